Context: an optimization exercise on an open-source flow, tuned for small area and a short achievable clock period. The choices shown serve that exercise and are no tape-out recipe.
Where RTL was checked, it was by simulation tests only, not by an equivalence proof against the original.
Order is by start time. A run may have started before the one above it ended, and the first run may already hold edits.
The series may have gaps, and a smaller design here may also do less where the tests do not look.
No functional check of the RTL was part of runs 2 to 10, 12 to 22, 34, 37, 42, 43, 46, 48, 50, 54 and 55.
The clock port is modelled as an ideal driver; clocking choices that lean on that would not hold on a real chip.
Power figures rest on the tool's default switching activity, not on a simulated workload.

==> design/flow/design.v <==
`timescale 1ns/1ps
module counter #(
    parameter length = 10
) (
    input  logic                  clk,
    input  logic                  ld,       
    input  logic                  u_d,      
    input  logic                  cen,      
    input  logic [length-1:0]     d_in,     
    output logic [length-1:0]     q,        
    output logic                  cout      
);
    logic [length-1:0] next_q;
    always_ff @(posedge clk) begin
        if (cen) begin
            if (ld) begin
                q <= d_in;
                cout <= 0;
            end else begin
                if (u_d) begin
                    next_q = q + 1;
                    cout <= (q == {length{1'b1}});
                    q <= next_q;
                end else begin
                    next_q = q - 1;
                    cout <= (q == {length{1'b0}});
                    q <= next_q;
                end
            end
        end
    end
endmodule
`timescale 1ns/1ps
module controller (
    input  logic clk,         
    input  logic rst,         
    input  logic start,       
    input  logic cout,        
    output logic NbarT,       
    output logic ld           
);
    typedef enum logic [1:0] {RESET, TEST} state_t;
    state_t state, next;
    always_ff @(posedge clk or posedge rst) begin
        if (rst)
            state <= RESET;
        else
            state <= next;
    end
    always_comb begin
        NbarT = 0;
        ld = 0;
        case (state)
            RESET: begin
                ld = 1;
                if (start)
                    next = TEST;
                else
                    next = RESET;
            end
            TEST: begin
                NbarT = 1;
                if (cout)
                    next = RESET;
                else
                    next = TEST;
            end
            default: next = RESET;
        endcase
    end
endmodule
`timescale 1ns/1ps
module decoder (
    input  logic [2:0] q,          
    output logic [7:0] data_t      
);
    always_comb begin
        case (q)
            3'b000: data_t = 8'b10101010;
            3'b001: data_t = 8'b01010101;
            3'b010: data_t = 8'b11110000;
            3'b011: data_t = 8'b00001111;
            3'b100: data_t = 8'b00000000;
            3'b101: data_t = 8'b11111111;
            default: data_t = 8'bxxxxxxxx;
        endcase
    end
endmodule
`timescale 1ns/1ps
module comparator (
    input  logic [7:0] data_t,    
    input  logic [7:0] ramout,    
    output logic       gt,        
    output logic       eq,        
    output logic       lt         
);
    always_comb begin
        gt = 0;
        eq = 0;
        lt = 0;
        if (data_t > ramout)
            gt = 1;
        else if (data_t < ramout)
            lt = 1;
        else
            eq = 1;
    end
endmodule
`timescale 1ns/1ps
module multiplexer #(
    parameter WIDTH = 8
) (
    input  logic [WIDTH-1:0] normal_in,
    input  logic [WIDTH-1:0] bist_in,
    input  logic             NbarT,      
    output logic [WIDTH-1:0] out
);
    always_comb begin
        if (NbarT)
            out = bist_in;
        else
            out = normal_in;
    end
endmodule
`timescale 1ns/1ps
module single_port_ram (
    input  logic         clk,
    input  logic         we,          
    input  logic [5:0]   ramaddr,     
    input  logic [7:0]   ramin,       
    output logic [7:0]   ramout       
);
    logic [7:0] ram [0:63];           
    logic [5:0] addr_reg;
    always_ff @(posedge clk) begin
        addr_reg <= ramaddr;
        if (we)
            ram[ramaddr] <= ramin;
    end
    assign ramout = ram[addr_reg];
endmodule
`timescale 1ns/1ps
module bist #(
    parameter size   = 6,   
    parameter length = 8    
)(
    input  logic                 clk,
    input  logic                 rst,
    input  logic                 start,
    input  logic                 csin,
    input  logic                 rwbarin,
    input  logic                 opr,            
    input  logic [size-1:0]      address,
    input  logic [length-1:0]    datain,
    output logic [length-1:0]    dataout,
    output logic                 fail
);
    logic [size-1:0]      bist_addr;
    logic [length-1:0]    bist_data;
    logic [length-1:0]    ramout;
    logic [length-1:0]    ref_data;
    logic [length-1:0]    pattern_latched;
    logic [6:0]           q;
    logic                 cout, NbarT, ld;
    logic                 we_select;
    logic                 eq, gt, lt;
    logic [2:0]           selector;
    counter #(.length(7)) u_counter (
        .clk(clk),
        .ld(ld),
        .u_d(1'b1),
        .cen(1'b1),
        .d_in(7'd0),
        .q(q),
        .cout(cout)
    );
    controller u_controller (
        .clk(clk),
        .rst(rst),
        .start(start),
        .cout(cout),
        .NbarT(NbarT),
        .ld(ld)
    );
    assign selector = (q[6:4] <= 3'b101) ? q[6:4] : 3'b000;
    decoder u_decoder (
        .q(selector),
        .data_t(ref_data)
    );
    always_ff @(posedge clk or posedge rst) begin
        if (rst)
            pattern_latched <= 0;
        else if (NbarT && q[6] == 1'b0 && q[5:0] == 6'd0)
            pattern_latched <= ref_data;
    end
    comparator u_comparator (
        .data_t(pattern_latched),
        .ramout(ramout),
        .gt(gt),
        .eq(eq),
        .lt(lt)
    );
    multiplexer #(.WIDTH(size)) u_addr_mux (
        .normal_in(address),
        .bist_in(q[size-1:0]),
        .NbarT(NbarT),
        .out(bist_addr)
    );
    multiplexer #(.WIDTH(length)) u_data_mux (
        .normal_in(datain),
        .bist_in(pattern_latched),
        .NbarT(NbarT),
        .out(bist_data)
    );
    assign we_select = (NbarT) ? ~q[6] : ~rwbarin;
    single_port_ram u_ram (
        .clk(clk),
        .we(we_select),
        .ramaddr(bist_addr),
        .ramin(bist_data),
        .ramout(ramout)
    );
    assign dataout = ramout;
    always_ff @(posedge clk or posedge rst) begin
    if (rst) begin
        fail <= 0;
    end 
    else if (NbarT && q[6] == 0 && q[5:0] == 6'd0) begin
        fail <= 0;
    end 
    else if (NbarT && opr && q[6] && !eq) begin
        fail <= 1;
    end
    end
endmodule
==> design/flow/run.sh <==
#!/bin/bash
# synth_recipe.tcl (not shown) runs the flow's synth.tcl, then flattens the netlist and writes it again
# the make line also repeats each setting of config.mk as NAME=value (left out here)
make -C /OpenROAD-flow-scripts/flow DESIGN_CONFIG=/design/flow/config.mk WORK_HOME=/design/flow/orfs CLKGATE_MAP_FILE= SYNTH_SCRIPT=/design/flow/synth_recipe.tcl finish
==> design/flow/config.mk <==
export PLATFORM = sky130hd
export DESIGN_NAME = bist
export DESIGN_NICKNAME = bist
export VERILOG_FILES = /design/flow/design.v
export SDC_FILE = /design/flow/constraint.sdc
export NUM_CORES = 4
export LEC_CHECK = 0
export CAP_MARGIN = 20
export CORE_MARGIN = 2
export CORE_UTILIZATION = 40
export SLEW_MARGIN = 20
==> design/flow/constraint.sdc <==
create_clock -name core_clock -period 6.0 [get_ports {clk}]
set_input_delay 1.2000 -clock core_clock [delete_from_list [all_inputs] [get_ports {clk}]]
set_output_delay 1.2000 -clock core_clock [all_outputs]
set_load 0.01 [all_outputs]
==> flow_summary.json, run 1 <==
{
  "hold_buffers": 0,
  "clk_latency_ps": 580,
  "post_dp_cell_area_um2": 22000,
  "syn_area_per_cell_um2": 20.2,
  "post_cts_buffers": 0,
  "cp_common_cell": "mux2i_1",
  "drt-total-wl_um": 46400,
  "clockPowerShare_pct": 28.8,
  "cts.clk_slew.worst_paths_ps": 70,
  "die_w_um": 233,
  "final_util_pct": 46.0,
  "clkSinkCount": 532,
  "drtIter0Drc": 1181,
  "p_sw_share_pct": 31.2,
  "crit_chain": "buf_4, mux4_2, mux2i_1, mux2i_1, a21oi_1, o21ai_0, clkdlybuf4s50_1",
  "antenna_found_initial": 0,
  "min_to": "u_controller.state[0]$_DFF_PP0_",
  "avgViaCountPerCell": 5.64,
  "grt.overflow.total": 0,
  "slew_viol_final": 0,
  "cts_tree": "done",
  "min_path_cells": 1,
  "async_flop_share_pct": 1.13,
  "io_buffers": 27,
  "end_kind": "output pin",
  "synth_cells": 1034,
  "drive_gt1_share_pct": 22.2,
  "max_slew.worst_pin.slew_ps": 1090,
  "powerDensity_nw_per_um2": 466,
  "reg2reg_depth": 11,
  "start_util_pct": 40.6,
  "drc": 0,
  "final_common_cell": "edfxtp_1",
  "cts_made_buffers": 51,
  "yosysWarnings": 8,
  "grt_pass1_wl_um": 68900,
  "max-slew-margin-rel_pct": 27.3,
  "r2r_end": "fail$_DFFE_PP0P_",
  "yosysSeqAreaShare_pct": 75.7,
  "clockRootBuffer": "clkbuf_16",
  "rsz0062_at_grt": "no",
  "fin_hold_ws_ps": 399,
  "synth_edf_count": 512,
  "syn-num-nets": 1064,
  "core_um2": 51500,
  "arrival_ps": 4030,
  "crit_fanout": 44,
  "worst-setup-path-type": "flop to output pin",
  "min-delay-path-class": "flop to flop",
  "max_freq_mhz": 191,
  "seq_power_share_pct": 43.2,
  "areaGrowthSynthToFinish_pct": 13.4,
  "wl_per_cell_um": 25.7,
  "pre_cts_slack_ps": 1410,
  "p_switching_w": 0.00344,
  "final_nets": 1119,
  "r2r_slack_ps": 2160,
  "dieHeight_um": 233,
  "ys_seq_elements": 532,
  "hold_violations": 0,
  "rows": 83,
  "cts_resized": 0,
  "finalCriticalPeriod_ps": 5230,
  "syn_area_um2": 20900,
  "place_hpwl_um": 28200,
  "hp-start": "u_counter.cout$_SDFF_PN0_",
  "die-area_um2": 54100,
  "gp_congestion": 0.789,
  "clockBufferDepth": 3,
  "ir_drop_uv": 241,
  "cpPeakStageDelay_ps": 790,
  "setup-tns-final_ps": 0,
  "fin_ws_ps": 767,
  "p_comb_share_pct": 28.0,
  "first_pass_iters": 5,
  "grt_pass1_vias": 10222,
  "grt_max_degree": 65,
  "vias": 10206,
  "worstPathRequired_ps": 4800,
  "synth_cell_types": 49,
  "cap_viol_max_count": 0,
  "htree_num_levels": 2,
  "clock_skew_ps": 12.1,
  "grt_usage_pct": 17.5,
  "startpoint_type": "flop",
  "synth_flop_cell": "edfxtp_1",
  "ant_nets": 0,
  "layout_common_cells": "edfxtp_1 (512), mux4_2 (129), nor2_1 (79), clkbuf_16 (51), nand2_1 (31)",
  "ios": 29,
  "postLayoutCellArea_um2": 23700,
  "setup_violations": 0,
  "fin_crit_sh_pct": 87.2,
  "internal-power_w": 0.00759,
  "worst_path_max_delay_cell": "dfxtp_4",
  "antenna_cells": 0,
  "leakagePower_nw": 7.30,
  "status": "no timing/DRC/antenna violations"
}
[cell families (layout without fill, tap and decap cells)]
group	after synthesis	in the layout	share of synthesized area [%]
fa+ha+maj	10	10	0.599
simple gates	162	162	3.49
flops	532	532	75.7
mux	153	153	15.1
buf+inv	70	164	1.69
xor+xnor	5	5	0.210
compound gates	102	102	3.24
[Yosys cell counts (12+ instances only)]
library cell  count  area, um2
edfxtp_1        512      15400
o22ai_1          15       93.8
a21oi_1          16       80.1
nor2_1           79        297
o21ai_0          21        105
mux4_2          129       2910
dfxtp_1          14        280
nand2_1          31        116
nand3_1          12       60.1
mux2i_1          15        150
buf_2            17       85.1
clkbuf_1         16       60.1
inv_1            20       75.1
[worst max-delay path by stage]
stage | from | cells past startpoint | slack (ps) | to
floorplan | datain[6] | 2 | 1540 | u_ram.ram[0][6]$_DFFE_PP_
global placement | flop | 7 | 1440 | dataout[5]
detailed placement | flop | 7 | 1410 | dataout[5]
CTS | flop | 7 | 780 | dataout[5]
global route | flop | 7 | 680 | dataout[5]
finish | flop | 7 | 770 | dataout[0]
[layout make-up]
type                            instances  area [um2]
Clock buffer                           59        1330
Clock inverter                         33         318
Fill cell                            4304       27800
Inverter                               21        78.8
Multi-Input combinational cell        432        4820
Sequential cell                       532       15800
Tap cell                              680         851
Timing Repair Buffer                   51         475
[critical path: cells and delay by family (launching register included)]
kind	cells	cell delay [ps]
AOI/OAI and AO/OA	2	800
buffers and inverters	2	1080
DFF	1	790
muxes	3	730
[registers in the layout, indices dropped and copies added (netlist names), named ones only]
register            count
u_ram.ram             512
u_counter.q             7
pattern_latched         4
fail                    1
u_controller.state      1
u_counter.cout          1
[metal layers]
| layer | vias up | routed length [um] | part of all wire, % | GRT usage [%] |
|---|---|---|---|---|
| met2 | 372 | 22000 | 47 | 27.3 |
| li1 | 4369 | - | - | - |
| met1 | 5398 | 20500 | 44 | 25.8 |
| met3 | 67 | 2930 | 6.3 | 2.76 |
| met4 | 0 | 993 | 2.1 | 4.88 |
| met5 | - | 0 | 0 | 0 |
[per-stage QoR]
stage | power (W) | cells
floorplan | 0.00675 | 1034
global placement | 0.00790 | 1716
detailed placement | 0.00795 | 1716
CTS | 0.0111 | 1808
global route | 0.0115 | 1808
finish | 0.0110 | 1808
[power by group through the flow]
| stage | Clock [W] | Sequential (W) | Combinational (W) |
|---|---|---|---|
| 6_report | 0.00318 | 0.00477 | 0.00309 |
| 5_1_grt | 0.00338 | 0.00480 | 0.00330 |
| 4_1_cts | 0.00324 | 0.00477 | 0.00311 |
| 3_5_place_dp | 0 | 0.00485 | 0.00310 |
| 3_3_place_gp | 0 | 0.00484 | 0.00307 |
| 2_1_floorplan | 0 | 0.00468 | 0.00207 |
==> run 2: changes to the inputs <==
==> design/flow/design.v (replaced) <==
`timescale 1ns/1ps
module bist #(
    parameter size   = 6,
    parameter length = 8
)(
    input  logic                 clk,
    input  logic                 rst,
    input  logic                 start,
    input  logic                 csin,
    input  logic                 rwbarin,
    input  logic                 opr,
    input  logic [size-1:0]      address,
    input  logic [length-1:0]    datain,
    output logic [length-1:0]    dataout,
    output logic                 fail
);
    logic       NbarT;
    logic [6:0] q;
    logic       cout;
    logic       pat;        
    always_ff @(posedge clk or posedge rst) begin
        if (rst)
            NbarT <= 1'b0;
        else if (NbarT)
            NbarT <= ~cout;
        else
            NbarT <= start;
    end
    always_ff @(posedge clk) begin
        if (!NbarT) begin
            q    <= 7'd0;
            cout <= 1'b0;
        end else begin
            q    <= q + 7'd1;
            cout <= (q == 7'd127);
        end
    end
    wire q_zero = (q == 7'd0);
    always_ff @(posedge clk or posedge rst) begin
        if (rst)
            pat <= 1'b0;
        else if (NbarT && q_zero)
            pat <= 1'b1;
    end
    wire [7:0] P = {pat, 1'b0, pat, 1'b0, pat, 1'b0, pat, 1'b0};
    wire [5:0] a  = NbarT ? q[5:0] : address;
    wire       we = NbarT ? ~q[6]  : ~rwbarin;
    wire [7:0] wd = NbarT ? P      : datain;
    logic [7:0] ram [0:63];
    always_ff @(posedge clk) begin
        if (we)
            ram[a] <= wd;
    end
    always_ff @(posedge clk) begin
        dataout <= we ? wd : ram[a];
    end
    always_ff @(posedge clk or posedge rst) begin
        if (rst)
            fail <= 1'b0;
        else if (NbarT && q_zero)
            fail <= 1'b0;
        else if (NbarT && opr && q[6] && (dataout != P))
            fail <= 1'b1;
    end
endmodule
==> run 2 against run 1 <==
Compared with the run above:
- die area rose by 0.20%
- via count rose by 0.73%
- still clean
- worst setup slack improved by 70 ps
- synthesized cell count rose by 1.7%
- clock power barely moved
- combinational power rose by 15%
- largest cell class unchanged
- fmax rose by 1.4%
- critical endpoint is now dataout[1]
- utilization rose by 0.085 points
==> flow_summary.json, run 2 <==
{
  "crit_chain": "buf_4, nor2_1, a22oi_1, nand3_1, o21ai_0, a221oi_1, clkdlybuf4s50_1",
  "yosysWarnings": 1,
  "cap_viol_max_count": 0,
  "synth_edf_count": 512,
  "dieHeight_um": 233,
  "synth_cells": 1052,
  "core_um2": 51500,
  "worst_path_max_delay_cell": "a221oi_1",
  "end_kind": "output pin",
  "start_util_pct": 40.6,
  "r2r_slack_ps": 2330,
  "synth_cell_types": 55,
  "place_hpwl_um": 29600,
  "r2r_end": "fail$_DFFE_PP0P_",
  "layout_common_cells": "edfxtp_1 (512), mux4_2 (107), nor2_1 (86), clkbuf_16 (57), nand2_1 (56)",
  "hold_buffers": 0,
  "crit_fanout": 16,
  "first_pass_iters": 5,
  "ant_nets": 0,
  "grt_usage_pct": 18.2,
  "cpLargestDelayFamily": "compound AO/OA/AOI/OAI gates",
  "syn_area_um2": 20900,
  "cts.clk_slew.worst_paths_ps": 60,
  "powerDensity_nw_per_um2": 487,
  "arrival_ps": 3960,
  "clkSinkCount": 529,
  "drt-total-wl_um": 48100,
  "max-slew-margin-rel_pct": 31.2,
  "rows": 83,
  "clockRootBuffer": "clkbuf_16",
  "grt_pass1_wl_um": 70800,
  "synth_common_cells": "edfxtp_1 (512), mux4_2 (107), nor2_1 (86)",
  "yosysSeqAreaShare_pct": 75.2,
  "fin_crit_sh_pct": 86.1,
  "rsz0062_at_grt": "no",
  "ys_seq_elements": 529,
  "antenna_found_initial": 1,
  "syn-num-nets": 1074,
  "reg_top3": "ram (512), q (7)",
  "die-area_um2": 54200,
  "grt.overflow.total": 0,
  "startpoint_type": "flop",
  "die_w_um": 233,
  "final_nets": 1139,
  "max_freq_mhz": 194,
  "reg2reg_depth": 9,
  "largest-register": "ram",
  "netlist.area_leader.share_pct": 73.5,
  "clock_skew_ps": 15.3,
  "cp_num_buf_inv": 2,
  "drc": 0,
  "min-delay-path-class": "flop to flop",
  "avgViaCountPerCell": 5.59,
  "worst-setup-path-type": "flop to output pin",
  "synth_flop_cell": "edfxtp_1",
  "vias": 10281,
  "setup_violations": 0,
  "leakagePower_nw": 7.53,
  "ios": 29,
  "gp_congestion": 0.818,
  "p_total_w": 0.0116,
  "async_flop_share_pct": 0.567,
  "yosysMostFrequentCell": "edfxtp_1",
  "setup-tns-final_ps": 0,
  "slew_viol_final": 0,
  "htree_num_levels": 2,
  "io_buffers": 27,
  "cpPeakStageDelay_ps": 830,
  "max_slew.worst_pin.slew_ps": 1030,
  "antenna_cells": 0,
  "post_cts_buffers": 0,
  "synth_area_leaders": "edfxtp_1 (73%), mux4_2 (12%), mux2i_1 (2.0%), nor2_1 (1.5%), mux4_1 (1.5%)",
  "areaGrowthSynthToFinish_pct": 13.4,
  "worstPathRequired_ps": 4800,
  "hold_violations": 0,
  "cts_made_buffers": 54,
  "status": "no timing/DRC/antenna violations",
  "clockBufferDepth": 3,
  "syn_area_per_cell_um2": 19.9,
  "fillers": 4356,
  "grt_max_degree": 65,
  "drive_gt1_share_pct": 20.2,
  "synth_top_area_cell": "edfxtp_1",
  "critical_path_cell_count": 7,
  "largest_reg_flops": 512,
  "grt_pass1_vias": 10502,
  "cts_tree": "done",
  "drtIter0Drc": 1016,
  "final_common_cell": "edfxtp_1",
  "cts_resized": 0,
  "clk_latency_ps": 600,
  "finalCriticalPeriod_ps": 5160,
  "cp-endpoint": "dataout[1]",
  "wl_per_cell_um": 26.1,
  "ir_drop_uv": 267
}
[run 2: area by class of cell]
type / count / area [um2] / area share, %
Clock inverter: 26 / 189 / 0.796
Timing Repair Buffer: 55 / 543 / 2.29
Multi-Input combinational cell: 461 / 4860 / 20.5
Clock buffer: 73 / 1490 / 6.26
Inverter: 16 / 60.1 / 0.253
Sequential cell: 529 / 15700 / 66.3
Tap cell: 680 / 851 / 3.59
[run 2: metal layers]
| metal | vias up | track usage (%) | wire, um |
|---|---|---|---|
| li1 | 4425 | - | - |
| met1 | 5434 | 24.9 | 20100 |
| met2 | 327 | 29.5 | 23600 |
| met3 | 93 | 3.10 | 2880 |
| met4 | 2 | 6.45 | 1450 |
| met5 | - | 0 | 11 |
[run 2: worst min-delay path by stage]
stage,start,endpoint,slack (ps),depth (start not counted)
floorplan,cout$_SDFF_PN0_,NbarT$_DFF_PP0_,390,1
global placement,cout$_SDFF_PN0_,NbarT$_DFF_PP0_,400,1
detailed placement,cout$_SDFF_PN0_,NbarT$_DFF_PP0_,420,1
CTS,cout$_SDFF_PN0_,NbarT$_DFF_PP0_,420,1
global route,cout$_SDFF_PN0_,NbarT$_DFF_PP0_,430,1
finish,cout$_SDFF_PN0_,NbarT$_DFF_PP0_,430,1
[run 2: power breakdown]
part | internal (W) | switching (W) | total (W)
clock | 0.00185 | 0.00136 | 0.00321
combinational | 0.00139 | 0.00215 | 0.00354
sequential | 0.00457 | 0.000227 | 0.00480
total | 0.00782 | 0.00373 | 0.0116
[run 2: per-stage QoR]
step           setup slack, ps  std cells  hold slack (ps)  util [%]  instance area, um2
2_1_floorplan             1550       1052              386         -               20900
3_3_place_gp              1410       1741              398      42.8               22100
3_5_place_dp              1400       1741              415      42.8               22100
4_1_cts                    764       1840              416      46.1               23700
5_1_grt                    545       1840              428      46.1               23700
6_report                   837       1840              426      46.1               23700
[run 2: kinds of logic after synthesis]
| group | Yosys count | share of synthesized area (%) |
|---|---|---|
| AND/OR/NAND/NOR | 207 | 4.40 |
| multiplexers | 171 | 15.6 |
| flip-flops | 529 | 75.2 |
| AO/OA/AOI/OAI | 76 | 2.55 |
| XOR/XNOR | 5 | 0.209 |
| buffers and inverters | 62 | 2.00 |
| adder cells (fa/ha/maj) | 2 | 0.120 |
==> run 3: changes to the inputs <==
--- a/design/flow/design.v
+++ b/design/flow/design.v
@@ -47,11 +47,24 @@
     wire       we = NbarT ? ~q[6]  : ~rwbarin;
     wire [7:0] wd = NbarT ? P      : datain;
-    logic [7:0] ram [0:63];
-    always_ff @(posedge clk) begin
-        if (we)
-            ram[a] <= wd;
+    logic [63:0] sel;
+    logic [7:0]  mem [64];
+    logic [7:0]  rd;
+    always_comb begin
+        for (int r = 0; r < 64; r++)
+            sel[r] = (a == r[5:0]);
+    end
+    for (genvar r = 0; r < 64; r++) begin : g_word
+        always_ff @(posedge clk) begin
+            if (we && sel[r])
+                mem[r] <= wd;
+        end
+    end
+    always_comb begin
+        rd = 8'd0;
+        for (int r = 0; r < 64; r++)
+            rd = rd | (mem[r] & {8{sel[r]}});
     end
     always_ff @(posedge clk) begin
-        dataout <= we ? wd : ram[a];
+        dataout <= we ? wd : rd;
     end
     always_ff @(posedge clk or posedge rst) begin
--- a/design/flow/config.mk
+++ b/design/flow/config.mk
@@ -9,3 +9,4 @@
 export CORE_MARGIN = 2
 export CORE_UTILIZATION = 40
+export SETUP_SLACK_MARGIN = 3.0
 export SLEW_MARGIN = 20
==> run 3 against run 2 <==
Compared with the run above:
- non-clock buffer count up 165
- largest power group unchanged
- global-route usage up 14 points
- synthesized cell count up 24%
- synthesized area down 0.92%
- worst setup slack better by 1900 ps
- die area down 0.90%
- highest routed layer unchanged
==> flow_summary.json, run 3 <==
{
  "status": "no timing/DRC/antenna violations",
  "worst-setup-path-type": "flop to flop",
  "hold_violations": 0,
  "largest_reg_flops": 512,
  "synth_top_family_by_area": "compound AO/OA/AOI/OAI gates",
  "r2r_slack_ps": 2730,
  "place_hpwl_um": 53900,
  "ir_drop_uv": 233,
  "core_um2": 51300,
  "synth_flop_cell": "edfxtp_1",
  "arrival_ps": 3740,
  "syn_area_per_cell_um2": 15.9,
  "synth_common_cells": "edfxtp_1 (512), a22oi_1 (125), nor2_1 (75)",
  "grt_pass1_vias": 14410,
  "synth_cell_types": 71,
  "die_w_um": 232,
  "powerDensity_nw_per_um2": 473,
  "synth_area_leaders": "edfxtp_1 (74%), a22oi_1 (4.5%), a22o_1 (1.6%), dfxtp_1 (1.5%), nor2_1 (1.4%)",
  "max_freq_mhz": 306,
  "clk_latency_ps": 640,
  "leakagePower_nw": 8.43,
  "areaGrowthSynthToFinish_pct": 26.4,
  "finalCriticalPeriod_ps": 3270,
  "wl_per_cell_um": 38.2,
  "first_pass_iters": 6,
  "cp-endpoint": "dataout[6]$_DFF_P_",
  "slew_viol_final": 0,
  "syn_area_um2": 20700,
  "synth_top_area_cell": "edfxtp_1",
  "worst_path_max_delay_cell": "or4_4",
  "syn-num-nets": 1324,
  "yosysMostFrequentCell": "edfxtp_1",
  "cts_made_buffers": 53,
  "setup-tns-final_ps": 0,
  "crit_fanout": 12,
  "async_flop_share_pct": 0.565,
  "synthMuxAreaShare_pct": 0.0483,
  "synth_cells": 1302,
  "ant_nets": 0,
  "htree_num_levels": 2,
  "dieHeight_um": 232,
  "end_kind": "flop",
  "fin_ws_ps": 2730,
  "layout_common_cells": "edfxtp_1 (512), buf_4 (160), a22oi_1 (115), clkbuf_16 (55), nand2_1 (45)",
  "cpLargestDelayFamily": "simple AND/OR/NAND/NOR gates",
  "reg2reg_depth": 9,
  "synth_edf_count": 512,
  "synthSimpleGateAreaFrac_pct": 8.95,
  "cpPeakStageDelay_ps": 560,
  "reg_top3": "mem (512), dataout (8), q (7)",
  "drt-total-wl_um": 85300,
  "ys_seq_elements": 531,
  "final_nets": 1532,
  "avgViaCountPerCell": 6.87,
  "die-area_um2": 53700,
  "crit_chain": "buf_12, and3b_2, buf_12, o22ai_4, buf_6, o22ai_1, or4_4, or4_4, o32a_1",
  "drive_gt1_share_pct": 29.8,
  "pre_cts_slack_ps": 1030,
  "clkSinkCount": 531,
  "drtIter0Drc": 2665,
  "max-slew-margin-rel_pct": 22.6,
  "synth-adder-area-share_pct": 0.121,
  "startpoint_type": "flop",
  "r2r_end": "dataout[6]$_DFF_P_",
  "gp_congestion": 0.989,
  "setup_violations": 0,
  "cts_tree": "done",
  "min-delay-path-class": "flop to flop",
  "largest-register": "mem",
  "clockBufferDepth": 3,
  "yosysWarnings": 2,
  "min_path_cells": 1,
  "cts.clk_slew.worst_paths_ps": 60,
  "grt.overflow.total": 0,
  "clock_skew_ps": 26.2,
  "antenna_found_initial": 1,
  "netlist.area_leader.share_pct": 74.1,
  "hold_buffers": 0,
  "rsz0062_at_grt": "yes",
  "vias": 15344,
  "io_buffers": 27,
  "rr_startpoint": "NbarT$_DFF_PP0_",
  "yosysSeqAreaShare_pct": 76.0,
  "start_util_pct": 40.4,
  "grt_pass1_wl_um": 116000,
  "rows": 83,
  "fin_crit_sh_pct": 54.4,
  "synth_xor_area_share_pct": 0.169,
  "final_util_pct": 51.1,
  "final_common_cell": "edfxtp_1",
  "clockRootBuffer": "clkbuf_16",
  "max_slew.worst_pin.slew_ps": 1150,
  "startpoint": "NbarT$_DFF_PP0_",
  "critical_path_cell_count": 9,
  "ios": 29,
  "cp_num_buf_inv": 3,
  "grt_usage_pct": 31.7,
  "grt_max_degree": 66,
  "worstPathRequired_ps": 6480,
  "drc": 0,
  "cap_viol_max_count": 0,
  "synth_compound_area_share_pct": 12.9
}
[run 3: cells by family after synthesis]
kind of cell    count (synthesis)
flops                         531
compound gates                345
simple gates                  341
buf+inv                        78
xor+xnor                        4
fa+ha+maj                       2
mux                             1
[run 3: final cells by class]
type / count / area (um2)
Antenna cell: 2 / 5.00
Clock buffer: 82 / 1520
Clock inverter: 16 / 214
Fill cell: 4169 / 25100
Inverter: 10 / 41.3
Multi-Input combinational cell: 694 / 5780
Sequential cell: 531 / 15800
Tap cell: 680 / 851
Timing Repair Buffer: 220 / 2020
[run 3: where the power goes]
part / internal (W) / switching [W]
combinational: 0.00131 / 0.00298
clock: 0.00195 / 0.00143
sequential: 0.00457 / 0.000151
total: 0.00783 / 0.00456
[run 3: per-layer routing]
layer  wire (um)  track usage [%]  vias up
li1            -                -     5831
met1       29000             39.4     7600
met2       35800             45.7     1499
met3       12900             12.1      412
met4        7620             21.8        2
met5          14                0        -
[run 3: metrics by stage]
step                hold WS, ps  total power [W]  std cells  instance area, um2
floorplan                   386          0.00642       1302               21100
global placement            398          0.00803       2035               22700
detailed placement          400          0.00806       2037               22700
CTS                         421           0.0120       2211               25800
global route                473           0.0125       2233               26200
finish                      430           0.0124       2235               26200
[run 3: worst min path at each step]
stage,endpoint,startpoint,slack [ps]
after floorplan,NbarT$_DFF_PP0_,cout$_SDFF_PN0_,390
after global placement,NbarT$_DFF_PP0_,cout$_SDFF_PN0_,400
after detailed placement,NbarT$_DFF_PP0_,cout$_SDFF_PN0_,400
after CTS,NbarT$_DFF_PP0_,cout$_SDFF_PN0_,420
after global routing,NbarT$_DFF_PP0_,cout$_SDFF_PN0_,470
final,NbarT$_DFF_PP0_,cout$_SDFF_PN0_,430
[run 3: what timing repair did]
item | in CTS | in global routing
buffers inserted | 74 | 22
pin swaps | 41 | 19
resized for setup | 188 | 42
setup endpoints to repair | 514 | 58
gates cloned | 2 | 0
==> run 4: changes to the inputs <==
--- a/design/flow/config.mk
+++ b/design/flow/config.mk
@@ -9,4 +9,3 @@
 export CORE_MARGIN = 2
 export CORE_UTILIZATION = 40
-export SETUP_SLACK_MARGIN = 3.0
 export SLEW_MARGIN = 20
==> run 4 against run 3 <==
Compared with the run above:
- power fell by 8.0%
- non-clock buffer count is 73 lower
- global-route usage fell by 1.3 points
- worst hold slack worse by 19 ps
- synthesized cell count unchanged
- register-to-register slack worse by 1100 ps
- highest routed layer unchanged
==> flow_summary.json, run 4 <==
{
  "final_nets": 1457,
  "cts_tree": "done",
  "p_sw_share_pct": 36.3,
  "post_cts_buffers": 0,
  "grt_pass1_wl_um": 111000,
  "clockBufferDepth": 3,
  "htree_num_levels": 2,
  "worst-setup-path-type": "primary input to flop",
  "antenna_found_initial": 3,
  "dpl.cell_count": 2059,
  "place_hpwl_um": 53700,
  "synthSimpleGateAreaFrac_pct": 8.95,
  "cpPeakStageDelay_ps": 870,
  "avgViaCountPerCell": 6.79,
  "syn-num-nets": 1324,
  "pg_clk_w": 0.00328,
  "setup-tns-final_ps": 0,
  "final_common_cell": "edfxtp_1",
  "finalCriticalPeriod_ps": 4610,
  "start_util_pct": 40.4,
  "synth_cells": 1302,
  "worst_path_max_delay_cell": "o22ai_1",
  "powerDensity_nw_per_um2": 468,
  "clockPowerShare_pct": 28.8,
  "r2r_slack_ps": 1590,
  "drive_gt1_share_pct": 16.4,
  "rsz0062_at_grt": "no",
  "synth_top_area_cell": "edfxtp_1",
  "ios": 29,
  "dieHeight_um": 232,
  "synth_flop_cell": "edfxtp_1",
  "synth_xor_area_share_pct": 0.169,
  "synth_common_cells": "edfxtp_1 (512), a22oi_1 (125), nor2_1 (75)",
  "grt_pass1_vias": 13687,
  "p_switching_w": 0.00413,
  "cts_made_buffers": 52,
  "clkSinkCount": 531,
  "clock_skew_ps": 26.0,
  "p_comb_w": 0.00341,
  "ant_nets": 0,
  "largest_reg_flops": 512,
  "seq_power_w": 0.00470,
  "synthMuxAreaShare_pct": 0.0483,
  "max_freq_mhz": 217,
  "yosysWarnings": 2,
  "fin_crit_sh_pct": 76.8,
  "drt-total-wl_um": 81200,
  "clk_latency_ps": 620,
  "first_pass_iters": 7,
  "arrival_ps": 5120,
  "r2r_end": "dataout[4]$_DFF_P_",
  "layout_common_cells": "edfxtp_1 (512), a22oi_1 (125), buf_4 (117), nor2_1 (70), nand2_1 (55)",
  "leakagePower_nw": 7.72,
  "core_um2": 51300,
  "crit_fanout": 7,
  "max-slew-margin-rel_pct": 14.2,
  "internal-power_w": 0.00726,
  "clockRootBuffer": "clkbuf_16",
  "max_slew.worst_pin.slew_ps": 1290,
  "synth-adder-area-share_pct": 0.121,
  "cp-endpoint": "dataout[4]$_DFF_P_",
  "async_flop_share_pct": 0.565,
  "netlist.area_leader.share_pct": 74.1,
  "drtIter0Drc": 2914,
  "status": "no timing/DRC/antenna violations",
  "synth_edf_count": 512,
  "ys_seq_elements": 531,
  "slew_viol_final": 0,
  "cts_resized": 0,
  "die-area_um2": 53700,
  "synth_cell_types": 71,
  "rows": 83,
  "worstPathRequired_ps": 6520,
  "grt_max_degree": 66,
  "grt.overflow.total": 0,
  "reg_top3": "mem (512), dataout (8), q (7)",
  "cts.clk_slew.worst_paths_ps": 70,
  "reg2reg_depth": 7,
  "fin_hold_ws_ps": 411,
  "crit_chain": "clkdlybuf4s50_1, nor3b_1, buf_4, o22ai_1, nor2_1, a221oi_1, nand4_1, or4_1, o32a_1",
  "end_kind": "flop",
  "cap_viol_max_count": 0,
  "wl_per_cell_um": 37.7,
  "finalNonFillerCells": 2155,
  "min-delay-path-class": "flop to flop",
  "drc": 0,
  "grt_usage_pct": 30.4,
  "startpoint": "address[5]",
  "setup_violations": 0,
  "startpoint_type": "primary input",
  "synth_compound_area_share_pct": 12.9,
  "areaGrowthSynthToFinish_pct": 17.3,
  "ir_drop_uv": 192,
  "gp_congestion": 0.985,
  "hold_buffers": 0,
  "io_buffers": 27,
  "synth_area_leaders": "edfxtp_1 (74%), a22oi_1 (4.5%), a22o_1 (1.6%), dfxtp_1 (1.5%), nor2_1 (1.4%)",
  "die_w_um": 232,
  "p_comb_share_pct": 29.9,
  "vias": 14632,
  "synth_top_family_by_area": "compound AO/OA/AOI/OAI gates",
  "syn_area_per_cell_um2": 15.9,
  "largest-register": "mem",
  "yosysSeqAreaShare_pct": 76.0,
  "fillers": 4363,
  "largestPowerGroup": "registers",
  "rr_startpoint": "NbarT$_DFF_PP0_",
  "hold_violations": 0,
  "syn_area_um2": 20700,
  "yosysMostFrequentCell": "edfxtp_1",
  "seq_power_share_pct": 41.3
}
run 4: cell types whose count changed in the layout (fill, tap and decap cells not counted), moves of 13 or more:
cell      delta
clkbuf_1    -13
buf_12      -18
nor2_4      -32
buf_6       -13
buf_4       -43
nor3_1      +15
nor2_1      +42
run 4: kinds of logic (layout without fill, tap and decap cells):
logic type,Yosys count,count (layout)
XOR/XNOR,4,4
multiplexers,1,1
AND/OR/NAND/NOR,341,341
buffers and inverters,78,250
flip-flops,531,531
other,0,1
AO/OA/AOI/OAI,345,345
adder cells (fa/ha/maj),2,2
run 4: cell type report:
cell class	instances	area (um2)	share of cell area [%]
Sequential cell	531	15800	64.8
Multi-Input combinational cell	693	4810	19.8
Timing Repair Buffer	147	1180	4.83
Antenna cell	1	2.50	0.0103
Inverter	10	37.5	0.154
Tap cell	680	851	3.50
Clock buffer	67	1410	5.79
Clock inverter	26	270	1.11
run 4: worst max-delay path, delay by kind of cell:
family	cells	cell delay (ps)
AND/OR/NAND/NOR	4	1380
buffers and inverters	2	740
AO/OA/AOI/OAI	3	1790
run 4: worst min-delay path by stage:
stage	start	end	depth (start not counted)
detailed placement	cout$_SDFF_PN0_	NbarT$_DFF_PP0_	1
floorplan	cout$_SDFF_PN0_	NbarT$_DFF_PP0_	1
CTS	cout$_SDFF_PN0_	NbarT$_DFF_PP0_	1
finish	cout$_SDFF_PN0_	NbarT$_DFF_PP0_	1
global route	cout$_SDFF_PN0_	NbarT$_DFF_PP0_	1
global placement	cout$_SDFF_PN0_	NbarT$_DFF_PP0_	1
run 4: metal layers:
| layer | share of wire (%) | wire length [um] | vias up | track usage, % |
|---|---|---|---|---|
| met5 | 0.016 | 13 | - | 0 |
| met4 | 7.8 | 6380 | 2 | 18.9 |
| met3 | 15 | 12400 | 335 | 10.3 |
| met2 | 42 | 34400 | 1413 | 44.2 |
| met1 | 35 | 28100 | 7213 | 39.1 |
| li1 | - | - | 5669 | - |
run 4: stage by stage:
stage / total power [W] / setup slack [ps] / util (%) / instance area, um2
after floorplan: 0.00633 / 1490 / - / 20700
after global placement: 0.00796 / 1010 / 44.1 / 22600
after detailed placement: 0.00799 / 1010 / 44.1 / 22600
after CTS: 0.0112 / 1620 / 47.4 / 24300
after global routing: 0.0116 / 1360 / 47.4 / 24300
final: 0.0114 / 1390 / 47.4 / 24300
==> run 5: changes to the inputs <==
--- a/design/flow/design.v
+++ b/design/flow/design.v
@@ -47,25 +47,47 @@
     wire       we = NbarT ? ~q[6]  : ~rwbarin;
     wire [7:0] wd = NbarT ? P      : datain;
-    logic [63:0] sel;
-    logic [7:0]  mem [64];
-    logic [7:0]  rd;
-    always_comb begin
-        for (int r = 0; r < 64; r++)
-            sel[r] = (a == r[5:0]);
+    logic       pw;
+    logic [5:0] pa;
+    logic [7:0] pd;
+    always_ff @(posedge clk) begin
+        pw <= we;
+        pa <= a;
+        pd <= wd;
     end
+    logic [7:0] mem [64];
     for (genvar r = 0; r < 64; r++) begin : g_word
         always_ff @(posedge clk) begin
-            if (we && sel[r])
-                mem[r] <= wd;
+            if (pw && pa == r[5:0])
+                mem[r] <= pd;
         end
     end
+    logic [15:0] lsel;
     always_comb begin
-        rd = 8'd0;
-        for (int r = 0; r < 64; r++)
-            rd = rd | (mem[r] & {8{sel[r]}});
+        for (int l = 0; l < 16; l++)
+            lsel[l] = (a[3:0] == l[3:0]);
+    end
+    wire lhit = pw && (pa[3:0] == a[3:0]);
+    logic [7:0] cand [4];
+    logic [1:0] hsel;
+    for (genvar j = 0; j < 4; j++) begin : g_cand
+        logic [7:0] rd;
+        always_comb begin
+            rd = 8'd0;
+            for (int l = 0; l < 16; l++)
+                rd = rd | (mem[j*16 + l] & {8{lsel[l]}});
+        end
+        always_ff @(posedge clk) begin
+            if (we)
+                cand[j] <= wd;
+            else if (lhit && pa[5:4] == j[1:0])
+                cand[j] <= pd;
+            else
+                cand[j] <= rd;
+        end
     end
     always_ff @(posedge clk) begin
-        dataout <= we ? wd : rd;
+        hsel <= a[5:4];
     end
+    assign dataout = cand[hsel];
     always_ff @(posedge clk or posedge rst) begin
         if (rst)
--- a/design/flow/config.mk
+++ b/design/flow/config.mk
@@ -9,3 +9,4 @@
 export CORE_MARGIN = 2
 export CORE_UTILIZATION = 40
+export SETUP_SLACK_MARGIN = 3.0
 export SLEW_MARGIN = 20
==> run 5 against run 4 <==
Compared with the run above:
- global-route usage down 4.5 points
- synthesized area is 8.6% higher
- critical path depth is 5 lower
- utilization shrank 0.38 points
- die area grew 8.5%
- routed wire length fell by 7.0%
- worst setup slack better by 1500 ps
- non-clock buffer count decreased by 24
- sequential power grew 1%
- register-to-register slack better by 1400 ps
- count of clock-buffer cells in the layout increased by 7
- clock power is 2% higher
==> flow_summary.json, run 5 <==
{
  "crit_fanout": 5,
  "antenna_cells": 0,
  "synth_area_leaders": "edfxtp_1 (68%), dfxtp_1 (4.9%), a22oi_1 (2.2%), o21ai_0 (1.8%), nor2_1 (1.8%)",
  "clkSinkCount": 570,
  "dieHeight_um": 241,
  "cap_viol_max_count": 0,
  "drt-total-wl_um": 75600,
  "syn_area_per_cell_um2": 14.7,
  "die_w_um": 241,
  "largest-register": "mem",
  "arrival_ps": 1930,
  "drive_gt1_share_pct": 16.7,
  "worstPathRequired_ps": 4800,
  "setup-tns-final_ps": 0,
  "synth_edf_count": 512,
  "powerDensity_nw_per_um2": 454,
  "synth_top_area_cell": "edfxtp_1",
  "grt_usage_pct": 25.9,
  "cts_tree": "done",
  "crit_chain": "buf_6, buf_6, mux4_2, buf_6",
  "worst-setup-path-type": "flop to output pin",
  "core_um2": 55400,
  "vias": 15337,
  "cts_made_buffers": 57,
  "max_freq_mhz": 319,
  "start_util_pct": 40.7,
  "fin_crit_sh_pct": 52.2,
  "avgViaCountPerCell": 6.40,
  "leakagePower_nw": 8.32,
  "synth_flop_cell": "edfxtp_1",
  "place_hpwl_um": 43800,
  "grt.overflow.total": 0,
  "clockBufferDepth": 3,
  "synth_cells": 1532,
  "wl_met3_um": 9620,
  "p_total_w": 0.0118,
  "max_slew.worst_pin.slew_ps": 1190,
  "rsz0062_at_grt": "yes",
  "first_pass_iters": 6,
  "gp_congestion": 0.914,
  "slew_viol_final": 0,
  "ir_drop_uv": 217,
  "largest_reg_flops": 512,
  "grt_max_degree": 69,
  "wl_per_cell_um": 31.5,
  "setup_violations": 0,
  "io_buffers": 27,
  "syn-num-nets": 1554,
  "drc": 0,
  "min-delay-path-class": "flop to flop",
  "hold_violations": 0,
  "final_common_cell": "edfxtp_1",
  "synth_common_cells": "edfxtp_1 (512), nor2_1 (109), o21ai_0 (83)",
  "finalCriticalPeriod_ps": 3130,
  "startpoint_type": "flop",
  "wl_met2_um": 33000,
  "grt_pass1_vias": 14415,
  "fin_hold_ws_ps": 416,
  "r2r_slack_ps": 2980,
  "end_kind": "output pin",
  "areaGrowthSynthToFinish_pct": 15.7,
  "clk_latency_ps": 620,
  "drtIter0Drc": 2620,
  "cts.clk_slew.worst_paths_ps": 60,
  "async_flop_share_pct": 0.526,
  "cpPeakStageDelay_ps": 570,
  "yosysSeqAreaShare_pct": 73.5,
  "die-area_um2": 58200,
  "grt_pass1_wl_um": 107000,
  "max-slew-margin-rel_pct": 20.1,
  "ant_nets": 0,
  "clockRootBuffer": "clkbuf_16",
  "ys_seq_elements": 570,
  "syn_area_um2": 22500,
  "top_layer": "met5",
  "cpLargestDelayFamily": "multiplexers",
  "layout_common_cells": "edfxtp_1 (512), nor2_1 (99), o21ai_0 (83), nand2_1 (76), buf_4 (73)",
  "yosysWarnings": 3,
  "status": "no timing/DRC/antenna violations",
  "cp_common_cell": "buf_6",
  "yosysMostFrequentCell": "edfxtp_1",
  "clock_skew_ps": 10.0,
  "reg_top3": "mem (512), cand (32), pd (8)",
  "final_nets": 1629,
  "fillers": 4773,
  "synth_cell_types": 76,
  "met1_length_um": 29100,
  "ios": 29,
  "rows": 86,
  "worst_path_max_delay_cell": "mux4_2",
  "htree_num_levels": 2,
  "cp_num_buf_inv": 3,
  "antenna_found_initial": 3,
  "netlist.area_leader.share_pct": 68.2
}
-- run 5: logic make-up after synthesis --
kind of cell / after synthesis / share of synthesized area [%]
DFF: 570 / 73.5
adders and majority gates: 2 / 0.111
xor gates and xnor gates: 9 / 0.350
buffers and inverters: 129 / 2.58
muxes: 51 / 2.92
AOI/OAI and AO/OA: 405 / 12.8
and+or+nand+nor: 366 / 7.83
-- run 5: what timing repair did --
action,4_1_cts,5_1_grt
buffers inserted,17,14
hold buffers,0,0
pin swaps,4,4
endpoints found under the setup margin,139,32
cloned,4,2
gates resized for setup,108,23
-- run 5: metrics by stage --
step | area, um2 | util [%] | instances | worst slack [ps]
finish | 26100 | 47.0 | 2398 | 2870
global route | 26100 | 47.0 | 2398 | 2850
CTS | 25900 | 46.7 | 2380 | 2840
detailed placement | 23800 | 42.9 | 2257 | 1380
global placement | 23700 | 42.9 | 2256 | 1380
floorplan | 22500 | - | 1532 | 3000
-- run 5: worst paths after layout --
kind,from,endpoint,cells past startpoint
worst max-delay path,hsel[1]$_DFF_P_,dataout[3],4
worst min-delay path,cout$_SDFF_PN0_,NbarT$_DFF_PP0_,1
worst max register to register,NbarT$_DFF_PP0_,cand[1][3]$_DFF_P_,9
worst min register to register,cout$_SDFF_PN0_,NbarT$_DFF_PP0_,1
max in group asynchronous,rst,NbarT$_DFF_PP0_,2
min in group asynchronous,rst,pat$_DFFE_PP0P_,2
-- run 5: area by class of cell --
| class | instances | area [um2] | area share, % |
|---|---|---|---|
| multi-input cells | 837 | 5620 | 21.5 |
| repair buffers | 123 | 1170 | 4.50 |
| clock inverters | 28 | 165 | 0.633 |
| clock buffers | 74 | 1530 | 5.87 |
| inverters | 18 | 76.3 | 0.293 |
| flip-flops and latches | 570 | 16600 | 63.6 |
| well taps | 748 | 936 | 3.59 |
-- run 5: per-layer routing --
| layer | up-vias | GRT usage [%] |
|---|---|---|
| met5 | - | 0 |
| met4 | 6 | 11.3 |
| met3 | 235 | 6.67 |
| met2 | 1106 | 38.8 |
| met1 | 7718 | 35.7 |
| li1 | 6272 | - |
-- run 5: power breakdown --
part / internal (W) / switching [W]
clock: 0.00183 / 0.00151
combinational: 0.00120 / 0.00253
sequential: 0.00460 / 0.000159
total: 0.00763 / 0.00420
==> run 6: changes to the inputs <==
--- a/design/flow/config.mk
+++ b/design/flow/config.mk
@@ -8,5 +8,6 @@
 export CAP_MARGIN = 20
 export CORE_MARGIN = 2
-export CORE_UTILIZATION = 40
-export SETUP_SLACK_MARGIN = 3.0
+export CORE_UTILIZATION = 60
+export CTS_BUF_LIST = sky130_fd_sc_hd__clkbuf_4 sky130_fd_sc_hd__clkbuf_8
+export SETUP_SLACK_MARGIN = 3.3
 export SLEW_MARGIN = 20
==> run 6 against run 5 <==
Compared with the run above:
- still clean
- sequential power about the same
- count of clock-buffer cells in the layout is 56 higher
- non-clock buffer count rose by 81
- synthesized area stayed put
- critical path type unchanged
- largest power group unchanged
- highest routed layer is now met4
==> flow_summary.json, run 6 <==
{
  "vias": 16176,
  "dieHeight_um": 198,
  "synth_cells": 1532,
  "status": "no timing/DRC/antenna violations",
  "die_w_um": 198,
  "ios": 29,
  "io_buffers": 27,
  "syn_area_um2": 22500,
  "worst-setup-path-type": "flop to output pin",
  "powerDensity_nw_per_um2": 464,
  "cap_viol_max_count": 0,
  "max_freq_mhz": 316,
  "drtIter0Drc": 2666,
  "yosysSeqAreaShare_pct": 73.5,
  "critical_path_cell_count": 3,
  "ys_seq_elements": 570,
  "grt_pass1_vias": 14989,
  "rsz0062_at_grt": "yes",
  "synth_area_leaders": "edfxtp_1 (68%), dfxtp_1 (4.9%), a22oi_1 (2.2%), o21ai_0 (1.8%), nor2_1 (1.8%)",
  "postLayoutCellArea_um2": 27300,
  "final_nets": 1741,
  "largest-register": "mem",
  "grt.overflow.total": 0,
  "avgViaCountPerCell": 7.17,
  "netlist.area_leader.share_pct": 68.2,
  "arrival_ps": 1960,
  "synth_cell_types": 76,
  "slew_viol_final": 0,
  "areaGrowthSynthToFinish_pct": 21.2,
  "leakagePower_nw": 9.04,
  "cts_made_buffers": 89,
  "start_util_pct": 61.3,
  "startpoint": "hsel[1]$_DFF_P_",
  "r2r_slack_ps": 3130,
  "syn_area_per_cell_um2": 14.7,
  "yosysMostFrequentCell": "edfxtp_1",
  "cp_num_buf_inv": 2,
  "drive_gt1_share_pct": 28.6,
  "clk_latency_ps": 680,
  "syn-num-nets": 1554,
  "layout_common_cells": "edfxtp_1 (512), buf_4 (113), clkbuf_8 (96), nand2_1 (74), o21ai_0 (74)",
  "synth_edf_count": 512,
  "synth_common_cells": "edfxtp_1 (512), nor2_1 (109), o21ai_0 (83)",
  "ant_nets": 0,
  "antenna_cells": 0,
  "place_hpwl_um": 42100,
  "min_path_cells": 1,
  "grt_usage_pct": 38.9,
  "clockBufferDepth": 3,
  "finalNonFillerCells": 2256,
  "drt-total-wl_um": 77900,
  "grt_max_degree": 69,
  "core_um2": 36800,
  "cp-endpoint": "dataout[3]",
  "end_kind": "output pin",
  "fin_crit_sh_pct": 52.7,
  "max-slew-margin-rel_pct": 26.6,
  "cts_tree": "done",
  "cpPeakStageDelay_ps": 600,
  "cts.clk_slew.worst_paths_ps": 60,
  "rows": 70,
  "max_slew.worst_pin.slew_ps": 1100,
  "finalCriticalPeriod_ps": 3160,
  "min-delay-path-class": "flop to flop",
  "synth_top_area_cell": "edfxtp_1",
  "final_util_pct": 74.2,
  "post_dp_cell_area_um2": 23400,
  "hold_buffers": 0,
  "clkSinkCount": 570,
  "wl_per_cell_um": 34.5,
  "final_common_cell": "edfxtp_1",
  "antenna_found_initial": 0,
  "rr_startpoint": "NbarT$_DFF_PP0_",
  "htree_num_levels": 3,
  "hold_violations": 0,
  "async_flop_share_pct": 0.526,
  "setup_violations": 0,
  "fillers": 2387,
  "die-area_um2": 39100,
  "ir_drop_uv": 263,
  "fin_hold_ws_ps": 411,
  "setup-tns-final_ps": 0,
  "startpoint_type": "flop",
  "gp_congestion": 0.918,
  "grt_pass1_wl_um": 106000,
  "worstPathRequired_ps": 4800,
  "largest_reg_flops": 512,
  "worst_path_max_delay_cell": "mux4_2",
  "clockRootBuffer": "clkbuf_8",
  "dpl.cell_count": 1971,
  "first_pass_iters": 7,
  "r2r_end": "cand[2][1]$_DFF_P_",
  "drc": 0,
  "reg2reg_depth": 12,
  "yosysWarnings": 3,
  "crit_chain": "buf_12, mux4_2, buf_6",
  "reg_top3": "mem (512), cand (32), pd (8)",
  "synth_flop_cell": "edfxtp_1",
  "crit_fanout": 6,
  "cpLargestDelayFamily": "multiplexers",
  "clock_skew_ps": 38.9
}
==> run 6: cell counts after synthesis <==
Identical to the previous run, type by type.
==> run 6: cell families (layout without fill, tap and decap cells) <==
family	count (synthesis)	after routing	synth area share (%)
flip-flops	570	570	73.5
buffers and inverters	129	382	2.58
XOR/XNOR	9	9	0.350
AND/OR/NAND/NOR	366	368	7.83
adder cells (fa/ha/maj)	2	2	0.111
multiplexers	51	52	2.92
AO/OA/AOI/OAI	405	405	12.8
==> run 6: how the worst min path moves through the flow <==
stage | start | end | slack (ps)
6_report | cout$_SDFF_PN0_ | NbarT$_DFF_PP0_ | 410
5_1_grt | cout$_SDFF_PN0_ | NbarT$_DFF_PP0_ | 450
4_1_cts | cout$_SDFF_PN0_ | NbarT$_DFF_PP0_ | 420
3_5_place_dp | cout$_SDFF_PN0_ | NbarT$_DFF_PP0_ | 410
3_3_place_gp | cout$_SDFF_PN0_ | NbarT$_DFF_PP0_ | 390
2_1_floorplan | cout$_SDFF_PN0_ | NbarT$_DFF_PP0_ | 380
==> run 6: layout make-up <==
class                   count  area (um2)  share of cell area, %
multi-input cells         836        6080                   22.3
clock inverters            30         135                  0.495
inverters                  18        93.8                  0.344
well taps                 468         586                   2.14
flip-flops and latches    570       16600                   60.7
clock buffers             130        1570                   5.75
repair buffers            204        2270                   8.30
==> run 6: report_power, final <==
| group | internal [W] | switching (W) | total (W) |
|---|---|---|---|
| Clock | 0.00167 | 0.00151 | 0.00318 |
| Sequential | 0.00460 | 0.000154 | 0.00476 |
| Combinational | 0.00183 | 0.00291 | 0.00473 |
==> run 6: routing by layer <==
| layer | track usage, % | share of wire (%) | vias up |
|---|---|---|---|
| met2 | 56.8 | 43 | 1431 |
| met3 | 11.5 | 16 | 255 |
| met4 | 18.2 | 4.9 | 0 |
| met1 | 54.4 | 36 | 7971 |
| met5 | 0 | 0 | - |
| li1 | - | - | 6519 |
==> run 6: timing repair <==
action	in CTS	in global routing
endpoints found under the setup margin	326	143
gates cloned	6	9
pin swaps	19	52
buffers inserted	51	57
resized for setup	190	114
==> run 6: stage by stage <==
step / setup slack (ps) / total power (W)
2_1_floorplan: 3120 / 0.00676
3_3_place_gp: 1450 / 0.00802
3_5_place_dp: 1480 / 0.00806
4_1_cts: 2870 / 0.0118
5_1_grt: 2850 / 0.0129
6_report: 2840 / 0.0127
==> run 7: changes to the inputs <==
--- a/design/flow/config.mk
+++ b/design/flow/config.mk
@@ -9,5 +9,6 @@
 export CORE_MARGIN = 2
 export CORE_UTILIZATION = 60
-export CTS_BUF_LIST = sky130_fd_sc_hd__clkbuf_4 sky130_fd_sc_hd__clkbuf_8
-export SETUP_SLACK_MARGIN = 3.3
+export CTS_CLUSTER_DIAMETER = 70
+export CTS_CLUSTER_SIZE = 30
+export SETUP_SLACK_MARGIN = 3.0
 export SLEW_MARGIN = 20
==> run 7 against run 6 <==
Compared with the run above:
- die area is the same
- synthesized area unchanged
- clock power decreased by 14%
- still clean on timing, DRC and antenna
- sequential power is essentially flat
- worst hold slack lost 2.7 ps
- utilization decreased by 5.1 points
- via count down 6.3%
- largest cell class unchanged
- first-iteration DRC count shrank 6.6%
- highest routed layer unchanged
- critical path depth unchanged
==> flow_summary.json, run 7 <==
{
  "status": "no timing/DRC/antenna violations",
  "grt_max_degree": 69,
  "clockBufferDepth": 3,
  "synth_common_cells": "edfxtp_1 (512), nor2_1 (109), o21ai_0 (83)",
  "max-slew-margin-rel_pct": 22.3,
  "place_hpwl_um": 42000,
  "wl_met2_um": 30900,
  "end_kind": "output pin",
  "final_common_cell": "edfxtp_1",
  "synth_cells": 1532,
  "fin_crit_sh_pct": 50.7,
  "grt_usage_pct": 37.4,
  "min-delay-path-class": "flop to flop",
  "leakagePower_nw": 8.15,
  "synth_area_leaders": "edfxtp_1 (68%), dfxtp_1 (4.9%), a22oi_1 (2.2%), o21ai_0 (1.8%), nor2_1 (1.8%)",
  "clkSinkCount": 570,
  "syn_area_per_cell_um2": 14.7,
  "synth_flop_cell": "edfxtp_1",
  "cts.clk_slew.worst_paths_ps": 110,
  "wl_met3_um": 9670,
  "drt-total-wl_um": 71800,
  "powerDensity_nw_per_um2": 446,
  "yosysSeqAreaShare_pct": 73.5,
  "die-area_um2": 39100,
  "finalNonFillerCells": 2078,
  "synthSimpleGateAreaFrac_pct": 7.83,
  "vias": 15157,
  "clockRootBuffer": "clkbuf_16",
  "ir_drop_uv": 308,
  "dpl.cell_count": 1972,
  "cts_made_buffers": 35,
  "rsz0062_at_grt": "yes",
  "slew_viol_final": 0,
  "synth_edf_count": 512,
  "drtIter0Drc": 2490,
  "synth-adder-area-share_pct": 0.111,
  "grt_pass1_vias": 14322,
  "setup-tns-final_ps": 0,
  "die_w_um": 198,
  "antenna_cells": 0,
  "ios": 29,
  "startpoint_type": "flop",
  "finalCriticalPeriod_ps": 3040,
  "antenna_found_initial": 1,
  "arrival_ps": 1840,
  "met1_length_um": 27500,
  "grt.overflow.total": 0,
  "synth_xor_area_share_pct": 0.350,
  "drive_gt1_share_pct": 16.0,
  "max_slew.worst_pin.slew_ps": 1160,
  "rows": 70,
  "worst-setup-path-type": "flop to output pin",
  "synthMuxAreaShare_pct": 2.92,
  "core_um2": 36800,
  "clock_skew_ps": 33.0,
  "dieHeight_um": 198,
  "max_freq_mhz": 329,
  "yosysMostFrequentCell": "edfxtp_1",
  "cts_tree": "done",
  "p_total_w": 0.0114,
  "first_pass_iters": 7,
  "syn-num-nets": 1554,
  "cap_viol_max_count": 0,
  "top_layer": "met4",
  "netlist.area_leader.share_pct": 68.2,
  "synth_top_area_cell": "edfxtp_1",
  "hold_buffers": 0,
  "crit_fanout": 4,
  "reg_top3": "mem (512), cand (32), pd (8)",
  "drc": 0,
  "wl_per_cell_um": 34.6,
  "layout_common_cells": "edfxtp_1 (512), nor2_1 (97), o21ai_0 (82), nand2_1 (75), buf_4 (70)",
  "ant_nets": 0,
  "clk_latency_ps": 590,
  "grt_pass1_wl_um": 102000,
  "setup_violations": 0,
  "hold_violations": 0,
  "largest-register": "mem",
  "final_nets": 1607,
  "largest_reg_flops": 512,
  "synth_compound_area_share_pct": 12.8,
  "syn_area_um2": 22500,
  "worstPathRequired_ps": 4800,
  "start_util_pct": 61.3,
  "htree_num_levels": 2,
  "gp_congestion": 0.932,
  "avgViaCountPerCell": 7.29,
  "synth_top_family_by_area": "compound AO/OA/AOI/OAI gates",
  "postLayoutCellArea_um2": 25400,
  "io_buffers": 27,
  "yosysWarnings": 3,
  "areaGrowthSynthToFinish_pct": 12.9,
  "synth_cell_types": 76,
  "post_dp_cell_area_um2": 23400,
  "async_flop_share_pct": 0.526,
  "ys_seq_elements": 570
}
## run 7: changes by cell type in the layout (fill, tap and decap cells not counted), sizes merged, moves of 2 or more
cell	previous run	this run
buf	175	105
clkbuf	141	38
bufinv	0	2
clkinv	30	10
clkdlybuf4s50	13	15
inv	15	31
clkinvlp	3	1
## run 7: final cells by class
| cell class | count | area, um2 |
|---|---|---|
| flip-flops and latches | 570 | 16600 |
| fillers | 2518 | 11300 |
| multi-input cells | 836 | 5660 |
| repair buffers | 124 | 1290 |
| clock buffers | 36 | 880 |
| well taps | 468 | 586 |
| clock inverters | 26 | 367 |
| inverters | 18 | 92.6 |
## run 7: path summary, 6_finish.rpt
| path | startpoint | end | slack (ps) | depth (start not counted) |
|---|---|---|---|---|
| worst max register to register | NbarT$_DFF_PP0_ | cand[1][1]$_DFF_P_ | 3060 | 8 |
| max in group asynchronous | rst | NbarT$_DFF_PP0_ | 5060 | 2 |
| min in group asynchronous | rst | fail$_DFFE_PP0P_ | 780 | 2 |
| worst max-delay path | hsel[1]$_DFF_P_ | dataout[5] | 2960 | 3 |
| worst min-delay path | cout$_SDFF_PN0_ | NbarT$_DFF_PP0_ | 410 | 1 |
| worst min register to register | cout$_SDFF_PN0_ | NbarT$_DFF_PP0_ | 410 | 1 |
## run 7: worst max-delay path, cell delays in order (launching register included)
cell and delay [ps]:
dfxtp_4 400, buf_6 110, mux4_2 580, buf_6 160
## run 7: what timing repair did
item | in CTS | in global routing
pin swaps | 8 | 6
buffers inserted | 29 | 9
gates resized for setup | 116 | 27
gates cloned | 5 | 1
endpoints found under the setup margin | 40 | 27
## run 7: through the flow
stage	setup WS [ps]	hold WS, ps	utilization (%)
3_5_place_dp	1400	398	63.6
4_1_cts	2950	409	68.5
3_3_place_gp	1430	389	63.6
2_1_floorplan	3000	384	-
5_1_grt	2940	433	69.2
6_report	2960	408	69.2
## run 7: report_power, final
part / switching, W / leakage (nW) / total (W) / internal (W)
Sequential: 0.000157 / 5.08 / 0.00475 / 0.00459
Combinational: 0.00254 / 2.46 / 0.00387 / 0.00133
Clock: 0.00147 / 0.607 / 0.00274 / 0.00126
Total: 0.00417 / 8.15 / 0.0114 / 0.00718
## run 7: metal layers
metal / vias up / global-route usage (%)
li1: 6223 / -
met1: 7555 / 54.1
met2: 1160 / 54.1
met3: 219 / 9.28
met4: 0 / 17.3
met5: - / 0
==> run 8: changes to the inputs <==
--- a/design/flow/config.mk
+++ b/design/flow/config.mk
@@ -9,6 +9,6 @@
 export CORE_MARGIN = 2
 export CORE_UTILIZATION = 60
-export CTS_CLUSTER_DIAMETER = 70
-export CTS_CLUSTER_SIZE = 30
+export CTS_CLUSTER_DIAMETER = 120
+export CTS_CLUSTER_SIZE = 24
 export SETUP_SLACK_MARGIN = 3.0
 export SLEW_MARGIN = 20
==> run 8 against run 7 <==
Compared with the run above:
- still clean
- routed wire length is essentially flat
- fmax is 0.97% lower
- via count decreased by 1.1%
- cell count fell by 0.96%
- critical endpoint unchanged
- largest power group unchanged
- highest routed layer is now met5
==> flow_summary.json, run 8 <==
{
  "synth_cells": 1532,
  "start_util_pct": 61.3,
  "largest-register": "mem",
  "antenna_cells": 0,
  "multi_input_comb_area_um2": 5610,
  "cts.clk_slew.worst_paths_ps": 100,
  "grt.overflow.total": 0,
  "rsz0062_at_grt": "yes",
  "areaGrowthSynthToFinish_pct": 10.2,
  "end_kind": "output pin",
  "yosysSeqAreaShare_pct": 73.5,
  "max_freq_mhz": 326,
  "post_dp_cell_area_um2": 23400,
  "ir_drop_uv": 296,
  "status": "no timing/DRC/antenna violations",
  "hold_violations": 0,
  "yosysWarnings": 3,
  "finalNonFillerCells": 2058,
  "dieHeight_um": 198,
  "grt_usage_pct": 37.1,
  "synth_flop_cell": "edfxtp_1",
  "cap_viol_max_count": 0,
  "min-delay-path-class": "flop to flop",
  "regArea_um2": 16600,
  "fin_crit_sh_pct": 51.2,
  "fin_ws_ps": 2930,
  "clk_latency_ps": 620,
  "rows": 70,
  "largest_reg_flops": 512,
  "fillers": 2577,
  "clkSinkCount": 570,
  "core_um2": 36800,
  "leakagePower_nw": 7.85,
  "synth_top_area_cell": "edfxtp_1",
  "final_util_pct": 67.5,
  "setup-tns-final_ps": 0,
  "startpoint_type": "flop",
  "vias": 14997,
  "clockBufferDepth": 3,
  "drive_gt1_share_pct": 13.3,
  "max-slew-margin-rel_pct": 19.7,
  "syn_area_um2": 22500,
  "reg_top3": "mem (512), cand (32), pd (8)",
  "die-area_um2": 39100,
  "drtIter0Drc": 2472,
  "synth_edf_count": 512,
  "avgViaCountPerCell": 7.29,
  "ant_nets": 0,
  "grt_pass1_vias": 14152,
  "syn_area_per_cell_um2": 14.7,
  "gp_congestion": 0.932,
  "fin_hold_ws_ps": 407,
  "setup_violations": 0,
  "synth_area_leaders": "edfxtp_1 (68%), dfxtp_1 (4.9%), a22oi_1 (2.2%), o21ai_0 (1.8%), nor2_1 (1.8%)",
  "crit_fanout": 5,
  "slew_viol_final": 0,
  "max_slew.worst_pin.slew_ps": 1200,
  "htree_num_levels": 1,
  "die_w_um": 198,
  "worstPathRequired_ps": 4800,
  "io_buffers": 27,
  "antenna_found_initial": 2,
  "grt_max_degree": 69,
  "final_nets": 1591,
  "ios": 29,
  "drc": 0,
  "finalCriticalPeriod_ps": 3070,
  "netlist.area_leader.share_pct": 68.2,
  "postLayoutCellArea_um2": 24800,
  "synth_cell_types": 76,
  "syn-num-nets": 1554,
  "hold_buffers": 0,
  "arrival_ps": 1870,
  "wl_per_cell_um": 34.9,
  "pre_cts_slack_ps": 1400,
  "dpl.cell_count": 1972,
  "drt-total-wl_um": 71800,
  "final_common_cell": "edfxtp_1",
  "powerDensity_nw_per_um2": 426,
  "grt_pass1_wl_um": 101000,
  "clockRootBuffer": "clkbuf_16",
  "ys_seq_elements": 570,
  "place_hpwl_um": 42000,
  "async_flop_share_pct": 0.526,
  "layout_common_cells": "edfxtp_1 (512), nor2_1 (99), o21ai_0 (82), nand2_1 (76), a22oi_1 (65)",
  "yosysMostFrequentCell": "edfxtp_1",
  "cts_tree": "done",
  "synth_common_cells": "edfxtp_1 (512), nor2_1 (109), o21ai_0 (83)",
  "worst-setup-path-type": "flop to output pin",
  "p_total_w": 0.0106,
  "clock_skew_ps": 29.3,
  "first_pass_iters": 6,
  "cts_made_buffers": 27
}
## run 8: cell count changes in the layout (fill, tap and decap cells not counted), moves of 3 or more
cell	previous run	this run
clkbuf_1	1	21
inv_8	8	0
clkbuf_16	36	29
buf_4	70	64
clkinv_8	6	0
buf_12	13	10
inv_6	5	2
## run 8: cell type report
| type | instances | area share (%) |
|---|---|---|
| flip-flops and latches | 570 | 66.8 |
| multi-input cells | 836 | 22.6 |
| repair buffers | 116 | 4.83 |
| clock buffers | 48 | 3.04 |
| well taps | 468 | 2.36 |
| inverters | 18 | 0.343 |
| clock inverters | 2 | 0.0706 |
## run 8: where the power goes
| part | switching [W] | leakage (nW) | internal (W) | total [W] |
|---|---|---|---|---|
| sequential | 0.000159 | 5.08 | 0.00459 | 0.00475 |
| combinational | 0.00251 | 2.40 | 0.00125 | 0.00376 |
| clock | 0.00121 | 0.366 | 0.000863 | 0.00207 |
## run 8: worst paths after layout
path,slack [ps],from,end,cells after the start
max in group asynchronous,5090,rst,NbarT$_DFF_PP0_,2
min in group asynchronous,760,rst,NbarT$_DFF_PP0_,2
worst max-delay path,2930,hsel[1]$_DFF_P_,dataout[5],3
worst max register to register,3050,NbarT$_DFF_PP0_,cand[3][1]$_DFF_P_,9
worst min register to register,410,cout$_SDFF_PN0_,NbarT$_DFF_PP0_,1
worst min-delay path,410,cout$_SDFF_PN0_,NbarT$_DFF_PP0_,1
## run 8: worst max-delay path: stages (launching register included)
cell and delay [ps]:
dfxtp_4 400, buf_6 120, mux4_2 590, buf_6 160
## run 8: layer usage
layer / vias to the layer above / GRT usage, % / wire length, um
met1: 7430 / 54.6 / 27400
met2: 1170 / 53.7 / 30900
met4: 2 / 15.0 / 3600
met3: 221 / 8.98 / 9900
met5: - / 0 / 8
li1: 6174 / - / -
## run 8: timing repair
| action | 4_1_cts | 5_1_grt |
|---|---|---|
| endpoints found under the setup margin | 40 | 24 |
| pin swaps | 6 | 4 |
| gates resized for setup | 109 | 23 |
| gates cloned | 5 | 2 |
| setup buffers | 22 | 7 |
## run 8: logic make-up (layout without fill, tap and decap cells)
logic type      Yosys count  count (layout)  share of synthesized area [%]
simple gates            366             369                           7.83
buf+inv                 129             184                           2.58
flops                   570             570                           73.5
compound gates          405             405                           12.8
mux                      51              51                           2.92
fa+ha+maj                 2               2                          0.111
xor+xnor                  9               9                          0.350
==> run 9: changes to the inputs <==
--- a/design/flow/design.v
+++ b/design/flow/design.v
@@ -47,17 +47,9 @@
     wire       we = NbarT ? ~q[6]  : ~rwbarin;
     wire [7:0] wd = NbarT ? P      : datain;
-    logic       pw;
-    logic [5:0] pa;
-    logic [7:0] pd;
-    always_ff @(posedge clk) begin
-        pw <= we;
-        pa <= a;
-        pd <= wd;
-    end
     logic [7:0] mem [64];
     for (genvar r = 0; r < 64; r++) begin : g_word
         always_ff @(posedge clk) begin
-            if (pw && pa == r[5:0])
-                mem[r] <= pd;
+            if (we && a == r[5:0])
+                mem[r] <= wd;
         end
     end
@@ -67,5 +59,4 @@
             lsel[l] = (a[3:0] == l[3:0]);
     end
-    wire lhit = pw && (pa[3:0] == a[3:0]);
     logic [7:0] cand [4];
     logic [1:0] hsel;
@@ -78,10 +69,5 @@
         end
         always_ff @(posedge clk) begin
-            if (we)
-                cand[j] <= wd;
-            else if (lhit && pa[5:4] == j[1:0])
-                cand[j] <= pd;
-            else
-                cand[j] <= rd;
+            cand[j] <= we ? wd : rd;
         end
     end
==> run 9 against run 8 <==
Compared with the run above:
- critical path type is now primary input to flop
- sequential power grew 4.2%
- global-route usage shrank 0.95 points
- count of clock-buffer cells in the layout is the same
- combinational power grew 19%
- worst hold slack lost 3.0 ps
- cell count shrank 4.6%
- power grew 8.5%
- via count shrank 4.4%
- non-clock buffer count shrank 10
- still clean on timing, DRC and antenna
- sequential share of layout area shrank 0.36 points
- largest power group unchanged
==> flow_summary.json, run 9 <==
{
  "status": "no timing/DRC/antenna violations",
  "hp-start": "cout$_SDFF_PN0_",
  "htree_num_levels": 1,
  "crit_chain": "clkdlybuf4s15_2, nand3b_4, nand2_1, nand2_1, nor2_4",
  "areaGrowthSynthToFinish_pct": 12.3,
  "startpoint_type": "primary input",
  "avgViaCountPerCell": 7.30,
  "wl_per_cell_um": 34.8,
  "max_slew.worst_pin.slew_ps": 1060,
  "postLayoutCellArea_um2": 24600,
  "rr_startpoint": "q[1]$_SDFF_PN0_",
  "cp_common_cell": "nand2_1",
  "yosysSeqAreaShare_pct": 74.5,
  "clk_latency_ps": 580,
  "leakagePower_nw": 7.63,
  "synth_cells": 1439,
  "async_flop_share_pct": 0.539,
  "grt_usage_pct": 36.1,
  "die_w_um": 195,
  "powerDensity_nw_per_um2": 468,
  "syn_area_per_cell_um2": 15.2,
  "clkSinkCount": 557,
  "reg_top3": "mem (512), cand (32), q (7)",
  "layout_common_cells": "edfxtp_1 (512), a22oi_1 (89), nand3_1 (83), a21oi_1 (82), buf_4 (57)",
  "core_um2": 35700,
  "synth_top_family_by_area": "compound AO/OA/AOI/OAI gates",
  "end_kind": "flop",
  "cts_tree": "done",
  "ys_seq_elements": 557,
  "p_total_w": 0.0115,
  "largest_reg_flops": 512,
  "p_comb_share_pct": 39.1,
  "cts.clk_slew.worst_paths_ps": 100,
  "slew_viol_final": 0,
  "yosysWarnings": 3,
  "cap_viol_max_count": 0,
  "p_sw_share_pct": 39.3,
  "grt_pass1_wl_um": 96600,
  "synth_common_cells": "edfxtp_1 (512), nor2_1 (109), a22oi_1 (89)",
  "clock_skew_ps": 28.8,
  "worstPathRequired_ps": 6240,
  "cts_made_buffers": 27,
  "synth_area_leaders": "edfxtp_1 (70%), dfxtp_1 (3.8%), a22oi_1 (3.1%), a21oi_1 (1.9%), nand3_1 (1.9%)",
  "synth_top_area_cell": "edfxtp_1",
  "seq_power_share_pct": 43.1,
  "p_switching_w": 0.00451,
  "synth-adder-area-share_pct": 0.114,
  "cpLargestDelayFamily": "simple AND/OR/NAND/NOR gates",
  "worst_path_max_delay_cell": "nand2_1",
  "yosysMostFrequentCell": "edfxtp_1",
  "start_util_pct": 61.1,
  "cpPeakStageDelay_ps": 500,
  "clockRootBuffer": "clkbuf_16",
  "arrival_ps": 3320,
  "fillers": 2495,
  "synth_compound_area_share_pct": 12.5,
  "drtIter0Drc": 2239,
  "drt-total-wl_um": 68300,
  "post_dp_cell_area_um2": 22700,
  "netlist.area_leader.share_pct": 70.3,
  "grt_max_degree": 66,
  "synthMuxAreaShare_pct": 2.48,
  "grt.overflow.total": 0,
  "synthSimpleGateAreaFrac_pct": 7.55,
  "cp_num_buf_inv": 1,
  "drive_gt1_share_pct": 17.5,
  "finalCriticalPeriod_ps": 3080,
  "ant_nets": 0,
  "first_pass_iters": 7,
  "clockPowerShare_pct": 17.8,
  "rows": 69,
  "ir_drop_uv": 296,
  "final_nets": 1503,
  "die-area_um2": 38000,
  "worst-setup-path-type": "primary input to flop",
  "syn_area_um2": 21900,
  "finalNonFillerCells": 1963,
  "rsz0062_at_grt": "yes",
  "grt_pass1_vias": 13315,
  "min-delay-path-class": "flop to flop",
  "fin_crit_sh_pct": 51.4,
  "synth_cell_types": 74,
  "vias": 14330,
  "largest-register": "mem",
  "dieHeight_um": 195,
  "hold_violations": 0,
  "antenna_found_initial": 0,
  "clockBufferDepth": 3,
  "crit_fanout": 11,
  "syn-num-nets": 1461,
  "synth_edf_count": 512,
  "setup-tns-final_ps": 0,
  "dpl.cell_count": 1875,
  "internal-power_w": 0.00698,
  "final_common_cell": "edfxtp_1",
  "startpoint": "address[1]",
  "max-slew-margin-rel_pct": 29.3,
  "io_buffers": 27,
  "synth_xor_area_share_pct": 0.200,
  "max_freq_mhz": 324,
  "setup_violations": 0,
  "ios": 29,
  "place_hpwl_um": 40900,
  "gp_congestion": 1.01,
  "drc": 0,
  "synth_flop_cell": "edfxtp_1"
}
run 9: changes by cell type after synthesis, sizes merged, moves of 14 or more:
cell / change
o21ai: -67
a21oi: +28
a22oi: +24
clkbuf: -20
nand3: +19
a32oi: -18
nand2: -16
a222oi: -14
run 9: power groups by stage:
| stage | Clock, W | Combinational [W] | Sequential (W) |
|---|---|---|---|
| final | 0.00204 | 0.00449 | 0.00495 |
| after global routing | 0.00218 | 0.00462 | 0.00496 |
| after CTS | 0.00204 | 0.00424 | 0.00494 |
| after detailed placement | 0 | 0.00377 | 0.00503 |
| after global placement | 0 | 0.00375 | 0.00502 |
| after floorplan | 0 | 0.00233 | 0.00489 |
run 9: stage by stage:
step           setup WS, ps  util, %  hold WS (ps)
2_1_floorplan          2680        -           386
3_3_place_gp           1400     63.5           387
3_5_place_dp           1380     63.5           389
4_1_cts                2840     68.0           403
5_1_grt                2920     68.7           435
6_report               2920     68.7           404
run 9: path summary, 6_finish.rpt:
check                                  endpoint  slack [ps]  depth (start not counted)
hold / removal                  NbarT$_DFF_PP0_         400                          1
hold reg to reg                 NbarT$_DFF_PP0_         400                          1
max in group asynchronous       NbarT$_DFF_PP0_        5070                          2
min in group asynchronous       NbarT$_DFF_PP0_         770                          2
setup reg to reg           mem[47][6]$_DFFE_PP_        2920                          4
setup / recovery           mem[47][6]$_DFFE_PP_        2920                          5
run 9: metal layers:
metal / track usage, % / share of wire, % / up-vias
met5: 0.255 / 0 / -
li1: - / - / 5830
met2: 53.3 / 44 / 1095
met4: 13.7 / 4.8 / 0
met3: 8.36 / 13 / 209
met1: 53.1 / 38 / 7196
run 9: area by class of cell:
| cell class | count | area [um2] | area share, % |
|---|---|---|---|
| clock buffers | 48 | 754 | 3.07 |
| diodes | 1 | 2.50 | 0.0102 |
| flip-flops and latches | 557 | 16300 | 66.4 |
| clock inverters | 1 | 20.0 | 0.0815 |
| inverters | 12 | 45.0 | 0.183 |
| repair buffers | 106 | 1080 | 4.40 |
| well taps | 461 | 577 | 2.35 |
| multi-input cells | 777 | 5770 | 23.5 |
run 9: timing repair:
action / in CTS / in global routing
setup buffers: 22 / 12
hold buffers: 0 / 0
resized for setup: 190 / 28
gates cloned: 4 / 0
pin swaps: 8 / 6
endpoints found under the setup margin: 552 / 502
endpoints found under the hold margin: 0 / 0
==> run 10: changes to the inputs <==
--- a/design/flow/design.v
+++ b/design/flow/design.v
@@ -47,9 +47,17 @@
     wire       we = NbarT ? ~q[6]  : ~rwbarin;
     wire [7:0] wd = NbarT ? P      : datain;
+    logic       pw;
+    logic [5:0] pa;
+    logic [7:0] pd;
+    always_ff @(posedge clk) begin
+        pw <= we;
+        pa <= a;
+        pd <= wd;
+    end
     logic [7:0] mem [64];
     for (genvar r = 0; r < 64; r++) begin : g_word
         always_ff @(posedge clk) begin
-            if (we && a == r[5:0])
-                mem[r] <= wd;
+            if (pw && pa == r[5:0])
+                mem[r] <= pd;
         end
     end
@@ -59,4 +67,5 @@
             lsel[l] = (a[3:0] == l[3:0]);
     end
+    wire lhit = pw && (pa[3:0] == a[3:0]);
     logic [7:0] cand [4];
     logic [1:0] hsel;
@@ -69,5 +78,10 @@
         end
         always_ff @(posedge clk) begin
-            cand[j] <= we ? wd : rd;
+            if (we)
+                cand[j] <= wd;
+            else if (lhit && pa[5:4] == j[1:0])
+                cand[j] <= pd;
+            else
+                cand[j] <= rd;
         end
     end
--- a/design/flow/config.mk
+++ b/design/flow/config.mk
@@ -6,5 +6,5 @@
 export NUM_CORES = 4
 export LEC_CHECK = 0
-export CAP_MARGIN = 20
+export CAP_MARGIN = 5
 export CORE_MARGIN = 2
 export CORE_UTILIZATION = 60
@@ -12,3 +12,3 @@
 export CTS_CLUSTER_SIZE = 24
 export SETUP_SLACK_MARGIN = 3.0
-export SLEW_MARGIN = 20
+export SLEW_MARGIN = 5
==> run 10 against run 9 <==
Compared with the run above:
- die area grew 3.0%
- first-iteration DRC count grew 6.2%
- global-route usage grew 0.97 points
- worst hold slack gained 1.3 ps
- sequential share of layout area grew 0.40 points
==> flow_summary.json, run 10 <==
{
  "synth_cells": 1532,
  "yosysMostFrequentCell": "edfxtp_1",
  "dieHeight_um": 198,
  "grt_usage_pct": 37.1,
  "fin_crit_sh_pct": 51.2,
  "final_common_cell": "edfxtp_1",
  "synth_edf_count": 512,
  "final_nets": 1591,
  "grt_pass1_vias": 14197,
  "setup-tns-final_ps": 0,
  "regArea_um2": 16600,
  "worst-setup-path-type": "flop to output pin",
  "layout_common_cells": "edfxtp_1 (512), nor2_1 (103), o21ai_0 (82), nand2_1 (76), buf_4 (66)",
  "synth_area_leaders": "edfxtp_1 (68%), dfxtp_1 (4.9%), a22oi_1 (2.2%), o21ai_0 (1.8%), nor2_1 (1.8%)",
  "r2r_slack_ps": 3060,
  "worstPathRequired_ps": 4800,
  "synth_top_area_cell": "edfxtp_1",
  "yosysSeqAreaShare_pct": 73.5,
  "max-slew-margin-rel_pct": 22.4,
  "cts_resized": 108,
  "ios": 29,
  "htree_num_levels": 1,
  "largest-register": "mem",
  "ant_nets": 0,
  "rsz0062_at_grt": "yes",
  "grt_max_degree": 69,
  "arrival_ps": 1870,
  "clockBufferDepth": 3,
  "ir_drop_uv": 274,
  "rr_startpoint": "NbarT$_DFF_PP0_",
  "synth_cell_types": 76,
  "min-delay-path-class": "flop to flop",
  "leakagePower_nw": 7.84,
  "synth_flop_cell": "edfxtp_1",
  "die_w_um": 198,
  "finalCriticalPeriod_ps": 3070,
  "crit_fanout": 5,
  "syn_area_per_cell_um2": 14.7,
  "grt_pass1_wl_um": 101000,
  "final_util_pct": 67.4,
  "netlist.area_leader.share_pct": 68.2,
  "core_um2": 36800,
  "reg2reg_depth": 8,
  "hold_buffers": 0,
  "clk_latency_ps": 610,
  "areaGrowthSynthToFinish_pct": 10.1,
  "status": "no timing/DRC/antenna violations",
  "finalNonFillerCells": 2059,
  "antenna_found_initial": 3,
  "r2r_end": "cand[1][1]$_DFF_P_",
  "place_hpwl_um": 42000,
  "wl_met3_um": 9850,
  "drive_gt1_share_pct": 13.3,
  "startpoint_type": "flop",
  "synth_common_cells": "edfxtp_1 (512), nor2_1 (109), o21ai_0 (83)",
  "post_cts_buffers": 27,
  "max_slew.worst_pin.slew_ps": 1160,
  "gp_congestion": 0.932,
  "cts_made_buffers": 27,
  "dpl.cell_count": 1972,
  "clockRootBuffer": "clkbuf_16",
  "largest_reg_flops": 512,
  "slew_viol_final": 0,
  "grt.overflow.total": 0,
  "cts_tree": "done",
  "rows": 70,
  "reg_top3": "mem (512), cand (32), pd (8)",
  "wl_met2_um": 31300,
  "top_layer": "met4",
  "powerDensity_nw_per_um2": 426,
  "async_flop_share_pct": 0.526,
  "syn-num-nets": 1554,
  "ys_seq_elements": 570,
  "fillers": 2574,
  "yosysWarnings": 3,
  "met1_length_um": 27200,
  "clkSinkCount": 570,
  "io_buffers": 27,
  "cap_viol_max_count": 0,
  "drtIter0Drc": 2378,
  "first_pass_iters": 6,
  "clock_skew_ps": 33.7,
  "avgViaCountPerCell": 7.27,
  "max_freq_mhz": 326,
  "hp-start": "cout$_SDFF_PN0_",
  "cts.clk_slew.worst_paths_ps": 100,
  "wl_per_cell_um": 34.8,
  "die-area_um2": 39100,
  "drt-total-wl_um": 71600,
  "syn_area_um2": 22500,
  "start_util_pct": 61.3,
  "drc": 0,
  "end_kind": "output pin",
  "vias": 14974,
  "setup_violations": 0,
  "min_path_cells": 1,
  "hold_violations": 0,
  "min_to": "NbarT$_DFF_PP0_",
  "multi_input_comb_area_um2": 5610
}
-- run 10: cell types whose count changed after synthesis, sizes merged, moves of 13 or more --
cell,previous run,this run
a32oi,2,20
a22oi,89,65
nand3,83,64
nand2,65,81
a31oi,22,9
dfxtp,42,55
clkbuf,18,38
mux2,2,15
o21ai,23,90
o221ai,4,17
a222oi,13,27
a21oi,87,59
-- run 10: layout make-up --
cell class | count | share of cell area (%)
clock inverters | 2 | 0.0706
multi-input cells | 836 | 22.6
diodes | 1 | 0.0101
flip-flops and latches | 570 | 66.8
well taps | 468 | 2.36
repair buffers | 116 | 4.77
inverters | 18 | 0.338
clock buffers | 48 | 3.04
-- run 10: kinds of logic (layout without fill, tap and decap cells) --
family,Yosys count,in the layout,synth area share [%]
compound gates,405,405,12.8
fa+ha+maj,2,2,0.111
simple gates,366,369,7.83
xor+xnor,9,9,0.350
mux,51,51,2.92
other cells,0,1,0
buf+inv,129,184,2.58
flops,570,570,73.5
-- run 10: per-layer routing --
metal / up-vias / GRT usage, %
met3: 200 / 8.57
met1: 7429 / 54.5
met4: 0 / 15.7
li1: 6159 / -
met5: - / 0.383
met2: 1186 / 53.9
-- run 10: power breakdown --
part           internal [W]  switching (W)
Sequential          0.00459       0.000158
Clock              0.000863        0.00120
Combinational       0.00124        0.00250
Total               0.00670        0.00386
-- run 10: how the worst max path moves through the flow --
stage	start	endpoint	slack [ps]	cells after the start
after floorplan	address[0]	cand[3][6]$_DFF_P_	3000	9
after global placement	address[2]	cand[1][2]$_DFF_P_	1430	9
after detailed placement	address[2]	cand[1][5]$_DFF_P_	1400	9
after CTS	hsel[1]$_DFF_P_	dataout[3]	2940	3
after global routing	hsel[1]$_DFF_P_	dataout[5]	2880	3
final	hsel[1]$_DFF_P_	dataout[3]	2930	3
-- run 10: critical path, stage by stage, from the launching register on --
cell and delay, ps:
dfxtp_4 410, buf_6 130, mux4_2 580, buf_6 160
-- run 10: per-stage QoR --
stage	total power [W]	hold WS, ps	setup slack (ps)	cell area (um2)
3_3_place_gp	0.00801	389	1430	23400
2_1_floorplan	0.00668	384	3000	22500
6_report	0.0106	406	2930	24800
3_5_place_dp	0.00804	398	1400	23400
4_1_cts	0.0104	411	2940	24700
5_1_grt	0.0108	431	2880	24800
==> run 11: changes to the inputs <==
--- a/design/flow/design.v
+++ b/design/flow/design.v
@@ -1,3 +1,17 @@
 `timescale 1ns/1ps
+module ao8 (
+    input  logic [7:0] s,
+    input  logic [7:0] d,
+    output logic       y
+);
+    assign y = |(s & d);
+endmodule
+module ao4 (
+    input  logic [3:0] s,
+    input  logic [3:0] d,
+    output logic       y
+);
+    assign y = |(s & d);
+endmodule
 module bist #(
     parameter size   = 6,
@@ -69,11 +83,16 @@
     wire lhit = pw && (pa[3:0] == a[3:0]);
     logic [7:0] cand [4];
-    logic [1:0] hsel;
+    logic [3:0] hsel;
     for (genvar j = 0; j < 4; j++) begin : g_cand
         logic [7:0] rd;
-        always_comb begin
-            rd = 8'd0;
-            for (int l = 0; l < 16; l++)
-                rd = rd | (mem[j*16 + l] & {8{lsel[l]}});
+        for (genvar b = 0; b < 8; b++) begin : g_bit
+            logic [15:0] col;
+            logic [1:0]  half;
+            for (genvar l = 0; l < 16; l++) begin : g_col
+                assign col[l] = mem[j*16 + l][b];
+            end
+            ao8 u_lo (.s(lsel[7:0]),  .d(col[7:0]),  .y(half[0]));
+            ao8 u_hi (.s(lsel[15:8]), .d(col[15:8]), .y(half[1]));
+            assign rd[b] = half[0] | half[1];
         end
         always_ff @(posedge clk) begin
@@ -87,7 +106,11 @@
     end
     always_ff @(posedge clk) begin
-        hsel <= a[5:4];
+        for (int j = 0; j < 4; j++)
+            hsel[j] <= (a[5:4] == j[1:0]);
     end
-    assign dataout = cand[hsel];
+    for (genvar b = 0; b < 8; b++) begin : g_out
+        ao4 u_out (.s(hsel), .d({cand[3][b], cand[2][b], cand[1][b], cand[0][b]}),
+                   .y(dataout[b]));
+    end
     always_ff @(posedge clk or posedge rst) begin
         if (rst)
--- a/design/flow/config.mk
+++ b/design/flow/config.mk
@@ -6,5 +6,5 @@
 export NUM_CORES = 4
 export LEC_CHECK = 0
-export CAP_MARGIN = 5
+export CAP_MARGIN = 20
 export CORE_MARGIN = 2
 export CORE_UTILIZATION = 60
@@ -12,3 +12,4 @@
 export CTS_CLUSTER_SIZE = 24
 export SETUP_SLACK_MARGIN = 3.0
-export SLEW_MARGIN = 5
+export SLEW_MARGIN = 20
+export SYNTH_HIERARCHICAL = 1
==> run 11 against run 10 <==
Compared with the run above:
- fmax rose by 4.6%
- via count down 17%
- utilization increased by 1.2 points
- worst hold slack improved by 6.9 ps
- die area fell by 6.2%
- largest cell class unchanged
- sequential share of layout area is 3.3 points higher
- combinational power is 4% higher
- worst setup slack better by 130 ps
- sequential power rose by about 10%
- routed wire length down 24%
- critical path type is now primary input to flop
- count of clock-buffer cells in the layout rose by 1
==> flow_summary.json, run 11 <==
{
  "status": "no timing/DRC/antenna violations",
  "cts.clk_slew.worst_paths_ps": 100,
  "seq_power_share_pct": 46.8,
  "clockRootBuffer": "clkbuf_16",
  "final_nets": 1402,
  "clkSinkCount": 574,
  "wl_met2_um": 26300,
  "multi_input_comb_area_um2": 4660,
  "post_dp_cell_area_um2": 22100,
  "crit_fanout": 6,
  "setup-tns-final_ps": 0,
  "ir_drop_uv": 331,
  "top_layer": "met4",
  "pre_cts_slack_ps": 1570,
  "min-delay-path-class": "flop to flop",
  "grt_pass1_wl_um": 78200,
  "clockBufferDepth": 3,
  "final_util_pct": 68.6,
  "drc": 0,
  "startpoint_type": "primary input",
  "cpLargestDelayFamily": "buffers and inverters",
  "async_flop_share_pct": 0.523,
  "dieHeight_um": 192,
  "finalNonFillerCells": 1855,
  "final_common_cell": "edfxtp_1",
  "leakagePower_nw": 7.32,
  "cpPeakStageDelay_ps": 620,
  "grt_max_degree": 69,
  "setup_violations": 0,
  "fillers": 2317,
  "fin_hold_ws_ps": 413,
  "yosysSeqAreaShare_pct": 78.8,
  "first_pass_iters": 6,
  "die_w_um": 192,
  "drt-total-wl_um": 54500,
  "internal-power_w": 0.00710,
  "max_slew.worst_pin.slew_ps": 920,
  "fin_crit_sh_pct": 49.0,
  "max-slew-margin-rel_pct": 38.4,
  "max_freq_mhz": 340,
  "antenna_cells": 0,
  "die-area_um2": 36700,
  "syn_area_um2": 21100,
  "start_util_pct": 61.0,
  "core_um2": 34600,
  "reg2reg_depth": 8,
  "drive_gt1_share_pct": 12.7,
  "antenna_found_initial": 0,
  "yosysMostFrequentCell": "edfxtp_1",
  "cp_common_cell": "buf_4",
  "p_sw_share_pct": 36.5,
  "regArea_um2": 16700,
  "avgViaCountPerCell": 6.71,
  "ant_nets": 0,
  "met1_length_um": 22000,
  "synth_common_cells": "edfxtp_1 (512), a22oi_1 (272), nor2_1 (104)",
  "synth_edf_count": 512,
  "cts_tree": "done",
  "netlist.area_leader.share_pct": 72.8,
  "reg_top3": "mem (512), cand (32), pd (8)",
  "r2r_slack_ps": 3110,
  "synth_cell_types": 40,
  "slew_viol_final": 0,
  "clk_latency_ps": 580,
  "synth_cells": 1272,
  "yosysWarnings": 9,
  "cp_num_buf_inv": 3,
  "rows": 68,
  "gp_congestion": 0.893,
  "finalCriticalPeriod_ps": 2940,
  "rsz0062_at_grt": "no",
  "worstPathRequired_ps": 6490,
  "crit_chain": "dlygate4sd2_1, mux2i_4, buf_4, buf_4, xnor2_1, or3_2, o31a_1, o31ai_1",
  "worst-setup-path-type": "primary input to flop",
  "synth_top_area_cell": "edfxtp_1",
  "hold_buffers": 0,
  "grt_pass1_vias": 12026,
  "syn_area_per_cell_um2": 16.6,
  "clockPowerShare_pct": 18.2,
  "cts_made_buffers": 27,
  "layout_common_cells": "edfxtp_1 (512), a22oi_1 (266), nor2_1 (83), nand4_1 (65), buf_4 (53)",
  "clock_skew_ps": 30.0,
  "postLayoutCellArea_um2": 23800,
  "worst_path_max_delay_cell": "or3_2",
  "p_total_w": 0.0112,
  "largest_reg_flops": 512,
  "htree_num_levels": 1,
  "critical_path_cell_count": 8,
  "synth_flop_cell": "edfxtp_1",
  "synth_area_leaders": "edfxtp_1 (73%), a22oi_1 (9.7%), dfxtp_1 (5.6%), nand4_1 (1.9%), nor2_1 (1.8%)",
  "largest-register": "mem",
  "syn-num-nets": 1294,
  "p_comb_share_pct": 35.0,
  "powerDensity_nw_per_um2": 470,
  "fin_ws_ps": 3060,
  "grt.overflow.total": 0,
  "hold_violations": 0,
  "drtIter0Drc": 1519,
  "ys_seq_elements": 574,
  "wl_per_cell_um": 29.4,
  "arrival_ps": 3430,
  "min_path_cells": 1,
  "vias": 12449,
  "grt_usage_pct": 29.7,
  "ios": 29,
  "p_switching_w": 0.00408,
  "end_kind": "flop",
  "wl_met3_um": 4750,
  "dpl.cell_count": 1741,
  "place_hpwl_um": 31200,
  "cap_viol_max_count": 0,
  "areaGrowthSynthToFinish_pct": 12.5,
  "io_buffers": 27
}
-- run 11: cell count changes after synthesis, moves of 22 or more --
cell      change
a22oi_1     +207
o21ai_0      -78
a21oi_1      -58
nand4_1      +54
nand3_1      -52
nand2_1      -46
buf_2        -41
o31ai_1      +29
a222oi_1     -27
o22ai_1      -25
nor4_1       +23
a221oi_1     -22
-- run 11: per-module statistics from Yosys (local to each module, per instance) --
| module | flip-flops and latches | copies in the design | cells inside |
|---|---|---|---|
| ao8 | 0 | 64 | 5 |
| bist | 574 | 1 | 928 |
| ao4 | 0 | 8 | 3 |
-- run 11: layout make-up --
cell class / count / share of cell area, %
flip-flops and latches: 574 / 70.1
multi-input cells: 661 / 19.6
repair buffers: 102 / 4.46
clock buffers: 49 / 3.23
well taps: 455 / 2.40
inverters: 14 / 0.221
-- run 11: kinds of logic after synthesis --
| logic type | after synthesis | share of synthesized area (%) |
|---|---|---|
| flops | 574 | 78.8 |
| compound gates | 343 | 12.3 |
| fa+ha+maj | 2 | 0.118 |
| simple gates | 286 | 6.83 |
| buf+inv | 49 | 1.00 |
| mux | 9 | 0.604 |
| xor+xnor | 9 | 0.373 |
-- run 11: routing by layer --
metal / GRT usage (%) / up-vias
li1: - / 5506
met5: 0 / -
met2: 48.1 / 562
met1: 42.9 / 6303
met4: 7.99 / 0
met3: 4.44 / 78
-- run 11: path summary, 6_finish.rpt --
kind                                 start            endpoint
hold reg to reg            cout$_SDFF_PN0_     NbarT$_DFF_PP0_
setup / recovery                address[1]  cand[2][0]$_DFF_P_
min in group asynchronous              rst     pat$_DFFE_PP0P_
max in group asynchronous              rst     NbarT$_DFF_PP0_
hold / removal             cout$_SDFF_PN0_     NbarT$_DFF_PP0_
setup reg to reg           NbarT$_DFF_PP0_  cand[2][0]$_DFF_P_
-- run 11: power groups by stage --
stage               combinational [W]  clock [W]  sequential [W]
floorplan                     0.00193          0         0.00531
finish                        0.00391    0.00203         0.00523
detailed placement            0.00325          0         0.00530
CTS                           0.00373    0.00205         0.00522
global route                  0.00410    0.00219         0.00526
global placement              0.00319          0         0.00528
-- run 11: repair_timing --
| action | CTS | global route |
|---|---|---|
| cloned | 9 | 3 |
| setup endpoints to repair | 40 | 33 |
| setup buffers | 52 | 1 |
| pin swaps | 33 | 6 |
| resized for setup | 64 | 21 |
==> run 12: changes to the inputs <==
--- a/design/flow/design.v
+++ b/design/flow/design.v
@@ -61,17 +61,9 @@
     wire       we = NbarT ? ~q[6]  : ~rwbarin;
     wire [7:0] wd = NbarT ? P      : datain;
-    logic       pw;
-    logic [5:0] pa;
-    logic [7:0] pd;
-    always_ff @(posedge clk) begin
-        pw <= we;
-        pa <= a;
-        pd <= wd;
-    end
     logic [7:0] mem [64];
     for (genvar r = 0; r < 64; r++) begin : g_word
         always_ff @(posedge clk) begin
-            if (pw && pa == r[5:0])
-                mem[r] <= pd;
+            if (we && a == r[5:0])
+                mem[r] <= wd;
         end
     end
@@ -81,5 +73,4 @@
             lsel[l] = (a[3:0] == l[3:0]);
     end
-    wire lhit = pw && (pa[3:0] == a[3:0]);
     logic [7:0] cand [4];
     logic [3:0] hsel;
@@ -97,10 +88,5 @@
         end
         always_ff @(posedge clk) begin
-            if (we)
-                cand[j] <= wd;
-            else if (lhit && pa[5:4] == j[1:0])
-                cand[j] <= pd;
-            else
-                cand[j] <= rd;
+            cand[j] <= we ? wd : rd;
         end
     end
==> run 12 against run 11 <==
Compared with the run above:
- highest routed layer unchanged
- largest power group unchanged
- worst setup slack gained 32 ps
- first-iteration DRC count is 7.8% lower
- sequential share of layout area decreased by 0.78 points
- via count shrank 2.1%
==> flow_summary.json, run 12 <==
{
  "status": "no timing/DRC/antenna violations",
  "clock_area_share_pct": 3.32,
  "pre_cts_slack_ps": 1500,
  "fillers": 2213,
  "r2r_slack_ps": 3110,
  "antenna_found_initial": 0,
  "clockRootBuffer": "clkbuf_16",
  "syn-num-nets": 1215,
  "ys_seq_elements": 559,
  "yosysSeqAreaShare_pct": 79.5,
  "nMultiInputCombCells": 593,
  "drc": 0,
  "clkSinkCount": 559,
  "dieHeight_um": 189,
  "worst_path_max_delay_cell": "nor2_2",
  "vias": 12189,
  "antenna_cells": 0,
  "die_w_um": 189,
  "p_total_w": 0.00886,
  "multi_input_area_share_pct": 19.3,
  "grt_pass1_vias": 11835,
  "first_pass_iters": 6,
  "gp_congestion": 0.860,
  "reg2reg_depth": 11,
  "cts_made_buffers": 27,
  "nonClkBufAreaFrac_pct": 5.53,
  "grt_max_degree": 65,
  "end_kind": "flop",
  "largest_reg_flops": 512,
  "sh_seq_area_pct": 69.3,
  "post_dp_cell_area_um2": 22000,
  "areaGrowthSynthToFinish_pct": 14.9,
  "largest_cell_class": "flip-flops and latches",
  "largest-register": "mem",
  "clockBufferDepth": 3,
  "regArea_um2": 16300,
  "cts.clk_slew.worst_paths_ps": 100,
  "cpPeakStageDelay_ps": 870,
  "min-delay-path-class": "flop to flop",
  "yosysWarnings": 9,
  "worst-setup-path-type": "primary input to flop",
  "nWellTaps": 448,
  "ir_drop_uv": 328,
  "layout_common_cells": "edfxtp_1 (512), a22oi_1 (262), buf_4 (104), nand4_1 (65), dfxtp_1 (40)",
  "drtIter0Drc": 1400,
  "syn_area_per_cell_um2": 17.2,
  "cap_viol_max_count": 0,
  "syn_area_um2": 20500,
  "ios": 29,
  "start_util_pct": 61.1,
  "min_path_cells": 1,
  "htree_num_levels": 1,
  "n_all_buffers": 148,
  "powerDensity_nw_per_um2": 375,
  "busiest_layer": "met2",
  "avgViaCountPerCell": 6.73,
  "multi_input_comb_area_um2": 4550,
  "dpl.cell_count": 1708,
  "clock_skew_ps": 21.2,
  "p_comb_share_pct": 25.7,
  "grt_usage_pct": 29.3,
  "p_sw_share_pct": 31.3,
  "grt_use_met2_pct": 48.0,
  "fin_crit_sh_pct": 48.4,
  "synth_common_cells": "edfxtp_1 (512), a22oi_1 (272), nand4_1 (65)",
  "synth_area_leaders": "edfxtp_1 (75%), a22oi_1 (9.9%), dfxtp_1 (4.3%), nand4_1 (2.0%), nor4_1 (0.94%)",
  "crit_fanout": 16,
  "io_buffers": 27,
  "leakagePower_nw": 7.25,
  "drt-total-wl_um": 51400,
  "startpoint_type": "primary input",
  "critical_path_cell_count": 8,
  "clockPowerShare_pct": 22.8,
  "seq_power_share_pct": 51.6,
  "synth_edf_count": 512,
  "finalCriticalPeriod_ps": 2900,
  "inverters": 12,
  "grt.overflow.total": 0,
  "synth_cells": 1193,
  "p_switching_w": 0.00277,
  "numSequentialCells": 559,
  "cp_num_buf_inv": 2,
  "ant_nets": 0,
  "yosysMostFrequentCell": "edfxtp_1",
  "place_hpwl_um": 31000,
  "setup_violations": 0,
  "cpLargestDelayFamily": "simple AND/OR/NAND/NOR gates",
  "met1_usage_pct": 42.4,
  "max_freq_mhz": 344,
  "final_common_cell": "edfxtp_1",
  "slew_viol_final": 0,
  "rsz0062_at_grt": "yes",
  "clk_latency_ps": 580,
  "grt_pass1_wl_um": 76500,
  "reg_top3": "mem (512), cand (32), q (7)",
  "fin_ws_ps": 3100,
  "hold_violations": 0,
  "die-area_um2": 35700,
  "final_nets": 1363,
  "fin_hold_ws_ps": 415,
  "rows": 67,
  "drive_gt1_share_pct": 17.8,
  "cts_tree": "done",
  "internal-power_w": 0.00609,
  "postLayoutCellArea_um2": 23600,
  "finalNonFillerCells": 1810,
  "worstPathRequired_ps": 6530,
  "synth_cell_types": 46,
  "max_slew.worst_pin.slew_ps": 1120,
  "async_flop_share_pct": 0.537,
  "wl_per_cell_um": 28.4,
  "max-slew-margin-rel_pct": 25.0,
  "core_um2": 33600,
  "clock_buffers": 48,
  "crit_chain": "dlygate4sd2_1, nor3b_2, nor2_1, buf_6, nor2_2, a22oi_1, nand4_1, o31a_1",
  "arrival_ps": 3430,
  "grt_util_met3_pct": 3.43,
  "setup-tns-final_ps": 0,
  "synth_top_area_cell": "edfxtp_1",
  "final_util_pct": 70.2,
  "netlist.area_leader.share_pct": 74.9,
  "synth_flop_cell": "edfxtp_1"
}
==> run 12: changes by cell type after synthesis, moves of 16 or more <==
| cell | delta |
|---|---|
| a311oi_1 | -16 |
| buf_2 | +17 |
| clkbuf_1 | -16 |
| nand2_1 | -20 |
| nor2_1 | -59 |
| nor3_1 | +26 |
| o21ai_0 | +31 |
| o31ai_1 | -32 |
==> run 12: per-layer routing <==
metal  share of wire, %  up-vias
met3                7.4       89
li1                   -     5345
met2                 49      538
met4                2.9        0
met5                  0        -
met1                 40     6217
==> run 12: cells by family (layout without fill, tap and decap cells) <==
| group | Yosys count | count (layout) | synth area share [%] |
|---|---|---|---|
| DFF | 559 | 559 | 79.5 |
| AOI/OAI and AO/OA | 360 | 360 | 12.8 |
| and+or+nand+nor | 221 | 227 | 6.24 |
| buffers and inverters | 47 | 210 | 1.10 |
| xor gates and xnor gates | 3 | 3 | 0.128 |
| adders and majority gates | 2 | 2 | 0.122 |
| muxes | 1 | 1 | 0.0488 |
==> run 12: power groups by stage <==
| stage | clock network, W | logic [W] | registers [W] |
|---|---|---|---|
| 4_1_cts | 0.00204 | 0.00221 | 0.00456 |
| 5_1_grt | 0.00218 | 0.00239 | 0.00459 |
| 3_3_place_gp | 0 | 0.00182 | 0.00464 |
| 6_report | 0.00202 | 0.00227 | 0.00457 |
| 2_1_floorplan | 0 | 0.00105 | 0.00461 |
| 3_5_place_dp | 0 | 0.00185 | 0.00464 |
==> run 12: path summary, 6_finish.rpt <==
check / start / endpoint
worst max-delay path: address[2] / cand[1][7]$_DFF_P_
worst min-delay path: cout$_SDFF_PN0_ / NbarT$_DFF_PP0_
worst max register to register: NbarT$_DFF_PP0_ / cand[1][4]$_DFF_P_
worst min register to register: cout$_SDFF_PN0_ / NbarT$_DFF_PP0_
max in group asynchronous: rst / NbarT$_DFF_PP0_
min in group asynchronous: rst / NbarT$_DFF_PP0_
==> run 12: modules after synthesis, one instance, submodules excluded <==
module  cells inside  copies in the design  cell area [um2]
ao8                5                    64             36.3
ao4                3                     8             18.8
bist             849                     1            18100
==> run 12: repair_timing <==
| action | 4_1_cts | 5_1_grt |
|---|---|---|
| pin swaps | 33 | 7 |
| gates cloned | 8 | 0 |
| hold buffers | 0 | 0 |
| buffers inserted | 38 | 5 |
| resized for setup | 84 | 13 |
| endpoints found under the setup margin | 283 | 85 |
==> run 13: changes to the inputs <==
--- a/design/flow/design.v
+++ b/design/flow/design.v
@@ -7,7 +7,7 @@
     assign y = |(s & d);
 endmodule
-module ao4 (
-    input  logic [3:0] s,
-    input  logic [3:0] d,
+module ao3 (
+    input  logic [2:0] s,
+    input  logic [2:0] d,
     output logic       y
 );
@@ -61,40 +61,53 @@
     wire       we = NbarT ? ~q[6]  : ~rwbarin;
     wire [7:0] wd = NbarT ? P      : datain;
+    logic       pw;
+    logic [5:0] pa;
+    logic [7:0] pd;
+    always_ff @(posedge clk) begin
+        pw <= we;
+        pa <= a;
+        if (we)
+            pd <= wd;
+    end
     logic [7:0] mem [64];
     for (genvar r = 0; r < 64; r++) begin : g_word
         always_ff @(posedge clk) begin
-            if (we && a == r[5:0])
-                mem[r] <= wd;
+            if (pw && pa == r[5:0])
+                mem[r] <= pd;
         end
     end
-    logic [15:0] lsel;
+    logic [31:0] lsel;
     always_comb begin
-        for (int l = 0; l < 16; l++)
-            lsel[l] = (a[3:0] == l[3:0]);
+        for (int l = 0; l < 32; l++)
+            lsel[l] = (a[4:0] == l[4:0]);
     end
-    logic [7:0] cand [4];
-    logic [3:0] hsel;
-    for (genvar j = 0; j < 4; j++) begin : g_cand
+    logic [7:0] cand [2];
+    for (genvar j = 0; j < 2; j++) begin : g_cand
         logic [7:0] rd;
         for (genvar b = 0; b < 8; b++) begin : g_bit
-            logic [15:0] col;
-            logic [1:0]  half;
-            for (genvar l = 0; l < 16; l++) begin : g_col
-                assign col[l] = mem[j*16 + l][b];
+            logic [31:0] col;
+            logic [3:0]  part;
+            for (genvar l = 0; l < 32; l++) begin : g_col
+                assign col[l] = mem[j*32 + l][b];
             end
-            ao8 u_lo (.s(lsel[7:0]),  .d(col[7:0]),  .y(half[0]));
-            ao8 u_hi (.s(lsel[15:8]), .d(col[15:8]), .y(half[1]));
-            assign rd[b] = half[0] | half[1];
+            for (genvar k = 0; k < 4; k++) begin : g_part
+                ao8 u_ao (.s(lsel[k*8 +: 8]), .d(col[k*8 +: 8]), .y(part[k]));
+            end
+            assign rd[b] = |part;
         end
         always_ff @(posedge clk) begin
-            cand[j] <= we ? wd : rd;
+            cand[j] <= rd;
         end
     end
+    wire use_pd = we || (pw && pa == a);
+    logic [1:0] hsel;
+    logic       psel;
     always_ff @(posedge clk) begin
-        for (int j = 0; j < 4; j++)
-            hsel[j] <= (a[5:4] == j[1:0]);
+        psel    <= use_pd;
+        hsel[0] <= ~use_pd && ~a[5];
+        hsel[1] <= ~use_pd &&  a[5];
     end
     for (genvar b = 0; b < 8; b++) begin : g_out
-        ao4 u_out (.s(hsel), .d({cand[3][b], cand[2][b], cand[1][b], cand[0][b]}),
+        ao3 u_out (.s({psel, hsel}), .d({pd[b], cand[1][b], cand[0][b]}),
                    .y(dataout[b]));
     end
==> run 13 against run 12 <==
Compared with the run above:
- synthesized area down 2.2%
- critical path depth down 4
- die area down 2.1%
- largest cell class unchanged
- non-clock buffer count down 14
- synthesized cell count down 4.7%
- highest routed layer unchanged
- cell area down 1.7%
- flip-flop and latch count down 2
- worst setup slack worse by 400 ps
- count of clock-buffer cells in the layout unchanged
==> flow_summary.json, run 13 <==
{
  "cts.clk_slew.worst_paths_ps": 100,
  "worstPathRequired_ps": 4800,
  "grt_pass1_vias": 11100,
  "final_common_cell": "edfxtp_1",
  "leakagePower_nw": 7.36,
  "areaGrowthSynthToFinish_pct": 15.4,
  "ant_nets": 0,
  "largest_reg_flops": 512,
  "die-area_um2": 35000,
  "yosysWarnings": 9,
  "synth_common_cells": "edfxtp_1 (520), a22oi_1 (256), nor2_1 (104)",
  "clk_latency_ps": 580,
  "htree_num_levels": 1,
  "max_slew.worst_pin.slew_ps": 904,
  "async_flop_share_pct": 0.539,
  "yosysMostFrequentCell": "edfxtp_1",
  "grt_max_degree": 33,
  "cts_resized": 112,
  "synth_area_leaders": "edfxtp_1 (78%), a22oi_1 (9.6%), dfxtp_1 (3.4%), nand4_1 (2.1%), nor2_1 (1.9%)",
  "first_pass_iters": 7,
  "final_util_pct": 69.6,
  "drc": 0,
  "hp-start": "cout$_SDFF_PN0_",
  "top_layer": "met4",
  "clockBufferDepth": 3,
  "setup_violations": 0,
  "place_hpwl_um": 29800,
  "start_util_pct": 60.4,
  "drive_gt1_share_pct": 14.7,
  "min_path_cells": 1,
  "ir_drop_uv": 301,
  "syn-num-nets": 1159,
  "min-delay-path-class": "flop to flop",
  "yosysSeqAreaShare_pct": 81.5,
  "die_w_um": 187,
  "clkSinkCount": 557,
  "reg_top3": "mem (512), cand (16), pd (8)",
  "wl_met2_um": 25100,
  "synthSimpleGateAreaFrac_pct": 6.20,
  "ios": 29,
  "grt_usage_pct": 30.8,
  "io_buffers": 27,
  "synth_edf_count": 520,
  "met1_length_um": 22000,
  "rr_startpoint": "pd[7]$_DFFE_PP_",
  "synth_compound_area_share_pct": 10.3,
  "synth_flop_cell": "edfxtp_1",
  "arrival_ps": 2100,
  "drtIter0Drc": 1539,
  "cts_tree": "done",
  "synth_cell_types": 36,
  "fin_crit_sh_pct": 55.0,
  "startpoint_type": "flop",
  "gp_congestion": 0.854,
  "max-slew-margin-rel_pct": 39.5,
  "cap_viol_max_count": 0,
  "rows": 67,
  "hold_violations": 0,
  "final_nets": 1309,
  "avgViaCountPerCell": 6.53,
  "min_to": "NbarT$_DFF_PP0_",
  "wl_met3_um": 4550,
  "syn_area_per_cell_um2": 17.7,
  "layout_common_cells": "edfxtp_1 (520), a22oi_1 (244), nor2_1 (95), nand4_1 (66), buf_4 (65)",
  "cts_made_buffers": 27,
  "synth_cells": 1137,
  "post_cts_buffers": 54,
  "powerDensity_nw_per_um2": 460,
  "core_um2": 33300,
  "antenna_found_initial": 3,
  "synth_xor_area_share_pct": 0.436,
  "netlist.area_leader.share_pct": 77.7,
  "hold_buffers": 0,
  "slew_viol_final": 0,
  "clock_skew_ps": 22.3,
  "status": "no timing/DRC/antenna violations",
  "synth_top_family_by_area": "compound AO/OA/AOI/OAI gates",
  "synthMuxAreaShare_pct": 0.716,
  "synth-adder-area-share_pct": 0.125,
  "finalCriticalPeriod_ps": 3300,
  "fin_hold_ws_ps": 441,
  "largest-register": "mem",
  "drt-total-wl_um": 53300,
  "clockRootBuffer": "clkbuf_16",
  "worst-setup-path-type": "flop to output pin",
  "ys_seq_elements": 557,
  "synth_top_area_cell": "edfxtp_1",
  "r2r_end": "fail$_DFFE_PP0P_",
  "grt_pass1_wl_um": 77200,
  "r2r_slack_ps": 2810,
  "wl_per_cell_um": 30.3,
  "end_kind": "output pin",
  "grt.overflow.total": 0,
  "vias": 11466,
  "syn_area_um2": 20100,
  "setup-tns-final_ps": 0,
  "crit_fanout": 3,
  "max_freq_mhz": 303,
  "reg2reg_depth": 18,
  "rsz0062_at_grt": "yes",
  "dieHeight_um": 187
}
-- run 13: cell types whose count changed in the layout (fill, tap and decap cells not counted), sizes merged, moves of 11 or more --
cell    change
o31a       -16
or4        +16
bufbuf     +14
nor4       -39
o21ai      -32
o21a       -11
nor2       +53
a22oi      -16
buf        -20
nand2      +12
nor3       -28
-- run 13: cell type report --
cell class | instances | area [um2]
Sequential cell | 557 | 16400
Fill cell | 2197 | 10100
Multi-Input combinational cell | 545 | 3770
Timing Repair Buffer | 134 | 1610
Clock buffer | 48 | 754
Tap cell | 448 | 561
Inverter | 22 | 82.6
Clock inverter | 1 | 20.0
Antenna cell | 2 | 5.00
-- run 13: how the worst max path moves through the flow --
stage,cells past startpoint,from,slack (ps),end
5_1_grt,4,pd[5]$_DFFE_PP_,2700,dataout[5]
3_3_place_gp,8,address[1],1820,cand[1][6]$_DFF_P_
2_1_floorplan,7,address[1],3190,cand[0][0]$_DFF_P_
6_report,4,pd[5]$_DFFE_PP_,2700,dataout[5]
4_1_cts,4,pd[5]$_DFFE_PP_,2780,dataout[5]
3_5_place_dp,9,address[1],1870,cand[1][1]$_DFF_P_
-- run 13: modules after synthesis (local to each module, per instance) --
module  flip-flops and latches  area (um2)  cells inside
bist                       557       17700           801
ao8                          0        36.3             5
ao3                          0        13.8             2
-- run 13: per-layer routing --
metal	GRT usage (%)	up-vias
li1	-	5013
met1	45.5	5830
met2	48.9	543
met3	4.52	80
met4	8.42	0
met5	0	-
-- run 13: through the flow --
stage | setup slack [ps] | cells | total power [W] | area (um2)
6_report | 2700 | 1757 | 0.0107 | 23200
5_1_grt | 2700 | 1755 | 0.0110 | 23200
3_3_place_gp | 1820 | 1634 | 0.00757 | 21100
2_1_floorplan | 3190 | 1137 | 0.00651 | 20100
4_1_cts | 2780 | 1753 | 0.0105 | 23100
3_5_place_dp | 1870 | 1634 | 0.00765 | 21100
-- run 13: power breakdown --
part | switching [W] | total, W | internal [W]
combinational | 0.00210 | 0.00339 | 0.00128
sequential | 0.000194 | 0.00525 | 0.00506
clock | 0.00115 | 0.00202 | 0.000865
-- run 13: critical path, stage by stage, from the launching register on --
cell	delay [ps]
edfxtp_1	450
buf_12	170
a222oi_1	550
inv_1	170
buf_2	190
==> run 14: changes to the inputs <==
--- a/design/flow/design.v
+++ b/design/flow/design.v
@@ -7,7 +7,7 @@
     assign y = |(s & d);
 endmodule
-module ao3 (
-    input  logic [2:0] s,
-    input  logic [2:0] d,
+module ao2 (
+    input  logic [1:0] s,
+    input  logic [1:0] d,
     output logic       y
 );
@@ -77,38 +77,34 @@
         end
     end
-    logic [31:0] lsel;
+    logic [63:0] lsel;
     always_comb begin
-        for (int l = 0; l < 32; l++)
-            lsel[l] = (a[4:0] == l[4:0]);
+        for (int l = 0; l < 64; l++)
+            lsel[l] = (a == l[5:0]);
     end
-    logic [7:0] cand [2];
-    for (genvar j = 0; j < 2; j++) begin : g_cand
-        logic [7:0] rd;
-        for (genvar b = 0; b < 8; b++) begin : g_bit
-            logic [31:0] col;
-            logic [3:0]  part;
-            for (genvar l = 0; l < 32; l++) begin : g_col
-                assign col[l] = mem[j*32 + l][b];
-            end
-            for (genvar k = 0; k < 4; k++) begin : g_part
-                ao8 u_ao (.s(lsel[k*8 +: 8]), .d(col[k*8 +: 8]), .y(part[k]));
-            end
-            assign rd[b] = |part;
+    logic [7:0] dout;
+    logic [7:0] rd;
+    for (genvar b = 0; b < 8; b++) begin : g_bit
+        logic [63:0] col;
+        logic [7:0]  part;
+        for (genvar l = 0; l < 64; l++) begin : g_col
+            assign col[l] = mem[l][b];
         end
-        always_ff @(posedge clk) begin
-            cand[j] <= rd;
+        for (genvar k = 0; k < 8; k++) begin : g_part
+            ao8 u_ao (.s(lsel[k*8 +: 8]), .d(col[k*8 +: 8]), .y(part[k]));
         end
+        assign rd[b] = |part;
+    end
+    always_ff @(posedge clk) begin
+        dout <= rd;
     end
     wire use_pd = we || (pw && pa == a);
-    logic [1:0] hsel;
-    logic       psel;
+    logic hsel;
+    logic psel;
     always_ff @(posedge clk) begin
-        psel    <= use_pd;
-        hsel[0] <= ~use_pd && ~a[5];
-        hsel[1] <= ~use_pd &&  a[5];
+        psel <= use_pd;
+        hsel <= ~use_pd;
     end
     for (genvar b = 0; b < 8; b++) begin : g_out
-        ao3 u_out (.s({psel, hsel}), .d({pd[b], cand[1][b], cand[0][b]}),
-                   .y(dataout[b]));
+        ao2 u_out (.s({psel, hsel}), .d({pd[b], dout[b]}), .y(dataout[b]));
     end
     always_ff @(posedge clk or posedge rst) begin
==> run 14 against run 13 <==
Compared with the run above:
- cell area grew 1.4%
- largest cell class unchanged
- synthesized area is 0.11% lower
- synthesized cell count up 3.9%
- sequential power is 2% lower
- critical endpoint is now dout[3]$_DFF_P_
==> flow_summary.json, run 14 <==
{
  "status": "no timing/DRC/antenna violations",
  "reg_top3": "mem (512), dout (8), pd (8)",
  "cts_tree": "done",
  "end_kind": "flop",
  "antenna_cells": 0,
  "ir_drop_uv": 302,
  "hold_violations": 0,
  "cts_made_buffers": 26,
  "met1_length_um": 21200,
  "max-slew-margin-rel_pct": 44.5,
  "drc": 0,
  "slew_viol_final": 0,
  "setup_violations": 0,
  "clkSinkCount": 548,
  "powerDensity_nw_per_um2": 445,
  "wl_per_cell_um": 31.7,
  "worstPathRequired_ps": 6460,
  "hold_buffers": 0,
  "areaGrowthSynthToFinish_pct": 17.1,
  "core_um2": 32700,
  "crit_chain": "dlygate4sd2_1, nand2b_4, o22ai_2, nand2_2, nor2_2, a22oi_1, nand4_1, nor4_2, nand2_1",
  "setup-tns-final_ps": 0,
  "yosysSeqAreaShare_pct": 80.7,
  "synth_edf_count": 520,
  "synth_top_area_cell": "edfxtp_1",
  "largest_reg_flops": 512,
  "synth_cell_types": 38,
  "min-delay-path-class": "flop to flop",
  "max_freq_mhz": 333,
  "cts.clk_slew.worst_paths_ps": 100,
  "worst-setup-path-type": "primary input to flop",
  "syn_area_um2": 20100,
  "syn-num-nets": 1203,
  "die-area_um2": 34900,
  "postLayoutCellArea_um2": 23500,
  "io_buffers": 27,
  "wl_met2_um": 26800,
  "cap_viol_max_count": 0,
  "post_dp_cell_area_um2": 20900,
  "async_flop_share_pct": 0.547,
  "first_pass_iters": 6,
  "drive_gt1_share_pct": 18.1,
  "grt_util_met3_pct": 5.20,
  "gp_congestion": 0.849,
  "clockBufferDepth": 3,
  "final_util_pct": 71.9,
  "dieHeight_um": 187,
  "yosysMostFrequentCell": "edfxtp_1",
  "finalCriticalPeriod_ps": 3000,
  "clk_latency_ps": 580,
  "grt_use_met2_pct": 50.7,
  "layout_common_cells": "edfxtp_1 (520), a22oi_1 (239), nor2_1 (69), nand4_1 (67), nor2_2 (41)",
  "synth_common_cells": "edfxtp_1 (520), a22oi_1 (256), nor2_1 (132)",
  "cpLargestDelayFamily": "simple AND/OR/NAND/NOR gates",
  "antenna_found_initial": 1,
  "grt_pass1_vias": 11407,
  "cpPeakStageDelay_ps": 420,
  "die_w_um": 187,
  "synth_flop_cell": "edfxtp_1",
  "top_layer": "met4",
  "wl_met3_um": 5260,
  "grt_max_degree": 34,
  "largest-register": "mem",
  "start_util_pct": 61.4,
  "cp_num_buf_inv": 1,
  "grt.overflow.total": 0,
  "met1_usage_pct": 43.6,
  "ant_nets": 0,
  "ys_seq_elements": 548,
  "rsz0062_at_grt": "no",
  "final_nets": 1307,
  "busiest_layer": "met2",
  "synth_cells": 1181,
  "max_slew.worst_pin.slew_ps": 829,
  "synth_area_leaders": "edfxtp_1 (78%), a22oi_1 (9.6%), dfxtp_1 (2.5%), nor2_1 (2.5%), nand4_1 (2.1%)",
  "clock_skew_ps": 27.4,
  "worst_path_max_delay_cell": "nor4_2",
  "leakagePower_nw": 7.35,
  "final_common_cell": "edfxtp_1",
  "fin_crit_sh_pct": 50.0,
  "htree_num_levels": 1,
  "ios": 29,
  "arrival_ps": 3460,
  "grt_usage_pct": 31.2,
  "rows": 66,
  "netlist.area_leader.share_pct": 77.8,
  "vias": 11895,
  "grt_pass1_wl_um": 77500,
  "yosysWarnings": 8,
  "avgViaCountPerCell": 6.81,
  "fillers": 2093,
  "place_hpwl_um": 31100,
  "syn_area_per_cell_um2": 17.0,
  "crit_fanout": 8,
  "drt-total-wl_um": 55400,
  "startpoint_type": "primary input",
  "drtIter0Drc": 1502,
  "clockRootBuffer": "clkbuf_16"
}
[run 14: cells by family (layout without fill, tap and decap cells)]
logic type / after synthesis / count (layout) / share of synthesized area (%)
compound gates: 281 / 281 / 10.5
xor+xnor: 10 / 10 / 0.436
fa+ha+maj: 2 / 2 / 0.125
buf+inv: 32 / 155 / 0.680
flops: 548 / 548 / 80.7
mux: 7 / 7 / 0.399
simple gates: 301 / 302 / 7.19
[run 14: area by class of cell]
class,count,area [um2],area share (%)
clock buffers,48,776,3.30
inverters,13,56.3,0.240
multi-input cells,602,4560,19.4
flip-flops and latches,548,16200,68.9
repair buffers,94,1370,5.81
well taps,442,553,2.35
[run 14: timing repair]
item                                    CTS  global route
buffers inserted                         24            17
pin swaps                                10            16
endpoints found under the setup margin   16            14
resized for setup                       193            40
gates cloned                             16             1
[run 14: final timing paths]
| kind | from | endpoint | slack, ps | depth (start not counted) |
|---|---|---|---|---|
| max | address[0] | dout[3]$_DFF_P_ | 3000 | 9 |
| min | cout$_SDFF_PN0_ | NbarT$_DFF_PP0_ | 410 | 1 |
| max reg2reg | NbarT$_DFF_PP0_ | dout[6]$_DFF_P_ | 3040 | 9 |
| min reg2reg | cout$_SDFF_PN0_ | NbarT$_DFF_PP0_ | 410 | 1 |
| max in group asynchronous | rst | NbarT$_DFF_PP0_ | 4930 | 2 |
| min in group asynchronous | rst | NbarT$_DFF_PP0_ | 850 | 2 |
[run 14: per-module statistics from Yosys, one instance, submodules excluded]
module,area [um2],times used,flops+latches,cells inside
bist,17700,1,548,853
ao8,36.3,64,0,5
ao2,8.76,8,0,1
[run 14: worst reg2reg max path: stages, from the launching register on]
cell	delay, ps
dfrtp_2	780
mux2i_4	460
inv_4	130
nand2_8	190
buf_12	150
nor2_4	50
a22oi_1	310
nand4_1	280
nor4_1	390
nand2_1	100
[run 14: power by group]
group / internal, W / leakage (nW) / total, W / switching, W
logic: 0.00120 / 2.09 / 0.00332 / 0.00212
clock network: 0.000880 / 0.369 / 0.00200 / 0.00112
registers: 0.00493 / 4.89 / 0.00513 / 0.000205
[run 14: metrics by stage]
stage	worst slack, ps	hold slack (ps)	std cells	total power [W]
floorplan	3250	386	1181	0.00626
detailed placement	1560	399	1641	0.00723
global placement	1600	398	1641	0.00718
finish	3000	407	1747	0.0104
global route	2980	421	1747	0.0107
CTS	2820	409	1729	0.0101
==> run 15: changes to the inputs <==
==> design/flow/design.v: back to that of run 12 <==
--- a/design/flow/config.mk
+++ b/design/flow/config.mk
@@ -11,5 +11,5 @@
 export CTS_CLUSTER_DIAMETER = 120
 export CTS_CLUSTER_SIZE = 24
-export SETUP_SLACK_MARGIN = 3.0
+export SETUP_SLACK_MARGIN = 3.3
 export SLEW_MARGIN = 20
 export SYNTH_HIERARCHICAL = 1
==> run 15 against run 14 <==
Compared with the run above:
- still clean
- sequential power shrank 11%
- cell area grew 6.6%
- flip-flop and latch count grew 11
- clock skew grew 5.4 ps
- sequential share of layout area shrank 3.6 points
- register-to-register slack gained 70 ps
- synthesized area grew 2.3%
- synthesized cell count grew 1.0%
- cell count grew 8.1%
- critical path depth grew 5
- critical path type is now flop to flop
- largest power group unchanged
==> flow_summary.json, run 15 <==
{
  "finalCriticalPeriod_ps": 2890,
  "netlist.area_leader.share_pct": 74.9,
  "multi_input_comb_area_um2": 5060,
  "htree_num_levels": 1,
  "clock_buffers": 48,
  "worst_path_max_delay_cell": "dfxtp_4",
  "inverters": 12,
  "grt.overflow.total": 0,
  "yosysMostFrequentCell": "edfxtp_1",
  "cp-endpoint": "fail$_DFFE_PP0P_",
  "drtIter0Drc": 1397,
  "wl_per_cell_um": 29.7,
  "powerDensity_nw_per_um2": 375,
  "cpPeakStageDelay_ps": 410,
  "clock_skew_ps": 32.8,
  "syn_area_per_cell_um2": 17.2,
  "rsz0062_at_grt": "yes",
  "start_util_pct": 61.1,
  "min-delay-path-class": "flop to flop",
  "finalNonFillerCells": 1889,
  "numSequentialCells": 559,
  "largest_cell_class": "flip-flops and latches",
  "max_freq_mhz": 346,
  "regArea_um2": 16300,
  "io_buffers": 27,
  "min_path_cells": 1,
  "cp_common_cell": "buf_4",
  "cp_num_buf_inv": 9,
  "ys_seq_elements": 559,
  "setup_violations": 0,
  "setup-tns-final_ps": 0,
  "cpLargestDelayFamily": "buffers and inverters",
  "synth_top_area_cell": "edfxtp_1",
  "dieHeight_um": 189,
  "grt_max_degree": 65,
  "areaGrowthSynthToFinish_pct": 22.0,
  "max_slew.worst_pin.slew_ps": 1080,
  "max-slew-margin-rel_pct": 27.7,
  "synth_cells": 1193,
  "cts_resized": 144,
  "synth_common_cells": "edfxtp_1 (512), a22oi_1 (272), nand4_1 (65)",
  "vias": 12776,
  "n_all_buffers": 217,
  "critical_path_cell_count": 14,
  "yosysSeqAreaShare_pct": 79.5,
  "reg_top3": "mem (512), cand (32), q (7)",
  "layout_common_cells": "edfxtp_1 (512), a22oi_1 (247), buf_4 (135), nand4_1 (65), buf_12 (43)",
  "drive_gt1_share_pct": 26.1,
  "crit_fanout": 8,
  "ant_nets": 0,
  "post_dp_cell_area_um2": 22100,
  "cts.clk_slew.worst_paths_ps": 100,
  "postLayoutCellArea_um2": 25000,
  "nonClkBufAreaFrac_pct": 8.99,
  "clk_latency_ps": 600,
  "gp_congestion": 0.887,
  "slew_viol_final": 0,
  "end_kind": "flop",
  "ir_drop_uv": 318,
  "syn_area_um2": 20500,
  "largest_reg_flops": 512,
  "drc": 0,
  "post_cts_buffers": 107,
  "clkSinkCount": 559,
  "grt_pass1_vias": 12241,
  "syn-num-nets": 1215,
  "drt-total-wl_um": 56100,
  "r2r_end": "fail$_DFFE_PP0P_",
  "synth_edf_count": 512,
  "status": "no timing/DRC/antenna violations",
  "cts_tree": "done",
  "startpoint_type": "flop",
  "r2r_slack_ps": 3110,
  "nWellTaps": 448,
  "synth_area_leaders": "edfxtp_1 (75%), a22oi_1 (9.9%), dfxtp_1 (4.3%), nand4_1 (2.0%), nor4_1 (0.94%)",
  "final_nets": 1442,
  "startpoint": "hsel[0]$_DFF_P_",
  "dpl.cell_count": 1681,
  "rr_startpoint": "hsel[0]$_DFF_P_",
  "arrival_ps": 3340,
  "fin_crit_sh_pct": 48.2,
  "antenna_found_initial": 1,
  "worst-setup-path-type": "flop to flop",
  "largest-register": "mem",
  "cts_made_buffers": 27,
  "leakagePower_nw": 7.75,
  "clockRootBuffer": "clkbuf_16",
  "hold_violations": 0,
  "core_um2": 33600,
  "clock_area_share_pct": 3.13,
  "final_common_cell": "edfxtp_1",
  "first_pass_iters": 6,
  "grt_usage_pct": 30.7,
  "sh_seq_area_pct": 65.3,
  "place_hpwl_um": 30100,
  "clockBufferDepth": 3,
  "nMultiInputCombCells": 603,
  "grt_pass1_wl_um": 79600,
  "rows": 67,
  "hold_buffers": 0,
  "synth_cell_types": 46,
  "cap_viol_max_count": 0,
  "yosysWarnings": 9,
  "async_flop_share_pct": 0.537,
  "antenna_cells": 0,
  "reg2reg_depth": 14,
  "synth_flop_cell": "edfxtp_1",
  "die_w_um": 189,
  "ios": 29,
  "crit_chain": "a22oi_2, nand2_1, buf_4, buf_4, buf_4, buf_4, buf_4, buf_4, buf_4, buf_4, buf_4, or4_1, mux2i_1, a31oi_1",
  "worstPathRequired_ps": 6450,
  "fillers": 1980,
  "avgViaCountPerCell": 6.76,
  "die-area_um2": 35700,
  "multi_input_area_share_pct": 20.2
}
run 15: cell count changes after synthesis, sizes merged, moves of 22 or more:
cell	previous run	this run
nor4	18	40
o21ai	6	37
nand2	42	15
nor2	132	45
nor3	2	29
run 15: routing by layer:
metal | vias up | part of all wire (%) | global-route usage, %
met1 | 6508 | 40 | 45.4
met3 | 129 | 8.5 | 4.13
li1 | 5511 | - | -
met2 | 626 | 47 | 48.1
met5 | - | 0.020 | 0
met4 | 2 | 4.1 | 10.2
run 15: how the worst min path moves through the flow:
stage	from	end	slack (ps)
CTS	cout$_SDFF_PN0_	NbarT$_DFF_PP0_	440
floorplan	cout$_SDFF_PN0_	NbarT$_DFF_PP0_	380
global route	cout$_SDFF_PN0_	NbarT$_DFF_PP0_	470
global placement	cout$_SDFF_PN0_	NbarT$_DFF_PP0_	410
detailed placement	cout$_SDFF_PN0_	NbarT$_DFF_PP0_	420
finish	cout$_SDFF_PN0_	NbarT$_DFF_PP0_	460
run 15: cells by family (layout without fill, tap and decap cells):
kind of cell               count (synthesis)  after routing  share of synthesized area [%]
DFF                                      559            559                           79.5
AOI/OAI and AO/OA                        360            362                           12.8
and+or+nand+nor                          221            235                           6.24
buffers and inverters                     47            279                           1.10
xor gates and xnor gates                   3              3                          0.128
adders and majority gates                  2              2                          0.122
muxes                                      1              1                         0.0488
run 15: worst reg2reg max path: stages, from the launching register on:
cell,delay [ps]
dfxtp_4,410
a22oi_2,340
nand2_1,150
buf_4,160
buf_4,120
buf_4,120
buf_4,120
buf_4,120
buf_4,120
buf_4,120
buf_4,120
buf_4,130
or4_1,390
mux2i_1,240
a31oi_1,110
run 15: power by group:
part	internal, W	total (W)	switching, W
Clock	0.000868	0.00202	0.00115
Combinational	0.00105	0.00278	0.00173
Sequential	0.00447	0.00458	0.000111
Total	0.00639	0.00939	0.00299
run 15: per-stage QoR:
stage / setup slack, ps / utilization [%] / hold slack, ps / total power, W
after floorplan: 2890 / - / 384 / 0.00579
after global placement: 1620 / 65.7 / 411 / 0.00648
after detailed placement: 1530 / 65.7 / 423 / 0.00652
after CTS: 3200 / 72.9 / 436 / 0.00916
after global routing: 3090 / 74.5 / 467 / 0.00965
final: 3110 / 74.5 / 457 / 0.00939
==> run 16: changes to the inputs <==
--- a/design/flow/design.v
+++ b/design/flow/design.v
@@ -7,10 +7,17 @@
     assign y = |(s & d);
 endmodule
-module ao4 (
-    input  logic [3:0] s,
-    input  logic [3:0] d,
-    output logic       y
+module nor2m (
+    input  logic a,
+    input  logic b,
+    output logic y
 );
-    assign y = |(s & d);
+    assign y = ~(a | b);
+endmodule
+module nand2m (
+    input  logic a,
+    input  logic b,
+    output logic y
+);
+    assign y = ~(a & b);
 endmodule
 module bist #(
@@ -68,22 +75,26 @@
         end
     end
-    logic [15:0] lsel;
+    logic [31:0] lsel;
     always_comb begin
-        for (int l = 0; l < 16; l++)
-            lsel[l] = (a[3:0] == l[3:0]);
+        for (int l = 0; l < 32; l++)
+            lsel[l] = (a[4:0] == l[4:0]);
     end
-    logic [7:0] cand [4];
-    logic [3:0] hsel;
-    for (genvar j = 0; j < 4; j++) begin : g_cand
+    logic [7:0] cand [2];
+    logic [1:0] hsel;
+    for (genvar j = 0; j < 2; j++) begin : g_cand
         logic [7:0] rd;
         for (genvar b = 0; b < 8; b++) begin : g_bit
-            logic [15:0] col;
-            logic [1:0]  half;
-            for (genvar l = 0; l < 16; l++) begin : g_col
-                assign col[l] = mem[j*16 + l][b];
+            logic [31:0] col;
+            logic [3:0]  part;
+            logic [1:0]  nor_part;
+            for (genvar l = 0; l < 32; l++) begin : g_col
+                assign col[l] = mem[j*32 + l][b];
             end
-            ao8 u_lo (.s(lsel[7:0]),  .d(col[7:0]),  .y(half[0]));
-            ao8 u_hi (.s(lsel[15:8]), .d(col[15:8]), .y(half[1]));
-            assign rd[b] = half[0] | half[1];
+            for (genvar k = 0; k < 4; k++) begin : g_part
+                ao8 u_ao (.s(lsel[k*8 +: 8]), .d(col[k*8 +: 8]), .y(part[k]));
+            end
+            nor2m u_n0 (.a(part[0]), .b(part[1]), .y(nor_part[0]));
+            nor2m u_n1 (.a(part[2]), .b(part[3]), .y(nor_part[1]));
+            assign rd[b] = ~(nor_part[0] & nor_part[1]);
         end
         always_ff @(posedge clk) begin
@@ -92,10 +103,12 @@
     end
     always_ff @(posedge clk) begin
-        for (int j = 0; j < 4; j++)
-            hsel[j] <= (a[5:4] == j[1:0]);
+        hsel[0] <= ~a[5];
+        hsel[1] <=  a[5];
     end
     for (genvar b = 0; b < 8; b++) begin : g_out
-        ao4 u_out (.s(hsel), .d({cand[3][b], cand[2][b], cand[1][b], cand[0][b]}),
-                   .y(dataout[b]));
+        logic [1:0] t;
+        nand2m u_t0 (.a(hsel[0]), .b(cand[0][b]), .y(t[0]));
+        nand2m u_t1 (.a(hsel[1]), .b(cand[1][b]), .y(t[1]));
+        nand2m u_o  (.a(t[0]),    .b(t[1]),       .y(dataout[b]));
     end
     always_ff @(posedge clk or posedge rst) begin
--- a/design/flow/config.mk
+++ b/design/flow/config.mk
@@ -11,5 +11,5 @@
 export CTS_CLUSTER_DIAMETER = 120
 export CTS_CLUSTER_SIZE = 24
-export SETUP_SLACK_MARGIN = 3.3
+export SETUP_SLACK_MARGIN = 3.0
 export SLEW_MARGIN = 20
 export SYNTH_HIERARCHICAL = 1
==> run 16 against run 15 <==
Compared with the run above:
- utilization is 5.3 points lower
- highest routed layer is now met4
- die area is 2.7% lower
- synthesized cell count is 3.3% lower
- worst setup slack worse by 140 ps
- critical path type is now primary input to flop
- sequential power is 4% lower
- clock power is 4% lower
==> flow_summary.json, run 16 <==
{
  "cpPeakStageDelay_ps": 850,
  "min_path_cells": 1,
  "drt-total-wl_um": 47400,
  "dieHeight_um": 186,
  "rsz0062_at_grt": "yes",
  "status": "no timing/DRC/antenna violations",
  "synth_common_cells": "edfxtp_1 (512), a22oi_1 (256), nor2_1 (127)",
  "first_pass_iters": 6,
  "layout_common_cells": "edfxtp_1 (512), a22oi_1 (255), nand4_1 (65), nor2_1 (55), buf_4 (54)",
  "vias": 11337,
  "synth_top_area_cell": "edfxtp_1",
  "yosysWarnings": 11,
  "wl_per_cell_um": 27.6,
  "synth_area_leaders": "edfxtp_1 (77%), a22oi_1 (9.6%), dfxtp_1 (2.6%), nor2_1 (2.4%), nand4_1 (2.0%)",
  "startpoint": "rwbarin",
  "die_w_um": 186,
  "syn-num-nets": 1176,
  "clkSinkCount": 541,
  "grt_pass1_vias": 10758,
  "die-area_um2": 34700,
  "hold_violations": 0,
  "cp-endpoint": "mem[16][5]$_DFFE_PP_",
  "htree_num_levels": 1,
  "finalNonFillerCells": 1717,
  "crit_fanout": 8,
  "ir_drop_uv": 249,
  "yosysMostFrequentCell": "edfxtp_1",
  "clock_skew_ps": 17.9,
  "max-slew-margin-rel_pct": 26.4,
  "p_total_w": 0.00817,
  "grt_usage_pct": 27.0,
  "clk_latency_ps": 570,
  "max_freq_mhz": 330,
  "cts_tree": "done",
  "grt_max_degree": 66,
  "antenna_cells": 0,
  "end_kind": "flop",
  "cp_num_buf_inv": 2,
  "grt.overflow.total": 0,
  "hp-start": "cout$_SDFF_PN0_",
  "reg2reg_depth": 9,
  "clockRootBuffer": "clkbuf_16",
  "max_slew.worst_pin.slew_ps": 1100,
  "cts_made_buffers": 26,
  "yosysSeqAreaShare_pct": 80.0,
  "synth_cell_types": 41,
  "crit_chain": "clkdlybuf4s50_1, nor3_4, nor2_1, nor3_1, buf_4",
  "syn_area_um2": 20000,
  "leakagePower_nw": 6.87,
  "final_common_cell": "edfxtp_1",
  "critical_path_cell_count": 5,
  "setup-tns-final_ps": 0,
  "areaGrowthSynthToFinish_pct": 13.1,
  "clockBufferDepth": 3,
  "min-delay-path-class": "flop to flop",
  "gp_congestion": 0.813,
  "dpl.cell_count": 1634,
  "cpLargestDelayFamily": "simple AND/OR/NAND/NOR gates",
  "grt_pass1_wl_um": 69200,
  "final_util_pct": 69.2,
  "cts.clk_slew.worst_paths_ps": 90,
  "worst-setup-path-type": "primary input to flop",
  "reg_top3": "mem (512), cand (16), q (7)",
  "min_to": "NbarT$_DFF_PP0_",
  "avgViaCountPerCell": 6.60,
  "finalCriticalPeriod_ps": 3030,
  "place_hpwl_um": 29100,
  "synth_edf_count": 512,
  "largest_reg_flops": 512,
  "synth_flop_cell": "edfxtp_1",
  "r2r_slack_ps": 3040,
  "largest-register": "mem",
  "async_flop_share_pct": 0.555,
  "powerDensity_nw_per_um2": 362,
  "drtIter0Drc": 1423,
  "fillers": 2142,
  "fin_crit_sh_pct": 50.5,
  "final_nets": 1287,
  "rr_startpoint": "NbarT$_DFF_PP0_",
  "worstPathRequired_ps": 6330,
  "core_um2": 32600,
  "hold_buffers": 0,
  "cap_viol_max_count": 0,
  "start_util_pct": 61.2,
  "ys_seq_elements": 541,
  "slew_viol_final": 0,
  "ios": 29,
  "fin_hold_ws_ps": 403,
  "netlist.area_leader.share_pct": 77.0,
  "io_buffers": 27,
  "ant_nets": 0,
  "drc": 0,
  "synth_cells": 1154,
  "rows": 66,
  "antenna_found_initial": 1,
  "syn_area_per_cell_um2": 17.3,
  "r2r_end": "cand[1][2]$_DFF_P_",
  "startpoint_type": "primary input",
  "arrival_ps": 3360,
  "setup_violations": 0,
  "worst_path_max_delay_cell": "nor2_1",
  "drive_gt1_share_pct": 17.7
}
[run 16: cell count changes in the layout (fill, tap and decap cells not counted), moves of 12 or more]
cell     before  now
buf_4       135   54
nor2_2        1   44
buf_12       43    9
nor2_1       27   55
nand2_1       9   36
a22oi_2      25    1
o21ai_0      26    3
nor4_1       20    0
o31a_1       16    0
dfxtp_1      39   24
nor4_4       15    0
buf_6        14    0
nor3_4       15    2
o21a_1       12    0
[run 16: what timing repair did]
action / 4_1_cts / 5_1_grt
pin swaps: 13 / 10
setup buffers: 28 / 14
endpoints found under the setup margin: 130 / 300
hold endpoints to repair: 0 / 0
resized for setup: 95 / 46
gates cloned: 1 / 1
[run 16: metal layers]
| layer | vias to the layer above | share of wire [%] | track usage [%] |
|---|---|---|---|
| li1 | 5006 | - | - |
| met1 | 5704 | 44 | 43.7 |
| met2 | 561 | 44 | 39.4 |
| met3 | 66 | 9.0 | 3.10 |
| met4 | 0 | 2.8 | 7.05 |
| met5 | - | 0 | 0 |
[run 16: through the flow]
step           instance area, um2  worst slack (ps)
3_3_place_gp                20900              1470
2_1_floorplan               20000              2660
3_5_place_dp                20900              1540
6_report                    22600              2970
5_1_grt                     22600              2910
4_1_cts                     22300              2750
[run 16: cell type report]
cell class	instances	area, um2	share of cell area, %
tap	442	553	2.45
timing repair buffer	91	860	3.81
multi-input combinational	600	4430	19.6
sequential	541	16000	70.8
inverter	5	18.8	0.0832
clock buffer	37	713	3.16
clock inverter	1	16.3	0.0721
[run 16: logic make-up (layout without fill, tap and decap cells)]
family | count (synthesis) | count (layout) | share of synthesized area (%)
flops | 541 | 541 | 80.0
compound gates | 297 | 298 | 11.3
simple gates | 287 | 288 | 7.31
buf+inv | 15 | 134 | 0.495
mux | 9 | 9 | 0.571
xor+xnor | 3 | 3 | 0.132
fa+ha+maj | 2 | 2 | 0.125
[run 16: Yosys stat by module (local to each module, per instance)]
module  area (um2)  times used  flops+latches
bist         17400           1            541
ao8           36.3          64              0
nor2m         3.75          32              0
nand2m        3.75          24              0
[run 16: where the power goes]
| part | leakage [nW] | internal (W) | switching [W] |
|---|---|---|---|
| registers | 4.81 | 0.00431 | 0.0000839 |
| logic | 1.71 | 0.000575 | 0.00127 |
| clock network | 0.351 | 0.000832 | 0.00109 |
| total | 6.87 | 0.00572 | 0.00245 |
==> run 17: changes to the inputs <==
==> design/flow/design.v (replaced) <==
`timescale 1ns/1ps
module ao8 (
    input  logic [7:0] s,
    input  logic [7:0] d,
    output logic       y
);
    assign y = |(s & d);
endmodule
module or9 (
    input  logic [7:0] p,
    input  logic       e,
    output logic       y
);
    logic [3:0] n;
    assign n[0] = ~(p[0] | p[1]);
    assign n[1] = ~(p[2] | p[3]);
    assign n[2] = ~(p[4] | p[5]);
    assign n[3] = ~(p[6] | p[7] | e);
    assign y = ~(n[0] & n[1] & n[2] & n[3]);
endmodule
module pre3 (
    input  logic [2:0] a,
    output logic [7:0] y_n
);
    always_comb begin
        for (int i = 0; i < 8; i++)
            y_n[i] = ~(a == i[2:0]);
    end
endmodule
module sel8 (
    input  logic       hi_n,
    input  logic [7:0] lo_n,
    input  logic       we,
    output logic [7:0] rsel,
    output logic [7:0] wen
);
    assign rsel = ~({8{hi_n}} | lo_n | {8{we}});
    assign wen  = ~({8{hi_n}} | lo_n | {8{~we}});
endmodule
module bist #(
    parameter size   = 6,
    parameter length = 8
)(
    input  logic                 clk,
    input  logic                 rst,
    input  logic                 start,
    input  logic                 csin,
    input  logic                 rwbarin,
    input  logic                 opr,
    input  logic [size-1:0]      address,
    input  logic [length-1:0]    datain,
    output logic [length-1:0]    dataout,
    output logic                 fail
);
    logic       NbarT;
    logic [6:0] q;
    logic       cout;
    logic       pat;        
    always_ff @(posedge clk or posedge rst) begin
        if (rst)
            NbarT <= 1'b0;
        else if (NbarT)
            NbarT <= ~cout;
        else
            NbarT <= start;
    end
    always_ff @(posedge clk) begin
        if (!NbarT) begin
            q    <= 7'd0;
            cout <= 1'b0;
        end else begin
            q    <= q + 7'd1;
            cout <= (q == 7'd127);
        end
    end
    wire q_zero = (q == 7'd0);
    always_ff @(posedge clk or posedge rst) begin
        if (rst)
            pat <= 1'b0;
        else if (NbarT && q_zero)
            pat <= 1'b1;
    end
    wire [7:0] P = {pat, 1'b0, pat, 1'b0, pat, 1'b0, pat, 1'b0};
    wire [5:0] a    = NbarT ? q[5:0] : address;
    wire       we   = NbarT ? ~q[6]  : ~rwbarin;
    wire [7:0] wd   = NbarT ? P      : datain;
    logic [7:0] lo_n, hi_n;
    pre3 u_lo (.a(a[2:0]), .y_n(lo_n));
    pre3 u_hi (.a(a[5:3]), .y_n(hi_n));
    logic [63:0] rsel, wen;
    for (genvar h = 0; h < 8; h++) begin : g_sel
        sel8 u_sel (.hi_n(hi_n[h]), .lo_n(lo_n), .we(we),
                    .rsel(rsel[h*8 +: 8]), .wen(wen[h*8 +: 8]));
    end
    logic [7:0] mem [64];
    for (genvar r = 0; r < 64; r++) begin : g_word
        always_ff @(posedge clk) begin
            if (wen[r])
                mem[r] <= wd;
        end
    end
    wire [7:0] bw = wd & {8{we}};
    logic [7:0] rd;
    for (genvar b = 0; b < 8; b++) begin : g_bit
        logic [63:0] col;
        logic [7:0]  p;
        for (genvar r = 0; r < 64; r++) begin : g_col
            assign col[r] = mem[r][b];
        end
        for (genvar m = 0; m < 8; m++) begin : g_p
            ao8 u_ao (.s(rsel[m*8 +: 8]), .d(col[m*8 +: 8]), .y(p[m]));
        end
        or9 u_or (.p(p), .e(bw[b]), .y(rd[b]));
    end
    logic [7:0] dout;
    always_ff @(posedge clk) begin
        dout <= rd;
    end
    assign dataout = dout;
    always_ff @(posedge clk or posedge rst) begin
        if (rst)
            fail <= 1'b0;
        else if (NbarT && q_zero)
            fail <= 1'b0;
        else if (NbarT && opr && q[6] && (dataout != P))
            fail <= 1'b1;
    end
endmodule
==> run 17 against run 16 <==
Compared with the run above:
- still clean
- count of clock-buffer cells in the layout is the same
- sequential share of layout area shrank 5.9 points
- fmax grew 0.71%
- clock power is essentially flat
- flip-flop and latch count shrank 10
- critical path depth grew 4
- routed wire length grew 6.8%
- global-route usage grew 1.8 points
- synthesized area grew 1.8%
- largest cell class unchanged
- clock skew grew 2.6 ps
- worst hold slack gained 23 ps
- combinational power shrank 26%
==> flow_summary.json, run 17 <==
{
  "status": "no timing/DRC/antenna violations",
  "core_um2": 33400,
  "die-area_um2": 35400,
  "rsz0062_at_grt": "yes",
  "cts_made_buffers": 26,
  "first_pass_iters": 5,
  "areaGrowthSynthToFinish_pct": 19.5,
  "fin_ws_ps": 2990,
  "post_cts_buffers": 66,
  "dpl.cell_count": 1613,
  "synth_flop_cell": "edfxtp_1",
  "syn_area_per_cell_um2": 18.1,
  "clockBufferDepth": 3,
  "crit_chain": "clkdlybuf4s15_1, mux2_4, or3b_4, buf_12, nor3_4, a22oi_1, nand4_1, nor4_4, nand3_1",
  "grt_use_met2_pct": 45.9,
  "slew_viol_final": 0,
  "pre_cts_slack_ps": 1340,
  "yosysWarnings": 9,
  "netlist.area_leader.share_pct": 75.7,
  "largest-register": "mem",
  "arrival_ps": 3460,
  "end_kind": "flop",
  "synth_cell_types": 33,
  "place_hpwl_um": 29900,
  "start_util_pct": 60.8,
  "grt_pass1_wl_um": 74400,
  "yosysMostFrequentCell": "edfxtp_1",
  "post_dp_cell_area_um2": 21500,
  "wl_per_cell_um": 28.9,
  "ant_nets": 0,
  "busiest_layer": "met2",
  "grt_max_degree": 65,
  "antenna_cells": 0,
  "gp_congestion": 0.824,
  "synth_top_area_cell": "edfxtp_1",
  "powerDensity_nw_per_um2": 315,
  "antenna_found_initial": 0,
  "io_buffers": 27,
  "hold_violations": 0,
  "yosysSeqAreaShare_pct": 77.6,
  "clock_skew_ps": 20.4,
  "finalCriticalPeriod_ps": 3010,
  "final_common_cell": "edfxtp_1",
  "clk_latency_ps": 580,
  "drc": 0,
  "clockRootBuffer": "clkbuf_16",
  "p_total_w": 0.00766,
  "leakagePower_nw": 7.96,
  "fin_crit_sh_pct": 50.1,
  "reg_top3": "mem (512), dout (8), q (7)",
  "grt_util_met3_pct": 3.82,
  "ir_drop_uv": 307,
  "avgViaCountPerCell": 6.68,
  "synth_common_cells": "edfxtp_1 (512), a22oi_1 (256), nand4_1 (65)",
  "cts_resized": 175,
  "drtIter0Drc": 1358,
  "min-delay-path-class": "flop to flop",
  "cpPeakStageDelay_ps": 410,
  "setup-tns-final_ps": 0,
  "worst_path_max_delay_cell": "nor4_4",
  "max_freq_mhz": 333,
  "synth_area_leaders": "edfxtp_1 (76%), a22oi_1 (9.5%), nor3_2 (3.2%), nand4_1 (2.0%), dfxtp_1 (1.6%)",
  "cpLargestDelayFamily": "simple AND/OR/NAND/NOR gates",
  "grt_usage_pct": 28.7,
  "cp_num_buf_inv": 2,
  "postLayoutCellArea_um2": 24300,
  "layout_common_cells": "edfxtp_1 (512), a22oi_1 (225), buf_4 (97), nand4_1 (65), nor3_4 (62)",
  "htree_num_levels": 1,
  "clkSinkCount": 531,
  "max_slew.worst_pin.slew_ps": 968,
  "crit_fanout": 8,
  "final_util_pct": 72.6,
  "drive_gt1_share_pct": 27.3,
  "worstPathRequired_ps": 6450,
  "hold_buffers": 0,
  "cap_viol_max_count": 0,
  "dieHeight_um": 188,
  "largest_reg_flops": 512,
  "async_flop_share_pct": 0.565,
  "vias": 11699,
  "max-slew-margin-rel_pct": 35.2,
  "syn_area_um2": 20300,
  "startpoint_type": "primary input",
  "setup_violations": 0,
  "ys_seq_elements": 531,
  "ios": 29,
  "fin_hold_ws_ps": 426,
  "final_nets": 1315,
  "synth_edf_count": 512,
  "grt_pass1_vias": 11672,
  "cts_tree": "done",
  "rows": 67,
  "die_w_um": 188,
  "met1_usage_pct": 42.8,
  "syn-num-nets": 1145,
  "cts.clk_slew.worst_paths_ps": 100,
  "grt.overflow.total": 0,
  "finalNonFillerCells": 1751,
  "drt-total-wl_um": 50600,
  "synth_cells": 1123,
  "worst-setup-path-type": "primary input to flop"
}
## run 17: changes by cell type in the layout (fill, tap and decap cells not counted), sizes merged, moves of 8 or more
cell	delta
nor4	+8
nor2	-119
a21o	-8
nand2	-31
dfxtp	-10
nand3	+8
a31oi	-8
nor3	+54
nor3b	+57
buf	+68
## run 17: area by class of cell
type / instances / area, um2
clock inverters: 1 / 30.0
clock buffers: 37 / 713
inverters: 10 / 41.3
repair buffers: 162 / 1750
fillers: 2029 / 9160
multi-input cells: 561 / 5430
well taps: 448 / 561
flip-flops and latches: 531 / 15800
repair inverters: 1 / 5.00
## run 17: modules after synthesis (local to each module, per instance)
| module | times used | cells inside |
|---|---|---|
| bist | 1 | 603 |
| ao8 | 64 | 5 |
| or9 | 8 | 4 |
| sel8 | 8 | 19 |
| pre3 | 2 | 8 |
## run 17: cells by family after synthesis
| logic type | Yosys count | share of synthesized area (%) |
|---|---|---|
| adders and majority gates | 2 | 0.123 |
| DFF | 531 | 77.6 |
| AOI/OAI and AO/OA | 270 | 9.85 |
| and+or+nand+nor | 274 | 10.4 |
| muxes | 7 | 0.382 |
| buffers and inverters | 36 | 1.56 |
| xor gates and xnor gates | 3 | 0.129 |
## run 17: where the power goes
| part | switching [W] | total, W | internal (W) | leakage (nW) |
|---|---|---|---|---|
| Combinational | 0.000865 | 0.00137 | 0.000502 | 2.85 |
| Sequential | 0.0000763 | 0.00435 | 0.00428 | 4.76 |
| Clock | 0.00110 | 0.00194 | 0.000836 | 0.356 |
| Total | 0.00204 | 0.00766 | 0.00561 | 7.96 |
## run 17: routing by layer
metal	share of wire (%)	up-vias
li1	-	5133
met1	41	6023
met2	49	477
met3	7.6	66
met4	2.4	0
met5	0	-
## run 17: path summary, 6_finish.rpt
kind                            startpoint               to  slack (ps)  cells after the start
min reg2reg                cout$_SDFF_PN0_  NbarT$_DFF_PP0_         430                      1
min in group asynchronous              rst  pat$_DFFE_PP0P_         940                      2
max reg2reg                NbarT$_DFF_PP0_  dout[7]$_DFF_P_        3140                      9
max                             address[5]  dout[3]$_DFF_P_        2990                      9
max in group asynchronous              rst  NbarT$_DFF_PP0_        4910                      2
min                        cout$_SDFF_PN0_  NbarT$_DFF_PP0_         430                      1
==> run 18: changes to the inputs <==
--- a/design/flow/config.mk
+++ b/design/flow/config.mk
@@ -11,5 +11,5 @@
 export CTS_CLUSTER_DIAMETER = 120
 export CTS_CLUSTER_SIZE = 24
-export SETUP_SLACK_MARGIN = 3.0
+export SETUP_SLACK_MARGIN = 3.5
 export SLEW_MARGIN = 20
 export SYNTH_HIERARCHICAL = 1
==> run 18 against run 17 <==
Compared with the run above:
- count of clock-buffer cells in the layout rose by 9
- worst setup slack improved by 180 ps
- cell count up 11%
- critical endpoint unchanged
- synthesized area stayed put
- cell area grew 13%
==> flow_summary.json, run 18 <==
{
  "gp_congestion": 0.785,
  "met1_usage_pct": 46.3,
  "ant_nets": 0,
  "drive_gt1_share_pct": 43.2,
  "first_pass_iters": 7,
  "r2r_slack_ps": 3260,
  "finalCriticalPeriod_ps": 2830,
  "place_hpwl_um": 28700,
  "reg_top3": "mem (512), dout (8), q (7)",
  "max_slew.worst_pin.slew_ps": 944,
  "grt.overflow.total": 0,
  "synth_cell_types": 33,
  "grt_pass1_vias": 12871,
  "status": "no timing/DRC/antenna violations",
  "die_w_um": 188,
  "grt_use_met2_pct": 51.6,
  "syn_area_um2": 20300,
  "cp_num_buf_inv": 4,
  "grt_usage_pct": 32.6,
  "hold_buffers": 0,
  "antenna_found_initial": 0,
  "worst-setup-path-type": "primary input to flop",
  "crit_fanout": 6,
  "cpPeakStageDelay_ps": 410,
  "vias": 13053,
  "clk_latency_ps": 610,
  "fin_crit_sh_pct": 47.1,
  "wl_met2_um": 27500,
  "hold_violations": 0,
  "layout_common_cells": "edfxtp_1 (512), a22oi_1 (151), buf_4 (147), a22oi_2 (105), buf_12 (82)",
  "setup_violations": 0,
  "largest_reg_flops": 512,
  "multi_input_comb_area_um2": 6170,
  "top_layer": "met4",
  "synth_edf_count": 512,
  "start_util_pct": 60.8,
  "synth_area_leaders": "edfxtp_1 (76%), a22oi_1 (9.5%), nor3_2 (3.2%), nand4_1 (2.0%), dfxtp_1 (1.6%)",
  "regArea_um2": 15800,
  "rows": 67,
  "drt-total-wl_um": 58100,
  "ir_drop_uv": 309,
  "wl_met3_um": 6000,
  "drc": 0,
  "syn-num-nets": 1145,
  "areaGrowthSynthToFinish_pct": 35.1,
  "synth_cells": 1123,
  "worst_path_max_delay_cell": "nor4_4",
  "largest-register": "mem",
  "min_path_cells": 1,
  "cap_viol_max_count": 0,
  "clock_skew_ps": 43.2,
  "min-delay-path-class": "flop to flop",
  "cts.clk_slew.worst_paths_ps": 100,
  "synth_top_area_cell": "edfxtp_1",
  "ios": 29,
  "end_kind": "flop",
  "final_common_cell": "edfxtp_1",
  "synth_flop_cell": "edfxtp_1",
  "slew_viol_final": 0,
  "clockBufferDepth": 3,
  "met1_length_um": 22400,
  "rsz0062_at_grt": "yes",
  "drtIter0Drc": 1825,
  "reg2reg_depth": 11,
  "fin_hold_ws_ps": 438,
  "grt_max_degree": 66,
  "wl_per_cell_um": 30.0,
  "syn_area_per_cell_um2": 18.1,
  "max-slew-margin-rel_pct": 36.8,
  "cts_tree": "done",
  "arrival_ps": 3270,
  "clkSinkCount": 531,
  "avgViaCountPerCell": 6.74,
  "r2r_end": "dout[3]$_DFF_P_",
  "die-area_um2": 35400,
  "max_freq_mhz": 354,
  "yosysMostFrequentCell": "edfxtp_1",
  "fin_ws_ps": 3170,
  "grt_util_met3_pct": 6.68,
  "core_um2": 33400,
  "antenna_cells": 0,
  "rr_startpoint": "NbarT$_DFF_PP0_",
  "setup-tns-final_ps": 0,
  "worstPathRequired_ps": 6440,
  "clockRootBuffer": "clkbuf_16",
  "cts_made_buffers": 26,
  "min_to": "NbarT$_DFF_PP0_",
  "synth_common_cells": "edfxtp_1 (512), a22oi_1 (256), nand4_1 (65)",
  "busiest_layer": "met2",
  "yosysWarnings": 9,
  "grt_pass1_wl_um": 84000,
  "hp-start": "cout$_SDFF_PN0_",
  "final_nets": 1492,
  "p_total_w": 0.00832,
  "netlist.area_leader.share_pct": 75.7,
  "leakagePower_nw": 9.31,
  "async_flop_share_pct": 0.565,
  "htree_num_levels": 1,
  "crit_chain": "buf_8, mux2_4, nand3b_1, buf_4, buf_12, nor3_4, buf_6, a22oi_2, nand4_1, nor4_4, nand3_1",
  "ys_seq_elements": 531,
  "powerDensity_nw_per_um2": 303,
  "fillers": 1571,
  "startpoint_type": "primary input",
  "dieHeight_um": 188,
  "pre_cts_slack_ps": 1230,
  "io_buffers": 27,
  "yosysSeqAreaShare_pct": 77.6,
  "cpLargestDelayFamily": "simple AND/OR/NAND/NOR gates"
}
[run 18: modules after synthesis (local to each module, per instance)]
module | area (um2) | cells inside
ao8 | 36.3 | 5
bist | 16200 | 603
or9 | 20.0 | 4
pre3 | 60.1 | 8
sel8 | 189 | 19
[run 18: kinds of logic (layout without fill, tap and decap cells)]
logic type / count (synthesis) / after routing / synth area share (%)
flip-flops: 531 / 531 / 77.6
AND/OR/NAND/NOR: 274 / 278 / 10.4
AO/OA/AOI/OAI: 270 / 270 / 9.85
buffers and inverters: 36 / 396 / 1.56
multiplexers: 7 / 10 / 0.382
XOR/XNOR: 3 / 3 / 0.129
adder cells (fa/ha/maj): 2 / 2 / 0.123
[run 18: area by class of cell]
| cell class | count | share of cell area [%] |
|---|---|---|
| timing repair buffer | 337 | 15.0 |
| sequential | 531 | 57.5 |
| multi-input combinational | 563 | 22.5 |
| clock buffer | 46 | 2.64 |
| clock inverter | 2 | 0.169 |
| timing repair inverter | 1 | 0.0182 |
| inverter | 10 | 0.160 |
| tap | 448 | 2.04 |
[run 18: power by group]
| group | switching [W] | total (W) | internal, W |
|---|---|---|---|
| Sequential | 0.0000858 | 0.00436 | 0.00428 |
| Combinational | 0.00109 | 0.00198 | 0.000886 |
| Clock | 0.00114 | 0.00198 | 0.000840 |
| Total | 0.00232 | 0.00832 | 0.00601 |
[run 18: metrics by stage]
stage          util [%]  cells  cell area (um2)
3_3_place_gp       64.2   1592            21500
2_1_floorplan         -   1123            20700
4_1_cts            80.2   1898            26800
5_1_grt            82.1   1938            27500
3_5_place_dp       64.2   1592            21500
6_report           82.1   1938            27500
[run 18: worst max-delay path by stage]
stage / from / to / slack [ps] / cells after the start
floorplan: address[1] / mem[13][0]$_DFFE_PP_ / 2920 / 3
global placement: address[5] / dout[4]$_DFF_P_ / 1260 / 8
detailed placement: address[5] / dout[4]$_DFF_P_ / 1230 / 8
CTS: address[4] / dout[4]$_DFF_P_ / 3270 / 11
global route: address[4] / dout[4]$_DFF_P_ / 3210 / 11
finish: address[4] / dout[3]$_DFF_P_ / 3170 / 11
[run 18: what timing repair did]
item / 4_1_cts / 5_1_grt
pin swaps: 195 / 60
setup endpoints to repair: 557 / 375
gates cloned: 15 / 1
resized for setup: 392 / 38
buffers inserted: 243 / 39
==> run 19: changes to the inputs <==
==> design/flow/design.v (replaced) <==
`timescale 1ns/1ps
module ao8 (
    input  logic [7:0] s,
    input  logic [7:0] d,
    output logic       y
);
    assign y = |(s & d);
endmodule
module nor2m (input logic a, b, output logic y);
    assign y = ~(a | b);
endmodule
module nor3m (input logic a, b, c, output logic y);
    assign y = ~(a | b | c);
endmodule
module nand4m (input logic a, b, c, d, output logic y);
    assign y = ~(a & b & c & d);
endmodule
module pre3 (
    input  logic [2:0] a,
    input  logic       idle,
    input  logic [7:0] t,
    output logic [7:0] y_n
);
    always_comb begin
        for (int i = 0; i < 8; i++)
            y_n[i] = ~((idle && a == i[2:0]) || t[i]);
    end
endmodule
module sel8 (
    input  logic       hi_n,
    input  logic [7:0] lo_n,
    input  logic       we,
    input  logic       we_n,
    output logic [7:0] rsel,
    output logic [7:0] wen
);
    assign rsel = ~({8{hi_n}} | lo_n | {8{we}});
    assign wen  = ~({8{hi_n}} | lo_n | {8{we_n}});
endmodule
module bist #(
    parameter size   = 6,
    parameter length = 8
)(
    input  logic                 clk,
    input  logic                 rst,
    input  logic                 start,
    input  logic                 csin,
    input  logic                 rwbarin,
    input  logic                 opr,
    input  logic [size-1:0]      address,
    input  logic [length-1:0]    datain,
    output logic [length-1:0]    dataout,
    output logic                 fail
);
    logic       NbarT;
    logic       cout;
    logic [7:0] qlo;        
    logic [7:0] qhi;        
    logic       q6;         
    logic       pat;        
    wire next_T = NbarT ? ~cout : start;
    always_ff @(posedge clk or posedge rst) begin
        if (rst)
            NbarT <= 1'b0;
        else
            NbarT <= next_T;
    end
    always_ff @(posedge clk or posedge rst) begin
        if (rst) begin
            qlo <= 8'd0;
            qhi <= 8'd0;
        end else if (!next_T) begin
            qlo <= 8'd0;
            qhi <= 8'd0;
        end else if (!NbarT) begin
            qlo <= 8'd1;
            qhi <= 8'd1;
        end else begin
            qlo <= {qlo[6:0], qlo[7]};
            if (qlo[7])
                qhi <= {qhi[6:0], qhi[7]};
        end
    end
    always_ff @(posedge clk) begin
        if (!NbarT) begin
            q6   <= 1'b0;
            cout <= 1'b0;
        end else begin
            if (qlo[7] && qhi[7])
                q6 <= ~q6;
            cout <= qlo[7] && qhi[7] && q6;
        end
    end
    wire q_zero = qlo[0] && qhi[0] && !q6;
    always_ff @(posedge clk or posedge rst) begin
        if (rst)
            pat <= 1'b0;
        else if (NbarT && q_zero)
            pat <= 1'b1;
    end
    wire [7:0] P = {pat, 1'b0, pat, 1'b0, pat, 1'b0, pat, 1'b0};
    wire       idle = ~NbarT;
    wire       we   = NbarT ? ~q6 : ~rwbarin;
    wire       we_n = ~we;
    wire [7:0] wd   = NbarT ? P   : datain;
    logic [7:0] lo_n, hi_n;
    pre3 u_lo (.a(address[2:0]), .idle(idle), .t(qlo), .y_n(lo_n));
    pre3 u_hi (.a(address[5:3]), .idle(idle), .t(qhi), .y_n(hi_n));
    logic [63:0] rsel, wen;
    for (genvar h = 0; h < 8; h++) begin : g_sel
        sel8 u_sel (.hi_n(hi_n[h]), .lo_n(lo_n), .we(we), .we_n(we_n),
                    .rsel(rsel[h*8 +: 8]), .wen(wen[h*8 +: 8]));
    end
    logic [7:0] mem [64];
    for (genvar r = 0; r < 64; r++) begin : g_word
        always_ff @(posedge clk) begin
            if (wen[r])
                mem[r] <= wd;
        end
    end
    wire [7:0] bw = wd & {8{we}};
    logic [7:0] rd;
    for (genvar b = 0; b < 8; b++) begin : g_bit
        logic [63:0] col;
        logic [7:0]  p;
        logic [3:0]  n;
        for (genvar r = 0; r < 64; r++) begin : g_col
            assign col[r] = mem[r][b];
        end
        for (genvar m = 0; m < 8; m++) begin : g_p
            ao8 u_ao (.s(rsel[m*8 +: 8]), .d(col[m*8 +: 8]), .y(p[m]));
        end
        nor2m  u_n0 (.a(p[0]), .b(p[1]), .y(n[0]));
        nor2m  u_n1 (.a(p[2]), .b(p[3]), .y(n[1]));
        nor2m  u_n2 (.a(p[4]), .b(p[5]), .y(n[2]));
        nor3m  u_n3 (.a(p[6]), .b(p[7]), .c(bw[b]), .y(n[3]));
        nand4m u_rd (.a(n[0]), .b(n[1]), .c(n[2]), .d(n[3]), .y(rd[b]));
    end
    logic [7:0] dout;
    always_ff @(posedge clk) begin
        dout <= rd;
    end
    assign dataout = dout;
    always_ff @(posedge clk or posedge rst) begin
        if (rst)
            fail <= 1'b0;
        else if (NbarT && q_zero)
            fail <= 1'b0;
        else if (NbarT && opr && q6 && (dataout != P))
            fail <= 1'b1;
    end
endmodule
--- a/design/flow/config.mk
+++ b/design/flow/config.mk
@@ -11,5 +11,5 @@
 export CTS_CLUSTER_DIAMETER = 120
 export CTS_CLUSTER_SIZE = 24
-export SETUP_SLACK_MARGIN = 3.5
+export SETUP_SLACK_MARGIN = 3.4
 export SLEW_MARGIN = 20
 export SYNTH_HIERARCHICAL = 1
==> run 19 against run 18 <==
Compared with the run above:
- register-to-register slack improved by 140 ps
- cell count decreased by 6.0%
- global-route usage decreased by 0.54 points
- highest routed layer is now met5
==> flow_summary.json, run 19 <==
{
  "synth_flop_cell": "edfxtp_1",
  "place_hpwl_um": 30100,
  "regArea_um2": 16100,
  "min-delay-path-class": "flop to flop",
  "synth_cells": 1158,
  "yosysWarnings": 9,
  "htree_num_levels": 1,
  "min_to": "qlo[3]$_DFF_PP0_",
  "hold_violations": 0,
  "syn-num-nets": 1178,
  "worst-setup-path-type": "primary input to flop",
  "crit_chain": "clkdlybuf4s50_1, nor2b_2",
  "syn_area_um2": 20600,
  "worstPathRequired_ps": 6220,
  "clockBufferDepth": 3,
  "end_kind": "flop",
  "yosysMostFrequentCell": "edfxtp_1",
  "synth_cell_types": 30,
  "yosysSeqAreaShare_pct": 78.0,
  "ant_nets": 0,
  "syn_area_per_cell_um2": 17.8,
  "cp_num_buf_inv": 1,
  "cts.clk_slew.worst_paths_ps": 110,
  "min_path_cells": 1,
  "max_freq_mhz": 375,
  "areaGrowthSynthToFinish_pct": 23.3,
  "io_buffers": 27,
  "avgViaCountPerCell": 6.95,
  "r2r_end": "dout[1]$_DFF_P_",
  "rsz0062_at_grt": "yes",
  "cts_tree": "done",
  "drc": 0,
  "rows": 67,
  "cap_viol_max_count": 0,
  "rr_startpoint": "NbarT$_DFF_PP0_",
  "hp-start": "qlo[2]$_DFF_PP0_",
  "max-slew-margin-rel_pct": 23.3,
  "wl_per_cell_um": 31.8,
  "status": "no timing/DRC/antenna violations",
  "startpoint_type": "primary input",
  "vias": 12654,
  "finalCriticalPeriod_ps": 2670,
  "worst_path_max_delay_cell": "nor2b_2",
  "ys_seq_elements": 541,
  "largest_reg_flops": 512,
  "ios": 29,
  "fin_crit_sh_pct": 44.4,
  "final_common_cell": "edfxtp_1",
  "synth_top_area_cell": "edfxtp_1",
  "clk_latency_ps": 580,
  "final_nets": 1370,
  "synth_edf_count": 512,
  "gp_congestion": 0.834,
  "multi_input_comb_area_um2": 5770,
  "reg2reg_depth": 14,
  "start_util_pct": 61.1,
  "setup_violations": 0,
  "grt_pass1_vias": 12128,
  "dieHeight_um": 189,
  "core_um2": 33700,
  "drt-total-wl_um": 57800,
  "clockRootBuffer": "clkbuf_16",
  "drive_gt1_share_pct": 32.1,
  "async_flop_share_pct": 3.51,
  "r2r_slack_ps": 3400,
  "grt.overflow.total": 0,
  "cpPeakStageDelay_ps": 980,
  "crit_fanout": 20,
  "arrival_ps": 2880,
  "synth_common_cells": "edfxtp_1 (512), a22oi_1 (256), nor3_2 (80)",
  "antenna_found_initial": 3,
  "die-area_um2": 35800,
  "clkSinkCount": 541,
  "layout_common_cells": "edfxtp_1 (512), a22oi_1 (225), nor3_4 (116), buf_4 (98), nand4_1 (73)",
  "largest-register": "mem",
  "die_w_um": 189,
  "netlist.area_leader.share_pct": 74.7,
  "grt_usage_pct": 32.1,
  "synth_area_leaders": "edfxtp_1 (75%), a22oi_1 (9.3%), nor3_2 (3.9%), dfrtp_1 (2.3%), nand4_1 (2.2%)",
  "cpLargestDelayFamily": "simple AND/OR/NAND/NOR gates",
  "drtIter0Drc": 1997,
  "first_pass_iters": 6,
  "slew_viol_final": 0,
  "cts_made_buffers": 26,
  "setup-tns-final_ps": 0,
  "clock_skew_ps": 26.9,
  "grt_pass1_wl_um": 81400,
  "grt_max_degree": 41,
  "max_slew.worst_pin.slew_ps": 1150,
  "fillers": 1975
}
run 19: changes by cell type in the layout (fill, tap and decap cells not counted), moves of 10 or more:
cell	previous run	this run
a22oi_1	151	225
a22oi_2	105	31
buf_12	82	34
buf_4	147	98
buf_6	67	16
dfrtp_1	3	18
nand3_1	11	1
nor2_2	6	19
nor3_2	10	20
nor3_4	62	116
nor3b_4	64	0
run 19: logic make-up (layout without fill, tap and decap cells):
kind of cell | Yosys count | after routing | share of synthesized area, %
compound gates | 282 | 288 | 10.1
xor+xnor | 1 | 1 | 0.0426
buf+inv | 43 | 244 | 1.82
flops | 541 | 541 | 78.0
mux | 9 | 9 | 0.438
other cells | 0 | 3 | 0
simple gates | 282 | 287 | 9.66
run 19: stage by stage:
step | hold WS, ps | area (um2) | util [%] | setup WS (ps) | std cells
finish | 551 | 25400 | 75.3 | 3330 | 1821
global route | 573 | 25400 | 75.3 | 3320 | 1818
CTS | 516 | 24900 | 73.7 | 3330 | 1787
global placement | 495 | 21800 | 64.6 | 1570 | 1621
detailed placement | 499 | 21800 | 64.6 | 1540 | 1622
floorplan | 473 | 21000 | - | 3260 | 1158
run 19: worst max path at each step:
stage,depth (start not counted),to,start
4_1_cts,6,dout[6]$_DFF_P_,datain[6]
5_1_grt,14,dout[1]$_DFF_P_,NbarT$_DFF_PP0_
2_1_floorplan,7,dout[0]$_DFF_P_,address[1]
6_report,2,mem[16][6]$_DFFE_PP_,datain[6]
3_3_place_gp,8,dout[2]$_DFF_P_,address[0]
3_5_place_dp,8,dout[0]$_DFF_P_,address[0]
run 19: timing repair:
item	4_1_cts	5_1_grt
hold endpoints to repair	0	0
hold buffers	0	0
pin swaps	55	46
setup buffers	97	29
gates resized for setup	252	55
cloned	20	2
endpoints found under the setup margin	751	135
run 19: final cells by class:
cell class	count	area share (%)
repair buffers	182	8.10
flip-flops and latches	541	63.3
well taps	448	2.21
inverters	8	0.237
multi-input cells	585	22.7
diodes	3	0.0296
repair inverters	6	0.385
clock inverters	1	0.0641
clock buffers	47	2.96
run 19: routing by layer:
layer  vias to the layer above  GRT usage, %  wire length, um
li1                       5319             -                -
met1                      6401          46.1            21700
met2                       796          51.0            27700
met3                       136          5.49             6030
met4                         2          10.7             2300
met5                         -             0               19
Power of run 19 is not shown: the default activity estimate is doubtful for this run.
==> run 20: changes to the inputs <==
--- a/design/flow/config.mk
+++ b/design/flow/config.mk
@@ -11,5 +11,5 @@
 export CTS_CLUSTER_DIAMETER = 120
 export CTS_CLUSTER_SIZE = 24
-export SETUP_SLACK_MARGIN = 3.4
+export SETUP_SLACK_MARGIN = 3.0
 export SLEW_MARGIN = 20
 export SYNTH_HIERARCHICAL = 1
==> run 20 against run 19 <==
Compared with the run above:
- critical path type unchanged
- critical path depth up 8
- fmax down 11%
- largest cell class unchanged
- die area did not move
- highest routed layer unchanged
- clock skew hardly changed
- still clean
- utilization shrank 6.1 points
- flip-flop and latch count stayed put
==> flow_summary.json, run 20 <==
{
  "status": "no timing/DRC/antenna violations",
  "ys_seq_elements": 541,
  "final_nets": 1271,
  "first_pass_iters": 5,
  "fin_ws_ps": 3020,
  "syn-num-nets": 1178,
  "synth_top_area_cell": "edfxtp_1",
  "hold_violations": 0,
  "grt.overflow.total": 0,
  "fin_crit_sh_pct": 49.7,
  "yosysWarnings": 9,
  "largest-register": "mem",
  "max_freq_mhz": 335,
  "antenna_found_initial": 2,
  "rr_startpoint": "NbarT$_DFF_PP0_",
  "end_kind": "flop",
  "io_buffers": 27,
  "min_to": "qlo[5]$_DFF_PP0_",
  "drc": 0,
  "rsz0062_at_grt": "yes",
  "rows": 67,
  "r2r_end": "dout[4]$_DFF_P_",
  "dieHeight_um": 189,
  "clk_latency_ps": 580,
  "dpl.cell_count": 1625,
  "crit_fanout": 18,
  "worst_path_max_delay_cell": "clkdlybuf4s50_1",
  "die-area_um2": 35800,
  "worstPathRequired_ps": 6520,
  "clockBufferDepth": 3,
  "grt_pass1_vias": 11004,
  "synth_cell_types": 30,
  "areaGrowthSynthToFinish_pct": 13.3,
  "min_path_cells": 1,
  "min-delay-path-class": "flop to flop",
  "yosysSeqAreaShare_pct": 78.0,
  "vias": 11439,
  "grt_usage_pct": 27.4,
  "synth_area_leaders": "edfxtp_1 (75%), a22oi_1 (9.3%), nor3_2 (3.9%), dfrtp_1 (2.3%), nand4_1 (2.2%)",
  "htree_num_levels": 1,
  "grt_max_degree": 66,
  "wl_per_cell_um": 28.2,
  "core_um2": 33700,
  "crit_chain": "clkdlybuf4s50_1, inv_2, o21ai_4, inv_8, buf_8, nor3_2, a22oi_1, nand4_1, nor2_1, nand4_1",
  "netlist.area_leader.share_pct": 74.7,
  "final_common_cell": "edfxtp_1",
  "cpPeakStageDelay_ps": 540,
  "hold_buffers": 0,
  "place_hpwl_um": 30200,
  "synth_edf_count": 512,
  "worst-setup-path-type": "primary input to flop",
  "synth_cells": 1158,
  "layout_common_cells": "edfxtp_1 (512), a22oi_1 (255), nor3_2 (97), nand4_1 (73), buf_4 (56)",
  "avgViaCountPerCell": 6.65,
  "cap_viol_max_count": 0,
  "synth_flop_cell": "edfxtp_1",
  "drt-total-wl_um": 48500,
  "post_dp_cell_area_um2": 21500,
  "cp_common_cell": "nand4_1",
  "fillers": 2251,
  "r2r_slack_ps": 3090,
  "cp_num_buf_inv": 4,
  "cts_tree": "done",
  "clkSinkCount": 541,
  "arrival_ps": 3500,
  "finalCriticalPeriod_ps": 2980,
  "drive_gt1_share_pct": 22.2,
  "synth_common_cells": "edfxtp_1 (512), a22oi_1 (256), nor3_2 (80)",
  "hp-start": "qlo[4]$_DFF_PP0_",
  "ios": 29,
  "slew_viol_final": 0,
  "syn_area_um2": 20600,
  "start_util_pct": 61.1,
  "drtIter0Drc": 1253,
  "setup_violations": 0,
  "postLayoutCellArea_um2": 23300,
  "cts.clk_slew.worst_paths_ps": 100,
  "finalNonFillerCells": 1720,
  "grt_pass1_wl_um": 71500,
  "max-slew-margin-rel_pct": 30.8,
  "yosysMostFrequentCell": "edfxtp_1",
  "ant_nets": 0,
  "reg2reg_depth": 11,
  "cts_resized": 112,
  "max_slew.worst_pin.slew_ps": 1030,
  "pre_cts_slack_ps": 1430,
  "die_w_um": 189,
  "clockRootBuffer": "clkbuf_16",
  "syn_area_per_cell_um2": 17.8,
  "largest_reg_flops": 512,
  "post_cts_buffers": 42,
  "gp_congestion": 0.844,
  "cts_made_buffers": 26,
  "setup-tns-final_ps": 0,
  "async_flop_share_pct": 3.51,
  "clock_skew_ps": 27.3,
  "cpLargestDelayFamily": "buffers and inverters",
  "startpoint_type": "primary input"
}
==> run 20: cell counts after synthesis <==
Identical to the previous run, type by type.
==> run 20: final cells by class <==
type                            count  area, um2  share of cell area (%)
Sequential cell                   541      16100                    68.8
Multi-Input combinational cell    576       4950                    21.2
Timing Repair Buffer               98        956                    4.10
Clock buffer                       47        751                    3.22
Tap cell                          448        561                    2.40
Inverter                            8       41.3                   0.177
Clock inverter                      1       16.3                  0.0697
Antenna cell                        1       2.50                  0.0107
==> run 20: per-stage QoR <==
step / hold slack [ps] / utilization (%)
2_1_floorplan: 472 / -
3_3_place_gp: 483 / 63.7
3_5_place_dp: 498 / 63.7
4_1_cts: 527 / 68.6
5_1_grt: 575 / 69.2
6_report: 569 / 69.2
==> run 20: kinds of logic (layout without fill, tap and decap cells) <==
group	count (synthesis)	after routing	share of synthesized area, %
muxes	9	9	0.438
AOI/OAI and AO/OA	282	284	10.1
other	0	1	0
xor gates and xnor gates	1	1	0.0426
buffers and inverters	43	154	1.82
DFF	541	541	78.0
and+or+nand+nor	282	282	9.66
==> run 20: routing by layer <==
| metal | wire, um | global-route usage [%] | vias up | share of wire, % |
|---|---|---|---|---|
| li1 | - | - | 5066 | - |
| met1 | 21000 | 41.4 | 5897 | 43 |
| met2 | 23500 | 43.5 | 416 | 48 |
| met3 | 3240 | 3.95 | 58 | 6.7 |
| met4 | 835 | 5.34 | 2 | 1.7 |
| met5 | 16 | 0 | - | 0.033 |
==> run 20: per-module statistics from Yosys, one instance, submodules excluded <==
module | cells | flops+latches | area (um2)
pre3 | 12 | 0 | 73.8
nor2m | 1 | 0 | 3.75
sel8 | 20 | 0 | 178
nor3m | 1 | 0 | 10.0
ao8 | 5 | 0 | 36.3
bist | 614 | 541 | 16500
nand4m | 1 | 0 | 6.26
==> run 20: how the worst max path moves through the flow <==
stage	cells past startpoint	startpoint	endpoint	slack, ps
floorplan	9	rwbarin	dout[0]$_DFF_P_	3030
global placement	8	address[3]	dout[2]$_DFF_P_	1470
detailed placement	8	address[3]	dout[5]$_DFF_P_	1430
CTS	8	rwbarin	dout[3]$_DFF_P_	3040
global route	11	NbarT$_DFF_PP0_	dout[2]$_DFF_P_	2940
finish	10	rwbarin	dout[0]$_DFF_P_	3020
Power of run 20 is not shown: the default activity estimate is doubtful for this run.
==> run 21: changes to the inputs <==
--- a/design/flow/config.mk
+++ b/design/flow/config.mk
@@ -11,5 +11,6 @@
 export CTS_CLUSTER_DIAMETER = 120
 export CTS_CLUSTER_SIZE = 24
-export SETUP_SLACK_MARGIN = 3.0
+export SETUP_SLACK_MARGIN = 3.7
 export SLEW_MARGIN = 20
 export SYNTH_HIERARCHICAL = 1
+export TNS_END_PERCENT = 100
==> run 21 against run 20 <==
Compared with the run above:
- first-iteration DRC count increased by 21%
- cell area increased by 16%
- cell count increased by 11%
- synthesized area unchanged
- critical path type unchanged
==> flow_summary.json, run 21 <==
{
  "antenna_cells": 0,
  "fin_hold_ws_ps": 556,
  "gp_congestion": 0.833,
  "drc": 0,
  "cts.clk_slew.worst_paths_ps": 100,
  "status": "no timing/DRC/antenna violations",
  "grt_pass1_wl_um": 83400,
  "drive_gt1_share_pct": 38.5,
  "ios": 29,
  "place_hpwl_um": 30800,
  "met1_usage_pct": 45.3,
  "busiest_layer": "met2",
  "htree_num_levels": 1,
  "worst-setup-path-type": "primary input to flop",
  "ys_seq_elements": 541,
  "max-slew-margin-rel_pct": 44.9,
  "async_flop_share_pct": 3.51,
  "min-delay-path-class": "flop to flop",
  "fin_crit_sh_pct": 42.4,
  "arrival_ps": 3000,
  "wl_per_cell_um": 30.8,
  "yosysWarnings": 9,
  "core_um2": 33700,
  "max_freq_mhz": 393,
  "worstPathRequired_ps": 6450,
  "areaGrowthSynthToFinish_pct": 31.1,
  "min_path_cells": 1,
  "startpoint_type": "primary input",
  "multi_input_comb_area_um2": 5980,
  "syn-num-nets": 1178,
  "synth_common_cells": "edfxtp_1 (512), a22oi_1 (256), nor3_2 (80)",
  "drtIter0Drc": 1516,
  "syn_area_per_cell_um2": 17.8,
  "layout_common_cells": "edfxtp_1 (512), a22oi_1 (209), buf_4 (140), nor3_4 (129), buf_12 (83)",
  "end_kind": "flop",
  "slew_viol_final": 0,
  "first_pass_iters": 8,
  "hold_buffers": 0,
  "clockRootBuffer": "clkbuf_16",
  "synth_cells": 1158,
  "avgViaCountPerCell": 6.73,
  "clkSinkCount": 541,
  "rsz0062_at_grt": "yes",
  "regArea_um2": 16100,
  "dieHeight_um": 189,
  "setup-tns-final_ps": 0,
  "finalNonFillerCells": 1914,
  "reg2reg_depth": 11,
  "start_util_pct": 61.1,
  "grt_usage_pct": 32.9,
  "grt_pass1_vias": 12341,
  "largest_reg_flops": 512,
  "syn_area_um2": 20600,
  "setup_violations": 0,
  "final_common_cell": "edfxtp_1",
  "rows": 67,
  "grt_max_degree": 48,
  "synth_flop_cell": "edfxtp_1",
  "clk_latency_ps": 590,
  "synth_edf_count": 512,
  "cap_viol_max_count": 0,
  "synth_area_leaders": "edfxtp_1 (75%), a22oi_1 (9.3%), nor3_2 (3.9%), dfrtp_1 (2.3%), nand4_1 (2.2%)",
  "grt.overflow.total": 0,
  "netlist.area_leader.share_pct": 74.7,
  "grt_use_met2_pct": 55.7,
  "finalCriticalPeriod_ps": 2540,
  "clockBufferDepth": 3,
  "clock_skew_ps": 24.9,
  "antenna_found_initial": 1,
  "yosysSeqAreaShare_pct": 78.0,
  "final_nets": 1466,
  "largest-register": "mem",
  "crit_fanout": 12,
  "yosysMostFrequentCell": "edfxtp_1",
  "grt_util_met3_pct": 3.91,
  "fillers": 1731,
  "synth_cell_types": 30,
  "synth_top_area_cell": "edfxtp_1",
  "cts_made_buffers": 26,
  "die-area_um2": 35800,
  "io_buffers": 27,
  "cts_tree": "done",
  "hold_violations": 0,
  "drt-total-wl_um": 59000,
  "die_w_um": 189,
  "max_slew.worst_pin.slew_ps": 826,
  "ant_nets": 0,
  "vias": 12881,
  "dpl.cell_count": 1627
}
==> run 21: cell counts after synthesis <==
No cell type changed its count.
==> run 21: cells by family (layout without fill, tap and decap cells) <==
| family | Yosys count | after routing | synth area share (%) |
|---|---|---|---|
| AOI/OAI and AO/OA | 282 | 289 | 10.1 |
| xor gates and xnor gates | 1 | 1 | 0.0426 |
| buffers and inverters | 43 | 340 | 1.82 |
| DFF | 541 | 541 | 78.0 |
| muxes | 9 | 9 | 0.438 |
| and+or+nand+nor | 282 | 286 | 9.66 |
==> run 21: area by class of cell <==
cell class,instances,area share (%)
timing repair inverter,4,0.264
multi-input combinational,585,22.1
clock inverter,1,0.0602
sequential,541,59.5
inverter,8,0.185
timing repair buffer,280,13.0
tap,448,2.08
clock buffer,47,2.78
==> run 21: final timing paths <==
kind                                  start                  to  slack, ps
hold / removal             qlo[3]$_DFF_PP0_    qlo[4]$_DFF_PP0_        560
setup reg to reg            NbarT$_DFF_PP0_     dout[0]$_DFF_P_       3460
min in group asynchronous               rst  qhi[5]$_DFFE_PP0P_       1090
hold reg to reg            qlo[3]$_DFF_PP0_    qlo[4]$_DFF_PP0_        560
max in group asynchronous               rst     NbarT$_DFF_PP0_       4340
setup / recovery                 address[1]     dout[2]$_DFF_P_       3460
==> run 21: timing repair <==
action	4_1_cts	5_1_grt
setup buffers	160	55
endpoints found under the hold margin	0	0
endpoints found under the setup margin	807	565
pin swaps	109	74
gates resized for setup	299	62
gates cloned	19	5
==> run 21: layer usage <==
metal / wire, um / vias up
met4: 2360 / 2
met2: 30400 / 710
met5: 10 / -
met1: 20900 / 6536
li1: - / 5503
met3: 5350 / 130
==> run 21: through the flow <==
stage | util [%] | cell area [um2] | setup WS (ps)
2_1_floorplan | - | 21300 | 3260
3_3_place_gp | 65.4 | 22000 | 1620
3_5_place_dp | 65.4 | 22100 | 1580
4_1_cts | 76.9 | 25900 | 3500
5_1_grt | 80.1 | 27000 | 3400
6_report | 80.1 | 27000 | 3460
==> run 21: critical path: stages <==
cell and delay [ps]:
buf_8 130, nor2b_4 150, a31oi_4 260, buf_12 240, nor3_4 90, a22oi_1 280
nand4_1 250, nor2_2 270, nand4_1 110
Power of run 21 is not shown: the default activity estimate is doubtful for this run.
==> run 22: changes to the inputs <==
--- a/design/flow/config.mk
+++ b/design/flow/config.mk
@@ -11,5 +11,5 @@
 export CTS_CLUSTER_DIAMETER = 120
 export CTS_CLUSTER_SIZE = 24
-export SETUP_SLACK_MARGIN = 3.7
+export SETUP_SLACK_MARGIN = 3.4
 export SLEW_MARGIN = 20
 export SYNTH_HIERARCHICAL = 1
==> run 22 against run 21 <==
Compared with the run above:
- via count is 1.8% lower
- utilization shrank 4.8 points
- critical endpoint is now mem[16][6]$_DFFE_PP_
- global-route usage is 0.78 points lower
- largest cell class unchanged
- synthesized cell count is the same
- still clean on timing, DRC and antenna
==> flow_summary.json, run 22 <==
{
  "status": "no timing/DRC/antenna violations",
  "netlist.area_leader.share_pct": 74.7,
  "regArea_um2": 16100,
  "met1_length_um": 21700,
  "grt_max_degree": 41,
  "synth_cells": 1158,
  "clock_skew_ps": 26.9,
  "grt_usage_pct": 32.1,
  "drtIter0Drc": 1997,
  "max_freq_mhz": 375,
  "final_common_cell": "edfxtp_1",
  "worstPathRequired_ps": 6220,
  "cpLargestDelayFamily": "simple AND/OR/NAND/NOR gates",
  "synthSimpleGateAreaFrac_pct": 9.66,
  "top_layer": "met5",
  "grt_pass1_vias": 12128,
  "rows": 67,
  "yosysWarnings": 9,
  "fillers": 1975,
  "worst-setup-path-type": "primary input to flop",
  "slew_viol_final": 0,
  "grt.overflow.total": 0,
  "max-slew-margin-rel_pct": 23.3,
  "wl_met3_um": 6030,
  "synth_top_family_by_area": "compound AO/OA/AOI/OAI gates",
  "finalCriticalPeriod_ps": 2670,
  "synth_flop_cell": "edfxtp_1",
  "cts_made_buffers": 26,
  "grt_pass1_wl_um": 81400,
  "core_um2": 33700,
  "ios": 29,
  "startpoint_type": "primary input",
  "cts_tree": "done",
  "setup-tns-final_ps": 0,
  "layout_common_cells": "edfxtp_1 (512), a22oi_1 (225), nor3_4 (116), buf_4 (98), nand4_1 (73)",
  "hold_violations": 0,
  "clockRootBuffer": "clkbuf_16",
  "fin_ws_ps": 3330,
  "async_flop_share_pct": 3.51,
  "cp_num_buf_inv": 1,
  "dieHeight_um": 189,
  "start_util_pct": 61.1,
  "synth_top_area_cell": "edfxtp_1",
  "cap_viol_max_count": 0,
  "areaGrowthSynthToFinish_pct": 23.3,
  "hold_buffers": 0,
  "min-delay-path-class": "flop to flop",
  "first_pass_iters": 6,
  "worst_path_max_delay_cell": "nor2b_2",
  "cts.clk_slew.worst_paths_ps": 110,
  "end_kind": "flop",
  "clk_latency_ps": 580,
  "synth_common_cells": "edfxtp_1 (512), a22oi_1 (256), nor3_2 (80)",
  "ant_nets": 0,
  "syn_area_per_cell_um2": 17.8,
  "ys_seq_elements": 541,
  "synth_xor_area_share_pct": 0.0425,
  "pre_cts_slack_ps": 1540,
  "syn_area_um2": 20600,
  "synth_compound_area_share_pct": 10.1,
  "yosysSeqAreaShare_pct": 78.0,
  "arrival_ps": 2880,
  "cpPeakStageDelay_ps": 980,
  "fin_crit_sh_pct": 44.4,
  "max_slew.worst_pin.slew_ps": 1150,
  "crit_fanout": 20,
  "die_w_um": 189,
  "drive_gt1_share_pct": 32.1,
  "wl_met2_um": 27700,
  "final_nets": 1370,
  "setup_violations": 0,
  "yosysMostFrequentCell": "edfxtp_1",
  "largest-register": "mem",
  "largest_reg_flops": 512,
  "drt-total-wl_um": 57800,
  "multi_input_comb_area_um2": 5770,
  "syn-num-nets": 1178,
  "drc": 0,
  "io_buffers": 27,
  "clkSinkCount": 541,
  "avgViaCountPerCell": 6.95,
  "synth_cell_types": 30,
  "antenna_found_initial": 3,
  "htree_num_levels": 1,
  "synth_edf_count": 512,
  "clockBufferDepth": 3,
  "die-area_um2": 35800,
  "place_hpwl_um": 30100,
  "synthMuxAreaShare_pct": 0.438,
  "vias": 12654,
  "synth_area_leaders": "edfxtp_1 (75%), a22oi_1 (9.3%), nor3_2 (3.9%), dfrtp_1 (2.3%), nand4_1 (2.2%)",
  "rsz0062_at_grt": "yes",
  "crit_chain": "clkdlybuf4s50_1, nor2b_2",
  "wl_per_cell_um": 31.8,
  "synth-adder-area-share_pct": 0,
  "gp_congestion": 0.834
}
## run 22: changes by cell type in the layout (fill, tap and decap cells not counted), sizes merged
cell,before,now
a21oi,10,11
a31oi,10,8
buf,261,153
bufbuf,1,3
bufinv,0,2
clkbuf,50,53
clkdlybuf4s15,4,0
diode,0,3
dlygate4sd2,0,9
nor2b,15,16
## run 22: cells by family after synthesis
family,Yosys count
multiplexers,9
AO/OA/AOI/OAI,282
buffers and inverters,43
XOR/XNOR,1
flip-flops,541
AND/OR/NAND/NOR,282
## run 22: area by class of cell
class / count / share of cell area [%]
Clock buffer: 47 / 2.96
Inverter: 8 / 0.237
Antenna cell: 3 / 0.0296
Clock inverter: 1 / 0.0641
Timing Repair Buffer: 182 / 8.10
Tap cell: 448 / 2.21
Sequential cell: 541 / 63.3
Multi-Input combinational cell: 585 / 22.7
Timing Repair inverter: 6 / 0.385
## run 22: timing repair
item                                   in CTS  in global routing
setup endpoints to repair                 751                135
endpoints found under the hold margin       0                  0
buffers inserted                           97                 29
gates resized for setup                   252                 55
gates cloned                               20                  2
pin swaps                                  55                 46
## run 22: metrics by stage
step	util, %	area [um2]	cells	hold WS [ps]
after floorplan	-	21000	1158	473
after global placement	64.6	21800	1621	495
after detailed placement	64.6	21800	1622	499
after CTS	73.7	24900	1787	516
after global routing	75.3	25400	1818	573
final	75.3	25400	1821	551
## run 22: per-module statistics from Yosys (local to each module, per instance)
module / flops+latches / area, um2
pre3: 0 / 73.8
sel8: 0 / 178
nor3m: 0 / 10.0
nand4m: 0 / 6.26
nor2m: 0 / 3.75
ao8: 0 / 36.3
bist: 541 / 16500
## run 22: routing by layer
layer / vias up / track usage (%)
li1: 5319 / -
met1: 6401 / 46.1
met2: 796 / 51.0
met3: 136 / 5.49
met4: 2 / 10.7
met5: - / 0
## run 22: worst paths after layout
check	from	end	slack (ps)	cells past startpoint
setup / recovery	datain[6]	mem[16][6]$_DFFE_PP_	3330	2
hold / removal	qlo[2]$_DFF_PP0_	qlo[3]$_DFF_PP0_	550	1
setup reg to reg	NbarT$_DFF_PP0_	dout[1]$_DFF_P_	3400	14
hold reg to reg	qlo[2]$_DFF_PP0_	qlo[3]$_DFF_PP0_	550	1
max in group asynchronous	rst	fail$_DFFE_PP0P_	4180	2
min in group asynchronous	rst	NbarT$_DFF_PP0_	1220	2
Power of run 22 is not shown: the default activity estimate is doubtful for this run.
==> run 23: changes to the inputs <==
--- a/design/flow/design.v
+++ b/design/flow/design.v
@@ -30,11 +30,21 @@
     input  logic       hi_n,
     input  logic [7:0] lo_n,
-    input  logic       we,
-    input  logic       we_n,
+    input  logic       test,
+    input  logic       q6,
+    input  logic       rwbarin,
     output logic [7:0] rsel,
     output logic [7:0] wen
 );
+    wire we = test ? ~q6 : ~rwbarin;
     assign rsel = ~({8{hi_n}} | lo_n | {8{we}});
-    assign wen  = ~({8{hi_n}} | lo_n | {8{we_n}});
+    assign wen  = ~({8{hi_n}} | lo_n | {8{~we}});
+endmodule
+module wdat (
+    input  logic [7:0] datain,
+    input  logic       test,
+    input  logic       pat,
+    output logic [7:0] wd
+);
+    assign wd = test ? {pat, 1'b0, pat, 1'b0, pat, 1'b0, pat, 1'b0} : datain;
 endmodule
 module bist #(
@@ -102,5 +112,4 @@
     wire       idle = ~NbarT;
     wire       we   = NbarT ? ~q6 : ~rwbarin;
-    wire       we_n = ~we;
     wire [7:0] wd   = NbarT ? P   : datain;
     logic [7:0] lo_n, hi_n;
@@ -109,12 +118,16 @@
     logic [63:0] rsel, wen;
     for (genvar h = 0; h < 8; h++) begin : g_sel
-        sel8 u_sel (.hi_n(hi_n[h]), .lo_n(lo_n), .we(we), .we_n(we_n),
-                    .rsel(rsel[h*8 +: 8]), .wen(wen[h*8 +: 8]));
+        sel8 u_sel (.hi_n(hi_n[h]), .lo_n(lo_n), .test(NbarT), .q6(q6),
+                    .rwbarin(rwbarin), .rsel(rsel[h*8 +: 8]), .wen(wen[h*8 +: 8]));
     end
     logic [7:0] mem [64];
+    logic [7:0] wdg [4];
+    for (genvar g = 0; g < 4; g++) begin : g_wd
+        wdat u_wd (.datain(datain), .test(NbarT), .pat(pat), .wd(wdg[g]));
+    end
     for (genvar r = 0; r < 64; r++) begin : g_word
         always_ff @(posedge clk) begin
             if (wen[r])
-                mem[r] <= wd;
+                mem[r] <= wdg[r / 16];
         end
     end
--- a/design/flow/config.mk
+++ b/design/flow/config.mk
@@ -14,3 +14,2 @@
 export SLEW_MARGIN = 20
 export SYNTH_HIERARCHICAL = 1
-export TNS_END_PERCENT = 100
==> run 23 against run 22 <==
Compared with the run above:
- flip-flop and latch count stayed put
- worst hold slack better by 1.8 ps
- synthesized area is 1.3% higher
- clock skew is 4.1 ps higher
- utilization is 4.1 points lower
- synthesized cell count is 1.8% higher
- sequential share of layout area is 2.3 points higher
- non-clock buffer count is 71 lower
- routed wire length is 11% lower
- die area is 1.2% higher
- still clean
==> flow_summary.json, run 23 <==
{
  "antenna_found_initial": 2,
  "place_hpwl_um": 31900,
  "grt_pass1_wl_um": 75200,
  "areaGrowthSynthToFinish_pct": 17.5,
  "dieHeight_um": 190,
  "grt_pass1_vias": 11544,
  "rows": 68,
  "syn-num-nets": 1199,
  "critical_path_cell_count": 8,
  "die-area_um2": 36300,
  "regArea_um2": 16100,
  "yosysWarnings": 11,
  "clock_skew_ps": 31.0,
  "syn_area_per_cell_um2": 17.7,
  "cts.clk_slew.worst_paths_ps": 90,
  "grt_max_degree": 29,
  "finalCriticalPeriod_ps": 2650,
  "worst_path_max_delay_cell": "nor3_2",
  "synth_top_area_cell": "edfxtp_1",
  "cp-endpoint": "dout[7]$_DFF_P_",
  "gp_congestion": 0.812,
  "synth_edf_count": 512,
  "worst-setup-path-type": "primary input to flop",
  "r2r_end": "dout[7]$_DFF_P_",
  "hold_violations": 0,
  "layout_common_cells": "edfxtp_1 (512), a22oi_1 (240), nor3_4 (75), nand4_1 (73), nor3_2 (61)",
  "netlist.area_leader.share_pct": 73.8,
  "cap_viol_max_count": 0,
  "clockRootBuffer": "clkbuf_16",
  "vias": 11822,
  "rr_startpoint": "NbarT$_DFF_PP0_",
  "synth_common_cells": "edfxtp_1 (512), a22oi_1 (256), nand4_1 (73)",
  "htree_num_levels": 1,
  "first_pass_iters": 5,
  "max_freq_mhz": 377,
  "ios": 29,
  "synth_flop_cell": "edfxtp_1",
  "post_cts_buffers": 64,
  "drc": 0,
  "clockBufferDepth": 3,
  "arrival_ps": 3100,
  "setup_violations": 0,
  "ys_seq_elements": 541,
  "reg2reg_depth": 9,
  "largest_reg_flops": 512,
  "avgViaCountPerCell": 6.66,
  "yosysMostFrequentCell": "edfxtp_1",
  "cts_resized": 171,
  "final_common_cell": "edfxtp_1",
  "setup-tns-final_ps": 0,
  "multi_input_comb_area_um2": 5830,
  "max-slew-margin-rel_pct": 47.9,
  "cpLargestDelayFamily": "simple AND/OR/NAND/NOR gates",
  "drive_gt1_share_pct": 27.7,
  "largest-register": "mem",
  "drt-total-wl_um": 51300,
  "cpPeakStageDelay_ps": 330,
  "core_um2": 34400,
  "io_buffers": 27,
  "yosysSeqAreaShare_pct": 77.0,
  "slew_viol_final": 0,
  "async_flop_share_pct": 3.51,
  "grt.overflow.total": 0,
  "ant_nets": 0,
  "cts_made_buffers": 26,
  "drtIter0Drc": 1392,
  "final_nets": 1319,
  "cts_tree": "done",
  "fillers": 2181,
  "synth_cell_types": 32,
  "synth_area_leaders": "edfxtp_1 (74%), a22oi_1 (9.2%), nor3_2 (3.5%), dfrtp_1 (2.3%), nand4_1 (2.2%)",
  "hold_buffers": 0,
  "r2r_slack_ps": 3370,
  "end_kind": "flop",
  "clkSinkCount": 541,
  "cp_num_buf_inv": 2,
  "fin_crit_sh_pct": 44.2,
  "startpoint_type": "primary input",
  "start_util_pct": 60.6,
  "grt_usage_pct": 28.9,
  "status": "no timing/DRC/antenna violations",
  "crit_fanout": 16,
  "die_w_um": 190,
  "wl_per_cell_um": 28.9,
  "max_slew.worst_pin.slew_ps": 781,
  "clk_latency_ps": 580,
  "startpoint": "address[5]",
  "worstPathRequired_ps": 6450,
  "synth_cells": 1179,
  "syn_area_um2": 20800,
  "crit_chain": "clkbuf_4, a41oi_2, buf_12, nor3_2, a22oi_1, nand4_1, nor3_2, nand4_1",
  "rsz0062_at_grt": "yes",
  "min-delay-path-class": "flop to flop"
}
-- run 23: cell types whose count changed after synthesis, sizes merged, moves of 2 or more --
| cell | delta |
|---|---|
| mux2 | +24 |
| mux2i | +8 |
| buf | -13 |
| o21ai | -5 |
| a21o | +4 |
| inv | -5 |
| and2b | +12 |
| nor2b | -4 |
| nand2 | -2 |
-- run 23: cell type report --
cell class | instances | area share [%]
Sequential cell | 541 | 65.6
Multi-Input combinational cell | 616 | 23.8
Inverter | 3 | 0.0613
Timing Repair Buffer | 111 | 5.06
Antenna cell | 2 | 0.0204
Clock buffer | 47 | 3.07
Tap cell | 455 | 2.32
Clock inverter | 1 | 0.0664
-- run 23: worst min-delay path by stage --
stage | from | end | depth (start not counted)
after floorplan | qhi[3]$_DFFE_PP0P_ | qhi[3]$_DFFE_PP0P_ | 2
after global placement | qlo[3]$_DFF_PP0_ | qlo[4]$_DFF_PP0_ | 1
after detailed placement | qlo[2]$_DFF_PP0_ | qlo[3]$_DFF_PP0_ | 1
after CTS | qlo[2]$_DFF_PP0_ | qlo[3]$_DFF_PP0_ | 1
after global routing | qlo[2]$_DFF_PP0_ | qlo[3]$_DFF_PP0_ | 1
final | qlo[2]$_DFF_PP0_ | qlo[3]$_DFF_PP0_ | 1
-- run 23: logic make-up (layout without fill, tap and decap cells) --
group / after synthesis / count (layout) / synth area share (%)
and+or+nand+nor: 290 / 290 / 9.35
other: 0 / 2 / 0
AOI/OAI and AO/OA: 281 / 284 / 9.99
buffers and inverters: 25 / 162 / 0.936
xor gates and xnor gates: 1 / 1 / 0.0420
DFF: 541 / 541 / 77.0
muxes: 41 / 41 / 2.69
-- run 23: metrics by stage --
step                      worst slack, ps  util, %  instance area, um2  instances  hold slack (ps)
after floorplan                      3300        -               21300       1179              509
after global placement               1550     64.3               22100       1653              545
after detailed placement             1500     64.3               22100       1653              547
after CTS                            3400     70.6               24300       1768              563
after global routing                 3310     71.2               24500       1774              577
final                                3350     71.3               24500       1776              553
-- run 23: per-layer routing --
metal  track usage (%)  vias to the layer above  part of all wire [%]
li1                  -                     5262                     -
met1              41.8                     6010                    41
met2              45.8                      479                    49
met3              4.71                       71                   7.4
met4              9.33                        0                   3.2
met5                 0                        -                     0
Power of run 23 is not shown: the default activity estimate is doubtful for this run.
==> run 24: changes to the inputs <==
--- a/design/flow/design.v
+++ b/design/flow/design.v
@@ -20,4 +20,16 @@
     input  logic       idle,
     input  logic [7:0] t,
+    input  logic       mask,
+    output logic [7:0] y_n
+);
+    always_comb begin
+        for (int i = 0; i < 8; i++)
+            y_n[i] = ~(((idle && a == i[2:0]) || t[i]) && mask);
+    end
+endmodule
+module pre3u (
+    input  logic [2:0] a,
+    input  logic       idle,
+    input  logic [7:0] t,
     output logic [7:0] y_n
 );
@@ -27,16 +39,13 @@
     end
 endmodule
-module sel8 (
-    input  logic       hi_n,
-    input  logic [7:0] lo_n,
-    input  logic       test,
-    input  logic       q6,
-    input  logic       rwbarin,
-    output logic [7:0] rsel,
-    output logic [7:0] wen
+module wflag (
+    input  logic test,
+    input  logic q6,
+    input  logic rwbarin,
+    output logic we,
+    output logic we_n
 );
-    wire we = test ? ~q6 : ~rwbarin;
-    assign rsel = ~({8{hi_n}} | lo_n | {8{we}});
-    assign wen  = ~({8{hi_n}} | lo_n | {8{~we}});
+    assign we   = test ? ~q6 : ~rwbarin;
+    assign we_n = ~we;
 endmodule
 module wdat (
@@ -113,11 +122,16 @@
     wire       we   = NbarT ? ~q6 : ~rwbarin;
     wire [7:0] wd   = NbarT ? P   : datain;
-    logic [7:0] lo_n, hi_n;
-    pre3 u_lo (.a(address[2:0]), .idle(idle), .t(qlo), .y_n(lo_n));
-    pre3 u_hi (.a(address[5:3]), .idle(idle), .t(qhi), .y_n(hi_n));
+    logic r_we, r_we_n, w_we, w_we_n;
+    wflag u_wfr (.test(NbarT), .q6(q6), .rwbarin(rwbarin), .we(r_we), .we_n(r_we_n));
+    wflag u_wfw (.test(NbarT), .q6(q6), .rwbarin(rwbarin), .we(w_we), .we_n(w_we_n));
+    logic [7:0] rlo_n, rhi_n, wlo_n, whi_n;
+    pre3 u_rlo (.a(address[2:0]), .idle(idle), .t(qlo), .mask(r_we_n), .y_n(rlo_n));
+    pre3u u_rhi (.a(address[5:3]), .idle(idle), .t(qhi), .y_n(rhi_n));
+    pre3 u_wlo (.a(address[2:0]), .idle(idle), .t(qlo), .mask(w_we),   .y_n(wlo_n));
+    pre3u u_whi (.a(address[5:3]), .idle(idle), .t(qhi), .y_n(whi_n));
     logic [63:0] rsel, wen;
-    for (genvar h = 0; h < 8; h++) begin : g_sel
-        sel8 u_sel (.hi_n(hi_n[h]), .lo_n(lo_n), .test(NbarT), .q6(q6),
-                    .rwbarin(rwbarin), .rsel(rsel[h*8 +: 8]), .wen(wen[h*8 +: 8]));
+    for (genvar r = 0; r < 64; r++) begin : g_sel
+        nor2m u_rs (.a(rhi_n[r / 8]), .b(rlo_n[r % 8]), .y(rsel[r]));
+        nor2m u_ws (.a(whi_n[r / 8]), .b(wlo_n[r % 8]), .y(wen[r]));
     end
     logic [7:0] mem [64];
==> run 24 against run 23 <==
Compared with the run above:
- critical path depth fell by 3
- utilization fell by 0.82 points
- non-clock buffer count fell by 33
- highest routed layer is now met5
- global-route usage rose by 0.068 points
- cell count fell by 1.4%
- fmax rose by 1.5%
==> flow_summary.json, run 24 <==
{
  "ios": 29,
  "first_pass_iters": 6,
  "clockRootBuffer": "clkbuf_16",
  "worst_path_max_delay_cell": "nor2_1",
  "avgViaCountPerCell": 6.69,
  "drive_gt1_share_pct": 27.6,
  "rows": 67,
  "startpoint": "NbarT$_DFF_PP0_",
  "cap_viol_max_count": 0,
  "crit_chain": "buf_4, clkinvlp_4, nor2b_2, a31oi_2, nor2_1",
  "grt_usage_pct": 29.0,
  "vias": 11720,
  "cts_tree": "done",
  "reg2reg_depth": 5,
  "r2r_end": "mem[25][7]$_DFFE_PP_",
  "slew_viol_final": 0,
  "clkSinkCount": 541,
  "htree_num_levels": 1,
  "areaGrowthSynthToFinish_pct": 16.1,
  "grt_pass1_wl_um": 74100,
  "die_w_um": 188,
  "drtIter0Drc": 1329,
  "rsz0062_at_grt": "yes",
  "fin_crit_sh_pct": 43.5,
  "gp_congestion": 0.851,
  "arrival_ps": 2810,
  "grt.overflow.total": 0,
  "setup-tns-final_ps": 0,
  "drt-total-wl_um": 50700,
  "clock_skew_ps": 18.4,
  "ant_nets": 0,
  "clockBufferDepth": 3,
  "pre_cts_slack_ps": 1460,
  "met1_usage_pct": 42.1,
  "layout_common_cells": "edfxtp_1 (512), a22oi_1 (200), nor2_2 (94), nand4_1 (73), a22oi_2 (56)",
  "largest_reg_flops": 512,
  "rr_startpoint": "NbarT$_DFF_PP0_",
  "core_um2": 33400,
  "largest-register": "mem",
  "cts.clk_slew.worst_paths_ps": 100,
  "busiest_layer": "met2",
  "cts_made_buffers": 26,
  "finalNonFillerCells": 1751,
  "syn-num-nets": 1201,
  "final_nets": 1302,
  "grt_pass1_vias": 11324,
  "cpPeakStageDelay_ps": 640,
  "cpLargestDelayFamily": "simple AND/OR/NAND/NOR gates",
  "max_slew.worst_pin.slew_ps": 1080,
  "worstPathRequired_ps": 6200,
  "max-slew-margin-rel_pct": 28.2,
  "clk_latency_ps": 570,
  "cp-endpoint": "mem[25][7]$_DFFE_PP_",
  "io_buffers": 27,
  "dpl.cell_count": 1652,
  "setup_violations": 0,
  "syn_area_per_cell_um2": 17.2,
  "cp_num_buf_inv": 2,
  "worst-setup-path-type": "flop to flop",
  "finalCriticalPeriod_ps": 2610,
  "grt_util_met3_pct": 5.07,
  "status": "no timing/DRC/antenna violations",
  "synth_cells": 1181,
  "r2r_slack_ps": 3390,
  "place_hpwl_um": 32100,
  "final_common_cell": "edfxtp_1",
  "drc": 0,
  "antenna_found_initial": 3,
  "syn_area_um2": 20300,
  "yosysWarnings": 12,
  "fin_hold_ws_ps": 606,
  "grt_use_met2_pct": 45.2,
  "min-delay-path-class": "flop to flop",
  "start_util_pct": 60.7,
  "crit_fanout": 14,
  "hold_violations": 0,
  "startpoint_type": "flop",
  "fin_ws_ps": 3390,
  "end_kind": "flop",
  "max_freq_mhz": 383,
  "dieHeight_um": 188,
  "wl_per_cell_um": 29.0,
  "critical_path_cell_count": 5,
  "grt_max_degree": 26,
  "die-area_um2": 35300
}
## run 24: changes by cell type in the layout (fill, tap and decap cells not counted), sizes merged, moves of 2 or more
cell    previous run  this run
nor4bb             0         4
o21ai              1        15
a21oi             11         8
and4bb             0         2
and4b              0         6
nor3             137         9
nor2              36       164
a41o               1         3
mux2i             17        10
mux2              24        17
buf               90        56
nor4b              0         2
nand2              5         7
## run 24: layer usage
layer | share of wire [%] | routed length, um | up-vias
li1 | - | - | 5107
met1 | 41 | 20700 | 5956
met2 | 47 | 23900 | 555
met3 | 8.8 | 4450 | 100
met4 | 3.4 | 1740 | 2
met5 | 0.032 | 16 | -
## run 24: timing repair
action                                  CTS  global route
hold buffers                              0             0
endpoints found under the setup margin  529           143
pin swaps                                60            18
cloned                                    1             0
buffers inserted                         39             9
resized for setup                       279            40
## run 24: stage by stage
| stage | utilization, % | cell area [um2] |
|---|---|---|
| 3_5_place_dp | 63.2 | 21100 |
| 5_1_grt | 70.4 | 23600 |
| 4_1_cts | 69.7 | 23300 |
| 2_1_floorplan | - | 20300 |
| 3_3_place_gp | 63.2 | 21100 |
| 6_report | 70.4 | 23600 |
## run 24: area by class of cell
type / count / area, um2
Inverter: 3 / 15.0
Antenna cell: 1 / 2.50
Tap cell: 448 / 561
Fill cell: 2124 / 9890
Multi-Input combinational cell: 631 / 5250
Timing Repair Buffer: 78 / 892
Timing Repair inverter: 1 / 7.51
Sequential cell: 541 / 16100
Clock buffer: 47 / 751
Clock inverter: 1 / 16.3
## run 24: how the worst min path moves through the flow
stage                     start          endpoint  slack (ps)  cells past startpoint
2_1_floorplan  qlo[1]$_DFF_PP0_  qlo[2]$_DFF_PP0_         500                      1
6_report       qlo[3]$_DFF_PP0_  qlo[4]$_DFF_PP0_         610                      1
5_1_grt        qlo[3]$_DFF_PP0_  qlo[4]$_DFF_PP0_         620                      1
3_3_place_gp   qlo[4]$_DFF_PP0_  qlo[5]$_DFF_PP0_         530                      1
4_1_cts        qlo[4]$_DFF_PP0_  qlo[5]$_DFF_PP0_         590                      1
3_5_place_dp   qlo[4]$_DFF_PP0_  qlo[5]$_DFF_PP0_         540                      1
Power of run 24 is not shown: the default activity estimate is doubtful for this run.
==> run 25: changes to the inputs <==
--- a/design/flow/config.mk
+++ b/design/flow/config.mk
@@ -11,5 +11,5 @@
 export CTS_CLUSTER_DIAMETER = 120
 export CTS_CLUSTER_SIZE = 24
-export SETUP_SLACK_MARGIN = 3.4
+export SETUP_SLACK_MARGIN = 3.6
 export SLEW_MARGIN = 20
 export SYNTH_HIERARCHICAL = 1
==> run 25 against run 24 <==
Compared with the run above:
- routed wire length rose by 2.3%
- flip-flop and latch count did not move
- clock skew rose by 1.6 ps
- worst setup slack improved by 31 ps
- register-to-register slack improved by 70 ps
- first-iteration DRC count rose by 7.3%
- synthesized cell count did not move
- largest cell class unchanged
==> flow_summary.json, run 25 <==
{
  "status": "no timing/DRC/antenna violations",
  "grt_usage_pct": 29.5,
  "grt_pass1_wl_um": 75500,
  "synth_cells": 1181,
  "die_w_um": 188,
  "rsz0062_at_grt": "yes",
  "yosysWarnings": 12,
  "hold_violations": 0,
  "cts.clk_slew.worst_paths_ps": 90,
  "max_freq_mhz": 388,
  "grt_max_degree": 26,
  "die-area_um2": 35300,
  "cpLargestDelayFamily": "simple AND/OR/NAND/NOR gates",
  "largest-register": "mem",
  "final_util_pct": 72.6,
  "fin_crit_sh_pct": 43.0,
  "clock_skew_ps": 19.9,
  "drt-total-wl_um": 51900,
  "final_common_cell": "edfxtp_1",
  "cpPeakStageDelay_ps": 390,
  "startpoint_type": "primary input",
  "arrival_ps": 3020,
  "drc": 0,
  "ios": 29,
  "cts_made_buffers": 26,
  "drtIter0Drc": 1426,
  "place_hpwl_um": 32300,
  "cp_num_buf_inv": 2,
  "cap_viol_max_count": 0,
  "layout_common_cells": "edfxtp_1 (512), a22oi_1 (176), a22oi_2 (80), nor2_4 (74), nand4_1 (73)",
  "setup_violations": 0,
  "final_nets": 1316,
  "largest_reg_flops": 512,
  "min-delay-path-class": "flop to flop",
  "cp_common_cell": "nand4_1",
  "gp_congestion": 0.836,
  "grt_pass1_vias": 11546,
  "finalCriticalPeriod_ps": 2580,
  "ant_nets": 0,
  "cts_tree": "done",
  "core_um2": 33400,
  "vias": 11840,
  "rows": 67,
  "crit_fanout": 8,
  "syn_area_um2": 20300,
  "clockRootBuffer": "clkbuf_16",
  "worst_path_max_delay_cell": "mux2_4",
  "worst-setup-path-type": "primary input to flop",
  "grt.overflow.total": 0,
  "slew_viol_final": 0,
  "end_kind": "flop",
  "first_pass_iters": 5,
  "max-slew-margin-rel_pct": 35.2,
  "wl_per_cell_um": 29.4,
  "avgViaCountPerCell": 6.70,
  "start_util_pct": 60.7,
  "io_buffers": 27,
  "clockBufferDepth": 3,
  "max_slew.worst_pin.slew_ps": 968,
  "syn-num-nets": 1201,
  "worstPathRequired_ps": 6440,
  "fin_ws_ps": 3420,
  "pre_cts_slack_ps": 1550,
  "crit_chain": "buf_8, mux2_4, o21ai_4, buf_12, nor2_4, a22oi_1, nand4_1, nor3_4, nand4_1",
  "htree_num_levels": 1,
  "dieHeight_um": 188,
  "drive_gt1_share_pct": 32.7,
  "antenna_found_initial": 3,
  "areaGrowthSynthToFinish_pct": 19.6,
  "clk_latency_ps": 580,
  "syn_area_per_cell_um2": 17.2,
  "clkSinkCount": 541,
  "setup-tns-final_ps": 0
}
-- run 25: final timing paths --
| kind | slack [ps] | start | cells past startpoint | end |
|---|---|---|---|---|
| worst min-delay path | 610 | mem[31][6]$_DFFE_PP_ | 4 | dout[6]$_DFF_P_ |
| worst max-delay path | 3420 | rwbarin | 9 | dout[2]$_DFF_P_ |
| min in group asynchronous | 1200 | rst | 2 | qhi[4]$_DFFE_PP0P_ |
| worst min register to register | 610 | mem[31][6]$_DFFE_PP_ | 4 | dout[6]$_DFF_P_ |
| max in group asynchronous | 4160 | rst | 2 | NbarT$_DFF_PP0_ |
| worst max register to register | 3460 | NbarT$_DFF_PP0_ | 9 | dout[2]$_DFF_P_ |
-- run 25: final cells by class --
cell class,count,area [um2]
diodes,2,5.00
clock buffers,47,751
clock inverters,1,16.3
fillers,2049,9180
inverters,3,15.0
multi-input cells,631,5760
flip-flops and latches,541,16100
well taps,448,561
repair buffers,92,1100
repair inverters,1,5.00
-- run 25: timing repair --
item | CTS | global route
setup endpoints to repair | 529 | 352
gates resized for setup | 309 | 58
pin swaps | 108 | 40
hold buffers | 0 | 0
cloned | 1 | 0
setup buffers | 54 | 9
-- run 25: layer usage --
layer  part of all wire, %  GRT usage [%]
met4                   2.4           7.93
met1                    41           43.5
met2                    49           46.9
met5                 0.031              0
met3                   7.5           4.32
-- run 25: through the flow --
stage	cell area (um2)	hold slack (ps)	std cells
final	24300	612	1766
after global routing	24300	636	1764
after CTS	23900	621	1755
after detailed placement	21400	549	1652
after global placement	21400	537	1652
after floorplan	20600	520	1181
-- run 25: tightest hold or removal path, cell delays in order (launching register included) --
cell and delay [ps]:
edfxtp_1 330, a22oi_1 60, nand4_1 90, nor2_1 50, nand4_1 60
Power of run 25 is not shown: the default activity estimate is doubtful for this run.
==> run 26: changes to the inputs <==
--- a/design/flow/design.v
+++ b/design/flow/design.v
@@ -16,14 +16,15 @@
     assign y = ~(a & b & c & d);
 endmodule
-module pre3 (
+module pre3k (
     input  logic [2:0] a,
     input  logic       idle,
+    input  logic       k,
     input  logic [7:0] t,
-    input  logic       mask,
+    input  logic       tk,
     output logic [7:0] y_n
 );
     always_comb begin
         for (int i = 0; i < 8; i++)
-            y_n[i] = ~(((idle && a == i[2:0]) || t[i]) && mask);
+            y_n[i] = ~((idle && k && a == i[2:0]) || (t[i] && tk));
     end
 endmodule
@@ -39,21 +40,11 @@
     end
 endmodule
-module wflag (
-    input  logic test,
-    input  logic q6,
-    input  logic rwbarin,
-    output logic we,
-    output logic we_n
-);
-    assign we   = test ? ~q6 : ~rwbarin;
-    assign we_n = ~we;
-endmodule
 module wdat (
     input  logic [7:0] datain,
-    input  logic       test,
+    input  logic       idle,
     input  logic       pat,
     output logic [7:0] wd
 );
-    assign wd = test ? {pat, 1'b0, pat, 1'b0, pat, 1'b0, pat, 1'b0} : datain;
+    assign wd = idle ? datain : {pat, 1'b0, pat, 1'b0, pat, 1'b0, pat, 1'b0};
 endmodule
 module bist #(
@@ -119,14 +110,23 @@
     end
     wire [7:0] P = {pat, 1'b0, pat, 1'b0, pat, 1'b0, pat, 1'b0};
-    wire       idle = ~NbarT;
-    wire       we   = NbarT ? ~q6 : ~rwbarin;
-    wire [7:0] wd   = NbarT ? P   : datain;
-    logic r_we, r_we_n, w_we, w_we_n;
-    wflag u_wfr (.test(NbarT), .q6(q6), .rwbarin(rwbarin), .we(r_we), .we_n(r_we_n));
-    wflag u_wfw (.test(NbarT), .q6(q6), .rwbarin(rwbarin), .we(w_we), .we_n(w_we_n));
+    wire next_q6 = NbarT && (q6 ^ (qlo[7] && qhi[7]));
+    logic idle, tr, tw;
+    always_ff @(posedge clk or posedge rst) begin
+        if (rst) begin
+            idle <= 1'b1;
+            tr   <= 1'b0;
+            tw   <= 1'b0;
+        end else begin
+            idle <= ~next_T;
+            tr   <= next_T && next_q6;
+            tw   <= next_T && !next_q6;
+        end
+    end
+    wire       we   = tw || (idle && !rwbarin);
+    wire [7:0] wd   = idle ? datain : P;
     logic [7:0] rlo_n, rhi_n, wlo_n, whi_n;
-    pre3 u_rlo (.a(address[2:0]), .idle(idle), .t(qlo), .mask(r_we_n), .y_n(rlo_n));
+    pre3k u_rlo (.a(address[2:0]), .idle(idle), .k(rwbarin),  .t(qlo), .tk(tr), .y_n(rlo_n));
     pre3u u_rhi (.a(address[5:3]), .idle(idle), .t(qhi), .y_n(rhi_n));
-    pre3 u_wlo (.a(address[2:0]), .idle(idle), .t(qlo), .mask(w_we),   .y_n(wlo_n));
+    pre3k u_wlo (.a(address[2:0]), .idle(idle), .k(~rwbarin), .t(qlo), .tk(tw), .y_n(wlo_n));
     pre3u u_whi (.a(address[5:3]), .idle(idle), .t(qhi), .y_n(whi_n));
     logic [63:0] rsel, wen;
@@ -138,5 +138,5 @@
     logic [7:0] wdg [4];
     for (genvar g = 0; g < 4; g++) begin : g_wd
-        wdat u_wd (.datain(datain), .test(NbarT), .pat(pat), .wd(wdg[g]));
+        wdat u_wd (.datain(datain), .idle(idle), .pat(pat), .wd(wdg[g]));
     end
     for (genvar r = 0; r < 64; r++) begin : g_word
--- a/design/flow/config.mk
+++ b/design/flow/config.mk
@@ -11,5 +11,5 @@
 export CTS_CLUSTER_DIAMETER = 120
 export CTS_CLUSTER_SIZE = 24
-export SETUP_SLACK_MARGIN = 3.6
+export SETUP_SLACK_MARGIN = 3.4
 export SLEW_MARGIN = 20
 export SYNTH_HIERARCHICAL = 1
==> run 26 against run 25 <==
Compared with the run above:
- still clean
- cell area down 3.9%
- count of clock-buffer cells in the layout unchanged
- flip-flop and latch count up 3
- sequential share of layout area up 3.0 points
==> flow_summary.json, run 26 <==
{
  "worst-setup-path-type": "primary input to flop",
  "final_common_cell": "edfxtp_1",
  "synth_area_leaders": "edfxtp_1 (76%), a22oi_1 (9.9%), nor2_1 (3.1%), dfrtp_1 (2.6%), nand4_1 (2.3%)",
  "clockRootBuffer": "clkbuf_16",
  "synth_edf_count": 512,
  "cts_tree": "done",
  "crit_fanout": 10,
  "cts_resized": 244,
  "areaGrowthSynthToFinish_pct": 15.0,
  "netlist.area_leader.share_pct": 75.8,
  "hold_violations": 0,
  "fin_crit_sh_pct": 43.9,
  "grt_use_met2_pct": 44.9,
  "clk_latency_ps": 580,
  "gp_congestion": 0.900,
  "status": "no timing/DRC/antenna violations",
  "rows": 67,
  "hold_buffers": 0,
  "drc": 0,
  "ios": 29,
  "yosysWarnings": 12,
  "htree_num_levels": 1,
  "grt_max_degree": 26,
  "grt.overflow.total": 0,
  "ant_nets": 0,
  "largest-register": "mem",
  "wl_per_cell_um": 29.2,
  "end_kind": "flop",
  "clkSinkCount": 544,
  "drive_gt1_share_pct": 25.7,
  "avgViaCountPerCell": 6.75,
  "clockBufferDepth": 3,
  "cts.clk_slew.worst_paths_ps": 90,
  "synth_cells": 1182,
  "max_slew.worst_pin.slew_ps": 968,
  "post_cts_buffers": 36,
  "grt_usage_pct": 29.2,
  "slew_viol_final": 0,
  "io_buffers": 27,
  "startpoint_type": "primary input",
  "arrival_ps": 3080,
  "final_nets": 1296,
  "core_um2": 33400,
  "drt-total-wl_um": 51000,
  "synth_common_cells": "edfxtp_1 (512), a22oi_1 (268), nor2_1 (165)",
  "largest_reg_flops": 512,
  "max_freq_mhz": 380,
  "async_flop_share_pct": 4.04,
  "setup_violations": 0,
  "vias": 11796,
  "ys_seq_elements": 544,
  "setup-tns-final_ps": 0,
  "antenna_found_initial": 5,
  "syn_area_um2": 20300,
  "syn-num-nets": 1203,
  "min-delay-path-class": "flop to flop",
  "syn_area_per_cell_um2": 17.2,
  "die_w_um": 188,
  "start_util_pct": 60.7,
  "met1_usage_pct": 43.2,
  "yosysMostFrequentCell": "edfxtp_1",
  "grt_pass1_wl_um": 74600,
  "worstPathRequired_ps": 6440,
  "first_pass_iters": 5,
  "drtIter0Drc": 1534,
  "layout_common_cells": "edfxtp_1 (512), a22oi_1 (199), nor2_2 (93), nand4_1 (73), a22oi_2 (69)",
  "dieHeight_um": 188,
  "die-area_um2": 35300,
  "cap_viol_max_count": 0,
  "synth_flop_cell": "edfxtp_1",
  "finalCriticalPeriod_ps": 2630,
  "yosysSeqAreaShare_pct": 79.5,
  "cts_made_buffers": 26,
  "synth_cell_types": 36,
  "synth_top_area_cell": "edfxtp_1",
  "grt_util_met3_pct": 4.79,
  "busiest_layer": "met2",
  "place_hpwl_um": 33300,
  "max-slew-margin-rel_pct": 35.4,
  "rsz0062_at_grt": "yes",
  "grt_pass1_vias": 11388,
  "clock_skew_ps": 21.0
}
[run 26: cell count changes in the layout (fill, tap and decap cells not counted), moves of 16 or more]
cell and delta:
a22oi_1 +23, and2_2 +16, and2b_2 -16, nor2_1 +28, nor2_2 +24, nor2_4 -51
[run 26: worst max-delay path, stage by stage]
cell and delay (ps):
clkbuf_4 190, nor2b_1 200, a22oi_2 230, buf_4 170, buf_8 150, nor2_4 90
a22oi_2 240, nand4_1 200, nor2_2 280, nand4_1 130
[run 26: kinds of logic (layout without fill, tap and decap cells)]
| logic type | after synthesis | count (layout) | synth area share, % |
|---|---|---|---|
| and+or+nand+nor | 299 | 299 | 7.46 |
| xor gates and xnor gates | 1 | 1 | 0.0432 |
| buffers and inverters | 12 | 125 | 0.395 |
| AOI/OAI and AO/OA | 301 | 301 | 11.0 |
| muxes | 24 | 24 | 1.58 |
| DFF | 544 | 544 | 79.5 |
| other | 0 | 5 | 0 |
| adders and majority gates | 1 | 1 | 0.0617 |
[run 26: final timing paths]
path                                      start                   end  slack [ps]  depth (start not counted)
min in group asynchronous                   rst    qhi[5]$_DFFE_PP0P_        1220                          2
worst max-delay path                 address[1]       dout[2]$_DFF_P_        3370                         10
max in group asynchronous                   rst      fail$_DFFE_PP0P_        4170                          2
worst min-delay path            q6$_SDFFE_PN0P_       pat$_DFFE_PP0P_         560                          1
worst max register to register   idle$_DFF_PP1_  mem[18][0]$_DFFE_PP_        3460                          4
worst min register to register  q6$_SDFFE_PN0P_       pat$_DFFE_PP0P_         560                          1
[run 26: through the flow]
step	cell area [um2]	std cells	setup slack, ps	hold WS [ps]	util, %
after CTS	23100	1741	3370	539	69.2
after global routing	23300	1744	3360	572	69.7
after detailed placement	21200	1657	1420	524	63.4
final	23300	1748	3370	560	69.8
after floorplan	20400	1182	3410	480	-
after global placement	21200	1657	1430	514	63.4
[run 26: cell type report]
class / instances / area (um2)
Antenna cell: 5 / 12.5
Multi-Input combinational cell: 626 / 5070
Fill cell: 2182 / 10100
Timing Repair Buffer: 73 / 781
Sequential cell: 544 / 16100
Clock buffer: 47 / 751
Inverter: 4 / 15.0
Clock inverter: 1 / 8.76
Tap cell: 448 / 561
[run 26: per-layer routing]
layer	wire length (um)	up-vias
met4	1770	0
met2	23900	567
met3	4310	100
met5	0	-
li1	-	5077
met1	21000	6052
Power of run 26 is not shown: the default activity estimate is doubtful for this run.
==> run 27: changes to the inputs <==
--- a/design/flow/config.mk
+++ b/design/flow/config.mk
@@ -8,5 +8,5 @@
 export CAP_MARGIN = 20
 export CORE_MARGIN = 2
-export CORE_UTILIZATION = 60
+export CORE_UTILIZATION = 75
 export CTS_CLUSTER_DIAMETER = 120
 export CTS_CLUSTER_SIZE = 24
==> run 27 against run 26 <==
Compared with the run above:
- clock skew shrank 6.2 ps
- synthesized cell count is the same
- first-iteration DRC count grew 31%
==> flow_summary.json, run 27 <==
{
  "worst-setup-path-type": "primary input to flop",
  "clk_latency_ps": 570,
  "crit_fanout": 8,
  "grt_usage_pct": 36.0,
  "synth_top_family_by_area": "compound AO/OA/AOI/OAI gates",
  "largest_reg_flops": 512,
  "htree_num_levels": 1,
  "arrival_ps": 3100,
  "max-slew-margin-rel_pct": 29.8,
  "vias": 12173,
  "clockBufferDepth": 3,
  "worst_path_max_delay_cell": "a22oi_1",
  "final_nets": 1295,
  "synth_area_leaders": "edfxtp_1 (76%), a22oi_1 (9.9%), nor2_1 (3.1%), dfrtp_1 (2.6%), nand4_1 (2.3%)",
  "fillers": 1172,
  "ys_seq_elements": 544,
  "syn_area_per_cell_um2": 17.2,
  "synthMuxAreaShare_pct": 1.58,
  "grt_max_degree": 26,
  "status": "no timing/DRC/antenna violations",
  "min-delay-path-class": "flop to flop",
  "first_pass_iters": 5,
  "fin_hold_ws_ps": 566,
  "gp_congestion": 0.944,
  "cpPeakStageDelay_ps": 390,
  "io_buffers": 27,
  "slew_viol_final": 0,
  "synth_edf_count": 512,
  "grt_pass1_wl_um": 73800,
  "rsz0062_at_grt": "yes",
  "synth_compound_area_share_pct": 11.0,
  "avgViaCountPerCell": 7.44,
  "areaGrowthSynthToFinish_pct": 13.0,
  "core_um2": 26700,
  "post_dp_cell_area_um2": 21100,
  "final_util_pct": 85.8,
  "drc": 0,
  "dieHeight_um": 168,
  "synth_top_area_cell": "edfxtp_1",
  "largest-register": "mem",
  "synth_cells": 1182,
  "syn-num-nets": 1203,
  "synth-adder-area-share_pct": 0.0617,
  "wl_per_cell_um": 31.0,
  "max_slew.worst_pin.slew_ps": 1050,
  "synth_xor_area_share_pct": 0.0432,
  "ios": 29,
  "yosysMostFrequentCell": "edfxtp_1",
  "ant_nets": 0,
  "postLayoutCellArea_um2": 22900,
  "setup-tns-final_ps": 0,
  "finalCriticalPeriod_ps": 2660,
  "drive_gt1_share_pct": 22.9,
  "fin_crit_sh_pct": 44.4,
  "synthSimpleGateAreaFrac_pct": 7.46,
  "layout_common_cells": "edfxtp_1 (512), a22oi_1 (218), nor2_2 (92), nand4_1 (73), nor2_1 (65)",
  "async_flop_share_pct": 4.04,
  "yosysWarnings": 12,
  "clock_skew_ps": 14.8,
  "cts_made_buffers": 26,
  "max_freq_mhz": 375,
  "synth_cell_types": 36,
  "netlist.area_leader.share_pct": 75.8,
  "cts_tree": "done",
  "clkSinkCount": 544,
  "yosysSeqAreaShare_pct": 79.5,
  "startpoint_type": "primary input",
  "hold_buffers": 0,
  "start_util_pct": 75.9,
  "antenna_found_initial": 2,
  "multi_input_comb_area_um2": 4880,
  "drtIter0Drc": 2007,
  "setup_violations": 0,
  "clockRootBuffer": "clkbuf_16",
  "die-area_um2": 28400,
  "crit_chain": "buf_6, and3b_2, a32oi_4, buf_6, nor2_2, a22oi_1, nand4_1, nor2_4, nand4_1",
  "die_w_um": 168,
  "drt-total-wl_um": 50800,
  "syn_area_um2": 20300,
  "hold_violations": 0,
  "synth_common_cells": "edfxtp_1 (512), a22oi_1 (268), nor2_1 (165)",
  "cts.clk_slew.worst_paths_ps": 100,
  "end_kind": "flop",
  "grt_pass1_vias": 11554,
  "final_common_cell": "edfxtp_1",
  "grt.overflow.total": 0,
  "cp_num_buf_inv": 2,
  "worstPathRequired_ps": 6440,
  "place_hpwl_um": 32000,
  "rows": 60,
  "synth_flop_cell": "edfxtp_1",
  "cpLargestDelayFamily": "simple AND/OR/NAND/NOR gates",
  "regArea_um2": 16100,
  "cap_viol_max_count": 0
}
run 27: cell types whose count changed in the layout (fill, tap and decap cells not counted), moves of 2 or more:
cell / delta
a22oi_1: +19
a22oi_2: -19
nor2_1: +16
nor2_4: -15
buf_12: -5
buf_4: +4
diode_2: -3
nor3_2: -3
nor3_4: +3
buf_6: +2
run 27: through the flow:
stage,worst slack [ps],instances
finish,3340,1637
global route,3350,1635
CTS,3320,1630
detailed placement,1470,1550
global placement,1490,1550
floorplan,3410,1182
run 27: repair_timing:
action                                  CTS  global route
pin swaps                                49            28
setup buffers                            32             5
gates resized for setup                 204            40
endpoints found under the setup margin  529           377
run 27: cell families after synthesis:
group / Yosys count
AO/OA/AOI/OAI: 301
AND/OR/NAND/NOR: 299
adder cells (fa/ha/maj): 1
multiplexers: 24
buffers and inverters: 12
XOR/XNOR: 1
flip-flops: 544
run 27: layout make-up:
class                      instances  share of cell area [%]
inverter                           4                  0.0655
clock buffer                      47                    3.27
timing repair buffer              72                    3.10
antenna                            2                  0.0218
multi-input combinational        626                    21.3
clock inverter                     1                  0.0382
tap                              341                    1.86
sequential                       544                    70.4
run 27: worst register-to-register path, stage by stage, from the launching register on:
cell and delay, ps:
dfstp_4 770, and3b_2 330, a32oi_4 170, buf_6 180
nor2_2 400, a22oi_1 270, nand4_1 220, nor2_4 80
nand4_1 100
run 27: worst paths after layout:
| kind | slack, ps | end | depth (start not counted) | start |
|---|---|---|---|---|
| worst min-delay path | 570 | qlo[5]$_DFF_PP0_ | 1 | qlo[4]$_DFF_PP0_ |
| worst min register to register | 570 | qlo[5]$_DFF_PP0_ | 1 | qlo[4]$_DFF_PP0_ |
| worst max-delay path | 3340 | dout[1]$_DFF_P_ | 9 | rwbarin |
| min in group asynchronous | 1140 | fail$_DFFE_PP0P_ | 2 | rst |
| max in group asynchronous | 4270 | qlo[5]$_DFF_PP0_ | 2 | rst |
| worst max register to register | 3430 | dout[1]$_DFF_P_ | 8 | idle$_DFF_PP1_ |
run 27: routing by layer:
metal,vias to the layer above,part of all wire [%],GRT usage [%]
met3,143,12,5.68
li1,5070,-,-
met2,932,48,57.3
met5,-,0,0
met4,0,4.1,12.6
met1,6028,37,52.6
Power of run 27 is not shown: the default activity estimate is doubtful for this run.
==> run 28: changes to the inputs <==
==> design/flow/flow/run.sh (new file) <==
#!/bin/bash
# The standard layout, with timing repair free to change a cell's
# footprint when it resizes it, and plain buffers on the ports.
bash standard.sh MATCH_CELL_FOOTPRINT=0 "BUFFER_PORTS_ARGS=-buffer_cell sky130_fd_sc_hd__buf_4" finish > standard.log 2>&1
==> design/flow/standard.sh (new file) <==
#!/bin/bash
# synth_recipe.tcl (not shown) runs the flow's synth.tcl, then flattens the netlist and writes it again
# the make line also repeats each setting of config.mk as NAME=value (left out here)
make -C /OpenROAD-flow-scripts/flow DESIGN_CONFIG=/design/flow/config.mk WORK_HOME=/design/flow/orfs CLKGATE_MAP_FILE= SYNTH_SCRIPT=/design/flow/synth_recipe.tcl "${@:-finish}"
--- a/design/flow/config.mk
+++ b/design/flow/config.mk
@@ -8,5 +8,5 @@
 export CAP_MARGIN = 20
 export CORE_MARGIN = 2
-export CORE_UTILIZATION = 75
+export CORE_UTILIZATION = 60
 export CTS_CLUSTER_DIAMETER = 120
 export CTS_CLUSTER_SIZE = 24
removed: design/flow/run.sh
==> run 28 against run 27 <==
Compared with the run above:
- critical path depth fell by 5
- die area rose by 24%
- synthesized cell count did not move
- global-route usage fell by 7.1 points
- non-clock buffer count fell by 5
- flip-flop and latch count did not move
- largest cell class unchanged
- critical endpoint is now mem[10][6]$_DFFE_PP_
- cell area fell by 0.32%
- count of clock-buffer cells in the layout did not move
- sequential share of layout area rose by 0.19 points
- routed wire length fell by 0.90%
- worst hold slack got worse by 15 ps
- synthesized area did not move
==> flow_summary.json, run 28 <==
{
  "dieHeight_um": 188,
  "synth_cell_types": 36,
  "grt.overflow.total": 0,
  "synth_top_family_by_area": "compound AO/OA/AOI/OAI gates",
  "synth_flop_cell": "edfxtp_1",
  "drt-total-wl_um": 50300,
  "ant_nets": 0,
  "die_w_um": 188,
  "yosysMostFrequentCell": "edfxtp_1",
  "async_flop_share_pct": 4.04,
  "cap_viol_max_count": 0,
  "clockRootBuffer": "clkbuf_16",
  "avgViaCountPerCell": 6.60,
  "multi_input_comb_area_um2": 4770,
  "rows": 67,
  "antenna_cells": 0,
  "wl_per_cell_um": 29.0,
  "cts_made_buffers": 26,
  "synthSimpleGateAreaFrac_pct": 7.46,
  "synthMuxAreaShare_pct": 1.58,
  "synth-adder-area-share_pct": 0.0617,
  "worst-setup-path-type": "primary input to flop",
  "vias": 11466,
  "syn_area_um2": 20300,
  "finalCriticalPeriod_ps": 2680,
  "final_nets": 1290,
  "synth_xor_area_share_pct": 0.0432,
  "areaGrowthSynthToFinish_pct": 12.7,
  "grt_pass1_vias": 11220,
  "synth_edf_count": 512,
  "max-slew-margin-rel_pct": 23.6,
  "rsz0062_at_grt": "yes",
  "postLayoutCellArea_um2": 22900,
  "hold_violations": 0,
  "syn_area_per_cell_um2": 17.2,
  "ios": 29,
  "synth_compound_area_share_pct": 11.0,
  "status": "no timing/DRC/antenna violations",
  "antenna_found_initial": 3,
  "yosysWarnings": 12,
  "drive_gt1_share_pct": 22.2,
  "clk_latency_ps": 570,
  "min-delay-path-class": "flop to flop",
  "clock_skew_ps": 16.3,
  "slew_viol_final": 0,
  "max_freq_mhz": 373,
  "post_dp_cell_area_um2": 21100,
  "yosysSeqAreaShare_pct": 79.5,
  "fin_crit_sh_pct": 44.7,
  "syn-num-nets": 1203,
  "first_pass_iters": 6,
  "die-area_um2": 35300,
  "clkSinkCount": 544,
  "worstPathRequired_ps": 6220,
  "grt_max_degree": 49,
  "max_slew.worst_pin.slew_ps": 1150,
  "synth_area_leaders": "edfxtp_1 (76%), a22oi_1 (9.9%), nor2_1 (3.1%), dfrtp_1 (2.6%), nand4_1 (2.3%)",
  "startpoint_type": "primary input",
  "drc": 0,
  "start_util_pct": 60.7,
  "drtIter0Drc": 1534,
  "regArea_um2": 16100,
  "cts.clk_slew.worst_paths_ps": 100,
  "synth_top_area_cell": "edfxtp_1",
  "largest-register": "mem",
  "grt_pass1_wl_um": 73900,
  "hold_buffers": 0,
  "setup-tns-final_ps": 0,
  "final_common_cell": "edfxtp_1",
  "io_buffers": 27,
  "ys_seq_elements": 544,
  "setup_violations": 0,
  "end_kind": "flop",
  "htree_num_levels": 1,
  "core_um2": 33400,
  "crit_fanout": 10,
  "layout_common_cells": "edfxtp_1 (512), a22oi_1 (246), nor2_2 (94), nand4_1 (73)",
  "fillers": 2253,
  "place_hpwl_um": 33200,
  "hp-start": "q6$_SDFFE_PN0P_",
  "grt_usage_pct": 28.9,
  "synth_cells": 1182,
  "synth_common_cells": "edfxtp_1 (512), a22oi_1 (268), nor2_1 (165)",
  "netlist.area_leader.share_pct": 75.8,
  "gp_congestion": 0.884,
  "arrival_ps": 2900,
  "startpoint": "address[3]",
  "rr_startpoint": "idle$_DFF_PP1_",
  "cts_tree": "done",
  "clockBufferDepth": 3,
  "largest_reg_flops": 512
}
run 28: per-layer routing:
layer	part of all wire, %	up-vias	track usage, %
li1	-	5048	-
met1	42	5833	43.6
met2	47	501	45.5
met3	8.0	82	4.10
met4	2.8	2	7.03
met5	0.026	-	0
run 28: path summary, 6_finish.rpt:
check                                            end  slack, ps  depth (start not counted)
worst max-delay path            mem[10][6]$_DFFE_PP_       3320                          4
worst min register to register       pat$_DFFE_PP0P_        550                          1
max in group asynchronous           qlo[3]$_DFF_PP0_       4620                          2
worst min-delay path                 pat$_DFFE_PP0P_        550                          1
worst max register to register  mem[30][2]$_DFFE_PP_       3380                          5
min in group asynchronous         qhi[4]$_DFFE_PP0P_        820                          2
run 28: cell families after synthesis:
kind of cell,after synthesis
xor+xnor,1
fa+ha+maj,1
buf+inv,12
mux,24
simple gates,299
flops,544
compound gates,301
run 28: per-stage QoR:
stage                     cells  hold slack, ps  worst slack [ps]  utilization [%]
final                      1737             552              3320             68.3
after global placement     1658             509              1910             63.2
after global routing       1737             570              3270             68.3
after detailed placement   1658             529              1900             63.2
after CTS                  1731             556              3300             67.2
after floorplan            1182             480              3410                -
run 28: what timing repair did:
item	CTS	global route
setup buffers	25	6
setup endpoints to repair	511	428
pin swaps	12	15
gates resized for setup	99	73
endpoints found under the hold margin	0	0
run 28: modules after synthesis (local to each module, per instance):
module,copies in the design,cell area [um2],cells
ao8,64,36.3,5
pre3u,2,73.8,12
nand4m,8,6.26,1
pre3k,2,97.6,14
wdat,4,101,9
bist,1,16500,606
nor2m,152,3.75,1
nor3m,8,10.0,1
run 28: cell type report:
class	instances	share of cell area, %
Inverter	4	0.0657
Clock buffer	47	3.28
Sequential cell	544	70.6
Clock inverter	1	0.0383
Tap cell	448	2.45
Multi-Input combinational cell	626	20.9
Timing Repair Buffer	67	2.74
run 28: worst max-delay path, cell delays in order:
cell and delay (ps):
buf_4 160, nor2b_1 180, a21oi_1 900, nor2_1 440
Power of run 28 is not shown: the default activity estimate is doubtful for this run.
==> run 29: changes to the inputs <==
==> design/flow/flow/run.sh (replaced) <==
#!/bin/bash
# The standard layout, with timing repair free to change a cell's
# footprint when it resizes it.
bash standard.sh MATCH_CELL_FOOTPRINT=0 finish > standard.log 2>&1
==> run 29 against run 28 <==
Compared with the run above:
- still clean
- cell count grew 0.75%
- non-clock buffer count up 8
- clock skew grew 6.0 ps
- synthesized area stayed put
- register-to-register slack better by 40 ps
- utilization is 1.6 points higher
- critical path depth fell by 1
- critical path type unchanged
==> flow_summary.json, run 29 <==
{
  "status": "no timing/DRC/antenna violations",
  "hold_buffers": 0,
  "fin_ws_ps": 3370,
  "avgViaCountPerCell": 6.72,
  "antenna_found_initial": 5,
  "rows": 67,
  "max_freq_mhz": 380,
  "clock_skew_ps": 22.4,
  "yosysSeqAreaShare_pct": 79.5,
  "vias": 11763,
  "clk_latency_ps": 580,
  "drt-total-wl_um": 51000,
  "synth_cells": 1182,
  "rsz0062_at_grt": "yes",
  "max-slew-margin-rel_pct": 21.0,
  "finalCriticalPeriod_ps": 2630,
  "setup-tns-final_ps": 0,
  "cts.clk_slew.worst_paths_ps": 90,
  "hp-start": "qlo[2]$_DFF_PP0_",
  "synth_top_area_cell": "edfxtp_1",
  "synth_common_cells": "edfxtp_1 (512), a22oi_1 (268), nor2_1 (165)",
  "layout_common_cells": "edfxtp_1 (512), a22oi_1 (195), nor2_2 (88), nand4_1 (73), a22oi_2 (73)",
  "ys_seq_elements": 544,
  "crit_fanout": 10,
  "htree_num_levels": 1,
  "grt_pass1_vias": 11328,
  "max_slew.worst_pin.slew_ps": 1170,
  "startpoint_type": "primary input",
  "drtIter0Drc": 1657,
  "syn_area_um2": 20300,
  "synth_flop_cell": "edfxtp_1",
  "syn_area_per_cell_um2": 17.2,
  "grt_pass1_wl_um": 74200,
  "fillers": 2163,
  "syn-num-nets": 1203,
  "io_buffers": 27,
  "async_flop_share_pct": 4.04,
  "end_kind": "flop",
  "areaGrowthSynthToFinish_pct": 15.3,
  "start_util_pct": 60.7,
  "first_pass_iters": 5,
  "worst-setup-path-type": "primary input to flop",
  "ios": 29,
  "setup_violations": 0,
  "synth_area_leaders": "edfxtp_1 (76%), a22oi_1 (9.9%), nor2_1 (3.1%), dfrtp_1 (2.6%), nand4_1 (2.3%)",
  "clkSinkCount": 544,
  "min-delay-path-class": "flop to flop",
  "final_common_cell": "edfxtp_1",
  "yosysWarnings": 12,
  "netlist.area_leader.share_pct": 75.8,
  "core_um2": 33400,
  "dieHeight_um": 188,
  "hold_violations": 0,
  "startpoint": "address[3]",
  "rr_startpoint": "idle$_DFF_PP1_",
  "pre_cts_slack_ps": 1420,
  "synth_edf_count": 512,
  "fin_crit_sh_pct": 43.9,
  "yosysMostFrequentCell": "edfxtp_1",
  "grt_max_degree": 26,
  "largest-register": "mem",
  "final_nets": 1298,
  "gp_congestion": 0.900,
  "grt_usage_pct": 29.0,
  "ant_nets": 0,
  "grt.overflow.total": 0,
  "synth_cell_types": 36,
  "clockRootBuffer": "clkbuf_16",
  "worstPathRequired_ps": 6220,
  "clockBufferDepth": 3,
  "cts_made_buffers": 26,
  "die_w_um": 188,
  "largest_reg_flops": 512,
  "drive_gt1_share_pct": 25.6,
  "die-area_um2": 35300,
  "arrival_ps": 2850,
  "place_hpwl_um": 33300,
  "cap_viol_max_count": 0,
  "drc": 0,
  "slew_viol_final": 0,
  "wl_per_cell_um": 29.2,
  "cts_tree": "done"
}
-- run 29: area by class of cell --
type	instances	area, um2	area share, %
repair buffers	75	843	3.61
clock buffers	47	751	3.21
flip-flops and latches	544	16100	69.0
inverters	4	15.0	0.0642
multi-input cells	626	5060	21.6
well taps	448	561	2.40
diodes	5	12.5	0.0535
clock inverters	1	8.76	0.0374
-- run 29: cells by family (layout without fill, tap and decap cells) --
family	after synthesis	count (layout)	share of synthesized area, %
adder cells (fa/ha/maj)	1	1	0.0617
AND/OR/NAND/NOR	299	299	7.46
XOR/XNOR	1	1	0.0432
flip-flops	544	544	79.5
buffers and inverters	12	127	0.395
other	0	5	0
multiplexers	24	24	1.58
AO/OA/AOI/OAI	301	301	11.0
-- run 29: final timing paths --
path,end,slack (ps),cells after the start
setup / recovery,mem[60][2]$_DFFE_PP_,3370,3
hold / removal,qlo[3]$_DFF_PP0_,570,1
setup reg to reg,mem[60][2]$_DFFE_PP_,3420,4
hold reg to reg,qlo[3]$_DFF_PP0_,570,1
max in group asynchronous,fail$_DFFE_PP0P_,4130,2
min in group asynchronous,qhi[5]$_DFFE_PP0P_,1230,2
-- run 29: what timing repair did --
item / CTS / global route
setup buffers: 33 / 7
endpoints found under the setup margin: 529 / 376
pin swaps: 58 / 42
gates resized for setup: 199 / 78
-- run 29: layer usage --
| layer | vias up | part of all wire, % | GRT usage, % |
|---|---|---|---|
| li1 | 5079 | - | - |
| met1 | 6038 | 41 | 42.8 |
| met2 | 560 | 47 | 44.4 |
| met3 | 86 | 9.1 | 5.35 |
| met4 | 0 | 3.2 | 9.78 |
| met5 | - | 0 | 0 |
-- run 29: Yosys stat by module, one instance, submodules excluded --
module | cells inside | copies in the design
bist | 606 | 1
wdat | 9 | 4
pre3k | 14 | 2
pre3u | 12 | 2
ao8 | 5 | 64
nor3m | 1 | 8
nand4m | 1 | 8
nor2m | 1 | 152
-- run 29: worst max-delay path: stages --
cell and delay (ps):
clkbuf_2 210, a41oi_1 990, nor2_1 450
-- run 29: through the flow --
stage | cell area (um2) | cells | hold slack [ps] | util [%]
after floorplan | 20400 | 1182 | 480 | -
after global placement | 21200 | 1657 | 514 | 63.4
after detailed placement | 21200 | 1657 | 524 | 63.4
after CTS | 23000 | 1738 | 539 | 68.9
after global routing | 23400 | 1746 | 585 | 69.9
final | 23400 | 1750 | 570 | 69.9
Power of run 29 is not shown: the default activity estimate is doubtful for this run.
==> run 30: changes to the inputs <==
==> design/flow/flow/run.sh (replaced) <==
#!/bin/bash
# The standard layout, with extra timing-repair passes after CTS
# (flow/extra_cts.tcl, run through ORFS's POST_CTS_TCL hook).
bash standard.sh "POST_CTS_TCL=$PWD/flow/extra_cts.tcl" finish > standard.log 2>&1
==> design/flow/flow/extra_cts.tcl (new file) <==
# Extra timing-repair passes after clock tree synthesis: repair_timing often
# stops on one endpoint; running it again from the repaired state lets it
# work on the rest.
for {set i 0} {$i < 3} {incr i} {
  estimate_parasitics -placement
  repair_timing_helper
  detailed_placement
}
check_placement -verbose
estimate_parasitics -placement
report_worst_slack -max
==> run 30 against run 29 <==
Compared with the run above:
- cell count barely moved
- non-clock buffer count shrank 1
- sequential share of layout area grew 0.33 points
- first-iteration DRC count decreased by 6.0%
- cell area down 0.48%
- critical path type unchanged
==> flow_summary.json, run 30 <==
{
  "postLayoutCellArea_um2": 23300,
  "yosysSeqAreaShare_pct": 79.5,
  "grt_util_met3_pct": 4.90,
  "syn-num-nets": 1203,
  "fin_ws_ps": 3380,
  "areaGrowthSynthToFinish_pct": 14.7,
  "cpPeakStageDelay_ps": 330,
  "clock_skew_ps": 23.1,
  "largest-register": "mem",
  "clkSinkCount": 544,
  "min-delay-path-class": "flop to flop",
  "synth_area_leaders": "edfxtp_1 (76%), a22oi_1 (9.9%), nor2_1 (3.1%), dfrtp_1 (2.6%), nand4_1 (2.3%)",
  "ant_nets": 0,
  "final_common_cell": "edfxtp_1",
  "grt_max_degree": 26,
  "setup_violations": 0,
  "drtIter0Drc": 1557,
  "rsz0062_at_grt": "yes",
  "worst_path_max_delay_cell": "nor3_2",
  "cp_common_cell": "nand4_1",
  "synth_top_area_cell": "edfxtp_1",
  "crit_fanout": 10,
  "start_util_pct": 60.7,
  "fillers": 2197,
  "async_flop_share_pct": 4.04,
  "finalCriticalPeriod_ps": 2620,
  "cap_viol_max_count": 0,
  "pre_cts_slack_ps": 1420,
  "grt_usage_pct": 29.2,
  "drc": 0,
  "first_pass_iters": 6,
  "setup-tns-final_ps": 0,
  "max_slew.worst_pin.slew_ps": 991,
  "die-area_um2": 35300,
  "post_dp_cell_area_um2": 21200,
  "antenna_found_initial": 5,
  "synth_cells": 1182,
  "die_w_um": 188,
  "grt_use_met2_pct": 45.0,
  "yosysMostFrequentCell": "edfxtp_1",
  "final_nets": 1297,
  "drive_gt1_share_pct": 24.8,
  "reg2reg_depth": 3,
  "rows": 67,
  "vias": 11722,
  "layout_common_cells": "edfxtp_1 (512), a22oi_1 (207), nor2_2 (92), nand4_1 (73), a22oi_2 (61)",
  "hold_violations": 0,
  "worstPathRequired_ps": 6430,
  "end_kind": "flop",
  "netlist.area_leader.share_pct": 75.8,
  "gp_congestion": 0.900,
  "critical_path_cell_count": 9,
  "final_util_pct": 69.6,
  "avgViaCountPerCell": 6.70,
  "crit_chain": "buf_2, nor2b_2, a31oi_4, buf_12, nor2_4, a22oi_2, nand4_1, nor3_2, nand4_1",
  "ios": 29,
  "syn_area_um2": 20300,
  "drt-total-wl_um": 50900,
  "slew_viol_final": 0,
  "largest_reg_flops": 512,
  "ys_seq_elements": 544,
  "cpLargestDelayFamily": "simple AND/OR/NAND/NOR gates",
  "synth_common_cells": "edfxtp_1 (512), a22oi_1 (268), nor2_1 (165)",
  "max-slew-margin-rel_pct": 34.0,
  "worst-setup-path-type": "primary input to flop",
  "cp_num_buf_inv": 2,
  "grt_pass1_wl_um": 74800,
  "busiest_layer": "met2",
  "arrival_ps": 3050,
  "max_freq_mhz": 382,
  "syn_area_per_cell_um2": 17.2,
  "wl_per_cell_um": 29.1,
  "r2r_slack_ps": 3470,
  "dieHeight_um": 188,
  "cts_tree": "done",
  "synth_flop_cell": "edfxtp_1",
  "min_path_cells": 1,
  "clk_latency_ps": 580,
  "synth_edf_count": 512,
  "status": "no timing/DRC/antenna violations",
  "fin_crit_sh_pct": 43.6,
  "grt.overflow.total": 0,
  "yosysWarnings": 12,
  "io_buffers": 27,
  "cts.clk_slew.worst_paths_ps": 90,
  "grt_pass1_vias": 11409,
  "met1_usage_pct": 43.2,
  "synth_cell_types": 36,
  "place_hpwl_um": 33300,
  "startpoint_type": "primary input",
  "core_um2": 33400
}
==> run 30: routing by layer <==
metal | share of wire, % | vias to the layer above | routed length, um
li1 | - | 5081 | -
met4 | 3.3 | 0 | 1670
met3 | 8.5 | 86 | 4330
met1 | 41 | 6008 | 20900
met5 | 0 | - | 0
met2 | 47 | 547 | 24000
==> run 30: through the flow <==
stage | hold slack [ps] | instances
5_1_grt | 572 | 1745
3_5_place_dp | 524 | 1657
3_3_place_gp | 514 | 1657
6_report | 554 | 1749
2_1_floorplan | 480 | 1182
==> run 30: worst paths after layout <==
path	startpoint	end
setup reg to reg	idle$_DFF_PP1_	mem[55][2]$_DFFE_PP_
min in group asynchronous	rst	qhi[5]$_DFFE_PP0P_
hold reg to reg	q6$_SDFFE_PN0P_	pat$_DFFE_PP0P_
hold / removal	q6$_SDFFE_PN0P_	pat$_DFFE_PP0P_
max in group asynchronous	rst	fail$_DFFE_PP0P_
setup / recovery	address[4]	dout[7]$_DFF_P_
==> run 30: layout make-up <==
| cell class | count | area [um2] | area share [%] |
|---|---|---|---|
| antenna | 5 | 12.5 | 0.0538 |
| clock buffer | 47 | 751 | 3.23 |
| clock inverter | 1 | 8.76 | 0.0376 |
| multi-input combinational | 626 | 5000 | 21.5 |
| timing repair buffer | 74 | 796 | 3.42 |
| sequential | 544 | 16100 | 69.3 |
| tap | 448 | 561 | 2.41 |
| inverter | 4 | 15.0 | 0.0645 |
==> run 30: logic make-up (layout without fill, tap and decap cells) <==
logic type	count (synthesis)	count (layout)	share of synthesized area, %
compound gates	301	301	11.0
other cells	0	5	0
flops	544	544	79.5
buf+inv	12	126	0.395
simple gates	299	299	7.46
xor+xnor	1	1	0.0432
fa+ha+maj	1	1	0.0617
mux	24	24	1.58
==> run 30: modules after synthesis, one instance, submodules excluded <==
module / flip-flops and latches / cells inside / times used / cell area [um2]
ao8: 0 / 5 / 64 / 36.3
bist: 544 / 606 / 1 / 16500
nand4m: 0 / 1 / 8 / 6.26
nor2m: 0 / 1 / 152 / 3.75
nor3m: 0 / 1 / 8 / 10.0
pre3k: 0 / 14 / 2 / 97.6
pre3u: 0 / 12 / 2 / 73.8
wdat: 0 / 9 / 4 / 101
Power of run 30 is not shown: the default activity estimate is doubtful for this run.
==> run 31: changes to the inputs <==
==> design/flow/flow/run.sh (replaced) <==
#!/bin/bash
# The standard layout, with extra timing-repair passes and area recovery after CTS
# (flow/extra_cts.tcl, run through ORFS's POST_CTS_TCL hook).
bash standard.sh "POST_CTS_TCL=$PWD/flow/extra_cts.tcl" finish > standard.log 2>&1
==> design/flow/flow/downsize.tcl (new file) <==
# Area recovery: swap each combinational cell for its smallest drive-strength
# variant that keeps the worst setup slack (placement parasitics).
proc my_variants {lc} {
  set name [get_name $lc]
  if {![regexp {^(.*)_([0-9]+)$} $name -> base drive]} { return {} }
  set out {}
  foreach c [get_lib_cells */${base}_*] {
    if {[regexp "^${base}_\[0-9\]+\$" [get_name $c]] && [sta::equiv_cells $lc $c]} {
      lappend out [list [get_property $c area] $c]
    }
  }
  return [lsort -real -index 0 $out]
}

proc my_downsize {{tol 0.0}} {
  estimate_parasitics -placement
  set ws0 [worst_slack -max]
  set saved 0.0
  set insts {}
  foreach inst [get_cells *] {
    set lc [get_lib_cells -of_objects $inst]
    if {$lc eq "" || $lc eq "NULL"} continue
    if {[regexp {__(df|edf|sdf|dl|sdl)} [get_name $lc]]} continue
    set n [get_name $lc]
    if {[string match *clkbuf* $n] || [string match *tap* $n] || [string match *fill* $n] || [string match *decap* $n] || [string match *conb* $n]} continue
    lappend insts [list [get_property $lc area] $inst]
  }
  foreach item [lsort -real -decreasing -index 0 $insts] {
    set inst [lindex $item 1]
    set lc [get_lib_cells -of_objects $inst]
    set a0 [get_property $lc area]
    foreach v [my_variants $lc] {
      lassign $v a c
      if {$a >= $a0} break
      replace_cell $inst $c
      estimate_parasitics -placement
      if {[worst_slack -max] >= $ws0 - $tol} {
        set saved [expr {$saved + $a0 - $a}]
        set lc $c
        break
      }
      replace_cell $inst $lc
    }
  }
  estimate_parasitics -placement
  puts "my_downsize: saved $saved um2, worst slack $ws0 -> [worst_slack -max]"
}
==> design/flow/flow/extra_cts.tcl (replaced) <==
# Runs after clock tree synthesis (ORFS POST_CTS_TCL hook).
# 1. Extra timing-repair passes: repair_timing often stops on one endpoint;
#    running it again from the repaired state lets it work on the rest.
# 2. Area recovery: each combinational cell goes to its smallest drive
#    strength that keeps the worst setup slack (flow/downsize.tcl).
source [file join [file dirname [info script]] downsize.tcl]
for {set i 0} {$i < 3} {incr i} {
  estimate_parasitics -placement
  repair_timing_helper
  detailed_placement
}
my_downsize
detailed_placement
check_placement -verbose
estimate_parasitics -placement
report_worst_slack -max
--- a/design/flow/config.mk
+++ b/design/flow/config.mk
@@ -11,5 +11,5 @@
 export CTS_CLUSTER_DIAMETER = 120
 export CTS_CLUSTER_SIZE = 24
-export SETUP_SLACK_MARGIN = 3.4
+export SETUP_SLACK_MARGIN = 3.6
 export SLEW_MARGIN = 20
 export SYNTH_HIERARCHICAL = 1
==> run 31 against run 30 <==
Compared with the run above:
- routed wire length up 0.95%
- fmax increased by 1.3%
- register-to-register slack better by 60 ps
==> flow_summary.json, run 31 <==
{
  "yosysWarnings": 12,
  "clk_latency_ps": 580,
  "synth_top_area_cell": "edfxtp_1",
  "status": "no timing/DRC/antenna violations",
  "die_w_um": 188,
  "max_freq_mhz": 387,
  "min-delay-path-class": "flop to flop",
  "hold_violations": 0,
  "drive_gt1_share_pct": 26.6,
  "first_pass_iters": 7,
  "vias": 11705,
  "async_flop_share_pct": 4.04,
  "grt_pass1_wl_um": 76200,
  "synth_top_family_by_area": "compound AO/OA/AOI/OAI gates",
  "largest-register": "mem",
  "netlist.area_leader.share_pct": 75.8,
  "regArea_um2": 16100,
  "gp_congestion": 0.853,
  "wl_per_cell_um": 29.0,
  "fin_crit_sh_pct": 43.0,
  "setup_violations": 0,
  "synth_xor_area_share_pct": 0.0432,
  "drt-total-wl_um": 51400,
  "dieHeight_um": 188,
  "die-area_um2": 35300,
  "yosysSeqAreaShare_pct": 79.5,
  "drtIter0Drc": 1243,
  "rows": 67,
  "syn-num-nets": 1203,
  "synth_edf_count": 512,
  "min_path_cells": 1,
  "fillers": 2182,
  "worst-setup-path-type": "primary input to flop",
  "synth_cell_types": 36,
  "ant_nets": 0,
  "avgViaCountPerCell": 6.60,
  "syn_area_per_cell_um2": 17.2,
  "rsz0062_at_grt": "yes",
  "synth_area_leaders": "edfxtp_1 (76%), a22oi_1 (9.9%), nor2_1 (3.1%), dfrtp_1 (2.6%), nand4_1 (2.3%)",
  "cpPeakStageDelay_ps": 290,
  "multi_input_comb_area_um2": 5270,
  "synthSimpleGateAreaFrac_pct": 7.46,
  "grt_max_degree": 44,
  "crit_fanout": 8,
  "setup-tns-final_ps": 0,
  "cts_tree": "done",
  "synth_compound_area_share_pct": 11.0,
  "synth-adder-area-share_pct": 0.0617,
  "syn_area_um2": 20300,
  "clkSinkCount": 544,
  "start_util_pct": 60.7,
  "areaGrowthSynthToFinish_pct": 16.2,
  "slew_viol_final": 0,
  "reg2reg_depth": 9,
  "synthMuxAreaShare_pct": 1.58,
  "max_slew.worst_pin.slew_ps": 1070,
  "grt_usage_pct": 29.7,
  "synth_cells": 1182,
  "worstPathRequired_ps": 6430,
  "final_nets": 1326,
  "largest_reg_flops": 512,
  "synth_common_cells": "edfxtp_1 (512), a22oi_1 (268), nor2_1 (165)",
  "synth_flop_cell": "edfxtp_1",
  "startpoint_type": "primary input",
  "worst_path_max_delay_cell": "nand4_1",
  "drc": 0,
  "ios": 29,
  "max-slew-margin-rel_pct": 28.5,
  "core_um2": 33400,
  "crit_chain": "buf_8, and3b_2, a22oi_2, buf_4, buf_2, nor2_4, a22oi_1, nand4_1, nor2_4, nand4_1",
  "cts.clk_slew.worst_paths_ps": 100,
  "cp_num_buf_inv": 3,
  "antenna_cells": 0,
  "io_buffers": 27,
  "finalCriticalPeriod_ps": 2580,
  "cap_viol_max_count": 0,
  "grt_pass1_vias": 11505,
  "end_kind": "flop",
  "layout_common_cells": "edfxtp_1 (512), a22oi_1 (198), nor2_2 (74), nand4_1 (73)",
  "final_common_cell": "edfxtp_1",
  "cpLargestDelayFamily": "simple AND/OR/NAND/NOR gates",
  "arrival_ps": 3010,
  "place_hpwl_um": 33500,
  "grt.overflow.total": 0,
  "clock_skew_ps": 26.9,
  "yosysMostFrequentCell": "edfxtp_1",
  "antenna_found_initial": 0,
  "ys_seq_elements": 544,
  "critical_path_cell_count": 10
}
-- run 31: final timing paths --
| check | startpoint | end | slack [ps] |
|---|---|---|---|
| worst max register to register | idle$_DFF_PP1_ | dout[6]$_DFF_P_ | 3530 |
| worst max-delay path | rwbarin | dout[6]$_DFF_P_ | 3420 |
| worst min-delay path | q6$_SDFFE_PN0P_ | pat$_DFFE_PP0P_ | 540 |
| max in group asynchronous | rst | fail$_DFFE_PP0P_ | 4240 |
| min in group asynchronous | rst | fail$_DFFE_PP0P_ | 1170 |
| worst min register to register | q6$_SDFFE_PN0P_ | pat$_DFFE_PP0P_ | 540 |
-- run 31: kinds of logic after synthesis --
group | count (synthesis)
AOI/OAI and AO/OA | 301
xor gates and xnor gates | 1
adders and majority gates | 1
buffers and inverters | 12
DFF | 544
muxes | 24
and+or+nand+nor | 299
-- run 31: metrics by stage --
step                cell area, um2  hold slack [ps]  util (%)  setup WS (ps)  cells
floorplan                    20600              480         -           3430   1182
global placement             21500              514      64.2           1390   1656
detailed placement           21500              519      64.3           1380   1658
global route                 23600              553      70.5           3370   1773
finish                       23600              536      70.5           3420   1773
-- run 31: layout make-up --
type | instances | share of cell area [%]
Sequential cell | 544 | 68.4
Multi-Input combinational cell | 626 | 22.4
Timing Repair Buffer | 103 | 3.56
Clock buffer | 47 | 3.18
Tap cell | 448 | 2.38
Inverter | 4 | 0.0637
Clock inverter | 1 | 0.0159
-- run 31: layer usage --
metal	part of all wire [%]	track usage, %
met5	0	0
met4	3.0	8.33
met3	6.6	3.87
met2	49	48.9
met1	41	42.5
-- run 31: worst reg2reg max path: cells and delay by family, from the launching register on --
family | cells | cell delay [ps]
simple gates | 5 | 1090
buf+inv | 2 | 410
compound gates | 2 | 280
flops | 1 | 610
-- run 31: per-module statistics from Yosys (local to each module, per instance) --
| module | cells | times used |
|---|---|---|
| ao8 | 5 | 64 |
| pre3u | 12 | 2 |
| nor3m | 1 | 8 |
| pre3k | 14 | 2 |
| nand4m | 1 | 8 |
| nor2m | 1 | 152 |
| wdat | 9 | 4 |
| bist | 606 | 1 |
Power of run 31 is not shown: the default activity estimate is doubtful for this run.
==> run 32: changes to the inputs <==
==> design/flow/flow/run.sh (replaced) <==
#!/bin/bash
# The standard layout, with extra timing-repair passes and area recovery
# after CTS (flow/extra_cts.tcl) and area recovery after global routing
# (flow/extra_grt.tcl), run through ORFS's POST_CTS_TCL and
# POST_GLOBAL_ROUTE_TCL hooks.
bash standard.sh "POST_CTS_TCL=$PWD/flow/extra_cts.tcl" "POST_GLOBAL_ROUTE_TCL=$PWD/flow/extra_grt.tcl" finish > standard.log 2>&1
--- a/design/flow/flow/downsize.tcl
+++ b/design/flow/flow/downsize.tcl
@@ -1,4 +1,5 @@
 # Area recovery: swap each combinational cell for its smallest drive-strength
-# variant that keeps the worst setup slack (placement parasitics).
+# variant that keeps the worst setup slack. par is the parasitics source:
+# placement or global_routing.
 proc my_variants {lc} {
   set name [get_name $lc]
@@ -13,6 +14,6 @@
 }
 
-proc my_downsize {{tol 0.0}} {
-  estimate_parasitics -placement
+proc my_downsize {{par placement} {tol 0.0}} {
+  estimate_parasitics -$par
   set ws0 [worst_slack -max]
   set saved 0.0
@@ -34,5 +35,5 @@
       if {$a >= $a0} break
       replace_cell $inst $c
-      estimate_parasitics -placement
+      estimate_parasitics -$par
       if {[worst_slack -max] >= $ws0 - $tol} {
         set saved [expr {$saved + $a0 - $a}]
@@ -43,5 +44,5 @@
     }
   }
-  estimate_parasitics -placement
+  estimate_parasitics -$par
   puts "my_downsize: saved $saved um2, worst slack $ws0 -> [worst_slack -max]"
 }
==> design/flow/flow/extra_grt.tcl (new file) <==
# Runs at the end of global routing (ORFS POST_GLOBAL_ROUTE_TCL hook), after
# ORFS's own repair: area recovery with global-route parasitics, then the
# routes and guides are brought up to date.
source [file join [file dirname [info script]] downsize.tcl]
global_route -start_incremental
my_downsize global_routing
detailed_placement
global_route -end_incremental
check_placement -verbose
estimate_parasitics -global_routing
report_worst_slack -max
write_guides $::env(RESULTS_DIR)/route.guide
--- a/design/flow/config.mk
+++ b/design/flow/config.mk
@@ -11,5 +11,5 @@
 export CTS_CLUSTER_DIAMETER = 120
 export CTS_CLUSTER_SIZE = 24
-export SETUP_SLACK_MARGIN = 3.6
+export SETUP_SLACK_MARGIN = 3.4
 export SLEW_MARGIN = 20
 export SYNTH_HIERARCHICAL = 1
==> run 32 against run 31 <==
Compared with the run above:
- still clean
- synthesized cell count is the same
- fmax shrank 4.6%
- sequential share of layout area grew 3.9 points
- via count shrank 0.22%
- critical endpoint is now dout[0]$_DFF_P_
- largest cell class unchanged
==> flow_summary.json, run 32 <==
{
  "status": "no timing/DRC/antenna violations",
  "dieHeight_um": 188,
  "ys_seq_elements": 544,
  "yosysMostFrequentCell": "edfxtp_1",
  "drt-total-wl_um": 50800,
  "grt_pass1_wl_um": 74600,
  "max-slew-margin-rel_pct": 28.9,
  "rows": 67,
  "worst-setup-path-type": "primary input to flop",
  "avgViaCountPerCell": 6.69,
  "die-area_um2": 35300,
  "grt_pass1_vias": 11436,
  "setup_violations": 0,
  "syn_area_per_cell_um2": 17.2,
  "synth_compound_area_share_pct": 11.0,
  "synthMuxAreaShare_pct": 1.58,
  "cts.clk_slew.worst_paths_ps": 100,
  "fin_crit_sh_pct": 45.1,
  "place_hpwl_um": 33300,
  "final_common_cell": "edfxtp_1",
  "ant_nets": 0,
  "clk_latency_ps": 570,
  "grt_usage_pct": 29.2,
  "core_um2": 33400,
  "synth_cells": 1182,
  "setup-tns-final_ps": 0,
  "max_slew.worst_pin.slew_ps": 1050,
  "cap_viol_max_count": 0,
  "synth_edf_count": 512,
  "synth_xor_area_share_pct": 0.0432,
  "clkSinkCount": 544,
  "synth_flop_cell": "edfxtp_1",
  "synth_top_area_cell": "edfxtp_1",
  "drc": 0,
  "synth_cell_types": 36,
  "finalCriticalPeriod_ps": 2710,
  "drive_gt1_share_pct": 12.8,
  "grt_max_degree": 26,
  "die_w_um": 188,
  "end_kind": "flop",
  "synth_area_leaders": "edfxtp_1 (76%), a22oi_1 (9.9%), nor2_1 (3.1%), dfrtp_1 (2.6%), nand4_1 (2.3%)",
  "worstPathRequired_ps": 6450,
  "clock_skew_ps": 26.2,
  "antenna_found_initial": 6,
  "wl_per_cell_um": 29.1,
  "crit_fanout": 8,
  "max_freq_mhz": 369,
  "synth_common_cells": "edfxtp_1 (512), a22oi_1 (268), nor2_1 (165)",
  "largest_reg_flops": 512,
  "synth_top_family_by_area": "compound AO/OA/AOI/OAI gates",
  "min-delay-path-class": "flop to flop",
  "layout_common_cells": "edfxtp_1 (512), a22oi_1 (256), nor2_1 (105), nand4_1 (73), nor2_2 (53)",
  "ios": 29,
  "syn-num-nets": 1203,
  "first_pass_iters": 8,
  "syn_area_um2": 20300,
  "arrival_ps": 3160,
  "regArea_um2": 16100,
  "netlist.area_leader.share_pct": 75.8,
  "io_buffers": 27,
  "cts_tree": "done",
  "final_nets": 1295,
  "yosysWarnings": 12,
  "startpoint_type": "primary input",
  "areaGrowthSynthToFinish_pct": 9.87,
  "synth-adder-area-share_pct": 0.0617,
  "fillers": 2372,
  "vias": 11679,
  "hold_violations": 0,
  "async_flop_share_pct": 4.04,
  "start_util_pct": 60.7,
  "slew_viol_final": 0,
  "multi_input_comb_area_um2": 4310,
  "largest-register": "mem",
  "grt.overflow.total": 0,
  "synthSimpleGateAreaFrac_pct": 7.46,
  "yosysSeqAreaShare_pct": 79.5,
  "gp_congestion": 0.900,
  "drtIter0Drc": 1470
}
## run 32: changes by cell type in the layout (fill, tap and decap cells not counted), sizes merged
cell,previous run,this run
diode,0,5
clkbuf,53,55
clkdlybuf4s15,2,0
dlygate4sd2,1,9
buf,83,44
## run 32: routing by layer
layer | part of all wire (%) | track usage, % | vias to the layer above
met2 | 46 | 44.1 | 566
met1 | 41 | 43.2 | 5955
met3 | 9.1 | 5.07 | 95
li1 | - | - | 5063
met5 | 0 | 0 | -
met4 | 3.8 | 11.1 | 0
## run 32: area by class of cell
type / instances / area share, %
diodes: 5 / 0.0561
clock buffers: 47 / 3.37
clock inverters: 1 / 0.0168
inverters: 4 / 0.0674
multi-input cells: 626 / 19.3
flip-flops and latches: 544 / 72.4
well taps: 448 / 2.51
repair buffers: 72 / 2.28
## run 32: path summary, 6_finish.rpt
| kind | from | endpoint | slack, ps | depth (start not counted) |
|---|---|---|---|---|
| max | rwbarin | dout[0]$_DFF_P_ | 3290 | 10 |
| min | q6$_SDFFE_PN0P_ | pat$_DFFE_PP0P_ | 550 | 1 |
| max reg2reg | idle$_DFF_PP1_ | mem[60][6]$_DFFE_PP_ | 3390 | 4 |
| min reg2reg | q6$_SDFFE_PN0P_ | pat$_DFFE_PP0P_ | 550 | 1 |
| max in group asynchronous | rst | fail$_DFFE_PP0P_ | 4160 | 2 |
| min in group asynchronous | rst | qhi[5]$_DFFE_PP0P_ | 1230 | 2 |
## run 32: per-stage QoR
step	instances	utilization, %	setup WS (ps)	hold WS, ps	instance area [um2]
after detailed placement	1657	63.4	1420	524	21200
after floorplan	1182	-	3410	480	20400
final	1747	66.6	3290	546	22300
after global placement	1657	63.4	1430	514	21200
## run 32: logic make-up after synthesis
family | Yosys count
multiplexers | 24
AND/OR/NAND/NOR | 299
flip-flops | 544
buffers and inverters | 12
adder cells (fa/ha/maj) | 1
XOR/XNOR | 1
AO/OA/AOI/OAI | 301
## run 32: modules after synthesis, one instance, submodules excluded
module,area (um2),flip-flops and latches
bist,16500,544
wdat,101,0
pre3k,97.6,0
pre3u,73.8,0
ao8,36.3,0
nor3m,10.0,0
nand4m,6.26,0
nor2m,3.75,0
## run 32: critical path, cell delays in order
cell and delay [ps]:
buf_6 100, and3b_2 250, a22oi_1 200, buf_4 210
buf_4 160, nor2_1 130, a22oi_1 260, nand4_1 170
nor2_1 350, nand4_1 130
Power of run 32 is not shown: the default activity estimate is doubtful for this run.
==> run 33: changes to the inputs <==
==> design/flow/flow/run.sh (replaced) <==
#!/bin/bash
# The standard layout, with extra timing-repair passes and area recovery after CTS
# (flow/extra_cts.tcl, run through ORFS's POST_CTS_TCL hook).
bash standard.sh "POST_CTS_TCL=$PWD/flow/extra_cts.tcl" finish > standard.log 2>&1
--- a/design/flow/flow/downsize.tcl
+++ b/design/flow/flow/downsize.tcl
@@ -1,5 +1,4 @@
 # Area recovery: swap each combinational cell for its smallest drive-strength
-# variant that keeps the worst setup slack. par is the parasitics source:
-# placement or global_routing.
+# variant that keeps the worst setup slack (placement parasitics).
 proc my_variants {lc} {
   set name [get_name $lc]
@@ -14,6 +13,6 @@
 }
 
-proc my_downsize {{par placement} {tol 0.0}} {
-  estimate_parasitics -$par
+proc my_downsize {{tol 0.0}} {
+  estimate_parasitics -placement
   set ws0 [worst_slack -max]
   set saved 0.0
@@ -35,5 +34,5 @@
       if {$a >= $a0} break
       replace_cell $inst $c
-      estimate_parasitics -$par
+      estimate_parasitics -placement
       if {[worst_slack -max] >= $ws0 - $tol} {
         set saved [expr {$saved + $a0 - $a}]
@@ -44,5 +43,5 @@
     }
   }
-  estimate_parasitics -$par
+  estimate_parasitics -placement
   puts "my_downsize: saved $saved um2, worst slack $ws0 -> [worst_slack -max]"
 }
removed: design/flow/flow/extra_grt.tcl
==> run 33 against run 32 <==
Compared with the run above:
- critical path depth is 1 lower
- synthesized area is the same
- synthesized cell count unchanged
- via count increased by 0.12%
- global-route usage unchanged
==> flow_summary.json, run 33 <==
{
  "syn_area_per_cell_um2": 17.2,
  "die-area_um2": 35300,
  "syn_area_um2": 20300,
  "ys_seq_elements": 544,
  "synth_cells": 1182,
  "clock_skew_ps": 26.1,
  "synth_area_leaders": "edfxtp_1 (76%), a22oi_1 (9.9%), nor2_1 (3.1%), dfrtp_1 (2.6%), nand4_1 (2.3%)",
  "clkSinkCount": 544,
  "synth_top_area_cell": "edfxtp_1",
  "largest_reg_flops": 512,
  "wl_per_cell_um": 29.0,
  "worst-setup-path-type": "primary input to flop",
  "netlist.area_leader.share_pct": 75.8,
  "grt_pass1_vias": 11436,
  "synth_edf_count": 512,
  "dieHeight_um": 188,
  "min-delay-path-class": "flop to flop",
  "max_slew.worst_pin.slew_ps": 1010,
  "ant_nets": 0,
  "regArea_um2": 16100,
  "core_um2": 33400,
  "grt_max_degree": 26,
  "yosysMostFrequentCell": "edfxtp_1",
  "rsz0062_at_grt": "yes",
  "synth_cell_types": 36,
  "io_buffers": 27,
  "end_kind": "flop",
  "cap_viol_max_count": 0,
  "ios": 29,
  "clk_latency_ps": 570,
  "grt_usage_pct": 29.2,
  "drc": 0,
  "setup-tns-final_ps": 0,
  "die_w_um": 188,
  "synth_flop_cell": "edfxtp_1",
  "startpoint_type": "primary input",
  "fillers": 2304,
  "layout_common_cells": "edfxtp_1 (512), a22oi_1 (227), nor2_2 (78), nand4_1 (73), nor2_1 (71)",
  "yosysWarnings": 12,
  "synth_common_cells": "edfxtp_1 (512), a22oi_1 (268), nor2_1 (165)",
  "status": "no timing/DRC/antenna violations",
  "cts_tree": "done",
  "grt.overflow.total": 0,
  "hold_violations": 0,
  "largest-register": "mem",
  "multi_input_comb_area_um2": 4620,
  "rows": 67,
  "max-slew-margin-rel_pct": 32.6,
  "grt_pass1_wl_um": 74600,
  "arrival_ps": 3090,
  "drive_gt1_share_pct": 18.2,
  "final_common_cell": "edfxtp_1",
  "crit_fanout": 10,
  "drtIter0Drc": 1492,
  "worstPathRequired_ps": 6440,
  "setup_violations": 0,
  "yosysSeqAreaShare_pct": 79.5,
  "areaGrowthSynthToFinish_pct": 11.7,
  "syn-num-nets": 1203,
  "antenna_found_initial": 6,
  "cts.clk_slew.worst_paths_ps": 90,
  "slew_viol_final": 0,
  "avgViaCountPerCell": 6.69,
  "final_nets": 1295,
  "first_pass_iters": 5,
  "fin_hold_ws_ps": 547,
  "start_util_pct": 60.7,
  "async_flop_share_pct": 4.04,
  "fin_crit_sh_pct": 44.0,
  "drt-total-wl_um": 50700,
  "vias": 11693,
  "max_freq_mhz": 379,
  "gp_congestion": 0.900,
  "place_hpwl_um": 33300,
  "finalCriticalPeriod_ps": 2640
}
==> run 33: cell types whose count changed in the layout (fill, tap and decap cells not counted), moves of 3 or more <==
cell	delta
buf_6	+6
nor2_2	+25
nor2_4	+9
a22oi_1	-29
nor2_1	-34
buf_1	-3
buf_2	-4
a22oi_2	+29
==> run 33: per-stage QoR <==
stage	util, %	cell area [um2]	setup WS [ps]	instances
2_1_floorplan	-	20400	3410	1182
3_3_place_gp	63.4	21200	1430	1657
3_5_place_dp	63.4	21200	1420	1657
5_1_grt	67.7	22600	3310	1743
6_report	67.7	22700	3360	1747
==> run 33: final timing paths <==
check,slack [ps],cells after the start,startpoint,endpoint
worst max register to register,3470,4,idle$_DFF_PP1_,mem[60][2]$_DFFE_PP_
worst max-delay path,3360,9,address[1],dout[5]$_DFF_P_
worst min-delay path,550,1,q6$_SDFFE_PN0P_,pat$_DFFE_PP0P_
min in group asynchronous,1230,2,rst,qhi[5]$_DFFE_PP0P_
max in group asynchronous,4180,2,rst,fail$_DFFE_PP0P_
worst min register to register,550,1,q6$_SDFFE_PN0P_,pat$_DFFE_PP0P_
==> run 33: area by class of cell <==
class | instances | share of cell area, %
sequential | 544 | 71.2
tap | 448 | 2.47
antenna | 5 | 0.0552
multi-input combinational | 626 | 20.4
inverter | 4 | 0.0663
clock inverter | 1 | 0.0166
clock buffer | 47 | 3.31
timing repair buffer | 72 | 2.47
==> run 33: worst max-delay path, stage by stage <==
cell and delay, ps:
clkbuf_4 180, nor2b_1 200, a22oi_2 300, buf_4 230, nor2_2 100, a22oi_1 230
nand4_1 250, nor2_2 280, nand4_1 110
==> run 33: cells by family (layout without fill, tap and decap cells) <==
logic type / count (synthesis) / in the layout / share of synthesized area (%)
flops: 544 / 544 / 79.5
compound gates: 301 / 301 / 11.0
simple gates: 299 / 299 / 7.46
mux: 24 / 24 / 1.58
buf+inv: 12 / 124 / 0.395
fa+ha+maj: 1 / 1 / 0.0617
xor+xnor: 1 / 1 / 0.0432
other cells: 0 / 5 / 0
==> run 33: layer usage <==
layer | part of all wire [%] | global-route usage [%]
met3 | 8.6 | 5.07
met5 | 0 | 0
met1 | 41 | 43.2
met2 | 46 | 44.1
met4 | 3.9 | 11.1
Power of run 33 is not shown: the default activity estimate is doubtful for this run.
==> run 34: changes to the inputs <==
--- a/design/flow/design.v
+++ b/design/flow/design.v
@@ -125,12 +125,16 @@
     wire       we   = tw || (idle && !rwbarin);
     wire [7:0] wd   = idle ? datain : P;
-    logic [7:0] rlo_n, rhi_n, wlo_n, whi_n;
-    pre3k u_rlo (.a(address[2:0]), .idle(idle), .k(rwbarin),  .t(qlo), .tk(tr), .y_n(rlo_n));
-    pre3u u_rhi (.a(address[5:3]), .idle(idle), .t(qhi), .y_n(rhi_n));
+    logic [7:0] rlo_n [2];
+    logic [7:0] rhi_n [2];
+    logic [7:0] wlo_n, whi_n;
+    for (genvar c = 0; c < 2; c++) begin : g_rpre
+        pre3k u_rlo (.a(address[2:0]), .idle(idle), .k(rwbarin), .t(qlo), .tk(tr), .y_n(rlo_n[c]));
+        pre3u u_rhi (.a(address[5:3]), .idle(idle), .t(qhi), .y_n(rhi_n[c]));
+    end
     pre3k u_wlo (.a(address[2:0]), .idle(idle), .k(~rwbarin), .t(qlo), .tk(tw), .y_n(wlo_n));
     pre3u u_whi (.a(address[5:3]), .idle(idle), .t(qhi), .y_n(whi_n));
     logic [63:0] rsel, wen;
     for (genvar r = 0; r < 64; r++) begin : g_sel
-        nor2m u_rs (.a(rhi_n[r / 8]), .b(rlo_n[r % 8]), .y(rsel[r]));
+        nor2m u_rs (.a(rhi_n[(r % 8) / 4][r / 8]), .b(rlo_n[(r / 8) / 4][r % 8]), .y(rsel[r]));
         nor2m u_ws (.a(whi_n[r / 8]), .b(wlo_n[r % 8]), .y(wen[r]));
     end
==> run 34 against run 33 <==
Compared with the run above:
- still clean
- register-to-register slack worse by 110 ps
- utilization rose by 0.55 points
- clock skew decreased by 1.2 ps
- die area is 0.83% higher
- flip-flop and latch count did not move
- worst setup slack worse by 110 ps
- via count increased by 2.0%
- synthesized cell count grew 2.2%
- critical endpoint is now mem[27][4]$_DFFE_PP_
- highest routed layer is now met5
==> flow_summary.json, run 34 <==
{
  "status": "no timing/DRC/antenna violations",
  "startpoint_type": "primary input",
  "slew_viol_final": 0,
  "clkSinkCount": 544,
  "yosysSeqAreaShare_pct": 78.8,
  "first_pass_iters": 7,
  "synth_flop_cell": "edfxtp_1",
  "gp_congestion": 0.900,
  "worst-setup-path-type": "primary input to flop",
  "min_path_cells": 1,
  "syn-num-nets": 1229,
  "hold_violations": 0,
  "wl_met3_um": 4110,
  "cts_tree": "done",
  "max_freq_mhz": 363,
  "drt-total-wl_um": 51600,
  "yosysWarnings": 14,
  "antenna_cells": 0,
  "netlist.area_leader.share_pct": 75.1,
  "wl_per_cell_um": 29.3,
  "areaGrowthSynthToFinish_pct": 11.9,
  "setup-tns-final_ps": 0,
  "fin_crit_sh_pct": 45.9,
  "largest-register": "mem",
  "largest_reg_flops": 512,
  "grt_pass1_vias": 11702,
  "worstPathRequired_ps": 6260,
  "final_nets": 1318,
  "synth_cell_types": 36,
  "clock_skew_ps": 24.9,
  "ant_nets": 0,
  "max-slew-margin-rel_pct": 21.4,
  "grt_util_met3_pct": 3.84,
  "synth_top_area_cell": "edfxtp_1",
  "die_w_um": 189,
  "crit_fanout": 8,
  "cts.clk_slew.worst_paths_ps": 90,
  "grt_use_met2_pct": 45.8,
  "start_util_pct": 61.0,
  "yosysMostFrequentCell": "edfxtp_1",
  "synth_common_cells": "edfxtp_1 (512), a22oi_1 (274), nor2_1 (167)",
  "ys_seq_elements": 544,
  "met1_usage_pct": 43.6,
  "min-delay-path-class": "flop to flop",
  "die-area_um2": 35600,
  "synth_edf_count": 512,
  "place_hpwl_um": 34600,
  "drc": 0,
  "async_flop_share_pct": 4.04,
  "top_layer": "met5",
  "antenna_found_initial": 2,
  "layout_common_cells": "edfxtp_1 (512), a22oi_1 (235), nor2_2 (80), nor2_1 (76), nand4_1 (73)",
  "reg2reg_depth": 4,
  "drive_gt1_share_pct": 18.5,
  "rsz0062_at_grt": "yes",
  "dieHeight_um": 189,
  "clk_latency_ps": 580,
  "max_slew.worst_pin.slew_ps": 1160,
  "io_buffers": 27,
  "wl_met2_um": 24300,
  "vias": 11927,
  "busiest_layer": "met2",
  "avgViaCountPerCell": 6.76,
  "final_common_cell": "edfxtp_1",
  "grt_usage_pct": 29.2,
  "rows": 67,
  "synth_cells": 1208,
  "grt_max_degree": 28,
  "grt.overflow.total": 0,
  "syn_area_per_cell_um2": 16.9,
  "end_kind": "flop",
  "grt_pass1_wl_um": 75900,
  "syn_area_um2": 20500,
  "cap_viol_max_count": 0,
  "arrival_ps": 3020,
  "drtIter0Drc": 1498,
  "setup_violations": 0,
  "finalCriticalPeriod_ps": 2750,
  "core_um2": 33500,
  "ios": 29,
  "synth_area_leaders": "edfxtp_1 (75%), a22oi_1 (10%), nor2_1 (3.1%), dfrtp_1 (2.6%), nand4_1 (2.2%)",
  "met1_length_um": 21600
}
==> run 34: cell count changes in the layout (fill, tap and decap cells not counted), sizes merged <==
cell	before	now
nor2	165	167
and3b	2	3
a31oi	8	12
nor2b	12	17
buf	44	48
and3	2	3
a41oi	2	3
a21oi	10	13
clkbuf	55	49
a32oi	4	6
a22oi	268	274
diode	5	0
==> run 34: layout make-up <==
cell class | instances | area, um2
flip-flops and latches | 544 | 16100
fillers | 2317 | 10600
multi-input cells | 651 | 4920
clock buffers | 47 | 751
well taps | 448 | 561
repair buffers | 70 | 522
inverters | 4 | 15.0
clock inverters | 1 | 3.75
==> run 34: worst max-delay path: stages <==
cell	delay [ps]
buf_8	90
inv_1	60
and3b_1	230
a32oi_1	860
buf_2	410
nor2_2	160
==> run 34: cells by family after synthesis <==
kind of cell | count (synthesis) | share of synthesized area [%]
multiplexers | 24 | 1.57
XOR/XNOR | 1 | 0.0428
AO/OA/AOI/OAI | 317 | 11.4
AND/OR/NAND/NOR | 308 | 7.67
flip-flops | 544 | 78.8
buffers and inverters | 13 | 0.410
adder cells (fa/ha/maj) | 1 | 0.0611
==> run 34: worst paths after layout <==
check / endpoint / start / slack (ps)
worst min register to register: pat$_DFFE_PP0P_ / q6$_SDFFE_PN0P_ / 530
worst max-delay path: mem[27][4]$_DFFE_PP_ / rwbarin / 3250
worst min-delay path: pat$_DFFE_PP0P_ / q6$_SDFFE_PN0P_ / 530
worst max register to register: mem[27][4]$_DFFE_PP_ / idle$_DFF_PP1_ / 3360
max in group asynchronous: qlo[7]$_DFF_PP0_ / rst / 4320
min in group asynchronous: qlo[5]$_DFF_PP0_ / rst / 1120
==> run 34: Yosys stat by module, one instance, submodules excluded <==
module,cells,area (um2),copies in the design
nand4m,1,6.26,8
nor2m,1,3.75,152
ao8,5,36.3,64
wdat,9,101,4
pre3u,12,73.8,3
nor3m,1,10.0,8
bist,606,16500,1
pre3k,14,97.6,3
==> run 34: stage by stage <==
stage          hold WS [ps]  instances  util [%]  setup WS [ps]  cell area (um2)
2_1_floorplan           480       1208         -           3450            20500
3_3_place_gp            504       1682      63.5           1790            21300
3_5_place_dp            510       1682      63.5           1690            21300
5_1_grt                 552       1765      68.3           3300            22900
6_report                527       1765      68.3           3250            22900
Power of run 34 is not shown: the default activity estimate is doubtful for this run.
==> run 35: changes to the inputs <==
--- a/design/flow/design.v
+++ b/design/flow/design.v
@@ -125,16 +125,12 @@
     wire       we   = tw || (idle && !rwbarin);
     wire [7:0] wd   = idle ? datain : P;
-    logic [7:0] rlo_n [2];
-    logic [7:0] rhi_n [2];
-    logic [7:0] wlo_n, whi_n;
-    for (genvar c = 0; c < 2; c++) begin : g_rpre
-        pre3k u_rlo (.a(address[2:0]), .idle(idle), .k(rwbarin), .t(qlo), .tk(tr), .y_n(rlo_n[c]));
-        pre3u u_rhi (.a(address[5:3]), .idle(idle), .t(qhi), .y_n(rhi_n[c]));
-    end
+    logic [7:0] rlo_n, rhi_n, wlo_n, whi_n;
+    pre3k u_rlo (.a(address[2:0]), .idle(idle), .k(rwbarin),  .t(qlo), .tk(tr), .y_n(rlo_n));
+    pre3u u_rhi (.a(address[5:3]), .idle(idle), .t(qhi), .y_n(rhi_n));
     pre3k u_wlo (.a(address[2:0]), .idle(idle), .k(~rwbarin), .t(qlo), .tk(tw), .y_n(wlo_n));
     pre3u u_whi (.a(address[5:3]), .idle(idle), .t(qhi), .y_n(whi_n));
     logic [63:0] rsel, wen;
     for (genvar r = 0; r < 64; r++) begin : g_sel
-        nor2m u_rs (.a(rhi_n[(r % 8) / 4][r / 8]), .b(rlo_n[(r / 8) / 4][r % 8]), .y(rsel[r]));
+        nor2m u_rs (.a(rhi_n[r / 8]), .b(rlo_n[r % 8]), .y(rsel[r]));
         nor2m u_ws (.a(whi_n[r / 8]), .b(wlo_n[r % 8]), .y(wen[r]));
     end
--- a/design/flow/config.mk
+++ b/design/flow/config.mk
@@ -8,5 +8,5 @@
 export CAP_MARGIN = 20
 export CORE_MARGIN = 2
-export CORE_UTILIZATION = 60
+export CORE_UTILIZATION = 70
 export CTS_CLUSTER_DIAMETER = 120
 export CTS_CLUSTER_SIZE = 24
==> run 35 against run 34 <==
Compared with the run above:
- count of clock-buffer cells in the layout unchanged
- sequential share of layout area increased by 1.4 points
- cell area decreased by 1.9%
- routed wire length decreased by 3.7%
- fmax increased by 3.6%
- die area decreased by 15%
- clock skew increased by 4.4 ps
- via count about the same
- synthesized area decreased by 0.84%
- worst setup slack improved by 96 ps
- critical endpoint is now dout[2]$_DFF_P_
- largest cell class unchanged
==> flow_summary.json, run 35 <==
{
  "drc": 0,
  "dieHeight_um": 174,
  "wl_per_cell_um": 29.6,
  "drtIter0Drc": 1915,
  "status": "no timing/DRC/antenna violations",
  "synth_top_area_cell": "edfxtp_1",
  "synth_area_leaders": "edfxtp_1 (76%), a22oi_1 (9.9%), nor2_1 (3.1%), dfrtp_1 (2.6%), nand4_1 (2.3%)",
  "worst_path_max_delay_cell": "a22oi_1",
  "grt.overflow.total": 0,
  "core_um2": 28600,
  "final_nets": 1296,
  "first_pass_iters": 6,
  "syn_area_per_cell_um2": 17.2,
  "clkSinkCount": 544,
  "yosysMostFrequentCell": "edfxtp_1",
  "synth_flop_cell": "edfxtp_1",
  "start_util_pct": 70.9,
  "drt-total-wl_um": 49700,
  "crit_chain": "clkbuf_4, nor2b_1, a22oi_2, buf_4, buf_2, nor2_2, a22oi_1, nand4_1, nor2_2, nand4_1",
  "gp_congestion": 0.902,
  "layout_common_cells": "edfxtp_1 (512), a22oi_1 (231), nor2_1 (81), nor2_2 (81), nand4_1 (73)",
  "synth_edf_count": 512,
  "arrival_ps": 3100,
  "vias": 11937,
  "syn-num-nets": 1203,
  "yosysSeqAreaShare_pct": 79.5,
  "die-area_um2": 30400,
  "grt_pass1_wl_um": 72500,
  "largest_reg_flops": 512,
  "cts_tree": "done",
  "finalCriticalPeriod_ps": 2660,
  "slew_viol_final": 0,
  "reg2reg_depth": 4,
  "avgViaCountPerCell": 7.11,
  "min-delay-path-class": "flop to flop",
  "largest-register": "mem",
  "grt_usage_pct": 33.1,
  "io_buffers": 27,
  "yosysWarnings": 12,
  "hp-start": "qlo[4]$_DFF_PP0_",
  "cpPeakStageDelay_ps": 280,
  "ant_nets": 0,
  "cap_viol_max_count": 0,
  "max_slew.worst_pin.slew_ps": 1080,
  "die_w_um": 174,
  "areaGrowthSynthToFinish_pct": 10.7,
  "grt_pass1_vias": 11444,
  "final_common_cell": "edfxtp_1",
  "startpoint": "address[0]",
  "syn_area_um2": 20300,
  "cts.clk_slew.worst_paths_ps": 90,
  "antenna_found_initial": 2,
  "startpoint_type": "primary input",
  "rows": 62,
  "drive_gt1_share_pct": 17.0,
  "max-slew-margin-rel_pct": 27.3,
  "synth_cells": 1182,
  "clock_skew_ps": 29.2,
  "worst-setup-path-type": "primary input to flop",
  "setup-tns-final_ps": 0,
  "synth_cell_types": 36,
  "async_flop_share_pct": 4.04,
  "ys_seq_elements": 544,
  "clk_latency_ps": 570,
  "max_freq_mhz": 376,
  "grt_max_degree": 26,
  "rsz0062_at_grt": "yes",
  "netlist.area_leader.share_pct": 75.8,
  "hold_violations": 0,
  "end_kind": "flop",
  "worstPathRequired_ps": 6440,
  "setup_violations": 0,
  "place_hpwl_um": 32000,
  "rr_startpoint": "idle$_DFF_PP1_",
  "ios": 29,
  "min_path_cells": 1,
  "synth_common_cells": "edfxtp_1 (512), a22oi_1 (268), nor2_1 (165)",
  "fin_crit_sh_pct": 44.3,
  "crit_fanout": 10
}
run 35: changes by cell type in the layout (fill, tap and decap cells not counted), sizes merged, moves of 3 or more:
cell	before	now
a22oi	274	268
a31oi	12	8
buf	48	45
nor2b	17	12
a21oi	13	10
clkbuf	49	55
run 35: metrics by stage:
step	util [%]	hold WS (ps)	setup slack (ps)	instance area, um2	instances
after global routing	78.5	580	3300	22500	1680
after detailed placement	73.7	534	1550	21100	1593
after global placement	73.7	519	1620	21100	1593
final	78.5	549	3340	22500	1680
after floorplan	-	480	3410	20400	1182
run 35: worst paths after layout:
check                      slack (ps)                    to
min in group asynchronous        1130      qlo[6]$_DFF_PP0_
max                              3340       dout[2]$_DFF_P_
min reg2reg                       550      qlo[5]$_DFF_PP0_
max reg2reg                      3420  mem[15][3]$_DFFE_PP_
max in group asynchronous        4250      fail$_DFFE_PP0P_
min                               550      qlo[5]$_DFF_PP0_
run 35: area by class of cell:
cell class,instances,area (um2)
antenna,1,2.50
clock buffer,47,751
clock inverter,1,3.75
fill,1554,6160
inverter,4,15.0
multi-input combinational,626,4550
sequential,544,16100
tap,384,480
timing repair buffer,73,526
run 35: worst max-delay path: cells and delay by family:
family / cells / cell delay [ps]
buffers and inverters: 3 / 540
and+or+nand+nor: 5 / 900
AOI/OAI and AO/OA: 2 / 450
run 35: logic make-up (layout without fill, tap and decap cells):
| group | after synthesis | in the layout | synth area share, % |
|---|---|---|---|
| XOR/XNOR | 1 | 1 | 0.0432 |
| flip-flops | 544 | 544 | 79.5 |
| AND/OR/NAND/NOR | 299 | 299 | 7.46 |
| AO/OA/AOI/OAI | 301 | 301 | 11.0 |
| multiplexers | 24 | 24 | 1.58 |
| adder cells (fa/ha/maj) | 1 | 1 | 0.0617 |
| buffers and inverters | 12 | 125 | 0.395 |
| other | 0 | 1 | 0 |
run 35: layer usage:
metal | wire length [um] | vias to the layer above | GRT usage (%)
met5 | 10 | - | 0
met4 | 1830 | 2 | 11.4
met3 | 5260 | 109 | 4.90
met2 | 23600 | 747 | 52.3
met1 | 19000 | 6005 | 48.4
li1 | - | 5074 | -
Power of run 35 is not shown: the default activity estimate is doubtful for this run.
==> run 36: changes to the inputs <==
--- a/design/flow/config.mk
+++ b/design/flow/config.mk
@@ -8,7 +8,8 @@
 export CAP_MARGIN = 20
 export CORE_MARGIN = 2
-export CORE_UTILIZATION = 70
-export CTS_CLUSTER_DIAMETER = 120
-export CTS_CLUSTER_SIZE = 24
+export CORE_UTILIZATION = 60
+export CTS_BUF_LIST = sky130_fd_sc_hd__clkbuf_8
+export CTS_CLUSTER_DIAMETER = 80
+export CTS_CLUSTER_SIZE = 16
 export SETUP_SLACK_MARGIN = 3.4
 export SLEW_MARGIN = 20
==> run 36 against run 35 <==
Compared with the run above:
- register-to-register slack about the same
- fmax about the same
- cell count grew 5.6%
- global-route usage down 3.5 points
- utilization shrank 11 points
- sequential share of layout area shrank 0.44 points
- synthesized cell count did not move
- routed wire length is 3.7% higher
- die area up 16%
- critical path type unchanged
- largest cell class unchanged
==> flow_summary.json, run 36 <==
{
  "clkSinkCount": 544,
  "rr_startpoint": "idle$_DFF_PP1_",
  "crit_fanout": 10,
  "grt.overflow.total": 0,
  "setup_violations": 0,
  "worst-setup-path-type": "primary input to flop",
  "dieHeight_um": 188,
  "ys_seq_elements": 544,
  "drive_gt1_share_pct": 19.0,
  "synth_cell_types": 36,
  "hold_violations": 0,
  "startpoint_type": "primary input",
  "drt-total-wl_um": 51500,
  "arrival_ps": 3130,
  "fillers": 2330,
  "synth_top_area_cell": "edfxtp_1",
  "die-area_um2": 35300,
  "drc": 0,
  "netlist.area_leader.share_pct": 75.8,
  "cp_num_buf_inv": 2,
  "status": "no timing/DRC/antenna violations",
  "setup-tns-final_ps": 0,
  "grt_max_degree": 25,
  "cts.clk_slew.worst_paths_ps": 110,
  "avgViaCountPerCell": 6.63,
  "fin_hold_ws_ps": 518,
  "crit_chain": "buf_2, nor2b_1, a22oi_2, buf_4, nor2_2, a22oi_1, nand4_1, nor3_4, nand4_1",
  "syn_area_per_cell_um2": 17.2,
  "drtIter0Drc": 1520,
  "largest-register": "mem",
  "io_buffers": 27,
  "cap_viol_max_count": 0,
  "worstPathRequired_ps": 6470,
  "synth_area_leaders": "edfxtp_1 (76%), a22oi_1 (9.9%), nor2_1 (3.1%), dfrtp_1 (2.6%), nand4_1 (2.3%)",
  "max_freq_mhz": 376,
  "place_hpwl_um": 33300,
  "grt_pass1_wl_um": 75300,
  "final_nets": 1312,
  "first_pass_iters": 5,
  "largest_reg_flops": 512,
  "core_um2": 33400,
  "slew_viol_final": 0,
  "yosysMostFrequentCell": "edfxtp_1",
  "wl_per_cell_um": 29.0,
  "grt_usage_pct": 29.6,
  "synth_common_cells": "edfxtp_1 (512), a22oi_1 (268), nor2_1 (165)",
  "start_util_pct": 60.7,
  "clock_skew_ps": 43.1,
  "clk_latency_ps": 600,
  "yosysWarnings": 12,
  "antenna_found_initial": 6,
  "layout_common_cells": "edfxtp_1 (512), a22oi_1 (233), nor2_2 (83), nand4_1 (73), nor2_1 (68)",
  "gp_congestion": 0.900,
  "ios": 29,
  "cts_tree": "done",
  "worst_path_max_delay_cell": "nor3_4",
  "hp-start": "q6$_SDFFE_PN0P_",
  "syn-num-nets": 1203,
  "final_common_cell": "edfxtp_1",
  "min-delay-path-class": "flop to flop",
  "yosysSeqAreaShare_pct": 79.5,
  "cpLargestDelayFamily": "simple AND/OR/NAND/NOR gates",
  "synth_flop_cell": "edfxtp_1",
  "ant_nets": 0,
  "end_kind": "flop",
  "max-slew-margin-rel_pct": 32.9,
  "areaGrowthSynthToFinish_pct": 11.4,
  "die_w_um": 188,
  "cp_common_cell": "nand4_1",
  "grt_pass1_vias": 11533,
  "rsz0062_at_grt": "yes",
  "rows": 67,
  "synth_edf_count": 512,
  "startpoint": "address[1]",
  "max_slew.worst_pin.slew_ps": 1010,
  "cpPeakStageDelay_ps": 360,
  "vias": 11755,
  "synth_cells": 1182,
  "fin_crit_sh_pct": 44.3,
  "finalCriticalPeriod_ps": 2660,
  "async_flop_share_pct": 4.04,
  "syn_area_um2": 20300
}
run 36: cell count changes in the layout (fill, tap and decap cells not counted), sizes merged:
| cell | previous run | this run |
|---|---|---|
| inv | 5 | 34 |
| buf | 45 | 46 |
| diode | 1 | 5 |
| clkinv | 0 | 1 |
| clkbuf | 55 | 50 |
run 36: path summary, 6_finish.rpt:
kind	to	cells past startpoint	slack, ps
setup / recovery	dout[4]$_DFF_P_	9	3340
hold / removal	pat$_DFFE_PP0P_	1	520
setup reg to reg	mem[32][3]$_DFFE_PP_	4	3410
hold reg to reg	pat$_DFFE_PP0P_	1	520
max in group asynchronous	fail$_DFFE_PP0P_	2	4200
min in group asynchronous	pat$_DFFE_PP0P_	2	1200
run 36: Yosys stat by module (local to each module, per instance):
module / cell area (um2) / copies in the design
nor2m: 3.75 / 152
bist: 16500 / 1
nor3m: 10.0 / 8
ao8: 36.3 / 64
pre3u: 73.8 / 2
wdat: 101 / 4
nand4m: 6.26 / 8
pre3k: 97.6 / 2
run 36: per-layer routing:
| layer | global-route usage (%) | wire (um) |
|---|---|---|
| met5 | 0 | 0 |
| met4 | 11.3 | 1760 |
| met3 | 5.71 | 4400 |
| met2 | 44.2 | 24000 |
| met1 | 44.0 | 21300 |
run 36: per-stage QoR:
step                instance area [um2]  utilization (%)  worst slack, ps  instances
global placement                  21200             63.4             1430       1657
finish                            22600             67.6             3340       1774
floorplan                         20400                -             3410       1182
global route                      22600             67.5             3330       1770
detailed placement                21200             63.4             1420       1657
run 36: layout make-up:
cell class | instances | area, um2 | area share [%]
Sequential cell | 544 | 16100 | 71.4
Multi-Input combinational cell | 626 | 4630 | 20.5
Timing Repair Buffer | 75 | 569 | 2.52
Clock buffer | 41 | 564 | 2.50
Tap cell | 448 | 561 | 2.48
Clock inverter | 31 | 116 | 0.515
Inverter | 4 | 15.0 | 0.0664
Antenna cell | 5 | 12.5 | 0.0554
run 36: logic make-up after synthesis:
| kind of cell | count (synthesis) | share of synthesized area [%] |
|---|---|---|
| AOI/OAI and AO/OA | 301 | 11.0 |
| xor gates and xnor gates | 1 | 0.0432 |
| adders and majority gates | 1 | 0.0617 |
| buffers and inverters | 12 | 0.395 |
| DFF | 544 | 79.5 |
| muxes | 24 | 1.58 |
| and+or+nand+nor | 299 | 7.46 |
Power of run 36 is not shown: the default activity estimate is doubtful for this run.
==> run 37: changes to the inputs <==
--- a/design/flow/design.v
+++ b/design/flow/design.v
@@ -15,4 +15,7 @@
 module nand4m (input logic a, b, c, d, output logic y);
     assign y = ~(a & b & c & d);
+endmodule
+module ao2 (input logic s0, d0, s1, d1, output logic y);
+    assign y = (s0 & d0) | (s1 & d1);
 endmodule
 module pre3k (
@@ -111,13 +114,11 @@
     wire [7:0] P = {pat, 1'b0, pat, 1'b0, pat, 1'b0, pat, 1'b0};
     wire next_q6 = NbarT && (q6 ^ (qlo[7] && qhi[7]));
-    logic idle, tr, tw;
+    logic idle, tw;
     always_ff @(posedge clk or posedge rst) begin
         if (rst) begin
             idle <= 1'b1;
-            tr   <= 1'b0;
             tw   <= 1'b0;
         end else begin
             idle <= ~next_T;
-            tr   <= next_T && next_q6;
             tw   <= next_T && !next_q6;
         end
@@ -126,5 +127,5 @@
     wire [7:0] wd   = idle ? datain : P;
     logic [7:0] rlo_n, rhi_n, wlo_n, whi_n;
-    pre3k u_rlo (.a(address[2:0]), .idle(idle), .k(rwbarin),  .t(qlo), .tk(tr), .y_n(rlo_n));
+    pre3u u_rlo (.a(address[2:0]), .idle(idle), .t(qlo), .y_n(rlo_n));
     pre3u u_rhi (.a(address[5:3]), .idle(idle), .t(qhi), .y_n(rhi_n));
     pre3k u_wlo (.a(address[2:0]), .idle(idle), .k(~rwbarin), .t(qlo), .tk(tw), .y_n(wlo_n));
@@ -146,5 +147,4 @@
         end
     end
-    wire [7:0] bw = wd & {8{we}};
     logic [7:0] rd;
     for (genvar b = 0; b < 8; b++) begin : g_bit
@@ -161,12 +161,18 @@
         nor2m  u_n1 (.a(p[2]), .b(p[3]), .y(n[1]));
         nor2m  u_n2 (.a(p[4]), .b(p[5]), .y(n[2]));
-        nor3m  u_n3 (.a(p[6]), .b(p[7]), .c(bw[b]), .y(n[3]));
+        nor2m  u_n3 (.a(p[6]), .b(p[7]), .y(n[3]));
         nand4m u_rd (.a(n[0]), .b(n[1]), .c(n[2]), .d(n[3]), .y(rd[b]));
     end
-    logic [7:0] dout;
+    logic [7:0] dout, wdo;
+    logic       sel_r, sel_w;
     always_ff @(posedge clk) begin
-        dout <= rd;
+        dout  <= rd;
+        wdo   <= wd;
+        sel_r <= ~we;
+        sel_w <= we;
     end
-    assign dataout = dout;
+    for (genvar b = 0; b < 8; b++) begin : g_out
+        ao2 u_out (.s0(sel_r), .d0(dout[b]), .s1(sel_w), .d1(wdo[b]), .y(dataout[b]));
+    end
     always_ff @(posedge clk or posedge rst) begin
         if (rst)
--- a/design/flow/config.mk
+++ b/design/flow/config.mk
@@ -9,7 +9,6 @@
 export CORE_MARGIN = 2
 export CORE_UTILIZATION = 60
-export CTS_BUF_LIST = sky130_fd_sc_hd__clkbuf_8
-export CTS_CLUSTER_DIAMETER = 80
-export CTS_CLUSTER_SIZE = 16
+export CTS_CLUSTER_DIAMETER = 120
+export CTS_CLUSTER_SIZE = 24
 export SETUP_SLACK_MARGIN = 3.4
 export SLEW_MARGIN = 20
==> run 37 against run 36 <==
Compared with the run above:
- count of clock-buffer cells in the layout up 6
- routed wire length down 1.4%
- synthesized cell count up 1.6%
- fmax down 2.8%
- via count up 0.26%
- register-to-register slack worse by 100 ps
- utilization up 1.1 points
==> flow_summary.json, run 37 <==
{
  "status": "no timing/DRC/antenna violations",
  "r2r_slack_ps": 3310,
  "rsz0062_at_grt": "yes",
  "synth_area_leaders": "edfxtp_1 (75%), a22oi_1 (9.6%), nor2_1 (3.2%), dfrtp_1 (2.4%), nand4_1 (2.2%)",
  "setup_violations": 0,
  "synth_flop_cell": "edfxtp_1",
  "gp_congestion": 0.865,
  "cap_viol_max_count": 0,
  "grt_pass1_vias": 11503,
  "crit_chain": "clkdlybuf4s50_1, inv_1, and3_1, a22oi_1, buf_2, nor2_1",
  "max_freq_mhz": 365,
  "syn_area_per_cell_um2": 17.0,
  "cts.clk_slew.worst_paths_ps": 90,
  "end_kind": "flop",
  "arrival_ps": 2950,
  "pre_cts_slack_ps": 1470,
  "rows": 67,
  "synth_cell_types": 36,
  "grt.overflow.total": 0,
  "slew_viol_final": 0,
  "finalCriticalPeriod_ps": 2740,
  "ys_seq_elements": 553,
  "io_buffers": 27,
  "cts_tree": "done",
  "grt_max_degree": 30,
  "synth_cells": 1201,
  "areaGrowthSynthToFinish_pct": 12.5,
  "die-area_um2": 35600,
  "yosysSeqAreaShare_pct": 79.7,
  "ant_nets": 0,
  "reg2reg_depth": 3,
  "avgViaCountPerCell": 6.67,
  "async_flop_share_pct": 3.80,
  "r2r_end": "mem[5][5]$_DFFE_PP_",
  "max-slew-margin-rel_pct": 8.06,
  "antenna_cells": 0,
  "final_util_pct": 68.6,
  "synth_top_area_cell": "edfxtp_1",
  "clock_skew_ps": 57.2,
  "setup-tns-final_ps": 0,
  "grt_usage_pct": 28.9,
  "synth_edf_count": 512,
  "antenna_found_initial": 0,
  "cpPeakStageDelay_ps": 650,
  "grt_pass1_wl_um": 74700,
  "clkSinkCount": 553,
  "ios": 29,
  "drt-total-wl_um": 50800,
  "layout_common_cells": "edfxtp_1 (512), a22oi_1 (247), nor2_2 (93), nand4_1 (73), nor2_4 (43)",
  "fin_crit_sh_pct": 45.6,
  "die_w_um": 189,
  "core_um2": 33500,
  "syn-num-nets": 1222,
  "min_to": "pat$_DFFE_PP0P_",
  "hold_violations": 0,
  "final_common_cell": "edfxtp_1",
  "wl_per_cell_um": 28.7,
  "vias": 11785,
  "hp-start": "q6$_SDFFE_PN0P_",
  "startpoint_type": "primary input",
  "yosysWarnings": 12,
  "start_util_pct": 61.0,
  "fin_ws_ps": 3260,
  "crit_fanout": 8,
  "yosysMostFrequentCell": "edfxtp_1",
  "syn_area_um2": 20500,
  "final_nets": 1321,
  "first_pass_iters": 5,
  "drive_gt1_share_pct": 19.8,
  "netlist.area_leader.share_pct": 75.1,
  "fillers": 2283,
  "max_slew.worst_pin.slew_ps": 1360,
  "min-delay-path-class": "flop to flop",
  "place_hpwl_um": 32400,
  "synth_common_cells": "edfxtp_1 (512), a22oi_1 (262), nor2_1 (172)",
  "drtIter0Drc": 1437,
  "rr_startpoint": "idle$_DFF_PP1_",
  "worstPathRequired_ps": 6210,
  "clk_latency_ps": 570,
  "worst_path_max_delay_cell": "nor2_1",
  "min_path_cells": 1,
  "drc": 0,
  "dieHeight_um": 189,
  "largest_reg_flops": 512,
  "largest-register": "mem",
  "worst-setup-path-type": "primary input to flop"
}
## run 37: changes by cell type after synthesis, moves of 6 or more
cell     before  now
nor2_1      165  172
a22oi_1     268  262
dfxtp_1      10   20
a22o_1        0    8
nor3_2        8    0
nand2_1       2    9
## run 37: final cells by class
class                      instances  area, um2  share of cell area (%)
tap                              448        561                    2.44
clock buffer                      47        751                    3.26
multi-input combinational        635       4750                    20.6
sequential                       553      16300                    70.9
clock inverter                     2       7.51                  0.0326
inverter                           5       18.8                  0.0815
timing repair buffer              78        618                    2.69
## run 37: logic make-up after synthesis
| logic type | Yosys count | synth area share [%] |
|---|---|---|
| xor+xnor | 1 | 0.0428 |
| flops | 553 | 79.7 |
| buf+inv | 13 | 0.410 |
| compound gates | 305 | 11.0 |
| simple gates | 304 | 7.24 |
| fa+ha+maj | 1 | 0.0611 |
| mux | 24 | 1.57 |
## run 37: worst max path at each step
stage,from,depth (start not counted),to
finish,rwbarin,6,mem[5][5]$_DFFE_PP_
global route,rwbarin,6,mem[1][1]$_DFFE_PP_
detailed placement,address[0],8,dout[4]$_DFF_P_
global placement,address[0],8,dout[4]$_DFF_P_
floorplan,address[0],7,dout[0]$_DFF_P_
## run 37: metrics by stage
step / hold WS [ps] / cells / instance area [um2]
after floorplan: 438 / 1201 / 20500
after global routing: 581 / 1768 / 23000
final: 534 / 1768 / 23000
after global placement: 505 / 1675 / 21300
after detailed placement: 518 / 1675 / 21300
## run 37: layer usage
layer	track usage [%]	part of all wire, %	routed length (um)	vias to the layer above
li1	-	-	-	5146
met1	42.5	40	20500	6006
met2	45.9	48	24500	549
met3	3.65	8.1	4110	84
met4	8.62	3.4	1750	0
met5	0	0	0	-
## run 37: per-module statistics from Yosys (local to each module, per instance)
module | flops+latches | times used | area [um2] | cells
ao8 | 0 | 64 | 36.3 | 5
wdat | 0 | 4 | 101 | 9
bist | 553 | 1 | 16700 | 619
pre3k | 0 | 1 | 97.6 | 14
pre3u | 0 | 3 | 73.8 | 12
nor2m | 0 | 160 | 3.75 | 1
ao2 | 0 | 8 | 8.76 | 1
nand4m | 0 | 8 | 6.26 | 1
## run 37: critical path, delay by kind of cell
kind                   cells  cell delay (ps)
AOI/OAI and AO/OA          1              110
buffers and inverters      3              730
and+or+nand+nor            2              900
Power of run 37 is not shown: the default activity estimate is doubtful for this run.
==> run 38: changes to the inputs <==
--- a/design/flow/design.v
+++ b/design/flow/design.v
@@ -15,7 +15,4 @@
 module nand4m (input logic a, b, c, d, output logic y);
     assign y = ~(a & b & c & d);
-endmodule
-module ao2 (input logic s0, d0, s1, d1, output logic y);
-    assign y = (s0 & d0) | (s1 & d1);
 endmodule
 module pre3k (
@@ -114,11 +111,13 @@
     wire [7:0] P = {pat, 1'b0, pat, 1'b0, pat, 1'b0, pat, 1'b0};
     wire next_q6 = NbarT && (q6 ^ (qlo[7] && qhi[7]));
-    logic idle, tw;
+    logic idle, tr, tw;
     always_ff @(posedge clk or posedge rst) begin
         if (rst) begin
             idle <= 1'b1;
+            tr   <= 1'b0;
             tw   <= 1'b0;
         end else begin
             idle <= ~next_T;
+            tr   <= next_T && next_q6;
             tw   <= next_T && !next_q6;
         end
@@ -127,5 +126,5 @@
     wire [7:0] wd   = idle ? datain : P;
     logic [7:0] rlo_n, rhi_n, wlo_n, whi_n;
-    pre3u u_rlo (.a(address[2:0]), .idle(idle), .t(qlo), .y_n(rlo_n));
+    pre3k u_rlo (.a(address[2:0]), .idle(idle), .k(rwbarin),  .t(qlo), .tk(tr), .y_n(rlo_n));
     pre3u u_rhi (.a(address[5:3]), .idle(idle), .t(qhi), .y_n(rhi_n));
     pre3k u_wlo (.a(address[2:0]), .idle(idle), .k(~rwbarin), .t(qlo), .tk(tw), .y_n(wlo_n));
@@ -147,4 +146,5 @@
         end
     end
+    wire [7:0] bw = wd & {8{we}};
     logic [7:0] rd;
     for (genvar b = 0; b < 8; b++) begin : g_bit
@@ -161,18 +161,12 @@
         nor2m  u_n1 (.a(p[2]), .b(p[3]), .y(n[1]));
         nor2m  u_n2 (.a(p[4]), .b(p[5]), .y(n[2]));
-        nor2m  u_n3 (.a(p[6]), .b(p[7]), .y(n[3]));
+        nor3m  u_n3 (.a(p[6]), .b(p[7]), .c(bw[b]), .y(n[3]));
         nand4m u_rd (.a(n[0]), .b(n[1]), .c(n[2]), .d(n[3]), .y(rd[b]));
     end
-    logic [7:0] dout, wdo;
-    logic       sel_r, sel_w;
+    logic [7:0] dout;
     always_ff @(posedge clk) begin
-        dout  <= rd;
-        wdo   <= wd;
-        sel_r <= ~we;
-        sel_w <= we;
+        dout <= rd;
     end
-    for (genvar b = 0; b < 8; b++) begin : g_out
-        ao2 u_out (.s0(sel_r), .d0(dout[b]), .s1(sel_w), .d1(wdo[b]), .y(dataout[b]));
-    end
+    assign dataout = dout;
     always_ff @(posedge clk or posedge rst) begin
         if (rst)
==> design/flow/flow/run.sh (replaced) <==
#!/bin/bash
# The standard layout, with extra timing-repair passes and area recovery after CTS
# (flow/extra_cts.tcl, run through ORFS's POST_CTS_TCL hook), with timing
# repair free to change a cell's footprint when it resizes it.
bash standard.sh MATCH_CELL_FOOTPRINT=0 "POST_CTS_TCL=$PWD/flow/extra_cts.tcl" finish > standard.log 2>&1
==> run 38 against run 37 <==
Compared with the run above:
- clock skew fell by 29 ps
- critical endpoint is now mem[4][6]$_DFFE_PP_
- cell area fell by 0.20%
- cell count fell by 1.0%
- still clean
==> flow_summary.json, run 38 <==
{
  "io_buffers": 27,
  "netlist.area_leader.share_pct": 75.8,
  "rr_startpoint": "idle$_DFF_PP1_",
  "grt_pass1_vias": 11350,
  "drtIter0Drc": 1593,
  "worstPathRequired_ps": 6230,
  "grt.overflow.total": 0,
  "syn-num-nets": 1203,
  "hold_violations": 0,
  "synth_common_cells": "edfxtp_1 (512), a22oi_1 (268), nor2_1 (165)",
  "first_pass_iters": 7,
  "setup_violations": 0,
  "drt-total-wl_um": 50900,
  "ios": 29,
  "drc": 0,
  "synth_flop_cell": "edfxtp_1",
  "startpoint": "address[3]",
  "grt_pass1_wl_um": 74400,
  "synth_area_leaders": "edfxtp_1 (76%), a22oi_1 (9.9%), nor2_1 (3.1%), dfrtp_1 (2.6%), nand4_1 (2.3%)",
  "cts.clk_slew.worst_paths_ps": 90,
  "grt_usage_pct": 29.1,
  "grt_use_met2_pct": 44.4,
  "largest_reg_flops": 512,
  "yosysWarnings": 12,
  "ys_seq_elements": 544,
  "die-area_um2": 35300,
  "areaGrowthSynthToFinish_pct": 13.2,
  "final_util_pct": 68.7,
  "crit_fanout": 10,
  "grt_util_met3_pct": 5.03,
  "synth_cells": 1182,
  "avgViaCountPerCell": 6.67,
  "largest-register": "mem",
  "place_hpwl_um": 33300,
  "start_util_pct": 60.7,
  "fin_ws_ps": 3290,
  "cp_common_cell": "nor2_1",
  "yosysSeqAreaShare_pct": 79.5,
  "yosysMostFrequentCell": "edfxtp_1",
  "syn_area_um2": 20300,
  "reg2reg_depth": 3,
  "grt_max_degree": 26,
  "startpoint_type": "primary input",
  "rsz0062_at_grt": "yes",
  "rows": 67,
  "ant_nets": 0,
  "wl_per_cell_um": 29.1,
  "fin_crit_sh_pct": 45.2,
  "pre_cts_slack_ps": 1420,
  "finalNonFillerCells": 1750,
  "drive_gt1_share_pct": 21.2,
  "r2r_slack_ps": 3420,
  "arrival_ps": 2940,
  "cts_tree": "done",
  "fillers": 2243,
  "final_nets": 1298,
  "layout_common_cells": "edfxtp_1 (512), a22oi_1 (207), nor2_2 (87), nand4_1 (73), a22oi_2 (61)",
  "max_freq_mhz": 369,
  "finalCriticalPeriod_ps": 2710,
  "synth_edf_count": 512,
  "slew_viol_final": 0,
  "crit_chain": "buf_2, nor2_1, a21oi_1, nor2_1",
  "clkSinkCount": 544,
  "met1_usage_pct": 43.1,
  "status": "no timing/DRC/antenna violations",
  "vias": 11681,
  "antenna_found_initial": 6,
  "worst_path_max_delay_cell": "a21oi_1",
  "worst-setup-path-type": "primary input to flop",
  "max_slew.worst_pin.slew_ps": 1120,
  "r2r_end": "mem[4][6]$_DFFE_PP_",
  "core_um2": 33400,
  "dpl.cell_count": 1657,
  "clock_skew_ps": 28.1,
  "setup-tns-final_ps": 0,
  "cp-endpoint": "mem[4][6]$_DFFE_PP_",
  "cpPeakStageDelay_ps": 890,
  "dieHeight_um": 188,
  "end_kind": "flop",
  "busiest_layer": "met2",
  "min-delay-path-class": "flop to flop",
  "die_w_um": 188,
  "final_common_cell": "edfxtp_1",
  "synth_top_area_cell": "edfxtp_1",
  "max-slew-margin-rel_pct": 25.2,
  "async_flop_share_pct": 4.04,
  "clk_latency_ps": 580,
  "syn_area_per_cell_um2": 17.2,
  "cap_viol_max_count": 0,
  "gp_congestion": 0.900,
  "synth_cell_types": 36
}
==> run 38: changes by cell type in the layout (fill, tap and decap cells not counted), sizes merged, moves of 3 or more <==
| cell | delta |
|---|---|
| nor2 | -7 |
| a21oi | -3 |
| nand2 | -7 |
| a21o | +3 |
| clkbuf | -9 |
| nor3 | +8 |
| dlymetal6s2s | +9 |
| dfxtp | -10 |
| diode | +5 |
| a31oi | -4 |
| a22oi | +6 |
| a22o | -8 |
==> run 38: critical path, delay by kind of cell <==
kind | cells | cell delay, ps
AO/OA/AOI/OAI | 1 | 890
buffers and inverters | 1 | 270
AND/OR/NAND/NOR | 2 | 560
==> run 38: final cells by class <==
| type | count | area (um2) | share of cell area [%] |
|---|---|---|---|
| Multi-Input combinational cell | 626 | 4840 | 21.1 |
| Inverter | 4 | 15.0 | 0.0654 |
| Tap cell | 448 | 561 | 2.44 |
| Timing Repair Buffer | 75 | 649 | 2.83 |
| Sequential cell | 544 | 16100 | 70.2 |
| Antenna cell | 5 | 12.5 | 0.0545 |
| Clock buffer | 47 | 751 | 3.27 |
| Clock inverter | 1 | 3.75 | 0.0163 |
==> run 38: worst min-delay path by stage <==
stage / to / startpoint / slack [ps] / depth (start not counted)
6_report: pat$_DFFE_PP0P_ / q6$_SDFFE_PN0P_ / 550 / 1
3_5_place_dp: qlo[5]$_DFF_PP0_ / qlo[4]$_DFF_PP0_ / 520 / 1
2_1_floorplan: pat$_DFFE_PP0P_ / q6$_SDFFE_PN0P_ / 480 / 1
3_3_place_gp: pat$_DFFE_PP0P_ / q6$_SDFFE_PN0P_ / 510 / 1
5_1_grt: pat$_DFFE_PP0P_ / q6$_SDFFE_PN0P_ / 570 / 1
==> run 38: logic make-up after synthesis <==
logic type,after synthesis,synth area share [%]
buf+inv,12,0.395
xor+xnor,1,0.0432
fa+ha+maj,1,0.0617
mux,24,1.58
compound gates,301,11.0
flops,544,79.5
simple gates,299,7.46
==> run 38: metrics by stage <==
stage          instance area [um2]  hold WS [ps]
2_1_floorplan                20400           480
3_3_place_gp                 21200           514
3_5_place_dp                 21200           524
5_1_grt                      23000           569
6_report                     23000           549
==> run 38: routing by layer <==
layer / vias up / share of wire [%]
met1: 5973 / 41
met3: 87 / 8.5
met5: - / 0
li1: 5076 / -
met4: 0 / 3.3
met2: 545 / 47
Power of run 38 is not shown: the default activity estimate is doubtful for this run.
==> run 39: changes to the inputs <==
==> design/flow/flow/run.sh (replaced) <==
#!/bin/bash
# The standard layout, with timing repair free to change a cell's
# footprint when it resizes it, plus extra timing-repair passes and area
# recovery after CTS (flow/extra_cts.tcl) and after global routing
# (flow/extra_grt.tcl), run through ORFS's POST_CTS_TCL and
# POST_GLOBAL_ROUTE_TCL hooks.
bash standard.sh MATCH_CELL_FOOTPRINT=0 "POST_CTS_TCL=$PWD/flow/extra_cts.tcl" "POST_GLOBAL_ROUTE_TCL=$PWD/flow/extra_grt.tcl" finish > standard.log 2>&1
--- a/design/flow/flow/downsize.tcl
+++ b/design/flow/flow/downsize.tcl
@@ -1,4 +1,5 @@
 # Area recovery: swap each combinational cell for its smallest drive-strength
-# variant that keeps the worst setup slack (placement parasitics).
+# variant that keeps the worst setup slack. par is the parasitics source:
+# placement or global_routing.
 proc my_variants {lc} {
   set name [get_name $lc]
@@ -13,6 +14,6 @@
 }
 
-proc my_downsize {{tol 0.0}} {
-  estimate_parasitics -placement
+proc my_downsize {{par placement} {tol 0.0}} {
+  estimate_parasitics -$par
   set ws0 [worst_slack -max]
   set saved 0.0
@@ -34,5 +35,5 @@
       if {$a >= $a0} break
       replace_cell $inst $c
-      estimate_parasitics -placement
+      estimate_parasitics -$par
       if {[worst_slack -max] >= $ws0 - $tol} {
         set saved [expr {$saved + $a0 - $a}]
@@ -43,5 +44,5 @@
     }
   }
-  estimate_parasitics -placement
+  estimate_parasitics -$par
   puts "my_downsize: saved $saved um2, worst slack $ws0 -> [worst_slack -max]"
 }
==> design/flow/flow/extra_grt.tcl (new file) <==
# Runs at the end of global routing (ORFS POST_GLOBAL_ROUTE_TCL hook): one
# more timing-repair pass and area recovery with global-route parasitics,
# then the routes and guides are brought up to date.
source [file join [file dirname [info script]] downsize.tcl]
global_route -start_incremental
estimate_parasitics -global_routing
repair_timing_helper
my_downsize global_routing
detailed_placement
global_route -end_incremental
check_placement -verbose
estimate_parasitics -global_routing
report_worst_slack -max
write_guides $::env(RESULTS_DIR)/route.guide
==> run 39 against run 38 <==
Compared with the run above:
- global-route usage unchanged
- cell area decreased by 2.5%
- clock skew is 0.65 ps higher
- utilization down 1.7 points
- first-iteration DRC count is 1.8% lower
- critical path depth is 5 higher
- die area did not move
- worst hold slack better by 1.8 ps
- critical endpoint is now dout[6]$_DFF_P_
==> flow_summary.json, run 39 <==
{
  "yosysMostFrequentCell": "edfxtp_1",
  "worst_path_max_delay_cell": "nor3_4",
  "setup_violations": 0,
  "setup-tns-final_ps": 0,
  "hp-start": "q6$_SDFFE_PN0P_",
  "worstPathRequired_ps": 6440,
  "startpoint_type": "primary input",
  "largest-register": "mem",
  "avgViaCountPerCell": 6.72,
  "status": "no timing/DRC/antenna violations",
  "grt.overflow.total": 0,
  "layout_common_cells": "edfxtp_1 (512), a22oi_1 (248), nor2_1 (101), nand4_1 (73), nor2_2 (56)",
  "cts_tree": "done",
  "grt_pass1_wl_um": 74400,
  "ant_nets": 0,
  "netlist.area_leader.share_pct": 75.8,
  "regArea_um2": 16100,
  "min-delay-path-class": "flop to flop",
  "cpPeakStageDelay_ps": 320,
  "crit_chain": "buf_2, and3b_2, a32oi_1, buf_4, nor2_2, a22oi_1, nand4_1, nor3_4, nand4_1",
  "slew_viol_final": 0,
  "cap_viol_max_count": 0,
  "syn_area_per_cell_um2": 17.2,
  "start_util_pct": 60.7,
  "wl_per_cell_um": 29.1,
  "syn_area_um2": 20300,
  "hold_violations": 0,
  "async_flop_share_pct": 4.04,
  "finalCriticalPeriod_ps": 2700,
  "synth_edf_count": 512,
  "grt_max_degree": 26,
  "ys_seq_elements": 544,
  "fin_crit_sh_pct": 45.0,
  "ios": 29,
  "final_nets": 1300,
  "clock_skew_ps": 28.7,
  "crit_fanout": 8,
  "synth_cell_types": 36,
  "rows": 67,
  "startpoint": "rwbarin",
  "synth_common_cells": "edfxtp_1 (512), a22oi_1 (268), nor2_1 (165)",
  "die_w_um": 188,
  "cp_common_cell": "nand4_1",
  "max_slew.worst_pin.slew_ps": 1090,
  "die-area_um2": 35300,
  "arrival_ps": 3150,
  "synth_area_leaders": "edfxtp_1 (76%), a22oi_1 (9.9%), nor2_1 (3.1%), dfrtp_1 (2.6%), nand4_1 (2.3%)",
  "yosysSeqAreaShare_pct": 79.5,
  "dieHeight_um": 188,
  "worst-setup-path-type": "primary input to flop",
  "core_um2": 33400,
  "first_pass_iters": 5,
  "areaGrowthSynthToFinish_pct": 10.4,
  "final_util_pct": 67.0,
  "syn-num-nets": 1203,
  "drt-total-wl_um": 51000,
  "clkSinkCount": 544,
  "largest_reg_flops": 512,
  "grt_pass1_vias": 11350,
  "drive_gt1_share_pct": 13.7,
  "final_common_cell": "edfxtp_1",
  "fillers": 2351,
  "antenna_found_initial": 6,
  "place_hpwl_um": 33300,
  "io_buffers": 27,
  "drtIter0Drc": 1564,
  "grt_usage_pct": 29.1,
  "cts.clk_slew.worst_paths_ps": 90,
  "max-slew-margin-rel_pct": 26.4,
  "clk_latency_ps": 580,
  "vias": 11779,
  "rr_startpoint": "idle$_DFF_PP1_",
  "synth_cells": 1182,
  "drc": 0,
  "multi_input_comb_area_um2": 4360,
  "gp_congestion": 0.900,
  "yosysWarnings": 12,
  "synth_flop_cell": "edfxtp_1",
  "synth_top_area_cell": "edfxtp_1",
  "max_freq_mhz": 370,
  "end_kind": "flop"
}
-- run 39: cell counts after synthesis --
No cell type changed its count.
-- run 39: final timing paths --
kind	endpoint	slack, ps	depth (start not counted)
min reg2reg	pat$_DFFE_PP0P_	550	1
min in group asynchronous	qhi[5]$_DFFE_PP0P_	1230	2
min	pat$_DFFE_PP0P_	550	1
max	dout[6]$_DFF_P_	3300	9
max in group asynchronous	fail$_DFFE_PP0P_	4160	2
max reg2reg	mem[56][5]$_DFFE_PP_	3390	3
-- run 39: logic make-up after synthesis --
logic type      count (synthesis)  synth area share, %
flops                         544                 79.5
compound gates                301                 11.0
simple gates                  299                 7.46
mux                            24                 1.58
buf+inv                        12                0.395
xor+xnor                        1               0.0432
fa+ha+maj                       1               0.0617
-- run 39: routing by layer --
layer  track usage (%)  share of wire [%]  vias up
met5                 0                  0        -
li1                  -                  -     5087
met1              43.1                 42     6100
met4              10.6                3.3        0
met3              5.03                8.3       85
met2              44.4                 47      507
-- run 39: per-stage QoR --
| stage | setup WS, ps | area [um2] | std cells | hold WS, ps |
|---|---|---|---|---|
| global placement | 1430 | 21200 | 1657 | 514 |
| detailed placement | 1420 | 21200 | 1657 | 524 |
| finish | 3300 | 22400 | 1752 | 551 |
| floorplan | 3410 | 20400 | 1182 | 480 |
-- run 39: modules after synthesis, one instance, submodules excluded --
module,cells inside,copies in the design
nand4m,1,8
pre3k,14,2
ao8,5,64
nor2m,1,152
bist,606,1
pre3u,12,2
nor3m,1,8
wdat,9,4
-- run 39: layout make-up --
type,instances,share of cell area [%]
diodes,5,0.0558
clock buffers,47,3.35
clock inverters,1,0.0168
inverters,4,0.0670
multi-input cells,626,19.5
flip-flops and latches,544,72.0
well taps,448,2.50
repair buffers,77,2.54
-- run 39: worst max-delay path, delay by kind of cell --
family	cells	cell delay, ps
AND/OR/NAND/NOR	5	1050
AO/OA/AOI/OAI	2	520
buffers and inverters	2	360
Power of run 39 is not shown: the default activity estimate is doubtful for this run.
==> run 40: changes to the inputs <==
==> design/flow/flow/run.sh (replaced) <==
#!/bin/bash
# The standard layout, with extra timing repair, greedy resizing of the
# worst path and area recovery after CTS (flow/extra_cts.tcl) and after
# global routing (flow/extra_grt.tcl), run through ORFS's POST_CTS_TCL and
# POST_GLOBAL_ROUTE_TCL hooks.
bash standard.sh "POST_CTS_TCL=$PWD/flow/extra_cts.tcl" "POST_GLOBAL_ROUTE_TCL=$PWD/flow/extra_grt.tcl" finish > standard.log 2>&1
==> design/flow/flow/extra_cts.tcl (replaced) <==
# Runs after clock tree synthesis (ORFS POST_CTS_TCL hook).
# 1. Extra timing-repair passes: repair_timing often stops on one endpoint;
#    running it again from the repaired state lets it work on the rest.
# 2. Greedy resizing of the cells on the worst path (flow/upsize.tcl).
# 3. Area recovery: each combinational cell goes to its smallest drive
#    strength that keeps the worst setup slack (flow/downsize.tcl).
source [file join [file dirname [info script]] downsize.tcl]
source [file join [file dirname [info script]] upsize.tcl]
for {set i 0} {$i < 3} {incr i} {
  estimate_parasitics -placement
  repair_timing_helper
  detailed_placement
}
my_upsize placement 150
my_downsize placement
detailed_placement
check_placement -verbose
estimate_parasitics -placement
report_worst_slack -max
==> design/flow/flow/extra_grt.tcl (replaced) <==
# Runs at the end of global routing (ORFS POST_GLOBAL_ROUTE_TCL hook):
# greedy resizing of the worst path and area recovery with global-route
# parasitics, then the routes and guides are brought up to date.
source [file join [file dirname [info script]] downsize.tcl]
source [file join [file dirname [info script]] upsize.tcl]
global_route -start_incremental
my_upsize global_routing 150
my_downsize global_routing
detailed_placement
global_route -end_incremental
check_placement -verbose
estimate_parasitics -global_routing
report_worst_slack -max
write_guides $::env(RESULTS_DIR)/route.guide
==> design/flow/flow/upsize.tcl (new file) <==
# Greedy sizing on the worst path: each step tries every larger drive
# strength of each cell driving a net on the worst path and keeps the one
# that most improves that path's endpoint slack without lowering the worst
# slack. Stops when no resize helps. par: placement or global_routing.
proc my_slack {name} {
  set obj [get_pins -quiet $name]
  if {$obj eq ""} { set obj [get_ports -quiet $name] }
  return [get_property $obj slack_max]
}

proc my_upsize {{par placement} {iters 200}} {
  estimate_parasitics -$par
  set ws_start [worst_slack -max]
  set n 0
  for {set it 0} {$it < $iters} {incr it} {
    set ws [worst_slack -max]
    set p [lindex [find_timing_paths -path_delay max -sort_by_slack -group_path_count 1 -endpoint_path_count 1] 0]
    if {$p eq ""} break
    set ep [get_property $p endpoint]
    set es0 [get_property $p slack]
    set epname [get_full_name $ep]
    set insts {}
    foreach pt [get_property $p points] {
      set pin [get_property $pt pin]
      if {[get_property $pin direction] ne "output"} continue
      set inst [get_cells -quiet -of_objects $pin]
      if {$inst eq ""} continue
      lappend insts $inst
    }
    set best_gain 0.001
    set best {}
    foreach inst $insts {
      set lc [get_lib_cells -quiet -of_objects $inst]
      if {$lc eq "" || $lc eq "NULL"} continue
      set ln [get_name $lc]
      if {[regexp {__(df|edf|sdf|dl|sdl)} $ln] || [string match *clkbuf* $ln]} continue
      set a0 [get_property $lc area]
      foreach v [my_variants $lc] {
        lassign $v a c
        if {$a <= $a0} continue
        replace_cell $inst $c
        estimate_parasitics -$par
        set es [my_slack $epname]
        set w [worst_slack -max]
        replace_cell $inst $lc
        set gain [expr {$es - $es0}]
        if {$w >= $ws - 1e-4 && $gain > $best_gain} {
          set best_gain $gain
          set best [list $inst $c]
        }
      }
    }
    if {$best eq {}} break
    replace_cell {*}$best
    estimate_parasitics -$par
    incr n
  }
  puts "my_upsize: $n resizes, worst slack $ws_start -> [worst_slack -max]"
}
==> run 40 against run 39 <==
Compared with the run above:
- synthesized area stayed put
- largest cell class unchanged
- still clean on timing, DRC and antenna
- clock skew is 2.5 ps lower
- synthesized cell count did not move
- critical endpoint is now dout[2]$_DFF_P_
- die area is the same
- cell count decreased by 0.23%
- cell area is 0.98% higher
- worst setup slack gained 140 ps
- first-iteration DRC count up 3.5%
- global-route usage increased by 0.18 points
- register-to-register slack improved by 160 ps
- routed wire length decreased by 0.16%
- via count down 0.42%
==> flow_summary.json, run 40 <==
{
  "status": "no timing/DRC/antenna violations",
  "dpl.cell_count": 1657,
  "grt.overflow.total": 0,
  "avgViaCountPerCell": 6.71,
  "die_w_um": 188,
  "arrival_ps": 3000,
  "synth_flop_cell": "edfxtp_1",
  "grt_pass1_vias": 11403,
  "largest-register": "mem",
  "grt_usage_pct": 29.3,
  "syn_area_per_cell_um2": 17.2,
  "ios": 29,
  "drtIter0Drc": 1618,
  "start_util_pct": 60.7,
  "syn-num-nets": 1203,
  "clkSinkCount": 544,
  "worst-setup-path-type": "primary input to flop",
  "cpPeakStageDelay_ps": 310,
  "wl_per_cell_um": 29.1,
  "max_slew.worst_pin.slew_ps": 932,
  "r2r_slack_ps": 3550,
  "cts.clk_slew.worst_paths_ps": 100,
  "finalNonFillerCells": 1748,
  "end_kind": "flop",
  "fin_ws_ps": 3440,
  "netlist.area_leader.share_pct": 75.8,
  "worst_path_max_delay_cell": "a22oi_1",
  "yosysWarnings": 12,
  "max_freq_mhz": 391,
  "synth_area_leaders": "edfxtp_1 (76%), a22oi_1 (9.9%), nor2_1 (3.1%), dfrtp_1 (2.6%), nand4_1 (2.3%)",
  "slew_viol_final": 0,
  "max-slew-margin-rel_pct": 37.9,
  "synth_cell_types": 36,
  "crit_chain": "buf_4, nor2b_1, a31oi_1, buf_4, nor2_2, a22oi_1, nand4_1, nor2_2, nand4_1",
  "ys_seq_elements": 544,
  "place_hpwl_um": 33300,
  "areaGrowthSynthToFinish_pct": 11.5,
  "drt-total-wl_um": 50900,
  "synth_cells": 1182,
  "synth_common_cells": "edfxtp_1 (512), a22oi_1 (268), nor2_1 (165)",
  "grt_pass1_wl_um": 75200,
  "async_flop_share_pct": 4.04,
  "clk_latency_ps": 570,
  "drc": 0,
  "finalCriticalPeriod_ps": 2560,
  "rows": 67,
  "grt_max_degree": 26,
  "synth_top_area_cell": "edfxtp_1",
  "setup_violations": 0,
  "min-delay-path-class": "flop to flop",
  "syn_area_um2": 20300,
  "layout_common_cells": "edfxtp_1 (512), a22oi_1 (237), nor2_2 (80), nor2_1 (76), nand4_1 (71)",
  "yosysMostFrequentCell": "edfxtp_1",
  "hold_violations": 0,
  "io_buffers": 27,
  "die-area_um2": 35300,
  "final_nets": 1297,
  "dieHeight_um": 188,
  "first_pass_iters": 5,
  "antenna_found_initial": 4,
  "startpoint_type": "primary input",
  "cap_viol_max_count": 0,
  "ant_nets": 0,
  "drive_gt1_share_pct": 17.3,
  "setup-tns-final_ps": 0,
  "largest_reg_flops": 512,
  "crit_fanout": 10,
  "fin_crit_sh_pct": 42.7,
  "worstPathRequired_ps": 6440,
  "cts_tree": "done",
  "core_um2": 33400,
  "yosysSeqAreaShare_pct": 79.5,
  "clock_skew_ps": 26.3,
  "pre_cts_slack_ps": 1420,
  "gp_congestion": 0.900,
  "final_common_cell": "edfxtp_1",
  "synth_edf_count": 512,
  "vias": 11729
}
==> run 40: path summary, 6_finish.rpt <==
kind / from / endpoint / cells past startpoint
worst max-delay path: address[3] / dout[2]$_DFF_P_ / 9
worst min register to register: q6$_SDFFE_PN0P_ / pat$_DFFE_PP0P_ / 1
max in group asynchronous: rst / fail$_DFFE_PP0P_ / 2
min in group asynchronous: rst / qhi[5]$_DFFE_PP0P_ / 2
worst min-delay path: q6$_SDFFE_PN0P_ / pat$_DFFE_PP0P_ / 1
worst max register to register: idle$_DFF_PP1_ / dout[7]$_DFF_P_ / 8
==> run 40: critical path, delay by kind of cell <==
kind	cells	cell delay [ps]
compound gates	2	520
simple gates	5	870
buf+inv	2	400
==> run 40: modules after synthesis (local to each module, per instance) <==
module,area [um2],flops+latches,cells,times used
bist,16500,544,606,1
wdat,101,0,9,4
pre3k,97.6,0,14,2
pre3u,73.8,0,12,2
ao8,36.3,0,5,64
nor3m,10.0,0,1,8
nand4m,6.26,0,1,8
nor2m,3.75,0,1,152
==> run 40: logic make-up after synthesis <==
kind of cell / Yosys count / share of synthesized area, %
AOI/OAI and AO/OA: 301 / 11.0
xor gates and xnor gates: 1 / 0.0432
adders and majority gates: 1 / 0.0617
buffers and inverters: 12 / 0.395
DFF: 544 / 79.5
muxes: 24 / 1.58
and+or+nand+nor: 299 / 7.46
==> run 40: metal layers <==
metal	share of wire [%]	up-vias	track usage (%)	routed length, um
met3	7.8	68	4.01	3960
met5	0	-	0	0
met4	2.7	0	8.36	1400
li1	-	5074	-	-
met2	47	524	45.8	24000
met1	42	6063	44.1	21500
==> run 40: area by class of cell <==
cell class | instances | area [um2]
diodes | 4 | 10.0
clock buffers | 47 | 751
clock inverters | 1 | 3.75
fillers | 2318 | 10800
inverters | 4 | 15.0
multi-input cells | 626 | 4570
flip-flops and latches | 544 | 16100
well taps | 448 | 561
repair buffers | 74 | 574
==> run 40: through the flow <==
step	hold WS [ps]	util (%)	instance area, um2
after floorplan	480	-	20400
after global placement	514	63.4	21200
after detailed placement	524	63.4	21200
final	544	67.6	22600
Power of run 40 is not shown: the default activity estimate is doubtful for this run.
==> run 41: changes to the inputs <==
==> design/flow/flow/extra_cts.tcl (replaced) <==
# Runs after clock tree synthesis (ORFS POST_CTS_TCL hook).
# 1. Extra timing-repair passes alternating with greedy resizing of the
#    cells on the worst path (flow/upsize.tcl): repair_timing often stops on
#    one endpoint, and each method gets past some of the other's stops.
# 2. Area recovery: each combinational cell goes to its smallest drive
#    strength that keeps the worst setup slack (flow/downsize.tcl).
source [file join [file dirname [info script]] downsize.tcl]
source [file join [file dirname [info script]] upsize.tcl]
for {set i 0} {$i < 3} {incr i} {
  estimate_parasitics -placement
  repair_timing_helper
  detailed_placement
  my_upsize placement 150
  detailed_placement
}
my_downsize placement
detailed_placement
check_placement -verbose
estimate_parasitics -placement
report_worst_slack -max
==> run 41 against run 40 <==
Compared with the run above:
- global-route usage barely moved
- synthesized area did not move
- critical path type unchanged
- clock skew up 1.4 ps
- fmax is 0.88% lower
- utilization up 0.24 points
==> flow_summary.json, run 41 <==
{
  "status": "no timing/DRC/antenna violations",
  "netlist.area_leader.share_pct": 75.8,
  "dieHeight_um": 188,
  "end_kind": "flop",
  "top_layer": "met4",
  "syn_area_um2": 20300,
  "io_buffers": 27,
  "avgViaCountPerCell": 6.68,
  "antenna_found_initial": 4,
  "largest-register": "mem",
  "clkSinkCount": 544,
  "ios": 29,
  "synth_cells": 1182,
  "slew_viol_final": 0,
  "cap_viol_max_count": 0,
  "drt-total-wl_um": 51000,
  "drc": 0,
  "yosysMostFrequentCell": "edfxtp_1",
  "gp_congestion": 0.900,
  "fillers": 2322,
  "grt.overflow.total": 0,
  "ys_seq_elements": 544,
  "drtIter0Drc": 1508,
  "cts_tree": "done",
  "clock_skew_ps": 27.6,
  "core_um2": 33400,
  "grt_usage_pct": 29.3,
  "die_w_um": 188,
  "hold_violations": 0,
  "die-area_um2": 35300,
  "ant_nets": 0,
  "worstPathRequired_ps": 6430,
  "final_nets": 1297,
  "syn-num-nets": 1203,
  "wl_per_cell_um": 29.2,
  "max-slew-margin-rel_pct": 36.5,
  "synth_edf_count": 512,
  "syn_area_per_cell_um2": 17.2,
  "rows": 67,
  "clk_latency_ps": 580,
  "crit_fanout": 8,
  "start_util_pct": 60.7,
  "yosysSeqAreaShare_pct": 79.5,
  "cts.clk_slew.worst_paths_ps": 100,
  "synth_cell_types": 36,
  "synth_flop_cell": "edfxtp_1",
  "async_flop_share_pct": 4.04,
  "drive_gt1_share_pct": 18.3,
  "first_pass_iters": 7,
  "yosysWarnings": 12,
  "met1_length_um": 21200,
  "synth_top_area_cell": "edfxtp_1",
  "min-delay-path-class": "flop to flop",
  "multi_input_comb_area_um2": 4630,
  "vias": 11685,
  "grt_max_degree": 26,
  "max_slew.worst_pin.slew_ps": 953,
  "worst-setup-path-type": "primary input to flop",
  "largest_reg_flops": 512,
  "layout_common_cells": "edfxtp_1 (512), a22oi_1 (234), nor2_2 (85), nor2_1 (72), nand4_1 (68)",
  "wl_met2_um": 24200,
  "startpoint_type": "primary input",
  "arrival_ps": 3020,
  "synth_area_leaders": "edfxtp_1 (76%), a22oi_1 (9.9%), nor2_1 (3.1%), dfrtp_1 (2.6%), nand4_1 (2.3%)",
  "final_common_cell": "edfxtp_1",
  "areaGrowthSynthToFinish_pct": 11.9,
  "max_freq_mhz": 387,
  "grt_pass1_vias": 11394,
  "synth_common_cells": "edfxtp_1 (512), a22oi_1 (268), nor2_1 (165)",
  "setup-tns-final_ps": 0,
  "regArea_um2": 16100,
  "setup_violations": 0,
  "wl_met3_um": 4190,
  "place_hpwl_um": 33300,
  "fin_crit_sh_pct": 43.0,
  "grt_pass1_wl_um": 75200,
  "finalCriticalPeriod_ps": 2580
}
==> run 41: final timing paths <==
check | from | to | slack, ps | cells past startpoint
max | address[2] | dout[7]$_DFF_P_ | 3420 | 9
min | q6$_SDFFE_PN0P_ | pat$_DFFE_PP0P_ | 540 | 1
max reg2reg | idle$_DFF_PP1_ | mem[40][3]$_DFFE_PP_ | 3540 | 4
min reg2reg | q6$_SDFFE_PN0P_ | pat$_DFFE_PP0P_ | 540 | 1
max in group asynchronous | rst | fail$_DFFE_PP0P_ | 4170 | 2
min in group asynchronous | rst | qhi[5]$_DFFE_PP0P_ | 1230 | 2
==> run 41: cells by family after synthesis <==
kind of cell / count (synthesis) / share of synthesized area (%)
xor+xnor: 1 / 0.0432
buf+inv: 12 / 0.395
compound gates: 301 / 11.0
simple gates: 299 / 7.46
fa+ha+maj: 1 / 0.0617
flops: 544 / 79.5
mux: 24 / 1.58
==> run 41: worst max-delay path: stages <==
cell,delay [ps]
buf_6,100
and3_4,200
a32oi_4,280
buf_4,190
nor2_2,80
a22oi_1,260
nand4_1,240
nor3_2,320
nand4_1,140
==> run 41: final cells by class <==
class	count	area share (%)
diodes	4	0.0441
repair buffers	74	2.64
clock inverters	1	0.0165
flip-flops and latches	544	71.1
inverters	4	0.0661
clock buffers	47	3.31
well taps	448	2.47
multi-input cells	626	20.4
==> run 41: metrics by stage <==
stage / instances / setup slack (ps) / hold WS (ps) / util (%) / cell area, um2
finish: 1748 / 3420 / 545 / 67.9 / 22700
global placement: 1657 / 1430 / 514 / 63.4 / 21200
floorplan: 1182 / 3410 / 480 / - / 20400
detailed placement: 1657 / 1420 / 524 / 63.4 / 21200
==> run 41: layer usage <==
metal / vias up / global-route usage [%]
li1: 5072 / -
met4: 0 / 8.33
met3: 66 / 4.08
met5: - / 0
met1: 6040 / 43.9
met2: 507 / 45.9
==> run 41: modules after synthesis, one instance, submodules excluded <==
module,times used,cells inside,flops+latches,area (um2)
wdat,4,9,0,101
nor2m,152,1,0,3.75
pre3k,2,14,0,97.6
ao8,64,5,0,36.3
nor3m,8,1,0,10.0
pre3u,2,12,0,73.8
nand4m,8,1,0,6.26
bist,1,606,544,16500
Power of run 41 is not shown: the default activity estimate is doubtful for this run.
==> run 42: changes to the inputs <==
--- a/design/flow/design.v
+++ b/design/flow/design.v
@@ -125,12 +125,16 @@
     wire       we   = tw || (idle && !rwbarin);
     wire [7:0] wd   = idle ? datain : P;
-    logic [7:0] rlo_n, rhi_n, wlo_n, whi_n;
-    pre3k u_rlo (.a(address[2:0]), .idle(idle), .k(rwbarin),  .t(qlo), .tk(tr), .y_n(rlo_n));
-    pre3u u_rhi (.a(address[5:3]), .idle(idle), .t(qhi), .y_n(rhi_n));
+    logic [7:0] rlo_n [2];
+    logic [7:0] rhi_n [2];
+    logic [7:0] wlo_n, whi_n;
+    for (genvar c = 0; c < 2; c++) begin : g_rpre
+        pre3k u_rlo (.a(address[2:0]), .idle(idle), .k(rwbarin), .t(qlo), .tk(tr), .y_n(rlo_n[c]));
+        pre3u u_rhi (.a(address[5:3]), .idle(idle), .t(qhi), .y_n(rhi_n[c]));
+    end
     pre3k u_wlo (.a(address[2:0]), .idle(idle), .k(~rwbarin), .t(qlo), .tk(tw), .y_n(wlo_n));
     pre3u u_whi (.a(address[5:3]), .idle(idle), .t(qhi), .y_n(whi_n));
     logic [63:0] rsel, wen;
     for (genvar r = 0; r < 64; r++) begin : g_sel
-        nor2m u_rs (.a(rhi_n[r / 8]), .b(rlo_n[r % 8]), .y(rsel[r]));
+        nor2m u_rs (.a(rhi_n[(r % 8) / 4][r / 8]), .b(rlo_n[(r / 8) / 4][r % 8]), .y(rsel[r]));
         nor2m u_ws (.a(whi_n[r / 8]), .b(wlo_n[r % 8]), .y(wen[r]));
     end
==> design/flow/flow/extra_cts.tcl (replaced) <==
# Runs after clock tree synthesis (ORFS POST_CTS_TCL hook).
# 1. Extra timing-repair passes: repair_timing often stops on one endpoint;
#    running it again from the repaired state lets it work on the rest.
# 2. Greedy resizing of the cells on the worst path (flow/upsize.tcl).
# 3. Area recovery: each combinational cell goes to its smallest drive
#    strength that keeps the worst setup slack (flow/downsize.tcl).
source [file join [file dirname [info script]] downsize.tcl]
source [file join [file dirname [info script]] upsize.tcl]
for {set i 0} {$i < 3} {incr i} {
  estimate_parasitics -placement
  repair_timing_helper
  detailed_placement
}
my_upsize placement 150
my_downsize placement
detailed_placement
check_placement -verbose
estimate_parasitics -placement
report_worst_slack -max
==> run 42 against run 41 <==
Compared with the run above:
- synthesized cell count rose by 2.2%
- cell area rose by 0.77%
- via count rose by 2.1%
- largest cell class unchanged
- non-clock buffer count fell by 7
- sequential share of layout area fell by 0.56 points
- flip-flop and latch count did not move
- routed wire length rose by 1.3%
- count of clock-buffer cells in the layout did not move
- critical path depth fell by 4
- cell count rose by 0.80%
- critical path type unchanged
- register-to-register slack got worse by 120 ps
- worst setup slack got worse by 97 ps
==> flow_summary.json, run 42 <==
{
  "status": "no timing/DRC/antenna violations",
  "clkSinkCount": 544,
  "grt_max_degree": 28,
  "grt_usage_pct": 29.3,
  "dieHeight_um": 189,
  "ios": 29,
  "synth_edf_count": 512,
  "start_util_pct": 61.0,
  "clk_latency_ps": 580,
  "syn_area_um2": 20500,
  "worst-setup-path-type": "primary input to flop",
  "die_w_um": 189,
  "core_um2": 33500,
  "drive_gt1_share_pct": 17.6,
  "max_slew.worst_pin.slew_ps": 1110,
  "largest-register": "mem",
  "max-slew-margin-rel_pct": 25.0,
  "grt_pass1_vias": 11748,
  "cap_viol_max_count": 0,
  "synth_common_cells": "edfxtp_1 (512), a22oi_1 (274), nor2_1 (167)",
  "drc": 0,
  "layout_common_cells": "edfxtp_1 (512), a22oi_1 (247), nor2_1 (90), nor2_2 (67), nand4_1 (66)",
  "syn-num-nets": 1229,
  "gp_congestion": 0.900,
  "clock_skew_ps": 28.6,
  "finalCriticalPeriod_ps": 2680,
  "io_buffers": 27,
  "fin_hold_ws_ps": 523,
  "cp_num_buf_inv": 2,
  "syn_area_per_cell_um2": 16.9,
  "yosysMostFrequentCell": "edfxtp_1",
  "antenna_cells": 0,
  "setup_violations": 0,
  "areaGrowthSynthToFinish_pct": 11.8,
  "netlist.area_leader.share_pct": 75.1,
  "crit_chain": "buf_8, inv_1, and3b_2, a32oi_1, nor2_1",
  "grt_pass1_wl_um": 76100,
  "largest_reg_flops": 512,
  "synth_cell_types": 36,
  "antenna_found_initial": 0,
  "crit_fanout": 8,
  "worst_path_max_delay_cell": "a32oi_1",
  "cts.clk_slew.worst_paths_ps": 90,
  "cpPeakStageDelay_ps": 850,
  "final_common_cell": "edfxtp_1",
  "die-area_um2": 35600,
  "finalNonFillerCells": 1762,
  "drt-total-wl_um": 51600,
  "synth_area_leaders": "edfxtp_1 (75%), a22oi_1 (10%), nor2_1 (3.1%), dfrtp_1 (2.6%), nand4_1 (2.2%)",
  "dpl.cell_count": 1682,
  "end_kind": "flop",
  "slew_viol_final": 0,
  "synth_top_area_cell": "edfxtp_1",
  "min-delay-path-class": "flop to flop",
  "fin_crit_sh_pct": 44.7,
  "first_pass_iters": 5,
  "avgViaCountPerCell": 6.77,
  "final_util_pct": 68.2,
  "vias": 11931,
  "startpoint_type": "primary input",
  "synth_flop_cell": "edfxtp_1",
  "synth_cells": 1208,
  "drtIter0Drc": 1535,
  "cts_tree": "done",
  "grt.overflow.total": 0,
  "worstPathRequired_ps": 6230,
  "max_freq_mhz": 373,
  "setup-tns-final_ps": 0,
  "yosysWarnings": 14,
  "yosysSeqAreaShare_pct": 78.8,
  "cpLargestDelayFamily": "compound AO/OA/AOI/OAI gates",
  "async_flop_share_pct": 4.04,
  "ant_nets": 0,
  "rows": 67,
  "place_hpwl_um": 34600,
  "arrival_ps": 2900,
  "wl_per_cell_um": 29.3,
  "hold_violations": 0,
  "ys_seq_elements": 544,
  "final_nets": 1315
}
## run 42: changes by cell type in the layout (fill, tap and decap cells not counted), sizes merged, moves of 2 or more
| cell | before | now |
|---|---|---|
| a22oi | 268 | 274 |
| buf | 52 | 46 |
| nor2b | 12 | 17 |
| a31oi | 8 | 12 |
| diode | 4 | 0 |
| a21oi | 10 | 13 |
| a32oi | 4 | 6 |
| nor2 | 165 | 167 |
## run 42: logic make-up (layout without fill, tap and decap cells)
logic type,Yosys count,after routing,synth area share (%)
compound gates,317,317,11.4
xor+xnor,1,1,0.0428
fa+ha+maj,1,1,0.0611
buf+inv,13,119,0.410
flops,544,544,78.8
mux,24,24,1.57
simple gates,308,308,7.67
## run 42: per-stage QoR
stage / setup WS, ps / instance area (um2)
6_report: 3320 / 22900
3_5_place_dp: 1690 / 21300
3_3_place_gp: 1790 / 21300
2_1_floorplan: 3450 / 20500
## run 42: area by class of cell
class                   count  area [um2]
flip-flops and latches    544       16100
clock inverters             1        3.75
multi-input cells         651        4880
fillers                  2314       10700
clock buffers              47         751
repair buffers             67         538
inverters                   4        15.0
well taps                 448         561
## run 42: routing by layer
metal | routed length, um | track usage, % | share of wire [%] | vias up
li1 | - | - | - | 5161
met4 | 1820 | 9.68 | 3.5 | 0
met5 | 0 | 0 | 0 | -
met2 | 24100 | 45.8 | 47 | 566
met1 | 21400 | 43.3 | 41 | 6097
met3 | 4240 | 4.32 | 8.2 | 107
## run 42: Yosys stat by module (local to each module, per instance)
module	cell area (um2)	flip-flops and latches	cells inside	copies in the design
pre3u	73.8	0	12	3
ao8	36.3	0	5	64
wdat	101	0	9	4
nand4m	6.26	0	1	8
bist	16500	544	606	1
nor3m	10.0	0	1	8
nor2m	3.75	0	1	152
pre3k	97.6	0	14	3
## run 42: worst paths after layout
check	slack, ps	cells after the start	start	endpoint
max in group asynchronous	4330	2	rst	qhi[3]$_DFFE_PP0P_
min in group asynchronous	1110	2	rst	qhi[2]$_DFFE_PP0P_
min reg2reg	520	1	q6$_SDFFE_PN0P_	pat$_DFFE_PP0P_
min	520	1	q6$_SDFFE_PN0P_	pat$_DFFE_PP0P_
max	3320	5	rwbarin	mem[3][4]$_DFFE_PP_
max reg2reg	3420	4	idle$_DFF_PP1_	mem[62][6]$_DFFE_PP_
Power of run 42 is not shown: the default activity estimate is doubtful for this run.
==> run 43: changes to the inputs <==
==> design/flow/design.v: back to that of run 37 <==
==> run 43 against run 42 <==
Compared with the run above:
- flip-flop and latch count up 9
- clock skew up 26 ps
- utilization down 0.92 points
- critical endpoint is now dout[4]$_DFF_P_
- non-clock buffer count up 11
- synthesized cell count down 0.58%
- critical path type unchanged
- worst setup slack worse by 34 ps
- still clean
==> flow_summary.json, run 43 <==
{
  "syn_area_um2": 20500,
  "startpoint_type": "primary input",
  "synth_xor_area_share_pct": 0.0428,
  "largest_reg_flops": 512,
  "async_flop_share_pct": 3.80,
  "end_kind": "flop",
  "die-area_um2": 35600,
  "die_w_um": 189,
  "drive_gt1_share_pct": 14.8,
  "drtIter0Drc": 1368,
  "rows": 67,
  "worst-setup-path-type": "primary input to flop",
  "crit_chain": "clkbuf_4, nor2b_1, a31oi_1, buf_2, nor2_2, a22oi_1, nand4_1, nor2_2, nand4_1",
  "first_pass_iters": 5,
  "cap_viol_max_count": 0,
  "multi_input_comb_area_um2": 4400,
  "setup-tns-final_ps": 0,
  "grt_usage_pct": 28.9,
  "syn-num-nets": 1222,
  "cts_tree": "done",
  "status": "no timing/DRC/antenna violations",
  "start_util_pct": 61.0,
  "cp_num_buf_inv": 2,
  "synth_flop_cell": "edfxtp_1",
  "grt_use_met2_pct": 45.9,
  "clk_latency_ps": 570,
  "synthSimpleGateAreaFrac_pct": 7.24,
  "drc": 0,
  "min-delay-path-class": "flop to flop",
  "io_buffers": 27,
  "netlist.area_leader.share_pct": 75.1,
  "met1_usage_pct": 42.5,
  "arrival_ps": 3160,
  "r2r_slack_ps": 3360,
  "dieHeight_um": 189,
  "regArea_um2": 16300,
  "drt-total-wl_um": 50800,
  "layout_common_cells": "edfxtp_1 (512), a22oi_1 (262), nor2_2 (88), nand4_1 (73), nor2_1 (72)",
  "synth_common_cells": "edfxtp_1 (512), a22oi_1 (262), nor2_1 (172)",
  "pre_cts_slack_ps": 1470,
  "yosysMostFrequentCell": "edfxtp_1",
  "grt.overflow.total": 0,
  "place_hpwl_um": 32400,
  "ios": 29,
  "reg2reg_depth": 8,
  "hp-start": "q6$_SDFFE_PN0P_",
  "vias": 11746,
  "areaGrowthSynthToFinish_pct": 10.3,
  "clkSinkCount": 553,
  "hold_violations": 0,
  "fin_crit_sh_pct": 45.2,
  "antenna_cells": 0,
  "largest-register": "mem",
  "ys_seq_elements": 553,
  "final_nets": 1321,
  "synth_area_leaders": "edfxtp_1 (75%), a22oi_1 (9.6%), nor2_1 (3.2%), dfrtp_1 (2.4%), nand4_1 (2.2%)",
  "clock_skew_ps": 55.0,
  "synth_cells": 1201,
  "fin_ws_ps": 3290,
  "synth_compound_area_share_pct": 11.0,
  "min_path_cells": 1,
  "finalCriticalPeriod_ps": 2710,
  "cpPeakStageDelay_ps": 360,
  "min_to": "pat$_DFFE_PP0P_",
  "post_dp_cell_area_um2": 21300,
  "core_um2": 33500,
  "grt_pass1_wl_um": 74700,
  "final_common_cell": "edfxtp_1",
  "max_freq_mhz": 369,
  "wl_per_cell_um": 28.7,
  "yosysWarnings": 12,
  "crit_fanout": 10,
  "cts.clk_slew.worst_paths_ps": 90,
  "ant_nets": 0,
  "synth_cell_types": 36,
  "antenna_found_initial": 0,
  "max-slew-margin-rel_pct": 10.9,
  "synth_edf_count": 512,
  "cpLargestDelayFamily": "simple AND/OR/NAND/NOR gates",
  "grt_util_met3_pct": 3.65,
  "synth-adder-area-share_pct": 0.0611,
  "max_slew.worst_pin.slew_ps": 1340,
  "grt_pass1_vias": 11503,
  "slew_viol_final": 0,
  "r2r_end": "dout[3]$_DFF_P_",
  "synth_top_family_by_area": "compound AO/OA/AOI/OAI gates",
  "worst_path_max_delay_cell": "a22oi_1",
  "synth_top_area_cell": "edfxtp_1",
  "grt_max_degree": 30,
  "gp_congestion": 0.865,
  "syn_area_per_cell_um2": 17.0,
  "yosysSeqAreaShare_pct": 79.7,
  "fillers": 2367,
  "postLayoutCellArea_um2": 22600,
  "synthMuxAreaShare_pct": 1.57,
  "setup_violations": 0,
  "worstPathRequired_ps": 6450,
  "rr_startpoint": "idle$_DFF_PP1_",
  "busiest_layer": "met2",
  "avgViaCountPerCell": 6.64
}
==> run 43: cell count changes in the layout (fill, tap and decap cells not counted), sizes merged, moves of 5 or more <==
cell	before	now
clkbuf	48	63
a22oi	274	262
dfxtp	10	20
a22o	0	8
dlygate4sd2	9	1
nor3	8	0
nand2	2	9
nor2	167	172
==> run 43: stage by stage <==
| step | hold slack, ps | util, % | std cells |
|---|---|---|---|
| global placement | 505 | 63.6 | 1675 |
| detailed placement | 518 | 63.6 | 1675 |
| floorplan | 438 | - | 1201 |
| finish | 535 | 67.3 | 1768 |
==> run 43: cells by family after synthesis <==
kind of cell	after synthesis
AO/OA/AOI/OAI	305
XOR/XNOR	1
adder cells (fa/ha/maj)	1
buffers and inverters	13
flip-flops	553
multiplexers	24
AND/OR/NAND/NOR	304
==> run 43: worst register-to-register path, cell delays in order, from the launching register on <==
cell and delay (ps):
dfstp_4 740, nor2b_1 370, a21oi_1 140, buf_4 240
nor2_1 480, a22oi_1 190, nand4_1 210, nor2_1 110
nand4_1 100
==> run 43: layout make-up <==
| type | count | share of cell area [%] |
|---|---|---|
| Clock buffer | 47 | 3.33 |
| Clock inverter | 2 | 0.0333 |
| Inverter | 5 | 0.0832 |
| Multi-Input combinational cell | 635 | 19.5 |
| Sequential cell | 553 | 72.3 |
| Tap cell | 448 | 2.48 |
| Timing Repair Buffer | 78 | 2.28 |
==> run 43: modules after synthesis, one instance, submodules excluded <==
module / copies in the design / area, um2 / flip-flops and latches / cells inside
pre3k: 1 / 97.6 / 0 / 14
wdat: 4 / 101 / 0 / 9
nand4m: 8 / 6.26 / 0 / 1
ao2: 8 / 8.76 / 0 / 1
bist: 1 / 16700 / 553 / 619
ao8: 64 / 36.3 / 0 / 5
nor2m: 160 / 3.75 / 0 / 1
pre3u: 3 / 73.8 / 0 / 12
==> run 43: routing by layer <==
layer  routed length (um)  share of wire, %
met5                    0                 0
met4                 1770               3.5
met3                 3810               7.5
met2                24400                48
met1                20800                41
==> run 43: worst max-delay path by stage <==
stage | start | end | slack (ps) | depth (start not counted)
2_1_floorplan | address[0] | dout[0]$_DFF_P_ | 3440 | 7
3_3_place_gp | address[0] | dout[4]$_DFF_P_ | 1480 | 8
3_5_place_dp | address[0] | dout[4]$_DFF_P_ | 1470 | 8
6_report | address[3] | dout[4]$_DFF_P_ | 3290 | 9
Power of run 43 is not shown: the default activity estimate is doubtful for this run.
==> run 44: changes to the inputs <==
--- a/design/flow/design.v
+++ b/design/flow/design.v
@@ -15,7 +15,4 @@
 module nand4m (input logic a, b, c, d, output logic y);
     assign y = ~(a & b & c & d);
-endmodule
-module ao2 (input logic s0, d0, s1, d1, output logic y);
-    assign y = (s0 & d0) | (s1 & d1);
 endmodule
 module pre3k (
@@ -114,11 +111,13 @@
     wire [7:0] P = {pat, 1'b0, pat, 1'b0, pat, 1'b0, pat, 1'b0};
     wire next_q6 = NbarT && (q6 ^ (qlo[7] && qhi[7]));
-    logic idle, tw;
+    logic idle, tr, tw;
     always_ff @(posedge clk or posedge rst) begin
         if (rst) begin
             idle <= 1'b1;
+            tr   <= 1'b0;
             tw   <= 1'b0;
         end else begin
             idle <= ~next_T;
+            tr   <= next_T && next_q6;
             tw   <= next_T && !next_q6;
         end
@@ -127,5 +126,5 @@
     wire [7:0] wd   = idle ? datain : P;
     logic [7:0] rlo_n, rhi_n, wlo_n, whi_n;
-    pre3u u_rlo (.a(address[2:0]), .idle(idle), .t(qlo), .y_n(rlo_n));
+    pre3k u_rlo (.a(address[2:0]), .idle(idle), .k(rwbarin),  .t(qlo), .tk(tr), .y_n(rlo_n));
     pre3u u_rhi (.a(address[5:3]), .idle(idle), .t(qhi), .y_n(rhi_n));
     pre3k u_wlo (.a(address[2:0]), .idle(idle), .k(~rwbarin), .t(qlo), .tk(tw), .y_n(wlo_n));
@@ -147,4 +146,5 @@
         end
     end
+    wire [7:0] bw = wd & {8{we}};
     logic [7:0] rd;
     for (genvar b = 0; b < 8; b++) begin : g_bit
@@ -161,18 +161,12 @@
         nor2m  u_n1 (.a(p[2]), .b(p[3]), .y(n[1]));
         nor2m  u_n2 (.a(p[4]), .b(p[5]), .y(n[2]));
-        nor2m  u_n3 (.a(p[6]), .b(p[7]), .y(n[3]));
+        nor3m  u_n3 (.a(p[6]), .b(p[7]), .c(bw[b]), .y(n[3]));
         nand4m u_rd (.a(n[0]), .b(n[1]), .c(n[2]), .d(n[3]), .y(rd[b]));
     end
-    logic [7:0] dout, wdo;
-    logic       sel_r, sel_w;
+    logic [7:0] dout;
     always_ff @(posedge clk) begin
-        dout  <= rd;
-        wdo   <= wd;
-        sel_r <= ~we;
-        sel_w <= we;
+        dout <= rd;
     end
-    for (genvar b = 0; b < 8; b++) begin : g_out
-        ao2 u_out (.s0(sel_r), .d0(dout[b]), .s1(sel_w), .d1(wdo[b]), .y(dataout[b]));
-    end
+    assign dataout = dout;
     always_ff @(posedge clk or posedge rst) begin
         if (rst)
--- a/design/flow/config.mk
+++ b/design/flow/config.mk
@@ -8,5 +8,5 @@
 export CAP_MARGIN = 20
 export CORE_MARGIN = 2
-export CORE_UTILIZATION = 60
+export CORE_UTILIZATION = 70
 export CTS_CLUSTER_DIAMETER = 120
 export CTS_CLUSTER_SIZE = 24
==> run 44 against run 43 <==
Compared with the run above:
- critical endpoint unchanged
- first-iteration DRC count grew 36%
- count of clock-buffer cells in the layout is the same
- highest routed layer is now met5
- largest cell class unchanged
- flip-flop and latch count shrank 9
- synthesized cell count shrank 1.6%
- fmax grew 3.9%
- cell count shrank 5.0%
- register-to-register slack gained 80 ps
- global-route usage grew 4.2 points
- synthesized area shrank 0.84%
==> flow_summary.json, run 44 <==
{
  "avgViaCountPerCell": 7.10,
  "grt_usage_pct": 33.0,
  "syn-num-nets": 1203,
  "setup-tns-final_ps": 0,
  "yosysMostFrequentCell": "edfxtp_1",
  "multi_input_comb_area_um2": 4320,
  "place_hpwl_um": 32000,
  "drive_gt1_share_pct": 12.7,
  "min-delay-path-class": "flop to flop",
  "final_common_cell": "edfxtp_1",
  "syn_area_per_cell_um2": 17.2,
  "synth_flop_cell": "edfxtp_1",
  "io_buffers": 27,
  "drc": 0,
  "clkSinkCount": 544,
  "yosysWarnings": 12,
  "cap_viol_max_count": 0,
  "async_flop_share_pct": 4.04,
  "synth_top_area_cell": "edfxtp_1",
  "fillers": 1587,
  "worstPathRequired_ps": 6450,
  "start_util_pct": 70.9,
  "dieHeight_um": 174,
  "crit_fanout": 8,
  "fin_crit_sh_pct": 43.5,
  "yosysSeqAreaShare_pct": 79.5,
  "r2r_slack_ps": 3440,
  "first_pass_iters": 6,
  "slew_viol_final": 0,
  "end_kind": "flop",
  "cts_tree": "done",
  "max_freq_mhz": 383,
  "hold_violations": 0,
  "grt_max_degree": 26,
  "ios": 29,
  "final_nets": 1296,
  "regArea_um2": 16100,
  "finalNonFillerCells": 1679,
  "finalCriticalPeriod_ps": 2610,
  "arrival_ps": 3060,
  "die_w_um": 174,
  "synth_edf_count": 512,
  "antenna_found_initial": 2,
  "vias": 11926,
  "largest_reg_flops": 512,
  "rows": 62,
  "dpl.cell_count": 1593,
  "drt-total-wl_um": 49500,
  "layout_common_cells": "edfxtp_1 (512), a22oi_1 (257), nor2_1 (113), nand4_1 (71), nor2_2 (50)",
  "grt_pass1_wl_um": 72400,
  "postLayoutCellArea_um2": 22300,
  "grt.overflow.total": 0,
  "drtIter0Drc": 1856,
  "synth_cells": 1182,
  "cts.clk_slew.worst_paths_ps": 90,
  "gp_congestion": 0.902,
  "antenna_cells": 0,
  "worst-setup-path-type": "primary input to flop",
  "max_slew.worst_pin.slew_ps": 1050,
  "largest-register": "mem",
  "syn_area_um2": 20300,
  "synth_area_leaders": "edfxtp_1 (76%), a22oi_1 (9.9%), nor2_1 (3.1%), dfrtp_1 (2.6%), nand4_1 (2.3%)",
  "ant_nets": 0,
  "max-slew-margin-rel_pct": 29.6,
  "wl_per_cell_um": 29.5,
  "ys_seq_elements": 544,
  "die-area_um2": 30400,
  "areaGrowthSynthToFinish_pct": 9.71,
  "status": "no timing/DRC/antenna violations",
  "clock_skew_ps": 30.9,
  "startpoint_type": "primary input",
  "core_um2": 28600,
  "synth_common_cells": "edfxtp_1 (512), a22oi_1 (268), nor2_1 (165)",
  "grt_pass1_vias": 11479,
  "synth_cell_types": 36,
  "netlist.area_leader.share_pct": 75.8,
  "setup_violations": 0,
  "post_dp_cell_area_um2": 21100,
  "clk_latency_ps": 570
}
run 44: cell count changes after synthesis, moves of 2 or more:
| cell | previous run | this run |
|---|---|---|
| nor3_2 | 0 | 8 |
| nor2_1 | 172 | 165 |
| a22oi_1 | 262 | 268 |
| dfxtp_1 | 20 | 10 |
| a21oi_1 | 13 | 10 |
| a21o_1 | 1 | 4 |
| a31oi_1 | 12 | 8 |
| nand2_1 | 9 | 2 |
| a32oi_1 | 2 | 4 |
| a22o_1 | 8 | 0 |
run 44: cells by family after synthesis:
group | Yosys count | synth area share, %
DFF | 544 | 79.5
adders and majority gates | 1 | 0.0617
buffers and inverters | 12 | 0.395
and+or+nand+nor | 299 | 7.46
xor gates and xnor gates | 1 | 0.0432
AOI/OAI and AO/OA | 301 | 11.0
muxes | 24 | 1.58
run 44: final cells by class:
cell class                 instances  area share (%)
clock buffer                      47            3.37
clock inverter                     1          0.0169
inverter                           4          0.0674
multi-input combinational        626            19.4
sequential                       544            72.5
tap                              384            2.16
timing repair buffer              73            2.49
run 44: per-layer routing:
layer  share of wire [%]  vias up  global-route usage (%)  wire length (um)
met1                  38     5904                    48.1             18700
met2                  47      824                    52.2             23300
met3                  11      129                    4.77              5260
met5               0.016        -                       0                 8
met4                 4.5        2                    12.3              2210
li1                    -     5067                       -                 -
run 44: critical path: stages:
cell,delay [ps]
buf_6,100
and3_4,190
a32oi_4,340
buf_6,170
buf_2,130
nor2_2,90
a22oi_1,250
nand4_1,210
nor2_2,250
nand4_1,120
run 44: per-stage QoR:
step | util, % | hold WS (ps) | setup slack, ps
finish | 77.8 | 539 | 3390
detailed placement | 73.7 | 534 | 1550
global placement | 73.7 | 519 | 1620
floorplan | - | 480 | 3410
run 44: worst paths after layout:
kind	start	to	cells after the start
worst max-delay path	address[2]	dout[4]$_DFF_P_	10
worst min-delay path	qlo[4]$_DFF_PP0_	qlo[5]$_DFF_PP0_	1
worst max register to register	idle$_DFF_PP1_	mem[15][3]$_DFFE_PP_	4
worst min register to register	qlo[4]$_DFF_PP0_	qlo[5]$_DFF_PP0_	1
max in group asynchronous	rst	fail$_DFFE_PP0P_	2
min in group asynchronous	rst	qlo[3]$_DFF_PP0_	2
Power of run 44 is not shown: the default activity estimate is doubtful for this run.
==> run 45: changes to the inputs <==
--- a/design/flow/config.mk
+++ b/design/flow/config.mk
@@ -8,7 +8,8 @@
 export CAP_MARGIN = 20
 export CORE_MARGIN = 2
-export CORE_UTILIZATION = 70
-export CTS_CLUSTER_DIAMETER = 120
-export CTS_CLUSTER_SIZE = 24
+export CORE_UTILIZATION = 60
+export CTS_BUF_LIST = sky130_fd_sc_hd__clkbuf_8
+export CTS_CLUSTER_DIAMETER = 80
+export CTS_CLUSTER_SIZE = 16
 export SETUP_SLACK_MARGIN = 3.4
 export SLEW_MARGIN = 20
==> run 45 against run 44 <==
Compared with the run above:
- synthesized cell count unchanged
- synthesized area unchanged
- still clean on timing, DRC and antenna
- count of clock-buffer cells in the layout down 6
- sequential share of layout area down 0.50 points
- register-to-register slack better by 20 ps
- fmax up 1.1%
- first-iteration DRC count down 15%
- via count down 0.60%
- worst setup slack better by 28 ps
- clock skew up 14 ps
- routed wire length up 3.5%
- critical path type unchanged
==> flow_summary.json, run 45 <==
{
  "status": "no timing/DRC/antenna violations",
  "max_freq_mhz": 387,
  "grt_pass1_wl_um": 75300,
  "grt.overflow.total": 0,
  "grt_util_met3_pct": 5.35,
  "grt_pass1_vias": 11502,
  "grt_max_degree": 25,
  "clkSinkCount": 544,
  "yosysMostFrequentCell": "edfxtp_1",
  "dpl.cell_count": 1657,
  "busiest_layer": "met2",
  "syn-num-nets": 1203,
  "synth_top_area_cell": "edfxtp_1",
  "grt_usage_pct": 29.6,
  "ios": 29,
  "reg2reg_depth": 3,
  "hold_violations": 0,
  "final_common_cell": "edfxtp_1",
  "largest-register": "mem",
  "antenna_found_initial": 5,
  "cts.clk_slew.worst_paths_ps": 110,
  "die-area_um2": 35300,
  "cpLargestDelayFamily": "simple AND/OR/NAND/NOR gates",
  "worstPathRequired_ps": 6460,
  "vias": 11854,
  "synth_cell_types": 36,
  "multi_input_comb_area_um2": 4480,
  "drt-total-wl_um": 51200,
  "cp_num_buf_inv": 3,
  "fillers": 2343,
  "dieHeight_um": 188,
  "drtIter0Drc": 1585,
  "yosysWarnings": 12,
  "pre_cts_slack_ps": 1420,
  "min-delay-path-class": "flop to flop",
  "critical_path_cell_count": 10,
  "die_w_um": 188,
  "io_buffers": 27,
  "avgViaCountPerCell": 6.69,
  "finalCriticalPeriod_ps": 2580,
  "max_slew.worst_pin.slew_ps": 994,
  "async_flop_share_pct": 4.04,
  "worst_path_max_delay_cell": "a22oi_1",
  "largest_reg_flops": 512,
  "slew_viol_final": 0,
  "crit_fanout": 10,
  "core_um2": 33400,
  "regArea_um2": 16100,
  "synth_cells": 1182,
  "syn_area_per_cell_um2": 17.2,
  "cpPeakStageDelay_ps": 270,
  "synth_flop_cell": "edfxtp_1",
  "synth_common_cells": "edfxtp_1 (512), a22oi_1 (268), nor2_1 (165)",
  "drive_gt1_share_pct": 16.4,
  "yosysSeqAreaShare_pct": 79.5,
  "arrival_ps": 3040,
  "synth_edf_count": 512,
  "cts_tree": "done",
  "place_hpwl_um": 33300,
  "min_path_cells": 1,
  "syn_area_um2": 20300,
  "final_nets": 1309,
  "cap_viol_max_count": 0,
  "synth_area_leaders": "edfxtp_1 (76%), a22oi_1 (9.9%), nor2_1 (3.1%), dfrtp_1 (2.6%), nand4_1 (2.3%)",
  "max-slew-margin-rel_pct": 32.9,
  "ant_nets": 0,
  "ys_seq_elements": 544,
  "layout_common_cells": "edfxtp_1 (512), a22oi_1 (254), nor2_1 (81), nor2_2 (73), nand4_1 (70)",
  "setup-tns-final_ps": 0,
  "crit_chain": "buf_4, nor2b_1, a22oi_1, buf_4, buf_6, nor2_2, a22oi_1, nand4_1, nor2_4, nand4_1",
  "finalNonFillerCells": 1771,
  "worst-setup-path-type": "primary input to flop",
  "met1_usage_pct": 44.2,
  "clk_latency_ps": 600,
  "areaGrowthSynthToFinish_pct": 10.5,
  "rows": 67,
  "grt_use_met2_pct": 44.5,
  "end_kind": "flop",
  "fin_ws_ps": 3420,
  "gp_congestion": 0.900,
  "first_pass_iters": 6,
  "setup_violations": 0,
  "fin_crit_sh_pct": 43.0,
  "startpoint_type": "primary input",
  "drc": 0,
  "start_util_pct": 60.7,
  "wl_per_cell_um": 28.9,
  "netlist.area_leader.share_pct": 75.8,
  "clock_skew_ps": 44.6
}
[run 45: changes by cell type in the layout (fill, tap and decap cells not counted), moves of 9 or more]
cell / previous run / this run
clkbuf_16: 27 / 0
clkbuf_1: 20 / 0
clkbuf_8: 0 / 41
inv_1: 5 / 34
nor2_1: 113 / 81
nor2_4: 2 / 11
nor2_2: 50 / 73
[run 45: cell families after synthesis]
family | share of synthesized area [%]
xor+xnor | 0.0432
buf+inv | 0.395
flops | 79.5
fa+ha+maj | 0.0617
simple gates | 7.46
mux | 1.58
compound gates | 11.0
[run 45: per-stage QoR]
step	area, um2	hold WS, ps	util, %
finish	22400	520	67.0
detailed placement	21200	524	63.4
global placement	21200	514	63.4
floorplan	20400	480	-
[run 45: worst paths after layout]
path                                 start              endpoint  slack, ps
setup / recovery                address[0]       dout[1]$_DFF_P_       3420
hold / removal             q6$_SDFFE_PN0P_       pat$_DFFE_PP0P_        520
setup reg to reg            idle$_DFF_PP1_  mem[58][5]$_DFFE_PP_       3460
hold reg to reg            q6$_SDFFE_PN0P_       pat$_DFFE_PP0P_        520
max in group asynchronous              rst      fail$_DFFE_PP0P_       4220
min in group asynchronous              rst      fail$_DFFE_PP0P_       1190
[run 45: layer usage]
layer | wire (um) | part of all wire, % | vias up
met2 | 23800 | 47 | 559
met1 | 21300 | 42 | 6094
met5 | 0 | 0 | -
met4 | 1770 | 3.5 | 0
met3 | 4340 | 8.5 | 107
li1 | - | - | 5094
[run 45: per-module statistics from Yosys, one instance, submodules excluded, a selection]
module | area (um2) | copies in the design | cells
bist | 16500 | 1 | 606
pre3k | 97.6 | 2 | 14
nand4m | 6.26 | 8 | 1
nor3m | 10.0 | 8 | 1
ao8 | 36.3 | 64 | 5
pre3u | 73.8 | 2 | 12
[run 45: cell type report]
class	count	share of cell area, %
tap	448	2.50
clock inverter	31	0.519
multi-input combinational	626	20.0
clock buffer	41	2.52
timing repair buffer	72	2.38
antenna	5	0.0558
sequential	544	72.0
inverter	4	0.0670
Power of run 45 is not shown: the default activity estimate is doubtful for this run.
==> run 46: changes to the inputs <==
--- a/design/flow/design.v
+++ b/design/flow/design.v
@@ -147,5 +147,5 @@
     end
     wire [7:0] bw = wd & {8{we}};
-    logic [7:0] rd;
+    logic [3:0] nq [8];
     for (genvar b = 0; b < 8; b++) begin : g_bit
         logic [63:0] col;
@@ -162,11 +162,10 @@
         nor2m  u_n2 (.a(p[4]), .b(p[5]), .y(n[2]));
         nor3m  u_n3 (.a(p[6]), .b(p[7]), .c(bw[b]), .y(n[3]));
-        nand4m u_rd (.a(n[0]), .b(n[1]), .c(n[2]), .d(n[3]), .y(rd[b]));
+        always_ff @(posedge clk) begin
+            nq[b] <= n;
+        end
+        nand4m u_rd (.a(nq[b][0]), .b(nq[b][1]), .c(nq[b][2]), .d(nq[b][3]),
+                     .y(dataout[b]));
     end
-    logic [7:0] dout;
-    always_ff @(posedge clk) begin
-        dout <= rd;
-    end
-    assign dataout = dout;
     always_ff @(posedge clk or posedge rst) begin
         if (rst)
--- a/design/flow/config.mk
+++ b/design/flow/config.mk
@@ -9,7 +9,6 @@
 export CORE_MARGIN = 2
 export CORE_UTILIZATION = 60
-export CTS_BUF_LIST = sky130_fd_sc_hd__clkbuf_8
-export CTS_CLUSTER_DIAMETER = 80
-export CTS_CLUSTER_SIZE = 16
+export CTS_CLUSTER_DIAMETER = 120
+export CTS_CLUSTER_SIZE = 24
 export SETUP_SLACK_MARGIN = 3.4
 export SLEW_MARGIN = 20
==> run 46 against run 45 <==
Compared with the run above:
- still clean
- flip-flop and latch count is 24 higher
- count of clock-buffer cells in the layout up 7
- die area is 2.3% higher
- utilization is 0.18 points higher
- via count is 2.5% lower
- non-clock buffer count decreased by 9
- global-route usage decreased by 0.89 points
- cell area is 2.8% higher
- critical path type unchanged
- largest cell class unchanged
==> flow_summary.json, run 46 <==
{
  "drc": 0,
  "grt_pass1_vias": 11360,
  "drive_gt1_share_pct": 17.6,
  "cts_tree": "done",
  "slew_viol_final": 0,
  "synth_common_cells": "edfxtp_1 (512), a22oi_1 (268), nor2_1 (165)",
  "wl_per_cell_um": 29.0,
  "multi_input_comb_area_um2": 4610,
  "fillers": 2371,
  "cap_viol_max_count": 0,
  "final_nets": 1311,
  "fin_crit_sh_pct": 43.4,
  "netlist.area_leader.share_pct": 74.0,
  "grt.overflow.total": 0,
  "start_util_pct": 60.6,
  "grt_usage_pct": 28.8,
  "grt_pass1_wl_um": 73700,
  "ios": 29,
  "drt-total-wl_um": 51200,
  "yosysWarnings": 14,
  "grt_max_degree": 26,
  "async_flop_share_pct": 3.87,
  "core_um2": 34300,
  "die-area_um2": 36100,
  "yosysSeqAreaShare_pct": 80.0,
  "largest_reg_flops": 512,
  "max-slew-margin-rel_pct": 30.5,
  "avgViaCountPerCell": 6.55,
  "cpLargestDelayFamily": "simple AND/OR/NAND/NOR gates",
  "antenna_cells": 0,
  "drtIter0Drc": 1332,
  "regArea_um2": 16600,
  "vias": 11560,
  "min-delay-path-class": "flop to flop",
  "yosysMostFrequentCell": "edfxtp_1",
  "rows": 68,
  "synth_flop_cell": "edfxtp_1",
  "clkSinkCount": 568,
  "max_freq_mhz": 384,
  "synth_cell_types": 36,
  "hold_violations": 0,
  "syn_area_per_cell_um2": 17.2,
  "setup_violations": 0,
  "cp_num_buf_inv": 1,
  "ys_seq_elements": 568,
  "cpPeakStageDelay_ps": 870,
  "arrival_ps": 2820,
  "crit_fanout": 16,
  "synth_top_area_cell": "edfxtp_1",
  "areaGrowthSynthToFinish_pct": 10.9,
  "finalNonFillerCells": 1765,
  "synth_area_leaders": "edfxtp_1 (74%), a22oi_1 (9.7%), dfxtp_1 (3.3%), nor2_1 (3.0%), dfrtp_1 (2.5%)",
  "cts.clk_slew.worst_paths_ps": 90,
  "place_hpwl_um": 33100,
  "status": "no timing/DRC/antenna violations",
  "antenna_found_initial": 2,
  "worst-setup-path-type": "primary input to flop",
  "clk_latency_ps": 570,
  "clock_skew_ps": 24.5,
  "io_buffers": 27,
  "layout_common_cells": "edfxtp_1 (512), a22oi_1 (244), nor2_2 (97), nand4_1 (69), nor2_1 (55)",
  "final_common_cell": "edfxtp_1",
  "setup-tns-final_ps": 0,
  "dieHeight_um": 190,
  "crit_chain": "clkdlybuf4s50_1, and2_0",
  "end_kind": "flop",
  "startpoint_type": "primary input",
  "max_slew.worst_pin.slew_ps": 1040,
  "ant_nets": 0,
  "finalCriticalPeriod_ps": 2600,
  "gp_congestion": 0.863,
  "syn-num-nets": 1227,
  "synth_edf_count": 512,
  "synth_cells": 1206,
  "die_w_um": 190,
  "first_pass_iters": 5,
  "dpl.cell_count": 1692,
  "syn_area_um2": 20800,
  "worstPathRequired_ps": 6220,
  "largest-register": "mem",
  "worst_path_max_delay_cell": "and2_0",
  "reg_top3": "mem (512), nq (32)"
}
## run 46: final timing paths
kind / start / endpoint / slack [ps] / depth (start not counted)
min: q6$_SDFFE_PN0P_ / pat$_DFFE_PP0P_ / 530 / 1
max in group asynchronous: rst / qhi[7]$_DFFE_PP0P_ / 4370 / 2
min in group asynchronous: rst / qlo[4]$_DFF_PP0_ / 1100 / 2
min reg2reg: q6$_SDFFE_PN0P_ / pat$_DFFE_PP0P_ / 530 / 1
max: datain[2] / mem[43][2]$_DFFE_PP_ / 3400 / 2
max reg2reg: idle$_DFF_PP1_ / mem[23][5]$_DFFE_PP_ / 3530 / 5
## run 46: logic make-up after synthesis
kind of cell	share of synthesized area (%)
AOI/OAI and AO/OA	10.7
xor gates and xnor gates	0.0422
adders and majority gates	0.0602
buffers and inverters	0.386
DFF	80.0
muxes	1.54
and+or+nand+nor	7.29
## run 46: per-layer routing
| layer | GRT usage, % | share of wire, % | up-vias |
|---|---|---|---|
| met4 | 8.05 | 2.5 | 4 |
| met1 | 43.0 | 42 | 5877 |
| li1 | - | - | 5131 |
| met5 | 0 | 0.043 | - |
| met3 | 5.39 | 8.7 | 78 |
| met2 | 44.0 | 47 | 470 |
## run 46: area by class of cell
cell class / count / share of cell area (%)
sequential: 568 / 72.1
multi-input combinational: 626 / 20.0
clock buffer: 48 / 3.28
tap: 455 / 2.47
timing repair buffer: 63 / 2.02
inverter: 4 / 0.0652
clock inverter: 1 / 0.0163
## run 46: modules after synthesis, one instance, submodules excluded
module / cells / times used / cell area [um2]
bist: 630 / 1 / 17000
wdat: 9 / 4 / 101
pre3k: 14 / 2 / 97.6
pre3u: 12 / 2 / 73.8
ao8: 5 / 64 / 36.3
nor3m: 1 / 8 / 10.0
nand4m: 1 / 8 / 6.26
nor2m: 1 / 152 / 3.75
## run 46: metrics by stage
step	area [um2]	hold WS (ps)	worst slack, ps	util (%)
3_3_place_gp	21700	513	1810	63.2
2_1_floorplan	20800	477	3400	-
6_report	23000	531	3400	67.2
3_5_place_dp	21700	509	1770	63.2
Power of run 46 is not shown: the default activity estimate is doubtful for this run.
==> run 47: changes to the inputs <==
--- a/design/flow/design.v
+++ b/design/flow/design.v
@@ -147,5 +147,5 @@
     end
     wire [7:0] bw = wd & {8{we}};
-    logic [3:0] nq [8];
+    logic [7:0] rd;
     for (genvar b = 0; b < 8; b++) begin : g_bit
         logic [63:0] col;
@@ -162,10 +162,11 @@
         nor2m  u_n2 (.a(p[4]), .b(p[5]), .y(n[2]));
         nor3m  u_n3 (.a(p[6]), .b(p[7]), .c(bw[b]), .y(n[3]));
-        always_ff @(posedge clk) begin
-            nq[b] <= n;
-        end
-        nand4m u_rd (.a(nq[b][0]), .b(nq[b][1]), .c(nq[b][2]), .d(nq[b][3]),
-                     .y(dataout[b]));
+        nand4m u_rd (.a(n[0]), .b(n[1]), .c(n[2]), .d(n[3]), .y(rd[b]));
     end
+    logic [7:0] dout;
+    always_ff @(posedge clk) begin
+        dout <= rd;
+    end
+    assign dataout = dout;
     always_ff @(posedge clk or posedge rst) begin
         if (rst)
==> design/flow/flow/run.sh (replaced) <==
#!/bin/bash
# The standard layout, with extra timing repair, greedy resizing of the
# worst path and area recovery after CTS (flow/extra_cts.tcl) and after
# global routing (flow/extra_grt.tcl), run through ORFS's POST_CTS_TCL and
# POST_GLOBAL_ROUTE_TCL hooks. Ports are buffered with buf_2 (resizable
# like any buffer) instead of the cell buffer_ports picks by itself.
bash standard.sh "BUFFER_PORTS_ARGS=-buffer_cell sky130_fd_sc_hd__buf_2" "POST_CTS_TCL=$PWD/flow/extra_cts.tcl" "POST_GLOBAL_ROUTE_TCL=$PWD/flow/extra_grt.tcl" finish > standard.log 2>&1
==> run 47 against run 46 <==
Compared with the run above:
- critical path depth is 4 higher
- global-route usage up 0.26 points
- utilization about the same
- synthesized area down 2.3%
- critical path type unchanged
- critical endpoint is now mem[12][0]$_DFFE_PP_
- largest cell class unchanged
==> flow_summary.json, run 47 <==
{
  "finalCriticalPeriod_ps": 2640,
  "grt_max_degree": 49,
  "synth_edf_count": 512,
  "r2r_slack_ps": 3460,
  "final_nets": 1290,
  "dieHeight_um": 188,
  "gp_congestion": 0.891,
  "synth_cell_types": 36,
  "syn_area_um2": 20300,
  "synth_common_cells": "edfxtp_1 (512), a22oi_1 (268), nor2_1 (165)",
  "grt_pass1_vias": 11245,
  "setup_violations": 0,
  "start_util_pct": 60.7,
  "grt_pass1_wl_um": 74000,
  "largest_reg_flops": 512,
  "slew_viol_final": 0,
  "drt-total-wl_um": 50400,
  "synth_flop_cell": "edfxtp_1",
  "worstPathRequired_ps": 6260,
  "arrival_ps": 2900,
  "syn-num-nets": 1203,
  "async_flop_share_pct": 4.04,
  "die-area_um2": 35300,
  "synth_cells": 1182,
  "grt_usage_pct": 29.0,
  "cts_tree": "done",
  "postLayoutCellArea_um2": 22500,
  "setup-tns-final_ps": 0,
  "netlist.area_leader.share_pct": 75.8,
  "synth_top_area_cell": "edfxtp_1",
  "avgViaCountPerCell": 6.60,
  "areaGrowthSynthToFinish_pct": 10.7,
  "status": "no timing/DRC/antenna violations",
  "final_common_cell": "edfxtp_1",
  "post_dp_cell_area_um2": 21100,
  "max_freq_mhz": 379,
  "max-slew-margin-rel_pct": 28.7,
  "place_hpwl_um": 33200,
  "yosysWarnings": 12,
  "end_kind": "flop",
  "cts.clk_slew.worst_paths_ps": 100,
  "yosysSeqAreaShare_pct": 79.5,
  "clk_latency_ps": 570,
  "crit_fanout": 8,
  "largest-register": "mem",
  "startpoint_type": "primary input",
  "yosysMostFrequentCell": "edfxtp_1",
  "min-delay-path-class": "flop to flop",
  "rows": 67,
  "clkSinkCount": 544,
  "max_slew.worst_pin.slew_ps": 1070,
  "core_um2": 33400,
  "ys_seq_elements": 544,
  "io_buffers": 27,
  "clock_skew_ps": 32.1,
  "syn_area_per_cell_um2": 17.2,
  "drtIter0Drc": 1623,
  "fin_crit_sh_pct": 44.0,
  "ant_nets": 0,
  "ios": 29,
  "vias": 11477,
  "grt.overflow.total": 0,
  "worst-setup-path-type": "primary input to flop",
  "die_w_um": 188,
  "hold_violations": 0,
  "drc": 0,
  "synth_area_leaders": "edfxtp_1 (76%), a22oi_1 (9.9%), nor2_1 (3.1%), dfrtp_1 (2.6%), nand4_1 (2.3%)",
  "layout_common_cells": "edfxtp_1 (512), a22oi_1 (253), nor2_2 (88), nor2_1 (73), nand4_1 (70)",
  "antenna_found_initial": 3,
  "drive_gt1_share_pct": 16.5,
  "wl_per_cell_um": 29.0,
  "cap_viol_max_count": 0,
  "first_pass_iters": 6
}
[run 47: cell types whose count changed in the layout (fill, tap and decap cells not counted), sizes merged, moves of 3 or more]
cell and delta:
dlygate4sd2 -3, clkbuf -4, clkdlybuf4s50 -11, clkdlybuf4s15 -5, buf +26, dfxtp -24
[run 47: per-module statistics from Yosys, one instance, submodules excluded, a selection]
module | flip-flops and latches | times used | area, um2
bist | 544 | 1 | 16500
wdat | 0 | 4 | 101
ao8 | 0 | 64 | 36.3
nor3m | 0 | 8 | 10.0
nand4m | 0 | 8 | 6.26
nor2m | 0 | 152 | 3.75
[run 47: path summary, 6_finish.rpt]
kind	depth (start not counted)	from	to
setup / recovery	6	rwbarin	mem[12][0]$_DFFE_PP_
hold / removal	1	qlo[4]$_DFF_PP0_	qlo[5]$_DFF_PP0_
setup reg to reg	9	idle$_DFF_PP1_	dout[6]$_DFF_P_
hold reg to reg	1	qlo[4]$_DFF_PP0_	qlo[5]$_DFF_PP0_
max in group asynchronous	2	rst	qhi[5]$_DFFE_PP0P_
min in group asynchronous	2	rst	qhi[2]$_DFFE_PP0P_
[run 47: kinds of logic after synthesis]
| family | after synthesis | synth area share (%) |
|---|---|---|
| buffers and inverters | 12 | 0.395 |
| DFF | 544 | 79.5 |
| and+or+nand+nor | 299 | 7.46 |
| muxes | 24 | 1.58 |
| adders and majority gates | 1 | 0.0617 |
| AOI/OAI and AO/OA | 301 | 11.0 |
| xor gates and xnor gates | 1 | 0.0432 |
[run 47: worst max-delay path, stage by stage]
cell and delay (ps):
buf_6 80, inv_1 60, and3_2 210, a22oi_1 750
buf_2 420, nor2_2 170
[run 47: layer usage]
layer  GRT usage, %  routed length, um
met4           5.45                781
met2           46.2              24200
met3           3.80               3600
met1           44.2              21800
met5              0                  0
[run 47: layout make-up]
class,instances,area (um2)
sequential,544,16100
antenna,2,5.00
timing repair buffer,67,465
clock buffer,47,751
fill,2317,11000
tap,448,561
clock inverter,1,3.75
inverter,4,15.0
multi-input combinational,626,4540
[run 47: through the flow]
step | instances | utilization (%) | hold slack, ps | setup slack (ps)
3_3_place_gp | 1658 | 63.0 | 515 | 1920
3_5_place_dp | 1658 | 63.0 | 526 | 1900
2_1_floorplan | 1182 | - | 480 | 3410
6_report | 1739 | 67.2 | 531 | 3360
Power of run 47 is not shown: the default activity estimate is doubtful for this run.
==> run 48: changes to the inputs <==
--- a/design/flow/design.v
+++ b/design/flow/design.v
@@ -147,5 +147,5 @@
     end
     wire [7:0] bw = wd & {8{we}};
-    logic [7:0] rd;
+    logic [3:0] nq [8];
     for (genvar b = 0; b < 8; b++) begin : g_bit
         logic [63:0] col;
@@ -162,11 +162,10 @@
         nor2m  u_n2 (.a(p[4]), .b(p[5]), .y(n[2]));
         nor3m  u_n3 (.a(p[6]), .b(p[7]), .c(bw[b]), .y(n[3]));
-        nand4m u_rd (.a(n[0]), .b(n[1]), .c(n[2]), .d(n[3]), .y(rd[b]));
+        always_ff @(posedge clk) begin
+            nq[b] <= n;
+        end
+        nand4m u_rd (.a(nq[b][0]), .b(nq[b][1]), .c(nq[b][2]), .d(nq[b][3]),
+                     .y(dataout[b]));
     end
-    logic [7:0] dout;
-    always_ff @(posedge clk) begin
-        dout <= rd;
-    end
-    assign dataout = dout;
     always_ff @(posedge clk or posedge rst) begin
         if (rst)
==> run 48 against run 47 <==
Compared with the run above:
- still clean
- count of clock-buffer cells in the layout increased by 1
- synthesized area increased by 2.4%
- flip-flop and latch count increased by 24
- routed wire length increased by 2.0%
==> flow_summary.json, run 48 <==
{
  "status": "no timing/DRC/antenna violations",
  "fin_crit_sh_pct": 43.8,
  "max-slew-margin-rel_pct": 25.3,
  "max_freq_mhz": 381,
  "synth_cell_types": 36,
  "die_w_um": 190,
  "rows": 68,
  "antenna_cells": 0,
  "worstPathRequired_ps": 6230,
  "yosysMostFrequentCell": "edfxtp_1",
  "clkSinkCount": 568,
  "synth_cells": 1206,
  "setup_violations": 0,
  "dieHeight_um": 190,
  "final_util_pct": 66.0,
  "grt_pass1_wl_um": 74400,
  "cap_viol_max_count": 0,
  "antenna_found_initial": 3,
  "die-area_um2": 36100,
  "clk_latency_ps": 570,
  "drc": 0,
  "drive_gt1_share_pct": 12.8,
  "syn_area_per_cell_um2": 17.2,
  "ant_nets": 0,
  "start_util_pct": 60.6,
  "largest-register": "mem",
  "clock_skew_ps": 25.1,
  "ys_seq_elements": 568,
  "core_um2": 34300,
  "avgViaCountPerCell": 6.60,
  "fillers": 2416,
  "hold_violations": 0,
  "synth_common_cells": "edfxtp_1 (512), a22oi_1 (268), nor2_1 (165)",
  "wl_per_cell_um": 29.3,
  "startpoint_type": "primary input",
  "place_hpwl_um": 33500,
  "cpPeakStageDelay_ps": 820,
  "slew_viol_final": 0,
  "finalNonFillerCells": 1755,
  "grt_max_degree": 26,
  "arrival_ps": 2860,
  "io_buffers": 27,
  "worst-setup-path-type": "primary input to flop",
  "reg_top3": "mem (512), nq (32)",
  "postLayoutCellArea_um2": 22600,
  "fin_hold_ws_ps": 549,
  "dpl.cell_count": 1692,
  "end_kind": "flop",
  "drtIter0Drc": 1354,
  "cts_tree": "done",
  "r2r_slack_ps": 3430,
  "synth_top_area_cell": "edfxtp_1",
  "vias": 11591,
  "pre_cts_slack_ps": 2170,
  "fin_ws_ps": 3370,
  "cts.clk_slew.worst_paths_ps": 100,
  "setup-tns-final_ps": 0,
  "synth_flop_cell": "edfxtp_1",
  "final_common_cell": "edfxtp_1",
  "drt-total-wl_um": 51400,
  "max_slew.worst_pin.slew_ps": 1120,
  "ios": 29,
  "finalCriticalPeriod_ps": 2630,
  "grt_pass1_vias": 11129,
  "crit_fanout": 8,
  "largest_reg_flops": 512,
  "syn_area_um2": 20800,
  "min-delay-path-class": "flop to flop",
  "yosysWarnings": 14,
  "areaGrowthSynthToFinish_pct": 8.90,
  "grt.overflow.total": 0,
  "first_pass_iters": 5,
  "post_dp_cell_area_um2": 21500,
  "syn-num-nets": 1227,
  "crit_chain": "buf_2, inv_1, and3_2, a22oi_1, nor2_1",
  "grt_usage_pct": 28.9,
  "async_flop_share_pct": 3.87,
  "worst_path_max_delay_cell": "a22oi_1",
  "synth_area_leaders": "edfxtp_1 (74%), a22oi_1 (9.7%), dfxtp_1 (3.3%), nor2_1 (3.0%), dfrtp_1 (2.5%)",
  "netlist.area_leader.share_pct": 74.0,
  "layout_common_cells": "edfxtp_1 (512), a22oi_1 (260), nor2_1 (88), nor2_2 (74), nand4_1 (73)",
  "yosysSeqAreaShare_pct": 80.0,
  "synth_edf_count": 512,
  "final_nets": 1301,
  "gp_congestion": 0.862
}
## run 48: changes by cell type in the layout (fill, tap and decap cells not counted), moves of 7 or more
cell / previous run / this run
a22oi_1: 253 / 260
nor2_1: 73 / 88
a22oi_2: 15 / 8
and2_1: 17 / 24
dfxtp_1: 10 / 34
buf_6: 11 / 1
nor2_2: 88 / 74
and2_0: 13 / 6
## run 48: worst max-delay path: cells and delay by family
| family | cells | cell delay, ps |
|---|---|---|
| buf+inv | 2 | 170 |
| simple gates | 2 | 660 |
| compound gates | 1 | 820 |
## run 48: kinds of logic after synthesis
kind of cell / Yosys count / share of synthesized area [%]
flip-flops: 568 / 80.0
AO/OA/AOI/OAI: 301 / 10.7
AND/OR/NAND/NOR: 299 / 7.29
multiplexers: 24 / 1.54
buffers and inverters: 12 / 0.386
XOR/XNOR: 1 / 0.0422
adder cells (fa/ha/maj): 1 / 0.0602
## run 48: path summary, 6_finish.rpt
kind	endpoint	depth (start not counted)	start
worst max-delay path	mem[62][4]$_DFFE_PP_	5	rwbarin
worst min-delay path	pat$_DFFE_PP0P_	1	q6$_SDFFE_PN0P_
worst max register to register	mem[14][6]$_DFFE_PP_	3	idle$_DFF_PP1_
worst min register to register	pat$_DFFE_PP0P_	1	q6$_SDFFE_PN0P_
max in group asynchronous	NbarT$_DFF_PP0_	2	rst
min in group asynchronous	qlo[2]$_DFF_PP0_	2	rst
## run 48: Yosys stat by module, one instance, submodules excluded
module	cells inside	copies in the design	area, um2
ao8	5	64	36.3
nor3m	1	8	10.0
nand4m	1	8	6.26
pre3u	12	2	73.8
bist	630	1	17000
nor2m	1	152	3.75
wdat	9	4	101
pre3k	14	2	97.6
## run 48: routing by layer
layer / track usage, % / part of all wire (%)
met5: 0 / 0.072
met4: 6.95 / 2.4
met3: 6.36 / 9.6
met2: 43.2 / 45
met1: 44.2 / 43
## run 48: cell type report
class,count,area [um2],share of cell area (%)
clock buffers,48,754,3.34
clock inverters,1,3.75,0.0166
inverters,4,15.0,0.0664
multi-input cells,626,4400,19.5
flip-flops and latches,568,16600,73.4
well taps,455,569,2.52
repair buffers,53,263,1.16
Power of run 48 is not shown: the default activity estimate is doubtful for this run.
==> run 49: changes to the inputs <==
--- a/design/flow/design.v
+++ b/design/flow/design.v
@@ -147,5 +147,5 @@
     end
     wire [7:0] bw = wd & {8{we}};
-    logic [3:0] nq [8];
+    logic [7:0] rd;
     for (genvar b = 0; b < 8; b++) begin : g_bit
         logic [63:0] col;
@@ -162,10 +162,11 @@
         nor2m  u_n2 (.a(p[4]), .b(p[5]), .y(n[2]));
         nor3m  u_n3 (.a(p[6]), .b(p[7]), .c(bw[b]), .y(n[3]));
-        always_ff @(posedge clk) begin
-            nq[b] <= n;
-        end
-        nand4m u_rd (.a(nq[b][0]), .b(nq[b][1]), .c(nq[b][2]), .d(nq[b][3]),
-                     .y(dataout[b]));
+        nand4m u_rd (.a(n[0]), .b(n[1]), .c(n[2]), .d(n[3]), .y(rd[b]));
     end
+    logic [7:0] dout;
+    always_ff @(posedge clk) begin
+        dout <= rd;
+    end
+    assign dataout = dout;
     always_ff @(posedge clk or posedge rst) begin
         if (rst)
==> design/flow/flow/run.sh (replaced) <==
#!/bin/bash
# The standard layout, with extra timing repair, greedy resizing of the
# worst path and area recovery after CTS (flow/extra_cts.tcl) and after
# global routing (flow/extra_grt.tcl), run through ORFS's POST_CTS_TCL and
# POST_GLOBAL_ROUTE_TCL hooks.
bash standard.sh "POST_CTS_TCL=$PWD/flow/extra_cts.tcl" "POST_GLOBAL_ROUTE_TCL=$PWD/flow/extra_grt.tcl" finish > standard.log 2>&1
--- a/design/flow/flow/downsize.tcl
+++ b/design/flow/flow/downsize.tcl
@@ -1,5 +1,6 @@
 # Area recovery: swap each combinational cell for its smallest drive-strength
-# variant that keeps the worst setup slack. par is the parasitics source:
-# placement or global_routing.
+# variant that keeps the worst setup slack, and keeps the paths through the
+# cell at least keep ns above it. par is the parasitics source: placement
+# or global_routing.
 proc my_variants {lc} {
   set name [get_name $lc]
@@ -14,5 +15,15 @@
 }
 
-proc my_downsize {{par placement} {tol 0.0}} {
+# Worst setup slack of the paths through an instance's outputs.
+proc my_inst_slack {inst} {
+  set worst 1e30
+  foreach pin [get_pins -of_objects $inst -filter "direction==output"] {
+    set sl [get_property $pin slack_max]
+    if {$sl ne "" && $sl < $worst} { set worst $sl }
+  }
+  return $worst
+}
+
+proc my_downsize {{par placement} {keep 0.0} {tol 0.0}} {
   estimate_parasitics -$par
   set ws0 [worst_slack -max]
@@ -36,5 +47,5 @@
       replace_cell $inst $c
       estimate_parasitics -$par
-      if {[worst_slack -max] >= $ws0 - $tol} {
+      if {[worst_slack -max] >= $ws0 - $tol && [my_inst_slack $inst] >= $ws0 + $keep} {
         set saved [expr {$saved + $a0 - $a}]
         set lc $c
--- a/design/flow/flow/extra_cts.tcl
+++ b/design/flow/flow/extra_cts.tcl
@@ -13,5 +13,5 @@
 }
 my_upsize placement 150
-my_downsize placement
+my_downsize placement 0.1
 detailed_placement
 check_placement -verbose
--- a/design/flow/flow/extra_grt.tcl
+++ b/design/flow/flow/extra_grt.tcl
@@ -6,5 +6,5 @@
 global_route -start_incremental
 my_upsize global_routing 150
-my_downsize global_routing
+my_downsize global_routing 0.1
 detailed_placement
 global_route -end_incremental
==> run 49 against run 48 <==
Compared with the run above:
- die area is 2.3% lower
- largest cell class unchanged
- sequential share of layout area shrank 3.4 points
- via count is 0.97% higher
- worst hold slack lost 3.5 ps
- first-iteration DRC count grew 6.3%
- utilization is 2.9 points higher
- cell area is 1.8% higher
- global-route usage is 0.38 points higher
- still clean on timing, DRC and antenna
- cell count is 0.51% lower
- clock skew is 0.53 ps lower
- flip-flop and latch count fell by 24
- fmax increased by 3.1%
==> flow_summary.json, run 49 <==
{
  "layout_common_cells": "edfxtp_1 (512), a22oi_1 (212), nor2_2 (92), nand4_1 (71), nor2_1 (59)",
  "yosysSeqAreaShare_pct": 79.5,
  "synth_cell_types": 36,
  "start_util_pct": 60.7,
  "final_nets": 1295,
  "max-slew-margin-rel_pct": 40.5,
  "final_common_cell": "edfxtp_1",
  "grt_usage_pct": 29.3,
  "setup-tns-final_ps": 0,
  "avgViaCountPerCell": 6.70,
  "dpl.cell_count": 1657,
  "syn_area_per_cell_um2": 17.2,
  "hold_violations": 0,
  "arrival_ps": 2980,
  "io_buffers": 27,
  "clk_latency_ps": 570,
  "clkSinkCount": 544,
  "ys_seq_elements": 544,
  "fillers": 2237,
  "synth_cells": 1182,
  "end_kind": "flop",
  "synthMuxAreaShare_pct": 1.58,
  "cap_viol_max_count": 0,
  "fin_hold_ws_ps": 545,
  "cts.clk_slew.worst_paths_ps": 100,
  "die_w_um": 188,
  "pre_cts_slack_ps": 1420,
  "synth_top_area_cell": "edfxtp_1",
  "rows": 67,
  "worstPathRequired_ps": 6430,
  "areaGrowthSynthToFinish_pct": 13.5,
  "setup_violations": 0,
  "drt-total-wl_um": 50900,
  "fin_ws_ps": 3450,
  "slew_viol_final": 0,
  "hp-start": "q6$_SDFFE_PN0P_",
  "place_hpwl_um": 33300,
  "synth_common_cells": "edfxtp_1 (512), a22oi_1 (268), nor2_1 (165)",
  "max_freq_mhz": 393,
  "busiest_layer": "met2",
  "synth_xor_area_share_pct": 0.0432,
  "finalCriticalPeriod_ps": 2550,
  "largest-register": "mem",
  "ant_nets": 0,
  "rr_startpoint": "idle$_DFF_PP1_",
  "synth_flop_cell": "edfxtp_1",
  "ios": 29,
  "drc": 0,
  "cts_tree": "done",
  "synth_top_family_by_area": "compound AO/OA/AOI/OAI gates",
  "vias": 11703,
  "drtIter0Drc": 1439,
  "yosysMostFrequentCell": "edfxtp_1",
  "grt_pass1_wl_um": 75200,
  "grt_pass1_vias": 11405,
  "status": "no timing/DRC/antenna violations",
  "clock_skew_ps": 24.6,
  "crit_fanout": 10,
  "dieHeight_um": 188,
  "grt_util_met3_pct": 4.04,
  "gp_congestion": 0.900,
  "max_slew.worst_pin.slew_ps": 892,
  "synth_compound_area_share_pct": 11.0,
  "antenna_found_initial": 4,
  "syn_area_um2": 20300,
  "largest_reg_flops": 512,
  "min-delay-path-class": "flop to flop",
  "finalNonFillerCells": 1746,
  "met1_usage_pct": 44.0,
  "first_pass_iters": 5,
  "wl_per_cell_um": 29.2,
  "grt.overflow.total": 0,
  "syn-num-nets": 1203,
  "grt_max_degree": 26,
  "synth_edf_count": 512,
  "grt_use_met2_pct": 45.9,
  "netlist.area_leader.share_pct": 75.8,
  "fin_crit_sh_pct": 42.5,
  "worst-setup-path-type": "primary input to flop",
  "synthSimpleGateAreaFrac_pct": 7.46,
  "core_um2": 33400,
  "die-area_um2": 35300,
  "synth-adder-area-share_pct": 0.0617,
  "yosysWarnings": 12,
  "startpoint": "address[1]",
  "synth_area_leaders": "edfxtp_1 (76%), a22oi_1 (9.9%), nor2_1 (3.1%), dfrtp_1 (2.6%), nand4_1 (2.3%)",
  "drive_gt1_share_pct": 22.4,
  "startpoint_type": "primary input",
  "async_flop_share_pct": 4.04
}
-- run 49: worst max-delay path: stages --
cell	delay, ps
buf_4	170
nor2b_1	190
a22oi_2	200
buf_4	170
nor2_2	100
a22oi_1	280
nand4_1	180
nor3_2	330
nand4_1	140
-- run 49: cells by family (layout without fill, tap and decap cells) --
logic type	Yosys count	in the layout
muxes	24	24
and+or+nand+nor	299	299
DFF	544	544
buffers and inverters	12	124
AOI/OAI and AO/OA	301	301
xor gates and xnor gates	1	1
adders and majority gates	1	1
other	0	4
-- run 49: area by class of cell --
type                            instances  area, um2  area share (%)
Antenna cell                            4       10.0          0.0435
Clock inverter                          1       3.75          0.0163
Sequential cell                       544      16100            70.1
Inverter                                4       15.0          0.0652
Clock buffer                           47        751            3.26
Tap cell                              448        561            2.43
Timing Repair Buffer                   72        686            2.98
Multi-Input combinational cell        626       4870            21.1
-- run 49: per-module statistics from Yosys, one instance, submodules excluded --
module  times used  flip-flops and latches
bist             1                     544
wdat             4                       0
pre3k            2                       0
pre3u            2                       0
ao8             64                       0
nor3m            8                       0
nand4m           8                       0
nor2m          152                       0
-- run 49: metrics by stage --
step	utilization, %	cell area (um2)
after floorplan	-	20400
after global placement	63.4	21200
after detailed placement	63.4	21200
final	68.8	23000
-- run 49: routing by layer --
metal	vias to the layer above	wire, um
met5	-	0
met4	0	1430
met3	77	4100
met2	503	24200
met1	6048	21200
li1	5075	-
-- run 49: path summary, 6_finish.rpt --
kind | cells past startpoint | slack, ps | to
max | 9 | 3450 | dout[7]$_DFF_P_
min | 1 | 550 | pat$_DFFE_PP0P_
max reg2reg | 4 | 3510 | mem[32][2]$_DFFE_PP_
min reg2reg | 1 | 550 | pat$_DFFE_PP0P_
max in group asynchronous | 2 | 4190 | fail$_DFFE_PP0P_
min in group asynchronous | 2 | 1220 | fail$_DFFE_PP0P_
Power of run 49 is not shown: the default activity estimate is doubtful for this run.
==> run 50: changes to the inputs <==
--- a/design/flow/design.v
+++ b/design/flow/design.v
@@ -147,5 +147,5 @@
     end
     wire [7:0] bw = wd & {8{we}};
-    logic [7:0] rd;
+    logic [3:0] nq [8];
     for (genvar b = 0; b < 8; b++) begin : g_bit
         logic [63:0] col;
@@ -162,11 +162,10 @@
         nor2m  u_n2 (.a(p[4]), .b(p[5]), .y(n[2]));
         nor3m  u_n3 (.a(p[6]), .b(p[7]), .c(bw[b]), .y(n[3]));
-        nand4m u_rd (.a(n[0]), .b(n[1]), .c(n[2]), .d(n[3]), .y(rd[b]));
+        always_ff @(posedge clk) begin
+            nq[b] <= n;
+        end
+        nand4m u_rd (.a(nq[b][0]), .b(nq[b][1]), .c(nq[b][2]), .d(nq[b][3]),
+                     .y(dataout[b]));
     end
-    logic [7:0] dout;
-    always_ff @(posedge clk) begin
-        dout <= rd;
-    end
-    assign dataout = dout;
     always_ff @(posedge clk or posedge rst) begin
         if (rst)
==> design/flow/flow/run.sh (replaced) <==
#!/bin/bash
# The standard layout, with extra timing repair, greedy resizing of the
# worst path (cells on it and the other loads of its nets) and area recovery after CTS (flow/extra_cts.tcl) and after
# global routing (flow/extra_grt.tcl), run through ORFS's POST_CTS_TCL and
# POST_GLOBAL_ROUTE_TCL hooks.
bash standard.sh "POST_CTS_TCL=$PWD/flow/extra_cts.tcl" "POST_GLOBAL_ROUTE_TCL=$PWD/flow/extra_grt.tcl" finish > standard.log 2>&1
--- a/design/flow/flow/downsize.tcl
+++ b/design/flow/flow/downsize.tcl
@@ -1,6 +1,5 @@
 # Area recovery: swap each combinational cell for its smallest drive-strength
-# variant that keeps the worst setup slack, and keeps the paths through the
-# cell at least keep ns above it. par is the parasitics source: placement
-# or global_routing.
+# variant that keeps the worst setup slack. par is the parasitics source:
+# placement or global_routing.
 proc my_variants {lc} {
   set name [get_name $lc]
@@ -15,15 +14,5 @@
 }
 
-# Worst setup slack of the paths through an instance's outputs.
-proc my_inst_slack {inst} {
-  set worst 1e30
-  foreach pin [get_pins -of_objects $inst -filter "direction==output"] {
-    set sl [get_property $pin slack_max]
-    if {$sl ne "" && $sl < $worst} { set worst $sl }
-  }
-  return $worst
-}
-
-proc my_downsize {{par placement} {keep 0.0} {tol 0.0}} {
+proc my_downsize {{par placement} {tol 0.0}} {
   estimate_parasitics -$par
   set ws0 [worst_slack -max]
@@ -47,5 +36,5 @@
       replace_cell $inst $c
       estimate_parasitics -$par
-      if {[worst_slack -max] >= $ws0 - $tol && [my_inst_slack $inst] >= $ws0 + $keep} {
+      if {[worst_slack -max] >= $ws0 - $tol} {
         set saved [expr {$saved + $a0 - $a}]
         set lc $c
--- a/design/flow/flow/extra_cts.tcl
+++ b/design/flow/flow/extra_cts.tcl
@@ -13,5 +13,5 @@
 }
 my_upsize placement 150
-my_downsize placement 0.1
+my_downsize placement
 detailed_placement
 check_placement -verbose
--- a/design/flow/flow/extra_grt.tcl
+++ b/design/flow/flow/extra_grt.tcl
@@ -6,5 +6,5 @@
 global_route -start_incremental
 my_upsize global_routing 150
-my_downsize global_routing 0.1
+my_downsize global_routing
 detailed_placement
 global_route -end_incremental
--- a/design/flow/flow/upsize.tcl
+++ b/design/flow/flow/upsize.tcl
@@ -1,6 +1,7 @@
 # Greedy sizing on the worst path: each step tries every larger drive
-# strength of each cell driving a net on the worst path and keeps the one
-# that most improves that path's endpoint slack without lowering the worst
-# slack. Stops when no resize helps. par: placement or global_routing.
+# strength of each cell driving a net on the worst path, and every smaller
+# one of the other cells those nets drive, and keeps the change that most
+# improves that path's endpoint slack without lowering the worst slack.
+# Stops when no resize helps. par: placement or global_routing.
 proc my_slack {name} {
   set obj [get_pins -quiet $name]
@@ -21,10 +22,22 @@
     set epname [get_full_name $ep]
     set insts {}
+    set loads {}
     foreach pt [get_property $p points] {
       set pin [get_property $pt pin]
       if {[get_property $pin direction] ne "output"} continue
       set inst [get_cells -quiet -of_objects $pin]
-      if {$inst eq ""} continue
-      lappend insts $inst
+      if {$inst ne ""} { lappend insts $inst }
+      set net [get_nets -quiet -of_objects $pin]
+      if {$net ne ""} {
+        foreach lp [get_pins -quiet -of_objects $net -filter "direction==input"] {
+          lappend loads [get_cells -of_objects $lp]
+        }
+      }
+    }
+    set onpath {}
+    foreach i $insts { lappend onpath [get_full_name $i] }
+    set side {}
+    foreach l $loads {
+      if {[lsearch -exact $onpath [get_full_name $l]] < 0} { lappend side $l }
     }
     set best_gain 0.001
@@ -34,5 +47,5 @@
       if {$lc eq "" || $lc eq "NULL"} continue
       set ln [get_name $lc]
-      if {[regexp {__(df|edf|sdf|dl|sdl)} $ln] || [string match *clkbuf* $ln]} continue
+      if {[string match *clkbuf* $ln]} continue
       set a0 [get_property $lc area]
       foreach v [my_variants $lc] {
@@ -51,5 +64,27 @@
       }
     }
-    if {$best eq {}} break
+    # Smaller off-path loads on the path's nets.
+    foreach inst $side {
+      set lc [get_lib_cells -quiet -of_objects $inst]
+      if {$lc eq "" || $lc eq "NULL"} continue
+      set ln [get_name $lc]
+      if {[regexp {__(df|edf|sdf|dl|sdl)} $ln] || [string match *clkbuf* $ln]} continue
+      set a0 [get_property $lc area]
+      foreach v [my_variants $lc] {
+        lassign $v a c
+        if {$a >= $a0} break
+        replace_cell $inst $c
+        estimate_parasitics -$par
+        set es [my_slack $epname]
+        set w [worst_slack -max]
+        replace_cell $inst $lc
+        set gain [expr {$es - $es0}]
+        if {$w >= $ws - 1e-4 && $gain > $best_gain} {
+          set best_gain $gain
+          set best [list $inst $c]
+        }
+      }
+    }
+    if {$best eq {}} { puts "my_upsize: stuck at $epname ($es0), [llength $insts] on path, [llength $side] side loads"; break }
     replace_cell {*}$best
     estimate_parasitics -$par
==> run 50 against run 49 <==
Compared with the run above:
- still clean
- register-to-register slack about the same
- clock skew up 2.8 ps
- utilization down 1.5 points
- critical endpoint is now mem[55][0]$_DFFE_PP_
- highest routed layer is now met5
==> flow_summary.json, run 50 <==
{
  "status": "no timing/DRC/antenna violations",
  "ys_seq_elements": 568,
  "finalNonFillerCells": 1769,
  "grt_pass1_vias": 11372,
  "syn-num-nets": 1227,
  "die_w_um": 190,
  "max_freq_mhz": 384,
  "setup-tns-final_ps": 0,
  "synth_flop_cell": "edfxtp_1",
  "hp-start": "q6$_SDFFE_PN0P_",
  "min_path_cells": 1,
  "syn_area_per_cell_um2": 17.2,
  "syn_area_um2": 20800,
  "die-area_um2": 36100,
  "worst_path_max_delay_cell": "and2_0",
  "cpLargestDelayFamily": "simple AND/OR/NAND/NOR gates",
  "synth_area_leaders": "edfxtp_1 (74%), a22oi_1 (9.7%), dfxtp_1 (3.3%), nor2_1 (3.0%), dfrtp_1 (2.5%)",
  "grt_max_degree": 26,
  "end_kind": "flop",
  "drt-total-wl_um": 51400,
  "drtIter0Drc": 1308,
  "synth_cell_types": 36,
  "synth_xor_area_share_pct": 0.0422,
  "arrival_ps": 2810,
  "reg_top3": "mem (512), nq (32)",
  "dieHeight_um": 190,
  "startpoint_type": "primary input",
  "io_buffers": 27,
  "async_flop_share_pct": 3.87,
  "rr_startpoint": "idle$_DFF_PP1_",
  "cpPeakStageDelay_ps": 890,
  "synthMuxAreaShare_pct": 1.54,
  "core_um2": 34300,
  "crit_fanout": 16,
  "max-slew-margin-rel_pct": 24.6,
  "synth_top_family_by_area": "compound AO/OA/AOI/OAI gates",
  "r2r_end": "nq[4][1]$_DFF_P_",
  "ios": 29,
  "fin_crit_sh_pct": 43.4,
  "clkSinkCount": 568,
  "clk_latency_ps": 570,
  "grt_pass1_wl_um": 73700,
  "gp_congestion": 0.863,
  "cap_viol_max_count": 0,
  "yosysMostFrequentCell": "edfxtp_1",
  "final_nets": 1314,
  "ant_nets": 0,
  "reg2reg_depth": 8,
  "place_hpwl_um": 33100,
  "avgViaCountPerCell": 6.62,
  "min-delay-path-class": "flop to flop",
  "dpl.cell_count": 1692,
  "synth_common_cells": "edfxtp_1 (512), a22oi_1 (268), nor2_1 (165)",
  "min_to": "pat$_DFFE_PP0P_",
  "netlist.area_leader.share_pct": 74.0,
  "start_util_pct": 60.6,
  "clock_skew_ps": 27.3,
  "grt.overflow.total": 0,
  "largest_reg_flops": 512,
  "synth-adder-area-share_pct": 0.0602,
  "synth_cells": 1206,
  "max_slew.worst_pin.slew_ps": 1130,
  "fillers": 2365,
  "r2r_slack_ps": 3520,
  "synth_compound_area_share_pct": 10.7,
  "first_pass_iters": 5,
  "wl_per_cell_um": 29.1,
  "synth_edf_count": 512,
  "final_common_cell": "edfxtp_1",
  "vias": 11711,
  "worstPathRequired_ps": 6200,
  "yosysSeqAreaShare_pct": 80.0,
  "layout_common_cells": "edfxtp_1 (512), a22oi_1 (244), nor2_2 (107), nand4_1 (66), nor2_1 (48)",
  "setup_violations": 0,
  "antenna_found_initial": 3,
  "final_util_pct": 67.3,
  "drc": 0,
  "worst-setup-path-type": "primary input to flop",
  "cts_tree": "done",
  "grt_usage_pct": 28.8,
  "yosysWarnings": 14,
  "synthSimpleGateAreaFrac_pct": 7.29,
  "rows": 68,
  "areaGrowthSynthToFinish_pct": 11.1,
  "synth_top_area_cell": "edfxtp_1",
  "crit_chain": "clkdlybuf4s50_1, and2_0",
  "finalCriticalPeriod_ps": 2600,
  "slew_viol_final": 0,
  "cts.clk_slew.worst_paths_ps": 90,
  "drive_gt1_share_pct": 18.5,
  "hold_violations": 0,
  "largest-register": "mem",
  "cp_num_buf_inv": 1
}
-- run 50: cell count changes after synthesis, sizes merged --
cell	previous run	this run
dfxtp	10	34
-- run 50: how the worst max path moves through the flow --
stage                          start                    to  cells after the start
final                      datain[0]  mem[55][0]$_DFFE_PP_                      2
after detailed placement  address[1]      nq[2][3]$_DFF_P_                      8
after global placement    address[1]      nq[5][3]$_DFF_P_                      8
after floorplan              rwbarin      nq[0][3]$_DFF_P_                      6
-- run 50: logic make-up after synthesis --
group / after synthesis
AOI/OAI and AO/OA: 301
and+or+nand+nor: 299
buffers and inverters: 12
DFF: 568
xor gates and xnor gates: 1
muxes: 24
adders and majority gates: 1
-- run 50: layer usage --
metal	wire length [um]	global-route usage, %
met1	21800	42.9
met2	24100	44.1
met3	4340	5.44
met4	1130	7.93
met5	22	0
-- run 50: area by class of cell --
cell class                      instances  area, um2  share of cell area (%)
Antenna cell                            1       2.50                  0.0108
Clock buffer                           48        754                    3.27
Clock inverter                          1       3.75                  0.0163
Inverter                                4       15.0                  0.0650
Multi-Input combinational cell        626       4640                    20.1
Sequential cell                       568      16600                    72.0
Tap cell                              455        569                    2.47
Timing Repair Buffer                   66        483                    2.09
-- run 50: per-stage QoR --
step | setup WS, ps | area [um2] | hold slack, ps
floorplan | 3400 | 20800 | 477
global placement | 1810 | 21700 | 513
detailed placement | 1770 | 21700 | 509
finish | 3400 | 23100 | 527
-- run 50: Yosys stat by module (local to each module, per instance) --
module	cell area (um2)	cells
ao8	36.3	5
nor3m	10.0	1
wdat	101	9
bist	17000	630
pre3k	97.6	14
nor2m	3.75	1
pre3u	73.8	12
nand4m	6.26	1
Power of run 50 is not shown: the default activity estimate is doubtful for this run.
==> run 51: changes to the inputs <==
--- a/design/flow/design.v
+++ b/design/flow/design.v
@@ -147,5 +147,5 @@
     end
     wire [7:0] bw = wd & {8{we}};
-    logic [3:0] nq [8];
+    logic [7:0] rd;
     for (genvar b = 0; b < 8; b++) begin : g_bit
         logic [63:0] col;
@@ -162,10 +162,11 @@
         nor2m  u_n2 (.a(p[4]), .b(p[5]), .y(n[2]));
         nor3m  u_n3 (.a(p[6]), .b(p[7]), .c(bw[b]), .y(n[3]));
-        always_ff @(posedge clk) begin
-            nq[b] <= n;
-        end
-        nand4m u_rd (.a(nq[b][0]), .b(nq[b][1]), .c(nq[b][2]), .d(nq[b][3]),
-                     .y(dataout[b]));
+        nand4m u_rd (.a(n[0]), .b(n[1]), .c(n[2]), .d(n[3]), .y(rd[b]));
     end
+    logic [7:0] dout;
+    always_ff @(posedge clk) begin
+        dout <= rd;
+    end
+    assign dataout = dout;
     always_ff @(posedge clk or posedge rst) begin
         if (rst)
--- a/design/flow/config.mk
+++ b/design/flow/config.mk
@@ -8,7 +8,8 @@
 export CAP_MARGIN = 20
 export CORE_MARGIN = 2
-export CORE_UTILIZATION = 60
-export CTS_CLUSTER_DIAMETER = 120
-export CTS_CLUSTER_SIZE = 24
+export CORE_UTILIZATION = 70
+export CTS_BUF_LIST = sky130_fd_sc_hd__clkbuf_8
+export CTS_CLUSTER_DIAMETER = 80
+export CTS_CLUSTER_SIZE = 16
 export SETUP_SLACK_MARGIN = 3.4
 export SLEW_MARGIN = 20
==> run 51 against run 50 <==
Compared with the run above:
- cell area decreased by 3.3%
- fmax decreased by 0.29%
- register-to-register slack got worse by 70 ps
- critical path depth increased by 8
- clock skew increased by 1.7 ps
- sequential share of layout area increased by 0.30 points
- synthesized cell count decreased by 2.0%
- worst setup slack got worse by 7.6 ps
- via count increased by 1.7%
- flip-flop and latch count decreased by 24
- synthesized area decreased by 2.3%
- worst hold slack improved by 18 ps
- largest cell class unchanged
- highest routed layer unchanged
==> flow_summary.json, run 51 <==
{
  "status": "no timing/DRC/antenna violations",
  "cts_tree": "done",
  "setup_violations": 0,
  "dieHeight_um": 174,
  "startpoint_type": "primary input",
  "cts.clk_slew.worst_paths_ps": 100,
  "die-area_um2": 30400,
  "arrival_ps": 3050,
  "die_w_um": 174,
  "largest-register": "mem",
  "synth_cells": 1182,
  "io_buffers": 27,
  "cp_common_cell": "buf_4",
  "vias": 11911,
  "clkSinkCount": 544,
  "clk_latency_ps": 590,
  "grt_pass1_wl_um": 72200,
  "cpLargestDelayFamily": "simple AND/OR/NAND/NOR gates",
  "cp_num_buf_inv": 3,
  "startpoint": "rwbarin",
  "rows": 62,
  "start_util_pct": 70.9,
  "cap_viol_max_count": 0,
  "synth_cell_types": 36,
  "layout_common_cells": "edfxtp_1 (512), a22oi_1 (244), nor2_1 (102), nand4_1 (66), nor2_2 (61)",
  "grt.overflow.total": 0,
  "synth_area_leaders": "edfxtp_1 (76%), a22oi_1 (9.9%), nor2_1 (3.1%), dfrtp_1 (2.6%), nand4_1 (2.3%)",
  "largest_reg_flops": 512,
  "max-slew-margin-rel_pct": 33.2,
  "yosysSeqAreaShare_pct": 79.5,
  "ant_nets": 0,
  "max_freq_mhz": 383,
  "gp_congestion": 0.902,
  "synth_common_cells": "edfxtp_1 (512), a22oi_1 (268), nor2_1 (165)",
  "core_um2": 28600,
  "end_kind": "flop",
  "final_nets": 1309,
  "hp-start": "q6$_SDFFE_PN0P_",
  "slew_viol_final": 0,
  "ys_seq_elements": 544,
  "syn_area_um2": 20300,
  "setup-tns-final_ps": 0,
  "max_slew.worst_pin.slew_ps": 989,
  "grt_max_degree": 25,
  "rr_startpoint": "idle$_DFF_PP1_",
  "synth_flop_cell": "edfxtp_1",
  "wl_per_cell_um": 29.1,
  "clock_skew_ps": 29.0,
  "min-delay-path-class": "flop to flop",
  "avgViaCountPerCell": 7.02,
  "crit_fanout": 8,
  "synth_edf_count": 512,
  "ios": 29,
  "async_flop_share_pct": 4.04,
  "areaGrowthSynthToFinish_pct": 10.0,
  "antenna_found_initial": 3,
  "worst-setup-path-type": "primary input to flop",
  "first_pass_iters": 6,
  "drive_gt1_share_pct": 16.3,
  "drc": 0,
  "place_hpwl_um": 32000,
  "fin_hold_ws_ps": 546,
  "final_common_cell": "edfxtp_1",
  "syn-num-nets": 1203,
  "yosysMostFrequentCell": "edfxtp_1",
  "drt-total-wl_um": 49400,
  "grt_pass1_vias": 11459,
  "syn_area_per_cell_um2": 17.2,
  "finalCriticalPeriod_ps": 2610,
  "drtIter0Drc": 1816,
  "yosysWarnings": 12,
  "netlist.area_leader.share_pct": 75.8,
  "hold_violations": 0,
  "worst_path_max_delay_cell": "a22oi_1",
  "fin_crit_sh_pct": 43.5,
  "grt_usage_pct": 32.9,
  "cpPeakStageDelay_ps": 310,
  "crit_chain": "buf_8, and3b_4, a22oi_2, buf_4, buf_4, nor2_2, a22oi_1, nand4_1, nor2_1, nand4_2",
  "worstPathRequired_ps": 6440,
  "synth_top_area_cell": "edfxtp_1"
}
[run 51: cell count changes after synthesis, sizes merged]
cell	change
dfxtp	-24
[run 51: metrics by stage]
stage / setup WS [ps] / cells / utilization [%] / instance area (um2)
after floorplan: 3410 / 1182 / - / 20400
after global placement: 1620 / 1593 / 73.7 / 21100
after detailed placement: 1550 / 1593 / 73.7 / 21100
final: 3390 / 1696 / 78.0 / 22300
[run 51: layer usage]
metal | up-vias | routed length, um | GRT usage, %
met5 | - | 38 | 0
met2 | 747 | 23500 | 51.7
met1 | 5958 | 19000 | 48.2
li1 | 5093 | - | -
met4 | 2 | 1710 | 10.1
met3 | 111 | 5250 | 6.10
[run 51: final cells by class]
| type | instances | area, um2 |
|---|---|---|
| inverters | 4 | 15.0 |
| multi-input cells | 626 | 4470 |
| well taps | 384 | 480 |
| diodes | 1 | 2.50 |
| fillers | 1587 | 6310 |
| clock buffers | 41 | 564 |
| flip-flops and latches | 544 | 16100 |
| repair buffers | 73 | 564 |
| clock inverters | 23 | 86.3 |
[run 51: path summary, 6_finish.rpt]
path	end	slack, ps	depth (start not counted)
max	dout[3]$_DFF_P_	3390	10
min	pat$_DFFE_PP0P_	550	1
max reg2reg	dout[0]$_DFF_P_	3450	9
min reg2reg	pat$_DFFE_PP0P_	550	1
max in group asynchronous	fail$_DFFE_PP0P_	4300	2
min in group asynchronous	qlo[3]$_DFF_PP0_	1100	2
[run 51: worst register-to-register path, delay by kind of cell (launching register included)]
| kind | cells | cell delay (ps) |
|---|---|---|
| flops | 1 | 740 |
| buf+inv | 2 | 370 |
| compound gates | 2 | 220 |
| simple gates | 5 | 1150 |
[run 51: cells by family after synthesis]
kind of cell / share of synthesized area, %
DFF: 79.5
AOI/OAI and AO/OA: 11.0
and+or+nand+nor: 7.46
muxes: 1.58
buffers and inverters: 0.395
xor gates and xnor gates: 0.0432
adders and majority gates: 0.0617
Power of run 51 is not shown: the default activity estimate is doubtful for this run.
==> run 52: changes to the inputs <==
==> design/flow/config.mk (replaced) <==
export PLATFORM = sky130hd
export DESIGN_NAME = bist
export DESIGN_NICKNAME = bist
export VERILOG_FILES = /design/flow/design.v
export SDC_FILE = /design/flow/constraint.sdc
export NUM_CORES = 4
export LEC_CHECK = 0
export CAP_MARGIN = 20
export CORE_MARGIN = 2
export CORE_UTILIZATION = 60
export CTS_CLUSTER_DIAMETER = 120
export CTS_CLUSTER_SIZE = 24
export SETUP_SLACK_MARGIN = 3.5
export SLEW_MARGIN = 20
export SYNTH_HIERARCHICAL = 1
==> run 52 against run 51 <==
Compared with the run above:
- count of clock-buffer cells in the layout rose by 6
- worst hold slack improved by 4.4 ps
- worst setup slack improved by 75 ps
- via count fell by 2.2%
- critical path depth fell by 1
- utilization fell by 9.6 points
- cell count rose by 3.5%
- critical path type unchanged
- largest cell class unchanged
==> flow_summary.json, run 52 <==
{
  "first_pass_iters": 5,
  "dpl.cell_count": 1659,
  "crit_fanout": 10,
  "yosysWarnings": 12,
  "drive_gt1_share_pct": 20.5,
  "max-slew-margin-rel_pct": 8.22,
  "synth_edf_count": 512,
  "avgViaCountPerCell": 6.63,
  "syn_area_um2": 20300,
  "synth_top_area_cell": "edfxtp_1",
  "hold_violations": 0,
  "netlist.area_leader.share_pct": 75.8,
  "min-delay-path-class": "flop to flop",
  "core_um2": 33400,
  "io_buffers": 27,
  "max_freq_mhz": 394,
  "pre_cts_slack_ps": 1500,
  "antenna_found_initial": 0,
  "place_hpwl_um": 33100,
  "synth_common_cells": "edfxtp_1 (512), a22oi_1 (268), nor2_1 (165)",
  "crit_chain": "buf_6, a41oi_1, buf_6, buf_2, nor2_4, a22oi_1, nand4_1, nor3_2, nand4_1",
  "final_util_pct": 68.4,
  "clkSinkCount": 544,
  "setup-tns-final_ps": 0,
  "grt.overflow.total": 0,
  "final_nets": 1309,
  "start_util_pct": 60.7,
  "syn-num-nets": 1203,
  "die-area_um2": 35300,
  "rows": 67,
  "layout_common_cells": "edfxtp_1 (512), a22oi_1 (235), nor2_2 (103), nand4_1 (68), nor2_1 (52)",
  "worst_path_max_delay_cell": "nor3_2",
  "startpoint_type": "primary input",
  "async_flop_share_pct": 4.04,
  "ys_seq_elements": 544,
  "worstPathRequired_ps": 6440,
  "arrival_ps": 2980,
  "cpPeakStageDelay_ps": 320,
  "synth_flop_cell": "edfxtp_1",
  "grt_max_degree": 26,
  "slew_viol_final": 0,
  "max_slew.worst_pin.slew_ps": 1360,
  "gp_congestion": 0.884,
  "synth_cells": 1182,
  "areaGrowthSynthToFinish_pct": 12.7,
  "clock_skew_ps": 33.1,
  "grt_usage_pct": 29.2,
  "finalCriticalPeriod_ps": 2540,
  "largest_reg_flops": 512,
  "fin_ws_ps": 3460,
  "dieHeight_um": 188,
  "drc": 0,
  "cts_tree": "done",
  "cts.clk_slew.worst_paths_ps": 100,
  "vias": 11647,
  "worst-setup-path-type": "primary input to flop",
  "status": "no timing/DRC/antenna violations",
  "ios": 29,
  "syn_area_per_cell_um2": 17.2,
  "final_common_cell": "edfxtp_1",
  "grt_pass1_wl_um": 74700,
  "fillers": 2271,
  "ant_nets": 0,
  "drtIter0Drc": 1200,
  "die_w_um": 188,
  "setup_violations": 0,
  "end_kind": "flop",
  "largest-register": "mem",
  "antenna_cells": 0,
  "synth_area_leaders": "edfxtp_1 (76%), a22oi_1 (9.9%), nor2_1 (3.1%), dfrtp_1 (2.6%), nand4_1 (2.3%)",
  "drt-total-wl_um": 51100,
  "finalNonFillerCells": 1756,
  "grt_pass1_vias": 11327,
  "wl_per_cell_um": 29.1,
  "fin_crit_sh_pct": 42.3,
  "yosysMostFrequentCell": "edfxtp_1",
  "cap_viol_max_count": 0,
  "synth_cell_types": 36,
  "clk_latency_ps": 590,
  "yosysSeqAreaShare_pct": 79.5
}
==> run 52: kinds of logic (layout without fill, tap and decap cells) <==
| kind of cell | after synthesis | after routing | share of synthesized area, % |
|---|---|---|---|
| adders and majority gates | 1 | 1 | 0.0617 |
| DFF | 544 | 544 | 79.5 |
| muxes | 24 | 24 | 1.58 |
| and+or+nand+nor | 299 | 299 | 7.46 |
| xor gates and xnor gates | 1 | 1 | 0.0432 |
| AOI/OAI and AO/OA | 301 | 301 | 11.0 |
| buffers and inverters | 12 | 138 | 0.395 |
==> run 52: worst paths after layout <==
kind                                      start  slack [ps]  depth (start not counted)                to
worst max register to register   idle$_DFF_PP1_        3510                          9   dout[5]$_DFF_P_
worst min-delay path            q6$_SDFFE_PN0P_         550                          1   pat$_DFFE_PP0P_
worst max-delay path                 address[5]        3460                          9   dout[5]$_DFF_P_
worst min register to register  q6$_SDFFE_PN0P_         550                          1   pat$_DFFE_PP0P_
max in group asynchronous                   rst        4300                          2  fail$_DFFE_PP0P_
min in group asynchronous                   rst        1100                          2  qlo[4]$_DFF_PP0_
==> run 52: cell type report <==
class	count	area [um2]	share of cell area, %
clock buffers	47	751	3.28
inverters	4	15.0	0.0656
flip-flops and latches	544	16100	70.6
multi-input cells	626	4710	20.6
well taps	448	561	2.45
clock inverters	1	3.75	0.0164
repair buffers	86	696	3.04
==> run 52: worst max-delay path, delay by kind of cell <==
| family | cells | cell delay, ps |
|---|---|---|
| simple gates | 4 | 770 |
| compound gates | 2 | 520 |
| buf+inv | 3 | 480 |
==> run 52: routing by layer <==
layer / wire [um] / track usage [%] / up-vias
li1: - / - / 5095
met1: 21200 / 43.2 / 5949
met2: 24500 / 46.1 / 515
met3: 3980 / 4.27 / 88
met4: 1410 / 8.30 / 0
met5: 0 / 0 / -
==> run 52: Yosys stat by module, one instance, submodules excluded <==
module  cells inside  flops+latches
bist             606            544
wdat               9              0
pre3k             14              0
pre3u             12              0
ao8                5              0
nor3m              1              0
nand4m             1              0
nor2m              1              0
==> run 52: through the flow <==
stage / instance area [um2] / hold slack, ps
2_1_floorplan: 20400 / 480
3_3_place_gp: 21200 / 525
3_5_place_dp: 21200 / 530
6_report: 22900 / 550
Power of run 52 is not shown: the default activity estimate is doubtful for this run.
==> run 53: changes to the inputs <==
--- a/design/flow/config.mk
+++ b/design/flow/config.mk
@@ -11,5 +11,5 @@
 export CTS_CLUSTER_DIAMETER = 120
 export CTS_CLUSTER_SIZE = 24
-export SETUP_SLACK_MARGIN = 3.5
+export SETUP_SLACK_MARGIN = 3.4
 export SLEW_MARGIN = 20
 export SYNTH_HIERARCHICAL = 1
==> run 53 against run 52 <==
Compared with the run above:
- still clean
- sequential share of layout area is 0.46 points higher
- flip-flop and latch count unchanged
- fmax shrank 1.8%
- routed wire length decreased by 0.83%
- synthesized area unchanged
- global-route usage increased by 0.054 points
- first-iteration DRC count grew 26%
- clock skew shrank 8.7 ps
- register-to-register slack gained 20 ps
- cell count decreased by 0.51%
==> flow_summary.json, run 53 <==
{
  "clkSinkCount": 544,
  "ios": 29,
  "setup-tns-final_ps": 0,
  "postLayoutCellArea_um2": 22700,
  "syn_area_per_cell_um2": 17.2,
  "cts_tree": "done",
  "grt_usage_pct": 29.2,
  "min-delay-path-class": "flop to flop",
  "hold_violations": 0,
  "clk_latency_ps": 570,
  "syn_area_um2": 20300,
  "synth_cell_types": 36,
  "max_slew.worst_pin.slew_ps": 912,
  "yosysWarnings": 12,
  "synth_cells": 1182,
  "drtIter0Drc": 1510,
  "pre_cts_slack_ps": 1420,
  "max-slew-margin-rel_pct": 39.2,
  "crit_chain": "buf_6, and3b_4, a32oi_2, buf_6, nor2_4, a22oi_1, nand4_1, nor3_4, nand4_1",
  "synth_common_cells": "edfxtp_1 (512), a22oi_1 (268), nor2_1 (165)",
  "dpl.cell_count": 1657,
  "post_dp_cell_area_um2": 21200,
  "antenna_found_initial": 5,
  "worst_path_max_delay_cell": "nor3_4",
  "status": "no timing/DRC/antenna violations",
  "grt_pass1_vias": 11400,
  "clock_skew_ps": 24.4,
  "end_kind": "flop",
  "startpoint_type": "primary input",
  "fin_ws_ps": 3420,
  "max_freq_mhz": 387,
  "yosysMostFrequentCell": "edfxtp_1",
  "slew_viol_final": 0,
  "layout_common_cells": "edfxtp_1 (512), a22oi_1 (231), nor2_1 (82), nand4_1 (71), nor2_2 (70)",
  "drc": 0,
  "start_util_pct": 60.7,
  "arrival_ps": 3030,
  "place_hpwl_um": 33300,
  "worstPathRequired_ps": 6450,
  "drt-total-wl_um": 50700,
  "final_util_pct": 67.9,
  "final_nets": 1296,
  "synth_area_leaders": "edfxtp_1 (76%), a22oi_1 (9.9%), nor2_1 (3.1%), dfrtp_1 (2.6%), nand4_1 (2.3%)",
  "setup_violations": 0,
  "synth_flop_cell": "edfxtp_1",
  "first_pass_iters": 6,
  "syn-num-nets": 1203,
  "largest_reg_flops": 512,
  "areaGrowthSynthToFinish_pct": 12.0,
  "wl_per_cell_um": 29.0,
  "dieHeight_um": 188,
  "fin_crit_sh_pct": 43.1,
  "ys_seq_elements": 544,
  "crit_fanout": 8,
  "async_flop_share_pct": 4.04,
  "avgViaCountPerCell": 6.67,
  "rows": 67,
  "die_w_um": 188,
  "cpPeakStageDelay_ps": 330,
  "drive_gt1_share_pct": 17.5,
  "cts.clk_slew.worst_paths_ps": 90,
  "finalNonFillerCells": 1747,
  "regArea_um2": 16100,
  "worst-setup-path-type": "primary input to flop",
  "fin_hold_ws_ps": 543,
  "synth_top_area_cell": "edfxtp_1",
  "io_buffers": 27,
  "ant_nets": 0,
  "largest-register": "mem",
  "grt_max_degree": 26,
  "grt_pass1_wl_um": 74800,
  "grt.overflow.total": 0,
  "netlist.area_leader.share_pct": 75.8,
  "vias": 11660,
  "fillers": 2297,
  "finalCriticalPeriod_ps": 2580,
  "yosysSeqAreaShare_pct": 79.5,
  "multi_input_comb_area_um2": 4620,
  "synth_edf_count": 512,
  "final_common_cell": "edfxtp_1",
  "die-area_um2": 35300,
  "cap_viol_max_count": 0,
  "gp_congestion": 0.900,
  "core_um2": 33400
}
## run 53: cell counts after synthesis
No cell type changed its count.
## run 53: per-module statistics from Yosys, one instance, submodules excluded
module | flops+latches | area, um2 | cells | times used
nand4m | 0 | 6.26 | 1 | 8
wdat | 0 | 101 | 9 | 4
ao8 | 0 | 36.3 | 5 | 64
pre3k | 0 | 97.6 | 14 | 2
nor2m | 0 | 3.75 | 1 | 152
nor3m | 0 | 10.0 | 1 | 8
bist | 544 | 16500 | 606 | 1
pre3u | 0 | 73.8 | 12 | 2
## run 53: critical path: cells and delay by family
family / cells / cell delay [ps]
AND/OR/NAND/NOR: 5 / 1000
AO/OA/AOI/OAI: 2 / 520
buffers and inverters: 2 / 300
## run 53: layout make-up
type	instances	share of cell area, %
repair buffers	73	2.73
clock buffers	47	3.30
diodes	4	0.0441
well taps	448	2.47
clock inverters	1	0.0165
inverters	4	0.0661
flip-flops and latches	544	71.0
multi-input cells	626	20.4
## run 53: worst paths after layout
| path | from | cells after the start | slack (ps) | endpoint |
|---|---|---|---|---|
| hold reg to reg | q6$_SDFFE_PN0P_ | 1 | 540 | pat$_DFFE_PP0P_ |
| setup reg to reg | idle$_DFF_PP1_ | 4 | 3530 | mem[60][1]$_DFFE_PP_ |
| hold / removal | q6$_SDFFE_PN0P_ | 1 | 540 | pat$_DFFE_PP0P_ |
| max in group asynchronous | rst | 2 | 4170 | fail$_DFFE_PP0P_ |
| setup / recovery | rwbarin | 9 | 3420 | dout[6]$_DFF_P_ |
| min in group asynchronous | rst | 2 | 1220 | qhi[5]$_DFFE_PP0P_ |
## run 53: kinds of logic after synthesis
kind of cell             share of synthesized area, %
AO/OA/AOI/OAI                                    11.0
XOR/XNOR                                       0.0432
adder cells (fa/ha/maj)                        0.0617
buffers and inverters                           0.395
flip-flops                                       79.5
multiplexers                                     1.58
AND/OR/NAND/NOR                                  7.46
## run 53: layer usage
layer	GRT usage, %	part of all wire (%)	vias up
met5	0	0	-
met4	10.1	3.5	0
met3	5.09	9.2	96
met2	44.6	46	519
met1	43.3	41	5970
li1	-	-	5075
Power of run 53 is not shown: the default activity estimate is doubtful for this run.
==> run 54: changes to the inputs <==
--- a/design/flow/design.v
+++ b/design/flow/design.v
@@ -136,6 +136,6 @@
     end
     logic [7:0] mem [64];
-    logic [7:0] wdg [4];
-    for (genvar g = 0; g < 4; g++) begin : g_wd
+    logic [7:0] wdg [2];
+    for (genvar g = 0; g < 2; g++) begin : g_wd
         wdat u_wd (.datain(datain), .idle(idle), .pat(pat), .wd(wdg[g]));
     end
@@ -143,5 +143,5 @@
         always_ff @(posedge clk) begin
             if (wen[r])
-                mem[r] <= wdg[r / 16];
+                mem[r] <= wdg[r / 32];
         end
     end
==> run 54 against run 53 <==
Compared with the run above:
- first-iteration DRC count fell by 7.7%
- synthesized area fell by 1.0%
- sequential share of layout area rose by 1.1 points
- worst hold slack got worse by 8.9 ps
- cell count fell by 1.0%
- critical path depth did not move
- clock skew rose by 2.3 ps
- register-to-register slack got worse by 60 ps
==> flow_summary.json, run 54 <==
{
  "syn_area_per_cell_um2": 17.3,
  "ant_nets": 0,
  "place_hpwl_um": 32000,
  "rows": 67,
  "max-slew-margin-rel_pct": 34.0,
  "setup_violations": 0,
  "slew_viol_final": 0,
  "finalCriticalPeriod_ps": 2630,
  "regArea_um2": 16100,
  "multi_input_comb_area_um2": 4360,
  "vias": 11495,
  "largest-register": "mem",
  "drt-total-wl_um": 50500,
  "core_um2": 33300,
  "die-area_um2": 35000,
  "ys_seq_elements": 544,
  "gp_congestion": 0.824,
  "cts_tree": "done",
  "areaGrowthSynthToFinish_pct": 11.3,
  "synth_cell_types": 36,
  "grt_usage_pct": 29.2,
  "largest_reg_flops": 512,
  "hold_violations": 0,
  "avgViaCountPerCell": 6.65,
  "grt_max_degree": 33,
  "layout_common_cells": "edfxtp_1 (512), a22oi_1 (242), nor2_1 (87), nor2_2 (71), nand4_1 (69)",
  "final_util_pct": 67.2,
  "syn_area_um2": 20100,
  "wl_per_cell_um": 29.2,
  "io_buffers": 27,
  "worstPathRequired_ps": 6430,
  "fin_hold_ws_ps": 534,
  "cap_viol_max_count": 0,
  "max_slew.worst_pin.slew_ps": 989,
  "grt_pass1_wl_um": 74300,
  "syn-num-nets": 1185,
  "pre_cts_slack_ps": 1530,
  "clkSinkCount": 544,
  "clk_latency_ps": 580,
  "drtIter0Drc": 1393,
  "grt_pass1_vias": 11438,
  "synth_common_cells": "edfxtp_1 (512), a22oi_1 (268), nor2_1 (165)",
  "end_kind": "flop",
  "first_pass_iters": 6,
  "async_flop_share_pct": 4.04,
  "max_freq_mhz": 380,
  "drc": 0,
  "fin_ws_ps": 3370,
  "r2r_slack_ps": 3470,
  "final_nets": 1280,
  "clock_skew_ps": 26.8,
  "antenna_found_initial": 3,
  "arrival_ps": 3060,
  "die_w_um": 187,
  "synth_top_area_cell": "edfxtp_1",
  "yosysWarnings": 12,
  "drive_gt1_share_pct": 17.4,
  "ios": 29,
  "setup-tns-final_ps": 0,
  "fin_crit_sh_pct": 43.8,
  "start_util_pct": 60.4,
  "grt.overflow.total": 0,
  "synth_flop_cell": "edfxtp_1",
  "crit_fanout": 10,
  "startpoint_type": "primary input",
  "final_common_cell": "edfxtp_1",
  "netlist.area_leader.share_pct": 76.5,
  "min-delay-path-class": "flop to flop",
  "worst-setup-path-type": "primary input to flop",
  "synth_edf_count": 512,
  "fillers": 2364,
  "status": "no timing/DRC/antenna violations",
  "synth_cells": 1164,
  "cts.clk_slew.worst_paths_ps": 90,
  "synth_area_leaders": "edfxtp_1 (77%), a22oi_1 (10%), nor2_1 (3.1%), dfrtp_1 (2.6%), nand4_1 (2.3%)",
  "yosysMostFrequentCell": "edfxtp_1",
  "yosysSeqAreaShare_pct": 80.3,
  "dieHeight_um": 187
}
## run 54: changes by cell type in the layout (fill, tap and decap cells not counted), moves of 6 or more
cell     previous run  this run
mux2_1             16         0
buf_4              20        12
buf_2              10        21
a22oi_2            37        26
nor2_4             13         7
a22oi_1           231       242
and2_2              0         8
and2_1             30        14
mux2_2              0         8
## run 54: path summary, 6_finish.rpt
kind | start | endpoint | cells after the start
min in group asynchronous | rst | qlo[3]$_DFF_PP0_ | 2
max reg2reg | idle$_DFF_PP1_ | mem[47][5]$_DFFE_PP_ | 4
max in group asynchronous | rst | qlo[7]$_DFF_PP0_ | 2
min reg2reg | q6$_SDFFE_PN0P_ | pat$_DFFE_PP0P_ | 1
max | address[0] | dout[3]$_DFF_P_ | 9
min | q6$_SDFFE_PN0P_ | pat$_DFFE_PP0P_ | 1
## run 54: layer usage
layer | routed length, um | vias up | global-route usage [%] | part of all wire [%]
met2 | 24800 | 510 | 47.7 | 49
li1 | - | 5014 | - | -
met5 | 16 | - | 0 | 0.032
met3 | 3780 | 91 | 4.11 | 7.5
met1 | 20300 | 5878 | 41.3 | 40
met4 | 1640 | 2 | 9.52 | 3.2
## run 54: through the flow
stage | std cells | instance area (um2)
6_report | 1729 | 22400
3_5_place_dp | 1645 | 21000
3_3_place_gp | 1645 | 21000
2_1_floorplan | 1164 | 20200
## run 54: logic make-up after synthesis
family / after synthesis / share of synthesized area [%]
AO/OA/AOI/OAI: 301 / 11.1
XOR/XNOR: 1 / 0.0436
adder cells (fa/ha/maj): 1 / 0.0623
buffers and inverters: 10 / 0.287
flip-flops: 544 / 80.3
multiplexers: 16 / 0.997
AND/OR/NAND/NOR: 291 / 7.24
## run 54: final cells by class
cell class | instances | area share (%)
tap | 448 | 2.51
multi-input combinational | 610 | 19.5
timing repair buffer | 73 | 2.41
antenna | 2 | 0.0224
sequential | 544 | 72.1
clock buffer | 47 | 3.36
inverter | 4 | 0.0671
clock inverter | 1 | 0.0168
## run 54: worst max-delay path, stage by stage
cell	delay, ps
buf_4	150
nor2b_1	160
a22oi_2	250
buf_1	240
nor2_2	140
a22oi_1	240
nand4_1	230
nor3_2	300
nand4_1	150
Power of run 54 is not shown: the default activity estimate is doubtful for this run.
==> run 55: changes to the inputs <==
--- a/design/flow/config.mk
+++ b/design/flow/config.mk
@@ -11,5 +11,5 @@
 export CTS_CLUSTER_DIAMETER = 120
 export CTS_CLUSTER_SIZE = 24
-export SETUP_SLACK_MARGIN = 3.4
+export SETUP_SLACK_MARGIN = 3.5
 export SLEW_MARGIN = 20
 export SYNTH_HIERARCHICAL = 1
==> run 55 against run 54 <==
Compared with the run above:
- fmax rose by 1.6%
- synthesized cell count did not move
- critical path depth did not move
- largest cell class unchanged
- still clean on timing, DRC and antenna
==> flow_summary.json, run 55 <==
{
  "syn_area_per_cell_um2": 17.3,
  "status": "no timing/DRC/antenna violations",
  "ys_seq_elements": 544,
  "final_common_cell": "edfxtp_1",
  "max_freq_mhz": 386,
  "io_buffers": 27,
  "cp_num_buf_inv": 2,
  "netlist.area_leader.share_pct": 76.5,
  "largest-register": "mem",
  "min-delay-path-class": "flop to flop",
  "met1_usage_pct": 40.7,
  "place_hpwl_um": 31800,
  "synth_common_cells": "edfxtp_1 (512), a22oi_1 (268), nor2_1 (165)",
  "areaGrowthSynthToFinish_pct": 11.9,
  "finalCriticalPeriod_ps": 2590,
  "syn-num-nets": 1185,
  "hold_violations": 0,
  "yosysSeqAreaShare_pct": 80.3,
  "end_kind": "flop",
  "grt_pass1_vias": 11315,
  "cts.clk_slew.worst_paths_ps": 90,
  "wl_per_cell_um": 28.7,
  "drc": 0,
  "dieHeight_um": 187,
  "ios": 29,
  "synth_flop_cell": "edfxtp_1",
  "start_util_pct": 60.4,
  "synth_cell_types": 36,
  "first_pass_iters": 5,
  "ant_nets": 0,
  "cpLargestDelayFamily": "simple AND/OR/NAND/NOR gates",
  "yosysWarnings": 12,
  "startpoint_type": "primary input",
  "multi_input_comb_area_um2": 4390,
  "busiest_layer": "met2",
  "drt-total-wl_um": 49600,
  "worst-setup-path-type": "primary input to flop",
  "synth_area_leaders": "edfxtp_1 (77%), a22oi_1 (10%), nor2_1 (3.1%), dfrtp_1 (2.6%), nand4_1 (2.3%)",
  "gp_congestion": 0.854,
  "synth_cells": 1164,
  "crit_fanout": 8,
  "die-area_um2": 35000,
  "drive_gt1_share_pct": 18.6,
  "antenna_cells": 0,
  "worst_path_max_delay_cell": "nor2_2",
  "setup-tns-final_ps": 0,
  "worstPathRequired_ps": 6440,
  "yosysMostFrequentCell": "edfxtp_1",
  "grt_util_met3_pct": 4.11,
  "avgViaCountPerCell": 6.58,
  "rows": 67,
  "largest_reg_flops": 512,
  "clk_latency_ps": 570,
  "grt_pass1_wl_um": 73100,
  "die_w_um": 187,
  "layout_common_cells": "edfxtp_1 (512), a22oi_1 (245), nor2_1 (79), nor2_2 (75), nand4_1 (72)",
  "clkSinkCount": 544,
  "finalNonFillerCells": 1730,
  "grt.overflow.total": 0,
  "arrival_ps": 3030,
  "fin_crit_sh_pct": 43.1,
  "synth_edf_count": 512,
  "core_um2": 33300,
  "slew_viol_final": 0,
  "max_slew.worst_pin.slew_ps": 878,
  "setup_violations": 0,
  "max-slew-margin-rel_pct": 41.4,
  "fillers": 2371,
  "cpPeakStageDelay_ps": 290,
  "crit_chain": "buf_6, and3_4, a32oi_4, buf_4, nor2_2, a22oi_1, nand4_1, nor2_2, nand4_1",
  "dpl.cell_count": 1644,
  "grt_usage_pct": 28.7,
  "grt_use_met2_pct": 47.8,
  "cts_tree": "done",
  "drtIter0Drc": 1246,
  "regArea_um2": 16100,
  "syn_area_um2": 20100,
  "antenna_found_initial": 1,
  "async_flop_share_pct": 4.04,
  "vias": 11377,
  "cap_viol_max_count": 0,
  "clock_skew_ps": 24.3,
  "synth_top_area_cell": "edfxtp_1",
  "final_nets": 1283,
  "grt_max_degree": 33
}
run 55: cell counts after synthesis:
No cell type changed its count.
run 55: layer usage:
layer / routed length (um) / share of wire (%) / vias up
li1: - / - / 5020
met1: 20600 / 41 / 5872
met2: 24700 / 50 / 424
met3: 3400 / 6.9 / 61
met4: 1020 / 2.0 / 0
met5: 0 / 0 / -
run 55: layout make-up:
cell class / instances / area share, %
Clock buffer: 47 / 3.34
Clock inverter: 1 / 0.0167
Inverter: 4 / 0.0668
Multi-Input combinational cell: 610 / 19.5
Sequential cell: 544 / 71.8
Tap cell: 448 / 2.49
Timing Repair Buffer: 76 / 2.71
run 55: cell families (layout without fill, tap and decap cells):
| logic type | after synthesis | count (layout) | synth area share, % |
|---|---|---|---|
| multiplexers | 16 | 16 | 0.997 |
| XOR/XNOR | 1 | 1 | 0.0436 |
| adder cells (fa/ha/maj) | 1 | 1 | 0.0623 |
| flip-flops | 544 | 544 | 80.3 |
| AO/OA/AOI/OAI | 301 | 301 | 11.1 |
| AND/OR/NAND/NOR | 291 | 291 | 7.24 |
| buffers and inverters | 10 | 128 | 0.287 |
run 55: per-stage QoR:
step	utilization [%]	area, um2	hold WS [ps]	worst slack, ps
finish	67.5	22500	536	3410
detailed placement	63.3	21100	520	1470
global placement	63.3	21100	506	1480
floorplan	-	20200	479	3430
run 55: worst paths after layout:
kind / startpoint / end / slack [ps] / depth (start not counted)
max in group asynchronous: rst / qlo[3]$_DFF_PP0_ / 4360 / 2
min in group asynchronous: rst / qlo[6]$_DFF_PP0_ / 1110 / 2
worst min register to register: q6$_SDFFE_PN0P_ / pat$_DFFE_PP0P_ / 540 / 1
worst max register to register: idle$_DFF_PP1_ / mem[62][2]$_DFFE_PP_ / 3500 / 4
worst min-delay path: q6$_SDFFE_PN0P_ / pat$_DFFE_PP0P_ / 540 / 1
worst max-delay path: rwbarin / dout[2]$_DFF_P_ / 3410 / 9
run 55: modules after synthesis, one instance, submodules excluded:
module	flip-flops and latches	cells	area [um2]
nor2m	0	1	3.75
ao8	0	5	36.3
pre3u	0	12	73.8
nor3m	0	1	10.0
wdat	0	9	101
bist	544	606	16500
pre3k	0	14	97.6
nand4m	0	1	6.26
Power of run 55 is not shown: the default activity estimate is doubtful for this run.

afterwards: timing with drivers on the ports:
In the flow no input, the clock included, has a driving cell. The finished layouts below were timed again as built, in two steps.
Step 1 assumes that a clkbuf_16 drives the clock port and a buf_2 every other input.
Step 2 adds t to the input delays and takes it off the output delays; t is the mean of the earliest and latest rising clock arrival at the registers after step 1. Input paths then give back, and output paths get back, about the clock's delay inside the block.
Three values: no drivers, after step 1, after step 2; two values: the first two.
| run | t (ns) | slack for setup (ns) | worst setup path at the end | slew at the worst register clock pin (ns) | worst slew at a driven data input, ns |
|---|---|---|---|---|---|
| run 1 | 0.625 | 0.767 / 0.715 / 1.341 | register to output | 0.07 / 0.07 | 0.06 |
| run 2 | 0.653 | 0.837 / 0.780 / 1.432 | register to output | 0.07 / 0.07 | 0.04 |
| run 3 | 0.685 | 2.734 / 2.734 / 2.091 | input to register | 0.07 / 0.07 | 0.07 |
| run 4 | 0.668 | 1.395 / 1.424 / 0.756 | input to register | 0.07 / 0.07 | 0.05 |
| run 5 | 0.681 | 2.866 / 2.802 / 2.318 | input to register | 0.07 / 0.07 | 0.05 |
| run 6 | 0.716 | 2.840 / 2.787 / 2.457 | input to register | 0.07 / 0.07 | 0.07 |
| run 7 | 0.627 | 2.958 / 2.902 / 2.416 | input to register | 0.11 / 0.11 | 0.04 |
| run 8 | 0.663 | 2.928 / 2.867 / 2.369 | input to register | 0.11 / 0.11 | 0.04 |
| run 9 | 0.623 | 2.918 / 2.925 / 2.319 | input to register | 0.10 / 0.10 | 0.04 |
| run 10 | 0.657 | 2.928 / 2.868 / 2.380 | input to register | 0.10 / 0.10 | 0.04 |
| run 11 | 0.619 | 3.063 / 3.075 / 2.477 | input to register | 0.10 / 0.10 | 0.05 |
| run 12 | 0.625 | 3.095 / 3.050 / 2.503 | input to register | 0.10 / 0.10 | 0.09 |
| run 13 | 0.626 | 2.699 / 2.644 / 2.406 | input to register | 0.10 / 0.10 | 0.04 |
| run 14 | 0.625 | 3.000 / 2.998 / 2.412 | input to register | 0.11 / 0.11 | 0.05 |
| run 15 | 0.639 | 3.109 / 3.100 / 2.697 | input to register | 0.11 / 0.11 | 0.04 |
| run 16 | 0.614 | 2.973 / 2.980 / 2.387 | input to register | 0.10 / 0.10 | 0.08 |
| run 17 | 0.619 | 2.994 / 3.022 / 2.403 | input to register | 0.10 / 0.10 | 0.03 |
| run 18 | 0.636 | 3.172 / 3.184 / 2.548 | input to register | 0.11 / 0.11 | 0.05 |
| run 19 | 0.623 | 3.334 / 3.347 / 2.725 | input to register | 0.11 / 0.11 | 0.09 |
| run 20 | 0.621 | 3.019 / 3.028 / 2.407 | input to register | 0.10 / 0.10 | 0.09 |
| run 21 | 0.623 | 3.456 / 3.451 / 2.828 | input to register | 0.10 / 0.10 | 0.09 |
| run 22 | 0.623 | 3.334 / 3.347 / 2.725 | input to register | 0.11 / 0.11 | 0.09 |
| run 23 | 0.617 | 3.350 / 3.371 / 2.761 | input to register | 0.10 / 0.10 | 0.04 |
| run 24 | 0.609 | 3.390 / 3.390 / 2.818 | input to register | 0.10 / 0.10 | 0.09 |
| run 25 | 0.624 | 3.421 / 3.436 / 2.812 | input to register | 0.11 / 0.11 | 0.09 |
| run 26 | 0.622 | 3.368 / 3.364 / 2.742 | input to register | 0.10 / 0.10 | 0.08 |
| run 27 | 0.617 | 3.335 / 3.305 / 2.688 | input to register | 0.10 / 0.10 | 0.09 |
| run 28 | 0.623 | 3.319 / 3.303 / 2.681 | input to register | 0.10 / 0.10 | 0.09 |
| run 29 | 0.623 | 3.367 / 3.358 / 2.735 | input to register | 0.10 / 0.10 | 0.08 |
| run 30 | 0.623 | 3.384 / 3.375 / 2.752 | input to register | 0.10 / 0.10 | 0.08 |
| run 31 | 0.629 | 3.417 / 3.433 / 2.803 | input to register | 0.10 / 0.10 | 0.08 |
| run 32 | 0.618 | 3.291 / 3.308 / 2.690 | input to register | 0.10 / 0.10 | 0.08 |
| run 33 | 0.614 | 3.359 / 3.349 / 2.735 | input to register | 0.10 / 0.10 | 0.08 |
| run 34 | 0.616 | 3.246 / 3.244 / 2.628 | input to register | 0.10 / 0.10 | 0.10 |
| run 35 | 0.607 | 3.342 / 3.319 / 2.713 | input to register | 0.10 / 0.10 | 0.07 |
| run 36 | 0.637 | 3.341 / 3.330 / 2.693 | input to register | 0.11 / 0.11 | 0.08 |
| run 37 | 0.595 | 3.263 / 3.265 / 2.697 | input to register | 0.10 / 0.10 | 0.03 |
| run 38 | 0.619 | 3.287 / 3.256 / 2.638 | input to register | 0.10 / 0.10 | 0.08 |
| run 39 | 0.619 | 3.299 / 3.301 / 2.683 | input to register | 0.10 / 0.10 | 0.09 |
| run 40 | 0.615 | 3.441 / 3.432 / 2.817 | input to register | 0.10 / 0.10 | 0.09 |
| run 41 | 0.619 | 3.418 / 3.429 / 2.811 | input to register | 0.10 / 0.10 | 0.09 |
| run 42 | 0.621 | 3.321 / 3.322 / 2.701 | input to register | 0.10 / 0.10 | 0.10 |
| run 43 | 0.595 | 3.287 / 3.268 / 2.722 | input to register | 0.10 / 0.10 | 0.03 |
| run 44 | 0.607 | 3.389 / 3.390 / 2.783 | input to register | 0.10 / 0.10 | 0.09 |
| run 45 | 0.632 | 3.417 / 3.398 / 2.766 | input to register | 0.11 / 0.11 | 0.08 |
| run 46 | 0.617 | 3.396 / 3.387 / 2.770 | input to register | 0.10 / 0.10 | 0.10 |
| run 47 | 0.611 | 3.361 / 3.376 / 2.765 | input to register | 0.10 / 0.10 | 0.10 |
| run 48 | 0.615 | 3.373 / 3.378 / 2.788 | input to register | 0.10 / 0.10 | 0.10 |
| run 49 | 0.615 | 3.453 / 3.440 / 2.830 | input to register | 0.10 / 0.10 | 0.08 |
| run 50 | 0.617 | 3.396 / 3.393 / 2.777 | input to register | 0.10 / 0.10 | 0.09 |
| run 51 | 0.616 | 3.389 / 3.396 / 2.780 | input to register | 0.11 / 0.11 | 0.09 |
| run 52 | 0.624 | 3.464 / 3.443 / 2.819 | input to register | 0.10 / 0.10 | 0.09 |
| run 53 | 0.617 | 3.416 / 3.426 / 2.810 | input to register | 0.10 / 0.10 | 0.12 |
| run 54 | 0.615 | 3.370 / 3.374 / 2.759 | input to register | 0.10 / 0.10 | 0.10 |
| run 55 | 0.615 | 3.412 / 3.438 / 2.823 | input to register | 0.10 / 0.10 | 0.09 |
After both steps setup and hold are still met in every run listed. The setup slack of run 45, which loses most, moves by -0.019 ns with the drivers and by -0.651 ns with both steps.
